Source: an optimization exercise on an open RTL-to-GDS flow (aim: small area, a short achievable clock period and few clock cycles). Production flows keep margins and buffers that such runs may drop.
At most, simulation tests tie the RTL to the original design; equivalence was not proved.
The runs stand in the order in which they began. Some may have run side by side, so a run need not build on the results above it, and the first need not be the original design.
Not every run is shown, and edits may drop behaviour that the tests do not exercise.
For runs 2 to 10, 16 to 23 and 29 to 31, only the layout was checked, not whether the RTL still works.

[design/flow/design.v]
`timescale 1ns / 1ps
module MyDesign (
    input   wire dut_run                    ,    
    output  reg  dut_busy                   ,    
    input   wire reset_b                    ,    
    input   wire clk                        ,    
    output reg        input_sram_write_enable    ,    
    output wire [11:0] input_sram_write_addresss  ,    
    output wire [15:0] input_sram_write_data      ,    
    output reg [11:0] input_sram_read_address    ,    
    input  wire [15:0] input_sram_read_data      ,    
    output reg        output_sram_write_enable    ,    
    output reg [11:0] output_sram_write_addresss  ,    
    output reg [15:0] output_sram_write_data      ,    
    output wire [11:0] output_sram_read_address    ,    
    input  wire [15:0] output_sram_read_data      ,    
    output wire scratchpad_sram_write_enable    ,    
    output wire [11:0] scratchpad_sram_write_addresss  ,    
    output wire [15:0] scratchpad_sram_write_data      ,    
    output wire [11:0] scratchpad_sram_read_address    ,    
    input  wire [15:0] scratchpad_sram_read_data      ,    
    output reg        weights_sram_write_enable    ,    
    output wire [11:0] weights_sram_write_addresss  ,    
    output wire [15:0] weights_sram_write_data      ,    
    output reg [11:0] weights_sram_read_address    ,    
    input  wire [15:0] weights_sram_read_data          
  );
  parameter STATE_IDLE         = 4'b0000;   
  parameter STATE_READ_WEIGHT  = 4'b0001;   
  parameter STATE_SAVE_WEIGHT  = 4'b0010;   
  parameter STATE_READ_INPUT_1 = 5'd3;      
  parameter STATE_READ_INPUT_2 = 5'd4;      
  parameter STATE_READ_INPUT_3 = 5'd5;      
  parameter STATE_READ_INPUT_4 = 5'd6;      
  parameter STATE_READ_INPUT_5 = 5'd7;      
  parameter STATE_READ_INPUT_6 = 5'd8;      
  parameter STATE_READ_INPUT_7 = 5'd9;      
  parameter STATE_READ_INPUT_8 = 5'd10;     
  parameter STATE_READ_INPUT_9 = 5'd11;     
  parameter STATE_COMPUTE_OUTPUT = 5'd12;   
  parameter STATE_WRITE_OUTPUT  = 5'd13;    
  reg  [5:0] current_state;                 
  reg signed [15:0] input_buffer [5:0];    
  wire signed [7:0] processed_input [17:0];  
  reg signed [7:0] weight_buffer [9:0];    
  wire signed [15:0] multiplied_results [8:0];   
  wire signed [15:0] multiplied_results2[8:0];   
  wire signed [19:0] final_output;         
  wire signed [19:0] final_output2;        
  reg signed [15:0] relu_output;           
  reg [11:0] input_address, weight_address, output_address;  
  reg [10:0] row_counter;                                    
  always @(posedge clk)
  begin
    if (~reset_b)
    begin   
      current_state <= STATE_IDLE;
      dut_busy <= 1'b0;
      weights_sram_write_enable <= 1'b0;
      weights_sram_read_address <= 12'b0;
      input_sram_write_enable <= 1'b0;
      input_sram_read_address <= 12'b0;
      output_sram_write_enable <= 1'b0;
      output_sram_write_addresss <= 12'b0;
      output_sram_write_data <= 16'b0;
      input_address <= 12'b0;
      weight_address <= 12'b0;
      output_address <= 12'b0;
      row_counter <= 10'd0;
    end
    else
    begin
      case (current_state)
        STATE_IDLE:
        begin
          if (dut_run)
          begin
            current_state <= STATE_READ_WEIGHT;
            weights_sram_read_address <= 12'b0;
            input_sram_write_enable <= 1'b0;
            input_sram_read_address <= 12'b0;
            output_sram_write_enable <= 1'b0;
            output_sram_write_addresss <= 12'b0;
            output_sram_write_data <= 16'b0;
            input_address <= 12'b0;
            weight_address <= 12'b0;
            output_address <= 12'b0;
          end
          else
          begin
            current_state <= STATE_IDLE;   
            dut_busy <= 1'b0;
          end
        end
        STATE_READ_WEIGHT:
        begin
          dut_busy <= 1'b1;
          current_state <= STATE_SAVE_WEIGHT;
          weights_sram_write_enable <= 1'b0;
          weights_sram_read_address <= weight_address;   
          weight_address <= weight_address + 1'b1;       
        end
        STATE_SAVE_WEIGHT:
        begin
          if (weight_address > 0)
          begin
            {weight_buffer[(weights_sram_read_address*2)-2'd2], weight_buffer[(weights_sram_read_address*2)-2'd1]} <= weights_sram_read_data;
          end
          if (weight_address > 5)
          begin
            current_state <= STATE_READ_INPUT_1;
          end
          else
          begin
            current_state <= STATE_READ_WEIGHT;
          end
        end
        STATE_READ_INPUT_1:
        begin
          current_state <= STATE_READ_INPUT_2;
          output_sram_write_enable <= 1'b0;
          input_sram_write_enable <= 1'b0;
          input_sram_read_address <= input_address;
        end
        STATE_READ_INPUT_2:
        begin
          current_state <= STATE_READ_INPUT_3;
          input_sram_read_address <= input_address + 1'd1;
        end
        STATE_READ_INPUT_3:
        begin
          current_state <= STATE_READ_INPUT_4;
          input_sram_read_address <= input_address + 5'd8;
          input_buffer[0] <= input_sram_read_data;
        end
        STATE_READ_INPUT_4:
        begin
          current_state <= STATE_READ_INPUT_5;
          input_sram_read_address <= input_address + 5'd9;
          input_buffer[1] <= input_sram_read_data;
        end
        STATE_READ_INPUT_5:
        begin
          current_state <= STATE_READ_INPUT_6;
          input_sram_read_address <= input_address + 5'd16;
          input_buffer[2] <= input_sram_read_data;
        end
        STATE_READ_INPUT_6:
        begin
          current_state <= STATE_READ_INPUT_7;
          input_sram_read_address <= input_address + 5'd17;
          input_buffer[3] <= input_sram_read_data;
        end
        STATE_READ_INPUT_7:
        begin
          current_state <= STATE_READ_INPUT_8;
          input_buffer[4] <= input_sram_read_data;
        end
        STATE_READ_INPUT_8:
        begin
          current_state <= STATE_READ_INPUT_9;
          input_buffer[5] <= input_sram_read_data;
          if (row_counter > 5)
          begin
            input_address <= input_address + 2'd2;
            row_counter <= 8'd0;
          end
          else
          begin
            input_address <= input_address + 1'b1;
            row_counter <= row_counter + 1'b1;
          end
        end
        STATE_READ_INPUT_9:
        begin
          current_state <= STATE_COMPUTE_OUTPUT;
          if (final_output > 127)
          begin
            relu_output[15:8] <= 8'd127;
          end
          else if (final_output < 0)
          begin
            relu_output[15:8] <= 8'd0;
          end
          else
          begin
            relu_output[15:8] <= final_output;
          end
          if (final_output2 > 127)
          begin
            relu_output[7:0] <= 8'd127;
          end
          else if (final_output2 < 0)
          begin
            relu_output[7:0] <= 8'd0;
          end
          else
          begin
            relu_output[7:0] <= final_output2;
          end
        end
        STATE_COMPUTE_OUTPUT:
        begin
          output_sram_write_enable <= 1'b1;
          output_sram_write_addresss <= output_address;
          output_sram_write_data <= relu_output;   
          output_address <= output_address + 1'b1;
          if (input_address > 110)
          begin
            current_state <= STATE_WRITE_OUTPUT;
          end
          else
          begin
            current_state <= STATE_READ_INPUT_1;
          end
        end
        STATE_WRITE_OUTPUT:
        begin
          current_state <= STATE_IDLE;
          output_sram_write_enable <= 1'b0;
          dut_busy <= 1'b0;   
        end
        default:
        begin
          current_state <= STATE_IDLE;
        end
      endcase
    end
  end
  assign input_sram_write_addresss = 12'b0;
  assign input_sram_write_data = 16'b0;
  assign output_sram_read_address = 12'b0;
  assign scratchpad_sram_write_enable = 1'b0;
  assign scratchpad_sram_write_addresss = 12'b0;
  assign scratchpad_sram_write_data = 16'b0;
  assign scratchpad_sram_read_address = 12'b0;
  assign weights_sram_write_addresss = 12'b0;
  assign weights_sram_write_data = 16'b0;
  assign processed_input[0] = input_buffer[0][15:8];
  assign processed_input[1] = input_buffer[0][7:0];
  assign processed_input[2] = input_buffer[1][15:8];
  assign processed_input[3] = input_buffer[2][15:8];
  assign processed_input[4] = input_buffer[2][7:0];
  assign processed_input[5] = input_buffer[3][15:8];
  assign processed_input[6] = input_buffer[4][15:8];
  assign processed_input[7] = input_buffer[4][7:0];
  assign processed_input[8] = input_buffer[5][15:8];
  assign processed_input[9] = input_buffer[0][7:0];
  assign processed_input[10] = input_buffer[1][15:8];
  assign processed_input[11] = input_buffer[1][7:0];
  assign processed_input[12] = input_buffer[2][7:0];
  assign processed_input[13] = input_buffer[3][15:8];
  assign processed_input[14] = input_buffer[3][7:0];
  assign processed_input[15] = input_buffer[4][7:0];
  assign processed_input[16] = input_buffer[5][15:8];
  assign processed_input[17] = input_buffer[5][7:0];
  assign multiplied_results[0] = processed_input[0]*weight_buffer[0];
  assign multiplied_results[1] = processed_input[1]*weight_buffer[1];
  assign multiplied_results[2] = processed_input[2]*weight_buffer[2];
  assign multiplied_results[3] = processed_input[3]*weight_buffer[3];
  assign multiplied_results[4] = processed_input[4]*weight_buffer[4];
  assign multiplied_results[5] = processed_input[5]*weight_buffer[5];
  assign multiplied_results[6] = processed_input[6]*weight_buffer[6];
  assign multiplied_results[7] = processed_input[7]*weight_buffer[7];
  assign multiplied_results[8] = processed_input[8]*weight_buffer[8];
  assign final_output = multiplied_results[0]+multiplied_results[1]+multiplied_results[2]+multiplied_results[3]+multiplied_results[4]+multiplied_results[5]+multiplied_results[6]+multiplied_results[7]+multiplied_results[8];
  assign multiplied_results2[0] = processed_input[9]*weight_buffer[0];
  assign multiplied_results2[1] = processed_input[10]*weight_buffer[1];
  assign multiplied_results2[2] = processed_input[11]*weight_buffer[2];
  assign multiplied_results2[3] = processed_input[12]*weight_buffer[3];
  assign multiplied_results2[4] = processed_input[13]*weight_buffer[4];
  assign multiplied_results2[5] = processed_input[14]*weight_buffer[5];
  assign multiplied_results2[6] = processed_input[15]*weight_buffer[6];
  assign multiplied_results2[7] = processed_input[16]*weight_buffer[7];
  assign multiplied_results2[8] = processed_input[17]*weight_buffer[8];
  assign final_output2 = multiplied_results2[0]+multiplied_results2[1]+multiplied_results2[2]+multiplied_results2[3]+multiplied_results2[4]+multiplied_results2[5]+multiplied_results2[6]+multiplied_results2[7]+multiplied_results2[8];
endmodule
[design/flow/run.sh]
#!/bin/bash
# synth_recipe.tcl (not shown) runs the flow's synth.tcl, then flattens the netlist and writes it again
# the make line also repeats each setting of config.mk as NAME=value (left out here)
make -C /OpenROAD-flow-scripts/flow DESIGN_CONFIG=/design/flow/config.mk WORK_HOME=/design/flow/orfs CLKGATE_MAP_FILE= SYNTH_SCRIPT=/design/flow/synth_recipe.tcl finish
[design/flow/config.mk]
export PLATFORM = sky130hd
export DESIGN_NAME = MyDesign
export DESIGN_NICKNAME = MyDesign
export VERILOG_FILES = /design/flow/design.v
export SDC_FILE = /design/flow/constraint.sdc
export NUM_CORES = 4
export LEC_CHECK = 0
export CAP_MARGIN = 20
export CORE_MARGIN = 2
export CORE_UTILIZATION = 40
export SLEW_MARGIN = 20
[design/flow/constraint.sdc]
create_clock -name core_clock -period 11.0 [get_ports {clk}]
set_input_delay 2.2000 -clock core_clock [delete_from_list [all_inputs] [get_ports {clk}]]
set_output_delay 2.2000 -clock core_clock [all_outputs]
set_load 0.01 [all_outputs]
==> metrics.csv, run 1 <==
metric,value,unit
CP Launch Type,flop,
maximum fanout along the worst path,16,
critical path class,reg2reg,
"Clk Latency, worst-skew pair",600,ps
drt drc,0,
num rows,146,
gr usage total,23.7,%
Post-synth EDFFs,184,
Layout area overhead,6.49,%
CTS resizes,0,
Post-Syn Instances,6361,
"commonest non-fill, non-tap cell in the layout",inv_1,
Final Cycle Share,89.7,%
Clock Tree Root,clkbuf_16,
full die area,0.163,mm2
routability congestion estimate,0.951,
min cycle time layout,9860,ps
Final HPWL DP,158000,um
vias in the first global route,47900,
Layout Skew,41.2,ps
status,no timing/DRC/antenna violations,
Nets,8403,
vias,42600,
filler instances,15300,
Ports,232,
capturing element type of the critical path,flop,
worst-margin pin slew,1170,ps
CTS tree,done,
initial antenna violation count,31,
"Reg clk slew, reported paths",60,ps
Vias/cell,5.03,
share of cells above drive strength 1,3.06,%
die height,403,um
PortBufs,88,
Initial DRC Count,2928,
asr flop ratio synth,0,%
post-place setup slack,1160,ps
RSZ-0062 raised after global routing,no,
"Hold Vio Cnt, Final",0,
Top Family by Delay on Critical Path,adder cells,
clock buffer depth,3,
"FF+latch count, synth",289,
CP required,11290,ps
DRT antenna net count,0,
grt ovf,0,
number of post-CTS setup repair buffers,0,
mean routed wirelength per cell,22.1,um
Routed WL,187000,um
TritonCTS buffer count,37,
global-route wire length before repair,285000,um
Crit. Startpoint,weight_buffer[4][1]$_DFFE_PP_,
max cap viols,0,
final setup violation count,0,
Cell variety after synth,85,
setup TNS,0,ps
Initial Utilization,40.3,%
Slew headroom,21.7,%
CP Data Arrival Time,10150,ps
Peak Freq,0.101,GHz
CP max-delay cell,edfxtp_1,
crit-path cells,nand2_1 > fa_1 > inv_1 > fa_1 > inv_1 > fa_1 > fa_1 > inv_1 > fa_1 > fa_1 > fa_1 > fa_1 > fa_1 > inv_1 > fa_1 > inv_1 > ha_1 > a2111oi_0 > a211oi_1 > nor3_1 > a211oi_1 > o2111a_1 > a31oi_1,
hold buffers post-CTS,0,
CP dominant cell by count,fa_1,
CTS sink count,289,
synthesized area per cell,10.0,um2
most frequent cells in the layout,"1798 x inv_1, 1577 x fa_1, 641 x and2_1, 514 x nand2_1, 391 x ha_1",
Hold Path Class,reg2reg,
CTS H-tree depth,2,
largest net degree at the start of global routing,64,
Reg2Reg Launch Point,weight_buffer[4][1]$_DFFE_PP_,
HP Start,output_sram_write_data[3]$_SDFFE_PN0P_,
Setup WS post-layout,1140,ps
Synth Cell Area,0.0638,mm2
Slew Limit Fails,0,
crit path buf inv count,5,
Yosys Warn Count,2,
"Top FF cell, synth",edfxtp_1,
die width,403,um
part of the Yosys area used for sequential elements,12.0,%
DRT Pass-1 Iters,5,
largest stage delay on the critical path,1040,ps
core box area,0.158,mm2
-- tightest hold or removal path, cell delays in order (launching register included) --
cell and delay, ps:
dfxtp_1 310, nand3_1 60, a21oi_1 60
-- metal layers --
layer	vias up	GRT usage (%)	wire length [um]
met5	-	0	108
li1	18300	-	-
met4	16	9.94	9210
met2	1310	41.4	93900
met1	22500	28.7	70100
met3	449	4.21	13700
-- registers in the layout, indices dropped and copies added, names as in the netlist --
register	count
input_address	12
row_counter	11
current_state	4
output_sram_write_enable	1
dut_busy	1
input_buffer	96
input_sram_read_address	12
weight_address	12
output_address	12
output_sram_write_addresss	12
relu_output	16
output_sram_write_data	16
weights_sram_read_address	12
weight_buffer	72
-- cells by family after synthesis --
logic type / synth area share, %
and+or+nand+nor: 13.1
muxes: 0.791
xor gates and xnor gates: 0.795
buffers and inverters: 13.0
adders and majority gates: 57.2
DFF: 12.0
other: 0.00588
AOI/OAI and AO/OA: 3.11
-- Yosys cell counts, types with 6 or more instances --
library cell / number / area share (%)
or3_1: 7 / 0.069
a21oi_1: 114 / 0.89
o21ai_0: 53 / 0.42
xnor2_1: 44 / 0.60
a22oi_1: 6 / 0.071
nor2_1: 117 / 0.69
a211oi_1: 12 / 0.14
a221oi_1: 9 / 0.12
nand2_1: 514 / 3.0
a211o_1: 7 / 0.096
nand4_1: 7 / 0.069
xor2_1: 12 / 0.16
fa_1: 1577 / 50
nor3b_1: 15 / 0.18
buf_2: 7 / 0.055
a21o_1: 12 / 0.14
and2_1: 641 / 6.3
mux2_2: 39 / 0.69
inv_1: 1798 / 11
a31oi_1: 22 / 0.22
and3_1: 21 / 0.21
nand3_1: 75 / 0.59
dfxtp_1: 105 / 3.3
o21a_1: 9 / 0.11
nor4_1: 6 / 0.059
clkbuf_1: 174 / 1.0
nor2b_1: 70 / 0.69
nand2b_1: 59 / 0.58
nor3_1: 30 / 0.24
edfxtp_1: 184 / 8.7
buf_4: 111 / 1.3
ha_1: 391 / 7.7
or2_2: 8 / 0.078
-- path summary, 6_finish.rpt --
path | to | slack, ps | cells after the start
setup / recovery | relu_output[10]$_SDFFCE_PN1P_ | 1140 | 23
hold / removal | output_sram_write_data[3]$_SDFFE_PN0P_ | 470 | 2
setup reg to reg | relu_output[10]$_SDFFCE_PN1P_ | 1140 | 23
hold reg to reg | output_sram_write_data[3]$_SDFFE_PN0P_ | 470 | 2
-- per-stage QoR --
stage | cell area, um2 | util (%) | hold slack, ps | cells
floorplan | 64200 | - | 445 | 6473
global placement | 66600 | 42.1 | 457 | 8400
detailed placement | 66600 | 42.1 | 460 | 8400
CTS | 67900 | 42.9 | 469 | 8466
global route | 67900 | 42.9 | 495 | 8467
finish | 67900 | 42.9 | 469 | 8469
-- area by class of cell --
class / count / area (um2) / share of cell area, %
clock inverter: 23 / 304 / 0.448
timing repair buffer: 153 / 1380 / 2.03
antenna: 2 / 5.00 / 0.00737
inverter: 1801 / 6760 / 9.95
clock buffer: 43 / 958 / 1.41
sequential: 289 / 7630 / 11.2
tap: 2072 / 2590 / 3.82
multi-input combinational: 4086 / 48300 / 71.1
Testbench counts, summed over its fixed seeds: cycles 63,608.
Power of run 1 is not shown: the default activity estimate is doubtful for this run.
--- run 2: outline of the changes from run 1 ---
design/flow/design.v: 277 -> 2115 lines; modules unchanged: 0
  MyDesign: edited, 276 -> 2111 lines, shown in part
  fa: new, 4 lines
  code outside the modules changed too, not shown
==> module MyDesign as of run 2, first 42 of 2111 lines <==
module MyDesign (
    input  wire        dut_run,
    output reg         dut_busy,
    input  wire        reset_b,
    input  wire        clk,
    output wire        input_sram_write_enable,
    output wire [11:0] input_sram_write_addresss,
    output wire [15:0] input_sram_write_data,
    output wire [11:0] input_sram_read_address,
    input  wire [15:0] input_sram_read_data,
    output reg         output_sram_write_enable,
    output wire [11:0] output_sram_write_addresss,
    output wire [15:0] output_sram_write_data,
    output wire [11:0] output_sram_read_address,
    input  wire [15:0] output_sram_read_data,
    output wire        scratchpad_sram_write_enable,
    output wire [11:0] scratchpad_sram_write_addresss,
    output wire [15:0] scratchpad_sram_write_data,
    output wire [11:0] scratchpad_sram_read_address,
    input  wire [15:0] scratchpad_sram_read_data,
    output wire        weights_sram_write_enable,
    output wire [11:0] weights_sram_write_addresss,
    output wire [15:0] weights_sram_write_data,
    output wire [11:0] weights_sram_read_address,
    input  wire [15:0] weights_sram_read_data
);
  assign input_sram_write_enable = 1'b0;
  assign input_sram_write_addresss = 12'b0;
  assign input_sram_write_data = 16'b0;
  assign output_sram_read_address = 12'b0;
  assign scratchpad_sram_write_enable = 1'b0;
  assign scratchpad_sram_write_addresss = 12'b0;
  assign scratchpad_sram_write_data = 16'b0;
  assign scratchpad_sram_read_address = 12'b0;
  assign weights_sram_write_enable = 1'b0;
  assign weights_sram_write_addresss = 12'b0;
  assign weights_sram_write_data = 16'b0;
  wire start = ~dut_busy & dut_run;
  reg  [7:0] a;
  reg  [6:0] raddr;
  reg  [2:0] waddr_w;
  wire [7:0] a_next = start ? 8'd1 : (a == 8'd0 || a == 8'd223) ? 8'd0 : a + 8'd1;
==> module fa as of run 2 <==
module fa (input wire a, input wire b, input wire c, output wire s, output wire co);
  assign s = a ^ b ^ c;
  assign co = (a & b) | (a & c) | (b & c);
endmodule
--- a/design/flow/config.mk
+++ b/design/flow/config.mk
@@ -6,6 +6,9 @@
 export NUM_CORES = 4
 export LEC_CHECK = 0
+export ABC_AREA = 1
 export CAP_MARGIN = 20
 export CORE_MARGIN = 2
 export CORE_UTILIZATION = 40
 export SLEW_MARGIN = 20
+export SYNTH_HIERARCHICAL = 1
+export SYNTH_MINIMUM_KEEP_SIZE = 0
==> metrics.csv, run 2 <==
metric,value,unit
die height,260,um
Yosys Warn Count,7,
DRT Pass-1 Iters,5,
"Most flops, register",wsh,
critical path class,reg2reg,
"reg-to-reg slack, setup",5600,ps
Ports,232,
setup TNS,0,ps
CTS sink count,370,
Post-Syn Instances,2430,
Hold Path Sink,x1[5]$_DFF_P_,
Hold Path Depth,0,
"commonest non-fill, non-tap cell in the layout",nand2_1,
"FF+latch count, synth",370,
DRT antenna net count,0,
drt drc,0,
worst-margin pin slew,1060,ps
final instance area,0.0287,mm2
core box area,0.0654,mm2
n_diodes,0,
Synth Cell Area,0.0263,mm2
Slew Limit Fails,0,
die width,260,um
RSZ-0062 raised after global routing,no,
gr usage total,24.5,%
status,no timing/DRC/antenna violations,
vias in the first global route,18200,
Finished Core Util,43.9,%
synthesized area per cell,10.8,um2
Slew headroom,28.7,%
maximum fanout along the worst path,49,
capturing element type of the critical path,flop,
TritonCTS buffer count,41,
Hold Path Class,reg2reg,
top cell type's share of synthesized area,41.2,%
Cell variety after synth,42,
share of cells above drive strength 1,6.51,%
initial antenna violation count,0,
Layout Skew,55.4,ps
global-route wire length before repair,120000,um
CTS H-tree depth,2,
full die area,0.0678,mm2
asr flop ratio synth,0,%
CP Launch Type,flop,
final setup violation count,0,
"Top FF cell, synth",dfxtp_1,
FF-to-FF path depth,10,
max reg flops,80,
Final Cycle Share,49.1,%
CP required,11430,ps
Initial Utilization,40.2,%
CP Data Arrival Time,5830,ps
CTS resizes,0,
Initial DRC Count,1464,
hold buffers post-CTS,0,
largest net degree at the start of global routing,50,
leading cell types by count after synthesis,"719 x nand2_1, 541 x fa_1, 290 x dfxtp_1",
CTS tree,done,
HP Start,x0[5]$_DFF_P_,
"Reg clk slew, reported paths",60,ps
vias,16700,
filler instances,6132,
Area after DPL,0.0274,mm2
Routed WL,80900,um
Nets,3133,
number of post-CTS setup repair buffers,0,
Reg2Reg Launch Point,ph$_SDFF_PP1_,
most frequent cells in the layout,"719 x nand2_1, 541 x fa_1, 289 x dfxtp_1, 236 x inv_1, 132 x conb_1",
mean routed wirelength per cell,24.0,um
PortBufs,67,
RR Endpoint,r977$_DFF_P_,
largest area contributor in the netlist,fa_1,
clock buffer depth,3,
num rows,94,
"Clk Latency, worst-skew pair",600,ps
"Hold Vio Cnt, Final",0,
Vias/cell,4.96,
Post-synth EDFFs,80,
part of the Yosys area used for sequential elements,31.2,%
grt ovf,0,
Clock Tree Root,clkbuf_16,
most frequent cell after synthesis,nand2_1,
Final HPWL DP,66000,um
routability congestion estimate,0.963,
min cycle time layout,5400,ps
ranking of synthesized cells by area,"fa_1 41%, dfxtp_1 22%, nand2_1 10%",
Peak Freq,0.185,GHz
Layout area overhead,9.11,%
max cap viols,0,
==> run 2: cell count changes in the layout (fill, tap and decap cells not counted), sizes merged, moves of 70 or more <==
cell,previous run,this run
fa,1577,541
inv,1804,255
edfxtp,184,80
dfxtp,105,290
and2,641,0
a21oi,115,39
nand2,514,735
ha,391,52
nor2b,70,0
==> run 2: Yosys stat by module, one instance, submodules excluded <==
module,flops+latches,area (um2),cells inside
MyDesign,370,15500,1890
fa,0,20.0,1
==> run 2: logic make-up after synthesis <==
logic type      share of synthesized area (%)
flops                                    31.2
mux                                     0.771
simple gates                             13.1
fa+ha+maj                                43.6
buf+inv                                  8.78
compound gates                           1.91
xor+xnor                                0.538
other cells                            0.0143
==> run 2: layer usage <==
metal  GRT usage [%]  vias up  routed length, um
li1                -     7129                  -
met1            33.4     8575              33700
met2            38.3      849              36500
met3            6.75      164               8240
met4            7.40        0               2490
met5               0        -                  0
==> run 2: how the worst max path moves through the flow <==
stage,end,slack [ps],startpoint,cells past startpoint
after floorplan,wsh[0]$_DFFE_PP_,880,a[0]$_SDFF_PN0_,3
after global placement,r995$_DFF_P_,5750,ph$_SDFF_PP1_,10
after detailed placement,r995$_DFF_P_,5700,ph$_SDFF_PP1_,10
after CTS,r995$_DFF_P_,5650,ph$_SDFF_PP1_,10
after global routing,r977$_DFF_P_,5430,ph$_SDFF_PP1_,10
final,r977$_DFF_P_,5600,ph$_SDFF_PP1_,10
==> run 2: final cells by class <==
| class | instances | area, um2 | area share [%] |
|---|---|---|---|
| clock buffers | 50 | 1070 | 3.73 |
| clock inverters | 24 | 238 | 0.828 |
| inverters | 253 | 950 | 3.31 |
| multi-input cells | 1714 | 16300 | 56.7 |
| flip-flops and latches | 370 | 8210 | 28.6 |
| well taps | 864 | 1080 | 3.77 |
| repair buffers | 93 | 866 | 3.02 |
==> run 2: critical path, cell delays in order, from the launching register on <==
cell and delay, ps:
dfxtp_4 670, buf_4 510, nor2_1 100, a21oi_1 750, nand2_1 180, fa_1 440, fa_1 530, fa_1 590
fa_1 450, fa_1 560, fa_1 410
==> run 2: stage by stage <==
stage                     setup slack [ps]  std cells  hold slack, ps
after detailed placement              5700       3293             313
after global placement                5750       3293             315
final                                 5600       3368             329
after floorplan                        879       2561             310
after global routing                  5430       3368             333
after CTS                             5650       3367             328
Power of run 2 is not shown: default switching activity piles up to over one toggle a cycle in this logic, so the estimate is an artifact.
## Run 3: large edit since run 2, in outline
design/flow/design.v: 2115 -> 1596 lines; modules unchanged: 1
  MyDesign: edited, 2111 -> 1592 lines, shown in part
==> module MyDesign, changes in run 3, first 44 of 3251 lines <==
@@ -40,5 +40,5 @@
   reg  [6:0] raddr;
   reg  [2:0] waddr_w;
-  wire [7:0] a_next = start ? 8'd1 : (a == 8'd0 || a == 8'd223) ? 8'd0 : a + 8'd1;
+  wire [7:0] a_inc = (a == 8'd0 || a == 8'd223) ? 8'd0 : a + 8'd1;
   always @(posedge clk) begin
     if (~reset_b) begin
@@ -47,2037 +47,1518 @@
       waddr_w <= 3'd0;
     end else begin
-      a <= a_next;
-      raddr <= {a_next[4:1], a_next[7:5] + {2'b0, a_next[0]}};
-      waddr_w <= (a_next <= 8'd4) ? a_next[2:0] : 3'd0;
+      a <= start ? 8'd1 : a_inc;
+      raddr <= start ? 7'd1 : {a_inc[4:1], a_inc[7:5] + {2'b0, a_inc[0]}};
+      waddr_w <= start ? 3'd1 : (a_inc <= 8'd4) ? a_inc[2:0] : 3'd0;
     end
   end
   assign input_sram_read_address = {5'b0, raddr};
   assign weights_sram_read_address = {9'b0, waddr_w};
-  reg [79:0] wsh;
-  always @(posedge clk)
-    if (a != 8'd0 && a <= 8'd5) wsh <= {wsh[63:0], weights_sram_read_data};
+  reg [71:0] kr;    
+  always @(posedge clk) begin
+    if (a == 8'd1) kr[15:0]  <= {weights_sram_read_data[7:0], weights_sram_read_data[15:8]};
+    if (a == 8'd2) kr[31:16] <= {weights_sram_read_data[7:0], weights_sram_read_data[15:8]};
+    if (a == 8'd3) kr[47:32] <= {weights_sram_read_data[7:0], weights_sram_read_data[15:8]};
+    if (a == 8'd4) kr[63:48] <= {weights_sram_read_data[7:0], weights_sram_read_data[15:8]};
+    if (a == 8'd5) kr[71:64] <= weights_sram_read_data[15:8];
+  end
   reg [15:0] x0, x1, x2, x3, x4, x5;
   reg [7:0]  x6;
-  reg ph;
+  reg [8:0] ph;    
   always @(posedge clk) begin
     x0 <= input_sram_read_data;
     x1 <= x0; x2 <= x1; x3 <= x2; x4 <= x3; x5 <= x4;
     x6 <= x5[7:0];
-    ph <= start ? 1'b1 : ~ph;
+    ph <= {9{start}} | ~ph;
   end
-  wire [7:0] px0 = ph ? x5[15:8] : x6[7:0];
-  wire [7:0] px1 = ph ? x5[7:0] : x5[15:8];
--- a/design/flow/config.mk
+++ b/design/flow/config.mk
@@ -6,5 +6,6 @@
 export NUM_CORES = 4
 export LEC_CHECK = 0
-export ABC_AREA = 1
+export ABC_AREA = 0
+export ABC_CLOCK_PERIOD_IN_PS = 3000
 export CAP_MARGIN = 20
 export CORE_MARGIN = 2
==> metrics.csv, run 3 <==
metric,value,unit
worst-margin pin slew,1090,ps
setup TNS,0,ps
"Reg clk slew, reported paths",60,ps
Synth Cell Area,0.0321,mm2
CTS resizes,0,
status,no timing/DRC/antenna violations,
gr usage total,23.3,%
filler instances,7751,
core box area,0.0791,mm2
global-route wire length before repair,145000,um
clock buffer depth,3,
most frequent cells in the layout,"569 x nand2_1, 354 x o21ai_0, 329 x dfxtp_1, 326 x fa_1, 309 x nor2_1",
Final Cycle Share,39.6,%
initial antenna violation count,9,
CP required,11470,ps
part of the Yosys area used for sequential elements,27.3,%
CP dominant cell by count,fa_1,
max reg flops,72,
"Most flops, register",kr,
Slew Limit Fails,0,
"Top FF cell, synth",dfxtp_1,
Top Family by Delay on Critical Path,adder cells,
HP Start,x0[0]$_DFF_P_,
Ports,232,
largest net degree at the start of global routing,51,
largest area contributor in the netlist,dfxtp_1,
"FF+latch count, synth",401,
Reg2Reg Launch Point,ph[4]$_DFF_P_,
most frequent cell after synthesis,nand2_1,
full die area,0.0824,mm2
Vias/cell,5.53,
Initial DRC Count,2766,
min cycle time layout,4350,ps
number of post-CTS setup repair buffers,0,
top cell type's share of synthesized area,20.5,%
hold buffers post-CTS,0,
routability congestion estimate,0.927,
CTS sink count,401,
Clock Tree Root,clkbuf_16,
n_diodes,0,
critical path class,reg2reg,
Slew headroom,27.0,%
RSZ-0062 raised after global routing,no,
CP max-delay cell,mux2i_1,
Layout area overhead,6.53,%
TritonCTS buffer count,46,
"commonest non-fill, non-tap cell in the layout",nand2_1,
Final HPWL DP,75200,um
Nets,3926,
capturing element type of the critical path,flop,
Peak Freq,0.230,GHz
grt ovf,0,
DRT antenna net count,0,
CTS tree,done,
Yosys Warn Count,7,
crit path buf inv count,0,
die width,287,um
vias,25300,
num rows,103,
Initial Utilization,40.5,%
mean routed wirelength per cell,21.3,um
Cell variety after synth,76,
DRT Pass-1 Iters,6,
CP Data Arrival Time,4820,ps
ranking of synthesized cells by area,"dfxtp_1 21%, fa_1 20%, edfxtp_1 6.7%",
drt drc,0,
"Clk Latency, worst-skew pair",620,ps
Post-synth EDFFs,72,
max cap viols,0,
CP Launch Type,flop,
maximum fanout along the worst path,15,
"Hold Vio Cnt, Final",0,
final setup violation count,0,
die height,287,um
largest stage delay on the critical path,910,ps
asr flop ratio synth,0,%
share of cells above drive strength 1,6.47,%
Hold Path Class,reg2reg,
vias in the first global route,22200,
Post-Syn Instances,3670,
Crit. Startpoint,ph[4]$_DFF_P_,
PortBufs,67,
CTS H-tree depth,2,
leading cell types by count after synthesis,"569 x nand2_1, 354 x o21ai_0, 329 x dfxtp_1",
Layout Skew,33.8,ps
crit-path cells,mux2i_1 > nor2_1 > a31oi_1 > o22ai_1 > a21oi_1 > fa_1 > fa_1 > fa_1 > fa_1,
Routed WL,97200,um
synthesized area per cell,8.74,um2
run 3: changes by cell type after synthesis, sizes merged, moves of 39 or more:
cell / before / now
fa: 541 / 326
nand2: 735 / 570
nor2: 76 / 310
maj3: 0 / 160
mux2: 18 / 67
o21ai: 49 / 358
dfxtp: 290 / 329
a21oi: 39 / 231
o22ai: 0 / 215
mux2i: 0 / 58
inv: 253 / 56
clkbuf: 9 / 292
xnor2: 5 / 66
run 3: layout make-up:
type	instances	area [um2]	share of cell area, %
well taps	1050	1310	3.85
clock buffers	71	1330	3.89
multi-input cells	2862	21200	62.2
clock inverters	15	144	0.421
repair buffers	117	1160	3.40
flip-flops and latches	401	8750	25.6
inverters	56	210	0.615
run 3: worst paths after layout:
check	to	slack [ps]	depth (start not counted)
hold / removal	x1[0]$_DFF_P_	330	0
hold reg to reg	x1[0]$_DFF_P_	330	0
setup / recovery	r553$_DFF_P_	6650	9
setup reg to reg	r553$_DFF_P_	6650	9
run 3: cells by family (layout without fill, tap and decap cells):
kind of cell               after synthesis  after routing  synth area share [%]
buffers and inverters                  538            259                  7.98
xor gates and xnor gates               101            101                  2.76
adders and majority gates              535            535                  27.3
muxes                                  125            125                  4.16
other                                    1            132                0.0117
DFF                                    401            401                  27.3
AOI/OAI and AO/OA                      947            947                  17.3
and+or+nand+nor                       1022           1022                  13.2
run 3: routing by layer:
layer	wire length, um	share of wire [%]	GRT usage (%)	vias to the layer above
met2	42800	44	35.6	962
met1	43600	45	34.5	12200
li1	-	-	-	12000
met4	3170	3.3	7.01	2
met5	16	0.016	0	-
met3	7640	7.9	2.75	123
run 3: modules after synthesis (local to each module, per instance):
module	times used	flops+latches	cell area [um2]	cells inside
fa	325	0	20.0	1
MyDesign	1	401	25600	3345
run 3: stage by stage:
stage               utilization [%]  std cells  hold WS (ps)  instance area (um2)  setup WS, ps
global route                   43.2       4572           332                34200          6480
floorplan                         -       3801           310                32600          7220
detailed placement             41.0       4474           312                32500          6490
CTS                            42.9       4560           327                34000          6700
finish                         43.2       4572           325                34200          6650
global placement               41.0       4474           310                32500          6440
Power of run 3 is not shown: the default activity estimate is doubtful for this run.
==> run 4: changes to the inputs <==
--- a/design/flow/config.mk
+++ b/design/flow/config.mk
@@ -6,6 +6,5 @@
 export NUM_CORES = 4
 export LEC_CHECK = 0
-export ABC_AREA = 0
-export ABC_CLOCK_PERIOD_IN_PS = 3000
+export ABC_AREA = 1
 export CAP_MARGIN = 20
 export CORE_MARGIN = 2
==> metrics.csv, run 4 <==
metric,value,unit
Initial Utilization,40.5,%
min cycle time layout,4490,ps
RR Endpoint,r580$_DFF_P_,
Post-synth EDFFs,72,
full die area,0.0661,mm2
CP Launch Type,flop,
core box area,0.0632,mm2
DRT Pass-1 Iters,6,
setup TNS,0,ps
max reg flops,72,
CTS sink count,401,
"Hold Vio Cnt, Final",0,
Slew headroom,19.4,%
leading cell types by count after synthesis,"329 x dfxtp_1, 326 x fa_1, 295 x xor2_1",
Post-Syn Instances,2476,
CP Data Arrival Time,4960,ps
Peak Freq,0.222,GHz
asr flop ratio synth,0,%
die height,257,um
final setup violation count,0,
most frequent cells in the layout,"329 x dfxtp_1, 326 x fa_1, 295 x xor2_1, 284 x nand2_1, 258 x inv_1",
routability congestion estimate,0.977,
vias in the first global route,17800,
Initial DRC Count,1758,
hold buffers post-CTS,0,
capturing element type of the critical path,flop,
Final HPWL DP,65200,um
RSZ-0062 raised after global routing,no,
final instance area,0.0283,mm2
"FF+latch count, synth",401,
share of cells above drive strength 1,4.52,%
drt drc,0,
critical path class,reg2reg,
largest area contributor in the netlist,dfxtp_1,
status,no timing/DRC/antenna violations,
DRT antenna net count,0,
Final Cycle Share,40.9,%
Cell variety after synth,39,
Slew Limit Fails,0,
die width,257,um
Area after DPL,0.0267,mm2
Hold Path Depth,0,
Ports,232,
synthesized area per cell,10.3,um2
Vias/cell,5.17,
largest net degree at the start of global routing,17,
Synth Cell Area,0.0256,mm2
"commonest non-fill, non-tap cell in the layout",dfxtp_1,
"Most flops, register",kr,
HP Start,x0[5]$_DFF_P_,
clock buffer depth,3,
Layout area overhead,10.4,%
"reg-to-reg slack, setup",6510,ps
CTS H-tree depth,2,
"Top FF cell, synth",dfxtp_1,
global-route wire length before repair,115000,um
number of post-CTS setup repair buffers,0,
Reg2Reg Launch Point,kr[5]$_DFFE_PN_,
gr usage total,23.8,%
initial antenna violation count,1,
"Reg clk slew, reported paths",60,ps
filler instances,5933,
worst-margin pin slew,1180,ps
Nets,2994,
vias,17700,
grt ovf,0,
Hold Path Class,reg2reg,
CP required,11470,ps
CTS tree,done,
Hold Path Sink,x1[5]$_DFF_P_,
mean routed wirelength per cell,22.8,um
maximum fanout along the worst path,10,
FF-to-FF path depth,9,
Clock Tree Root,clkbuf_16,
TritonCTS buffer count,45,
PortBufs,67,
most frequent cell after synthesis,dfxtp_1,
"Clk Latency, worst-skew pair",600,ps
Yosys Warn Count,7,
part of the Yosys area used for sequential elements,34.2,%
max cap viols,0,
top cell type's share of synthesized area,25.7,%
ranking of synthesized cells by area,"dfxtp_1 26%, fa_1 25%, xor2_1 10%",
Layout Skew,31.4,ps
CTS resizes,0,
num rows,92,
Routed WL,78400,um
[run 4: cell count changes after synthesis, moves of 201 or more]
cell and delta:
a21oi_1 -201, clkbuf_1 -289, inv_1 +203, nand2_1 -285, o21ai_0 -242, xor2_1 +260
[run 4: worst max path at each step]
stage                              end              from
after CTS                 r580$_DFF_P_   kr[5]$_DFFE_PN_
after detailed placement  r580$_DFF_P_   kr[5]$_DFFE_PN_
final                     r580$_DFF_P_   kr[5]$_DFFE_PN_
after global placement    r580$_DFF_P_   kr[5]$_DFFE_PN_
after global routing      r580$_DFF_P_   kr[5]$_DFFE_PN_
after floorplan           r562$_DFF_P_  kr[51]$_DFFE_PN_
[run 4: area by class of cell]
class | count | area, um2 | share of cell area, %
multi-input cells | 1764 | 15100 | 53.6
well taps | 846 | 1060 | 3.74
clock inverters | 25 | 330 | 1.17
inverters | 259 | 972 | 3.44
flip-flops and latches | 401 | 8750 | 30.9
repair buffers | 81 | 776 | 2.74
diodes | 1 | 2.50 | 0.00885
clock buffers | 56 | 1250 | 4.42
[run 4: critical path, cell delays in order, from the launching register on]
cell,delay [ps]
edfxtp_1,850
inv_1,290
o21ai_1,620
o22ai_1,170
xor2_1,210
fa_1,520
fa_1,730
fa_1,460
inv_1,80
fa_1,420
[run 4: through the flow]
step / utilization [%] / hold slack (ps) / setup slack (ps) / std cells
finish: 44.8 / 326 / 6510 / 3433
global route: 44.8 / 334 / 6430 / 3432
global placement: 42.2 / 310 / 6680 / 3350
floorplan: - / 310 / 7600 / 2607
CTS: 44.7 / 325 / 6570 / 3431
detailed placement: 42.2 / 312 / 6590 / 3350
[run 4: kinds of logic after synthesis]
| logic type | Yosys count | share of synthesized area [%] |
|---|---|---|
| compound gates | 384 | 8.67 |
| xor+xnor | 318 | 10.9 |
| fa+ha+maj | 375 | 27.9 |
| buf+inv | 442 | 8.70 |
| flops | 401 | 34.2 |
| mux | 39 | 1.52 |
| other cells | 1 | 0.0146 |
| simple gates | 516 | 8.19 |
[run 4: routing by layer]
metal	wire length (um)	track usage, %	vias to the layer above
li1	-	-	7938
met1	31800	31.1	8794
met2	37000	38.9	862
met3	5480	3.51	141
met4	4170	11.2	0
met5	0	0	-
[run 4: per-module statistics from Yosys, one instance, submodules excluded]
module	copies in the design	flip-flops and latches	cells
fa	325	0	1
MyDesign	1	401	2151
Power of run 4 is not shown: the default activity estimate is doubtful for this run.
==> run 5: changes to the inputs <==
==> design/flow/design.v (replaced) <==
module MyDesign (
    input  wire        dut_run,
    output reg         dut_busy,
    input  wire        reset_b,
    input  wire        clk,
    output wire        input_sram_write_enable,
    output wire [11:0] input_sram_write_addresss,
    output wire [15:0] input_sram_write_data,
    output wire [11:0] input_sram_read_address,
    input  wire [15:0] input_sram_read_data,
    output reg         output_sram_write_enable,
    output wire [11:0] output_sram_write_addresss,
    output wire [15:0] output_sram_write_data,
    output wire [11:0] output_sram_read_address,
    input  wire [15:0] output_sram_read_data,
    output wire        scratchpad_sram_write_enable,
    output wire [11:0] scratchpad_sram_write_addresss,
    output wire [15:0] scratchpad_sram_write_data,
    output wire [11:0] scratchpad_sram_read_address,
    input  wire [15:0] scratchpad_sram_read_data,
    output wire        weights_sram_write_enable,
    output wire [11:0] weights_sram_write_addresss,
    output wire [15:0] weights_sram_write_data,
    output wire [11:0] weights_sram_read_address,
    input  wire [15:0] weights_sram_read_data
);
  assign input_sram_write_enable = 1'b0;
  assign input_sram_write_addresss = 12'b0;
  assign input_sram_write_data = 16'b0;
  assign output_sram_read_address = 12'b0;
  assign scratchpad_sram_write_enable = 1'b0;
  assign scratchpad_sram_write_addresss = 12'b0;
  assign scratchpad_sram_write_data = 16'b0;
  assign scratchpad_sram_read_address = 12'b0;
  assign weights_sram_write_enable = 1'b0;
  assign weights_sram_write_addresss = 12'b0;
  assign weights_sram_write_data = 16'b0;
  reg busy;
  wire start = ~busy & dut_run;
  reg       rd;
  reg [2:0] st;
  reg [4:0] q;
  reg [6:0] raddr;
  reg [2:0] waddr_w;
  wire       q_end  = (q == 5'd31);
  wire       rd_c   = rd & ~(q_end & (st == 3'd6));
  wire [4:0] q_c    = q_end ? 5'd1 : (q == 5'd1 && st != 3'd0) ? 5'd3 : q + 5'd1;
  wire [2:0] st_c   = q_end ? st + 3'd1 : st;
  wire [3:0] row_c  = st_c[0] ? ~q_c[4:1] : q_c[4:1];
  wire [2:0] col_c  = st_c + {2'b0, q_c[0]};
  always @(posedge clk) begin
    if (~reset_b) begin
      rd <= 1'b0;
      st <= 3'd0;
      q <= 5'd0;
      raddr <= 7'd0;
      waddr_w <= 3'd0;
    end else if (start) begin
      rd <= 1'b1;
      st <= 3'd0;
      q <= 5'd1;
      raddr <= 7'd1;
      waddr_w <= 3'd1;
    end else begin
      rd <= rd_c;
      if (rd) begin
        st <= st_c;
        q <= q_c;
      end
      raddr <= rd_c ? {row_c, col_c} : 7'd0;
      waddr_w <= (rd && st == 3'd0 && q_c <= 5'd4) ? q_c[2:0] : 3'd0;
    end
  end
  assign input_sram_read_address = {5'b0, raddr};
  assign weights_sram_read_address = {9'b0, waddr_w};
  reg sw;
  always @(posedge clk)
    if (~reset_b) sw <= 1'b0;
    else sw <= rd & (q == 5'd3) & (st != 3'd0);
  function [11:0] booth;
    input [7:0] w;
    integer j;
    reg b2, b1, b0;
    begin
      for (j = 0; j < 4; j = j + 1) begin
        b2 = w[2*j+1]; b1 = w[2*j]; b0 = (j == 0) ? 1'b0 : w[2*j-1];
        booth[3*j]   = b1 ^ b0;
        booth[3*j+1] = (b2 & ~b1 & ~b0) | (~b2 & b1 & b0);
        booth[3*j+2] = b2;
      end
    end
  endfunction
  reg [107:0] kd;
  wire ld = rd & (st == 3'd0);
  always @(posedge clk) begin
    if (ld && q == 5'd1) kd[23:0]  <= {booth(weights_sram_read_data[7:0]), booth(weights_sram_read_data[15:8])};
    if (ld && q == 5'd2) kd[47:24] <= {booth(weights_sram_read_data[7:0]), booth(weights_sram_read_data[15:8])};
    if (ld && q == 5'd3) kd[71:48] <= {booth(weights_sram_read_data[7:0]), booth(weights_sram_read_data[15:8])};
    if (ld && q == 5'd4) kd[95:72] <= {booth(weights_sram_read_data[7:0]), booth(weights_sram_read_data[15:8])};
    if (ld && q == 5'd5) kd[107:96] <= booth(weights_sram_read_data[15:8]);
    if (sw) begin
      kd[35:0] <= kd[107:72];
      kd[107:72] <= kd[35:0];
    end
  end
  reg [15:0] x0, x1, x2, x3, x4, x5;
  reg [7:0]  x6;
  reg [8:0] ph;    
  always @(posedge clk) begin
    x0 <= input_sram_read_data;
    if (sw) begin
      x1 <= x3; x2 <= x0; x3 <= x1;
    end else begin
      x1 <= x0; x2 <= x1; x3 <= x2;
    end
    x4 <= x3; x5 <= x4;
    x6 <= x5[7:0];
    ph <= {9{start}} | ~ph;
  end
  wire [7:0] px0 = ph[0] ? x5[15:8] : x6[7:0];
  wire [7:0] px1 = ph[1] ? x5[7:0] : x5[15:8];
  wire [7:0] px2 = ph[2] ? x4[15:8] : x5[7:0];
  wire [7:0] px3 = ph[3] ? x3[15:8] : x4[7:0];
  wire [7:0] px4 = ph[4] ? x3[7:0] : x3[15:8];
  wire [7:0] px5 = ph[5] ? x2[15:8] : x3[7:0];
  wire [7:0] px6 = ph[6] ? x1[15:8] : x2[7:0];
  wire [7:0] px7 = ph[7] ? x1[7:0] : x1[15:8];
  wire [7:0] px8 = ph[8] ? x0[15:8] : x1[7:0];
  wire [11:0] kd0 = kd[11:0];
  wire [11:0] kd1 = kd[23:12];
  wire [11:0] kd2 = kd[35:24];
  wire [11:0] kd3 = kd[47:36];
  wire [11:0] kd4 = kd[59:48];
  wire [11:0] kd5 = kd[71:60];
  wire [11:0] kd6 = kd[83:72];
  wire [11:0] kd7 = kd[95:84];
  wire [11:0] kd8 = kd[107:96];
  wire y0_0_0 = (kd0[0] & px0[0]) ^ kd0[2];
  wire y0_0_1 = ((kd0[0] & px0[1]) | (kd0[1] & px0[0])) ^ kd0[2];
  wire y0_0_2 = ((kd0[0] & px0[2]) | (kd0[1] & px0[1])) ^ kd0[2];
  wire y0_0_3 = ((kd0[0] & px0[3]) | (kd0[1] & px0[2])) ^ kd0[2];
  wire y0_0_4 = ((kd0[0] & px0[4]) | (kd0[1] & px0[3])) ^ kd0[2];
  wire y0_0_5 = ((kd0[0] & px0[5]) | (kd0[1] & px0[4])) ^ kd0[2];
  wire y0_0_6 = ((kd0[0] & px0[6]) | (kd0[1] & px0[5])) ^ kd0[2];
  wire y0_0_7 = ((kd0[0] & px0[7]) | (kd0[1] & px0[6])) ^ kd0[2];
  wire y0_0_8 = ((kd0[0] & px0[7]) | (kd0[1] & px0[7])) ^ kd0[2];
  wire y0_1_0 = (kd0[3] & px0[0]) ^ kd0[5];
  wire y0_1_1 = ((kd0[3] & px0[1]) | (kd0[4] & px0[0])) ^ kd0[5];
  wire y0_1_2 = ((kd0[3] & px0[2]) | (kd0[4] & px0[1])) ^ kd0[5];
  wire y0_1_3 = ((kd0[3] & px0[3]) | (kd0[4] & px0[2])) ^ kd0[5];
  wire y0_1_4 = ((kd0[3] & px0[4]) | (kd0[4] & px0[3])) ^ kd0[5];
  wire y0_1_5 = ((kd0[3] & px0[5]) | (kd0[4] & px0[4])) ^ kd0[5];
  wire y0_1_6 = ((kd0[3] & px0[6]) | (kd0[4] & px0[5])) ^ kd0[5];
  wire y0_1_7 = ((kd0[3] & px0[7]) | (kd0[4] & px0[6])) ^ kd0[5];
  wire y0_1_8 = ((kd0[3] & px0[7]) | (kd0[4] & px0[7])) ^ kd0[5];
  wire y0_2_0 = (kd0[6] & px0[0]) ^ kd0[8];
  wire y0_2_1 = ((kd0[6] & px0[1]) | (kd0[7] & px0[0])) ^ kd0[8];
  wire y0_2_2 = ((kd0[6] & px0[2]) | (kd0[7] & px0[1])) ^ kd0[8];
  wire y0_2_3 = ((kd0[6] & px0[3]) | (kd0[7] & px0[2])) ^ kd0[8];
  wire y0_2_4 = ((kd0[6] & px0[4]) | (kd0[7] & px0[3])) ^ kd0[8];
  wire y0_2_5 = ((kd0[6] & px0[5]) | (kd0[7] & px0[4])) ^ kd0[8];
  wire y0_2_6 = ((kd0[6] & px0[6]) | (kd0[7] & px0[5])) ^ kd0[8];
  wire y0_2_7 = ((kd0[6] & px0[7]) | (kd0[7] & px0[6])) ^ kd0[8];
  wire y0_2_8 = ((kd0[6] & px0[7]) | (kd0[7] & px0[7])) ^ kd0[8];
  wire y0_3_0 = (kd0[9] & px0[0]) ^ kd0[11];
  wire y0_3_1 = ((kd0[9] & px0[1]) | (kd0[10] & px0[0])) ^ kd0[11];
  wire y0_3_2 = ((kd0[9] & px0[2]) | (kd0[10] & px0[1])) ^ kd0[11];
  wire y0_3_3 = ((kd0[9] & px0[3]) | (kd0[10] & px0[2])) ^ kd0[11];
  wire y0_3_4 = ((kd0[9] & px0[4]) | (kd0[10] & px0[3])) ^ kd0[11];
  wire y0_3_5 = ((kd0[9] & px0[5]) | (kd0[10] & px0[4])) ^ kd0[11];
  wire y0_3_6 = ((kd0[9] & px0[6]) | (kd0[10] & px0[5])) ^ kd0[11];
  wire y0_3_7 = ((kd0[9] & px0[7]) | (kd0[10] & px0[6])) ^ kd0[11];
  wire y0_3_8 = ((kd0[9] & px0[7]) | (kd0[10] & px0[7])) ^ kd0[11];
  wire y1_0_0 = (kd1[0] & px1[0]) ^ kd1[2];
  wire y1_0_1 = ((kd1[0] & px1[1]) | (kd1[1] & px1[0])) ^ kd1[2];
  wire y1_0_2 = ((kd1[0] & px1[2]) | (kd1[1] & px1[1])) ^ kd1[2];
  wire y1_0_3 = ((kd1[0] & px1[3]) | (kd1[1] & px1[2])) ^ kd1[2];
  wire y1_0_4 = ((kd1[0] & px1[4]) | (kd1[1] & px1[3])) ^ kd1[2];
  wire y1_0_5 = ((kd1[0] & px1[5]) | (kd1[1] & px1[4])) ^ kd1[2];
  wire y1_0_6 = ((kd1[0] & px1[6]) | (kd1[1] & px1[5])) ^ kd1[2];
  wire y1_0_7 = ((kd1[0] & px1[7]) | (kd1[1] & px1[6])) ^ kd1[2];
  wire y1_0_8 = ((kd1[0] & px1[7]) | (kd1[1] & px1[7])) ^ kd1[2];
  wire y1_1_0 = (kd1[3] & px1[0]) ^ kd1[5];
  wire y1_1_1 = ((kd1[3] & px1[1]) | (kd1[4] & px1[0])) ^ kd1[5];
  wire y1_1_2 = ((kd1[3] & px1[2]) | (kd1[4] & px1[1])) ^ kd1[5];
  wire y1_1_3 = ((kd1[3] & px1[3]) | (kd1[4] & px1[2])) ^ kd1[5];
  wire y1_1_4 = ((kd1[3] & px1[4]) | (kd1[4] & px1[3])) ^ kd1[5];
  wire y1_1_5 = ((kd1[3] & px1[5]) | (kd1[4] & px1[4])) ^ kd1[5];
  wire y1_1_6 = ((kd1[3] & px1[6]) | (kd1[4] & px1[5])) ^ kd1[5];
  wire y1_1_7 = ((kd1[3] & px1[7]) | (kd1[4] & px1[6])) ^ kd1[5];
  wire y1_1_8 = ((kd1[3] & px1[7]) | (kd1[4] & px1[7])) ^ kd1[5];
  wire y1_2_0 = (kd1[6] & px1[0]) ^ kd1[8];
  wire y1_2_1 = ((kd1[6] & px1[1]) | (kd1[7] & px1[0])) ^ kd1[8];
  wire y1_2_2 = ((kd1[6] & px1[2]) | (kd1[7] & px1[1])) ^ kd1[8];
  wire y1_2_3 = ((kd1[6] & px1[3]) | (kd1[7] & px1[2])) ^ kd1[8];
  wire y1_2_4 = ((kd1[6] & px1[4]) | (kd1[7] & px1[3])) ^ kd1[8];
  wire y1_2_5 = ((kd1[6] & px1[5]) | (kd1[7] & px1[4])) ^ kd1[8];
  wire y1_2_6 = ((kd1[6] & px1[6]) | (kd1[7] & px1[5])) ^ kd1[8];
  wire y1_2_7 = ((kd1[6] & px1[7]) | (kd1[7] & px1[6])) ^ kd1[8];
  wire y1_2_8 = ((kd1[6] & px1[7]) | (kd1[7] & px1[7])) ^ kd1[8];
  wire y1_3_0 = (kd1[9] & px1[0]) ^ kd1[11];
  wire y1_3_1 = ((kd1[9] & px1[1]) | (kd1[10] & px1[0])) ^ kd1[11];
  wire y1_3_2 = ((kd1[9] & px1[2]) | (kd1[10] & px1[1])) ^ kd1[11];
  wire y1_3_3 = ((kd1[9] & px1[3]) | (kd1[10] & px1[2])) ^ kd1[11];
  wire y1_3_4 = ((kd1[9] & px1[4]) | (kd1[10] & px1[3])) ^ kd1[11];
  wire y1_3_5 = ((kd1[9] & px1[5]) | (kd1[10] & px1[4])) ^ kd1[11];
  wire y1_3_6 = ((kd1[9] & px1[6]) | (kd1[10] & px1[5])) ^ kd1[11];
  wire y1_3_7 = ((kd1[9] & px1[7]) | (kd1[10] & px1[6])) ^ kd1[11];
  wire y1_3_8 = ((kd1[9] & px1[7]) | (kd1[10] & px1[7])) ^ kd1[11];
  wire y2_0_0 = (kd2[0] & px2[0]) ^ kd2[2];
  wire y2_0_1 = ((kd2[0] & px2[1]) | (kd2[1] & px2[0])) ^ kd2[2];
  wire y2_0_2 = ((kd2[0] & px2[2]) | (kd2[1] & px2[1])) ^ kd2[2];
  wire y2_0_3 = ((kd2[0] & px2[3]) | (kd2[1] & px2[2])) ^ kd2[2];
  wire y2_0_4 = ((kd2[0] & px2[4]) | (kd2[1] & px2[3])) ^ kd2[2];
  wire y2_0_5 = ((kd2[0] & px2[5]) | (kd2[1] & px2[4])) ^ kd2[2];
  wire y2_0_6 = ((kd2[0] & px2[6]) | (kd2[1] & px2[5])) ^ kd2[2];
  wire y2_0_7 = ((kd2[0] & px2[7]) | (kd2[1] & px2[6])) ^ kd2[2];
  wire y2_0_8 = ((kd2[0] & px2[7]) | (kd2[1] & px2[7])) ^ kd2[2];
  wire y2_1_0 = (kd2[3] & px2[0]) ^ kd2[5];
  wire y2_1_1 = ((kd2[3] & px2[1]) | (kd2[4] & px2[0])) ^ kd2[5];
  wire y2_1_2 = ((kd2[3] & px2[2]) | (kd2[4] & px2[1])) ^ kd2[5];
  wire y2_1_3 = ((kd2[3] & px2[3]) | (kd2[4] & px2[2])) ^ kd2[5];
  wire y2_1_4 = ((kd2[3] & px2[4]) | (kd2[4] & px2[3])) ^ kd2[5];
  wire y2_1_5 = ((kd2[3] & px2[5]) | (kd2[4] & px2[4])) ^ kd2[5];
  wire y2_1_6 = ((kd2[3] & px2[6]) | (kd2[4] & px2[5])) ^ kd2[5];
  wire y2_1_7 = ((kd2[3] & px2[7]) | (kd2[4] & px2[6])) ^ kd2[5];
  wire y2_1_8 = ((kd2[3] & px2[7]) | (kd2[4] & px2[7])) ^ kd2[5];
  wire y2_2_0 = (kd2[6] & px2[0]) ^ kd2[8];
  wire y2_2_1 = ((kd2[6] & px2[1]) | (kd2[7] & px2[0])) ^ kd2[8];
  wire y2_2_2 = ((kd2[6] & px2[2]) | (kd2[7] & px2[1])) ^ kd2[8];
  wire y2_2_3 = ((kd2[6] & px2[3]) | (kd2[7] & px2[2])) ^ kd2[8];
  wire y2_2_4 = ((kd2[6] & px2[4]) | (kd2[7] & px2[3])) ^ kd2[8];
  wire y2_2_5 = ((kd2[6] & px2[5]) | (kd2[7] & px2[4])) ^ kd2[8];
  wire y2_2_6 = ((kd2[6] & px2[6]) | (kd2[7] & px2[5])) ^ kd2[8];
  wire y2_2_7 = ((kd2[6] & px2[7]) | (kd2[7] & px2[6])) ^ kd2[8];
  wire y2_2_8 = ((kd2[6] & px2[7]) | (kd2[7] & px2[7])) ^ kd2[8];
  wire y2_3_0 = (kd2[9] & px2[0]) ^ kd2[11];
  wire y2_3_1 = ((kd2[9] & px2[1]) | (kd2[10] & px2[0])) ^ kd2[11];
  wire y2_3_2 = ((kd2[9] & px2[2]) | (kd2[10] & px2[1])) ^ kd2[11];
  wire y2_3_3 = ((kd2[9] & px2[3]) | (kd2[10] & px2[2])) ^ kd2[11];
  wire y2_3_4 = ((kd2[9] & px2[4]) | (kd2[10] & px2[3])) ^ kd2[11];
  wire y2_3_5 = ((kd2[9] & px2[5]) | (kd2[10] & px2[4])) ^ kd2[11];
  wire y2_3_6 = ((kd2[9] & px2[6]) | (kd2[10] & px2[5])) ^ kd2[11];
  wire y2_3_7 = ((kd2[9] & px2[7]) | (kd2[10] & px2[6])) ^ kd2[11];
  wire y2_3_8 = ((kd2[9] & px2[7]) | (kd2[10] & px2[7])) ^ kd2[11];
  wire y3_0_0 = (kd3[0] & px3[0]) ^ kd3[2];
  wire y3_0_1 = ((kd3[0] & px3[1]) | (kd3[1] & px3[0])) ^ kd3[2];
  wire y3_0_2 = ((kd3[0] & px3[2]) | (kd3[1] & px3[1])) ^ kd3[2];
  wire y3_0_3 = ((kd3[0] & px3[3]) | (kd3[1] & px3[2])) ^ kd3[2];
  wire y3_0_4 = ((kd3[0] & px3[4]) | (kd3[1] & px3[3])) ^ kd3[2];
  wire y3_0_5 = ((kd3[0] & px3[5]) | (kd3[1] & px3[4])) ^ kd3[2];
  wire y3_0_6 = ((kd3[0] & px3[6]) | (kd3[1] & px3[5])) ^ kd3[2];
  wire y3_0_7 = ((kd3[0] & px3[7]) | (kd3[1] & px3[6])) ^ kd3[2];
  wire y3_0_8 = ((kd3[0] & px3[7]) | (kd3[1] & px3[7])) ^ kd3[2];
  wire y3_1_0 = (kd3[3] & px3[0]) ^ kd3[5];
  wire y3_1_1 = ((kd3[3] & px3[1]) | (kd3[4] & px3[0])) ^ kd3[5];
  wire y3_1_2 = ((kd3[3] & px3[2]) | (kd3[4] & px3[1])) ^ kd3[5];
  wire y3_1_3 = ((kd3[3] & px3[3]) | (kd3[4] & px3[2])) ^ kd3[5];
  wire y3_1_4 = ((kd3[3] & px3[4]) | (kd3[4] & px3[3])) ^ kd3[5];
  wire y3_1_5 = ((kd3[3] & px3[5]) | (kd3[4] & px3[4])) ^ kd3[5];
  wire y3_1_6 = ((kd3[3] & px3[6]) | (kd3[4] & px3[5])) ^ kd3[5];
  wire y3_1_7 = ((kd3[3] & px3[7]) | (kd3[4] & px3[6])) ^ kd3[5];
  wire y3_1_8 = ((kd3[3] & px3[7]) | (kd3[4] & px3[7])) ^ kd3[5];
  wire y3_2_0 = (kd3[6] & px3[0]) ^ kd3[8];
  wire y3_2_1 = ((kd3[6] & px3[1]) | (kd3[7] & px3[0])) ^ kd3[8];
  wire y3_2_2 = ((kd3[6] & px3[2]) | (kd3[7] & px3[1])) ^ kd3[8];
  wire y3_2_3 = ((kd3[6] & px3[3]) | (kd3[7] & px3[2])) ^ kd3[8];
  wire y3_2_4 = ((kd3[6] & px3[4]) | (kd3[7] & px3[3])) ^ kd3[8];
  wire y3_2_5 = ((kd3[6] & px3[5]) | (kd3[7] & px3[4])) ^ kd3[8];
  wire y3_2_6 = ((kd3[6] & px3[6]) | (kd3[7] & px3[5])) ^ kd3[8];
  wire y3_2_7 = ((kd3[6] & px3[7]) | (kd3[7] & px3[6])) ^ kd3[8];
  wire y3_2_8 = ((kd3[6] & px3[7]) | (kd3[7] & px3[7])) ^ kd3[8];
  wire y3_3_0 = (kd3[9] & px3[0]) ^ kd3[11];
  wire y3_3_1 = ((kd3[9] & px3[1]) | (kd3[10] & px3[0])) ^ kd3[11];
  wire y3_3_2 = ((kd3[9] & px3[2]) | (kd3[10] & px3[1])) ^ kd3[11];
  wire y3_3_3 = ((kd3[9] & px3[3]) | (kd3[10] & px3[2])) ^ kd3[11];
  wire y3_3_4 = ((kd3[9] & px3[4]) | (kd3[10] & px3[3])) ^ kd3[11];
  wire y3_3_5 = ((kd3[9] & px3[5]) | (kd3[10] & px3[4])) ^ kd3[11];
  wire y3_3_6 = ((kd3[9] & px3[6]) | (kd3[10] & px3[5])) ^ kd3[11];
  wire y3_3_7 = ((kd3[9] & px3[7]) | (kd3[10] & px3[6])) ^ kd3[11];
  wire y3_3_8 = ((kd3[9] & px3[7]) | (kd3[10] & px3[7])) ^ kd3[11];
  wire y4_0_0 = (kd4[0] & px4[0]) ^ kd4[2];
  wire y4_0_1 = ((kd4[0] & px4[1]) | (kd4[1] & px4[0])) ^ kd4[2];
  wire y4_0_2 = ((kd4[0] & px4[2]) | (kd4[1] & px4[1])) ^ kd4[2];
  wire y4_0_3 = ((kd4[0] & px4[3]) | (kd4[1] & px4[2])) ^ kd4[2];
  wire y4_0_4 = ((kd4[0] & px4[4]) | (kd4[1] & px4[3])) ^ kd4[2];
  wire y4_0_5 = ((kd4[0] & px4[5]) | (kd4[1] & px4[4])) ^ kd4[2];
  wire y4_0_6 = ((kd4[0] & px4[6]) | (kd4[1] & px4[5])) ^ kd4[2];
  wire y4_0_7 = ((kd4[0] & px4[7]) | (kd4[1] & px4[6])) ^ kd4[2];
  wire y4_0_8 = ((kd4[0] & px4[7]) | (kd4[1] & px4[7])) ^ kd4[2];
  wire y4_1_0 = (kd4[3] & px4[0]) ^ kd4[5];
  wire y4_1_1 = ((kd4[3] & px4[1]) | (kd4[4] & px4[0])) ^ kd4[5];
  wire y4_1_2 = ((kd4[3] & px4[2]) | (kd4[4] & px4[1])) ^ kd4[5];
  wire y4_1_3 = ((kd4[3] & px4[3]) | (kd4[4] & px4[2])) ^ kd4[5];
  wire y4_1_4 = ((kd4[3] & px4[4]) | (kd4[4] & px4[3])) ^ kd4[5];
  wire y4_1_5 = ((kd4[3] & px4[5]) | (kd4[4] & px4[4])) ^ kd4[5];
  wire y4_1_6 = ((kd4[3] & px4[6]) | (kd4[4] & px4[5])) ^ kd4[5];
  wire y4_1_7 = ((kd4[3] & px4[7]) | (kd4[4] & px4[6])) ^ kd4[5];
  wire y4_1_8 = ((kd4[3] & px4[7]) | (kd4[4] & px4[7])) ^ kd4[5];
  wire y4_2_0 = (kd4[6] & px4[0]) ^ kd4[8];
  wire y4_2_1 = ((kd4[6] & px4[1]) | (kd4[7] & px4[0])) ^ kd4[8];
  wire y4_2_2 = ((kd4[6] & px4[2]) | (kd4[7] & px4[1])) ^ kd4[8];
  wire y4_2_3 = ((kd4[6] & px4[3]) | (kd4[7] & px4[2])) ^ kd4[8];
  wire y4_2_4 = ((kd4[6] & px4[4]) | (kd4[7] & px4[3])) ^ kd4[8];
  wire y4_2_5 = ((kd4[6] & px4[5]) | (kd4[7] & px4[4])) ^ kd4[8];
  wire y4_2_6 = ((kd4[6] & px4[6]) | (kd4[7] & px4[5])) ^ kd4[8];
  wire y4_2_7 = ((kd4[6] & px4[7]) | (kd4[7] & px4[6])) ^ kd4[8];
  wire y4_2_8 = ((kd4[6] & px4[7]) | (kd4[7] & px4[7])) ^ kd4[8];
  wire y4_3_0 = (kd4[9] & px4[0]) ^ kd4[11];
  wire y4_3_1 = ((kd4[9] & px4[1]) | (kd4[10] & px4[0])) ^ kd4[11];
  wire y4_3_2 = ((kd4[9] & px4[2]) | (kd4[10] & px4[1])) ^ kd4[11];
  wire y4_3_3 = ((kd4[9] & px4[3]) | (kd4[10] & px4[2])) ^ kd4[11];
  wire y4_3_4 = ((kd4[9] & px4[4]) | (kd4[10] & px4[3])) ^ kd4[11];
  wire y4_3_5 = ((kd4[9] & px4[5]) | (kd4[10] & px4[4])) ^ kd4[11];
  wire y4_3_6 = ((kd4[9] & px4[6]) | (kd4[10] & px4[5])) ^ kd4[11];
  wire y4_3_7 = ((kd4[9] & px4[7]) | (kd4[10] & px4[6])) ^ kd4[11];
  wire y4_3_8 = ((kd4[9] & px4[7]) | (kd4[10] & px4[7])) ^ kd4[11];
  wire y5_0_0 = (kd5[0] & px5[0]) ^ kd5[2];
  wire y5_0_1 = ((kd5[0] & px5[1]) | (kd5[1] & px5[0])) ^ kd5[2];
  wire y5_0_2 = ((kd5[0] & px5[2]) | (kd5[1] & px5[1])) ^ kd5[2];
  wire y5_0_3 = ((kd5[0] & px5[3]) | (kd5[1] & px5[2])) ^ kd5[2];
  wire y5_0_4 = ((kd5[0] & px5[4]) | (kd5[1] & px5[3])) ^ kd5[2];
  wire y5_0_5 = ((kd5[0] & px5[5]) | (kd5[1] & px5[4])) ^ kd5[2];
  wire y5_0_6 = ((kd5[0] & px5[6]) | (kd5[1] & px5[5])) ^ kd5[2];
  wire y5_0_7 = ((kd5[0] & px5[7]) | (kd5[1] & px5[6])) ^ kd5[2];
  wire y5_0_8 = ((kd5[0] & px5[7]) | (kd5[1] & px5[7])) ^ kd5[2];
  wire y5_1_0 = (kd5[3] & px5[0]) ^ kd5[5];
  wire y5_1_1 = ((kd5[3] & px5[1]) | (kd5[4] & px5[0])) ^ kd5[5];
  wire y5_1_2 = ((kd5[3] & px5[2]) | (kd5[4] & px5[1])) ^ kd5[5];
  wire y5_1_3 = ((kd5[3] & px5[3]) | (kd5[4] & px5[2])) ^ kd5[5];
  wire y5_1_4 = ((kd5[3] & px5[4]) | (kd5[4] & px5[3])) ^ kd5[5];
  wire y5_1_5 = ((kd5[3] & px5[5]) | (kd5[4] & px5[4])) ^ kd5[5];
  wire y5_1_6 = ((kd5[3] & px5[6]) | (kd5[4] & px5[5])) ^ kd5[5];
  wire y5_1_7 = ((kd5[3] & px5[7]) | (kd5[4] & px5[6])) ^ kd5[5];
  wire y5_1_8 = ((kd5[3] & px5[7]) | (kd5[4] & px5[7])) ^ kd5[5];
  wire y5_2_0 = (kd5[6] & px5[0]) ^ kd5[8];
  wire y5_2_1 = ((kd5[6] & px5[1]) | (kd5[7] & px5[0])) ^ kd5[8];
  wire y5_2_2 = ((kd5[6] & px5[2]) | (kd5[7] & px5[1])) ^ kd5[8];
  wire y5_2_3 = ((kd5[6] & px5[3]) | (kd5[7] & px5[2])) ^ kd5[8];
  wire y5_2_4 = ((kd5[6] & px5[4]) | (kd5[7] & px5[3])) ^ kd5[8];
  wire y5_2_5 = ((kd5[6] & px5[5]) | (kd5[7] & px5[4])) ^ kd5[8];
  wire y5_2_6 = ((kd5[6] & px5[6]) | (kd5[7] & px5[5])) ^ kd5[8];
  wire y5_2_7 = ((kd5[6] & px5[7]) | (kd5[7] & px5[6])) ^ kd5[8];
  wire y5_2_8 = ((kd5[6] & px5[7]) | (kd5[7] & px5[7])) ^ kd5[8];
  wire y5_3_0 = (kd5[9] & px5[0]) ^ kd5[11];
  wire y5_3_1 = ((kd5[9] & px5[1]) | (kd5[10] & px5[0])) ^ kd5[11];
  wire y5_3_2 = ((kd5[9] & px5[2]) | (kd5[10] & px5[1])) ^ kd5[11];
  wire y5_3_3 = ((kd5[9] & px5[3]) | (kd5[10] & px5[2])) ^ kd5[11];
  wire y5_3_4 = ((kd5[9] & px5[4]) | (kd5[10] & px5[3])) ^ kd5[11];
  wire y5_3_5 = ((kd5[9] & px5[5]) | (kd5[10] & px5[4])) ^ kd5[11];
  wire y5_3_6 = ((kd5[9] & px5[6]) | (kd5[10] & px5[5])) ^ kd5[11];
  wire y5_3_7 = ((kd5[9] & px5[7]) | (kd5[10] & px5[6])) ^ kd5[11];
  wire y5_3_8 = ((kd5[9] & px5[7]) | (kd5[10] & px5[7])) ^ kd5[11];
  wire y6_0_0 = (kd6[0] & px6[0]) ^ kd6[2];
  wire y6_0_1 = ((kd6[0] & px6[1]) | (kd6[1] & px6[0])) ^ kd6[2];
  wire y6_0_2 = ((kd6[0] & px6[2]) | (kd6[1] & px6[1])) ^ kd6[2];
  wire y6_0_3 = ((kd6[0] & px6[3]) | (kd6[1] & px6[2])) ^ kd6[2];
  wire y6_0_4 = ((kd6[0] & px6[4]) | (kd6[1] & px6[3])) ^ kd6[2];
  wire y6_0_5 = ((kd6[0] & px6[5]) | (kd6[1] & px6[4])) ^ kd6[2];
  wire y6_0_6 = ((kd6[0] & px6[6]) | (kd6[1] & px6[5])) ^ kd6[2];
  wire y6_0_7 = ((kd6[0] & px6[7]) | (kd6[1] & px6[6])) ^ kd6[2];
  wire y6_0_8 = ((kd6[0] & px6[7]) | (kd6[1] & px6[7])) ^ kd6[2];
  wire y6_1_0 = (kd6[3] & px6[0]) ^ kd6[5];
  wire y6_1_1 = ((kd6[3] & px6[1]) | (kd6[4] & px6[0])) ^ kd6[5];
  wire y6_1_2 = ((kd6[3] & px6[2]) | (kd6[4] & px6[1])) ^ kd6[5];
  wire y6_1_3 = ((kd6[3] & px6[3]) | (kd6[4] & px6[2])) ^ kd6[5];
  wire y6_1_4 = ((kd6[3] & px6[4]) | (kd6[4] & px6[3])) ^ kd6[5];
  wire y6_1_5 = ((kd6[3] & px6[5]) | (kd6[4] & px6[4])) ^ kd6[5];
  wire y6_1_6 = ((kd6[3] & px6[6]) | (kd6[4] & px6[5])) ^ kd6[5];
  wire y6_1_7 = ((kd6[3] & px6[7]) | (kd6[4] & px6[6])) ^ kd6[5];
  wire y6_1_8 = ((kd6[3] & px6[7]) | (kd6[4] & px6[7])) ^ kd6[5];
  wire y6_2_0 = (kd6[6] & px6[0]) ^ kd6[8];
  wire y6_2_1 = ((kd6[6] & px6[1]) | (kd6[7] & px6[0])) ^ kd6[8];
  wire y6_2_2 = ((kd6[6] & px6[2]) | (kd6[7] & px6[1])) ^ kd6[8];
  wire y6_2_3 = ((kd6[6] & px6[3]) | (kd6[7] & px6[2])) ^ kd6[8];
  wire y6_2_4 = ((kd6[6] & px6[4]) | (kd6[7] & px6[3])) ^ kd6[8];
  wire y6_2_5 = ((kd6[6] & px6[5]) | (kd6[7] & px6[4])) ^ kd6[8];
  wire y6_2_6 = ((kd6[6] & px6[6]) | (kd6[7] & px6[5])) ^ kd6[8];
  wire y6_2_7 = ((kd6[6] & px6[7]) | (kd6[7] & px6[6])) ^ kd6[8];
  wire y6_2_8 = ((kd6[6] & px6[7]) | (kd6[7] & px6[7])) ^ kd6[8];
  wire y6_3_0 = (kd6[9] & px6[0]) ^ kd6[11];
  wire y6_3_1 = ((kd6[9] & px6[1]) | (kd6[10] & px6[0])) ^ kd6[11];
  wire y6_3_2 = ((kd6[9] & px6[2]) | (kd6[10] & px6[1])) ^ kd6[11];
  wire y6_3_3 = ((kd6[9] & px6[3]) | (kd6[10] & px6[2])) ^ kd6[11];
  wire y6_3_4 = ((kd6[9] & px6[4]) | (kd6[10] & px6[3])) ^ kd6[11];
  wire y6_3_5 = ((kd6[9] & px6[5]) | (kd6[10] & px6[4])) ^ kd6[11];
  wire y6_3_6 = ((kd6[9] & px6[6]) | (kd6[10] & px6[5])) ^ kd6[11];
  wire y6_3_7 = ((kd6[9] & px6[7]) | (kd6[10] & px6[6])) ^ kd6[11];
  wire y6_3_8 = ((kd6[9] & px6[7]) | (kd6[10] & px6[7])) ^ kd6[11];
  wire y7_0_0 = (kd7[0] & px7[0]) ^ kd7[2];
  wire y7_0_1 = ((kd7[0] & px7[1]) | (kd7[1] & px7[0])) ^ kd7[2];
  wire y7_0_2 = ((kd7[0] & px7[2]) | (kd7[1] & px7[1])) ^ kd7[2];
  wire y7_0_3 = ((kd7[0] & px7[3]) | (kd7[1] & px7[2])) ^ kd7[2];
  wire y7_0_4 = ((kd7[0] & px7[4]) | (kd7[1] & px7[3])) ^ kd7[2];
  wire y7_0_5 = ((kd7[0] & px7[5]) | (kd7[1] & px7[4])) ^ kd7[2];
  wire y7_0_6 = ((kd7[0] & px7[6]) | (kd7[1] & px7[5])) ^ kd7[2];
  wire y7_0_7 = ((kd7[0] & px7[7]) | (kd7[1] & px7[6])) ^ kd7[2];
  wire y7_0_8 = ((kd7[0] & px7[7]) | (kd7[1] & px7[7])) ^ kd7[2];
  wire y7_1_0 = (kd7[3] & px7[0]) ^ kd7[5];
  wire y7_1_1 = ((kd7[3] & px7[1]) | (kd7[4] & px7[0])) ^ kd7[5];
  wire y7_1_2 = ((kd7[3] & px7[2]) | (kd7[4] & px7[1])) ^ kd7[5];
  wire y7_1_3 = ((kd7[3] & px7[3]) | (kd7[4] & px7[2])) ^ kd7[5];
  wire y7_1_4 = ((kd7[3] & px7[4]) | (kd7[4] & px7[3])) ^ kd7[5];
  wire y7_1_5 = ((kd7[3] & px7[5]) | (kd7[4] & px7[4])) ^ kd7[5];
  wire y7_1_6 = ((kd7[3] & px7[6]) | (kd7[4] & px7[5])) ^ kd7[5];
  wire y7_1_7 = ((kd7[3] & px7[7]) | (kd7[4] & px7[6])) ^ kd7[5];
  wire y7_1_8 = ((kd7[3] & px7[7]) | (kd7[4] & px7[7])) ^ kd7[5];
  wire y7_2_0 = (kd7[6] & px7[0]) ^ kd7[8];
  wire y7_2_1 = ((kd7[6] & px7[1]) | (kd7[7] & px7[0])) ^ kd7[8];
  wire y7_2_2 = ((kd7[6] & px7[2]) | (kd7[7] & px7[1])) ^ kd7[8];
  wire y7_2_3 = ((kd7[6] & px7[3]) | (kd7[7] & px7[2])) ^ kd7[8];
  wire y7_2_4 = ((kd7[6] & px7[4]) | (kd7[7] & px7[3])) ^ kd7[8];
  wire y7_2_5 = ((kd7[6] & px7[5]) | (kd7[7] & px7[4])) ^ kd7[8];
  wire y7_2_6 = ((kd7[6] & px7[6]) | (kd7[7] & px7[5])) ^ kd7[8];
  wire y7_2_7 = ((kd7[6] & px7[7]) | (kd7[7] & px7[6])) ^ kd7[8];
  wire y7_2_8 = ((kd7[6] & px7[7]) | (kd7[7] & px7[7])) ^ kd7[8];
  wire y7_3_0 = (kd7[9] & px7[0]) ^ kd7[11];
  wire y7_3_1 = ((kd7[9] & px7[1]) | (kd7[10] & px7[0])) ^ kd7[11];
  wire y7_3_2 = ((kd7[9] & px7[2]) | (kd7[10] & px7[1])) ^ kd7[11];
  wire y7_3_3 = ((kd7[9] & px7[3]) | (kd7[10] & px7[2])) ^ kd7[11];
  wire y7_3_4 = ((kd7[9] & px7[4]) | (kd7[10] & px7[3])) ^ kd7[11];
  wire y7_3_5 = ((kd7[9] & px7[5]) | (kd7[10] & px7[4])) ^ kd7[11];
  wire y7_3_6 = ((kd7[9] & px7[6]) | (kd7[10] & px7[5])) ^ kd7[11];
  wire y7_3_7 = ((kd7[9] & px7[7]) | (kd7[10] & px7[6])) ^ kd7[11];
  wire y7_3_8 = ((kd7[9] & px7[7]) | (kd7[10] & px7[7])) ^ kd7[11];
  wire y8_0_0 = (kd8[0] & px8[0]) ^ kd8[2];
  wire y8_0_1 = ((kd8[0] & px8[1]) | (kd8[1] & px8[0])) ^ kd8[2];
  wire y8_0_2 = ((kd8[0] & px8[2]) | (kd8[1] & px8[1])) ^ kd8[2];
  wire y8_0_3 = ((kd8[0] & px8[3]) | (kd8[1] & px8[2])) ^ kd8[2];
  wire y8_0_4 = ((kd8[0] & px8[4]) | (kd8[1] & px8[3])) ^ kd8[2];
  wire y8_0_5 = ((kd8[0] & px8[5]) | (kd8[1] & px8[4])) ^ kd8[2];
  wire y8_0_6 = ((kd8[0] & px8[6]) | (kd8[1] & px8[5])) ^ kd8[2];
  wire y8_0_7 = ((kd8[0] & px8[7]) | (kd8[1] & px8[6])) ^ kd8[2];
  wire y8_0_8 = ((kd8[0] & px8[7]) | (kd8[1] & px8[7])) ^ kd8[2];
  wire y8_1_0 = (kd8[3] & px8[0]) ^ kd8[5];
  wire y8_1_1 = ((kd8[3] & px8[1]) | (kd8[4] & px8[0])) ^ kd8[5];
  wire y8_1_2 = ((kd8[3] & px8[2]) | (kd8[4] & px8[1])) ^ kd8[5];
  wire y8_1_3 = ((kd8[3] & px8[3]) | (kd8[4] & px8[2])) ^ kd8[5];
  wire y8_1_4 = ((kd8[3] & px8[4]) | (kd8[4] & px8[3])) ^ kd8[5];
  wire y8_1_5 = ((kd8[3] & px8[5]) | (kd8[4] & px8[4])) ^ kd8[5];
  wire y8_1_6 = ((kd8[3] & px8[6]) | (kd8[4] & px8[5])) ^ kd8[5];
  wire y8_1_7 = ((kd8[3] & px8[7]) | (kd8[4] & px8[6])) ^ kd8[5];
  wire y8_1_8 = ((kd8[3] & px8[7]) | (kd8[4] & px8[7])) ^ kd8[5];
  wire y8_2_0 = (kd8[6] & px8[0]) ^ kd8[8];
  wire y8_2_1 = ((kd8[6] & px8[1]) | (kd8[7] & px8[0])) ^ kd8[8];
  wire y8_2_2 = ((kd8[6] & px8[2]) | (kd8[7] & px8[1])) ^ kd8[8];
  wire y8_2_3 = ((kd8[6] & px8[3]) | (kd8[7] & px8[2])) ^ kd8[8];
  wire y8_2_4 = ((kd8[6] & px8[4]) | (kd8[7] & px8[3])) ^ kd8[8];
  wire y8_2_5 = ((kd8[6] & px8[5]) | (kd8[7] & px8[4])) ^ kd8[8];
  wire y8_2_6 = ((kd8[6] & px8[6]) | (kd8[7] & px8[5])) ^ kd8[8];
  wire y8_2_7 = ((kd8[6] & px8[7]) | (kd8[7] & px8[6])) ^ kd8[8];
  wire y8_2_8 = ((kd8[6] & px8[7]) | (kd8[7] & px8[7])) ^ kd8[8];
  wire y8_3_0 = (kd8[9] & px8[0]) ^ kd8[11];
  wire y8_3_1 = ((kd8[9] & px8[1]) | (kd8[10] & px8[0])) ^ kd8[11];
  wire y8_3_2 = ((kd8[9] & px8[2]) | (kd8[10] & px8[1])) ^ kd8[11];
  wire y8_3_3 = ((kd8[9] & px8[3]) | (kd8[10] & px8[2])) ^ kd8[11];
  wire y8_3_4 = ((kd8[9] & px8[4]) | (kd8[10] & px8[3])) ^ kd8[11];
  wire y8_3_5 = ((kd8[9] & px8[5]) | (kd8[10] & px8[4])) ^ kd8[11];
  wire y8_3_6 = ((kd8[9] & px8[6]) | (kd8[10] & px8[5])) ^ kd8[11];
  wire y8_3_7 = ((kd8[9] & px8[7]) | (kd8[10] & px8[6])) ^ kd8[11];
  wire y8_3_8 = ((kd8[9] & px8[7]) | (kd8[10] & px8[7])) ^ kd8[11];
  wire s1, c2;
  fa us1 (.a(y0_0_4), .b(y0_1_2), .c(y0_2_0), .s(s1), .co(c2));
  wire s3, c4;
  fa us3 (.a(y1_0_4), .b(y1_1_2), .c(y1_2_0), .s(s3), .co(c4));
  wire s5, c6;
  fa us5 (.a(y2_0_4), .b(y2_1_2), .c(y2_2_0), .s(s5), .co(c6));
  wire s7, c8;
  fa us7 (.a(y3_0_4), .b(y3_1_2), .c(y3_2_0), .s(s7), .co(c8));
  wire s9 = y4_0_4 ^ y4_1_2;
  wire c10 = y4_0_4 & y4_1_2;
  wire s11, c12;
  fa us11 (.a(y0_0_5), .b(y0_1_3), .c(y0_2_1), .s(s11), .co(c12));
  wire s13, c14;
  fa us13 (.a(y1_0_5), .b(y1_1_3), .c(y1_2_1), .s(s13), .co(c14));
  wire s15 = y2_0_5 ^ y2_1_3;
  wire c16 = y2_0_5 & y2_1_3;
  wire s17, c18;
  fa us17 (.a(y0_0_6), .b(y0_1_4), .c(y0_2_2), .s(s17), .co(c18));
  wire s19, c20;
  fa us19 (.a(y0_3_0), .b(y1_0_6), .c(y1_1_4), .s(s19), .co(c20));
  wire s21, c22;
  fa us21 (.a(y1_2_2), .b(y1_3_0), .c(y2_0_6), .s(s21), .co(c22));
  wire s23, c24;
  fa us23 (.a(y2_1_4), .b(y2_2_2), .c(y2_3_0), .s(s23), .co(c24));
  wire s25, c26;
  fa us25 (.a(y3_0_6), .b(y3_1_4), .c(y3_2_2), .s(s25), .co(c26));
  wire s27, c28;
  fa us27 (.a(y3_3_0), .b(y4_0_6), .c(y4_1_4), .s(s27), .co(c28));
  wire s29, c30;
  fa us29 (.a(y4_2_2), .b(y4_3_0), .c(y5_0_6), .s(s29), .co(c30));
  wire s31, c32;
  fa us31 (.a(y5_1_4), .b(y5_2_2), .c(y5_3_0), .s(s31), .co(c32));
  wire s33, c34;
  fa us33 (.a(y6_0_6), .b(y6_1_4), .c(y6_2_2), .s(s33), .co(c34));
  wire s35, c36;
  fa us35 (.a(y6_3_0), .b(y7_0_6), .c(y7_1_4), .s(s35), .co(c36));
  wire s37 = y7_2_2 ^ y7_3_0;
  wire c38 = y7_2_2 & y7_3_0;
  wire s39, c40;
  fa us39 (.a(y0_0_7), .b(y0_1_5), .c(y0_2_3), .s(s39), .co(c40));
  wire s41, c42;
  fa us41 (.a(y0_3_1), .b(y1_0_7), .c(y1_1_5), .s(s41), .co(c42));
  wire s43, c44;
  fa us43 (.a(y1_2_3), .b(y1_3_1), .c(y2_0_7), .s(s43), .co(c44));
  wire s45, c46;
  fa us45 (.a(y2_1_5), .b(y2_2_3), .c(y2_3_1), .s(s45), .co(c46));
  wire s47, c48;
  fa us47 (.a(y3_0_7), .b(y3_1_5), .c(y3_2_3), .s(s47), .co(c48));
  wire s49, c50;
  fa us49 (.a(y3_3_1), .b(y4_0_7), .c(y4_1_5), .s(s49), .co(c50));
  wire s51, c52;
  fa us51 (.a(y4_2_3), .b(y4_3_1), .c(y5_0_7), .s(s51), .co(c52));
  wire s53, c54;
  fa us53 (.a(y5_1_5), .b(y5_2_3), .c(y5_3_1), .s(s53), .co(c54));
  wire s55, c56;
  fa us55 (.a(y6_0_7), .b(y6_1_5), .c(y6_2_3), .s(s55), .co(c56));
  wire s57, c58;
  fa us57 (.a(y6_3_1), .b(y7_0_7), .c(y7_1_5), .s(s57), .co(c58));
  wire s59 = ~(y0_1_6 ^ y0_2_4);
  wire c60 = y0_1_6 | y0_2_4;
  wire s61, c62;
  fa us61 (.a(y0_3_2), .b(y1_1_6), .c(y1_2_4), .s(s61), .co(c62));
  wire s63, c64;
  fa us63 (.a(y1_3_2), .b(y2_1_6), .c(y2_2_4), .s(s63), .co(c64));
  wire s65, c66;
  fa us65 (.a(y2_3_2), .b(y3_1_6), .c(y3_2_4), .s(s65), .co(c66));
  wire s67, c68;
  fa us67 (.a(y3_3_2), .b(y4_1_6), .c(y4_2_4), .s(s67), .co(c68));
  wire s69, c70;
  fa us69 (.a(y4_3_2), .b(y5_1_6), .c(y5_2_4), .s(s69), .co(c70));
  wire s71, c72;
  fa us71 (.a(y5_3_2), .b(y6_1_6), .c(y6_2_4), .s(s71), .co(c72));
  wire s73, c74;
  fa us73 (.a(y0_0_8), .b(y1_0_8), .c(y2_0_8), .s(s73), .co(c74));
  wire s75, c76;
  fa us75 (.a(y6_3_2), .b(y7_1_6), .c(y7_2_4), .s(s75), .co(c76));
  wire s77, c78;
  fa us77 (.a(y3_0_8), .b(y4_0_8), .c(y5_0_8), .s(s77), .co(c78));
  wire s79 = ~(y0_1_7 ^ y0_2_5);
  wire c80 = y0_1_7 | y0_2_5;
  wire s81, c82;
  fa us81 (.a(y0_3_3), .b(y1_1_7), .c(y1_2_5), .s(s81), .co(c82));
  wire s83, c84;
  fa us83 (.a(y1_3_3), .b(y2_1_7), .c(y2_2_5), .s(s83), .co(c84));
  wire s85, c86;
  fa us85 (.a(y2_3_3), .b(y3_1_7), .c(y3_2_5), .s(s85), .co(c86));
  wire s87, c88;
  fa us87 (.a(y3_3_3), .b(y4_1_7), .c(y4_2_5), .s(s87), .co(c88));
  wire s89 = y4_3_3 ^ y5_1_7;
  wire c90 = y4_3_3 & y5_1_7;
  wire s91, c92;
  fa us91 (.a(y0_2_6), .b(y0_3_4), .c(y1_2_6), .s(s91), .co(c92));
  wire s93, c94;
  fa us93 (.a(y1_3_4), .b(y2_2_6), .c(y2_3_4), .s(s93), .co(c94));
  wire s95, c96;
  fa us95 (.a(y3_2_6), .b(y3_3_4), .c(y4_2_6), .s(s95), .co(c96));
  wire s97, c98;
  fa us97 (.a(y0_0_2), .b(y0_1_0), .c(y1_0_2), .s(s97), .co(c98));
  wire s99, c100;
  fa us99 (.a(y1_1_0), .b(y2_0_2), .c(y2_1_0), .s(s99), .co(c100));
  wire s101, c102;
  fa us101 (.a(y3_0_2), .b(y3_1_0), .c(y4_0_2), .s(s101), .co(c102));
  wire s103, c104;
  fa us103 (.a(y4_1_0), .b(y5_0_2), .c(y5_1_0), .s(s103), .co(c104));
  wire s105 = y6_0_2 ^ y6_1_0;
  wire c106 = y6_0_2 & y6_1_0;
  wire s107, c108;
  fa us107 (.a(y0_0_3), .b(y0_1_1), .c(y1_0_3), .s(s107), .co(c108));
  wire s109, c110;
  fa us109 (.a(y1_1_1), .b(y2_0_3), .c(y2_1_1), .s(s109), .co(c110));
  wire s111 = y3_0_3 ^ y3_1_1;
  wire c112 = y3_0_3 & y3_1_1;
  wire s113, c114;
  fa us113 (.a(y4_2_0), .b(y5_0_4), .c(y5_1_2), .s(s113), .co(c114));
  wire s115, c116;
  fa us115 (.a(y5_2_0), .b(y6_0_4), .c(y6_1_2), .s(s115), .co(c116));
  wire s117, c118;
  fa us117 (.a(y6_2_0), .b(y7_0_4), .c(y7_1_2), .s(s117), .co(c118));
  wire s119, c120;
  fa us119 (.a(y7_2_0), .b(y8_0_4), .c(y8_1_2), .s(s119), .co(c120));
  wire s121, c122;
  fa us121 (.a(y8_2_0), .b(kd0[8]), .c(kd1[8]), .s(s121), .co(c122));
  wire s123, c124;
  fa us123 (.a(kd2[8]), .b(kd3[8]), .c(kd4[8]), .s(s123), .co(c124));
  wire s125, c126;
  fa us125 (.a(c2), .b(c4), .c(c6), .s(s125), .co(c126));
  wire s127, c128;
  fa us127 (.a(c8), .b(c10), .c(y2_2_1), .s(s127), .co(c128));
  wire s129, c130;
  fa us129 (.a(y3_0_5), .b(y3_1_3), .c(y3_2_1), .s(s129), .co(c130));
  wire s131, c132;
  fa us131 (.a(y4_0_5), .b(y4_1_3), .c(y4_2_1), .s(s131), .co(c132));
  wire s133, c134;
  fa us133 (.a(y5_0_5), .b(y5_1_3), .c(y5_2_1), .s(s133), .co(c134));
  wire s135, c136;
  fa us135 (.a(y6_0_5), .b(y6_1_3), .c(y6_2_1), .s(s135), .co(c136));
  wire s137, c138;
  fa us137 (.a(y7_0_5), .b(y7_1_3), .c(y7_2_1), .s(s137), .co(c138));
  wire s139 = y8_0_5 ^ y8_1_3;
  wire c140 = y8_0_5 & y8_1_3;
  wire s141, c142;
  fa us141 (.a(c12), .b(c14), .c(c16), .s(s141), .co(c142));
  wire s143, c144;
  fa us143 (.a(y8_0_6), .b(y8_1_4), .c(y8_2_2), .s(s143), .co(c144));
  wire s145, c146;
  fa us145 (.a(y8_3_0), .b(kd0[11]), .c(kd1[11]), .s(s145), .co(c146));
  wire s147, c148;
  fa us147 (.a(kd2[11]), .b(kd3[11]), .c(kd4[11]), .s(s147), .co(c148));
  wire s149, c150;
  fa us149 (.a(kd5[11]), .b(kd6[11]), .c(kd7[11]), .s(s149), .co(c150));
  wire s151, c152;
  fa us151 (.a(kd8[11]), .b(s17), .c(s19), .s(s151), .co(c152));
  wire s153, c154;
  fa us153 (.a(s21), .b(s23), .c(s25), .s(s153), .co(c154));
  wire s155, c156;
  fa us155 (.a(s27), .b(s29), .c(s31), .s(s155), .co(c156));
  wire s157 = s33 ^ s35;
  wire c158 = s33 & s35;
  wire s159, c160;
  fa us159 (.a(c18), .b(c20), .c(c22), .s(s159), .co(c160));
  wire s161, c162;
  fa us161 (.a(c24), .b(c26), .c(c28), .s(s161), .co(c162));
  wire s163, c164;
  fa us163 (.a(c30), .b(c32), .c(c34), .s(s163), .co(c164));
  wire s165, c166;
  fa us165 (.a(c36), .b(c38), .c(y7_2_3), .s(s165), .co(c166));
  wire s167, c168;
  fa us167 (.a(y7_3_1), .b(y8_0_7), .c(y8_1_5), .s(s167), .co(c168));
  wire s169, c170;
  fa us169 (.a(y8_2_3), .b(y8_3_1), .c(s39), .s(s169), .co(c170));
  wire s171, c172;
  fa us171 (.a(s41), .b(s43), .c(s45), .s(s171), .co(c172));
  wire s173, c174;
  fa us173 (.a(s47), .b(s49), .c(s51), .s(s173), .co(c174));
  wire s175, c176;
  fa us175 (.a(s53), .b(s55), .c(s57), .s(s175), .co(c176));
  wire s177, c178;
  fa us177 (.a(c40), .b(c42), .c(c44), .s(s177), .co(c178));
  wire s179, c180;
  fa us179 (.a(c46), .b(c48), .c(c50), .s(s179), .co(c180));
  wire s181, c182;
  fa us181 (.a(c52), .b(c54), .c(c56), .s(s181), .co(c182));
  wire s183, c184;
  fa us183 (.a(c58), .b(y7_3_2), .c(y8_1_6), .s(s183), .co(c184));
  wire s185, c186;
  fa us185 (.a(y8_2_4), .b(y8_3_2), .c(s59), .s(s185), .co(c186));
  wire s187, c188;
  fa us187 (.a(s61), .b(s63), .c(s65), .s(s187), .co(c188));
  wire s189, c190;
  fa us189 (.a(y6_0_8), .b(y7_0_8), .c(y8_0_8), .s(s189), .co(c190));
  wire s191, c192;
  fa us191 (.a(s67), .b(s69), .c(s71), .s(s191), .co(c192));
  wire s193, c194;
  fa us193 (.a(s73), .b(s77), .c(~s75), .s(s193), .co(c194));
  wire s195, c196;
  fa us195 (.a(c60), .b(c62), .c(c64), .s(s195), .co(c196));
  wire s197, c198;
  fa us197 (.a(c66), .b(c68), .c(c70), .s(s197), .co(c198));
  wire s199, c200;
  fa us199 (.a(c72), .b(c76), .c(y5_2_5), .s(s199), .co(c200));
  wire s201, c202;
  fa us201 (.a(y5_3_3), .b(y6_1_7), .c(y6_2_5), .s(s201), .co(c202));
  wire s203, c204;
  fa us203 (.a(y6_3_3), .b(y7_1_7), .c(y7_2_5), .s(s203), .co(c204));
  wire s205, c206;
  fa us205 (.a(y7_3_3), .b(y8_1_7), .c(y8_2_5), .s(s205), .co(c206));
  wire s207, c208;
  fa us207 (.a(y8_3_3), .b(s79), .c(s81), .s(s207), .co(c208));
  wire s209, c210;
  fa us209 (.a(s83), .b(s85), .c(s87), .s(s209), .co(c210));
  wire s211, c212;
  fa us211 (.a(c74), .b(c78), .c(~s89), .s(s211), .co(c212));
  wire s213, c214;
  fa us213 (.a(c80), .b(c82), .c(c84), .s(s213), .co(c214));
  wire s215, c216;
  fa us215 (.a(c86), .b(c88), .c(c90), .s(s215), .co(c216));
  wire s217, c218;
  fa us217 (.a(y4_3_4), .b(y5_2_6), .c(y5_3_4), .s(s217), .co(c218));
  wire s219, c220;
  fa us219 (.a(y0_1_8), .b(y1_1_8), .c(y2_1_8), .s(s219), .co(c220));
  wire s221, c222;
  fa us221 (.a(y6_2_6), .b(y6_3_4), .c(y7_2_6), .s(s221), .co(c222));
  wire s223, c224;
  fa us223 (.a(y3_1_8), .b(y4_1_8), .c(y5_1_8), .s(s223), .co(c224));
  wire s225, c226;
  fa us225 (.a(y7_3_4), .b(y8_2_6), .c(y8_3_4), .s(s225), .co(c226));
  wire s227, c228;
  fa us227 (.a(y6_1_8), .b(y7_1_8), .c(y8_1_8), .s(s227), .co(c228));
  wire s229, c230;
  fa us229 (.a(s91), .b(s93), .c(s95), .s(s229), .co(c230));
  wire s231, c232;
  fa us231 (.a(c92), .b(c94), .c(c96), .s(s231), .co(c232));
  wire s233, c234;
  fa us233 (.a(y0_2_7), .b(y0_3_5), .c(y1_2_7), .s(s233), .co(c234));
  wire s235, c236;
  fa us235 (.a(y1_3_5), .b(y2_2_7), .c(y2_3_5), .s(s235), .co(c236));
  wire s237, c238;
  fa us237 (.a(y3_2_7), .b(y3_3_5), .c(y4_2_7), .s(s237), .co(c238));
  wire s239, c240;
  fa us239 (.a(y4_3_5), .b(y5_2_7), .c(y5_3_5), .s(s239), .co(c240));
  wire s241, c242;
  fa us241 (.a(y6_2_7), .b(y6_3_5), .c(y7_2_7), .s(s241), .co(c242));
  wire s243, c244;
  fa us243 (.a(y0_2_8), .b(y1_2_8), .c(y2_2_8), .s(s243), .co(c244));
  wire s245, c246;
  fa us245 (.a(y0_3_6), .b(y1_3_6), .c(y2_3_6), .s(s245), .co(c246));
  wire s247, c248;
  fa us247 (.a(y3_2_8), .b(y4_2_8), .c(y5_2_8), .s(s247), .co(c248));
  wire s249, c250;
  fa us249 (.a(y0_0_0), .b(y1_0_0), .c(y2_0_0), .s(s249), .co(c250));
  wire s251, c252;
  fa us251 (.a(y3_0_0), .b(y4_0_0), .c(y5_0_0), .s(s251), .co(c252));
  wire s253, c254;
  fa us253 (.a(y6_0_0), .b(y7_0_0), .c(y8_0_0), .s(s253), .co(c254));
  wire s255, c256;
  fa us255 (.a(y7_0_2), .b(y7_1_0), .c(y8_0_2), .s(s255), .co(c256));
  wire s257, c258;
  fa us257 (.a(y8_1_0), .b(kd0[5]), .c(kd1[5]), .s(s257), .co(c258));
  wire s259, c260;
  fa us259 (.a(kd2[5]), .b(kd3[5]), .c(kd4[5]), .s(s259), .co(c260));
  wire s261, c262;
  fa us261 (.a(c98), .b(c100), .c(c102), .s(s261), .co(c262));
  wire s263, c264;
  fa us263 (.a(c104), .b(c106), .c(y4_0_3), .s(s263), .co(c264));
  wire s265, c266;
  fa us265 (.a(y4_1_1), .b(y5_0_3), .c(y5_1_1), .s(s265), .co(c266));
  wire s267, c268;
  fa us267 (.a(y6_0_3), .b(y6_1_1), .c(y7_0_3), .s(s267), .co(c268));
  wire s269 = y7_1_1 ^ y8_0_3;
  wire c270 = y7_1_1 & y8_0_3;
  wire s271, c272;
  fa us271 (.a(c108), .b(c110), .c(c112), .s(s271), .co(c272));
  wire s273, c274;
  fa us273 (.a(kd5[8]), .b(kd6[8]), .c(kd7[8]), .s(s273), .co(c274));
  wire s275, c276;
  fa us275 (.a(kd8[8]), .b(s1), .c(s3), .s(s275), .co(c276));
  wire s277, c278;
  fa us277 (.a(s5), .b(s7), .c(s9), .s(s277), .co(c278));
  wire s279, c280;
  fa us279 (.a(s113), .b(s115), .c(s117), .s(s279), .co(c280));
  wire s281 = s119 ^ s121;
  wire c282 = s119 & s121;
  wire s283, c284;
  fa us283 (.a(c114), .b(c116), .c(c118), .s(s283), .co(c284));
  wire s285, c286;
  fa us285 (.a(c120), .b(c122), .c(c124), .s(s285), .co(c286));
  wire s287, c288;
  fa us287 (.a(y8_2_1), .b(s11), .c(s13), .s(s287), .co(c288));
  wire s289, c290;
  fa us289 (.a(s15), .b(s125), .c(s127), .s(s289), .co(c290));
  wire s291, c292;
  fa us291 (.a(s129), .b(s131), .c(s133), .s(s291), .co(c292));
  wire s293, c294;
  fa us293 (.a(s135), .b(s137), .c(s139), .s(s293), .co(c294));
  wire s295, c296;
  fa us295 (.a(c126), .b(c128), .c(c130), .s(s295), .co(c296));
  wire s297, c298;
  fa us297 (.a(c132), .b(c134), .c(c136), .s(s297), .co(c298));
  wire s299, c300;
  fa us299 (.a(c138), .b(c140), .c(s37), .s(s299), .co(c300));
  wire s301, c302;
  fa us301 (.a(s141), .b(s143), .c(s145), .s(s301), .co(c302));
  wire s303, c304;
  fa us303 (.a(s147), .b(s149), .c(s151), .s(s303), .co(c304));
  wire s305, c306;
  fa us305 (.a(s153), .b(s155), .c(s157), .s(s305), .co(c306));
  wire s307, c308;
  fa us307 (.a(c142), .b(c144), .c(c146), .s(s307), .co(c308));
  wire s309, c310;
  fa us309 (.a(c148), .b(c150), .c(c152), .s(s309), .co(c310));
  wire s311, c312;
  fa us311 (.a(c154), .b(c156), .c(c158), .s(s311), .co(c312));
  wire s313, c314;
  fa us313 (.a(s159), .b(s161), .c(s163), .s(s313), .co(c314));
  wire s315, c316;
  fa us315 (.a(s165), .b(s167), .c(s169), .s(s315), .co(c316));
  wire s317, c318;
  fa us317 (.a(s171), .b(s173), .c(s175), .s(s317), .co(c318));
  wire s319, c320;
  fa us319 (.a(c160), .b(c162), .c(c164), .s(s319), .co(c320));
  wire s321, c322;
  fa us321 (.a(c166), .b(c168), .c(c170), .s(s321), .co(c322));
  wire s323, c324;
  fa us323 (.a(c172), .b(c174), .c(c176), .s(s323), .co(c324));
  wire s325, c326;
  fa us325 (.a(s177), .b(s179), .c(s181), .s(s325), .co(c326));
  wire s327, c328;
  fa us327 (.a(s183), .b(s185), .c(s187), .s(s327), .co(c328));
  wire s329, c330;
  fa us329 (.a(s189), .b(s193), .c(~s191), .s(s329), .co(c330));
  wire s331, c332;
  fa us331 (.a(c178), .b(c180), .c(c182), .s(s331), .co(c332));
  wire s333, c334;
  fa us333 (.a(c184), .b(c186), .c(c188), .s(s333), .co(c334));
  wire s335, c336;
  fa us335 (.a(c192), .b(s195), .c(s197), .s(s335), .co(c336));
  wire s337, c338;
  fa us337 (.a(s199), .b(s201), .c(s203), .s(s337), .co(c338));
  wire s339, c340;
  fa us339 (.a(c190), .b(c194), .c(s211), .s(s339), .co(c340));
  wire s341, c342;
  fa us341 (.a(s205), .b(s207), .c(s209), .s(s341), .co(c342));
  wire s343, c344;
  fa us343 (.a(c196), .b(c198), .c(c200), .s(s343), .co(c344));
  wire s345, c346;
  fa us345 (.a(c202), .b(c204), .c(c206), .s(s345), .co(c346));
  wire s347, c348;
  fa us347 (.a(c208), .b(c210), .c(s213), .s(s347), .co(c348));
  wire s349, c350;
  fa us349 (.a(s215), .b(s217), .c(s221), .s(s349), .co(c350));
  wire s351, c352;
  fa us351 (.a(c212), .b(s219), .c(s223), .s(s351), .co(c352));
  wire s353, c354;
  fa us353 (.a(s225), .b(s229), .c(~s227), .s(s353), .co(c354));
  wire s355, c356;
  fa us355 (.a(c214), .b(c216), .c(c218), .s(s355), .co(c356));
  wire s357, c358;
  fa us357 (.a(c222), .b(c226), .c(c230), .s(s357), .co(c358));
  wire s359, c360;
  fa us359 (.a(y7_3_5), .b(y8_2_7), .c(y8_3_5), .s(s359), .co(c360));
  wire s361, c362;
  fa us361 (.a(s231), .b(s233), .c(s235), .s(s361), .co(c362));
  wire s363, c364;
  fa us363 (.a(c220), .b(c224), .c(c228), .s(s363), .co(c364));
  wire s365, c366;
  fa us365 (.a(s237), .b(s239), .c(s241), .s(s365), .co(c366));
  wire s367, c368;
  fa us367 (.a(c232), .b(c234), .c(c236), .s(s367), .co(c368));
  wire s369, c370;
  fa us369 (.a(c238), .b(c240), .c(c242), .s(s369), .co(c370));
  wire s371, c372;
  fa us371 (.a(y3_3_6), .b(y4_3_6), .c(y5_3_6), .s(s371), .co(c372));
  wire s373, c374;
  fa us373 (.a(y6_2_8), .b(y7_2_8), .c(y8_2_8), .s(s373), .co(c374));
  wire s375, c376;
  fa us375 (.a(y6_3_6), .b(y7_3_6), .c(y8_3_6), .s(s375), .co(c376));
  wire s377, c378;
  fa us377 (.a(s243), .b(s247), .c(~s245), .s(s377), .co(c378));
  wire s379, c380;
  fa us379 (.a(c246), .b(y0_3_7), .c(y1_3_7), .s(s379), .co(c380));
  wire s381, c382;
  fa us381 (.a(y2_3_7), .b(y3_3_7), .c(y4_3_7), .s(s381), .co(c382));
  wire s383, c384;
  fa us383 (.a(y5_3_7), .b(y6_3_7), .c(y7_3_7), .s(s383), .co(c384));
  wire s385, c386;
  fa us385 (.a(kd0[2]), .b(kd1[2]), .c(kd2[2]), .s(s385), .co(c386));
  wire s387, c388;
  fa us387 (.a(kd3[2]), .b(kd4[2]), .c(kd5[2]), .s(s387), .co(c388));
  wire s389, c390;
  fa us389 (.a(c250), .b(c252), .c(c254), .s(s389), .co(c390));
  wire s391, c392;
  fa us391 (.a(y0_0_1), .b(y1_0_1), .c(y2_0_1), .s(s391), .co(c392));
  wire s393, c394;
  fa us393 (.a(y3_0_1), .b(y4_0_1), .c(y5_0_1), .s(s393), .co(c394));
  wire s395, c396;
  fa us395 (.a(kd5[5]), .b(kd6[5]), .c(kd7[5]), .s(s395), .co(c396));
  wire s397, c398;
  fa us397 (.a(kd8[5]), .b(s97), .c(s99), .s(s397), .co(c398));
  wire s399, c400;
  fa us399 (.a(s101), .b(s103), .c(s105), .s(s399), .co(c400));
  wire s401 = s255 ^ s257;
  wire c402 = s255 & s257;
  wire s403, c404;
  fa us403 (.a(c256), .b(c258), .c(c260), .s(s403), .co(c404));
  wire s405, c406;
  fa us405 (.a(y8_1_1), .b(s107), .c(s109), .s(s405), .co(c406));
  wire s407, c408;
  fa us407 (.a(s111), .b(s261), .c(s263), .s(s407), .co(c408));
  wire s409, c410;
  fa us409 (.a(s265), .b(s267), .c(s269), .s(s409), .co(c410));
  wire s411, c412;
  fa us411 (.a(c262), .b(c264), .c(c266), .s(s411), .co(c412));
  wire s413, c414;
  fa us413 (.a(c268), .b(c270), .c(s123), .s(s413), .co(c414));
  wire s415, c416;
  fa us415 (.a(s271), .b(s273), .c(s275), .s(s415), .co(c416));
  wire s417, c418;
  fa us417 (.a(s277), .b(s279), .c(s281), .s(s417), .co(c418));
  wire s419, c420;
  fa us419 (.a(c272), .b(c274), .c(c276), .s(s419), .co(c420));
  wire s421, c422;
  fa us421 (.a(c278), .b(c280), .c(c282), .s(s421), .co(c422));
  wire s423, c424;
  fa us423 (.a(s283), .b(s285), .c(s287), .s(s423), .co(c424));
  wire s425, c426;
  fa us425 (.a(s289), .b(s291), .c(s293), .s(s425), .co(c426));
  wire s427, c428;
  fa us427 (.a(c284), .b(c286), .c(c288), .s(s427), .co(c428));
  wire s429, c430;
  fa us429 (.a(c290), .b(c292), .c(c294), .s(s429), .co(c430));
  wire s431, c432;
  fa us431 (.a(s295), .b(s297), .c(s299), .s(s431), .co(c432));
  wire s433, c434;
  fa us433 (.a(s301), .b(s303), .c(s305), .s(s433), .co(c434));
  wire s435, c436;
  fa us435 (.a(c296), .b(c298), .c(c300), .s(s435), .co(c436));
  wire s437, c438;
  fa us437 (.a(c302), .b(c304), .c(c306), .s(s437), .co(c438));
  wire s439, c440;
  fa us439 (.a(s307), .b(s309), .c(s311), .s(s439), .co(c440));
  wire s441, c442;
  fa us441 (.a(s313), .b(s315), .c(s317), .s(s441), .co(c442));
  wire s443, c444;
  fa us443 (.a(c308), .b(c310), .c(c312), .s(s443), .co(c444));
  wire s445, c446;
  fa us445 (.a(c314), .b(c316), .c(c318), .s(s445), .co(c446));
  wire s447, c448;
  fa us447 (.a(s319), .b(s321), .c(s323), .s(s447), .co(c448));
  wire s449, c450;
  fa us449 (.a(s325), .b(s327), .c(~s329), .s(s449), .co(c450));
  wire s451, c452;
  fa us451 (.a(c320), .b(c322), .c(c324), .s(s451), .co(c452));
  wire s453, c454;
  fa us453 (.a(c326), .b(c328), .c(s331), .s(s453), .co(c454));
  wire s455, c456;
  fa us455 (.a(s333), .b(s335), .c(s337), .s(s455), .co(c456));
  wire s457, c458;
  fa us457 (.a(c330), .b(s339), .c(~s341), .s(s457), .co(c458));
  wire s459, c460;
  fa us459 (.a(c332), .b(c334), .c(c336), .s(s459), .co(c460));
  wire s461, c462;
  fa us461 (.a(c338), .b(c342), .c(s343), .s(s461), .co(c462));
  wire s463, c464;
  fa us463 (.a(s345), .b(s347), .c(s349), .s(s463), .co(c464));
  wire s465, c466;
  fa us465 (.a(c340), .b(s351), .c(~s353), .s(s465), .co(c466));
  wire s467, c468;
  fa us467 (.a(c344), .b(c346), .c(c348), .s(s467), .co(c468));
  wire s469, c470;
  fa us469 (.a(c350), .b(c354), .c(s355), .s(s469), .co(c470));
  wire s471, c472;
  fa us471 (.a(s357), .b(s359), .c(s361), .s(s471), .co(c472));
  wire s473, c474;
  fa us473 (.a(c352), .b(s363), .c(~s365), .s(s473), .co(c474));
  wire s475, c476;
  fa us475 (.a(c356), .b(c358), .c(c360), .s(s475), .co(c476));
  wire s477, c478;
  fa us477 (.a(c362), .b(c366), .c(s367), .s(s477), .co(c478));
  wire s479, c480;
  fa us479 (.a(c364), .b(s373), .c(s377), .s(s479), .co(c480));
  wire s481, c482;
  fa us481 (.a(s369), .b(s371), .c(s375), .s(s481), .co(c482));
  wire s483, c484;
  fa us483 (.a(c368), .b(c370), .c(c372), .s(s483), .co(c484));
  wire s485, c486;
  fa us485 (.a(c376), .b(y8_3_7), .c(s379), .s(s485), .co(c486));
  wire s487, c488;
  fa us487 (.a(c374), .b(c378), .c(c244), .s(s487), .co(c488));
  wire s489, c490;
  fa us489 (.a(s381), .b(s383), .c(~c248), .s(s489), .co(c490));
  wire s491, c492;
  fa us491 (.a(y0_3_8), .b(y1_3_8), .c(y2_3_8), .s(s491), .co(c492));
  wire s493, c494;
  fa us493 (.a(y3_3_8), .b(y4_3_8), .c(y5_3_8), .s(s493), .co(c494));
  wire s495, c496;
  fa us495 (.a(y6_3_8), .b(y7_3_8), .c(y8_3_8), .s(s495), .co(c496));
  wire s497, c498;
  fa us497 (.a(c380), .b(c382), .c(c384), .s(s497), .co(c498));
  wire s623, c624;
  fa us623 (.a(r499), .b(r500), .c(r501), .s(s623), .co(c624));
  wire s625, c626;
  fa us625 (.a(r507), .b(r508), .c(r509), .s(s625), .co(c626));
  wire s627 = r510 ^ r511;
  wire c628 = r510 & r511;
  wire s629, c630;
  fa us629 (.a(r515), .b(r516), .c(r517), .s(s629), .co(c630));
  wire s631, c632;
  fa us631 (.a(r518), .b(r519), .c(r520), .s(s631), .co(c632));
  wire s633, c634;
  fa us633 (.a(r523), .b(r524), .c(r525), .s(s633), .co(c634));
  wire s635, c636;
  fa us635 (.a(r526), .b(r527), .c(r528), .s(s635), .co(c636));
  wire s637, c638;
  fa us637 (.a(r531), .b(r532), .c(r533), .s(s637), .co(c638));
  wire s639, c640;
  fa us639 (.a(r534), .b(r535), .c(r536), .s(s639), .co(c640));
  wire s641, c642;
  fa us641 (.a(r539), .b(r540), .c(r541), .s(s641), .co(c642));
  wire s643, c644;
  fa us643 (.a(r542), .b(r543), .c(r544), .s(s643), .co(c644));
  wire s645, c646;
  fa us645 (.a(r547), .b(r548), .c(r549), .s(s645), .co(c646));
  wire s647, c648;
  fa us647 (.a(r550), .b(r551), .c(r552), .s(s647), .co(c648));
  wire s649, c650;
  fa us649 (.a(r555), .b(r556), .c(r557), .s(s649), .co(c650));
  wire s651, c652;
  fa us651 (.a(r558), .b(r559), .c(r560), .s(s651), .co(c652));
  wire s653, c654;
  fa us653 (.a(r563), .b(r564), .c(r565), .s(s653), .co(c654));
  wire s655, c656;
  fa us655 (.a(r566), .b(r567), .c(r568), .s(s655), .co(c656));
  wire s657, c658;
  fa us657 (.a(r571), .b(r572), .c(r573), .s(s657), .co(c658));
  wire s659, c660;
  fa us659 (.a(r574), .b(r575), .c(r576), .s(s659), .co(c660));
  wire s661, c662;
  fa us661 (.a(r579), .b(r580), .c(r581), .s(s661), .co(c662));
  wire s663, c664;
  fa us663 (.a(r583), .b(r584), .c(r585), .s(s663), .co(c664));
  wire s665, c666;
  fa us665 (.a(r587), .b(r588), .c(r589), .s(s665), .co(c666));
  wire s667, c668;
  fa us667 (.a(r591), .b(r592), .c(r593), .s(s667), .co(c668));
  wire s669, c670;
  fa us669 (.a(r595), .b(r596), .c(r597), .s(s669), .co(c670));
  wire s671, c672;
  fa us671 (.a(r599), .b(r600), .c(r602), .s(s671), .co(c672));
  wire s673, c674;
  fa us673 (.a(r603), .b(r604), .c(r606), .s(s673), .co(c674));
  wire s675, c676;
  fa us675 (.a(r607), .b(r608), .c(r610), .s(s675), .co(c676));
  wire s677, c678;
  fa us677 (.a(r613), .b(r615), .c(r616), .s(s677), .co(c678));
  wire s679, c680;
  fa us679 (.a(r611), .b(r612), .c(r614), .s(s679), .co(c680));
  wire s681, c682;
  fa us681 (.a(r502), .b(r503), .c(r504), .s(s681), .co(c682));
  wire s683, c684;
  fa us683 (.a(c624), .b(r512), .c(r513), .s(s683), .co(c684));
  wire s685 = r514 ^ s625;
  wire c686 = r514 & s625;
  wire s687, c688;
  fa us687 (.a(c626), .b(c628), .c(r521), .s(s687), .co(c688));
  wire s689, c690;
  fa us689 (.a(r522), .b(s629), .c(s631), .s(s689), .co(c690));
  wire s691, c692;
  fa us691 (.a(c630), .b(c632), .c(r529), .s(s691), .co(c692));
  wire s693, c694;
  fa us693 (.a(r530), .b(s633), .c(s635), .s(s693), .co(c694));
  wire s695, c696;
  fa us695 (.a(c634), .b(c636), .c(r537), .s(s695), .co(c696));
  wire s697, c698;
  fa us697 (.a(r538), .b(s637), .c(s639), .s(s697), .co(c698));
  wire s699, c700;
  fa us699 (.a(c638), .b(c640), .c(r545), .s(s699), .co(c700));
  wire s701, c702;
  fa us701 (.a(r546), .b(s641), .c(s643), .s(s701), .co(c702));
  wire s703, c704;
  fa us703 (.a(c642), .b(c644), .c(r553), .s(s703), .co(c704));
  wire s705, c706;
  fa us705 (.a(r554), .b(s645), .c(s647), .s(s705), .co(c706));
  wire s707, c708;
  fa us707 (.a(c646), .b(c648), .c(r561), .s(s707), .co(c708));
  wire s709, c710;
  fa us709 (.a(r562), .b(s649), .c(s651), .s(s709), .co(c710));
  wire s711, c712;
  fa us711 (.a(c650), .b(c652), .c(r569), .s(s711), .co(c712));
  wire s713, c714;
  fa us713 (.a(r570), .b(s653), .c(s655), .s(s713), .co(c714));
  wire s715, c716;
  fa us715 (.a(c654), .b(c656), .c(r577), .s(s715), .co(c716));
  wire s717, c718;
  fa us717 (.a(s657), .b(s659), .c(~r578), .s(s717), .co(c718));
  wire s719, c720;
  fa us719 (.a(c658), .b(c660), .c(s661), .s(s719), .co(c720));
  wire s721, c722;
  fa us721 (.a(r582), .b(r586), .c(~s663), .s(s721), .co(c722));
  wire s723, c724;
  fa us723 (.a(c662), .b(c664), .c(s665), .s(s723), .co(c724));
  wire s725, c726;
  fa us725 (.a(r590), .b(r594), .c(~s667), .s(s725), .co(c726));
  wire s727, c728;
  fa us727 (.a(c666), .b(c668), .c(s669), .s(s727), .co(c728));
  wire s729, c730;
  fa us729 (.a(r598), .b(r601), .c(~s671), .s(s729), .co(c730));
  wire s731, c732;
  fa us731 (.a(c670), .b(c672), .c(s673), .s(s731), .co(c732));
  wire s733, c734;
  fa us733 (.a(r605), .b(r609), .c(~s675), .s(s733), .co(c734));
  wire s735, c736;
  fa us735 (.a(c674), .b(c676), .c(r618), .s(s735), .co(c736));
  wire s737, c738;
  fa us737 (.a(r617), .b(s677), .c(~s679), .s(s737), .co(c738));
  wire s739, c740;
  fa us739 (.a(c678), .b(r619), .c(r620), .s(s739), .co(c740));
  wire s741, c742;
  fa us741 (.a(c680), .b(r622), .c(~r621), .s(s741), .co(c742));
  wire s743 = r505 ^ r506;
  wire c744 = r505 & r506;
  wire s745, c746;
  fa us745 (.a(c682), .b(s627), .c(s683), .s(s745), .co(c746));
  wire s747, c748;
  fa us747 (.a(c684), .b(c686), .c(s687), .s(s747), .co(c748));
  wire s749, c750;
  fa us749 (.a(c688), .b(c690), .c(s691), .s(s749), .co(c750));
  wire s751, c752;
  fa us751 (.a(c692), .b(c694), .c(s695), .s(s751), .co(c752));
  wire s753, c754;
  fa us753 (.a(c696), .b(c698), .c(s699), .s(s753), .co(c754));
  wire s755, c756;
  fa us755 (.a(c700), .b(c702), .c(s703), .s(s755), .co(c756));
  wire s757, c758;
  fa us757 (.a(c704), .b(c706), .c(s707), .s(s757), .co(c758));
  wire s759, c760;
  fa us759 (.a(c708), .b(c710), .c(s711), .s(s759), .co(c760));
  wire s761, c762;
  fa us761 (.a(c712), .b(c714), .c(s715), .s(s761), .co(c762));
  wire s763, c764;
  fa us763 (.a(c716), .b(c718), .c(s719), .s(s763), .co(c764));
  wire s765, c766;
  fa us765 (.a(c722), .b(s725), .c(~c720), .s(s765), .co(c766));
  wire s767, c768;
  fa us767 (.a(c726), .b(s729), .c(~c724), .s(s767), .co(c768));
  wire s769, c770;
  fa us769 (.a(c730), .b(s733), .c(~c728), .s(s769), .co(c770));
  wire s771, c772;
  fa us771 (.a(c734), .b(s737), .c(~c732), .s(s771), .co(c772));
  wire s773, c774;
  fa us773 (.a(c738), .b(s739), .c(~c736), .s(s773), .co(c774));
  wire s775 = s623 ^ s681;
  wire c776 = s623 & s681;
  wire s777, c778;
  fa us777 (.a(c744), .b(s685), .c(s745), .s(s777), .co(c778));
  wire s779, c780;
  fa us779 (.a(c746), .b(s689), .c(s747), .s(s779), .co(c780));
  wire s781, c782;
  fa us781 (.a(c748), .b(s693), .c(s749), .s(s781), .co(c782));
  wire s783, c784;
  fa us783 (.a(c750), .b(s697), .c(s751), .s(s783), .co(c784));
  wire s785, c786;
  fa us785 (.a(c752), .b(s701), .c(s753), .s(s785), .co(c786));
  wire s787, c788;
  fa us787 (.a(c754), .b(s705), .c(s755), .s(s787), .co(c788));
  wire s789, c790;
  fa us789 (.a(c756), .b(s709), .c(s757), .s(s789), .co(c790));
  wire s791, c792;
  fa us791 (.a(c758), .b(s713), .c(s759), .s(s791), .co(c792));
  wire s793, c794;
  fa us793 (.a(c760), .b(s717), .c(s761), .s(s793), .co(c794));
  wire s795, c796;
  fa us795 (.a(c762), .b(s763), .c(~s721), .s(s795), .co(c796));
  wire s797, c798;
  fa us797 (.a(c764), .b(s723), .c(~s765), .s(s797), .co(c798));
  wire s799, c800;
  fa us799 (.a(c766), .b(s767), .c(~s727), .s(s799), .co(c800));
  wire s801, c802;
  fa us801 (.a(c768), .b(s769), .c(~s731), .s(s801), .co(c802));
  wire s803, c804;
  fa us803 (.a(c770), .b(s771), .c(~s735), .s(s803), .co(c804));
  wire s805, c806;
  fa us805 (.a(c772), .b(s773), .c(~s741), .s(s805), .co(c806));
  wire s807, c808;
  fa us807 (.a(c742), .b(c740), .c(~c774), .s(s807), .co(c808));
  wire [18:0] rowa = {1'b1, r843, ~r841, ~r839, ~r837, ~r835, r833, r831, r829, r827, r825, r823, r821, r819, r817, r815, r813, r811, r809};
  wire [18:0] rowb = {1'b0, ~r844, r842, ~r840, ~r838, ~r836, ~r834, r832, r830, r828, r826, r824, r822, r820, r818, r816, r814, r812, r810};
  wire [18:0] acc = rowa + rowb;
  reg r499;
  reg r500;
  reg r501;
  reg r502;
  reg r503;
  reg r504;
  reg r505;
  reg r506;
  reg r507;
  reg r508;
  reg r509;
  reg r510;
  reg r511;
  reg r512;
  reg r513;
  reg r514;
  reg r515;
  reg r516;
  reg r517;
  reg r518;
  reg r519;
  reg r520;
  reg r521;
  reg r522;
  reg r523;
  reg r524;
  reg r525;
  reg r526;
  reg r527;
  reg r528;
  reg r529;
  reg r530;
  reg r531;
  reg r532;
  reg r533;
  reg r534;
  reg r535;
  reg r536;
  reg r537;
  reg r538;
  reg r539;
  reg r540;
  reg r541;
  reg r542;
  reg r543;
  reg r544;
  reg r545;
  reg r546;
  reg r547;
  reg r548;
  reg r549;
  reg r550;
  reg r551;
  reg r552;
  reg r553;
  reg r554;
  reg r555;
  reg r556;
  reg r557;
  reg r558;
  reg r559;
  reg r560;
  reg r561;
  reg r562;
  reg r563;
  reg r564;
  reg r565;
  reg r566;
  reg r567;
  reg r568;
  reg r569;
  reg r570;
  reg r571;
  reg r572;
  reg r573;
  reg r574;
  reg r575;
  reg r576;
  reg r577;
  reg r578;
  reg r579;
  reg r580;
  reg r581;
  reg r582;
  reg r583;
  reg r584;
  reg r585;
  reg r586;
  reg r587;
  reg r588;
  reg r589;
  reg r590;
  reg r591;
  reg r592;
  reg r593;
  reg r594;
  reg r595;
  reg r596;
  reg r597;
  reg r598;
  reg r599;
  reg r600;
  reg r601;
  reg r602;
  reg r603;
  reg r604;
  reg r605;
  reg r606;
  reg r607;
  reg r608;
  reg r609;
  reg r610;
  reg r611;
  reg r612;
  reg r613;
  reg r614;
  reg r615;
  reg r616;
  reg r617;
  reg r618;
  reg r619;
  reg r620;
  reg r621;
  reg r622;
  reg r809;
  reg r810;
  reg r811;
  reg r812;
  reg r813;
  reg r814;
  reg r815;
  reg r816;
  reg r817;
  reg r818;
  reg r819;
  reg r820;
  reg r821;
  reg r822;
  reg r823;
  reg r824;
  reg r825;
  reg r826;
  reg r827;
  reg r828;
  reg r829;
  reg r830;
  reg r831;
  reg r832;
  reg r833;
  reg r834;
  reg r835;
  reg r836;
  reg r837;
  reg r838;
  reg r839;
  reg r840;
  reg r841;
  reg r842;
  reg r843;
  reg r844;
  always @(posedge clk) begin
    r499 <= kd6[2];
    r500 <= kd7[2];
    r501 <= kd8[2];
    r502 <= s249;
    r503 <= s251;
    r504 <= s253;
    r505 <= s385;
    r506 <= s387;
    r507 <= c386;
    r508 <= c388;
    r509 <= y6_0_1;
    r510 <= y7_0_1;
    r511 <= y8_0_1;
    r512 <= s389;
    r513 <= s391;
    r514 <= s393;
    r515 <= c390;
    r516 <= c392;
    r517 <= c394;
    r518 <= s259;
    r519 <= s395;
    r520 <= s397;
    r521 <= s399;
    r522 <= s401;
    r523 <= c396;
    r524 <= c398;
    r525 <= c400;
    r526 <= c402;
    r527 <= s403;
    r528 <= s405;
    r529 <= s407;
    r530 <= s409;
    r531 <= c404;
    r532 <= c406;
    r533 <= c408;
    r534 <= c410;
    r535 <= s411;
    r536 <= s413;
    r537 <= s415;
    r538 <= s417;
    r539 <= c412;
    r540 <= c414;
    r541 <= c416;
    r542 <= c418;
    r543 <= s419;
    r544 <= s421;
    r545 <= s423;
    r546 <= s425;
    r547 <= c420;
    r548 <= c422;
    r549 <= c424;
    r550 <= c426;
    r551 <= s427;
    r552 <= s429;
    r553 <= s431;
    r554 <= s433;
    r555 <= c428;
    r556 <= c430;
    r557 <= c432;
    r558 <= c434;
    r559 <= s435;
    r560 <= s437;
    r561 <= s439;
    r562 <= s441;
    r563 <= c436;
    r564 <= c438;
    r565 <= c440;
    r566 <= c442;
    r567 <= s443;
    r568 <= s445;
    r569 <= s447;
    r570 <= s449;
    r571 <= c444;
    r572 <= c446;
    r573 <= c448;
    r574 <= c450;
    r575 <= s451;
    r576 <= s453;
    r577 <= s455;
    r578 <= s457;
    r579 <= c452;
    r580 <= c454;
    r581 <= c456;
    r582 <= c458;
    r583 <= s459;
    r584 <= s461;
    r585 <= s463;
    r586 <= s465;
    r587 <= c460;
    r588 <= c462;
    r589 <= c464;
    r590 <= c466;
    r591 <= s467;
    r592 <= s469;
    r593 <= s471;
    r594 <= s473;
    r595 <= c468;
    r596 <= c470;
    r597 <= c472;
    r598 <= c474;
    r599 <= s475;
    r600 <= s477;
    r601 <= s479;
    r602 <= s481;
    r603 <= c476;
    r604 <= c478;
    r605 <= c480;
    r606 <= c482;
    r607 <= s483;
    r608 <= s485;
    r609 <= s487;
    r610 <= s489;
    r611 <= c484;
    r612 <= c486;
    r613 <= c488;
    r614 <= c490;
    r615 <= s491;
    r616 <= s493;
    r617 <= s495;
    r618 <= s497;
    r619 <= c492;
    r620 <= c494;
    r621 <= c496;
    r622 <= c498;
    r809 <= s743;
    r810 <= s775;
    r811 <= c776;
    r812 <= s777;
    r813 <= c778;
    r814 <= s779;
    r815 <= c780;
    r816 <= s781;
    r817 <= c782;
    r818 <= s783;
    r819 <= c784;
    r820 <= s785;
    r821 <= c786;
    r822 <= s787;
    r823 <= c788;
    r824 <= s789;
    r825 <= c790;
    r826 <= s791;
    r827 <= c792;
    r828 <= s793;
    r829 <= c794;
    r830 <= s795;
    r831 <= c796;
    r832 <= s797;
    r833 <= c798;
    r834 <= s799;
    r835 <= c800;
    r836 <= s801;
    r837 <= c802;
    r838 <= s803;
    r839 <= c804;
    r840 <= s805;
    r841 <= c806;
    r842 <= s807;
    r843 <= c808;
    r844 <= c740;
  end
  wire [6:0] y = acc[18] ? 7'd0 : (|acc[17:7]) ? 7'd127 : acc[6:0];
  reg [6:0] wd_lo, wd_hi;
  always @(posedge clk) begin
    wd_lo <= y;
    wd_hi <= wd_lo;
  end
  assign output_sram_write_data = {1'b0, wd_hi, 1'b0, wd_lo};
  reg [4:0] vf;
  reg [6:0] oa;      
  reg       odn;     
  reg [6:0] waddr_o;
  reg       last;
  always @(posedge clk) begin
    if (~reset_b) begin
      busy <= 1'b0;
      dut_busy <= 1'b0;
      vf <= 0;
      output_sram_write_enable <= 1'b0;
      last <= 1'b0;
      oa <= 7'd0;
      odn <= 1'b0;
      waddr_o <= 7'd0;
    end else begin
      vf <= {vf[3:0], rd & q[0] & (q[4:2] != 3'd0)};
      output_sram_write_enable <= vf[4];
      last <= vf[4] & (oa == 7'd97);
      busy <= (~busy & dut_run) | (busy & ~last);
      dut_busy <= (~dut_busy & dut_run) | (dut_busy & ~last);
      if (start) begin
        oa <= 7'd0;
        odn <= 1'b0;
      end else if (vf[4]) begin
        waddr_o <= oa;
        if (~odn) begin
          if (oa >= 7'd91) begin oa <= oa + 7'd1; odn <= 1'b1; end
          else oa <= oa + 7'd7;
        end else begin
          if (oa <= 7'd6) begin oa <= oa + 7'd1; odn <= 1'b0; end
          else oa <= oa - 7'd7;
        end
      end
    end
  end
  assign output_sram_write_addresss = {5'b0, waddr_o};
endmodule
module fa (input wire a, input wire b, input wire c, output wire s, output wire co);
  assign s = a ^ b ^ c;
  assign co = (a & b) | (a & c) | (b & c);
endmodule
==> metrics.csv, run 5 <==
metric,value,unit
status,no timing/DRC/antenna violations,
part of the Yosys area used for sequential elements,35.8,%
crit-path cells,mux2i_1 > o22ai_1 > xor2_1 > fa_1 > fa_1 > fa_1 > inv_1 > fa_1,
global-route wire length before repair,131000,um
CP max-delay cell,mux2i_1,
CP Launch Type,flop,
synthesized area per cell,10.3,um2
Post-synth EDFFs,108,
most frequent cell after synthesis,xor2_1,
Clock Tree Root,clkbuf_16,
gr usage total,25.4,%
footprint of the multi-input gates,0.0159,mm2
n_diodes,0,
Post-Syn Instances,2670,
DRT antenna net count,0,
Routed WL,89700,um
number of post-CTS setup repair buffers,0,
Slew Limit Fails,0,
die height,267,um
FF-to-FF path depth,8,
Cell variety after synth,43,
"Hold Vio Cnt, Final",0,
die width,267,um
Layout Cells excl Fill,3670,
full die area,0.0710,mm2
CP required,11450,ps
Peak Freq,0.218,GHz
"Most flops, register",kd,
most frequent cells in the layout,"334 x xor2_1, 330 x dfxtp_1, 326 x fa_1, 303 x nand2_1, 252 x o22ai_1",
top cell type's share of synthesized area,24.0,%
vias,19600,
Nets,3191,
Reg2Reg Launch Point,ph[0]$_DFF_P_,
Setup WS post-layout,6410,ps
vias in the first global route,19700,
CTS H-tree depth,2,
Hold Path Sink,x5[2]$_DFF_P_,
max reg flops,108,
HP Start,x4[2]$_DFF_P_,
Yosys Warn Count,7,
"Clk Latency, worst-skew pair",610,ps
CP Data Arrival Time,5040,ps
routability congestion estimate,0.946,
CTS resizes,0,
"reg-to-reg slack, setup",6410,ps
mean routed wirelength per cell,24.4,um
RSZ-0062 raised after global routing,no,
min cycle time layout,4590,ps
initial antenna violation count,5,
worst-margin pin slew,1200,ps
"Top FF cell, synth",dfxtp_1,
clock buffer depth,3,
dpl cells,3579,
TritonCTS buffer count,50,
CTS tree,done,
post-place setup slack,6140,ps
Initial Utilization,40.3,%
ranking of synthesized cells by area,"dfxtp_1 24%, fa_1 24%, edfxtp_1 12%",
Hold Path Depth,0,
share of cells above drive strength 1,6.28,%
Synth Cell Area,0.0276,mm2
Final HPWL DP,73600,um
Crit. Startpoint,ph[0]$_DFF_P_,
final setup violation count,0,
asr flop ratio synth,0,%
CTS sink count,439,
FF+latch area,0.00987,mm2
Layout Skew,28.7,ps
core box area,0.0685,mm2
Vias/cell,5.35,
CP dominant cell by count,fa_1,
hold buffers post-CTS,0,
setup TNS,0,ps
drt drc,0,
Initial DRC Count,1668,
RR Endpoint,r586$_DFF_P_,
critical path class,reg2reg,
Final Cycle Share,41.7,%
"Reg clk slew, reported paths",60,ps
Slew headroom,19.3,%
largest area contributor in the netlist,dfxtp_1,
"FF+latch count, synth",439,
leading cell types by count after synthesis,"334 x xor2_1, 331 x dfxtp_1, 326 x fa_1",
PortBufs,67,
Hold Path Class,reg2reg,
Layout area overhead,11.1,%
capturing element type of the critical path,flop,
max cap viols,0,
"commonest non-fill, non-tap cell in the layout",xor2_1,
maximum fanout along the worst path,9,
num rows,96,
largest net degree at the start of global routing,95,
DRT Pass-1 Iters,5,
filler instances,6415,
largest stage delay on the critical path,920,ps
grt ovf,0,
Ports,232,
[run 5: Yosys stat by module, one instance, submodules excluded]
module / area [um2] / cells inside
fa: 20.0 / 1
MyDesign: 21100 / 2345
[run 5: cell type report]
cell class	count	area share, %
Tap cell	882	3.60
Inverter	268	3.28
Clock inverter	31	1.18
Clock buffer	60	4.55
Timing Repair Buffer	108	3.19
Sequential cell	439	32.2
Multi-Input combinational cell	1882	52.0
[run 5: worst max-delay path, delay by kind of cell (launching register included)]
| kind | cells | cell delay, ps |
|---|---|---|
| AO/OA/AOI/OAI | 1 | 200 |
| XOR/XNOR | 1 | 460 |
| adder cells (fa/ha/maj) | 4 | 2120 |
| buffers and inverters | 1 | 60 |
| flip-flops | 1 | 670 |
| multiplexers | 1 | 920 |
[run 5: kinds of logic (layout without fill, tap and decap cells)]
logic type | after synthesis | after routing | share of synthesized area [%]
fa+ha+maj | 375 | 375 | 25.9
mux | 32 | 32 | 1.16
compound gates | 522 | 522 | 10.8
xor+xnor | 340 | 340 | 10.8
buf+inv | 480 | 467 | 8.38
other cells | 1 | 132 | 0.0136
simple gates | 481 | 481 | 7.18
flops | 439 | 439 | 35.8
[run 5: through the flow]
step                      utilization (%)  area [um2]  hold slack, ps
after floorplan                         -       28100             330
after global placement               42.1       28900             334
after CTS                            44.7       30600             344
final                                44.7       30600             343
after global routing                 44.7       30600             348
after detailed placement             42.2       28900             336
[run 5: how the worst max path moves through the flow]
stage | to | cells after the start
CTS | r586$_DFF_P_ | 8
global route | r586$_DFF_P_ | 8
floorplan | r570$_DFF_P_ | 10
global placement | waddr_w[1]$_SDFF_PP0_ | 5
detailed placement | raddr[3]$_SDFF_PP0_ | 5
finish | r586$_DFF_P_ | 8
[run 5: routing by layer]
layer,GRT usage (%),wire length [um]
met4,8.87,3140
met2,40.8,41200
met1,34.4,37300
met3,4.75,7970
met5,0,23
Power of run 5 is not shown: the default activity estimate is doubtful for this run.
==> run 6: changes to the inputs <==
--- a/design/flow/config.mk
+++ b/design/flow/config.mk
@@ -10,4 +10,5 @@
 export CORE_MARGIN = 2
 export CORE_UTILIZATION = 40
+export CTS_BUF_LIST = sky130_fd_sc_hd__clkbuf_4 sky130_fd_sc_hd__clkbuf_8
 export SLEW_MARGIN = 20
 export SYNTH_HIERARCHICAL = 1
==> metrics.csv, run 6 <==
metric,value,unit
Area after DPL,0.0289,mm2
synthesized area per cell,10.3,um2
global-route wire length before repair,131000,um
largest area contributor in the netlist,dfxtp_1,
Reg2Reg Launch Point,ph[0]$_DFF_P_,
part of the Yosys area used for sequential elements,35.8,%
FF-to-FF path depth,8,
Final Cycle Share,42.0,%
final instance area,0.0306,mm2
RSZ-0062 raised after global routing,no,
top cell type's share of synthesized area,24.0,%
share of cells above drive strength 1,7.90,%
Slew Limit Fails,0,
Initial DRC Count,1828,
Layout area overhead,11.1,%
drt drc,0,
Hold Path Depth,0,
capturing element type of the critical path,flop,
hold buffers post-CTS,0,
DRT Pass-1 Iters,7,
critical path class,reg2reg,
max reg flops,108,
initial antenna violation count,5,
Peak Freq,0.216,GHz
"reg-to-reg slack, setup",6380,ps
grt ovf,0,
Post-Syn Instances,2670,
Nets,3218,
CP required,11500,ps
Hold Path Class,reg2reg,
"FF+latch count, synth",439,
Cell variety after synth,43,
met2 usage,40.4,%
final setup violation count,0,
GRT met1 Usage,34.3,%
HP Start,wd_lo[5]$_SDFF_PN0_,
gr usage total,25.5,%
Finished Core Util,44.8,%
num rows,96,
most frequent cell after synthesis,xor2_1,
"Top FF cell, synth",dfxtp_1,
routability congestion estimate,0.946,
setup TNS,0,ps
most frequent cells in the layout,"334 x xor2_1, 330 x dfxtp_1, 326 x fa_1, 303 x nand2_1, 252 x o22ai_1",
met3 Usage GRT,5.12,%
"Hold Vio Cnt, Final",0,
DRT antenna net count,0,
TritonCTS buffer count,77,
asr flop ratio synth,0,%
"Reg clk slew, reported paths",60,ps
CTS tree,done,
ranking of synthesized cells by area,"dfxtp_1 24%, fa_1 24%, edfxtp_1 12%",
dpl cells,3579,
Clock Tree Root,clkbuf_8,
Synth Cell Area,0.0276,mm2
mean routed wirelength per cell,24.2,um
status,no timing/DRC/antenna violations,
Slew headroom,15.3,%
core box area,0.0685,mm2
largest net degree at the start of global routing,95,
Post-synth EDFFs,108,
full die area,0.0710,mm2
max cap viols,0,
leading cell types by count after synthesis,"334 x xor2_1, 331 x dfxtp_1, 326 x fa_1",
CP Launch Type,flop,
CTS resizes,0,
"Clk Latency, worst-skew pair",700,ps
vias,19700,
CTS H-tree depth,3,
Yosys Warn Count,7,
CTS sink count,439,
Layout Skew,53.2,ps
Ports,232,
Layout Cells excl Fill,3721,
maximum fanout along the worst path,9,
clock buffer depth,3,
die height,267,um
PortBufs,67,
vias in the first global route,19900,
number of post-CTS setup repair buffers,0,
filler instances,6486,
RR Endpoint,r586$_DFF_P_,
min cycle time layout,4620,ps
Final HPWL DP,73600,um
Top Usage Layer GRT,met2,
worst-margin pin slew,1260,ps
CP Data Arrival Time,5120,ps
"commonest non-fill, non-tap cell in the layout",xor2_1,
Initial Utilization,40.3,%
Routed WL,89900,um
"Most flops, register",kd,
Hold Path Sink,wd_hi[5]$_DFF_P_,
Vias/cell,5.31,
die width,267,um
==> run 6: per-module statistics from Yosys (local to each module, per instance) <==
module / flops+latches / cells
MyDesign: 439 / 2345
fa: 0 / 1
==> run 6: how the worst max path moves through the flow <==
stage | from | endpoint | slack, ps | depth (start not counted)
floorplan | ph[3]$_DFF_P_ | r570$_DFF_P_ | 7570 | 10
global placement | reset_b | waddr_w[1]$_SDFF_PP0_ | 6220 | 5
detailed placement | reset_b | raddr[3]$_SDFF_PP0_ | 6140 | 5
CTS | ph[0]$_DFF_P_ | r586$_DFF_P_ | 6480 | 8
global route | ph[0]$_DFF_P_ | r586$_DFF_P_ | 6370 | 8
finish | ph[0]$_DFF_P_ | r586$_DFF_P_ | 6380 | 8
==> run 6: cells by family after synthesis <==
family	share of synthesized area [%]
fa+ha+maj	25.9
mux	1.16
buf+inv	8.38
other cells	0.0136
simple gates	7.18
compound gates	10.8
xor+xnor	10.8
flops	35.8
==> run 6: through the flow <==
step	hold WS, ps	setup WS [ps]
floorplan	330	7570
global placement	334	6220
detailed placement	336	6140
CTS	344	6480
global route	350	6370
finish	347	6380
==> run 6: worst max-delay path, stage by stage, from the launching register on <==
cell and delay [ps]:
dfxtp_1 660, mux2i_1 930, o22ai_1 200, xor2_1 460
fa_1 540, fa_1 530, fa_1 560, inv_1 60
fa_1 500
==> run 6: cell type report <==
class / count / area (um2) / share of cell area (%)
repair buffers: 108 / 978 / 3.19
inverters: 268 / 1010 / 3.28
diodes: 3 / 7.51 / 0.0245
clock inverters: 23 / 309 / 1.01
flip-flops and latches: 439 / 9870 / 32.2
clock buffers: 116 / 1440 / 4.70
well taps: 882 / 1100 / 3.60
multi-input cells: 1882 / 15900 / 52.0
==> run 6: per-layer routing <==
layer,part of all wire (%),wire [um]
met5,0.031,28
met1,43,38300
met3,7.9,7100
met2,46,40900
met4,3.9,3510
Power of run 6 is not shown: the default activity estimate is doubtful for this run.
==> run 7: changes to the inputs <==
--- a/design/flow/config.mk
+++ b/design/flow/config.mk
@@ -10,6 +10,5 @@
 export CORE_MARGIN = 2
 export CORE_UTILIZATION = 40
-export CTS_BUF_LIST = sky130_fd_sc_hd__clkbuf_4 sky130_fd_sc_hd__clkbuf_8
-export SLEW_MARGIN = 20
+export SLEW_MARGIN = 85
 export SYNTH_HIERARCHICAL = 1
 export SYNTH_MINIMUM_KEEP_SIZE = 0
==> metrics.csv, run 7 <==
metric,value,unit
vias in the first global route,21900,
Post-Syn Instances,2670,
full die area,0.0710,mm2
final setup violation count,0,
CTS sink count,439,
Routed WL,93800,um
synthesized area per cell,10.3,um2
CP required,11540,ps
Cell variety after synth,43,
num rows,96,
routability congestion estimate,0.946,
initial antenna violation count,7,
CP Launch Type,flop,
drt drc,0,
Hold Path Class,reg2reg,
Post-synth EDFFs,108,
status,no timing/DRC/antenna violations,
Final HPWL DP,78500,um
Initial Utilization,40.3,%
max reg flops,108,
"Hold Vio Cnt, Final",0,
Yosys Warn Count,7,
largest stage delay on the critical path,530,ps
die width,267,um
hold buffers post-CTS,0,
Final Cycle Share,45.7,%
capturing element type of the critical path,flop,
leading cell types by count after synthesis,"334 x xor2_1, 331 x dfxtp_1, 326 x fa_1",
mean routed wirelength per cell,23.2,um
PortBufs,67,
"commonest non-fill, non-tap cell in the layout",dfxtp_1,
"FF+latch count, synth",439,
largest net degree at the start of global routing,34,
number of post-CTS setup repair buffers,0,
clock buffer depth,3,
global-route wire length before repair,137000,um
filler instances,5893,
ranking of synthesized cells by area,"dfxtp_1 24%, fa_1 24%, edfxtp_1 12%",
die height,267,um
"Most flops, register",kd,
Vias/cell,5.24,
TritonCTS buffer count,49,
DRT antenna net count,0,
DRT Pass-1 Iters,7,
RSZ-0062 raised after global routing,no,
asr flop ratio synth,0,%
"Top FF cell, synth",dfxtp_1,
share of cells above drive strength 1,32.4,%
CP max-delay cell,clkdlybuf4s50_1,
Slew Limit Fails,0,
min cycle time layout,5030,ps
CTS tree,done,
setup TNS,0,ps
vias,21200,
Peak Freq,0.199,GHz
Initial DRC Count,1647,
maximum fanout along the worst path,3,
CP dominant cell by count,clkdlybuf4s50_1,
gr usage total,26.3,%
footprint of the multi-input gates,0.0196,mm2
Top Family by Delay on Critical Path,buffers and inverters,
CTS resizes,0,
Ports,232,
CTS H-tree depth,2,
CP Data Arrival Time,5570,ps
crit-path cells,ha_1 > inv_1 > fa_1 > inv_1 > nand2_1 > nand3_2 > nand2_1 > nand2_1 > nand3_1 > o211ai_1 > clkdlybuf4s50_1 > buf_1 > buf_1 > clkdlybuf4s50_1 > clkdlybuf4s50_1 > clkdlybuf4s50_1 > clkdlybuf4s50_1 > clkdlybuf4s50_1 > nand2_1 > inv_1,
Layout area overhead,33.4,%
max cap viols,0,
core box area,0.0685,mm2
part of the Yosys area used for sequential elements,35.8,%
grt ovf,0,
most frequent cells in the layout,"307 x dfxtp_1, 301 x nand2_1, 294 x fa_1, 180 x inv_1, 166 x xor2_1",
"Reg clk slew, reported paths",60,ps
Nets,3567,
top cell type's share of synthesized area,24.0,%
Layout Skew,24.3,ps
Synth Cell Area,0.0276,mm2
largest area contributor in the netlist,dfxtp_1,
FF+latch area,0.00993,mm2
crit path buf inv count,11,
most frequent cell after synthesis,xor2_1,
Clock Tree Root,clkbuf_16,
"Clk Latency, worst-skew pair",610,ps
critical path class,reg2reg,
==> run 7: layout make-up <==
type	count	area share, %
Clock inverter	23	0.636
Antenna cell	1	0.00680
Timing Repair Buffer	485	8.98
Clock buffer	67	3.82
Sequential cell	439	27.0
Inverter	268	3.33
Multi-Input combinational cell	1882	53.2
Tap cell	882	3.00
==> run 7: cell families (layout without fill, tap and decap cells) <==
| logic type | count (synthesis) | in the layout | synth area share (%) |
|---|---|---|---|
| simple gates | 481 | 481 | 7.18 |
| compound gates | 522 | 522 | 10.8 |
| fa+ha+maj | 375 | 375 | 25.9 |
| other cells | 1 | 133 | 0.0136 |
| buf+inv | 480 | 843 | 8.38 |
| flops | 439 | 439 | 35.8 |
| mux | 32 | 32 | 1.16 |
| xor+xnor | 340 | 340 | 10.8 |
==> run 7: Yosys stat by module (local to each module, per instance) <==
module / area, um2 / times used / cells
MyDesign: 21100 / 1 / 2345
fa: 20.0 / 325 / 1
==> run 7: worst paths after layout <==
| check | from | depth (start not counted) | endpoint | slack [ps] |
|---|---|---|---|---|
| worst max-delay path | r810$_DFF_P_ | 20 | wd_lo[1]$_SDFF_PN0_ | 5970 |
| worst max register to register | r810$_DFF_P_ | 20 | wd_lo[1]$_SDFF_PN0_ | 5970 |
| worst min register to register | wd_lo[0]$_SDFF_PN0_ | 0 | wd_hi[0]$_DFF_P_ | 350 |
| worst min-delay path | wd_lo[0]$_SDFF_PN0_ | 0 | wd_hi[0]$_DFF_P_ | 350 |
==> run 7: layer usage <==
layer,part of all wire [%],track usage [%],vias to the layer above
met5,0.029,0,-
met4,3.5,9.75,4
met3,8.3,4.79,212
met2,47,43.2,943
met1,41,34.7,10700
li1,-,-,9335
==> run 7: metrics by stage <==
stage                     worst slack [ps]  std cells  util [%]  hold slack, ps  area, um2
after floorplan                       7570       2801         -             330      28100
after global placement                6220       3578      42.1             334      28900
after detailed placement              5910       3948      49.2             338      33700
after CTS                             5890       4038      51.6             351      35300
after global routing                  5690       4047      53.7             352      36800
final                                 5970       4047      53.7             347      36800
Power of run 7 is not shown: the default activity estimate is doubtful for this run.
==> run 8: changes to the inputs <==
--- a/design/flow/config.mk
+++ b/design/flow/config.mk
@@ -10,5 +10,5 @@
 export CORE_MARGIN = 2
 export CORE_UTILIZATION = 40
-export SLEW_MARGIN = 85
+export SLEW_MARGIN = 65
 export SYNTH_HIERARCHICAL = 1
 export SYNTH_MINIMUM_KEEP_SIZE = 0
==> metrics.csv, run 8 <==
metric,value,unit
CP Data Arrival Time,4350,ps
largest stage delay on the critical path,550,ps
Finished Core Util,46.1,%
largest net degree at the start of global routing,95,
ranking of synthesized cells by area,"dfxtp_1 24%, fa_1 24%, edfxtp_1 12%",
"Most flops, register",kd,
"FF+latch count, synth",439,
Synth Cell Area,0.0276,mm2
gr usage total,25.3,%
worst-margin pin slew,521,ps
Slew headroom,65.0,%
max reg flops,108,
Post-Syn Instances,2670,
"Reg clk slew, reported paths",60,ps
most frequent cells in the layout,"333 x xor2_1, 326 x fa_1, 319 x dfxtp_1, 303 x nand2_1, 252 x o22ai_1",
Top Family by Delay on Critical Path,adder cells,
Slew Limit Fails,0,
GRT met1 Usage,33.8,%
"Hold Vio Cnt, Final",0,
num rows,96,
"Top FF cell, synth",dfxtp_1,
drt drc,0,
"Clk Latency, worst-skew pair",600,ps
largest area contributor in the netlist,dfxtp_1,
Reg2Reg Launch Point,ph[0]$_DFF_P_,
PortBufs,67,
TritonCTS buffer count,49,
Clock Tree Root,clkbuf_16,
min cycle time layout,3920,ps
Final Cycle Share,35.7,%
part of the Yosys area used for sequential elements,35.8,%
Cell variety after synth,43,
full die area,0.0710,mm2
routability congestion estimate,0.946,
"commonest non-fill, non-tap cell in the layout",xor2_1,
clock buffer depth,3,
Post-synth EDFFs,108,
Initial Utilization,40.3,%
vias,19900,
Yosys Warn Count,7,
critical path class,reg2reg,
CTS tree,done,
initial antenna violation count,5,
maximum fanout along the worst path,9,
final setup violation count,0,
hold_ws,345,ps
Crit. Startpoint,ph[0]$_DFF_P_,
core box area,0.0685,mm2
number of post-CTS setup repair buffers,0,
Ports,232,
Hold Path Class,reg2reg,
most frequent cell after synthesis,xor2_1,
Nets,3252,
share of cells above drive strength 1,9.96,%
die height,267,um
CP required,11430,ps
Layout area overhead,14.5,%
CP Launch Type,flop,
met2 usage,40.7,%
CP max-delay cell,fa_1,
Final HPWL DP,74600,um
CTS sink count,439,
global-route wire length before repair,131000,um
grt ovf,0,
capturing element type of the critical path,flop,
synthesized area per cell,10.3,um2
status,no timing/DRC/antenna violations,
Routed WL,89900,um
leading cell types by count after synthesis,"334 x xor2_1, 331 x dfxtp_1, 326 x fa_1",
RSZ-0062 raised after global routing,no,
met3 Usage GRT,5.12,%
Peak Freq,0.255,GHz
Vias/cell,5.33,
hold buffers post-CTS,0,
DRT antenna net count,0,
setup TNS,0,ps
Top Usage Layer GRT,met2,
Initial DRC Count,1701,
DRT Pass-1 Iters,5,
mean routed wirelength per cell,24.1,um
HP Start,wd_lo[3]$_SDFF_PN0_,
vias in the first global route,19900,
top cell type's share of synthesized area,24.0,%
CTS H-tree depth,2,
CTS resizes,0,
crit path buf inv count,1,
max cap viols,0,
die width,267,um
crit-path cells,mux2i_4 > o22ai_1 > xor2_1 > fa_1 > fa_1 > fa_1 > inv_1 > fa_1,
asr flop ratio synth,0,%
CP dominant cell by count,fa_1,
Layout Skew,27.6,ps
==> run 8: cell types whose count changed in the layout (fill, tap and decap cells not counted), sizes merged, moves of 3 or more <==
cell	previous run	this run
clkdlybuf4s15	28	0
clkbuf	149	63
clkdlybuf4s18	26	0
bufinv	3	6
buf	286	106
inv	230	211
clkinv	57	74
clkinvlp	1	5
==> run 8: area by class of cell <==
cell class / instances / area, um2
timing repair buffer: 170 / 1470
multi-input combinational: 1882 / 16400
fill: 6373 / 36900
antenna: 1 / 2.50
clock buffer: 63 / 1360
clock inverter: 28 / 318
tap: 882 / 1100
sequential: 439 / 9900
inverter: 268 / 1010
==> run 8: kinds of logic after synthesis <==
| logic type | Yosys count | synth area share [%] |
|---|---|---|
| mux | 32 | 1.16 |
| xor+xnor | 340 | 10.8 |
| other cells | 1 | 0.0136 |
| buf+inv | 480 | 8.38 |
| fa+ha+maj | 375 | 25.9 |
| flops | 439 | 35.8 |
| compound gates | 522 | 10.8 |
| simple gates | 481 | 7.18 |
==> run 8: path summary, 6_finish.rpt <==
path | to | slack [ps] | depth (start not counted)
setup / recovery | r586$_DFF_P_ | 7080 | 8
hold / removal | wd_hi[3]$_DFF_P_ | 340 | 0
setup reg to reg | r586$_DFF_P_ | 7080 | 8
hold reg to reg | wd_hi[3]$_DFF_P_ | 340 | 0
==> run 8: per-module statistics from Yosys (local to each module, per instance) <==
module	flip-flops and latches	cells inside	copies in the design	cell area (um2)
MyDesign	439	2345	1	21100
fa	0	1	325	20.0
==> run 8: routing by layer <==
metal	share of wire [%]	wire, um
met5	0.013	12
met4	3.5	3190
met3	8.5	7610
met2	46	41600
met1	42	37500
==> run 8: stage by stage <==
stage	setup slack, ps	area, um2	std cells
3_5_place_dp	6790	29800	3639
5_1_grt	7040	31600	3732
3_3_place_gp	6220	28900	3578
2_1_floorplan	7570	28100	2801
4_1_cts	7110	31500	3730
6_report	7080	31600	3733
==> run 8: worst register-to-register path: stages (launching register included) <==
cell and delay [ps]:
dfxtp_4 530, mux2i_4 500, o22ai_1 150, xor2_1 390
fa_1 530, fa_1 530, fa_1 550, inv_1 70
fa_1 510
Power of run 8 is not shown: the default activity estimate is doubtful for this run.
==> run 9: changes to the inputs <==
==> design/flow/flow/run.sh (new file) <==
#!/bin/bash
# Layout: the standard ORFS flow (standard.sh, unchanged synthesis),
# with repair_timing asked to keep a setup margin of 7.7 ns on the design's
# 11 ns clock, and the port buffers made as buf_2 cells.
# Each ORFS step writes its full log under orfs/logs; make's output goes to
# standard.log.
set -o pipefail
bash standard.sh SETUP_SLACK_MARGIN=7.7 "BUFFER_PORTS_ARGS=-buffer_cell sky130_fd_sc_hd__buf_2" finish > standard.log 2>&1
==> design/flow/standard.sh (new file) <==
#!/bin/bash
# synth_recipe.tcl (not shown) runs the flow's synth.tcl, then flattens the netlist and writes it again
# the make line also repeats each setting of config.mk as NAME=value (left out here)
make -C /OpenROAD-flow-scripts/flow DESIGN_CONFIG=/design/flow/config.mk WORK_HOME=/design/flow/orfs CLKGATE_MAP_FILE= SYNTH_SCRIPT=/design/flow/synth_recipe.tcl "${@:-finish}"
removed: design/flow/run.sh
==> metrics.csv, run 9 <==
metric,value,unit
Final Cycle Share,33.0,%
global-route wire length before repair,134000,um
largest area contributor in the netlist,dfxtp_1,
"commonest non-fill, non-tap cell in the layout",xor2_1,
Area after DPL,0.0297,mm2
"Hold Vio Cnt, Final",0,
capturing element type of the critical path,flop,
most frequent cell after synthesis,xor2_1,
TritonCTS buffer count,49,
Synth Cell Area,0.0276,mm2
share of cells above drive strength 1,20.3,%
largest net degree at the start of global routing,82,
Ports,232,
ranking of synthesized cells by area,"dfxtp_1 24%, fa_1 24%, edfxtp_1 12%",
"Clk Latency, worst-skew pair",600,ps
largest stage delay on the critical path,620,ps
full die area,0.0710,mm2
drt drc,0,
die width,267,um
Vias/cell,5.30,
CP max-delay cell,fa_2,
vias in the first global route,20800,
RSZ-0062 raised after global routing,yes,
Synth Area in XOR/XNOR,10.8,%
synthesized area per cell,10.3,um2
part of the Yosys area used for sequential elements,35.8,%
DRT Pass-1 Iters,5,
dpl cells,3628,
post-synthesis simple-gate area fraction,7.18,%
PortBufs,67,
CP dominant cell by count,fa_2,
Routed WL,91400,um
max cap viols,0,
"Most flops, register",kd,
final setup violation count,0,
post-synthesis mux area share,1.16,%
critical path class,reg2reg,
min cycle time layout,3620,ps
worst-margin pin slew,563,ps
"reg-to-reg slack, setup",7380,ps
Slew headroom,62.4,%
Post-Syn Instances,2670,
mean routed wirelength per cell,23.8,um
gr usage total,25.7,%
Yosys Warn Count,7,
CTS tree,done,
final instance area,0.0333,mm2
CTS sink count,439,
setup TNS,0,ps
Slew Limit Fails,0,
core box area,0.0685,mm2
CTS H-tree depth,2,
vias,20400,
top cell type's share of synthesized area,24.0,%
asr flop ratio synth,0,%
grt ovf,0,
Clock Tree Root,clkbuf_16,
Cell variety after synth,43,
Finished Core Util,48.6,%
num rows,96,
most frequent cells in the layout,"325 x xor2_1, 313 x dfxtp_1, 303 x nand2_1, 255 x fa_1, 232 x o22ai_1",
Layout area overhead,20.8,%
clock buffer depth,3,
largest family of logic cells by synthesized area,adder cells,
Nets,3365,
"Top FF cell, synth",dfxtp_1,
Peak Freq,0.276,GHz
Initial Utilization,40.3,%
Hold Path Class,reg2reg,
filler instances,6300,
Layout Skew,33.3,ps
CP Data Arrival Time,4070,ps
DRT antenna net count,0,
maximum fanout along the worst path,3,
leading cell types by count after synthesis,"334 x xor2_1, 331 x dfxtp_1, 326 x fa_1",
status,no timing/DRC/antenna violations,
Final HPWL DP,74200,um
"FF+latch count, synth",439,
die height,267,um
CP required,11450,ps
hold buffers post-CTS,0,
max reg flops,108,
adder and majority gate portion of the synthesized area,25.9,%
crit-path cells,buf_4 > mux2i_4 > buf_4 > o22ai_1 > xor2_1 > fa_2 > fa_1 > fa_2 > fa_2,
CP Launch Type,flop,
routability congestion estimate,0.989,
"Reg clk slew, reported paths",60,ps
initial antenna violation count,4,
Initial DRC Count,1679,
Post-synth EDFFs,108,
Layout Cells excl Fill,3846,
Synth Area in Compound Gates,10.8,%
run 9: cell counts after synthesis:
No cell type changed its count.
run 9: critical path: cells and delay by family, from the launching register on:
kind | cells | cell delay, ps
multiplexers | 1 | 370
adder cells (fa/ha/maj) | 4 | 2080
buffers and inverters | 2 | 320
flip-flops | 1 | 380
AO/OA/AOI/OAI | 1 | 80
XOR/XNOR | 1 | 230
run 9: area by class of cell:
cell class                      count  area, um2  area share, %
Sequential cell                   439       9910           29.8
Clock inverter                     26        250          0.751
Multi-Input combinational cell   1882      17100           51.3
Antenna cell                        1       2.50        0.00751
Inverter                          268       1040           3.12
Clock buffer                       65       1380           4.15
Tap cell                          882       1100           3.31
Timing Repair Buffer              283       2540           7.62
run 9: logic make-up after synthesis:
logic type               after synthesis
AO/OA/AOI/OAI                        522
XOR/XNOR                             340
adder cells (fa/ha/maj)              375
buffers and inverters                480
flip-flops                           439
multiplexers                          32
other                                  1
AND/OR/NAND/NOR                      481
run 9: what timing repair did:
| item | CTS | global route |
|---|---|---|
| pin swaps | 64 | 44 |
| setup buffers | 109 | 17 |
| endpoints found under the setup margin | 56 | 56 |
| endpoints found under the hold margin | 0 | 0 |
| resized for setup | 72 | 71 |
run 9: per-layer routing:
layer	GRT usage [%]	vias to the layer above	share of wire, %
met2	42.4	902	47
met3	6.09	199	8.6
met1	33.4	10200	41
li1	-	9066	-
met5	0	-	0.013
met4	8.28	2	3.0
run 9: path summary, 6_finish.rpt:
kind / from / to / depth (start not counted)
max: ph[3]$_DFF_P_ / r570$_DFF_P_ / 9
min: wd_lo[1]$_SDFF_PN0_ / wd_hi[1]$_DFF_P_ / 0
max reg2reg: ph[3]$_DFF_P_ / r570$_DFF_P_ / 9
min reg2reg: wd_lo[1]$_SDFF_PN0_ / wd_hi[1]$_DFF_P_ / 0
run 9: per-module statistics from Yosys, one instance, submodules excluded:
module,flip-flops and latches,cell area [um2]
fa,0,20.0
MyDesign,439,21100
run 9: stage by stage:
| stage | hold slack [ps] | worst slack [ps] |
|---|---|---|
| after floorplan | 346 | 7660 |
| after global placement | 331 | 6500 |
| after detailed placement | 333 | 7060 |
| after CTS | 347 | 7480 |
| after global routing | 350 | 7340 |
| final | 341 | 7380 |
Power of run 9 is not shown: the default activity estimate is doubtful for this run.
==> run 10: changes to the inputs <==
==> design/flow/flow/run.sh (replaced) <==
#!/bin/bash
# Layout: the standard ORFS flow (standard.sh, unchanged synthesis),
# with repair_timing asked to keep a setup margin of 7.3 ns on the design's
# 11 ns clock, and the port buffers made as buf_2 cells.
# Each ORFS step writes its full log under orfs/logs; make's output goes to
# standard.log.
set -o pipefail
bash standard.sh SETUP_SLACK_MARGIN=7.3 "BUFFER_PORTS_ARGS=-buffer_cell sky130_fd_sc_hd__buf_2" finish > standard.log 2>&1
==> metrics.csv, run 10 <==
metric,value,unit
"Hold Vio Cnt, Final",0,
mean routed wirelength per cell,23.9,um
CP required,11450,ps
TritonCTS buffer count,50,
share of cells above drive strength 1,13.7,%
Post-Syn Instances,2670,
CP max-delay cell,fa_1,
filler instances,6380,
max reg flops,108,
num rows,96,
max cap viols,0,
Reg2Reg Launch Point,ph[0]$_DFF_P_,
worst-margin pin slew,574,ps
CP Data Arrival Time,4130,ps
"Reg clk slew, reported paths",60,ps
largest net degree at the start of global routing,86,
die height,267,um
top cell type's share of synthesized area,24.0,%
n_diodes,0,
grt ovf,0,
Post-synth EDFFs,108,
leading cell types by count after synthesis,"334 x xor2_1, 331 x dfxtp_1, 326 x fa_1",
min cycle time layout,3680,ps
DRT Pass-1 Iters,5,
clock buffer depth,3,
"commonest non-fill, non-tap cell in the layout",xor2_1,
CTS sink count,439,
Ports,232,
asr flop ratio synth,0,%
Synth Cell Area,0.0276,mm2
RR Endpoint,r586$_DFF_P_,
crit-path cells,mux2i_1 > buf_4 > o22ai_1 > xor2_2 > fa_1 > fa_1 > fa_1 > inv_1 > fa_1,
DRT antenna net count,0,
Peak Freq,0.272,GHz
part of the Yosys area used for sequential elements,35.8,%
critical path class,reg2reg,
"Top FF cell, synth",dfxtp_1,
largest stage delay on the critical path,590,ps
status,no timing/DRC/antenna violations,
CTS H-tree depth,2,
Slew headroom,61.6,%
most frequent cell after synthesis,xor2_1,
ranking of synthesized cells by area,"dfxtp_1 24%, fa_1 24%, edfxtp_1 12%",
Yosys Warn Count,7,
CTS tree,done,
global-route wire length before repair,131000,um
drt drc,0,
most frequent cells in the layout,"330 x xor2_1, 326 x fa_1, 319 x dfxtp_1, 303 x nand2_1, 252 x o22ai_1",
maximum fanout along the worst path,8,
Slew Limit Fails,0,
Layout area overhead,15.5,%
synthesized area per cell,10.3,um2
capturing element type of the critical path,flop,
Nets,3283,
core box area,0.0685,mm2
"Most flops, register",kd,
Hold Path Class,reg2reg,
HP Start,wd_lo[4]$_SDFF_PN0_,
Layout Skew,54.6,ps
Clock Tree Root,clkbuf_16,
CP dominant cell by count,fa_1,
Final HPWL DP,74400,um
"FF+latch count, synth",439,
largest area contributor in the netlist,dfxtp_1,
final setup violation count,0,
vias,20000,
full die area,0.0710,mm2
setup TNS,0,ps
Hold Path Depth,0,
FF-to-FF path depth,9,
CP Launch Type,flop,
RSZ-0062 raised after global routing,no,
"reg-to-reg slack, setup",7320,ps
Hold Path Sink,wd_hi[4]$_DFF_P_,
vias in the first global route,20200,
routability congestion estimate,1.01,
Cell variety after synth,43,
die width,267,um
Initial DRC Count,1580,
Final Cycle Share,33.5,%
PortBufs,67,
"Clk Latency, worst-skew pair",610,ps
Initial Utilization,40.3,%
gr usage total,25.2,%
Routed WL,89900,um
Vias/cell,5.31,
initial antenna violation count,2,
## run 10: what timing repair did
item,4_1_cts,5_1_grt
pin swaps,1,2
endpoints found under the hold margin,0,0
endpoints found under the setup margin,43,19
gates resized for setup,3,2
hold buffers,0,0
setup buffers,17,17
## run 10: cell type report
cell class	instances	area (um2)	area share (%)
clock buffer	70	1530	4.81
clock inverter	23	233	0.731
inverter	268	1010	3.16
multi-input combinational	1882	16500	51.8
sequential	439	9910	31.1
tap	882	1100	3.47
timing repair buffer	200	1550	4.87
## run 10: Yosys stat by module, one instance, submodules excluded
module    cells  flip-flops and latches  area [um2]  times used
MyDesign   2345                     439       21100           1
fa            1                       0        20.0         325
## run 10: logic make-up after synthesis
group / share of synthesized area (%)
AOI/OAI and AO/OA: 10.8
and+or+nand+nor: 7.18
buffers and inverters: 8.38
DFF: 35.8
adders and majority gates: 25.9
xor gates and xnor gates: 10.8
muxes: 1.16
other: 0.0136
## run 10: how the worst max path moves through the flow
stage	from	to	slack [ps]	cells past startpoint
CTS	ph[1]$_DFF_P_	r570$_DFF_P_	7300	7
finish	ph[0]$_DFF_P_	r586$_DFF_P_	7320	9
floorplan	ph[3]$_DFF_P_	r570$_DFF_P_	7570	10
global placement	ph[3]$_DFF_P_	r586$_DFF_P_	6460	8
detailed placement	ph[0]$_DFF_P_	r586$_DFF_P_	7040	9
global route	ph[3]$_DFF_P_	r586$_DFF_P_	7260	9
## run 10: per-layer routing
| metal | share of wire [%] | GRT usage (%) | up-vias |
|---|---|---|---|
| met5 | 0.014 | 0 | - |
| met4 | 3.7 | 9.61 | 2 |
| met3 | 9.3 | 5.75 | 229 |
| met2 | 46 | 40.6 | 970 |
| met1 | 41 | 33.1 | 9889 |
| li1 | - | - | 8900 |
## run 10: metrics by stage
step                      hold slack, ps  cell area (um2)  cells  utilization, %  worst slack, ps
final                                345            31800   3764            46.5             7320
after global routing                 354            31800   3764            46.5             7260
after CTS                            348            31600   3746            46.1             7300
after detailed placement             331            29600   3636            43.2             7040
after global placement               333            28400   3570            41.6             6460
after floorplan                      330            28100   2801               -             7570
## run 10: worst max-delay path, delay by kind of cell (launching register included)
family                   cells  cell delay (ps)
AO/OA/AOI/OAI                1              130
buffers and inverters        2              300
multiplexers                 1              220
flip-flops                   1              430
adder cells (fa/ha/maj)      4             2090
XOR/XNOR                     1              320
Power of run 10 is not shown: the default activity estimate is doubtful for this run.
--- run 11: outline of the changes from run 10 ---
design/flow/design.v: 1519 -> 1603 lines; modules unchanged: 1
  MyDesign: edited, 1515 -> 1599 lines, shown in part
==> module MyDesign, changes in run 11, first 39 of 1660 lines <==
@@ -461,690 +461,778 @@
   wire y8_3_8 = ((kd8[9] & px8[7]) | (kd8[10] & px8[7])) ^ kd8[11];
   wire s1, c2;
-  fa us1 (.a(y0_0_4), .b(y0_1_2), .c(y0_2_0), .s(s1), .co(c2));
+  fa us1 (.a(y0_0_2), .b(y0_1_0), .c(y1_0_2), .s(s1), .co(c2));
   wire s3, c4;
-  fa us3 (.a(y1_0_4), .b(y1_1_2), .c(y1_2_0), .s(s3), .co(c4));
-  wire s5, c6;
-  fa us5 (.a(y2_0_4), .b(y2_1_2), .c(y2_2_0), .s(s5), .co(c6));
+  fa us3 (.a(y1_1_0), .b(y2_0_2), .c(y2_1_0), .s(s3), .co(c4));
+  wire s5 = y3_0_2 ^ y3_1_0;
+  wire c6 = y3_0_2 & y3_1_0;
   wire s7, c8;
-  fa us7 (.a(y3_0_4), .b(y3_1_2), .c(y3_2_0), .s(s7), .co(c8));
-  wire s9 = y4_0_4 ^ y4_1_2;
-  wire c10 = y4_0_4 & y4_1_2;
+  fa us7 (.a(y0_0_4), .b(y0_1_2), .c(y0_2_0), .s(s7), .co(c8));
+  wire s9, c10;
+  fa us9 (.a(y1_0_4), .b(y1_1_2), .c(y1_2_0), .s(s9), .co(c10));
   wire s11, c12;
-  fa us11 (.a(y0_0_5), .b(y0_1_3), .c(y0_2_1), .s(s11), .co(c12));
+  fa us11 (.a(y2_0_4), .b(y2_1_2), .c(y2_2_0), .s(s11), .co(c12));
   wire s13, c14;
-  fa us13 (.a(y1_0_5), .b(y1_1_3), .c(y1_2_1), .s(s13), .co(c14));
-  wire s15 = y2_0_5 ^ y2_1_3;
-  wire c16 = y2_0_5 & y2_1_3;
+  fa us13 (.a(y3_0_4), .b(y3_1_2), .c(y3_2_0), .s(s13), .co(c14));
+  wire s15, c16;
+  fa us15 (.a(y4_0_4), .b(y4_1_2), .c(y4_2_0), .s(s15), .co(c16));
   wire s17, c18;
-  fa us17 (.a(y0_0_6), .b(y0_1_4), .c(y0_2_2), .s(s17), .co(c18));
+  fa us17 (.a(y5_0_4), .b(y5_1_2), .c(y5_2_0), .s(s17), .co(c18));
   wire s19, c20;
-  fa us19 (.a(y0_3_0), .b(y1_0_6), .c(y1_1_4), .s(s19), .co(c20));
+  fa us19 (.a(y6_0_4), .b(y6_1_2), .c(y6_2_0), .s(s19), .co(c20));
   wire s21, c22;
-  fa us21 (.a(y1_2_2), .b(y1_3_0), .c(y2_0_6), .s(s21), .co(c22));
+  fa us21 (.a(y0_0_5), .b(y0_1_3), .c(y0_2_1), .s(s21), .co(c22));
   wire s23, c24;
==> design/flow/flow/run.sh (replaced) <==
#!/bin/bash
# Layout: the standard ORFS flow (standard.sh, unchanged synthesis),
# with repair_timing asked to keep a setup margin of 7.6 ns on the design's
# 11 ns clock, and the port buffers made as buf_2 cells.
# Each ORFS step writes its full log under orfs/logs; make's output goes to
# standard.log.
set -o pipefail
bash standard.sh SETUP_SLACK_MARGIN=7.6 "BUFFER_PORTS_ARGS=-buffer_cell sky130_fd_sc_hd__buf_2" finish > standard.log 2>&1
==> metrics.csv, run 11 <==
metric,value,unit
status,no timing/DRC/antenna violations,
most frequent cell after synthesis,dfxtp_1,
clock buffer depth,3,
routability congestion estimate,0.975,
setup TNS,0,ps
max cap viols,0,
critical path class,reg2reg,
full die area,0.0730,mm2
CP required,11450,ps
largest stage delay on the critical path,560,ps
Cell variety after synth,45,
RSZ-0062 raised after global routing,no,
Layout area overhead,13.7,%
gr usage total,24.5,%
top cell type's share of synthesized area,25.6,%
crit-path cells,mux2i_4 > o22ai_1 > xor2_1 > fa_1 > fa_1 > fa_1,
part of the Yosys area used for sequential elements,37.1,%
Initial DRC Count,1708,
"FF+latch count, synth",471,
CP max-delay cell,dfxtp_4,
most frequent cells in the layout,"353 x dfxtp_1, 334 x xor2_1, 325 x fa_1, 303 x nand2_1, 252 x o22ai_1",
CP Launch Type,flop,
hold buffers post-CTS,0,
CTS sink count,471,
Synth Cell Area,0.0283,mm2
Top Family by Delay on Critical Path,adder cells,
min cycle time layout,3320,ps
DRT antenna net count,0,
die width,270,um
DRT Pass-1 Iters,5,
CP dominant cell by count,fa_1,
share of cells above drive strength 1,12.4,%
CP Data Arrival Time,3780,ps
ranking of synthesized cells by area,"dfxtp_1 26%, fa_1 23%, edfxtp_1 11%",
mean routed wirelength per cell,23.6,um
"Most flops, register",kd,
asr flop ratio synth,0,%
core box area,0.0701,mm2
Post-synth EDFFs,108,
Ports,232,
global-route wire length before repair,133000,um
drt drc,0,
max reg flops,108,
"Hold Vio Cnt, Final",0,
Slew Limit Fails,0,
Nets,3303,
leading cell types by count after synthesis,"363 x dfxtp_1, 337 x xor2_1, 325 x fa_1",
synthesized area per cell,10.4,um2
Yosys Warn Count,7,
Clock Tree Root,clkbuf_16,
Initial Utilization,40.4,%
Slew headroom,64.3,%
Final Cycle Share,30.2,%
maximum fanout along the worst path,11,
Vias/cell,5.25,
num rows,97,
Post-Syn Instances,2716,
"commonest non-fill, non-tap cell in the layout",dfxtp_1,
Hold Path Class,reg2reg,
n_diodes,0,
capturing element type of the critical path,flop,
Layout Skew,41.8,ps
CTS tree,done,
grt ovf,0,
Peak Freq,0.301,GHz
largest net degree at the start of global routing,76,
crit path buf inv count,0,
worst-margin pin slew,535,ps
TritonCTS buffer count,53,
"Clk Latency, worst-skew pair",610,ps
final setup violation count,0,
Routed WL,90400,um
initial antenna violation count,5,
Final HPWL DP,75800,um
CTS H-tree depth,2,
"Reg clk slew, reported paths",60,ps
"Top FF cell, synth",dfxtp_1,
vias in the first global route,20500,
vias,20100,
PortBufs,67,
largest area contributor in the netlist,dfxtp_1,
die height,270,um
run 11: worst paths after layout:
path	startpoint	endpoint	slack [ps]	cells after the start
hold / removal	wd_lo[3]$_SDFF_PN0_	wd_hi[3]$_DFF_P_	340	0
setup / recovery	ph[2]$_DFF_P_	r522$_DFF_P_	7680	6
hold reg to reg	wd_lo[3]$_SDFF_PN0_	wd_hi[3]$_DFF_P_	340	0
setup reg to reg	ph[2]$_DFF_P_	r522$_DFF_P_	7680	6
run 11: kinds of logic (layout without fill, tap and decap cells):
| kind of cell | Yosys count | count (layout) | share of synthesized area (%) |
|---|---|---|---|
| DFF | 471 | 471 | 37.1 |
| xor gates and xnor gates | 345 | 345 | 10.7 |
| adders and majority gates | 385 | 385 | 25.6 |
| muxes | 24 | 24 | 0.847 |
| AOI/OAI and AO/OA | 531 | 531 | 10.7 |
| and+or+nand+nor | 480 | 480 | 7.00 |
| buffers and inverters | 479 | 524 | 8.14 |
| other | 1 | 132 | 0.0132 |
run 11: area by class of cell:
| class | instances | area [um2] |
|---|---|---|
| Sequential cell | 471 | 10500 |
| Inverter | 265 | 1000 |
| Multi-Input combinational cell | 1897 | 16700 |
| Clock buffer | 73 | 1510 |
| Fill cell | 6509 | 37900 |
| Tap cell | 940 | 1180 |
| Timing Repair Buffer | 163 | 1060 |
| Clock inverter | 23 | 183 |
run 11: worst reg2reg max path, cell delays in order, from the launching register on:
cell     delay (ps)
dfxtp_4         560
mux2i_4         530
o22ai_1         150
xor2_1          440
fa_1            500
fa_1            520
fa_1            480
run 11: timing repair:
| item | 4_1_cts | 5_1_grt |
|---|---|---|
| setup buffers | 0 | 0 |
| endpoints found under the setup margin | 0 | 2 |
| gates resized for setup | 0 | 2 |
run 11: routing by layer:
| metal | part of all wire, % | wire length, um | track usage (%) |
|---|---|---|---|
| met5 | 0.014 | 13 | 0 |
| met4 | 3.0 | 2710 | 7.78 |
| met3 | 7.9 | 7110 | 4.26 |
| met2 | 46 | 41800 | 40.0 |
| met1 | 43 | 38700 | 33.2 |
run 11: metrics by stage:
| step | util [%] | area, um2 | std cells | setup WS (ps) | hold slack, ps |
|---|---|---|---|---|---|
| 3_5_place_dp | 43.4 | 30500 | 3735 | 7160 | 334 |
| 2_1_floorplan | - | 28800 | 2847 | 7800 | 330 |
| 3_3_place_gp | 41.7 | 29200 | 3661 | 6970 | 332 |
| 5_1_grt | 45.9 | 32200 | 3832 | 7620 | 355 |
| 4_1_cts | 45.8 | 32200 | 3831 | 7640 | 347 |
| 6_report | 45.9 | 32200 | 3832 | 7680 | 344 |
run 11: per-module statistics from Yosys, one instance, submodules excluded:
module | cell area, um2 | times used | cells
MyDesign | 21900 | 1 | 2392
fa | 20.0 | 324 | 1
Testbench counts for the RTL of run 11, summed over its fixed seeds: cycles 13,944.
Power of run 11 is not shown: the default activity estimate is doubtful for this run.
==> run 12: changes to the inputs <==
--- a/design/flow/config.mk
+++ b/design/flow/config.mk
@@ -10,5 +10,5 @@
 export CORE_MARGIN = 2
 export CORE_UTILIZATION = 40
-export SLEW_MARGIN = 65
+export SLEW_MARGIN = 20
 export SYNTH_HIERARCHICAL = 1
 export SYNTH_MINIMUM_KEEP_SIZE = 0
==> metrics.csv, run 12 <==
metric,value,unit
largest net degree at the start of global routing,76,
final instance area,0.0314,mm2
"Hold Vio Cnt, Final",0,
crit-path cells,o21ai_1 > a21oi_1 > xor2_1 > fa_1 > fa_1 > inv_1 > fa_1,
Initial Utilization,40.4,%
Final Cycle Share,30.7,%
Hold Path Class,reg2reg,
mean routed wirelength per cell,24.1,um
Peak Freq,0.296,GHz
Setup WS post-layout,7620,ps
CP required,11460,ps
top cell type's share of synthesized area,25.6,%
Layout Skew,44.8,ps
global-route wire length before repair,133000,um
min cycle time layout,3380,ps
largest stage delay on the critical path,720,ps
setup TNS,0,ps
Routed WL,90400,um
status,no timing/DRC/antenna violations,
grt ovf,0,
"FF+latch count, synth",471,
max reg flops,108,
DRT Pass-1 Iters,6,
CP Launch Type,flop,
CP dominant cell by count,fa_1,
final setup violation count,0,
vias in the first global route,20300,
RSZ-0062 raised after global routing,no,
Clock Tree Root,clkbuf_16,
asr flop ratio synth,0,%
Initial DRC Count,1640,
CP max-delay cell,o21ai_1,
"commonest non-fill, non-tap cell in the layout",dfxtp_1,
Post-synth EDFFs,108,
TritonCTS buffer count,52,
most frequent cells in the layout,"353 x dfxtp_1, 337 x xor2_1, 325 x fa_1, 303 x nand2_1, 252 x o22ai_1",
Post-Syn Instances,2716,
vias,19900,
most frequent cell after synthesis,dfxtp_1,
filler instances,6626,
Final HPWL DP,74400,um
Cell variety after synth,45,
PortBufs,67,
routability congestion estimate,0.975,
synthesized area per cell,10.4,um2
ranking of synthesized cells by area,"dfxtp_1 26%, fa_1 23%, edfxtp_1 11%",
die width,270,um
"Clk Latency, worst-skew pair",620,ps
CTS H-tree depth,2,
Slew headroom,30.9,%
core box area,0.0701,mm2
hold_ws,336,ps
full die area,0.0730,mm2
"Top FF cell, synth",dfxtp_1,
critical path class,reg2reg,
Slew Limit Fails,0,
Ports,232,
CTS sink count,471,
Area after DPL,0.0292,mm2
maximum fanout along the worst path,17,
share of cells above drive strength 1,9.76,%
die height,270,um
capturing element type of the critical path,flop,
gr usage total,24.5,%
clock buffer depth,3,
drt drc,0,
leading cell types by count after synthesis,"363 x dfxtp_1, 337 x xor2_1, 325 x fa_1",
initial antenna violation count,5,
post-place setup slack,6910,ps
num rows,97,
"Reg clk slew, reported paths",70,ps
n_diodes,0,
"Most flops, register",kd,
part of the Yosys area used for sequential elements,37.1,%
max cap viols,0,
Vias/cell,5.29,
hold buffers post-CTS,0,
Yosys Warn Count,7,
Nets,3227,
worst-margin pin slew,1030,ps
DRT antenna net count,0,
largest area contributor in the netlist,dfxtp_1,
Layout area overhead,10.8,%
CTS tree,done,
CP Data Arrival Time,3840,ps
Synth Cell Area,0.0283,mm2
run 12: cell counts after synthesis:
No cell type changed its count.
run 12: critical path, delay by kind of cell (launching register included):
family                   cells  cell delay, ps
AO/OA/AOI/OAI                2             840
XOR/XNOR                     1             420
adder cells (fa/ha/maj)      3            1460
buffers and inverters        1              60
flip-flops                   1             440
run 12: area by class of cell:
class / instances / area, um2 / area share [%]
Clock buffer: 64 / 1460 / 4.65
Clock inverter: 32 / 324 / 1.03
Inverter: 265 / 995 / 3.17
Multi-Input combinational cell: 1897 / 16400 / 52.3
Sequential cell: 471 / 10500 / 33.5
Tap cell: 940 / 1180 / 3.75
Timing Repair Buffer: 88 / 493 / 1.57
run 12: per-module statistics from Yosys (local to each module, per instance):
| module | cells | times used | area, um2 | flops+latches |
|---|---|---|---|---|
| MyDesign | 2392 | 1 | 21900 | 471 |
| fa | 1 | 324 | 20.0 | 0 |
run 12: per-stage QoR:
step	utilization, %	instances
final	44.8	3757
after global routing	44.8	3757
after CTS	44.6	3757
after detailed placement	41.7	3661
after global placement	41.7	3661
after floorplan	-	2847
run 12: path summary, 6_finish.rpt:
check,startpoint,cells past startpoint,to,slack [ps]
setup / recovery,ph[8]$_DFF_P_,7,r522$_DFF_P_,7620
hold / removal,wd_lo[0]$_SDFF_PN0_,0,wd_hi[0]$_DFF_P_,340
setup reg to reg,ph[8]$_DFF_P_,7,r522$_DFF_P_,7620
hold reg to reg,wd_lo[0]$_SDFF_PN0_,0,wd_hi[0]$_DFF_P_,340
run 12: kinds of logic (layout without fill, tap and decap cells):
| group | Yosys count | in the layout | synth area share, % |
|---|---|---|---|
| AO/OA/AOI/OAI | 531 | 531 | 10.7 |
| multiplexers | 24 | 24 | 0.847 |
| flip-flops | 471 | 471 | 37.1 |
| XOR/XNOR | 345 | 345 | 10.7 |
| buffers and inverters | 479 | 449 | 8.14 |
| other | 1 | 132 | 0.0132 |
| AND/OR/NAND/NOR | 480 | 480 | 7.00 |
| adder cells (fa/ha/maj) | 385 | 385 | 25.6 |
run 12: routing by layer:
layer	share of wire [%]	track usage, %	wire length (um)
met5	0	0	0
met4	2.9	7.84	2650
met3	7.9	4.12	7140
met2	46	39.5	41500
met1	43	33.8	39000
run 12: repair_timing:
| action | 4_1_cts | 5_1_grt |
|---|---|---|
| buffers inserted | 0 | 0 |
| setup endpoints to repair | 87 | 40 |
| resized for setup | 56 | 26 |
Power of run 12 is not shown: the default activity estimate is doubtful for this run.
==> run 13: changes to the inputs <==
--- a/design/flow/config.mk
+++ b/design/flow/config.mk
@@ -10,4 +10,7 @@
 export CORE_MARGIN = 2
 export CORE_UTILIZATION = 40
+export CTS_BUF_LIST = sky130_fd_sc_hd__clkbuf_8 sky130_fd_sc_hd__clkbuf_16
+export CTS_CLUSTER_DIAMETER = 80
+export CTS_CLUSTER_SIZE = 30
 export SLEW_MARGIN = 20
 export SYNTH_HIERARCHICAL = 1
==> metrics.csv, run 13 <==
metric,value,unit
status,no timing/DRC/antenna violations,
largest stage delay on the critical path,780,ps
largest family of logic cells by synthesized area,adder cells,
Peak Freq,0.295,GHz
post-synthesis simple-gate area fraction,7.00,%
CTS H-tree depth,1,
clock buffer depth,3,
gr usage total,24.2,%
max cap viols,0,
Post-Syn Instances,2716,
CP dominant cell by count,fa_1,
Area after DPL,0.0292,mm2
"Reg clk slew, reported paths",110,ps
largest net degree at the start of global routing,76,
die height,270,um
final setup violation count,0,
"Most flops, register",kd,
Layout Skew,47.7,ps
Ports,232,
CTS tree,done,
initial antenna violation count,3,
share of cells above drive strength 1,8.44,%
final instance area,0.0307,mm2
setup TNS,0,ps
RSZ-0062 raised after global routing,yes,
Final Cycle Share,30.8,%
Routed WL,89600,um
Slew Limit Fails,0,
Synth Area in Compound Gates,10.7,%
"Top FF cell, synth",dfxtp_1,
crit-path cells,o21ai_1 > o22ai_1 > xor2_1 > fa_1 > fa_1 > fa_1,
full die area,0.0730,mm2
"Hold Vio Cnt, Final",0,
ranking of synthesized cells by area,"dfxtp_1 26%, fa_1 23%, edfxtp_1 11%",
CP Data Arrival Time,3890,ps
CP Launch Type,flop,
die width,270,um
post-synthesis mux area share,0.847,%
FF-to-FF path depth,6,
"FF+latch count, synth",471,
footprint of the multi-input gates,0.0164,mm2
Clock Tree Root,clkbuf_16,
Synth Area in XOR/XNOR,10.7,%
Initial DRC Count,1660,
n_diodes,0,
Synth Cell Area,0.0283,mm2
grt ovf,0,
Slew headroom,29.9,%
top cell type's share of synthesized area,25.6,%
leading cell types by count after synthesis,"363 x dfxtp_1, 337 x xor2_1, 325 x fa_1",
vias,19600,
filler instances,6674,
Cell variety after synth,45,
most frequent cells in the layout,"350 x dfxtp_1, 337 x xor2_1, 325 x fa_1, 303 x nand2_1, 252 x o22ai_1",
core box area,0.0701,mm2
worst-margin pin slew,1050,ps
FF+latch area,0.0105,mm2
Yosys Warn Count,7,
DRT Pass-1 Iters,5,
num rows,97,
Nets,3203,
routability congestion estimate,0.975,
Finished Core Util,43.8,%
max reg flops,108,
PortBufs,67,
largest area contributor in the netlist,dfxtp_1,
Final HPWL DP,74400,um
Hold Path Class,reg2reg,
Vias/cell,5.28,
global-route wire length before repair,131000,um
critical path class,reg2reg,
vias in the first global route,20000,
Hold Path Depth,0,
drt drc,0,
CP required,11500,ps
Initial Utilization,40.4,%
part of the Yosys area used for sequential elements,37.1,%
hold_ws,353,ps
asr flop ratio synth,0,%
min cycle time layout,3390,ps
mean routed wirelength per cell,24.1,um
Post-synth EDFFs,108,
"commonest non-fill, non-tap cell in the layout",dfxtp_1,
TritonCTS buffer count,28,
adder and majority gate portion of the synthesized area,25.6,%
synthesized area per cell,10.4,um2
Layout area overhead,8.33,%
most frequent cell after synthesis,dfxtp_1,
maximum fanout along the worst path,17,
capturing element type of the critical path,flop,
CP max-delay cell,o21ai_1,
CTS sink count,471,
DRT antenna net count,0,
"Clk Latency, worst-skew pair",640,ps
-- run 13: layout make-up --
class / instances / share of cell area [%]
Multi-Input combinational cell: 1897 / 53.4
Inverter: 265 / 3.24
Tap cell: 940 / 3.83
Clock buffer: 29 / 2.36
Clock inverter: 23 / 1.25
Timing Repair Buffer: 88 / 1.61
Sequential cell: 471 / 34.3
-- run 13: path summary, 6_finish.rpt --
path / startpoint / slack [ps] / endpoint
setup / recovery: ph[6]$_DFF_P_ / 7610 / r500$_DFF_P_
hold / removal: wd_lo[0]$_SDFF_PN0_ / 350 / wd_hi[0]$_DFF_P_
hold reg to reg: wd_lo[0]$_SDFF_PN0_ / 350 / wd_hi[0]$_DFF_P_
setup reg to reg: ph[6]$_DFF_P_ / 7610 / r500$_DFF_P_
-- run 13: stage by stage --
step | std cells | setup slack (ps)
2_1_floorplan | 2847 | 7800
3_3_place_gp | 3661 | 6970
3_5_place_dp | 3661 | 6910
4_1_cts | 3713 | 7560
5_1_grt | 3713 | 7570
6_report | 3713 | 7610
-- run 13: cell families after synthesis --
family / after synthesis
adders and majority gates: 385
AOI/OAI and AO/OA: 531
other: 1
xor gates and xnor gates: 345
buffers and inverters: 479
DFF: 471
and+or+nand+nor: 480
muxes: 24
-- run 13: timing repair --
| action | in CTS | in global routing |
|---|---|---|
| resized for setup | 55 | 25 |
| endpoints found under the setup margin | 85 | 45 |
| buffers inserted | 0 | 0 |
| hold buffers | 0 | 0 |
| pin swaps | 0 | 0 |
-- run 13: per-layer routing --
| metal | vias to the layer above | GRT usage (%) | wire length [um] |
|---|---|---|---|
| li1 | 8736 | - | - |
| met1 | 9835 | 32.9 | 38700 |
| met2 | 852 | 39.3 | 41100 |
| met4 | 0 | 7.57 | 2790 |
| met3 | 186 | 4.37 | 7050 |
| met5 | - | 0 | 0 |
-- run 13: worst max-delay path, delay by kind of cell (launching register included) --
family / cells / cell delay [ps]
AOI/OAI and AO/OA: 2 / 960
xor gates and xnor gates: 1 / 200
DFF: 1 / 480
adders and majority gates: 3 / 1620
-- run 13: Yosys stat by module (local to each module, per instance) --
| module | cell area (um2) | copies in the design | flip-flops and latches | cells |
|---|---|---|---|---|
| MyDesign | 21900 | 1 | 471 | 2392 |
| fa | 20.0 | 324 | 0 | 1 |
Power of run 13 is not shown: the default activity estimate is doubtful for this run.
==> run 14: changes to the inputs <==
--- a/design/flow/design.v
+++ b/design/flow/design.v
@@ -91,15 +91,15 @@
     end
   endfunction
-  reg [107:0] kd;
+  reg [71:0] kr;    
   wire ld = rd & (st == 3'd0);
   always @(posedge clk) begin
-    if (ld && q == 5'd1) kd[23:0]  <= {booth(weights_sram_read_data[7:0]), booth(weights_sram_read_data[15:8])};
-    if (ld && q == 5'd2) kd[47:24] <= {booth(weights_sram_read_data[7:0]), booth(weights_sram_read_data[15:8])};
-    if (ld && q == 5'd3) kd[71:48] <= {booth(weights_sram_read_data[7:0]), booth(weights_sram_read_data[15:8])};
-    if (ld && q == 5'd4) kd[95:72] <= {booth(weights_sram_read_data[7:0]), booth(weights_sram_read_data[15:8])};
-    if (ld && q == 5'd5) kd[107:96] <= booth(weights_sram_read_data[15:8]);
+    if (ld && q == 5'd1) kr[15:0]  <= {weights_sram_read_data[7:0], weights_sram_read_data[15:8]};
+    if (ld && q == 5'd2) kr[31:16] <= {weights_sram_read_data[7:0], weights_sram_read_data[15:8]};
+    if (ld && q == 5'd3) kr[47:32] <= {weights_sram_read_data[7:0], weights_sram_read_data[15:8]};
+    if (ld && q == 5'd4) kr[63:48] <= {weights_sram_read_data[7:0], weights_sram_read_data[15:8]};
+    if (ld && q == 5'd5) kr[71:64] <= weights_sram_read_data[15:8];
     if (sw) begin
-      kd[35:0] <= kd[107:72];
-      kd[107:72] <= kd[35:0];
+      kr[23:0] <= kr[71:48];
+      kr[71:48] <= kr[23:0];
     end
   end
@@ -127,13 +127,13 @@
   wire [7:0] px7 = ph[7] ? x1[7:0] : x1[15:8];
   wire [7:0] px8 = ph[8] ? x0[15:8] : x1[7:0];
-  wire [11:0] kd0 = kd[11:0];
-  wire [11:0] kd1 = kd[23:12];
-  wire [11:0] kd2 = kd[35:24];
-  wire [11:0] kd3 = kd[47:36];
-  wire [11:0] kd4 = kd[59:48];
-  wire [11:0] kd5 = kd[71:60];
-  wire [11:0] kd6 = kd[83:72];
-  wire [11:0] kd7 = kd[95:84];
-  wire [11:0] kd8 = kd[107:96];
+  wire [11:0] kd0 = booth(kr[7:0]);
+  wire [11:0] kd1 = booth(kr[15:8]);
+  wire [11:0] kd2 = booth(kr[23:16]);
+  wire [11:0] kd3 = booth(kr[31:24]);
+  wire [11:0] kd4 = booth(kr[39:32]);
+  wire [11:0] kd5 = booth(kr[47:40]);
+  wire [11:0] kd6 = booth(kr[55:48]);
+  wire [11:0] kd7 = booth(kr[63:56]);
+  wire [11:0] kd8 = booth(kr[71:64]);
   wire y0_0_0 = (kd0[0] & px0[0]) ^ kd0[2];
   wire y0_0_1 = ((kd0[0] & px0[1]) | (kd0[1] & px0[0])) ^ kd0[2];
--- a/design/flow/config.mk
+++ b/design/flow/config.mk
@@ -10,7 +10,4 @@
 export CORE_MARGIN = 2
 export CORE_UTILIZATION = 40
-export CTS_BUF_LIST = sky130_fd_sc_hd__clkbuf_8 sky130_fd_sc_hd__clkbuf_16
-export CTS_CLUSTER_DIAMETER = 80
-export CTS_CLUSTER_SIZE = 30
 export SLEW_MARGIN = 20
 export SYNTH_HIERARCHICAL = 1
==> metrics.csv, run 14 <==
metric,value,unit
max cap viols,0,
synthesized area per cell,9.74,um2
FF-to-FF path depth,7,
vias,20200,
"Clk Latency, worst-skew pair",600,ps
Synth Area in XOR/XNOR,10.2,%
HP Start,wd_lo[2]$_SDFF_PN0_,
largest stage delay on the critical path,710,ps
clock buffer depth,3,
"reg-to-reg slack, setup",7610,ps
post-synthesis simple-gate area fraction,9.10,%
Highest Signal Layer,met4,
part of the Yosys area used for sequential elements,34.0,%
critical path class,reg2reg,
share of cells above drive strength 1,11.2,%
DRT antenna net count,0,
DRT Pass-1 Iters,5,
Yosys Warn Count,7,
ranking of synthesized cells by area,"dfxtp_1 26%, fa_1 23%, xor2_1 9.9%",
vias in the first global route,19600,
Synth Cell Area,0.0277,mm2
"Reg clk slew, reported paths",60,ps
max reg flops,72,
initial antenna violation count,0,
full die area,0.0715,mm2
crit path buf inv count,1,
core box area,0.0686,mm2
Synth Area in Compound Gates,10.8,%
Reg2Reg Launch Point,ph[3]$_DFF_P_,
Hold Path Sink,wd_hi[2]$_DFF_P_,
met3 routed wirelength,8240,um
TritonCTS buffer count,46,
leading cell types by count after synthesis,"416 x nand2_1, 363 x dfxtp_1, 325 x fa_1",
filler instances,6490,
CP dominant cell by count,fa_1,
final setup violation count,0,
die width,267,um
Layout Skew,26.4,ps
largest family of logic cells by synthesized area,adder cells,
mean routed wirelength per cell,21.9,um
WP depth,7,
status,no timing/DRC/antenna violations,
met2 WL,37400,um
die height,267,um
crit-path cells,mux2i_2 > o22ai_1 > xor2_1 > fa_1 > fa_1 > inv_1 > fa_1,
Initial DRC Count,2310,
Clock Tree Root,clkbuf_16,
gr usage total,24.3,%
setup TNS,0,ps
Layout area overhead,12.2,%
adder and majority gate portion of the synthesized area,26.2,%
"Hold Vio Cnt, Final",0,
Nets,3416,
met1 WL,35200,um
capturing element type of the critical path,flop,
asr flop ratio synth,0,%
"FF+latch count, synth",435,
Finished Core Util,45.4,%
Ports,232,
post-synthesis mux area share,0.686,%
drt drc,0,
Post-synth EDFFs,72,
"commonest non-fill, non-tap cell in the layout",nand2_1,
RR Endpoint,r534$_DFF_P_,
CP max-delay cell,mux2i_2,
Cell variety after synth,43,
maximum fanout along the worst path,9,
CTS H-tree depth,2,
Hold Path Depth,0,
Hold Path Class,reg2reg,
min cycle time layout,3390,ps
Top Family by Delay on Critical Path,adder cells,
largest net degree at the start of global routing,86,
num rows,96,
Final Cycle Share,30.8,%
PortBufs,67,
grt ovf,0,
worst-margin pin slew,1040,ps
most frequent cells in the layout,"415 x nand2_1, 353 x dfxtp_1, 324 x fa_1, 307 x inv_1, 305 x xor2_1",
CP required,11460,ps
routability congestion estimate,0.982,
CP Launch Type,flop,
CTS tree,done,
CP Data Arrival Time,3850,ps
Post-Syn Instances,2848,
"Top FF cell, synth",dfxtp_1,
largest area contributor in the netlist,dfxtp_1,
RSZ-0062 raised after global routing,yes,
Slew headroom,30.7,%
top cell type's share of synthesized area,26.2,%
Slew Limit Fails,0,
global-route wire length before repair,125000,um
Vias/cell,5.14,
Initial Utilization,40.4,%
CTS sink count,435,
Peak Freq,0.295,GHz
most frequent cell after synthesis,nand2_1,
Final HPWL DP,69200,um
"Most flops, register",kr,
Routed WL,86000,um
[run 14: final cells by class]
type,instances,area [um2],area share (%)
Antenna cell,1,2.50,0.00804
Clock buffer,58,1290,4.14
Clock inverter,27,320,1.03
Inverter,314,1180,3.80
Multi-Input combinational cell,2020,16700,53.7
Sequential cell,435,9460,30.4
Tap cell,931,1160,3.74
Timing Repair Buffer,147,986,3.17
[run 14: worst max-delay path by stage]
stage             startpoint                  end
6_report       ph[3]$_DFF_P_         r534$_DFF_P_
5_1_grt        ph[1]$_DFF_P_         r522$_DFF_P_
4_1_cts        ph[1]$_DFF_P_         r522$_DFF_P_
3_5_place_dp         reset_b  raddr[5]$_SDFF_PP0_
3_3_place_gp         reset_b  raddr[5]$_SDFF_PP0_
2_1_floorplan        dut_run   oa[6]$_SDFFE_PP0P_
[run 14: what timing repair did]
action                     4_1_cts  5_1_grt
buffers inserted                52       14
pin swaps                        0        2
hold buffers                     0        0
resized for setup               74       33
setup endpoints to repair       90       50
[run 14: cells by family after synthesis]
logic type | Yosys count
flip-flops | 435
AO/OA/AOI/OAI | 531
AND/OR/NAND/NOR | 631
XOR/XNOR | 322
buffers and inverters | 524
multiplexers | 19
adder cells (fa/ha/maj) | 385
other | 1
[run 14: metal layers]
layer  up-vias  GRT usage (%)
met4         0           12.8
li1       9209              -
met1      9769           33.0
met3       183           4.64
met2      1058           36.9
met5         -              0
[run 14: stage by stage]
step	instance area [um2]	setup slack (ps)	cells	hold WS, ps
floorplan	28200	7990	2979	330
global placement	28500	6740	3781	332
detailed placement	28500	6750	3781	332
CTS	30900	7580	3918	346
global route	31100	7560	3932	353
finish	31100	7610	3933	343
[run 14: per-module statistics from Yosys (local to each module, per instance)]
| module | times used | cells inside |
|---|---|---|
| MyDesign | 1 | 2524 |
| fa | 324 | 1 |
Testbench counts for the RTL of run 14, summed over its fixed seeds: cycles 13,944.
Power of run 14 is not shown: the default activity estimate is doubtful for this run.
==> run 15: changes to the inputs <==
--- a/design/flow/config.mk
+++ b/design/flow/config.mk
@@ -10,4 +10,7 @@
 export CORE_MARGIN = 2
 export CORE_UTILIZATION = 40
+export CTS_BUF_LIST = sky130_fd_sc_hd__clkbuf_8 sky130_fd_sc_hd__clkbuf_16
+export CTS_CLUSTER_DIAMETER = 80
+export CTS_CLUSTER_SIZE = 30
 export SLEW_MARGIN = 20
 export SYNTH_HIERARCHICAL = 1
==> metrics.csv, run 15 <==
metric,value,unit
Clock Tree Root,clkbuf_16,
CTS sink count,435,
Hold Path Class,reg2reg,
Setup WS post-layout,7600,ps
die width,267,um
final instance area,0.0307,mm2
Yosys Warn Count,7,
crit-path cells,nand2_1 > inv_1 > nor2_1 > inv_1 > o22ai_1 > xor2_1 > fa_1 > fa_1 > fa_1,
min cycle time layout,3400,ps
Area after DPL,0.0285,mm2
TritonCTS buffer count,28,
most frequent cell after synthesis,nand2_1,
"Most flops, register",kr,
Top Family by Delay on Critical Path,adder cells,
DRT antenna net count,0,
Reg2Reg Launch Point,kr[38]$_DFFE_PP_,
maximum fanout along the worst path,6,
gr usage total,24.0,%
post-place setup slack,6750,ps
top cell type's share of synthesized area,26.2,%
"Hold Vio Cnt, Final",0,
final setup violation count,0,
largest stage delay on the critical path,650,ps
filler instances,6532,
Routed WL,85500,um
crit path buf inv count,2,
CP dominant cell by count,fa_1,
Ports,232,
Peak Freq,0.294,GHz
max cap viols,0,
Final HPWL DP,69200,um
"commonest non-fill, non-tap cell in the layout",nand2_1,
routability congestion estimate,0.982,
n_diodes,0,
setup TNS,0,ps
CTS H-tree depth,1,
PortBufs,67,
"FF+latch count, synth",435,
mean routed wirelength per cell,21.9,um
clock buffer depth,3,
Crit. Startpoint,kr[38]$_DFFE_PP_,
Hold Path Depth,0,
CP Data Arrival Time,3910,ps
CTS tree,done,
global-route wire length before repair,124000,um
Synth Cell Area,0.0277,mm2
die height,267,um
Slew headroom,28.6,%
Initial DRC Count,2227,
"Top FF cell, synth",dfxtp_1,
Slew Limit Fails,0,
Layout area overhead,10.6,%
full die area,0.0715,mm2
num rows,96,
FF-to-FF path depth,9,
most frequent cells in the layout,"416 x nand2_1, 353 x dfxtp_1, 324 x fa_1, 307 x xor2_1, 307 x inv_1",
synthesized area per cell,9.74,um2
Vias/cell,5.15,
Post-synth EDFFs,72,
Initial Utilization,40.4,%
share of cells above drive strength 1,10.6,%
vias in the first global route,19500,
RSZ-0062 raised after global routing,yes,
vias,20100,
initial antenna violation count,1,
WP depth,9,
hold buffers post-CTS,0,
CP required,11510,ps
worst-margin pin slew,1070,ps
"Clk Latency, worst-skew pair",640,ps
drt drc,0,
HP Start,wd_lo[2]$_SDFF_PN0_,
part of the Yosys area used for sequential elements,34.0,%
largest area contributor in the netlist,dfxtp_1,
Post-Syn Instances,2848,
Cell variety after synth,43,
max reg flops,72,
critical path class,reg2reg,
grt ovf,0,
status,no timing/DRC/antenna violations,
capturing element type of the critical path,flop,
Final Cycle Share,30.9,%
Layout Skew,37.9,ps
ranking of synthesized cells by area,"dfxtp_1 26%, fa_1 23%, xor2_1 9.9%",
largest net degree at the start of global routing,86,
core box area,0.0686,mm2
asr flop ratio synth,0,%
Nets,3408,
leading cell types by count after synthesis,"416 x nand2_1, 363 x dfxtp_1, 325 x fa_1",
CP Launch Type,flop,
"Reg clk slew, reported paths",100,ps
CP max-delay cell,fa_1,
DRT Pass-1 Iters,6,
==> run 15: cell types whose count changed in the layout (fill, tap and decap cells not counted), sizes merged <==
cell,change
buf,+10
clkinv,-3
inv,+4
bufinv,-4
clkbuf,-27
clkinvlp,-4
diode,-1
==> run 15: metal layers <==
| metal | vias to the layer above | part of all wire, % | wire (um) | GRT usage [%] |
|---|---|---|---|---|
| met1 | 9789 | 41 | 35100 | 32.4 |
| met3 | 169 | 9.4 | 8000 | 4.69 |
| met2 | 1027 | 43 | 36900 | 36.5 |
| li1 | 9156 | - | - | - |
| met4 | 2 | 6.4 | 5490 | 12.9 |
| met5 | - | 0.0094 | 8 | 0 |
==> run 15: layout make-up <==
type / instances / area, um2 / area share [%]
Clock buffer: 31 / 764 / 2.49
Timing Repair Buffer: 157 / 1060 / 3.46
Tap cell: 931 / 1160 / 3.80
Multi-Input combinational cell: 2020 / 16700 / 54.4
Clock inverter: 20 / 373 / 1.21
Sequential cell: 435 / 9460 / 30.8
Inverter: 314 / 1180 / 3.84
==> run 15: cell families after synthesis <==
logic type      count (synthesis)  share of synthesized area [%]
fa+ha+maj                     385                           26.2
compound gates                531                           10.8
simple gates                  631                           9.10
buf+inv                       524                           9.12
flops                         435                           34.0
xor+xnor                      322                           10.2
mux                            19                          0.686
other cells                     1                         0.0135
==> run 15: stage by stage <==
step	std cells	utilization [%]	hold slack, ps
after floorplan	2979	-	330
after global placement	3781	41.5	332
after detailed placement	3781	41.5	332
after CTS	3884	44.2	352
after global routing	3908	44.7	358
final	3908	44.7	350
==> run 15: repair_timing <==
action / 4_1_cts / 5_1_grt
setup endpoints to repair: 89 / 50
endpoints found under the hold margin: 0 / 0
gates resized for setup: 61 / 43
setup buffers: 52 / 24
pin swaps: 0 / 2
==> run 15: final timing paths <==
check,to,slack [ps]
worst min register to register,wd_hi[2]$_DFF_P_,350
worst min-delay path,wd_hi[2]$_DFF_P_,350
worst max register to register,r522$_DFF_P_,7600
worst max-delay path,r522$_DFF_P_,7600
==> run 15: Yosys stat by module, one instance, submodules excluded <==
module / cell area [um2] / flops+latches / copies in the design / cells
MyDesign: 21200 / 435 / 1 / 2524
fa: 20.0 / 0 / 324 / 1
Power of run 15 is not shown: the default activity estimate is doubtful for this run.
==> run 16: changes to the inputs <==
--- a/design/flow/design.v
+++ b/design/flow/design.v
@@ -38,4 +38,5 @@
   reg busy;
   wire start = ~busy & dut_run;
+  wire runi = dut_run;
   reg       rd;
   reg [2:0] st;
@@ -50,25 +51,15 @@
   wire [2:0] col_c  = st_c + {2'b0, q_c[0]};
   always @(posedge clk) begin
-    if (~reset_b) begin
-      rd <= 1'b0;
-      st <= 3'd0;
-      q <= 5'd0;
-      raddr <= 7'd0;
-      waddr_w <= 3'd0;
-    end else if (start) begin
-      rd <= 1'b1;
+    if (~reset_b) rd <= 1'b0;
+    else rd <= start | rd_c;
+    if (start) begin
       st <= 3'd0;
       q <= 5'd1;
-      raddr <= 7'd1;
-      waddr_w <= 3'd1;
-    end else begin
-      rd <= rd_c;
-      if (rd) begin
-        st <= st_c;
-        q <= q_c;
-      end
-      raddr <= rd_c ? {row_c, col_c} : 7'd0;
-      waddr_w <= (rd && st == 3'd0 && q_c <= 5'd4) ? q_c[2:0] : 3'd0;
+    end else if (rd) begin
+      st <= st_c;
+      q <= q_c;
     end
+    raddr <= start ? 7'd1 : rd_c ? {row_c, col_c} : 7'd0;
+    waddr_w <= start ? 3'd1 : (rd && st == 3'd0 && q_c <= 5'd4) ? q_c[2:0] : 3'd0;
   end
   assign input_sram_read_address = {5'b0, raddr};
@@ -76,6 +67,5 @@
   reg sw;
   always @(posedge clk)
-    if (~reset_b) sw <= 1'b0;
-    else sw <= rd & (q == 5'd3) & (st != 3'd0);
+    sw <= rd & (q == 5'd3) & (st != 3'd0);
   function [11:0] booth;
     input [7:0] w;
@@ -1571,26 +1561,22 @@
       vf <= 0;
       output_sram_write_enable <= 1'b0;
-      last <= 1'b0;
-      oa <= 7'd0;
-      odn <= 1'b0;
-      waddr_o <= 7'd0;
     end else begin
       vf <= {vf[3:0], rd & q[0] & (q[4:2] != 3'd0)};
       output_sram_write_enable <= vf[4];
-      last <= vf[4] & (oa == 7'd97);
-      busy <= (~busy & dut_run) | (busy & ~last);
-      dut_busy <= (~dut_busy & dut_run) | (dut_busy & ~last);
-      if (start) begin
-        oa <= 7'd0;
-        odn <= 1'b0;
-      end else if (vf[4]) begin
-        waddr_o <= oa;
-        if (~odn) begin
-          if (oa >= 7'd91) begin oa <= oa + 7'd1; odn <= 1'b1; end
-          else oa <= oa + 7'd7;
-        end else begin
-          if (oa <= 7'd6) begin oa <= oa + 7'd1; odn <= 1'b0; end
-          else oa <= oa - 7'd7;
-        end
+      busy <= (~busy & runi) | (busy & ~last);
+      dut_busy <= (~dut_busy & runi) | (dut_busy & ~last);
+    end
+    last <= vf[4] & (oa == 7'd97);
+    if (start) begin
+      oa <= 7'd0;
+      odn <= 1'b0;
+    end else if (vf[4]) begin
+      waddr_o <= oa;
+      if (~odn) begin
+        if (oa >= 7'd91) begin oa <= oa + 7'd1; odn <= 1'b1; end
+        else oa <= oa + 7'd7;
+      end else begin
+        if (oa <= 7'd6) begin oa <= oa + 7'd1; odn <= 1'b0; end
+        else oa <= oa - 7'd7;
       end
     end
==> design/flow/flow/run.sh (replaced) <==
#!/bin/bash
# Layout: the standard ORFS flow (standard.sh, unchanged synthesis),
# with repair_timing asked to keep a setup margin of 7.9 ns on the design's
# 11 ns clock, and the port buffers made as buf_2 cells.
# Each ORFS step writes its full log under orfs/logs; make's output goes to
# standard.log.
set -o pipefail
bash standard.sh SETUP_SLACK_MARGIN=7.9 "BUFFER_PORTS_ARGS=-buffer_cell sky130_fd_sc_hd__buf_2" finish > standard.log 2>&1
==> metrics.csv, run 16 <==
metric,value,unit
capturing element type of the critical path,output port,
crit path buf inv count,1,
Peak Freq,0.301,GHz
ranking of synthesized cells by area,"dfxtp_1 26%, fa_1 23%, xor2_1 10%",
synthesized area per cell,9.84,um2
largest stage delay on the critical path,380,ps
CTS sink count,435,
Slew headroom,34.0,%
Layout Skew,27.8,ps
Synth Cell Area,0.0277,mm2
most frequent cell after synthesis,nand2_1,
Nets,3492,
"Most flops, register",kr,
Yosys Warn Count,7,
clock buffer depth,3,
maximum fanout along the worst path,1,
CP max-delay cell,edfxtp_1,
met3 routed wirelength,7990,um
gr usage total,24.8,%
PortBufs,67,
share of cells above drive strength 1,22.5,%
Initial Utilization,40.4,%
CP required,8800,ps
DRT Pass-1 Iters,6,
"FF+latch count, synth",435,
Clock Tree Root,clkbuf_16,
most frequent cells in the layout,"392 x nand2_1, 336 x dfxtp_1, 288 x xor2_1, 285 x fa_1, 250 x inv_1",
Layout area overhead,19.3,%
Hold Path Class,reg2reg,
Slew Limit Fails,0,
CTS H-tree depth,1,
largest area contributor in the netlist,dfxtp_1,
DRT antenna net count,0,
min cycle time layout,3320,ps
global-route wire length before repair,128000,um
TritonCTS buffer count,24,
"Hold Vio Cnt, Final",0,
met1 WL,36000,um
met2 WL,39500,um
Routed WL,90000,um
initial antenna violation count,3,
mean routed wirelength per cell,22.6,um
max reg flops,72,
vias,20700,
Final Cycle Share,30.2,%
num rows,96,
Initial DRC Count,2081,
vias in the first global route,19600,
"Clk Latency, worst-skew pair",610,ps
Finished Core Util,48.2,%
die width,267,um
"Reg clk slew, reported paths",100,ps
Top Family by Delay on Critical Path,flip-flops,
crit-path cells,buf_2,
Post-Syn Instances,2818,
status,no timing/DRC/antenna violations,
RSZ-0062 raised after global routing,yes,
Post-synth EDFFs,79,
setup TNS,0,ps
"Top FF cell, synth",dfxtp_1,
max cap viols,0,
drt drc,0,
CTS tree,done,
final setup violation count,0,
largest net degree at the start of global routing,84,
Highest Signal Layer,met4,
part of the Yosys area used for sequential elements,34.3,%
"commonest non-fill, non-tap cell in the layout",nand2_1,
routability congestion estimate,1.00,
Cell variety after synth,43,
core box area,0.0686,mm2
critical path class,reg2out,
CP Launch Type,flop,
Ports,232,
Final HPWL DP,70800,um
worst-margin pin slew,991,ps
grt ovf,0,
top cell type's share of synthesized area,25.7,%
asr flop ratio synth,0,%
CP Data Arrival Time,1120,ps
Vias/cell,5.18,
full die area,0.0714,mm2
leading cell types by count after synthesis,"403 x nand2_1, 356 x dfxtp_1, 325 x fa_1",
die height,267,um
==> run 16: final cells by class <==
cell class,instances,area (um2)
fill,6390,35500
multi-input combinational,1998,18000
sequential,435,9550
timing repair buffer,269,2300
inverter,311,1200
tap,931,1160
clock buffer,26,651
clock inverter,18,249
timing repair inverter,1,5.00
antenna,1,2.50
==> run 16: cell families (layout without fill, tap and decap cells) <==
| logic type | after synthesis | after routing | share of synthesized area, % |
|---|---|---|---|
| and+or+nand+nor | 606 | 606 | 8.81 |
| AOI/OAI and AO/OA | 531 | 531 | 10.8 |
| buffers and inverters | 516 | 625 | 9.01 |
| DFF | 435 | 435 | 34.3 |
| adders and majority gates | 385 | 385 | 26.2 |
| xor gates and xnor gates | 323 | 323 | 10.2 |
| muxes | 21 | 21 | 0.763 |
| other | 1 | 133 | 0.0135 |
==> run 16: path summary, 6_finish.rpt <==
kind,end,start,cells after the start,slack [ps]
worst max-delay path,output_sram_write_addresss[2],waddr_o[2]$_DFFE_PP_,1,7680
worst min-delay path,wd_hi[5]$_DFF_P_,wd_lo[5]$_SDFF_PN0_,0,360
worst max register to register,r553$_DFF_P_,kr[5]$_DFFE_PP_,12,7790
worst min register to register,wd_hi[5]$_DFF_P_,wd_lo[5]$_SDFF_PN0_,0,360
==> run 16: repair_timing <==
item,CTS,global route
hold buffers,0,0
gates cloned,1,1
endpoints found under the setup margin,128,98
setup buffers,91,95
pin swaps,43,145
gates resized for setup,234,279
==> run 16: layer usage <==
metal | global-route usage, % | vias to the layer above
met4 | 13.2 | 0
met3 | 4.01 | 206
met1 | 33.4 | 10200
met5 | 0 | -
met2 | 38.3 | 1004
li1 | - | 9312
==> run 16: through the flow <==
stage	area (um2)	hold WS (ps)	setup WS, ps	instances
2_1_floorplan	28200	330	7950	2949
3_3_place_gp	28500	332	7070	3757
3_5_place_dp	28500	334	7070	3757
4_1_cts	31000	358	7640	3893
5_1_grt	33100	363	7640	3989
6_report	33100	359	7680	3990
==> run 16: Yosys stat by module, one instance, submodules excluded <==
module / flip-flops and latches / area, um2 / cells inside
MyDesign: 435 / 21200 / 2494
fa: 0 / 20.0 / 1
Power of run 16 is not shown: the default activity estimate is doubtful for this run.
==> run 17: changes to the inputs <==
==> design/flow/flow/run.sh (replaced) <==
#!/bin/bash
# Layout: the standard ORFS flow (standard.sh, unchanged synthesis),
# with repair_timing asked to keep a setup margin of 7.6 ns on the design's
# 11 ns clock, and the port buffers made as buf_2 cells.
# Each ORFS step writes its full log under orfs/logs; make's output goes to
# standard.log.
set -o pipefail
bash standard.sh SETUP_SLACK_MARGIN=7.6 "BUFFER_PORTS_ARGS=-buffer_cell sky130_fd_sc_hd__buf_2" finish > standard.log 2>&1
==> metrics.csv, run 17 <==
metric,value,unit
status,no timing/DRC/antenna violations,
top cell type's share of synthesized area,25.7,%
CTS sink count,435,
Clock Tree Root,clkbuf_16,
Setup WS post-layout,7520,ps
gr usage total,24.3,%
largest net degree at the start of global routing,83,
leading cell types by count after synthesis,"403 x nand2_1, 356 x dfxtp_1, 325 x fa_1",
post-place setup slack,7020,ps
Vias/cell,5.16,
asr flop ratio synth,0,%
setup TNS,0,ps
DRT antenna net count,0,
CTS H-tree depth,1,
Post-synth EDFFs,79,
Reg2Reg Launch Point,ph[2]$_DFF_P_,
Top Family by Delay on Critical Path,adder cells,
"Reg clk slew, reported paths",100,ps
Slew Limit Fails,0,
routability congestion estimate,1.01,
full die area,0.0714,mm2
core box area,0.0686,mm2
CP Launch Type,flop,
"reg-to-reg slack, setup",7520,ps
die height,267,um
largest stage delay on the critical path,650,ps
maximum fanout along the worst path,10,
synthesized area per cell,9.84,um2
vias in the first global route,19400,
max reg flops,72,
worst-margin pin slew,1110,ps
RR Endpoint,r522$_DFF_P_,
part of the Yosys area used for sequential elements,34.3,%
Crit. Startpoint,ph[2]$_DFF_P_,
most frequent cell after synthesis,nand2_1,
PortBufs,67,
hold buffers post-CTS,0,
Yosys Warn Count,7,
max cap viols,0,
grt ovf,0,
FF-to-FF path depth,6,
critical path class,reg2reg,
CP dominant cell by count,fa_1,
Layout area overhead,9.40,%
ranking of synthesized cells by area,"dfxtp_1 26%, fa_1 23%, xor2_1 10%",
Initial Utilization,40.4,%
DRT Pass-1 Iters,5,
Area after DPL,0.0286,mm2
CTS tree,done,
capturing element type of the critical path,flop,
CP max-delay cell,mux2i_2,
Slew headroom,25.6,%
most frequent cells in the layout,"402 x nand2_1, 346 x dfxtp_1, 321 x fa_1, 315 x xor2_1, 299 x inv_1",
"Clk Latency, worst-skew pair",620,ps
Final Cycle Share,31.6,%
"Most flops, register",kr,
CP Data Arrival Time,3950,ps
drt drc,0,
Peak Freq,0.287,GHz
crit-path cells,mux2i_2 > o22ai_1 > xor2_1 > fa_1 > fa_1 > fa_1,
n_diodes,0,
CP required,11470,ps
TritonCTS buffer count,25,
filler instances,6643,
Cell variety after synth,43,
largest area contributor in the netlist,dfxtp_1,
crit path buf inv count,0,
Nets,3373,
Synth Cell Area,0.0277,mm2
"FF+latch count, synth",435,
Layout Skew,46.9,ps
"Top FF cell, synth",dfxtp_1,
Finished Core Util,44.2,%
Ports,232,
Final HPWL DP,70600,um
WP depth,6,
mean routed wirelength per cell,22.2,um
share of cells above drive strength 1,10.4,%
RSZ-0062 raised after global routing,yes,
Hold Path Class,reg2reg,
global-route wire length before repair,125000,um
clock buffer depth,3,
Initial DRC Count,2044,
initial antenna violation count,2,
final instance area,0.0303,mm2
"Hold Vio Cnt, Final",0,
final setup violation count,0,
num rows,96,
Routed WL,86100,um
min cycle time layout,3480,ps
Post-Syn Instances,2818,
"commonest non-fill, non-tap cell in the layout",nand2_1,
vias,20000,
die width,267,um
worst setup path end,r522$_DFF_P_,
==> run 17: cell counts after synthesis <==
No cell type changed its count.
==> run 17: per-module statistics from Yosys, one instance, submodules excluded <==
module,cells,times used,flip-flops and latches
MyDesign,2494,1,435
fa,1,324,0
==> run 17: repair_timing <==
action,in CTS,in global routing
setup buffers,48,14
gates resized for setup,48,53
pin swaps,0,6
cloned,0,1
endpoints found under the setup margin,83,46
==> run 17: layout make-up <==
class                   instances  area, um2  share of cell area [%]
clock buffers                  26        639                    2.11
clock inverters                19        294                   0.970
inverters                     311       1180                    3.89
multi-input cells            1998      16500                    54.4
flip-flops and latches        435       9520                    31.4
well taps                     931       1160                    3.84
repair buffers                149       1020                    3.35
repair inverters                1       7.51                  0.0248
==> run 17: metrics by stage <==
step           hold slack (ps)  std cells
2_1_floorplan              330       2949
3_3_place_gp               334       3762
3_5_place_dp               332       3762
4_1_cts                    352       3855
5_1_grt                    356       3870
6_report                   350       3870
==> run 17: routing by layer <==
metal / up-vias / track usage (%) / routed length (um)
li1: 9090 / - / -
met1: 9740 / 32.6 / 35600
met2: 923 / 37.6 / 37600
met3: 198 / 3.79 / 7090
met4: 0 / 13.3 / 5710
met5: - / 0 / 0
==> run 17: worst min path at each step <==
| stage | start | endpoint | slack (ps) | cells past startpoint |
|---|---|---|---|---|
| 2_1_floorplan | x4[1]$_DFF_P_ | x5[1]$_DFF_P_ | 330 | 0 |
| 4_1_cts | wd_lo[1]$_SDFF_PN0_ | wd_hi[1]$_DFF_P_ | 350 | 0 |
| 3_5_place_dp | wd_lo[1]$_SDFF_PN0_ | wd_hi[1]$_DFF_P_ | 330 | 0 |
| 5_1_grt | wd_lo[1]$_SDFF_PN0_ | wd_hi[1]$_DFF_P_ | 360 | 0 |
| 6_report | wd_lo[2]$_SDFF_PN0_ | wd_hi[2]$_DFF_P_ | 350 | 0 |
| 3_3_place_gp | wd_lo[1]$_SDFF_PN0_ | wd_hi[1]$_DFF_P_ | 330 | 0 |
==> run 17: cell families (layout without fill, tap and decap cells) <==
kind of cell | Yosys count | count (layout) | share of synthesized area (%)
and+or+nand+nor | 606 | 606 | 8.81
AOI/OAI and AO/OA | 531 | 531 | 10.8
buffers and inverters | 516 | 506 | 9.01
DFF | 435 | 435 | 34.3
adders and majority gates | 385 | 385 | 26.2
xor gates and xnor gates | 323 | 323 | 10.2
muxes | 21 | 21 | 0.763
other | 1 | 132 | 0.0135
Power of run 17 is not shown: the default activity estimate is doubtful for this run.
--- run 18: outline of the changes from run 17 ---
design/flow/design.v: 1589 -> 1514 lines; modules unchanged: 1
  MyDesign: edited, 1585 -> 1510 lines, shown in part
==> module MyDesign, changes in run 18, first 55 of 1706 lines <==
@@ -95,6 +95,5 @@
   end
   reg [15:0] x0, x1, x2, x3, x4, x5;
-  reg [7:0]  x6;
-  reg [8:0] ph;    
+  reg [2:0] ph;    
   always @(posedge clk) begin
     x0 <= input_sram_read_data;
@@ -105,16 +104,26 @@
     end
     x4 <= x3; x5 <= x4;
-    x6 <= x5[7:0];
-    ph <= {9{start}} | ~ph;
+    ph <= {3{start}} | ~ph;
+  end
+  reg [7:0] px0;
+  reg [7:0] px1;
+  reg [7:0] px2;
+  reg [7:0] px3;
+  reg [7:0] px4;
+  reg [7:0] px5;
+  reg [7:0] px6;
+  reg [7:0] px7;
+  reg [7:0] px8;
+  always @(posedge clk) begin
+    px0 <= ph[0] ? x5[7:0] : x4[15:8];
+    px1 <= ph[1] ? x4[15:8] : x4[7:0];
+    px2 <= ph[2] ? x4[7:0] : x3[15:8];
+    px3 <= ph[0] ? x3[7:0] : x2[15:8];
+    px4 <= ph[1] ? x2[15:8] : x2[7:0];
+    px5 <= ph[2] ? x2[7:0] : x1[15:8];
+    px6 <= ph[0] ? x1[7:0] : x0[15:8];
+    px7 <= ph[1] ? x0[15:8] : x0[7:0];
+    px8 <= ph[2] ? x0[7:0] : input_sram_read_data[15:8];
   end
-  wire [7:0] px0 = ph[0] ? x5[15:8] : x6[7:0];
-  wire [7:0] px1 = ph[1] ? x5[7:0] : x5[15:8];
-  wire [7:0] px2 = ph[2] ? x4[15:8] : x5[7:0];
-  wire [7:0] px3 = ph[3] ? x3[15:8] : x4[7:0];
-  wire [7:0] px4 = ph[4] ? x3[7:0] : x3[15:8];
-  wire [7:0] px5 = ph[5] ? x2[15:8] : x3[7:0];
-  wire [7:0] px6 = ph[6] ? x1[15:8] : x2[7:0];
-  wire [7:0] px7 = ph[7] ? x1[7:0] : x1[15:8];
-  wire [7:0] px8 = ph[8] ? x0[15:8] : x1[7:0];
   wire [11:0] kd0 = booth(kr[7:0]);
   wire [11:0] kd1 = booth(kr[15:8]);
@@ -451,778 +460,690 @@
   wire y8_3_8 = ((kd8[9] & px8[7]) | (kd8[10] & px8[7])) ^ kd8[11];
   wire s1, c2;
-  fa us1 (.a(y0_0_2), .b(y0_1_0), .c(y1_0_2), .s(s1), .co(c2));
+  fa us1 (.a(y0_0_4), .b(y0_1_2), .c(y0_2_0), .s(s1), .co(c2));
   wire s3, c4;
-  fa us3 (.a(y1_1_0), .b(y2_0_2), .c(y2_1_0), .s(s3), .co(c4));
-  wire s5 = y3_0_2 ^ y3_1_0;
-  wire c6 = y3_0_2 & y3_1_0;
--- a/design/flow/config.mk
+++ b/design/flow/config.mk
@@ -9,5 +9,5 @@
 export CAP_MARGIN = 20
 export CORE_MARGIN = 2
-export CORE_UTILIZATION = 40
+export CORE_UTILIZATION = 55
 export CTS_BUF_LIST = sky130_fd_sc_hd__clkbuf_8 sky130_fd_sc_hd__clkbuf_16
 export CTS_CLUSTER_DIAMETER = 80
==> metrics.csv, run 18 <==
metric,value,unit
"reg-to-reg slack, setup",7370,ps
routability congestion estimate,1.04,
Initial Utilization,55.8,%
CP Data Arrival Time,4190,ps
max cap viols,0,
gr usage total,34.1,%
capturing element type of the critical path,flop,
CTS H-tree depth,1,
Layout Cells excl Fill,3729,
share of cells above drive strength 1,16.2,%
CTS sink count,453,
most frequent cell after synthesis,nand2_1,
leading cell types by count after synthesis,"435 x nand2_1, 374 x dfxtp_1, 344 x inv_1",
FF-to-FF path depth,10,
Crit. Startpoint,kr[37]$_DFFE_PP_,
grt ovf,0,
Hold Path Class,reg2reg,
Synth Area in XOR/XNOR,9.42,%
"Most flops, register",kr,
DRT antenna net count,0,
initial antenna violation count,0,
Layout Skew,40.0,ps
Area after DPL,0.0285,mm2
max reg flops,72,
Vias/cell,5.64,
Ports,232,
most frequent cells in the layout,"387 x nand2_1, 371 x dfxtp_1, 324 x inv_1, 286 x xor2_1, 267 x fa_1",
"FF+latch count, synth",453,
"Top FF cell, synth",dfxtp_1,
"commonest non-fill, non-tap cell in the layout",nand2_1,
post-place setup slack,6460,ps
CP required,11560,ps
Post-synth EDFFs,79,
die height,230,um
die width,230,um
asr flop ratio synth,0,%
post-synthesis mux area share,0.322,%
final setup violation count,0,
part of the Yosys area used for sequential elements,35.2,%
dpl cells,3547,
full die area,0.0527,mm2
Nets,3480,
adder and majority gate portion of the synthesized area,25.5,%
maximum fanout along the worst path,6,
ranking of synthesized cells by area,"dfxtp_1 27%, fa_1 23%, xor2_1 9.2%",
Hold Path Sink,wd_hi[1]$_DFF_P_,
RR Endpoint,r586$_DFF_P_,
largest net degree at the start of global routing,87,
"Hold Vio Cnt, Final",0,
"Clk Latency, worst-skew pair",630,ps
Final HPWL DP,73100,um
mean routed wirelength per cell,24.4,um
min cycle time layout,3630,ps
CP Launch Type,flop,
status,no timing/DRC/antenna violations,
top cell type's share of synthesized area,26.7,%
vias in the first global route,20500,
final instance area,0.0316,mm2
vias,21000,
Initial DRC Count,2470,
clock buffer depth,3,
filler instances,4145,
critical path class,reg2reg,
TritonCTS buffer count,27,
setup TNS,0,ps
Clock Tree Root,clkbuf_16,
Final Cycle Share,33.0,%
core box area,0.0502,mm2
largest family of logic cells by synthesized area,adder cells,
global-route wire length before repair,131000,um
Yosys Warn Count,7,
Slew Limit Fails,0,
Layout area overhead,12.8,%
drt drc,0,
num rows,82,
Hold Path Depth,0,
synthesized area per cell,9.74,um2
Routed WL,90900,um
CTS tree,done,
Peak Freq,0.275,GHz
Synth Cell Area,0.0280,mm2
largest area contributor in the netlist,dfxtp_1,
n_diodes,0,
Post-Syn Instances,2875,
Cell variety after synth,39,
HP Start,wd_lo[1]$_SDFF_PN0_,
Slew headroom,35.1,%
Reg2Reg Launch Point,kr[37]$_DFFE_PP_,
"Reg clk slew, reported paths",100,ps
RSZ-0062 raised after global routing,yes,
DRT Pass-1 Iters,6,
worst-margin pin slew,971,ps
PortBufs,67,
Synth Area in Compound Gates,11.0,%
post-synthesis simple-gate area fraction,9.19,%
Setup WS post-layout,7370,ps
[run 18: cell types whose count changed after synthesis, sizes merged, moves of 11 or more]
cell	change
a21oi	+20
buf	-13
clkbuf	+17
dfxtp	+18
ha	-11
inv	+35
mux2i	-20
nand2	+31
nand3	+27
nor2	-12
o21ai	-32
o22ai	+18
xor2	-21
[run 18: kinds of logic (layout without fill, tap and decap cells)]
family	count (synthesis)	count (layout)
buffers and inverters	553	604
and+or+nand+nor	642	642
AOI/OAI and AO/OA	542	542
DFF	453	453
other	1	132
xor gates and xnor gates	301	301
muxes	8	8
adders and majority gates	375	375
[run 18: per-layer routing]
layer  GRT usage (%)  wire [um]  vias up
met4            20.7       6900        0
met1            46.3      36200    10400
met3            4.71       7250      221
li1                -          -     9367
met5               0          0        -
met2            52.3      40600     1051
[run 18: timing repair]
action / CTS / global route
hold buffers: 0 / 0
resized for setup: 146 / 127
endpoints found under the hold margin: 0 / 0
buffers inserted: 97 / 37
pin swaps: 27 / 73
setup endpoints to repair: 79 / 54
[run 18: worst max path at each step]
| stage | slack, ps | endpoint |
|---|---|---|
| 5_1_grt | 7340 | r586$_DFF_P_ |
| 3_5_place_dp | 6460 | r562$_DFF_P_ |
| 4_1_cts | 7440 | r570$_DFF_P_ |
| 2_1_floorplan | 7600 | r570$_DFF_P_ |
| 3_3_place_gp | 6520 | r562$_DFF_P_ |
| 6_report | 7370 | r586$_DFF_P_ |
[run 18: modules after synthesis, one instance, submodules excluded]
module    area (um2)  flip-flops and latches
MyDesign       21500                     453
fa              20.0                       0
[run 18: layout make-up]
class	instances	area [um2]	share of cell area (%)
Multi-Input combinational cell	2000	17000	53.7
Sequential cell	453	9860	31.2
Timing Repair Buffer	212	1550	4.92
Inverter	344	1320	4.18
Tap cell	672	841	2.66
Clock buffer	28	689	2.18
Clock inverter	20	370	1.17
[run 18: worst max-delay path: stages (launching register included)]
cell      delay, ps
edfxtp_1        520
buf_6           170
buf_6           110
a21oi_4         270
o22ai_2         110
xor2_1          170
fa_2            630
fa_2            500
fa_1            530
inv_2            40
fa_2            530
[run 18: per-stage QoR]
step | util [%] | hold WS (ps)
floorplan | - | 331
global placement | 56.7 | 336
detailed placement | 56.7 | 341
CTS | 61.4 | 349
global route | 63.0 | 359
finish | 63.0 | 347
Power of run 18 is not shown: the default activity estimate is doubtful for this run.
==> run 19: changes to the inputs <==
==> design/flow/flow/run.sh (replaced) <==
#!/bin/bash
# Layout: the standard ORFS flow (standard.sh, unchanged synthesis),
# with repair_timing asked to keep a setup margin of 7.8 ns on the design's
# 11 ns clock, and the port buffers made as buf_2 cells.
# Each ORFS step writes its full log under orfs/logs; make's output goes to
# standard.log.
set -o pipefail
bash standard.sh SETUP_SLACK_MARGIN=7.8 "BUFFER_PORTS_ARGS=-buffer_cell sky130_fd_sc_hd__buf_2" finish > standard.log 2>&1
==> metrics.csv, run 19 <==
metric,value,unit
top cell type's share of synthesized area,26.7,%
Vias/cell,5.63,
"Hold Vio Cnt, Final",0,
largest stage delay on the critical path,610,ps
RSZ-0062 raised after global routing,yes,
Initial DRC Count,2290,
Layout Skew,31.5,ps
CTS sink count,453,
vias,21000,
capturing element type of the critical path,flop,
CP Data Arrival Time,4100,ps
TritonCTS buffer count,26,
most frequent cells in the layout,"389 x nand2_1, 354 x dfxtp_1, 322 x inv_1, 283 x xor2_1, 247 x fa_1",
Peak Freq,0.274,GHz
die width,230,um
final setup violation count,0,
CTS tree,done,
mean routed wirelength per cell,24.2,um
Top Family by Delay on Critical Path,adder cells,
"Clk Latency, worst-skew pair",600,ps
Nets,3480,
Post-Syn Instances,2875,
largest net degree at the start of global routing,91,
"Most flops, register",kr,
Initial Utilization,55.8,%
worst-margin pin slew,1050,ps
num rows,82,
share of cells above drive strength 1,17.7,%
min cycle time layout,3650,ps
hold buffers post-CTS,0,
Slew Limit Fails,0,
Routed WL,90400,um
critical path class,reg2reg,
clock buffer depth,3,
most frequent cell after synthesis,nand2_1,
CP Launch Type,flop,
DRT Pass-1 Iters,6,
largest area contributor in the netlist,dfxtp_1,
Layout area overhead,13.7,%
core box area,0.0502,mm2
max reg flops,72,
vias in the first global route,20400,
Slew headroom,29.7,%
initial antenna violation count,2,
DRT antenna net count,0,
CP required,11460,ps
setup TNS,0,ps
Ports,232,
asr flop ratio synth,0,%
"Reg clk slew, reported paths",110,ps
CP dominant cell by count,fa_2,
PortBufs,67,
Hold Path Class,reg2reg,
Cell variety after synth,39,
"FF+latch count, synth",453,
Final HPWL DP,72800,um
crit-path cells,nor2_2 > buf_6 > o21ai_4 > o22ai_2 > xor2_2 > fa_2 > fa_2 > fa_2 > inv_1 > fa_2,
status,no timing/DRC/antenna violations,
Post-synth EDFFs,79,
drt drc,0,
"commonest non-fill, non-tap cell in the layout",nand2_1,
global-route wire length before repair,130000,um
grt ovf,0,
Synth Cell Area,0.0280,mm2
CP max-delay cell,fa_2,
die height,230,um
max cap viols,0,
Yosys Warn Count,7,
synthesized area per cell,9.74,um2
gr usage total,33.8,%
crit path buf inv count,2,
routability congestion estimate,1.04,
Final Cycle Share,33.2,%
full die area,0.0527,mm2
ranking of synthesized cells by area,"dfxtp_1 27%, fa_1 23%, xor2_1 9.2%",
maximum fanout along the worst path,5,
Clock Tree Root,clkbuf_16,
leading cell types by count after synthesis,"435 x nand2_1, 374 x dfxtp_1, 344 x inv_1",
CTS H-tree depth,1,
part of the Yosys area used for sequential elements,35.2,%
"Top FF cell, synth",dfxtp_1,
-- run 19: cell counts after synthesis --
Identical to the previous run, type by type.
-- run 19: Yosys stat by module, one instance, submodules excluded --
module / cells inside / copies in the design / flip-flops and latches / cell area [um2]
MyDesign: 2550 / 1 / 453 / 21500
fa: 1 / 325 / 0 / 20.0
-- run 19: final cells by class --
cell class              count  area, um2
fillers                  4179      18400
multi-input cells        2000      17100
flip-flops and latches    453       9880
repair buffers            213       1670
inverters                 344       1330
well taps                 672        841
clock buffers              27        676
clock inverters            21        318
diodes                      1       2.50
-- run 19: final timing paths --
| kind | start | endpoint | slack, ps | depth (start not counted) |
|---|---|---|---|---|
| hold reg to reg | x4[0]$_DFF_P_ | x5[0]$_DFF_P_ | 360 | 0 |
| setup reg to reg | kr[21]$_DFFE_PP_ | r578$_DFF_P_ | 7350 | 10 |
| setup / recovery | kr[21]$_DFFE_PP_ | r578$_DFF_P_ | 7350 | 10 |
| hold / removal | x4[0]$_DFF_P_ | x5[0]$_DFF_P_ | 360 | 0 |
-- run 19: timing repair --
| item | CTS | global route |
|---|---|---|
| pin swaps | 53 | 58 |
| buffers inserted | 93 | 43 |
| endpoints found under the setup margin | 129 | 95 |
| gates resized for setup | 190 | 130 |
-- run 19: cells by family (layout without fill, tap and decap cells) --
group | after synthesis | after routing | share of synthesized area, %
AO/OA/AOI/OAI | 542 | 542 | 11.0
other | 1 | 133 | 0.0134
multiplexers | 8 | 8 | 0.322
XOR/XNOR | 301 | 301 | 9.42
adder cells (fa/ha/maj) | 375 | 375 | 25.5
buffers and inverters | 553 | 605 | 9.35
AND/OR/NAND/NOR | 642 | 642 | 9.19
flip-flops | 453 | 453 | 35.2
-- run 19: per-layer routing --
layer	vias up	GRT usage [%]	routed length, um
met4	2	19.5	6580
met1	10300	44.9	35100
met3	230	5.48	7590
met5	-	0	15
li1	9360	-	-
met2	1074	52.9	41100
-- run 19: per-stage QoR --
step / hold WS, ps / util (%) / worst slack (ps) / cell area (um2) / std cells
floorplan: 331 / - / 7770 / 28800 / 3006
global placement: 337 / 57.0 / 6720 / 28600 / 3546
detailed placement: 340 / 57.0 / 6640 / 28600 / 3546
CTS: 359 / 61.8 / 7390 / 31000 / 3687
global route: 368 / 63.4 / 7310 / 31800 / 3730
finish: 359 / 63.4 / 7350 / 31800 / 3731
Power of run 19 is not shown: the default activity estimate is doubtful for this run.
==> run 20: changes to the inputs <==
--- a/design/flow/design.v
+++ b/design/flow/design.v
@@ -81,15 +81,15 @@
     end
   endfunction
-  reg [71:0] kr;    
+  reg [107:0] kd;
   wire ld = rd & (st == 3'd0);
   always @(posedge clk) begin
-    if (ld && q == 5'd1) kr[15:0]  <= {weights_sram_read_data[7:0], weights_sram_read_data[15:8]};
-    if (ld && q == 5'd2) kr[31:16] <= {weights_sram_read_data[7:0], weights_sram_read_data[15:8]};
-    if (ld && q == 5'd3) kr[47:32] <= {weights_sram_read_data[7:0], weights_sram_read_data[15:8]};
-    if (ld && q == 5'd4) kr[63:48] <= {weights_sram_read_data[7:0], weights_sram_read_data[15:8]};
-    if (ld && q == 5'd5) kr[71:64] <= weights_sram_read_data[15:8];
+    if (ld && q == 5'd1) kd[23:0]  <= {booth(weights_sram_read_data[7:0]), booth(weights_sram_read_data[15:8])};
+    if (ld && q == 5'd2) kd[47:24] <= {booth(weights_sram_read_data[7:0]), booth(weights_sram_read_data[15:8])};
+    if (ld && q == 5'd3) kd[71:48] <= {booth(weights_sram_read_data[7:0]), booth(weights_sram_read_data[15:8])};
+    if (ld && q == 5'd4) kd[95:72] <= {booth(weights_sram_read_data[7:0]), booth(weights_sram_read_data[15:8])};
+    if (ld && q == 5'd5) kd[107:96] <= booth(weights_sram_read_data[15:8]);
     if (sw) begin
-      kr[23:0] <= kr[71:48];
-      kr[71:48] <= kr[23:0];
+      kd[35:0] <= kd[107:72];
+      kd[107:72] <= kd[35:0];
     end
   end
@@ -126,13 +126,13 @@
     px8 <= ph[2] ? x0[7:0] : input_sram_read_data[15:8];
   end
-  wire [11:0] kd0 = booth(kr[7:0]);
-  wire [11:0] kd1 = booth(kr[15:8]);
-  wire [11:0] kd2 = booth(kr[23:16]);
-  wire [11:0] kd3 = booth(kr[31:24]);
-  wire [11:0] kd4 = booth(kr[39:32]);
-  wire [11:0] kd5 = booth(kr[47:40]);
-  wire [11:0] kd6 = booth(kr[55:48]);
-  wire [11:0] kd7 = booth(kr[63:56]);
-  wire [11:0] kd8 = booth(kr[71:64]);
+  wire [11:0] kd0 = kd[11:0];
+  wire [11:0] kd1 = kd[23:12];
+  wire [11:0] kd2 = kd[35:24];
+  wire [11:0] kd3 = kd[47:36];
+  wire [11:0] kd4 = kd[59:48];
+  wire [11:0] kd5 = kd[71:60];
+  wire [11:0] kd6 = kd[83:72];
+  wire [11:0] kd7 = kd[95:84];
+  wire [11:0] kd8 = kd[107:96];
   wire y0_0_0 = (kd0[0] & px0[0]) ^ kd0[2];
   wire y0_0_1 = ((kd0[0] & px0[1]) | (kd0[1] & px0[0])) ^ kd0[2];
==> design/flow/flow/run.sh (replaced) <==
#!/bin/bash
# Layout: the standard ORFS flow (standard.sh, unchanged synthesis),
# with repair_timing asked to keep a setup margin of 7.6 ns on the design's
# 11 ns clock, and the port buffers made as buf_2 cells.
# Each ORFS step writes its full log under orfs/logs; make's output goes to
# standard.log.
set -o pipefail
bash standard.sh SETUP_SLACK_MARGIN=7.6 "BUFFER_PORTS_ARGS=-buffer_cell sky130_fd_sc_hd__buf_2" finish > standard.log 2>&1
==> metrics.csv, run 20 <==
metric,value,unit
asr flop ratio synth,0,%
maximum fanout along the worst path,5,
leading cell types by count after synthesis,"375 x inv_1, 374 x dfxtp_1, 326 x fa_1",
DRT antenna net count,0,
TritonCTS buffer count,29,
Final Cycle Share,31.3,%
"FF+latch count, synth",489,
Slew Limit Fails,0,
Post-Syn Instances,2816,
Layout Skew,44.5,ps
vias in the first global route,19800,
Final HPWL DP,74900,um
PortBufs,67,
Synth Cell Area,0.0288,mm2
most frequent cell after synthesis,inv_1,
"reg-to-reg slack, setup",7560,ps
initial antenna violation count,7,
mean routed wirelength per cell,25.1,um
DRT Pass-1 Iters,5,
CP max-delay cell,fa_1,
Finished Core Util,60.4,%
Routed WL,90800,um
vias,20300,
crit path buf inv count,2,
routability congestion estimate,1.09,
Nets,3357,
Setup WS post-layout,7560,ps
"Reg clk slew, reported paths",110,ps
"Hold Vio Cnt, Final",0,
Vias/cell,5.60,
Yosys Warn Count,7,
FF-to-FF path depth,8,
full die area,0.0542,mm2
Initial DRC Count,1991,
hold buffers post-CTS,0,
filler instances,4365,
Initial Utilization,56.0,%
Reg2Reg Launch Point,px1[7]$_DFF_P_,
capturing element type of the critical path,flop,
crit-path cells,inv_1 > o22ai_1 > xor2_1 > fa_1 > fa_1 > fa_1 > inv_1 > fa_1,
status,no timing/DRC/antenna violations,
CP required,11480,ps
post-place setup slack,6790,ps
setup TNS,0,ps
Cell variety after synth,35,
num rows,83,
"commonest non-fill, non-tap cell in the layout",dfxtp_1,
drt drc,0,
n_diodes,0,
ranking of synthesized cells by area,"dfxtp_1 26%, fa_1 23%, edfxtp_1 12%",
grt ovf,0,
Slew headroom,29.6,%
global-route wire length before repair,131000,um
gr usage total,33.7,%
"Top FF cell, synth",dfxtp_1,
max cap viols,0,
core box area,0.0515,mm2
clock buffer depth,3,
share of cells above drive strength 1,9.98,%
Peak Freq,0.291,GHz
CP Data Arrival Time,3920,ps
"Clk Latency, worst-skew pair",650,ps
die height,233,um
synthesized area per cell,10.2,um2
Hold Path Sink,x5[5]$_DFF_P_,
Top Family by Delay on Critical Path,adder cells,
max reg flops,108,
Clock Tree Root,clkbuf_16,
critical path class,reg2reg,
RR Endpoint,r578$_DFF_P_,
CTS sink count,489,
HP Start,x4[5]$_DFF_P_,
Layout area overhead,7.96,%
die width,233,um
"Most flops, register",kd,
CP Launch Type,flop,
CP dominant cell by count,fa_1,
part of the Yosys area used for sequential elements,38.0,%
final setup violation count,0,
Post-synth EDFFs,115,
largest net degree at the start of global routing,110,
CTS tree,done,
Ports,232,
CTS H-tree depth,1,
largest area contributor in the netlist,dfxtp_1,
Crit. Startpoint,px1[7]$_DFF_P_,
most frequent cells in the layout,"352 x dfxtp_1, 332 x inv_1, 322 x fa_1, 316 x nand2_1, 311 x xor2_1",
worst-margin pin slew,1060,ps
Hold Path Depth,0,
Hold Path Class,reg2reg,
min cycle time layout,3440,ps
largest stage delay on the critical path,610,ps
top cell type's share of synthesized area,26.0,%
RSZ-0062 raised after global routing,yes,
run 20: cell types whose count changed after synthesis, moves of 29 or more:
cell      delta
edfxtp_1    +36
buf_2       -35
clkbuf_1    +39
nor2_1      -29
nand2_1    -119
o21ai_0     +29
inv_1       +31
run 20: worst register-to-register path: stages, from the launching register on:
cell,delay (ps)
dfxtp_4,450
inv_1,150
o22ai_1,170
xor2_1,290
fa_1,550
fa_1,540
fa_1,610
inv_1,90
fa_1,460
run 20: how the worst max path moves through the flow:
stage | to | cells past startpoint
2_1_floorplan | oa[6]$_SDFFE_PP0P_ | 6
3_3_place_gp | raddr[4]$_SDFF_PP0_ | 6
3_5_place_dp | raddr[4]$_SDFF_PP0_ | 6
4_1_cts | r578$_DFF_P_ | 6
5_1_grt | r570$_DFF_P_ | 9
6_report | r578$_DFF_P_ | 8
run 20: through the flow:
step	cell area (um2)	hold slack, ps	instances
after detailed placement	29300	335	3495
after floorplan	29300	331	2947
after global placement	29300	332	3495
after global routing	31100	361	3615
final	31100	352	3615
after CTS	30700	355	3577
run 20: kinds of logic after synthesis:
group	count (synthesis)	synth area share, %
other	1	0.0130
XOR/XNOR	343	10.4
AO/OA/AOI/OAI	547	10.7
AND/OR/NAND/NOR	466	6.47
flip-flops	489	38.0
adder cells (fa/ha/maj)	375	24.8
buffers and inverters	587	9.37
multiplexers	8	0.313
run 20: per-layer routing:
metal	GRT usage [%]	share of wire, %	vias to the layer above	wire length (um)
li1	-	-	9043	-
met2	53.5	46	1007	41600
met4	15.5	5.6	2	5060
met5	0	0.014	-	13
met1	46.0	40	9989	36600
met3	4.66	8.3	214	7570
run 20: cell type report:
class                           count  area, um2  area share (%)
Clock inverter                     22        383            1.23
Clock buffer                       29        726            2.33
Sequential cell                   489      11000            35.3
Tap cell                          680        851            2.73
Inverter                          376       1450            4.67
Multi-Input combinational cell   1871      15700            50.6
Timing Repair Buffer              148        981            3.15
run 20: what timing repair did:
item | in CTS | in global routing
setup buffers | 31 | 38
setup endpoints to repair | 46 | 20
gates resized for setup | 32 | 48
endpoints found under the hold margin | 0 | 0
pin swaps | 0 | 6
run 20: modules after synthesis, one instance, submodules excluded:
module,cell area [um2],flip-flops and latches,cells inside
MyDesign,22300,489,2491
fa,20.0,0,1
Power of run 20 is not shown: the default activity estimate is doubtful for this run.
==> run 21: changes to the inputs <==
==> design/flow/flow/run.sh (replaced) <==
#!/bin/bash
# Layout: the standard ORFS flow (standard.sh, unchanged synthesis),
# with repair_timing asked to keep a setup margin of 7.75 ns on the design's
# 11 ns clock, and the port buffers made as buf_2 cells.
# Each ORFS step writes its full log under orfs/logs; make's output goes to
# standard.log.
set -o pipefail
bash standard.sh SETUP_SLACK_MARGIN=7.75 "BUFFER_PORTS_ARGS=-buffer_cell sky130_fd_sc_hd__buf_2" finish > standard.log 2>&1
==> metrics.csv, run 21 <==
metric,value,unit
"Reg clk slew, reported paths",120,ps
capturing element type of the critical path,flop,
"reg-to-reg slack, setup",7520,ps
CP max-delay cell,fa_2,
synthesized area per cell,10.2,um2
"Top FF cell, synth",dfxtp_1,
most frequent cell after synthesis,inv_1,
Final HPWL DP,75100,um
"Clk Latency, worst-skew pair",630,ps
gr usage total,34.2,%
largest net degree at the start of global routing,99,
post-place setup slack,7110,ps
routability congestion estimate,1.07,
Nets,3368,
vias in the first global route,20200,
CP Launch Type,flop,
Synth Cell Area,0.0288,mm2
Post-synth EDFFs,115,
worst setup path end,r570$_DFF_P_,
largest area contributor in the netlist,dfxtp_1,
CTS sink count,489,
num rows,83,
"FF+latch count, synth",489,
"commonest non-fill, non-tap cell in the layout",dfxtp_1,
initial antenna violation count,4,
max cap viols,0,
worst-margin pin slew,983,ps
hold buffers post-CTS,0,
Vias/cell,5.65,
grt ovf,0,
DRT antenna net count,0,
part of the Yosys area used for sequential elements,38.0,%
Layout Skew,44.8,ps
clock buffer depth,3,
Post-Syn Instances,2816,
FF-to-FF path depth,8,
global-route wire length before repair,133000,um
ranking of synthesized cells by area,"dfxtp_1 26%, fa_1 23%, edfxtp_1 12%",
Peak Freq,0.288,GHz
Yosys Warn Count,7,
drt drc,0,
CP Data Arrival Time,3980,ps
CP required,11500,ps
"Most flops, register",kd,
Initial Utilization,56.0,%
RR Endpoint,r570$_DFF_P_,
full die area,0.0542,mm2
most frequent cells in the layout,"337 x dfxtp_1, 316 x nand2_1, 307 x inv_1, 303 x xor2_1, 297 x fa_1",
PortBufs,67,
"Hold Vio Cnt, Final",0,
min cycle time layout,3480,ps
status,no timing/DRC/antenna violations,
WP depth,8,
vias,20500,
maximum fanout along the worst path,7,
FF+latch area,0.0110,mm2
core box area,0.0515,mm2
Crit. Startpoint,kd[15]$_DFFE_PP_,
final setup violation count,0,
RSZ-0062 raised after global routing,yes,
footprint of the multi-input gates,0.0160,mm2
Cell variety after synth,35,
largest stage delay on the critical path,610,ps
Slew Limit Fails,0,
Reg2Reg Launch Point,kd[15]$_DFFE_PP_,
CP dominant cell by count,fa_2,
Ports,232,
Slew headroom,34.4,%
mean routed wirelength per cell,25.4,um
critical path class,reg2reg,
top cell type's share of synthesized area,26.0,%
TritonCTS buffer count,28,
leading cell types by count after synthesis,"375 x inv_1, 374 x dfxtp_1, 326 x fa_1",
die height,233,um
Setup WS post-layout,7520,ps
Clock Tree Root,clkbuf_16,
asr flop ratio synth,0,%
DRT Pass-1 Iters,6,
Initial DRC Count,2210,
CTS tree,done,
Final Cycle Share,31.6,%
crit-path cells,clkinvlp_4 > buf_6 > o22ai_2 > xor2_2 > fa_2 > fa_1 > fa_2 > fa_2,
share of cells above drive strength 1,13.3,%
Layout area overhead,9.68,%
Hold Path Class,reg2reg,
setup TNS,0,ps
Routed WL,92200,um
CTS H-tree depth,1,
Top Family by Delay on Critical Path,adder cells,
filler instances,4315,
die width,233,um
max reg flops,108,
crit path buf inv count,2,
run 21: cell counts after synthesis:
No cell type changed its count.
run 21: through the flow:
stage	cell area [um2]	utilization, %	cells	hold slack (ps)
3_5_place_dp	29300	56.9	3493	333
5_1_grt	31600	61.4	3626	337
3_3_place_gp	29300	56.9	3493	333
6_report	31600	61.4	3627	336
4_1_cts	31300	60.7	3606	344
2_1_floorplan	29300	-	2947	331
run 21: cell type report:
cell class                 count  area share [%]
inverter                     376            4.66
tap                          680            2.69
clock buffer                  31            2.42
antenna                        1         0.00792
sequential                   489            34.8
timing repair buffer         160            3.90
multi-input combinational   1871            50.5
clock inverter                19            1.04
run 21: timing repair:
action	4_1_cts	5_1_grt
resized for setup	155	37
buffers inserted	63	20
setup endpoints to repair	84	68
pin swaps	21	19
run 21: cell families (layout without fill, tap and decap cells):
kind of cell	after synthesis	in the layout	share of synthesized area [%]
flip-flops	489	489	38.0
XOR/XNOR	343	343	10.4
AO/OA/AOI/OAI	547	547	10.7
AND/OR/NAND/NOR	466	466	6.47
multiplexers	8	8	0.313
buffers and inverters	587	586	9.37
other	1	133	0.0130
adder cells (fa/ha/maj)	375	375	24.8
run 21: per-layer routing:
metal	track usage (%)	share of wire [%]
met4	14.7	5.4
met5	0	0.029
met3	5.26	9.1
met1	45.2	39
met2	56.0	47
run 21: how the worst min path moves through the flow:
stage | from | slack [ps] | end | cells past startpoint
detailed placement | wd_lo[2]$_SDFF_PN0_ | 330 | wd_hi[2]$_DFF_P_ | 0
finish | wd_lo[3]$_SDFF_PN0_ | 340 | wd_hi[3]$_DFF_P_ | 0
CTS | wd_lo[3]$_SDFF_PN0_ | 340 | wd_hi[3]$_DFF_P_ | 0
global route | wd_lo[3]$_SDFF_PN0_ | 340 | wd_hi[3]$_DFF_P_ | 0
global placement | x4[0]$_DFF_P_ | 330 | x5[0]$_DFF_P_ | 0
floorplan | x4[0]$_DFF_P_ | 330 | x5[0]$_DFF_P_ | 0
run 21: per-module statistics from Yosys, one instance, submodules excluded:
module,cells inside,times used,flops+latches
MyDesign,2491,1,489
fa,1,325,0
run 21: worst reg2reg max path, stage by stage, from the launching register on:
cell and delay [ps]:
edfxtp_1 430, clkinvlp_4 250, buf_6 200, o22ai_2 150
xor2_2 200, fa_2 540, fa_1 520, fa_2 610
fa_2 450
Power of run 21 is not shown: the default activity estimate is doubtful for this run.
==> run 22: changes to the inputs <==
==> design/flow/design.v: back to that of run 16 <==
==> design/flow/flow/run.sh (replaced) <==
#!/bin/bash
# Layout: the standard ORFS flow (standard.sh, unchanged synthesis),
# with repair_timing asked to keep a setup margin of 7.6 ns on the design's
# 11 ns clock, and the port buffers made as buf_2 cells.
# Each ORFS step writes its full log under orfs/logs; make's output goes to
# standard.log.
set -o pipefail
bash standard.sh SETUP_SLACK_MARGIN=7.6 "BUFFER_PORTS_ARGS=-buffer_cell sky130_fd_sc_hd__buf_2" finish > standard.log 2>&1
==> metrics.csv, run 22 <==
metric,value,unit
CP required,11480,ps
filler instances,4264,
Slew Limit Fails,0,
asr flop ratio synth,0,%
vias in the first global route,20100,
synthesized area per cell,9.84,um2
PortBufs,67,
Final Cycle Share,31.1,%
Synth Cell Area,0.0277,mm2
Yosys Warn Count,7,
FF-to-FF path depth,6,
"reg-to-reg slack, setup",7580,ps
post-place setup slack,6950,ps
status,no timing/DRC/antenna violations,
"Reg clk slew, reported paths",110,ps
leading cell types by count after synthesis,"403 x nand2_1, 356 x dfxtp_1, 325 x fa_1",
vias,20500,
Setup WS post-layout,7580,ps
drt drc,0,
gr usage total,34.8,%
largest area contributor in the netlist,dfxtp_1,
part of the Yosys area used for sequential elements,34.3,%
Cell variety after synth,43,
"Most flops, register",kr,
Post-synth EDFFs,79,
max reg flops,72,
CP Launch Type,flop,
Hold Path Class,reg2reg,
routability congestion estimate,0.989,
CTS H-tree depth,1,
footprint of the multi-input gates,0.0166,mm2
Post-Syn Instances,2818,
Ports,232,
share of cells above drive strength 1,11.0,%
Slew headroom,23.7,%
Routed WL,91400,um
critical path class,reg2reg,
largest net degree at the start of global routing,78,
core box area,0.0500,mm2
CTS sink count,435,
DRT antenna net count,0,
CP Data Arrival Time,3900,ps
mean routed wirelength per cell,25.3,um
capturing element type of the critical path,flop,
setup TNS,0,ps
ranking of synthesized cells by area,"dfxtp_1 26%, fa_1 23%, xor2_1 10%",
RSZ-0062 raised after global routing,yes,
Clock Tree Root,clkbuf_16,
DRT Pass-1 Iters,6,
full die area,0.0522,mm2
Area after DPL,0.0282,mm2
CTS tree,done,
initial antenna violation count,0,
Initial DRC Count,2048,
global-route wire length before repair,132000,um
FF+latch area,0.00952,mm2
Layout Skew,36.6,ps
"commonest non-fill, non-tap cell in the layout",nand2_1,
hold buffers post-CTS,0,
most frequent cell after synthesis,nand2_1,
maximum fanout along the worst path,17,
clock buffer depth,3,
worst-margin pin slew,1130,ps
grt ovf,0,
"Hold Vio Cnt, Final",0,
top cell type's share of synthesized area,25.7,%
Nets,3374,
Vias/cell,5.68,
Finished Core Util,60.5,%
num rows,82,
Hold Path Depth,0,
TritonCTS buffer count,26,
"Top FF cell, synth",dfxtp_1,
min cycle time layout,3420,ps
Peak Freq,0.292,GHz
most frequent cells in the layout,"403 x nand2_1, 346 x dfxtp_1, 320 x fa_1, 313 x xor2_1, 298 x inv_1",
"Clk Latency, worst-skew pair",620,ps
"FF+latch count, synth",435,
die width,229,um
Final HPWL DP,74300,um
max cap viols,0,
die height,229,um
Initial Utilization,55.5,%
final setup violation count,0,
final instance area,0.0302,mm2
Layout area overhead,9.01,%
run 22: changes by cell type after synthesis, moves of 23 or more:
| cell | previous run | this run |
|---|---|---|
| inv_1 | 375 | 309 |
| nand2_1 | 316 | 403 |
| o21ai_0 | 227 | 203 |
| nor2_1 | 87 | 127 |
| o21ai_1 | 2 | 51 |
| o22ai_1 | 252 | 225 |
| clkbuf_1 | 76 | 20 |
| edfxtp_1 | 115 | 79 |
| xnor2_1 | 30 | 7 |
| buf_2 | 2 | 49 |
run 22: logic make-up (layout without fill, tap and decap cells):
logic type      Yosys count  count (layout)  share of synthesized area (%)
compound gates          531             531                           10.8
xor+xnor                323             323                           10.2
fa+ha+maj               385             385                           26.2
buf+inv                 516             509                           9.01
flops                   435             435                           34.3
mux                      21              21                          0.763
other cells               1             134                         0.0135
simple gates            606             606                           8.81
run 22: final cells by class:
type | count | share of cell area, %
sequential | 435 | 31.5
multi-input combinational | 1998 | 54.9
timing repair buffer | 150 | 3.44
clock inverter | 21 | 1.20
clock buffer | 27 | 2.24
inverter | 311 | 3.89
antenna | 2 | 0.0166
tap | 672 | 2.78
run 22: worst paths after layout:
check,start,end
setup reg to reg,ph[8]$_DFF_P_,r521$_DFF_P_
setup / recovery,ph[8]$_DFF_P_,r521$_DFF_P_
hold / removal,wd_lo[6]$_SDFF_PN0_,wd_hi[6]$_DFF_P_
hold reg to reg,wd_lo[6]$_SDFF_PN0_,wd_hi[6]$_DFF_P_
run 22: worst max-delay path, stage by stage, from the launching register on:
cell and delay, ps:
dfxtp_2 480, o21ai_1 760, o22ai_1 220, xor2_1 210, fa_1 530, fa_1 610, fa_1 470
run 22: repair_timing:
action                     4_1_cts  5_1_grt
pin swaps                        0        6
gates resized for setup         57       66
setup buffers                   53       13
setup endpoints to repair       86       34
run 22: layer usage:
| metal | part of all wire, % | up-vias | global-route usage, % |
|---|---|---|---|
| li1 | - | 9077 | - |
| met1 | 38 | 10200 | 44.9 |
| met2 | 47 | 1071 | 57.1 |
| met3 | 8.8 | 201 | 6.09 |
| met4 | 6.3 | 0 | 16.8 |
| met5 | 0 | - | 0 |
run 22: Yosys stat by module, one instance, submodules excluded:
module	cells	flip-flops and latches	area (um2)	copies in the design
MyDesign	2494	435	21200	1
fa	1	0	20.0	324
run 22: stage by stage:
step | hold slack (ps) | std cells
global route | 366 | 3614
floorplan | 330 | 2949
global placement | 332 | 3500
detailed placement | 334 | 3500
CTS | 351 | 3601
finish | 351 | 3616
Power of run 22 is not shown: the default activity estimate is doubtful for this run.
==> run 23: changes to the inputs <==
--- a/design/flow/config.mk
+++ b/design/flow/config.mk
@@ -9,5 +9,5 @@
 export CAP_MARGIN = 20
 export CORE_MARGIN = 2
-export CORE_UTILIZATION = 55
+export CORE_UTILIZATION = 65
 export CTS_BUF_LIST = sky130_fd_sc_hd__clkbuf_8 sky130_fd_sc_hd__clkbuf_16
 export CTS_CLUSTER_DIAMETER = 80
==> metrics.csv, run 23 <==
metric,value,unit
Peak Freq,0.293,GHz
Post-Syn Instances,2818,
share of cells above drive strength 1,10.1,%
core box area,0.0420,mm2
RSZ-0062 raised after global routing,yes,
CTS sink count,435,
critical path class,reg2reg,
Clock Tree Root,clkbuf_16,
grt ovf,0,
Synth Area in XOR/XNOR,10.2,%
post-synthesis mux area share,0.763,%
HP Start,wd_lo[2]$_SDFF_PN0_,
num rows,75,
Reg2Reg Launch Point,kr[3]$_DFFE_PP_,
CTS H-tree depth,1,
"FF+latch count, synth",435,
Cell variety after synth,43,
CP required,11460,ps
leading cell types by count after synthesis,"403 x nand2_1, 356 x dfxtp_1, 325 x fa_1",
CP dominant cell by count,fa_1,
final setup violation count,0,
most frequent cells in the layout,"403 x nand2_1, 346 x dfxtp_1, 322 x fa_1, 315 x xor2_1, 302 x inv_1",
capturing element type of the critical path,flop,
Hold Path Depth,0,
top cell type's share of synthesized area,25.7,%
CP max-delay cell,fa_2,
Hold Path Sink,wd_hi[2]$_DFF_P_,
Final HPWL DP,71200,um
Slew headroom,25.8,%
ranking of synthesized cells by area,"dfxtp_1 26%, fa_1 23%, xor2_1 10%",
most frequent cell after synthesis,nand2_1,
CP Data Arrival Time,3870,ps
maximum fanout along the worst path,7,
Top Family by Delay on Critical Path,adder cells,
Routed WL,88700,um
die width,211,um
Nets,3365,
gr usage total,40.6,%
Synth Cell Area,0.0277,mm2
setup TNS,0,ps
routability congestion estimate,1.03,
largest stage delay on the critical path,660,ps
CTS tree,done,
"Top FF cell, synth",dfxtp_1,
largest family of logic cells by synthesized area,adder cells,
DRT antenna net count,0,
adder and majority gate portion of the synthesized area,26.2,%
Slew Limit Fails,0,
global-route wire length before repair,129000,um
"Clk Latency, worst-skew pair",590,ps
largest area contributor in the netlist,dfxtp_1,
part of the Yosys area used for sequential elements,34.3,%
status,no timing/DRC/antenna violations,
post-synthesis simple-gate area fraction,8.81,%
clock buffer depth,3,
Final Cycle Share,31.0,%
"commonest non-fill, non-tap cell in the layout",nand2_1,
crit path buf inv count,1,
Initial Utilization,65.9,%
Hold Path Class,reg2reg,
drt drc,0,
"Reg clk slew, reported paths",110,ps
"Most flops, register",kr,
die height,211,um
Vias/cell,6.02,
Layout Skew,29.5,ps
worst-margin pin slew,1110,ps
full die area,0.0443,mm2
"reg-to-reg slack, setup",7590,ps
CP Launch Type,flop,
max cap viols,0,
crit-path cells,inv_1 > o21ai_1 > o22ai_1 > xor2_1 > fa_1 > fa_2 > fa_1,
Yosys Warn Count,7,
Post-synth EDFFs,79,
vias in the first global route,20600,
largest net degree at the start of global routing,82,
Ports,232,
max reg flops,72,
PortBufs,67,
RR Endpoint,r511$_DFF_P_,
hold buffers post-CTS,0,
DRT Pass-1 Iters,7,
initial antenna violation count,4,
Layout area overhead,7.43,%
Initial DRC Count,2786,
vias,20900,
asr flop ratio synth,0,%
"Hold Vio Cnt, Final",0,
TritonCTS buffer count,25,
Synth Area in Compound Gates,10.8,%
min cycle time layout,3410,ps
mean routed wirelength per cell,25.6,um
synthesized area per cell,9.84,um2
FF-to-FF path depth,7,
## run 23: Yosys stat by module, one instance, submodules excluded
module    times used  cells inside
fa               324             1
MyDesign           1          2494
## run 23: stage by stage
stage / worst slack, ps / hold slack (ps) / util, % / area, um2 / std cells
6_report: 7590 / 354 / 70.8 / 29800 / 3469
5_1_grt: 7590 / 361 / 70.8 / 29800 / 3468
3_5_place_dp: 6840 / 332 / 66.6 / 28000 / 3364
2_1_floorplan: 7850 / 330 / - / 28200 / 2949
3_3_place_gp: 6930 / 335 / 66.6 / 28000 / 3364
4_1_cts: 7560 / 355 / 70.0 / 29400 / 3448
## run 23: logic make-up (layout without fill, tap and decap cells)
group	after synthesis	after routing
AOI/OAI and AO/OA	531	531
xor gates and xnor gates	323	323
adders and majority gates	385	385
buffers and inverters	516	496
DFF	435	435
muxes	21	21
other	1	133
and+or+nand+nor	606	606
## run 23: cell type report
class	count	area, um2
antenna	1	2.50
clock buffer	26	651
clock inverter	17	288
fill	3152	12300
inverter	311	1170
multi-input combinational	1998	16500
sequential	435	9520
tap	539	674
timing repair buffer	141	936
timing repair inverter	1	7.51
## run 23: worst max path at each step
stage / start / end / slack, ps / cells past startpoint
final: kr[3]$_DFFE_PP_ / r511$_DFF_P_ / 7590 / 7
after CTS: dut_run / rd$_SDFF_PN0_ / 7560 / 5
after global placement: dut_run / oa[2]$_SDFFE_PP0P_ / 6930 / 5
after detailed placement: dut_run / oa[2]$_SDFFE_PP0P_ / 6840 / 5
after global routing: ph[7]$_DFF_P_ / r500$_DFF_P_ / 7590 / 8
after floorplan: dut_run / oa[3]$_SDFFE_PP0P_ / 7850 / 6
## run 23: timing repair
item                       4_1_cts  5_1_grt
setup buffers                   40       20
gates cloned                     1        0
resized for setup               48       51
setup endpoints to repair       91       73
## run 23: layer usage
metal | part of all wire, % | vias to the layer above | global-route usage, % | wire (um)
met5 | 0.016 | - | 0 | 14
met3 | 11 | 303 | 9.40 | 9520
met1 | 35 | 10200 | 49.2 | 31000
met4 | 8.7 | 2 | 27.8 | 7700
met2 | 46 | 1296 | 64.8 | 40500
li1 | - | 9060 | - | -
Power of run 23 is not shown: the default activity estimate is doubtful for this run.
==> run 24: changes to the inputs <==
==> design/flow/design.v: back to that of run 14 <==
--- a/design/flow/config.mk
+++ b/design/flow/config.mk
@@ -9,5 +9,5 @@
 export CAP_MARGIN = 20
 export CORE_MARGIN = 2
-export CORE_UTILIZATION = 65
+export CORE_UTILIZATION = 55
 export CTS_BUF_LIST = sky130_fd_sc_hd__clkbuf_8 sky130_fd_sc_hd__clkbuf_16
 export CTS_CLUSTER_DIAMETER = 80
==> metrics.csv, run 24 <==
metric,value,unit
"Reg clk slew, reported paths",110,ps
global-route wire length before repair,128000,um
maximum fanout along the worst path,17,
Vias/cell,5.64,
CTS H-tree depth,1,
DRT antenna net count,0,
CTS sink count,435,
min cycle time layout,3390,ps
Initial DRC Count,2004,
RSZ-0062 raised after global routing,yes,
drt drc,0,
top cell type's share of synthesized area,26.2,%
Synth Cell Area,0.0277,mm2
clock buffer depth,3,
Final HPWL DP,72500,um
vias,20600,
Peak Freq,0.295,GHz
final setup violation count,0,
Final Cycle Share,30.8,%
Layout area overhead,8.40,%
crit-path cells,o21ai_2 > inv_1 > nand2_1 > xor2_1 > fa_1 > fa_1 > fa_1,
CP Launch Type,flop,
TritonCTS buffer count,23,
Top Family by Delay on Critical Path,adder cells,
vias in the first global route,20000,
largest net degree at the start of global routing,54,
largest stage delay on the critical path,630,ps
capturing element type of the critical path,flop,
"commonest non-fill, non-tap cell in the layout",nand2_1,
Routed WL,88000,um
setup TNS,0,ps
Yosys Warn Count,7,
part of the Yosys area used for sequential elements,34.0,%
CTS tree,done,
CP required,11470,ps
Slew Limit Fails,0,
Slew headroom,26.6,%
DRT Pass-1 Iters,8,
PortBufs,67,
CP Data Arrival Time,3860,ps
share of cells above drive strength 1,10.3,%
FF+latch area,0.00945,mm2
full die area,0.0522,mm2
"Top FF cell, synth",dfxtp_1,
grt ovf,0,
die width,229,um
status,no timing/DRC/antenna violations,
Ports,232,
die height,229,um
filler instances,4326,
Hold Path Class,reg2reg,
Post-synth EDFFs,72,
most frequent cells in the layout,"416 x nand2_1, 353 x dfxtp_1, 322 x fa_1, 313 x xor2_1, 302 x inv_1",
CP dominant cell by count,fa_1,
asr flop ratio synth,0,%
most frequent cell after synthesis,nand2_1,
Nets,3406,
critical path class,reg2reg,
gr usage total,33.5,%
Initial Utilization,55.5,%
largest area contributor in the netlist,dfxtp_1,
crit path buf inv count,1,
ranking of synthesized cells by area,"dfxtp_1 26%, fa_1 23%, xor2_1 9.9%",
"Hold Vio Cnt, Final",0,
"FF+latch count, synth",435,
Cell variety after synth,43,
num rows,82,
max reg flops,72,
max cap viols,0,
initial antenna violation count,5,
Clock Tree Root,clkbuf_16,
Layout Skew,48.1,ps
footprint of the multi-input gates,0.0167,mm2
routability congestion estimate,1.02,
core box area,0.0500,mm2
synthesized area per cell,9.74,um2
"Clk Latency, worst-skew pair",610,ps
mean routed wirelength per cell,24.2,um
"Most flops, register",kr,
CP max-delay cell,o21ai_2,
Post-Syn Instances,2848,
worst-margin pin slew,1100,ps
leading cell types by count after synthesis,"416 x nand2_1, 363 x dfxtp_1, 325 x fa_1",
[run 24: cell count changes in the layout (fill, tap and decap cells not counted), sizes merged, moves of 3 or more]
cell    before  now
o21ai      254  251
nand3       38   41
nand2      411  421
edfxtp      79   72
o31ai        3    0
a21oi       38   41
nor2       134  146
nor3         6    9
buf        141  160
inv        317  322
dfxtp      356  363
xor2       316  313
[run 24: per-stage QoR]
step,area (um2),hold slack (ps),setup slack [ps],std cells,util (%)
after floorplan,28200,330,7990,2979,-
after global placement,28200,332,6860,3524,56.4
after detailed placement,28200,339,6850,3524,56.4
after CTS,29700,358,7600,3623,59.5
after global routing,30100,362,7570,3642,60.2
final,30100,356,7610,3643,60.2
[run 24: per-layer routing]
layer,vias to the layer above,track usage (%),wire [um]
met5,-,0,23
li1,9178,-,-
met3,217,4.43,6880
met4,4,19.9,6310
met2,1010,53.8,40400
met1,10100,43.7,34500
[run 24: what timing repair did]
action / CTS / global route
buffers inserted: 58 / 19
pin swaps: 0 / 7
endpoints found under the setup margin: 89 / 51
hold buffers: 0 / 0
hold endpoints to repair: 0 / 0
gates resized for setup: 57 / 58
[run 24: modules after synthesis (local to each module, per instance)]
| module | flops+latches | times used |
|---|---|---|
| MyDesign | 435 | 1 |
| fa | 0 | 324 |
[run 24: layout make-up]
type,count,share of cell area (%)
Antenna cell,1,0.00832
Clock buffer,25,2.01
Clock inverter,16,0.695
Inverter,314,3.94
Multi-Input combinational cell,2020,55.5
Sequential cell,435,31.4
Tap cell,672,2.80
Timing Repair Buffer,160,3.66
[run 24: worst paths after layout]
path,cells after the start,from,slack (ps),end
hold / removal,0,wd_lo[3]$_SDFF_PN0_,360,wd_hi[3]$_DFF_P_
setup / recovery,7,ph[6]$_DFF_P_,7610,r500$_DFF_P_
hold reg to reg,0,wd_lo[3]$_SDFF_PN0_,360,wd_hi[3]$_DFF_P_
setup reg to reg,7,ph[6]$_DFF_P_,7610,r500$_DFF_P_
[run 24: cells by family (layout without fill, tap and decap cells)]
group | Yosys count | after routing | share of synthesized area [%]
simple gates | 631 | 631 | 9.10
compound gates | 531 | 531 | 10.8
buf+inv | 524 | 515 | 9.12
flops | 435 | 435 | 34.0
fa+ha+maj | 385 | 385 | 26.2
xor+xnor | 322 | 322 | 10.2
mux | 19 | 19 | 0.686
other cells | 1 | 133 | 0.0135
Testbench counts for the RTL of run 24, summed over its fixed seeds: cycles 13,944.
Power of run 24 is not shown: the default activity estimate is doubtful for this run.
==> run 25: changes to the inputs <==
--- a/design/flow/design.v
+++ b/design/flow/design.v
@@ -38,4 +38,5 @@
   reg busy;
   wire start = ~busy & dut_run;
+  wire runi = dut_run;
   reg       rd;
   reg [2:0] st;
@@ -50,25 +51,15 @@
   wire [2:0] col_c  = st_c + {2'b0, q_c[0]};
   always @(posedge clk) begin
-    if (~reset_b) begin
-      rd <= 1'b0;
-      st <= 3'd0;
-      q <= 5'd0;
-      raddr <= 7'd0;
-      waddr_w <= 3'd0;
-    end else if (start) begin
-      rd <= 1'b1;
+    if (~reset_b) rd <= 1'b0;
+    else rd <= start | rd_c;
+    if (start) begin
       st <= 3'd0;
       q <= 5'd1;
-      raddr <= 7'd1;
-      waddr_w <= 3'd1;
-    end else begin
-      rd <= rd_c;
-      if (rd) begin
-        st <= st_c;
-        q <= q_c;
-      end
-      raddr <= rd_c ? {row_c, col_c} : 7'd0;
-      waddr_w <= (rd && st == 3'd0 && q_c <= 5'd4) ? q_c[2:0] : 3'd0;
+    end else if (rd) begin
+      st <= st_c;
+      q <= q_c;
     end
+    raddr <= start ? 7'd1 : rd_c ? {row_c, col_c} : 7'd0;
+    waddr_w <= start ? 3'd1 : (rd && st == 3'd0 && q_c <= 5'd4) ? q_c[2:0] : 3'd0;
   end
   assign input_sram_read_address = {5'b0, raddr};
@@ -76,6 +67,5 @@
   reg sw;
   always @(posedge clk)
-    if (~reset_b) sw <= 1'b0;
-    else sw <= rd & (q == 5'd3) & (st != 3'd0);
+    sw <= rd & (q == 5'd3) & (st != 3'd0);
   function [11:0] booth;
     input [7:0] w;
@@ -1561,8 +1551,8 @@
   assign output_sram_write_data = {1'b0, wd_hi, 1'b0, wd_lo};
   reg [4:0] vf;
-  reg [6:0] oa;      
-  reg       odn;     
-  reg [6:0] waddr_o;
-  reg       last;
+  reg [6:0] waddr_o;   
+  reg       odn;       
+  reg       ofirst;    
+  wire      last = output_sram_write_enable & (waddr_o == 7'd97);
   always @(posedge clk) begin
     if (~reset_b) begin
@@ -1571,26 +1561,22 @@
       vf <= 0;
       output_sram_write_enable <= 1'b0;
-      last <= 1'b0;
-      oa <= 7'd0;
-      odn <= 1'b0;
-      waddr_o <= 7'd0;
     end else begin
       vf <= {vf[3:0], rd & q[0] & (q[4:2] != 3'd0)};
       output_sram_write_enable <= vf[4];
-      last <= vf[4] & (oa == 7'd97);
-      busy <= (~busy & dut_run) | (busy & ~last);
-      dut_busy <= (~dut_busy & dut_run) | (dut_busy & ~last);
-      if (start) begin
-        oa <= 7'd0;
-        odn <= 1'b0;
-      end else if (vf[4]) begin
-        waddr_o <= oa;
-        if (~odn) begin
-          if (oa >= 7'd91) begin oa <= oa + 7'd1; odn <= 1'b1; end
-          else oa <= oa + 7'd7;
-        end else begin
-          if (oa <= 7'd6) begin oa <= oa + 7'd1; odn <= 1'b0; end
-          else oa <= oa - 7'd7;
-        end
+      busy <= (~busy & runi) | (busy & ~last);
+      dut_busy <= (~dut_busy & runi) | (dut_busy & ~last);
+    end
+    if (start) begin
+      ofirst <= 1'b1;
+      odn <= 1'b0;
+    end else if (vf[4]) begin
+      ofirst <= 1'b0;
+      if (ofirst) waddr_o <= 7'd0;
+      else if (~odn) begin
+        if (waddr_o >= 7'd91) begin waddr_o <= waddr_o + 7'd1; odn <= 1'b1; end
+        else waddr_o <= waddr_o + 7'd7;
+      end else begin
+        if (waddr_o <= 7'd6) begin waddr_o <= waddr_o + 7'd1; odn <= 1'b0; end
+        else waddr_o <= waddr_o - 7'd7;
       end
     end
--- a/design/flow/config.mk
+++ b/design/flow/config.mk
@@ -9,5 +9,5 @@
 export CAP_MARGIN = 20
 export CORE_MARGIN = 2
-export CORE_UTILIZATION = 55
+export CORE_UTILIZATION = 65
 export CTS_BUF_LIST = sky130_fd_sc_hd__clkbuf_8 sky130_fd_sc_hd__clkbuf_16
 export CTS_CLUSTER_DIAMETER = 80
==> metrics.csv, run 25 <==
metric,value,unit
Final HPWL DP,72600,um
Layout Skew,32.6,ps
Clock Tree Root,clkbuf_16,
Post-synth EDFFs,79,
Hold Path Class,reg2reg,
Layout area overhead,8.09,%
"Top FF cell, synth",dfxtp_1,
largest net degree at the start of global routing,86,
die width,210,um
Slew headroom,28.7,%
share of cells above drive strength 1,10.8,%
CTS sink count,428,
TritonCTS buffer count,24,
clock buffer depth,3,
min cycle time layout,3450,ps
"FF+latch count, synth",428,
gr usage total,40.9,%
die height,210,um
"Reg clk slew, reported paths",110,ps
most frequent cell after synthesis,nand2_1,
RSZ-0062 raised after global routing,yes,
Cell variety after synth,48,
critical path class,reg2reg,
drt drc,0,
FF-to-FF path depth,6,
initial antenna violation count,1,
Vias/cell,6.02,
"Clk Latency, worst-skew pair",600,ps
full die area,0.0441,mm2
mean routed wirelength per cell,25.8,um
CTS H-tree depth,1,
Setup WS post-layout,7550,ps
Nets,3367,
Yosys Warn Count,7,
FF+latch area,0.00938,mm2
Peak Freq,0.290,GHz
CP Data Arrival Time,3920,ps
CP required,11470,ps
largest area contributor in the netlist,dfxtp_1,
DRT Pass-1 Iters,8,
maximum fanout along the worst path,17,
Initial DRC Count,2688,
vias in the first global route,20500,
"Hold Vio Cnt, Final",0,
worst-margin pin slew,1070,ps
part of the Yosys area used for sequential elements,34.0,%
capturing element type of the critical path,flop,
Initial Utilization,65.8,%
Final Cycle Share,31.4,%
hold_ws,356,ps
filler instances,3124,
HP Start,wd_lo[1]$_SDFF_PN0_,
max reg flops,72,
final setup violation count,0,
core box area,0.0419,mm2
post-place setup slack,6990,ps
Routed WL,89700,um
"commonest non-fill, non-tap cell in the layout",nand2_1,
grt ovf,0,
max cap viols,0,
Synth Cell Area,0.0276,mm2
status,no timing/DRC/antenna violations,
"Most flops, register",kr,
footprint of the multi-input gates,0.0165,mm2
DRT antenna net count,0,
synthesized area per cell,9.84,um2
ranking of synthesized cells by area,"dfxtp_1 25%, fa_1 24%, xor2_1 10%",
Hold Path Sink,wd_hi[1]$_DFF_P_,
CP Launch Type,flop,
num rows,75,
Ports,232,
PortBufs,67,
vias,20900,
top cell type's share of synthesized area,25.4,%
Reg2Reg Launch Point,ph[6]$_DFF_P_,
setup TNS,0,ps
asr flop ratio synth,0,%
Hold Path Depth,0,
global-route wire length before repair,129000,um
Slew Limit Fails,0,
"reg-to-reg slack, setup",7550,ps
most frequent cells in the layout,"405 x nand2_1, 339 x dfxtp_1, 323 x fa_1, 318 x xor2_1, 288 x inv_1",
RR Endpoint,r500$_DFF_P_,
leading cell types by count after synthesis,"405 x nand2_1, 349 x dfxtp_1, 325 x fa_1",
CTS tree,done,
hold buffers post-CTS,0,
Post-Syn Instances,2800,
routability congestion estimate,1.02,
-- run 25: cell types whose count changed after synthesis, moves of 6 or more --
cell,previous run,this run
dfxtp_1,363,349
edfxtp_1,72,79
inv_1,311,295
inv_2,1,7
nand2_1,416,405
nor2_1,139,125
o21ai_0,201,190
-- run 25: cells by family (layout without fill, tap and decap cells) --
| logic type | count (synthesis) | in the layout | synth area share (%) |
|---|---|---|---|
| and+or+nand+nor | 610 | 610 | 8.94 |
| AOI/OAI and AO/OA | 515 | 515 | 10.5 |
| buffers and inverters | 513 | 512 | 9.04 |
| DFF | 428 | 428 | 34.0 |
| adders and majority gates | 385 | 385 | 26.3 |
| xor gates and xnor gates | 325 | 325 | 10.3 |
| muxes | 23 | 23 | 0.835 |
| other | 1 | 133 | 0.0136 |
-- run 25: worst max path at each step --
stage                        startpoint                             to  slack (ps)  depth (start not counted)
2_1_floorplan                   dut_run            raddr[0]$_SDFF_PP1_        7910                          6
3_3_place_gp            kr[5]$_DFFE_PP_                   r562$_DFF_P_        7010                          7
3_5_place_dp            kr[5]$_DFFE_PP_                   r562$_DFF_P_        6990                          7
4_1_cts        waddr_o[3]$_SDFFCE_PP0P_  output_sram_write_addresss[3]        7580                          1
5_1_grt                   ph[6]$_DFF_P_                   r522$_DFF_P_        7540                         10
6_report                  ph[6]$_DFF_P_                   r500$_DFF_P_        7550                          6
-- run 25: final cells by class --
class	instances	share of cell area, %
repair inverters	1	0.0252
clock buffers	26	2.18
diodes	1	0.00840
clock inverters	15	0.874
well taps	539	2.26
repair buffers	164	3.78
inverters	306	3.88
multi-input cells	1990	55.5
flip-flops and latches	428	31.5
-- run 25: Yosys stat by module (local to each module, per instance) --
module / flops+latches / cell area (um2)
MyDesign: 428 / 21100
fa: 0 / 20.0
-- run 25: worst max-delay path: stages (launching register included) --
cell	delay, ps
dfxtp_2	460
o21ai_1	770
o22ai_1	240
xor2_1	250
fa_1	480
fa_1	670
fa_1	460
-- run 25: per-layer routing --
layer  vias to the layer above  track usage, %  routed length, um
met5                         -               0                  0
li1                       9054               -                  -
met1                     10200            52.4              32100
met4                         0            28.4               8060
met3                       301            5.85               8670
met2                      1363            65.0              40800
-- run 25: repair_timing --
item | CTS | global route
setup buffers | 69 | 16
pin swaps | 0 | 1
resized for setup | 56 | 37
endpoints found under the setup margin | 90 | 40
gates cloned | 0 | 1
hold endpoints to repair | 0 | 0
-- run 25: metrics by stage --
step / util, % / instance area, um2 / cells
2_1_floorplan: - / 28000 / 2931
3_3_place_gp: 66.5 / 27800 / 3342
3_5_place_dp: 66.5 / 27800 / 3342
4_1_cts: 70.5 / 29500 / 3452
5_1_grt: 71.2 / 29800 / 3469
6_report: 71.2 / 29800 / 3470
Testbench counts for the RTL of run 25, summed over its fixed seeds: cycles 13,944.
Power of run 25 is not shown: the default activity estimate is doubtful for this run.
==> run 26: changes to the inputs <==
==> design/flow/flow/run.sh (replaced) <==
#!/bin/bash
# Layout: the standard ORFS flow (standard.sh, unchanged synthesis),
# with repair_timing asked to keep a setup margin of 7.4 ns on the design's
# 11 ns clock, and the port buffers made as buf_2 cells.
# Each ORFS step writes its full log under orfs/logs; make's output goes to
# standard.log.
set -o pipefail
bash standard.sh SETUP_SLACK_MARGIN=7.4 "BUFFER_PORTS_ARGS=-buffer_cell sky130_fd_sc_hd__buf_2" finish > standard.log 2>&1
--- a/design/flow/config.mk
+++ b/design/flow/config.mk
@@ -9,5 +9,5 @@
 export CAP_MARGIN = 20
 export CORE_MARGIN = 2
-export CORE_UTILIZATION = 65
+export CORE_UTILIZATION = 55
 export CTS_BUF_LIST = sky130_fd_sc_hd__clkbuf_8 sky130_fd_sc_hd__clkbuf_16
 export CTS_CLUSTER_DIAMETER = 80
==> metrics.csv, run 26 <==
metric,value,unit
Final Cycle Share,32.4,%
RR Endpoint,r544$_DFF_P_,
core box area,0.0498,mm2
Hold Path Depth,0,
CTS H-tree depth,1,
TritonCTS buffer count,24,
vias,20100,
most frequent cell after synthesis,nand2_1,
ranking of synthesized cells by area,"dfxtp_1 25%, fa_1 24%, xor2_1 10%",
Vias/cell,5.60,
die height,228,um
maximum fanout along the worst path,9,
Ports,232,
"commonest non-fill, non-tap cell in the layout",nand2_1,
synthesized area per cell,9.84,um2
DRT antenna net count,0,
Nets,3353,
global-route wire length before repair,127000,um
Hold Path Class,reg2reg,
min cycle time layout,3570,ps
"Most flops, register",kr,
Hold Path Sink,wd_hi[3]$_DFF_P_,
max reg flops,72,
Clock Tree Root,clkbuf_16,
hold_ws,354,ps
Layout area overhead,7.61,%
Crit. Startpoint,kr[5]$_DFFE_PP_,
num rows,82,
part of the Yosys area used for sequential elements,34.0,%
asr flop ratio synth,0,%
CP Launch Type,flop,
routability congestion estimate,1.04,
Post-synth EDFFs,79,
largest area contributor in the netlist,dfxtp_1,
CP Data Arrival Time,4030,ps
worst-margin pin slew,1130,ps
"Hold Vio Cnt, Final",0,
gr usage total,33.6,%
Post-Syn Instances,2800,
drt drc,0,
Slew headroom,24.4,%
"Top FF cell, synth",dfxtp_1,
largest net degree at the start of global routing,81,
initial antenna violation count,3,
share of cells above drive strength 1,9.39,%
top cell type's share of synthesized area,25.4,%
full die area,0.0519,mm2
status,no timing/DRC/antenna violations,
FF-to-FF path depth,10,
RSZ-0062 raised after global routing,yes,
"Clk Latency, worst-skew pair",600,ps
leading cell types by count after synthesis,"405 x nand2_1, 349 x dfxtp_1, 325 x fa_1",
grt ovf,0,
setup TNS,0,ps
capturing element type of the critical path,flop,
Initial Utilization,55.4,%
vias in the first global route,19900,
Initial DRC Count,2046,
"reg-to-reg slack, setup",7430,ps
most frequent cells in the layout,"405 x nand2_1, 339 x dfxtp_1, 325 x fa_1, 318 x xor2_1, 298 x inv_1",
CTS sink count,428,
Yosys Warn Count,7,
die width,228,um
Final HPWL DP,72500,um
final setup violation count,0,
Routed WL,87300,um
filler instances,4305,
clock buffer depth,3,
Reg2Reg Launch Point,kr[5]$_DFFE_PP_,
mean routed wirelength per cell,24.3,um
"Reg clk slew, reported paths",100,ps
CTS tree,done,
Peak Freq,0.280,GHz
critical path class,reg2reg,
DRT Pass-1 Iters,6,
Layout Skew,33.7,ps
Setup WS post-layout,7430,ps
HP Start,wd_lo[3]$_SDFF_PN0_,
Slew Limit Fails,0,
CP required,11470,ps
PortBufs,67,
post-place setup slack,7050,ps
max cap viols,0,
"FF+latch count, synth",428,
Cell variety after synth,48,
Synth Cell Area,0.0276,mm2
[run 26: cell counts after synthesis]
No cell type changed its count.
[run 26: how the worst max path moves through the flow]
| stage | end | slack [ps] | cells after the start |
|---|---|---|---|
| 4_1_cts | r500$_DFF_P_ | 7400 | 8 |
| 5_1_grt | r543$_DFF_P_ | 7400 | 6 |
| 3_5_place_dp | r553$_DFF_P_ | 7050 | 8 |
| 6_report | r544$_DFF_P_ | 7430 | 10 |
| 2_1_floorplan | raddr[0]$_SDFF_PP1_ | 7910 | 6 |
| 3_3_place_gp | r553$_DFF_P_ | 7060 | 8 |
[run 26: layer usage]
layer / vias to the layer above / part of all wire (%) / GRT usage [%]
met5: - / 0 / 0
met4: 0 / 7.5 / 20.8
met3: 220 / 8.2 / 4.86
met2: 944 / 46 / 54.0
met1: 9949 / 38 / 43.1
li1: 9014 / - / -
[run 26: cell type report]
| type | instances | area [um2] | share of cell area [%] |
|---|---|---|---|
| tap | 672 | 841 | 2.84 |
| clock inverter | 19 | 280 | 0.945 |
| sequential | 428 | 9370 | 31.6 |
| timing repair buffer | 151 | 1030 | 3.47 |
| clock buffer | 25 | 626 | 2.11 |
| multi-input combinational | 1990 | 16400 | 55.2 |
| inverter | 306 | 1150 | 3.87 |
| antenna | 1 | 2.50 | 0.00844 |
[run 26: logic make-up (layout without fill, tap and decap cells)]
logic type | Yosys count | in the layout | synth area share [%]
and+or+nand+nor | 610 | 610 | 8.94
AOI/OAI and AO/OA | 515 | 515 | 10.5
buffers and inverters | 513 | 501 | 9.04
DFF | 428 | 428 | 34.0
adders and majority gates | 385 | 385 | 26.3
xor gates and xnor gates | 325 | 325 | 10.3
muxes | 23 | 23 | 0.835
other | 1 | 133 | 0.0136
[run 26: Yosys stat by module (local to each module, per instance)]
module    times used  area [um2]  cells  flops+latches
fa               324        20.0      1              0
MyDesign           1       21100   2476            428
[run 26: through the flow]
step                      cell area, um2  cells  util, %
after floorplan                    28000   2931        -
after global placement             28000   3473     56.2
after detailed placement           28000   3473     56.2
after CTS                          29300   3553     58.9
after global routing               29700   3591     59.6
final                              29700   3592     59.6
[run 26: critical path, stage by stage (launching register included)]
cell and delay, ps:
edfxtp_1 490, buf_4 260, nor2_1 200, nand2_1 70
o21ai_0 100, inv_1 180, o22ai_1 200, xor2_1 240
fa_1 520, fa_1 700, fa_1 490
[run 26: repair_timing]
item / in CTS / in global routing
hold buffers: 0 / 0
gates resized for setup: 34 / 14
endpoints found under the setup margin: 78 / 56
setup buffers: 36 / 38
Power of run 26 is not shown: the default activity estimate is doubtful for this run.
==> run 27: changes to the inputs <==
==> design/flow/flow/run.sh (replaced) <==
#!/bin/bash
# Layout: the standard ORFS flow (standard.sh, unchanged synthesis),
# with repair_timing asked to keep a setup margin of 7.6 ns on the design's
# 11 ns clock, and the port buffers made as buf_2 cells.
# Each ORFS step writes its full log under orfs/logs; make's output goes to
# standard.log.
set -o pipefail
bash standard.sh SETUP_SLACK_MARGIN=7.6 "BUFFER_PORTS_ARGS=-buffer_cell sky130_fd_sc_hd__buf_2" finish > standard.log 2>&1
==> metrics.csv, run 27 <==
metric,value,unit
Ports,232,
CTS H-tree depth,1,
die height,228,um
share of cells above drive strength 1,11.5,%
Post-Syn Instances,2800,
maximum fanout along the worst path,2,
capturing element type of the critical path,output port,
Initial Utilization,55.4,%
Cell variety after synth,48,
mean routed wirelength per cell,24.6,um
Top Family by Delay on Critical Path,flip-flops,
"Top FF cell, synth",dfxtp_1,
ranking of synthesized cells by area,"dfxtp_1 25%, fa_1 24%, xor2_1 10%",
max cap viols,0,
clock buffer depth,3,
largest net degree at the start of global routing,81,
gr usage total,34.0,%
max reg flops,72,
"Clk Latency, worst-skew pair",600,ps
drt drc,0,
top cell type's share of synthesized area,25.4,%
CP Launch Type,flop,
Slew Limit Fails,0,
PortBufs,67,
"Most flops, register",kr,
die width,228,um
"Reg clk slew, reported paths",110,ps
Peak Freq,0.290,GHz
final setup violation count,0,
Routed WL,88500,um
Area after DPL,0.0280,mm2
post-place setup slack,7050,ps
worst-margin pin slew,1060,ps
num rows,82,
CP Data Arrival Time,1240,ps
part of the Yosys area used for sequential elements,34.0,%
Layout Skew,34.1,ps
full die area,0.0519,mm2
most frequent cells in the layout,"405 x nand2_1, 339 x dfxtp_1, 321 x fa_1, 318 x xor2_1, 288 x inv_1",
crit path buf inv count,1,
CP max-delay cell,edfxtp_1,
Synth Cell Area,0.0276,mm2
initial antenna violation count,2,
Final Cycle Share,31.3,%
asr flop ratio synth,0,%
Layout area overhead,8.94,%
Initial DRC Count,2068,
DRT antenna net count,0,
Post-synth EDFFs,79,
Final HPWL DP,72500,um
routability congestion estimate,1.04,
Vias/cell,5.64,
synthesized area per cell,9.84,um2
Nets,3362,
core box area,0.0498,mm2
grt ovf,0,
vias,20300,
CP required,8800,ps
largest area contributor in the netlist,dfxtp_1,
critical path class,reg2out,
final instance area,0.0300,mm2
"FF+latch count, synth",428,
dpl cells,3473,
filler instances,4267,
leading cell types by count after synthesis,"405 x nand2_1, 349 x dfxtp_1, 325 x fa_1",
crit-path cells,buf_2,
Setup WS post-layout,7560,ps
Slew headroom,28.8,%
CTS tree,done,
"commonest non-fill, non-tap cell in the layout",nand2_1,
Clock Tree Root,clkbuf_16,
largest stage delay on the critical path,470,ps
min cycle time layout,3440,ps
DRT Pass-1 Iters,6,
TritonCTS buffer count,24,
Hold Path Class,reg2reg,
"Hold Vio Cnt, Final",0,
status,no timing/DRC/antenna violations,
Yosys Warn Count,7,
Layout Cells excl Fill,3601,
CTS sink count,428,
setup TNS,0,ps
most frequent cell after synthesis,nand2_1,
global-route wire length before repair,128000,um
RSZ-0062 raised after global routing,yes,
vias in the first global route,20100,
==> run 27: per-layer routing <==
layer	GRT usage [%]	vias to the layer above	share of wire, %
li1	-	9044	-
met1	43.1	10100	38
met2	54.2	994	46
met3	5.41	221	8.3
met4	22.2	0	7.8
met5	0	-	0
==> run 27: final cells by class <==
cell class                      count  area (um2)  share of cell area [%]
Multi-Input combinational cell   1990       16600                    55.4
Sequential cell                   428        9390                    31.3
Inverter                          306        1150                    3.84
Timing Repair Buffer              159        1090                    3.64
Tap cell                          672         841                    2.80
Clock buffer                       25         626                    2.08
Clock inverter                     19         280                   0.934
Timing Repair inverter              1        5.00                  0.0167
Antenna cell                        1        2.50                 0.00834
==> run 27: path summary, 6_finish.rpt <==
check,from,to,slack (ps),cells after the start
setup / recovery,waddr_o[4]$_SDFFCE_PP0P_,output_sram_write_addresss[4],7560,1
hold / removal,wd_lo[3]$_SDFF_PN0_,wd_hi[3]$_DFF_P_,350,0
setup reg to reg,ph[0]$_DFF_P_,r553$_DFF_P_,7600,7
hold reg to reg,wd_lo[3]$_SDFF_PN0_,wd_hi[3]$_DFF_P_,350,0
==> run 27: logic make-up (layout without fill, tap and decap cells) <==
kind of cell	count (synthesis)	count (layout)	synth area share, %
and+or+nand+nor	610	610	8.94
AOI/OAI and AO/OA	515	515	10.5
buffers and inverters	513	510	9.04
DFF	428	428	34.0
adders and majority gates	385	385	26.3
xor gates and xnor gates	325	325	10.3
muxes	23	23	0.835
other	1	133	0.0136
==> run 27: what timing repair did <==
action                                  in CTS  in global routing
pin swaps                                    0                  5
hold buffers                                 0                  0
endpoints found under the setup margin      91                 56
cloned                                       0                  1
resized for setup                           56                 71
buffers inserted                            69                 13
==> run 27: per-module statistics from Yosys, one instance, submodules excluded <==
module / flops+latches / copies in the design
MyDesign: 428 / 1
fa: 0 / 324
==> run 27: per-stage QoR <==
stage	hold slack, ps	util (%)
2_1_floorplan	330	-
3_3_place_gp	333	56.2
3_5_place_dp	334	56.2
4_1_cts	354	59.6
5_1_grt	358	60.3
6_report	354	60.3
Power of run 27 is not shown: the default activity estimate is doubtful for this run.
==> run 28: changes to the inputs <==
--- a/design/flow/config.mk
+++ b/design/flow/config.mk
@@ -10,7 +10,7 @@
 export CORE_MARGIN = 2
 export CORE_UTILIZATION = 55
-export CTS_BUF_LIST = sky130_fd_sc_hd__clkbuf_8 sky130_fd_sc_hd__clkbuf_16
-export CTS_CLUSTER_DIAMETER = 80
-export CTS_CLUSTER_SIZE = 30
+export CTS_BUF_LIST = sky130_fd_sc_hd__clkbuf_8
+export CTS_CLUSTER_DIAMETER = 60
+export CTS_CLUSTER_SIZE = 20
 export SLEW_MARGIN = 20
 export SYNTH_HIERARCHICAL = 1
==> metrics.csv, run 28 <==
metric,value,unit
status,no timing/DRC/antenna violations,
Post-synth EDFFs,79,
Layout Cells excl Fill,3633,
Layout Skew,77.7,ps
top cell type's share of synthesized area,25.4,%
worst setup path end,output_sram_write_addresss[4],
CP Launch Type,flop,
TritonCTS buffer count,37,
Cell variety after synth,48,
Setup WS post-layout,7490,ps
Routed WL,89200,um
Final HPWL DP,72500,um
worst-margin pin slew,1090,ps
routability congestion estimate,1.04,
final setup violation count,0,
Peak Freq,0.285,GHz
initial antenna violation count,2,
largest area contributor in the netlist,dfxtp_1,
largest stage delay on the critical path,460,ps
vias in the first global route,20200,
crit-path cells,buf_2,
global-route wire length before repair,130000,um
setup TNS,0,ps
WP depth,1,
Yosys Warn Count,7,
mean routed wirelength per cell,24.6,um
CTS H-tree depth,2,
share of cells above drive strength 1,12.5,%
Top Family by Delay on Critical Path,flip-flops,
CTS sink count,428,
leading cell types by count after synthesis,"405 x nand2_1, 349 x dfxtp_1, 325 x fa_1",
Ports,232,
critical path class,reg2out,
FF-to-FF path depth,7,
"reg-to-reg slack, setup",7590,ps
clock buffer depth,3,
asr flop ratio synth,0,%
"Top FF cell, synth",dfxtp_1,
capturing element type of the critical path,output port,
CTS tree,done,
min cycle time layout,3510,ps
Slew Limit Fails,0,
Synth Cell Area,0.0276,mm2
hold buffers post-CTS,0,
num rows,82,
Reg2Reg Launch Point,ph[3]$_DFF_P_,
part of the Yosys area used for sequential elements,34.0,%
core box area,0.0498,mm2
"Most flops, register",kr,
Nets,3387,
synthesized area per cell,9.84,um2
crit path buf inv count,1,
PortBufs,67,
Layout area overhead,9.21,%
die height,228,um
Initial Utilization,55.4,%
most frequent cells in the layout,"405 x nand2_1, 336 x dfxtp_1, 320 x fa_1, 318 x xor2_1, 292 x inv_1",
Slew headroom,27.3,%
full die area,0.0519,mm2
"FF+latch count, synth",428,
Post-Syn Instances,2800,
Initial DRC Count,2146,
dpl cells,3473,
largest net degree at the start of global routing,81,
Crit. Startpoint,waddr_o[4]$_SDFFCE_PP0P_,
Hold Path Class,reg2reg,
DRT Pass-1 Iters,7,
most frequent cell after synthesis,nand2_1,
Clock Tree Root,clkbuf_8,
post-place setup slack,7050,ps
CP required,8800,ps
DRT antenna net count,0,
"Reg clk slew, reported paths",110,ps
"Hold Vio Cnt, Final",0,
RSZ-0062 raised after global routing,yes,
"Clk Latency, worst-skew pair",700,ps
Vias/cell,5.63,
maximum fanout along the worst path,2,
drt drc,0,
Final Cycle Share,31.9,%
grt ovf,0,
gr usage total,34.4,%
die width,228,um
vias,20500,
max cap viols,0,
CP max-delay cell,edfxtp_1,
max reg flops,72,
CP Data Arrival Time,1310,ps
RR Endpoint,r543$_DFF_P_,
ranking of synthesized cells by area,"dfxtp_1 25%, fa_1 24%, xor2_1 10%",
"commonest non-fill, non-tap cell in the layout",nand2_1,
-- run 28: cell count changes in the layout (fill, tap and decap cells not counted), sizes merged --
cell      previous run  this run
clkinvlp             2         1
clkinv              11        13
inv                312       319
bufinv               1         0
clkbuf              25        38
buf                159       171
-- run 28: kinds of logic (layout without fill, tap and decap cells) --
family | Yosys count | count (layout) | share of synthesized area (%)
other cells | 1 | 133 | 0.0136
flops | 428 | 428 | 34.0
buf+inv | 513 | 542 | 9.04
fa+ha+maj | 385 | 385 | 26.3
compound gates | 515 | 515 | 10.5
xor+xnor | 325 | 325 | 10.3
simple gates | 610 | 610 | 8.94
mux | 23 | 23 | 0.835
-- run 28: what timing repair did --
item                                   4_1_cts  5_1_grt
setup endpoints to repair                   94       54
setup buffers                               71       24
endpoints found under the hold margin        0        0
pin swaps                                    0        4
resized for setup                           76       61
-- run 28: area by class of cell --
cell class                      count  area, um2
Clock inverter                     27        308
Multi-Input combinational cell   1990      16700
Timing Repair Buffer              172       1200
Inverter                          306       1150
Fill cell                        4284      19700
Tap cell                          672        841
Sequential cell                   428       9390
Antenna cell                        1       2.50
Clock buffer                       37        509
-- run 28: routing by layer --
metal	GRT usage (%)	wire length (um)
met1	43.6	34000
met2	54.6	40700
met3	6.11	7480
met4	22.3	7040
met5	0	0
-- run 28: worst min path at each step --
| stage | start | endpoint | slack, ps | cells past startpoint |
|---|---|---|---|---|
| 2_1_floorplan | x4[1]$_DFF_P_ | x5[1]$_DFF_P_ | 330 | 0 |
| 3_3_place_gp | wd_lo[5]$_SDFF_PN0_ | wd_hi[5]$_DFF_P_ | 330 | 0 |
| 3_5_place_dp | wd_lo[3]$_SDFF_PN0_ | wd_hi[3]$_DFF_P_ | 330 | 0 |
| 4_1_cts | x3[7]$_DFF_P_ | x4[7]$_DFF_P_ | 350 | 0 |
| 5_1_grt | x3[7]$_DFF_P_ | x4[7]$_DFF_P_ | 360 | 0 |
| 6_report | x4[1]$_DFF_P_ | x5[1]$_DFF_P_ | 350 | 0 |
-- run 28: through the flow --
stage | hold slack, ps | area [um2] | util [%]
global route | 361 | 30100 | 60.5
global placement | 333 | 28000 | 56.2
detailed placement | 334 | 28000 | 56.2
finish | 350 | 30100 | 60.5
CTS | 347 | 29700 | 59.7
floorplan | 330 | 28000 | -
-- run 28: Yosys stat by module, one instance, submodules excluded --
| module | flops+latches | area (um2) | cells | copies in the design |
|---|---|---|---|---|
| MyDesign | 428 | 21100 | 2476 | 1 |
| fa | 0 | 20.0 | 1 | 324 |
Power of run 28 is not shown: the default activity estimate is doubtful for this run.
==> run 29: changes to the inputs <==
--- a/design/flow/design.v
+++ b/design/flow/design.v
@@ -37,6 +37,8 @@
   assign weights_sram_write_data = 16'b0;
   reg busy;
-  wire start = ~busy & dut_run;
-  wire runi = dut_run;
+  reg run_q;
+  always @(posedge clk) run_q <= dut_run;
+  wire start = ~busy & run_q;
+  wire runi = run_q;
   reg       rd;
   reg [2:0] st;
@@ -95,6 +97,5 @@
   end
   reg [15:0] x0, x1, x2, x3, x4, x5;
-  reg [7:0]  x6;
-  reg [8:0] ph;    
+  reg [2:0] ph;    
   always @(posedge clk) begin
     x0 <= input_sram_read_data;
@@ -105,16 +106,26 @@
     end
     x4 <= x3; x5 <= x4;
-    x6 <= x5[7:0];
-    ph <= {9{start}} | ~ph;
+    ph <= {3{start}} | ~ph;
+  end
+  reg [7:0] px0;
+  reg [7:0] px1;
+  reg [7:0] px2;
+  reg [7:0] px3;
+  reg [7:0] px4;
+  reg [7:0] px5;
+  reg [7:0] px6;
+  reg [7:0] px7;
+  reg [7:0] px8;
+  always @(posedge clk) begin
+    px0 <= ph[0] ? x5[7:0] : x4[15:8];
+    px1 <= ph[1] ? x4[15:8] : x4[7:0];
+    px2 <= ph[2] ? x4[7:0] : x3[15:8];
+    px3 <= ph[0] ? x3[7:0] : x2[15:8];
+    px4 <= ph[1] ? x2[15:8] : x2[7:0];
+    px5 <= ph[2] ? x2[7:0] : x1[15:8];
+    px6 <= ph[0] ? x1[7:0] : x0[15:8];
+    px7 <= ph[1] ? x0[15:8] : x0[7:0];
+    px8 <= ph[2] ? x0[7:0] : input_sram_read_data[15:8];
   end
-  wire [7:0] px0 = ph[0] ? x5[15:8] : x6[7:0];
-  wire [7:0] px1 = ph[1] ? x5[7:0] : x5[15:8];
-  wire [7:0] px2 = ph[2] ? x4[15:8] : x5[7:0];
-  wire [7:0] px3 = ph[3] ? x3[15:8] : x4[7:0];
-  wire [7:0] px4 = ph[4] ? x3[7:0] : x3[15:8];
-  wire [7:0] px5 = ph[5] ? x2[15:8] : x3[7:0];
-  wire [7:0] px6 = ph[6] ? x1[15:8] : x2[7:0];
-  wire [7:0] px7 = ph[7] ? x1[7:0] : x1[15:8];
-  wire [7:0] px8 = ph[8] ? x0[15:8] : x1[7:0];
   wire [11:0] kd0 = booth(kr[7:0]);
   wire [11:0] kd1 = booth(kr[15:8]);
==> design/flow/flow/run.sh (replaced) <==
#!/bin/bash
# Layout: the standard ORFS flow (standard.sh, unchanged synthesis),
# with repair_timing asked to keep a setup margin of 7.75 ns on the design's
# 11 ns clock, and the port buffers made as buf_2 cells.
# Each ORFS step writes its full log under orfs/logs; make's output goes to
# standard.log.
set -o pipefail
bash standard.sh SETUP_SLACK_MARGIN=7.75 "BUFFER_PORTS_ARGS=-buffer_cell sky130_fd_sc_hd__buf_2" finish > standard.log 2>&1
--- a/design/flow/config.mk
+++ b/design/flow/config.mk
@@ -10,7 +10,7 @@
 export CORE_MARGIN = 2
 export CORE_UTILIZATION = 55
-export CTS_BUF_LIST = sky130_fd_sc_hd__clkbuf_8
-export CTS_CLUSTER_DIAMETER = 60
-export CTS_CLUSTER_SIZE = 20
+export CTS_BUF_LIST = sky130_fd_sc_hd__clkbuf_8 sky130_fd_sc_hd__clkbuf_16
+export CTS_CLUSTER_DIAMETER = 80
+export CTS_CLUSTER_SIZE = 30
 export SLEW_MARGIN = 20
 export SYNTH_HIERARCHICAL = 1
==> metrics.csv, run 29 <==
metric,value,unit
min cycle time layout,3450,ps
Ports,232,
Synth Area in Compound Gates,11.0,%
routability congestion estimate,1.02,
num rows,83,
DRT Pass-1 Iters,6,
Yosys Warn Count,7,
initial antenna violation count,1,
Slew headroom,21.6,%
critical path class,reg2out,
CTS tree,done,
Slew Limit Fails,0,
asr flop ratio synth,0,%
full die area,0.0537,mm2
Hold Path Class,reg2reg,
"Clk Latency, worst-skew pair",650,ps
CP max-delay cell,edfxtp_1,
CTS sink count,479,
setup TNS,0,ps
max reg flops,72,
capturing element type of the critical path,output port,
crit-path cells,buf_2,
Synth Area in XOR/XNOR,8.60,%
CTS H-tree depth,1,
Clock Tree Root,clkbuf_16,
Peak Freq,0.290,GHz
share of cells above drive strength 1,9.70,%
worst-margin pin slew,1170,ps
Post-synth EDFFs,79,
top cell type's share of synthesized area,28.1,%
Final Cycle Share,31.4,%
Synth Cell Area,0.0285,mm2
largest family of logic cells by synthesized area,adder cells,
DRT antenna net count,0,
max cap viols,0,
most frequent cells in the layout,"425 x nand2_1, 387 x dfxtp_1, 323 x fa_1, 320 x inv_1, 276 x xor2_1",
drt drc,0,
grt ovf,0,
vias in the first global route,20100,
die height,232,um
CP Data Arrival Time,1250,ps
hold_ws,359,ps
adder and majority gate portion of the synthesized area,25.5,%
hold buffers post-CTS,0,
mean routed wirelength per cell,24.0,um
largest net degree at the start of global routing,100,
"FF+latch count, synth",479,
largest stage delay on the critical path,440,ps
post-synthesis simple-gate area fraction,9.26,%
largest area contributor in the netlist,dfxtp_1,
status,no timing/DRC/antenna violations,
footprint of the multi-input gates,0.0162,mm2
"Most flops, register",kr,
post-synthesis mux area share,0.316,%
"commonest non-fill, non-tap cell in the layout",nand2_1,
leading cell types by count after synthesis,"439 x nand2_1, 400 x dfxtp_1, 325 x fa_1",
final setup violation count,0,
"Top FF cell, synth",dfxtp_1,
most frequent cell after synthesis,nand2_1,
CP required,8800,ps
Initial DRC Count,1990,
Nets,3470,
ranking of synthesized cells by area,"dfxtp_1 28%, fa_1 23%, xor2_1 8.5%",
n_diodes,0,
filler instances,4410,
FF+latch area,0.0104,mm2
maximum fanout along the worst path,2,
"Reg clk slew, reported paths",110,ps
Cell variety after synth,41,
Top Family by Delay on Critical Path,flip-flops,
Initial Utilization,55.6,%
synthesized area per cell,9.80,um2
clock buffer depth,3,
die width,232,um
CP Launch Type,flop,
"Hold Vio Cnt, Final",0,
global-route wire length before repair,129000,um
Layout Skew,43.3,ps
crit path buf inv count,1,
Vias/cell,5.60,
Post-Syn Instances,2908,
RSZ-0062 raised after global routing,yes,
vias,20800,
TritonCTS buffer count,30,
PortBufs,67,
Routed WL,89200,um
part of the Yosys area used for sequential elements,36.4,%
Layout area overhead,8.64,%
gr usage total,33.2,%
core box area,0.0513,mm2
Final HPWL DP,72700,um
==> run 29: changes by cell type in the layout (fill, tap and decap cells not counted), sizes merged, moves of 4 or more <==
cell	previous run	this run
dfxtp	349	400
xor2	318	276
a21oi	39	75
nand2	413	443
nand3	36	66
mux2i	23	0
inv	319	341
buf	171	154
a21boi	0	9
clkbuf	38	30
mux2	0	8
o21ai	240	234
or2	5	0
o211ai	1	5
==> run 29: repair_timing <==
action	4_1_cts	5_1_grt
gates resized for setup	29	44
setup buffers	65	11
pin swaps	0	2
setup endpoints to repair	121	74
==> run 29: layout make-up <==
class | count | area share (%)
clock inverters | 25 | 1.41
flip-flops and latches | 479 | 33.6
multi-input cells | 2022 | 52.4
well taps | 680 | 2.75
repair buffers | 154 | 3.43
inverters | 331 | 4.01
clock buffers | 30 | 2.42
==> run 29: cell families (layout without fill, tap and decap cells) <==
logic type | Yosys count | count (layout)
simple gates | 661 | 661
compound gates | 556 | 556
buf+inv | 538 | 540
flops | 479 | 479
fa+ha+maj | 385 | 385
xor+xnor | 280 | 280
mux | 8 | 8
other cells | 1 | 132
==> run 29: final timing paths <==
check	from	endpoint	slack [ps]	depth (start not counted)
worst max-delay path	waddr_o[5]$_SDFFCE_PP0P_	output_sram_write_addresss[5]	7550	1
worst min-delay path	x4[4]$_DFF_P_	x5[4]$_DFF_P_	360	0
worst max register to register	kr[5]$_DFFE_PP_	r533$_DFF_P_	7790	9
worst min register to register	x4[4]$_DFF_P_	x5[4]$_DFF_P_	360	0
==> run 29: modules after synthesis (local to each module, per instance) <==
module    flops+latches  times used
MyDesign            479           1
fa                    0         324
==> run 29: stage by stage <==
step           setup slack [ps]  cells  area (um2)  util, %
2_1_floorplan              8040   3039       29000        -
3_3_place_gp               7140   3590       29000     56.5
3_5_place_dp               7090   3590       29000     56.5
4_1_cts                    7500   3710       30700     59.9
5_1_grt                    7480   3721       31000     60.4
6_report                   7550   3721       31000     60.4
==> run 29: layer usage <==
metal | vias to the layer above | wire length (um) | share of wire (%) | track usage [%]
met3 | 223 | 8440 | 9.5 | 7.05
met4 | 0 | 5730 | 6.4 | 17.8
li1 | 9380 | - | - | -
met2 | 1027 | 40300 | 45 | 52.3
met1 | 10200 | 34700 | 39 | 43.0
met5 | - | 0 | 0 | 0
Power of run 29 is not shown: the default activity estimate is doubtful for this run.
==> run 30: changes to the inputs <==
--- a/design/flow/design.v
+++ b/design/flow/design.v
@@ -37,8 +37,6 @@
   assign weights_sram_write_data = 16'b0;
   reg busy;
-  reg run_q;
-  always @(posedge clk) run_q <= dut_run;
-  wire start = ~busy & run_q;
-  wire runi = run_q;
+  wire start = ~busy & dut_run;
+  wire runi = dut_run;
   reg       rd;
   reg [2:0] st;
@@ -97,5 +95,6 @@
   end
   reg [15:0] x0, x1, x2, x3, x4, x5;
-  reg [2:0] ph;    
+  reg [7:0]  x6;
+  reg [17:0] ph;    
   always @(posedge clk) begin
     x0 <= input_sram_read_data;
@@ -106,26 +105,34 @@
     end
     x4 <= x3; x5 <= x4;
-    ph <= {3{start}} | ~ph;
-  end
-  reg [7:0] px0;
-  reg [7:0] px1;
-  reg [7:0] px2;
-  reg [7:0] px3;
-  reg [7:0] px4;
-  reg [7:0] px5;
-  reg [7:0] px6;
-  reg [7:0] px7;
-  reg [7:0] px8;
-  always @(posedge clk) begin
-    px0 <= ph[0] ? x5[7:0] : x4[15:8];
-    px1 <= ph[1] ? x4[15:8] : x4[7:0];
-    px2 <= ph[2] ? x4[7:0] : x3[15:8];
-    px3 <= ph[0] ? x3[7:0] : x2[15:8];
-    px4 <= ph[1] ? x2[15:8] : x2[7:0];
-    px5 <= ph[2] ? x2[7:0] : x1[15:8];
-    px6 <= ph[0] ? x1[7:0] : x0[15:8];
-    px7 <= ph[1] ? x0[15:8] : x0[7:0];
-    px8 <= ph[2] ? x0[7:0] : input_sram_read_data[15:8];
+    x6 <= x5[7:0];
+    ph <= {18{start}} | ~ph;
   end
+  wire [7:0] pa0 = x5[15:8];
+  wire [7:0] pb0 = x6[7:0];
+  wire [7:0] px0 = {ph[1] ? pa0[7:4] : pb0[7:4], ph[0] ? pa0[3:0] : pb0[3:0]};
+  wire [7:0] pa1 = x5[7:0];
+  wire [7:0] pb1 = x5[15:8];
+  wire [7:0] px1 = {ph[3] ? pa1[7:4] : pb1[7:4], ph[2] ? pa1[3:0] : pb1[3:0]};
+  wire [7:0] pa2 = x4[15:8];
+  wire [7:0] pb2 = x5[7:0];
+  wire [7:0] px2 = {ph[5] ? pa2[7:4] : pb2[7:4], ph[4] ? pa2[3:0] : pb2[3:0]};
+  wire [7:0] pa3 = x3[15:8];
+  wire [7:0] pb3 = x4[7:0];
+  wire [7:0] px3 = {ph[7] ? pa3[7:4] : pb3[7:4], ph[6] ? pa3[3:0] : pb3[3:0]};
+  wire [7:0] pa4 = x3[7:0];
+  wire [7:0] pb4 = x3[15:8];
+  wire [7:0] px4 = {ph[9] ? pa4[7:4] : pb4[7:4], ph[8] ? pa4[3:0] : pb4[3:0]};
+  wire [7:0] pa5 = x2[15:8];
+  wire [7:0] pb5 = x3[7:0];
+  wire [7:0] px5 = {ph[11] ? pa5[7:4] : pb5[7:4], ph[10] ? pa5[3:0] : pb5[3:0]};
+  wire [7:0] pa6 = x1[15:8];
+  wire [7:0] pb6 = x2[7:0];
+  wire [7:0] px6 = {ph[13] ? pa6[7:4] : pb6[7:4], ph[12] ? pa6[3:0] : pb6[3:0]};
+  wire [7:0] pa7 = x1[7:0];
+  wire [7:0] pb7 = x1[15:8];
+  wire [7:0] px7 = {ph[15] ? pa7[7:4] : pb7[7:4], ph[14] ? pa7[3:0] : pb7[3:0]};
+  wire [7:0] pa8 = x0[15:8];
+  wire [7:0] pb8 = x1[7:0];
+  wire [7:0] px8 = {ph[17] ? pa8[7:4] : pb8[7:4], ph[16] ? pa8[3:0] : pb8[3:0]};
   wire [11:0] kd0 = booth(kr[7:0]);
   wire [11:0] kd1 = booth(kr[15:8]);
==> design/flow/flow/run.sh (replaced) <==
#!/bin/bash
# Layout: the standard ORFS flow (standard.sh, unchanged synthesis),
# with repair_timing asked to keep a setup margin of 7.6 ns on the design's
# 11 ns clock, and the port buffers made as buf_2 cells.
# Each ORFS step writes its full log under orfs/logs; make's output goes to
# standard.log.
set -o pipefail
bash standard.sh SETUP_SLACK_MARGIN=7.6 "BUFFER_PORTS_ARGS=-buffer_cell sky130_fd_sc_hd__buf_2" finish > standard.log 2>&1
==> metrics.csv, run 30 <==
metric,value,unit
WP depth,1,
most frequent cell after synthesis,nand2_1,
critical path class,reg2out,
global-route wire length before repair,132000,um
CP Launch Type,flop,
crit path buf inv count,1,
PortBufs,67,
Hold Path Class,reg2reg,
final setup violation count,0,
filler instances,4314,
Initial Utilization,55.5,%
max reg flops,72,
Clock Tree Root,clkbuf_16,
grt ovf,0,
Cell variety after synth,42,
largest area contributor in the netlist,dfxtp_1,
largest stage delay on the critical path,430,ps
Peak Freq,0.294,GHz
Slew headroom,35.6,%
CTS sink count,437,
die height,229,um
drt drc,0,
Vias/cell,5.63,
Area after DPL,0.0282,mm2
TritonCTS buffer count,24,
CP required,8800,ps
CP max-delay cell,edfxtp_1,
synthesized area per cell,9.78,um2
Synth Cell Area,0.0278,mm2
mean routed wirelength per cell,25.2,um
Nets,3396,
maximum fanout along the worst path,2,
part of the Yosys area used for sequential elements,34.3,%
ranking of synthesized cells by area,"dfxtp_1 26%, fa_1 23%, xor2_1 10%",
top cell type's share of synthesized area,25.8,%
RSZ-0062 raised after global routing,yes,
"Most flops, register",kr,
Final Cycle Share,30.9,%
crit-path cells,buf_2,
DRT antenna net count,0,
Layout Skew,29.7,ps
"reg-to-reg slack, setup",7620,ps
CTS tree,done,
Hold Path Depth,0,
"Reg clk slew, reported paths",110,ps
Post-Syn Instances,2843,
share of cells above drive strength 1,9.53,%
asr flop ratio synth,0,%
Yosys Warn Count,7,
Post-synth EDFFs,79,
RR Endpoint,r511$_DFF_P_,
Initial DRC Count,2258,
Ports,232,
capturing element type of the critical path,output port,
routability congestion estimate,0.990,
FF-to-FF path depth,7,
clock buffer depth,3,
die width,229,um
Routed WL,91500,um
num rows,82,
CP Data Arrival Time,1200,ps
status,no timing/DRC/antenna violations,
vias,20500,
initial antenna violation count,7,
DRT Pass-1 Iters,6,
Layout area overhead,8.41,%
"commonest non-fill, non-tap cell in the layout",nand2_1,
Hold Path Sink,wd_hi[4]$_DFF_P_,
Final HPWL DP,74900,um
min cycle time layout,3400,ps
HP Start,wd_lo[4]$_SDFF_PN0_,
Slew Limit Fails,0,
"Clk Latency, worst-skew pair",610,ps
Top Family by Delay on Critical Path,flip-flops,
final instance area,0.0301,mm2
hold buffers post-CTS,0,
most frequent cells in the layout,"431 x nand2_1, 354 x dfxtp_1, 323 x fa_1, 319 x xor2_1, 306 x inv_1",
gr usage total,34.8,%
"FF+latch count, synth",437,
Reg2Reg Launch Point,kr[31]$_DFFE_PP_,
worst-margin pin slew,959,ps
setup TNS,0,ps
core box area,0.0501,mm2
leading cell types by count after synthesis,"431 x nand2_1, 358 x dfxtp_1, 325 x fa_1",
max cap viols,0,
full die area,0.0524,mm2
"Hold Vio Cnt, Final",0,
"Top FF cell, synth",dfxtp_1,
largest net degree at the start of global routing,82,
CTS H-tree depth,1,
vias in the first global route,20000,
[run 30: worst max path at each step]
stage / from / endpoint / slack, ps
after floorplan: dut_run / ph[10]$_DFF_P_ / 7910
after global placement: kr[5]$_DFFE_PP_ / r562$_DFF_P_ / 6940
after detailed placement: kr[5]$_DFFE_PP_ / r562$_DFF_P_ / 6920
after CTS: waddr_o[4]$_SDFFCE_PP0P_ / output_sram_write_addresss[4] / 7580
after global routing: waddr_o[4]$_SDFFCE_PP0P_ / output_sram_write_addresss[4] / 7560
final: waddr_o[5]$_SDFFCE_PP0P_ / output_sram_write_addresss[5] / 7600
[run 30: kinds of logic (layout without fill, tap and decap cells)]
group                    after synthesis  in the layout  share of synthesized area [%]
adder cells (fa/ha/maj)              385            385                           26.1
XOR/XNOR                             323            323                           10.2
multiplexers                          22             22                          0.792
AND/OR/NAND/NOR                      622            622                           8.96
other                                  1            135                         0.0135
buffers and inverters                532            518                           9.15
flip-flops                           437            437                           34.3
AO/OA/AOI/OAI                        521            521                           10.5
[run 30: metal layers]
metal	wire length, um	vias to the layer above	global-route usage (%)
met5	27	-	0
met4	5640	4	17.4
met3	8020	200	4.83
met2	42200	1060	56.5
met1	35600	10100	45.9
li1	-	9123	-
[run 30: metrics by stage]
stage	utilization [%]	cells	worst slack, ps	hold slack, ps
floorplan	-	2974	7910	326
global placement	56.4	3515	6940	330
detailed placement	56.4	3515	6920	332
CTS	59.4	3609	7580	351
global route	60.2	3632	7560	359
finish	60.2	3635	7600	353
[run 30: what timing repair did]
item / 4_1_cts / 5_1_grt
setup endpoints to repair: 87 / 55
cloned: 0 / 0
gates resized for setup: 35 / 50
buffers inserted: 52 / 22
pin swaps: 0 / 2
[run 30: area by class of cell]
cell class	instances	area, um2	area share [%]
diodes	3	7.51	0.0249
clock buffers	26	639	2.12
clock inverters	16	246	0.818
inverters	320	1200	3.99
multi-input cells	2005	16600	55.0
flip-flops and latches	437	9540	31.7
well taps	672	841	2.79
repair buffers	156	1090	3.60
[run 30: Yosys stat by module, one instance, submodules excluded]
module    copies in the design  cells
fa                         324      1
MyDesign                     1   2519
Power of run 30 is not shown: the default activity estimate is doubtful for this run.
==> run 31: changes to the inputs <==
==> design/flow/flow/run.sh (replaced) <==
#!/bin/bash
# Layout: the standard ORFS flow (standard.sh, unchanged synthesis),
# with repair_timing asked to keep a setup margin of 7.7 ns on the design's
# 11 ns clock, and the port buffers made as buf_2 cells.
# Each ORFS step writes its full log under orfs/logs; make's output goes to
# standard.log.
set -o pipefail
bash standard.sh SETUP_SLACK_MARGIN=7.7 "BUFFER_PORTS_ARGS=-buffer_cell sky130_fd_sc_hd__buf_2" finish > standard.log 2>&1
==> metrics.csv, run 31 <==
metric,value,unit
status,no timing/DRC/antenna violations,
Layout Skew,33.7,ps
Top Family by Delay on Critical Path,flip-flops,
crit-path cells,buf_2,
die width,229,um
Ports,232,
clock buffer depth,3,
PortBufs,67,
die height,229,um
Post-synth EDFFs,79,
filler instances,4289,
final setup violation count,0,
"Hold Vio Cnt, Final",0,
capturing element type of the critical path,output port,
"Most flops, register",kr,
CP max-delay cell,edfxtp_1,
hold buffers post-CTS,0,
TritonCTS buffer count,24,
most frequent cells in the layout,"431 x nand2_1, 345 x dfxtp_1, 317 x xor2_1, 317 x fa_1, 290 x inv_1",
part of the Yosys area used for sequential elements,34.3,%
CTS tree,done,
footprint of the multi-input gates,0.0168,mm2
Vias/cell,5.68,
Initial DRC Count,2147,
CP Data Arrival Time,1200,ps
max reg flops,72,
setup TNS,0,ps
leading cell types by count after synthesis,"431 x nand2_1, 358 x dfxtp_1, 325 x fa_1",
Cell variety after synth,42,
Final Cycle Share,30.9,%
initial antenna violation count,6,
Clock Tree Root,clkbuf_16,
routability congestion estimate,0.990,
Peak Freq,0.294,GHz
critical path class,reg2out,
Layout area overhead,9.89,%
Final HPWL DP,74900,um
asr flop ratio synth,0,%
worst-margin pin slew,972,ps
mean routed wirelength per cell,25.3,um
largest area contributor in the netlist,dfxtp_1,
DRT Pass-1 Iters,6,
min cycle time layout,3400,ps
global-route wire length before repair,132000,um
Initial Utilization,55.5,%
RR Endpoint,r522$_DFF_P_,
Crit. Startpoint,waddr_o[4]$_SDFFCE_PP0P_,
Hold Path Class,reg2reg,
drt drc,0,
vias,20700,
gr usage total,35.0,%
full die area,0.0524,mm2
RSZ-0062 raised after global routing,yes,
"Reg clk slew, reported paths",110,ps
largest stage delay on the critical path,440,ps
DRT antenna net count,0,
final instance area,0.0306,mm2
ranking of synthesized cells by area,"dfxtp_1 26%, fa_1 23%, xor2_1 10%",
max cap viols,0,
synthesized area per cell,9.78,um2
Area after DPL,0.0282,mm2
Routed WL,92300,um
"Clk Latency, worst-skew pair",610,ps
CP required,8800,ps
FF-to-FF path depth,10,
CTS H-tree depth,1,
Slew headroom,34.9,%
vias in the first global route,20100,
share of cells above drive strength 1,13.0,%
FF+latch area,0.00956,mm2
Nets,3416,
Reg2Reg Launch Point,kr[41]$_DFFE_PP_,
grt ovf,0,
crit path buf inv count,1,
Post-Syn Instances,2843,
CP Launch Type,flop,
num rows,82,
WP depth,1,
most frequent cell after synthesis,nand2_1,
maximum fanout along the worst path,2,
"reg-to-reg slack, setup",7660,ps
top cell type's share of synthesized area,25.8,%
"Top FF cell, synth",dfxtp_1,
"commonest non-fill, non-tap cell in the layout",nand2_1,
Yosys Warn Count,7,
Slew Limit Fails,0,
largest net degree at the start of global routing,82,
CTS sink count,437,
worst setup path end,output_sram_write_addresss[4],
Synth Cell Area,0.0278,mm2
"FF+latch count, synth",437,
core box area,0.0501,mm2
run 31: worst min path at each step:
stage / from / end / slack, ps / cells past startpoint
2_1_floorplan: x4[0]$_DFF_P_ / x5[0]$_DFF_P_ / 330 / 0
3_3_place_gp: wd_lo[3]$_SDFF_PN0_ / wd_hi[3]$_DFF_P_ / 330 / 0
3_5_place_dp: wd_lo[3]$_SDFF_PN0_ / wd_hi[3]$_DFF_P_ / 330 / 0
4_1_cts: wd_lo[4]$_SDFF_PN0_ / wd_hi[4]$_DFF_P_ / 350 / 0
5_1_grt: wd_lo[3]$_SDFF_PN0_ / wd_hi[3]$_DFF_P_ / 360 / 0
6_report: wd_lo[4]$_SDFF_PN0_ / wd_hi[4]$_DFF_P_ / 350 / 0
run 31: per-stage QoR:
stage / instances / hold slack (ps) / util [%] / worst slack (ps)
after CTS: 3617 / 351 / 59.8 / 7580
after floorplan: 2974 / 326 / - / 7910
after global placement: 3515 / 330 / 56.4 / 6940
final: 3653 / 352 / 61.0 / 7600
after global routing: 3652 / 359 / 61.0 / 7560
after detailed placement: 3515 / 332 / 56.4 / 6920
run 31: layer usage:
metal,up-vias,routed length (um),GRT usage [%]
met1,10300,35700,46.1
li1,9180,-,-
met4,6,5790,16.7
met5,-,40,0
met2,1077,42900,57.5
met3,217,7850,4.54
run 31: cell families (layout without fill, tap and decap cells):
logic type               after synthesis  after routing  share of synthesized area (%)
other                                  1            133                         0.0135
flip-flops                           437            437                           34.3
AO/OA/AOI/OAI                        521            521                           10.5
adder cells (fa/ha/maj)              385            385                           26.1
multiplexers                          22             22                          0.792
XOR/XNOR                             323            323                           10.2
buffers and inverters                532            538                           9.15
AND/OR/NAND/NOR                      622            622                           8.96
run 31: layout make-up:
| class | instances | area share [%] |
|---|---|---|
| diodes | 1 | 0.00819 |
| clock buffers | 26 | 2.09 |
| clock inverters | 16 | 0.807 |
| inverters | 320 | 3.95 |
| multi-input cells | 2005 | 55.0 |
| flip-flops and latches | 437 | 31.3 |
| well taps | 672 | 2.75 |
| repair buffers | 175 | 4.05 |
| repair inverters | 1 | 0.0246 |
run 31: modules after synthesis (local to each module, per instance):
module    times used  cells inside  flip-flops and latches
fa               324             1                       0
MyDesign           1          2519                     437
run 31: repair_timing:
item / in CTS / in global routing
buffers inserted: 59 / 35
pin swaps: 0 / 22
cloned: 1 / 0
gates resized for setup: 68 / 115
endpoints found under the setup margin: 97 / 89
Power of run 31 is not shown: the default activity estimate is doubtful for this run.
==> run 32: changes to the inputs <==
--- a/design/flow/design.v
+++ b/design/flow/design.v
@@ -81,15 +81,15 @@
     end
   endfunction
-  reg [71:0] kr;    
+  reg [107:0] kd;
   wire ld = rd & (st == 3'd0);
   always @(posedge clk) begin
-    if (ld && q == 5'd1) kr[15:0]  <= {weights_sram_read_data[7:0], weights_sram_read_data[15:8]};
-    if (ld && q == 5'd2) kr[31:16] <= {weights_sram_read_data[7:0], weights_sram_read_data[15:8]};
-    if (ld && q == 5'd3) kr[47:32] <= {weights_sram_read_data[7:0], weights_sram_read_data[15:8]};
-    if (ld && q == 5'd4) kr[63:48] <= {weights_sram_read_data[7:0], weights_sram_read_data[15:8]};
-    if (ld && q == 5'd5) kr[71:64] <= weights_sram_read_data[15:8];
+    if (ld && q == 5'd1) kd[23:0]  <= {booth(weights_sram_read_data[7:0]), booth(weights_sram_read_data[15:8])};
+    if (ld && q == 5'd2) kd[47:24] <= {booth(weights_sram_read_data[7:0]), booth(weights_sram_read_data[15:8])};
+    if (ld && q == 5'd3) kd[71:48] <= {booth(weights_sram_read_data[7:0]), booth(weights_sram_read_data[15:8])};
+    if (ld && q == 5'd4) kd[95:72] <= {booth(weights_sram_read_data[7:0]), booth(weights_sram_read_data[15:8])};
+    if (ld && q == 5'd5) kd[107:96] <= booth(weights_sram_read_data[15:8]);
     if (sw) begin
-      kr[23:0] <= kr[71:48];
-      kr[71:48] <= kr[23:0];
+      kd[35:0] <= kd[107:72];
+      kd[107:72] <= kd[35:0];
     end
   end
@@ -135,13 +135,13 @@
   wire [7:0] pb8 = x1[7:0];
   wire [7:0] px8 = {ph[17] ? pa8[7:4] : pb8[7:4], ph[16] ? pa8[3:0] : pb8[3:0]};
-  wire [11:0] kd0 = booth(kr[7:0]);
-  wire [11:0] kd1 = booth(kr[15:8]);
-  wire [11:0] kd2 = booth(kr[23:16]);
-  wire [11:0] kd3 = booth(kr[31:24]);
-  wire [11:0] kd4 = booth(kr[39:32]);
-  wire [11:0] kd5 = booth(kr[47:40]);
-  wire [11:0] kd6 = booth(kr[55:48]);
-  wire [11:0] kd7 = booth(kr[63:56]);
-  wire [11:0] kd8 = booth(kr[71:64]);
+  wire [11:0] kd0 = kd[11:0];
+  wire [11:0] kd1 = kd[23:12];
+  wire [11:0] kd2 = kd[35:24];
+  wire [11:0] kd3 = kd[47:36];
+  wire [11:0] kd4 = kd[59:48];
+  wire [11:0] kd5 = kd[71:60];
+  wire [11:0] kd6 = kd[83:72];
+  wire [11:0] kd7 = kd[95:84];
+  wire [11:0] kd8 = kd[107:96];
   wire y0_0_0 = (kd0[0] & px0[0]) ^ kd0[2];
   wire y0_0_1 = ((kd0[0] & px0[1]) | (kd0[1] & px0[0])) ^ kd0[2];
==> metrics.csv, run 32 <==
metric,value,unit
status,no timing/DRC/antenna violations,
Vias/cell,5.69,
leading cell types by count after synthesis,"358 x dfxtp_1, 336 x xor2_1, 325 x fa_1",
"Most flops, register",kd,
FF-to-FF path depth,6,
CP required,8800,ps
"FF+latch count, synth",473,
drt drc,0,
Final Cycle Share,30.9,%
grt ovf,0,
max cap viols,0,
"Hold Vio Cnt, Final",0,
"Clk Latency, worst-skew pair",610,ps
Reg2Reg Launch Point,ph[7]$_DFF_P_,
largest family of logic cells by synthesized area,adder cells,
Initial Utilization,55.4,%
met2 usage,52.7,%
"commonest non-fill, non-tap cell in the layout",dfxtp_1,
synthesized area per cell,10.5,um2
crit path buf inv count,1,
Yosys Warn Count,7,
Layout area overhead,7.09,%
Slew Limit Fails,0,
CTS tree,done,
CTS H-tree depth,1,
DRT antenna net count,0,
RSZ-0062 raised after global routing,yes,
met3 Usage GRT,7.44,%
gr usage total,32.5,%
CTS sink count,473,
Cell variety after synth,40,
setup TNS,0,ps
Ports,232,
CP max-delay cell,edfxtp_1,
Post-Syn Instances,2708,
most frequent cell after synthesis,dfxtp_1,
Final HPWL DP,70600,um
part of the Yosys area used for sequential elements,37.4,%
final instance area,0.0304,mm2
routability congestion estimate,1.07,
capturing element type of the critical path,output port,
"Reg clk slew, reported paths",100,ps
Synth Cell Area,0.0284,mm2
Setup WS post-layout,7600,ps
adder and majority gate portion of the synthesized area,25.6,%
Slew headroom,25.9,%
asr flop ratio synth,0,%
PortBufs,67,
GRT met1 Usage,43.7,%
Post-synth EDFFs,115,
core box area,0.0512,mm2
Hold Path Depth,0,
Clock Tree Root,clkbuf_16,
Initial DRC Count,1944,
num rows,83,
top cell type's share of synthesized area,25.3,%
"Top FF cell, synth",dfxtp_1,
n_diodes,0,
Crit. Startpoint,waddr_o[5]$_SDFFCE_PP0P_,
Hold Path Sink,wd_hi[0]$_DFF_P_,
"reg-to-reg slack, setup",7730,ps
RR Endpoint,r544$_DFF_P_,
ranking of synthesized cells by area,"dfxtp_1 25%, fa_1 23%, edfxtp_1 12%",
post-synthesis mux area share,0.847,%
dpl cells,3388,
final setup violation count,0,
Top Family by Delay on Critical Path,flip-flops,
clock buffer depth,3,
die height,231,um
CP Launch Type,flop,
TritonCTS buffer count,25,
vias in the first global route,19600,
post-place setup slack,7030,ps
initial antenna violation count,2,
min cycle time layout,3400,ps
CP Data Arrival Time,1200,ps
largest area contributor in the netlist,dfxtp_1,
global-route wire length before repair,126000,um
HP Start,wd_lo[0]$_SDFF_PN0_,
Synth Area in Compound Gates,10.2,%
share of cells above drive strength 1,9.07,%
largest net degree at the start of global routing,88,
Top Usage Layer GRT,met2,
most frequent cells in the layout,"341 x dfxtp_1, 336 x xor2_1, 325 x fa_1, 319 x nand2_1, 252 x o22ai_1",
Nets,3202,
Layout Cells excl Fill,3447,
Area after DPL,0.0289,mm2
critical path class,reg2out,
max reg flops,108,
full die area,0.0534,mm2
largest stage delay on the critical path,440,ps
die width,231,um
Synth Area in XOR/XNOR,10.6,%
Routed WL,86500,um
crit-path cells,buf_2,
worst-margin pin slew,1110,ps
Hold Path Class,reg2reg,
vias,19600,
hold buffers post-CTS,0,
DRT Pass-1 Iters,5,
mean routed wirelength per cell,25.1,um
Layout Skew,31.3,ps
post-synthesis simple-gate area fraction,7.13,%
maximum fanout along the worst path,2,
filler instances,4372,
Peak Freq,0.294,GHz
-- run 32: changes by cell type after synthesis, sizes merged, moves of 32 or more --
cell    previous run  this run
nand2            437       328
inv              315       208
o21ai            242       162
clkinv             5        60
clkbuf            40        77
edfxtp            79       115
buf              172       139
a21oi             46        78
-- run 32: logic make-up (layout without fill, tap and decap cells) --
kind of cell | count (synthesis) | in the layout
buffers and inverters | 484 | 412
DFF | 473 | 473
muxes | 24 | 24
xor gates and xnor gates | 345 | 345
AOI/OAI and AO/OA | 505 | 505
other | 1 | 132
adders and majority gates | 385 | 385
and+or+nand+nor | 491 | 491
-- run 32: cell type report --
type	count	area (um2)	area share (%)
Tap cell	680	851	2.80
Timing Repair Buffer	99	617	2.03
Clock buffer	26	651	2.14
Sequential cell	473	10600	35.0
Clock inverter	18	238	0.782
Timing Repair inverter	1	7.51	0.0247
Inverter	268	1010	3.32
Multi-Input combinational cell	1882	16400	53.9
-- run 32: timing repair --
action,CTS,global route
cloned,1,0
endpoints found under the setup margin,96,80
gates resized for setup,65,31
buffers inserted,8,6
-- run 32: how the worst max path moves through the flow --
| stage | endpoint | slack [ps] | cells past startpoint |
|---|---|---|---|
| 3_5_place_dp | raddr[6]$_SDFF_PP0_ | 7030 | 6 |
| 2_1_floorplan | kd[72]$_DFFE_PP_ | 7780 | 6 |
| 5_1_grt | output_sram_write_addresss[5] | 7560 | 1 |
| 6_report | output_sram_write_addresss[5] | 7600 | 1 |
| 4_1_cts | output_sram_write_addresss[5] | 7570 | 1 |
| 3_3_place_gp | raddr[2]$_SDFF_PP0_ | 7070 | 6 |
-- run 32: through the flow --
| stage | utilization (%) | hold WS [ps] |
|---|---|---|
| 2_1_floorplan | - | 330 |
| 3_3_place_gp | 56.5 | 334 |
| 3_5_place_dp | 56.5 | 335 |
| 4_1_cts | 59.0 | 356 |
| 5_1_grt | 59.3 | 362 |
| 6_report | 59.3 | 353 |
-- run 32: routing by layer --
layer,vias up,wire length [um]
met5,-,13
met4,2,2410
met3,157,8500
met2,955,40500
met1,9799,35100
li1,8702,-
-- run 32: per-module statistics from Yosys (local to each module, per instance) --
module | cells | flip-flops and latches
fa | 1 | 0
MyDesign | 2384 | 473
Testbench counts for the RTL of run 32, summed over its fixed seeds: cycles 13,944.
Power of run 32 is not shown: the default activity estimate is doubtful for this run.
==> run 33: changes to the inputs <==
==> design/flow/design.v: back to that of run 25 <==
==> design/flow/run.sh (new file) <==
#!/bin/bash
# synth_recipe.tcl (not shown) runs the flow's synth.tcl, then flattens the netlist and writes it again
# the make line also repeats each setting of config.mk as NAME=value (left out here)
make -C /OpenROAD-flow-scripts/flow DESIGN_CONFIG=/design/flow/config.mk WORK_HOME=/design/flow/orfs CLKGATE_MAP_FILE= SYNTH_SCRIPT=/design/flow/synth_recipe.tcl finish
--- a/design/flow/config.mk
+++ b/design/flow/config.mk
@@ -13,5 +13,6 @@
 export CTS_CLUSTER_DIAMETER = 80
 export CTS_CLUSTER_SIZE = 30
-export SLEW_MARGIN = 20
+export SETUP_SLACK_MARGIN = 5
+export SLEW_MARGIN = 65
 export SYNTH_HIERARCHICAL = 1
 export SYNTH_MINIMUM_KEEP_SIZE = 0
removed: design/flow/flow/run.sh
removed: design/flow/standard.sh
==> metrics.csv, run 33 <==
metric,value,unit
status,no timing/DRC/antenna violations,
Final HPWL DP,74300,um
"Clk Latency, worst-skew pair",600,ps
CP Data Arrival Time,1810,ps
routability congestion estimate,1.03,
Hold Path Class,reg2reg,
CTS sink count,428,
Post-synth EDFFs,79,
num rows,82,
crit path buf inv count,1,
largest net degree at the start of global routing,86,
largest stage delay on the critical path,620,ps
CP required,8800,ps
Layout area overhead,10.7,%
mean routed wirelength per cell,24.5,um
"Most flops, register",kr,
Highest Signal Layer,met4,
CP Launch Type,flop,
Nets,3341,
hold buffers post-CTS,0,
adder and majority gate portion of the synthesized area,26.3,%
Reg2Reg Launch Point,kr[67]$_DFFE_PP_,
Final Cycle Share,36.4,%
Initial DRC Count,2033,
synthesized area per cell,9.84,um2
min cycle time layout,4010,ps
maximum fanout along the worst path,8,
Vias/cell,5.63,
clock buffer depth,3,
Clock Tree Root,clkbuf_16,
"Hold Vio Cnt, Final",0,
top cell type's share of synthesized area,25.4,%
hold_ws,355,ps
Synth Area in XOR/XNOR,10.3,%
capturing element type of the critical path,output port,
most frequent cell after synthesis,nand2_1,
Ports,232,
Top Family by Delay on Critical Path,buffers and inverters,
post-synthesis mux area share,0.835,%
Slew headroom,62.1,%
Crit. Startpoint,waddr_o[4]$_SDFFCE_PP0P_,
DRT antenna net count,0,
footprint of the multi-input gates,0.0169,mm2
CTS tree,done,
"FF+latch count, synth",428,
max reg flops,72,
"commonest non-fill, non-tap cell in the layout",nand2_1,
grt ovf,0,
asr flop ratio synth,0,%
vias in the first global route,19900,
Peak Freq,0.250,GHz
largest area contributor in the netlist,dfxtp_1,
RSZ-0062 raised after global routing,no,
Slew Limit Fails,0,
TritonCTS buffer count,26,
initial antenna violation count,4,
filler instances,4251,
leading cell types by count after synthesis,"405 x nand2_1, 349 x dfxtp_1, 325 x fa_1",
DRT Pass-1 Iters,6,
Layout Skew,37.6,ps
met2 WL,40600,um
most frequent cells in the layout,"405 x nand2_1, 339 x dfxtp_1, 325 x fa_1, 316 x xor2_1, 296 x inv_1",
final setup violation count,0,
core box area,0.0498,mm2
"Reg clk slew, reported paths",100,ps
vias,20200,
setup TNS,0,ps
share of cells above drive strength 1,8.25,%
die height,228,um
Cell variety after synth,48,
Synth Cell Area,0.0276,mm2
critical path class,reg2out,
crit-path cells,clkdlybuf4s50_1,
post-synthesis simple-gate area fraction,8.94,%
Routed WL,87800,um
Post-Syn Instances,2800,
PortBufs,67,
Yosys Warn Count,7,
FF+latch area,0.00938,mm2
largest family of logic cells by synthesized area,adder cells,
ranking of synthesized cells by area,"dfxtp_1 25%, fa_1 24%, xor2_1 10%",
part of the Yosys area used for sequential elements,34.0,%
drt drc,0,
max cap viols,0,
full die area,0.0519,mm2
worst-margin pin slew,568,ps
met1 WL,34100,um
CTS resizes,0,
gr usage total,33.8,%
number of post-CTS setup repair buffers,0,
"Top FF cell, synth",dfxtp_1,
CTS H-tree depth,1,
die width,228,um
global-route wire length before repair,128000,um
Synth Area in Compound Gates,10.5,%
Initial Utilization,55.4,%
met3 routed wirelength,6940,um
HP Start,wd_lo[0]$_SDFF_PN0_,
CP max-delay cell,clkdlybuf4s50_1,
[run 33: cell count changes after synthesis, sizes merged, moves of 36 or more]
cell    delta
inv       +94
edfxtp    -36
clkbuf    -57
clkinv    -56
a21oi     -39
buf       +48
nand2     +85
o21ai     +78
[run 33: path summary, 6_finish.rpt]
kind | end | cells after the start | slack (ps)
worst max-delay path | output_sram_write_addresss[4] | 1 | 6990
worst min-delay path | wd_hi[0]$_DFF_P_ | 0 | 350
worst max register to register | r500$_DFF_P_ | 11 | 7240
worst min register to register | wd_hi[0]$_DFF_P_ | 0 | 350
[run 33: per-stage QoR]
stage / worst slack [ps] / utilization (%) / cell area [um2] / instances
2_1_floorplan: 7910 / - / 28000 / 2931
3_3_place_gp: 6840 / 56.9 / 28300 / 3477
3_5_place_dp: 7220 / 59.1 / 29400 / 3531
4_1_cts: 6970 / 61.2 / 30400 / 3578
5_1_grt: 6930 / 61.3 / 30500 / 3580
6_report: 6990 / 61.3 / 30500 / 3581
[run 33: cell families (layout without fill, tap and decap cells)]
logic type / Yosys count / after routing
AOI/OAI and AO/OA: 515 / 515
and+or+nand+nor: 610 / 610
buffers and inverters: 513 / 490
other: 1 / 133
xor gates and xnor gates: 325 / 325
muxes: 23 / 23
adders and majority gates: 385 / 385
DFF: 428 / 428
[run 33: layer usage]
metal  up-vias  GRT usage, %
met2       947          54.5
li1       9002             -
met1      9998          43.9
met4         0          19.5
met3       213          4.55
met5         -             0
[run 33: Yosys stat by module (local to each module, per instance)]
module | cells inside | area (um2)
MyDesign | 2476 | 21100
fa | 1 | 20.0
[run 33: final cells by class]
cell class,count,area share [%]
flip-flops and latches,428,30.7
clock inverters,20,1.12
clock buffers,27,2.21
repair buffers,137,4.00
diodes,1,0.00820
multi-input cells,1990,55.4
well taps,672,2.76
inverters,306,3.76
Testbench counts for the RTL of run 33, summed over its fixed seeds: cycles 13,944.
Power of run 33 is not shown: the default activity estimate is doubtful for this run.
==> run 34: changes to the inputs <==
--- a/design/flow/design.v
+++ b/design/flow/design.v
@@ -81,20 +81,20 @@
     end
   endfunction
-  reg [71:0] kr;    
+  reg [107:0] kd;
   wire ld = rd & (st == 3'd0);
   always @(posedge clk) begin
-    if (ld && q == 5'd1) kr[15:0]  <= {weights_sram_read_data[7:0], weights_sram_read_data[15:8]};
-    if (ld && q == 5'd2) kr[31:16] <= {weights_sram_read_data[7:0], weights_sram_read_data[15:8]};
-    if (ld && q == 5'd3) kr[47:32] <= {weights_sram_read_data[7:0], weights_sram_read_data[15:8]};
-    if (ld && q == 5'd4) kr[63:48] <= {weights_sram_read_data[7:0], weights_sram_read_data[15:8]};
-    if (ld && q == 5'd5) kr[71:64] <= weights_sram_read_data[15:8];
+    if (ld && q == 5'd1) kd[23:0]  <= {booth(weights_sram_read_data[7:0]), booth(weights_sram_read_data[15:8])};
+    if (ld && q == 5'd2) kd[47:24] <= {booth(weights_sram_read_data[7:0]), booth(weights_sram_read_data[15:8])};
+    if (ld && q == 5'd3) kd[71:48] <= {booth(weights_sram_read_data[7:0]), booth(weights_sram_read_data[15:8])};
+    if (ld && q == 5'd4) kd[95:72] <= {booth(weights_sram_read_data[7:0]), booth(weights_sram_read_data[15:8])};
+    if (ld && q == 5'd5) kd[107:96] <= booth(weights_sram_read_data[15:8]);
     if (sw) begin
-      kr[23:0] <= kr[71:48];
-      kr[71:48] <= kr[23:0];
+      kd[35:0] <= kd[107:72];
+      kd[107:72] <= kd[35:0];
     end
   end
   reg [15:0] x0, x1, x2, x3, x4, x5;
   reg [7:0]  x6;
-  reg [8:0] ph;    
+  reg [17:0] ph;    
   always @(posedge clk) begin
     x0 <= input_sram_read_data;
@@ -106,24 +106,42 @@
     x4 <= x3; x5 <= x4;
     x6 <= x5[7:0];
-    ph <= {9{start}} | ~ph;
+    ph <= {18{start}} | ~ph;
   end
-  wire [7:0] px0 = ph[0] ? x5[15:8] : x6[7:0];
-  wire [7:0] px1 = ph[1] ? x5[7:0] : x5[15:8];
-  wire [7:0] px2 = ph[2] ? x4[15:8] : x5[7:0];
-  wire [7:0] px3 = ph[3] ? x3[15:8] : x4[7:0];
-  wire [7:0] px4 = ph[4] ? x3[7:0] : x3[15:8];
-  wire [7:0] px5 = ph[5] ? x2[15:8] : x3[7:0];
-  wire [7:0] px6 = ph[6] ? x1[15:8] : x2[7:0];
-  wire [7:0] px7 = ph[7] ? x1[7:0] : x1[15:8];
-  wire [7:0] px8 = ph[8] ? x0[15:8] : x1[7:0];
-  wire [11:0] kd0 = booth(kr[7:0]);
-  wire [11:0] kd1 = booth(kr[15:8]);
-  wire [11:0] kd2 = booth(kr[23:16]);
-  wire [11:0] kd3 = booth(kr[31:24]);
-  wire [11:0] kd4 = booth(kr[39:32]);
-  wire [11:0] kd5 = booth(kr[47:40]);
-  wire [11:0] kd6 = booth(kr[55:48]);
-  wire [11:0] kd7 = booth(kr[63:56]);
-  wire [11:0] kd8 = booth(kr[71:64]);
+  wire [7:0] pa0 = x5[15:8];
+  wire [7:0] pb0 = x6[7:0];
+  wire [7:0] px0 = {ph[1] ? pa0[7:4] : pb0[7:4], ph[0] ? pa0[3:0] : pb0[3:0]};
+  wire [7:0] pa1 = x5[7:0];
+  wire [7:0] pb1 = x5[15:8];
+  wire [7:0] px1 = {ph[3] ? pa1[7:4] : pb1[7:4], ph[2] ? pa1[3:0] : pb1[3:0]};
+  wire [7:0] pa2 = x4[15:8];
+  wire [7:0] pb2 = x5[7:0];
+  wire [7:0] px2 = {ph[5] ? pa2[7:4] : pb2[7:4], ph[4] ? pa2[3:0] : pb2[3:0]};
+  wire [7:0] pa3 = x3[15:8];
+  wire [7:0] pb3 = x4[7:0];
+  wire [7:0] px3 = {ph[7] ? pa3[7:4] : pb3[7:4], ph[6] ? pa3[3:0] : pb3[3:0]};
+  wire [7:0] pa4 = x3[7:0];
+  wire [7:0] pb4 = x3[15:8];
+  wire [7:0] px4 = {ph[9] ? pa4[7:4] : pb4[7:4], ph[8] ? pa4[3:0] : pb4[3:0]};
+  wire [7:0] pa5 = x2[15:8];
+  wire [7:0] pb5 = x3[7:0];
+  wire [7:0] px5 = {ph[11] ? pa5[7:4] : pb5[7:4], ph[10] ? pa5[3:0] : pb5[3:0]};
+  wire [7:0] pa6 = x1[15:8];
+  wire [7:0] pb6 = x2[7:0];
+  wire [7:0] px6 = {ph[13] ? pa6[7:4] : pb6[7:4], ph[12] ? pa6[3:0] : pb6[3:0]};
+  wire [7:0] pa7 = x1[7:0];
+  wire [7:0] pb7 = x1[15:8];
+  wire [7:0] px7 = {ph[15] ? pa7[7:4] : pb7[7:4], ph[14] ? pa7[3:0] : pb7[3:0]};
+  wire [7:0] pa8 = x0[15:8];
+  wire [7:0] pb8 = x1[7:0];
+  wire [7:0] px8 = {ph[17] ? pa8[7:4] : pb8[7:4], ph[16] ? pa8[3:0] : pb8[3:0]};
+  wire [11:0] kd0 = kd[11:0];
+  wire [11:0] kd1 = kd[23:12];
+  wire [11:0] kd2 = kd[35:24];
+  wire [11:0] kd3 = kd[47:36];
+  wire [11:0] kd4 = kd[59:48];
+  wire [11:0] kd5 = kd[71:60];
+  wire [11:0] kd6 = kd[83:72];
+  wire [11:0] kd7 = kd[95:84];
+  wire [11:0] kd8 = kd[107:96];
   wire y0_0_0 = (kd0[0] & px0[0]) ^ kd0[2];
   wire y0_0_1 = ((kd0[0] & px0[1]) | (kd0[1] & px0[0])) ^ kd0[2];
@@ -1551,7 +1569,7 @@
   assign output_sram_write_data = {1'b0, wd_hi, 1'b0, wd_lo};
   reg [4:0] vf;
-  reg [6:0] waddr_o;   
+  reg [6:0] oa;        
   reg       odn;       
-  reg       ofirst;    
+  reg [6:0] waddr_o;   
   wire      last = output_sram_write_enable & (waddr_o == 7'd97);
   always @(posedge clk) begin
@@ -1567,16 +1585,15 @@
       dut_busy <= (~dut_busy & runi) | (dut_busy & ~last);
     end
+    waddr_o <= oa;
     if (start) begin
-      ofirst <= 1'b1;
+      oa <= 7'd0;
       odn <= 1'b0;
     end else if (vf[4]) begin
-      ofirst <= 1'b0;
-      if (ofirst) waddr_o <= 7'd0;
-      else if (~odn) begin
-        if (waddr_o >= 7'd91) begin waddr_o <= waddr_o + 7'd1; odn <= 1'b1; end
-        else waddr_o <= waddr_o + 7'd7;
+      if (~odn) begin
+        if (oa >= 7'd91) begin oa <= oa + 7'd1; odn <= 1'b1; end
+        else oa <= oa + 7'd7;
       end else begin
-        if (waddr_o <= 7'd6) begin waddr_o <= waddr_o + 7'd1; odn <= 1'b0; end
-        else waddr_o <= waddr_o - 7'd7;
+        if (oa <= 7'd6) begin oa <= oa + 7'd1; odn <= 1'b0; end
+        else oa <= oa - 7'd7;
       end
     end
==> design/flow/flow/run.sh (new file) <==
#!/bin/bash
# Layout: the standard ORFS flow (standard.sh, unchanged synthesis),
# with repair_timing asked to keep a setup margin of 7.7 ns on the design's
# 11 ns clock, and the port buffers made as buf_2 cells.
# Each ORFS step writes its full log under orfs/logs; make's output goes to
# standard.log.
set -o pipefail
bash standard.sh SETUP_SLACK_MARGIN=7.7 "BUFFER_PORTS_ARGS=-buffer_cell sky130_fd_sc_hd__buf_2" finish > standard.log 2>&1
==> design/flow/standard.sh (new file) <==
#!/bin/bash
# synth_recipe.tcl (not shown) runs the flow's synth.tcl, then flattens the netlist and writes it again
# the make line also repeats each setting of config.mk as NAME=value (left out here)
make -C /OpenROAD-flow-scripts/flow DESIGN_CONFIG=/design/flow/config.mk WORK_HOME=/design/flow/orfs CLKGATE_MAP_FILE= SYNTH_SCRIPT=/design/flow/synth_recipe.tcl "${@:-finish}"
--- a/design/flow/config.mk
+++ b/design/flow/config.mk
@@ -13,6 +13,5 @@
 export CTS_CLUSTER_DIAMETER = 80
 export CTS_CLUSTER_SIZE = 30
-export SETUP_SLACK_MARGIN = 5
-export SLEW_MARGIN = 65
+export SLEW_MARGIN = 20
 export SYNTH_HIERARCHICAL = 1
 export SYNTH_MINIMUM_KEEP_SIZE = 0
removed: design/flow/run.sh
==> metrics.csv, run 34 <==
metric,value,unit
status,no timing/DRC/antenna violations,
crit-path cells,buf_6,
Hold Path Depth,0,
die height,231,um
hold_ws,351,ps
Routed WL,85600,um
capturing element type of the critical path,output port,
footprint of the multi-input gates,0.0164,mm2
hold buffers post-CTS,0,
top cell type's share of synthesized area,26.1,%
Vias/cell,5.69,
maximum fanout along the worst path,2,
CTS H-tree depth,1,
max reg flops,108,
Layout area overhead,7.51,%
Clock Tree Root,clkbuf_16,
Ports,232,
Final Cycle Share,29.8,%
Slew Limit Fails,0,
Hold Path Sink,wd_hi[0]$_DFF_P_,
vias in the first global route,19900,
HP Start,wd_lo[0]$_SDFF_PN0_,
"reg-to-reg slack, setup",7770,ps
Cell variety after synth,44,
Nets,3214,
CP max-delay cell,dfxtp_2,
num rows,83,
global-route wire length before repair,125000,um
crit path buf inv count,1,
CP Launch Type,flop,
worst-margin pin slew,1120,ps
critical path class,reg2out,
largest area contributor in the netlist,dfxtp_1,
core box area,0.0512,mm2
most frequent cells in the layout,"348 x dfxtp_1, 331 x xor2_1, 325 x fa_1, 322 x nand2_1, 252 x o22ai_1",
drt drc,0,
CTS sink count,479,
Initial Utilization,55.6,%
Slew headroom,24.8,%
"Most flops, register",kd,
largest net degree at the start of global routing,71,
vias,19700,
Top Family by Delay on Critical Path,flip-flops,
PortBufs,67,
grt ovf,0,
Yosys Warn Count,7,
"Reg clk slew, reported paths",90,ps
min cycle time layout,3280,ps
DRT antenna net count,0,
"commonest non-fill, non-tap cell in the layout",dfxtp_1,
Initial DRC Count,1872,
Layout Skew,43.3,ps
Post-synth EDFFs,108,
setup TNS,0,ps
CTS tree,done,
CP Data Arrival Time,1080,ps
final setup violation count,0,
routability congestion estimate,1.01,
RSZ-0062 raised after global routing,yes,
Synth Cell Area,0.0284,mm2
"Top FF cell, synth",dfxtp_1,
FF+latch area,0.0107,mm2
leading cell types by count after synthesis,"371 x dfxtp_1, 331 x xor2_1, 325 x fa_1",
CP required,8800,ps
part of the Yosys area used for sequential elements,37.5,%
n_diodes,0,
RR Endpoint,r489$_DFF_P_,
post-place setup slack,7040,ps
"Clk Latency, worst-skew pair",630,ps
ranking of synthesized cells by area,"dfxtp_1 26%, fa_1 23%, edfxtp_1 11%",
DRT Pass-1 Iters,6,
Hold Path Class,reg2reg,
Final HPWL DP,70100,um
TritonCTS buffer count,27,
mean routed wirelength per cell,24.7,um
asr flop ratio synth,0,%
Post-Syn Instances,2721,
gr usage total,32.2,%
die width,231,um
full die area,0.0535,mm2
"Hold Vio Cnt, Final",0,
clock buffer depth,3,
Setup WS post-layout,7720,ps
Peak Freq,0.305,GHz
share of cells above drive strength 1,9.16,%
"FF+latch count, synth",479,
initial antenna violation count,1,
synthesized area per cell,10.5,um2
FF-to-FF path depth,6,
most frequent cell after synthesis,dfxtp_1,
max cap viols,0,
filler instances,4405,
Reg2Reg Launch Point,ph[8]$_DFF_P_,
largest stage delay on the critical path,360,ps
[run 34: per-layer routing]
metal	share of wire (%)	up-vias	track usage, %
li1	-	8766	-
met1	40	9786	42.5
met2	47	943	53.2
met3	9.2	194	6.39
met4	3.6	0	11.5
met5	0	-	0
[run 34: worst max path at each step]
stage	from	endpoint	slack, ps	cells after the start
after floorplan	st[0]$_SDFFE_PP0P_	kd[72]$_DFFE_PP_	7720	6
after global placement	dut_run	raddr[2]$_SDFF_PP0_	6670	6
after detailed placement	dut_run	raddr[2]$_SDFF_PP0_	7040	6
after CTS	ph[4]$_DFF_P_	r534$_DFF_P_	7690	7
after global routing	waddr_o[1]$_DFF_P_	output_sram_write_addresss[1]	7680	1
final	waddr_o[6]$_DFF_P_	output_sram_write_addresss[6]	7720	1
[run 34: layout make-up]
cell class,instances,area share [%]
sequential,479,35.0
tap,680,2.78
timing repair buffer,97,2.11
inverter,265,3.25
multi-input combinational,1893,53.6
clock buffer,27,2.21
clock inverter,22,1.06
[run 34: timing repair]
item                       in CTS  in global routing
resized for setup              89                 17
setup buffers                   2                  0
setup endpoints to repair      93                 59
[run 34: per-stage QoR]
| step | cell area, um2 | utilization (%) | std cells |
|---|---|---|---|
| 6_report | 30600 | 59.7 | 3463 |
| 5_1_grt | 30600 | 59.7 | 3463 |
| 4_1_cts | 30500 | 59.6 | 3463 |
| 3_5_place_dp | 29100 | 56.8 | 3412 |
| 3_3_place_gp | 29100 | 56.7 | 3409 |
| 2_1_floorplan | 28900 | - | 2852 |
[run 34: per-module statistics from Yosys, one instance, submodules excluded]
module / cells / cell area [um2]
fa: 1 / 20.0
MyDesign: 2397 / 22000
[run 34: kinds of logic after synthesis]
group                      synth area share (%)
buffers and inverters                      8.09
muxes                                     0.845
AOI/OAI and AO/OA                          10.4
xor gates and xnor gates                   10.4
adders and majority gates                  25.5
and+or+nand+nor                            7.21
DFF                                        37.5
other                                    0.0132
Testbench counts for the RTL of run 34, summed over its fixed seeds: cycles 13,944.
Power of run 34 is not shown: the default activity estimate is doubtful for this run.

[re-timing with driven ports]
No port has a modelled driver above. Below, the same layouts with a new extraction and two added sets of constraints.
Step 1 sets driving cells, clkbuf_16 on the clock port and buf_2 on the other inputs (assumed; they add their load-dependent delay and slew).
Step 2 times the ports against the registers' clock, not the clock port: input delays grow and output delays shrink by t, the midpoint of the rising clock arrivals with the driver on.
Slacks: ideal ports / drivers / drivers and shift; pairs: ideal ports / drivers.
run	t, ns	setup WS [ns]	worst setup path at the end
run 1	0.646	1.136 / 1.136 / 1.136	register to register
run 2	0.639	5.603 / 5.603 / 5.603	register to register
run 3	0.665	6.646 / 6.646 / 6.435	input to register
run 4	0.647	6.505 / 6.505 / 6.505	register to register
run 5	0.661	6.408 / 6.408 / 6.138	input to register
run 6	0.726	6.380 / 6.380 / 6.188	input to register
run 7	0.664	5.973 / 5.973 / 5.973	register to register
run 8	0.651	7.078 / 7.078 / 7.078	register to register
run 9	0.653	7.375 / 7.375 / 7.375	register to register
run 10	0.653	7.317 / 7.317 / 7.317	register to register
run 11	0.662	7.676 / 7.630 / 7.371	input to register
run 12	0.663	7.621 / 7.621 / 7.193	input to register
run 13	0.688	7.614 / 7.602 / 7.204	input to register
run 14	0.651	7.613 / 7.613 / 7.377	input to register
run 15	0.681	7.603 / 7.603 / 7.377	input to register
run 16	0.659	7.679 / 7.615 / 7.443	input to register
run 17	0.667	7.519 / 7.519 / 7.285	input to register
run 18	0.673	7.368 / 7.368 / 7.368	register to register
run 19	0.649	7.352 / 7.352 / 7.352	register to register
run 20	0.684	7.562 / 7.560 / 7.129	input to register
run 21	0.667	7.523 / 7.523 / 7.288	input to register
run 22	0.661	7.578 / 7.578 / 7.282	input to register
run 23	0.639	7.589 / 7.589 / 7.175	input to register
run 24	0.652	7.607 / 7.607 / 7.147	input to register
run 25	0.639	7.546 / 7.546 / 7.229	input to register
run 26	0.642	7.431 / 7.414 / 7.188	input to register
run 27	0.643	7.556 / 7.497 / 7.263	input to register
run 28	0.714	7.486 / 7.429 / 7.203	input to register
run 29	0.688	7.547 / 7.485 / 7.792	register to register
run 30	0.656	7.604 / 7.542 / 7.468	input to register
run 31	0.657	7.597 / 7.533 / 7.263	input to register
run 32	0.657	7.598 / 7.536 / 7.354	input to register
run 33	0.646	6.993 / 6.933 / 7.242	register to register
run 34	0.665	7.720 / 7.661 / 7.434	input to register
After both steps setup and hold are still met in every run listed. The setup slack of run 24, which loses most, moves by 0.000 ns with the drivers and by -0.460 ns with both steps.
